This is an optimization exercise on Yosys and OpenROAD, whose aim is small area and a short achievable clock period, not a production implementation.
Where RTL was checked, it was by simulation tests only, not by an equivalence proof against the original.
Order is by start time. A run may have started before the one above it ended, and the first run may already hold edits.
Some runs may be left out. An edit can pass the tests and still lose a function that they never use.
Function not checked in runs 4 to 8, 10, 13 to 15, 17, 23, 25 and 31: the RTL went through the layout flow alone.

[flow/config.mk]
export PLATFORM = sky130hd
export DESIGN_NAME = systolic_array_os
export DESIGN_NICKNAME = systolic_array_os
export VERILOG_FILES = /design/flow/design.v
export SDC_FILE = /design/flow/constraint.sdc
export NUM_CORES = 8
export LEC_CHECK = 0
export CAP_MARGIN = 20
export CORE_MARGIN = 2
export CORE_UTILIZATION = 40
export SLEW_MARGIN = 20
[flow/constraint.sdc]
create_clock -name core_clock -period 10.0 [get_ports {clk}]
set_input_delay 2.0000 -clock core_clock [delete_from_list [all_inputs] [get_ports {clk}]]
set_output_delay 2.0000 -clock core_clock [all_outputs]
set_load 0.01 [all_outputs]
[flow/design.v]
module mac_os #(
	parameter DATA_WIDTH = 16,
	parameter ACC_WIDTH = 64
	) (    
	input logic clk,
    input logic rstn,
	input logic acc_en,
    input logic signed  [DATA_WIDTH - 1:0] data_i,
	input logic signed  [DATA_WIDTH - 1:0] weight_i,
	output logic signed [DATA_WIDTH - 1:0] data_o,
    output logic signed [DATA_WIDTH - 1:0] weight_o,
	output signed [ACC_WIDTH  - 1:0] acc_o
    );
	logic signed [ACC_WIDTH  - 1:0] acc_r;
	logic signed [ACC_WIDTH  - 1:0] acc_prev_r;
	logic signed [DATA_WIDTH - 1:0] data_r;
    logic signed [DATA_WIDTH - 1:0] weight_r;
	always_ff @(posedge clk, negedge rstn) begin
		if(!rstn) begin
			acc_r      <= '0;
			data_r     <= '0;
            weight_r   <= '0;
		end else begin
            if (acc_en) begin
				acc_r    <= acc_prev_r + data_i * weight_i;
				data_r   <= data_i;
                weight_r <= weight_i;
			end
		end
	end
    assign acc_prev_r = acc_r;
	assign acc_o      = acc_r;
	assign data_o     = data_r;
    assign weight_o   = weight_r;
endmodule  
module pe_os #(
	parameter DATA_WIDTH = 16,
	parameter ACC_WIDTH = 64
	) (    
	input logic clk,
    input logic rstn,
	input logic acc_en,
    input logic signed  [DATA_WIDTH - 1:0] data_i,
	input logic signed  [DATA_WIDTH - 1:0] weight_i,
	output logic signed [DATA_WIDTH - 1:0] data_o,
	output logic signed [DATA_WIDTH - 1:0] weight_o,
	output logic signed [ACC_WIDTH  - 1:0] acc_o
    );
	mac_os #(
        .DATA_WIDTH(DATA_WIDTH),
        .ACC_WIDTH(ACC_WIDTH)
    ) mac_os_inst (
		.clk(clk),
		.rstn(rstn),
		.acc_en(acc_en),
		.data_i(data_i),
		.weight_i(weight_i),
		.data_o(data_o),
		.weight_o(weight_o),
		.acc_o(acc_o)
	);
endmodule
/*verilator lint_off UNUSEDSIGNAL*/
module systolic_array_os #(
    DATA_WIDTH = 16,
    ACC_WIDTH = 64
    )(
    input logic clk,
    input logic rstn,
    input  logic acc_en,
    input logic signed [DATA_WIDTH-1:0] data_0_i,
    input logic signed [DATA_WIDTH-1:0] data_1_i,
    input logic signed [DATA_WIDTH-1:0] data_2_i,
    input logic signed [DATA_WIDTH-1:0] data_3_i,
    input logic signed [DATA_WIDTH-1:0] weight_0_i,
    input logic signed [DATA_WIDTH-1:0] weight_1_i,
    input logic signed [DATA_WIDTH-1:0] weight_2_i,
    input logic signed [DATA_WIDTH-1:0] weight_3_i,
    output logic signed [ACC_WIDTH-1:0] acc_res_pe0_o,
    output logic signed [ACC_WIDTH-1:0] acc_res_pe1_o,
    output logic signed [ACC_WIDTH-1:0] acc_res_pe2_o,
    output logic signed [ACC_WIDTH-1:0] acc_res_pe3_o,
    output logic signed [ACC_WIDTH-1:0] acc_res_pe4_o,
    output logic signed [ACC_WIDTH-1:0] acc_res_pe5_o,
    output logic signed [ACC_WIDTH-1:0] acc_res_pe6_o,
    output logic signed [ACC_WIDTH-1:0] acc_res_pe7_o,
    output logic signed [ACC_WIDTH-1:0] acc_res_pe8_o,
    output logic signed [ACC_WIDTH-1:0] acc_res_pe9_o,
    output logic signed [ACC_WIDTH-1:0] acc_res_pe10_o,
    output logic signed [ACC_WIDTH-1:0] acc_res_pe11_o,
    output logic signed [ACC_WIDTH-1:0] acc_res_pe12_o,
    output logic signed [ACC_WIDTH-1:0] acc_res_pe13_o,
    output logic signed [ACC_WIDTH-1:0] acc_res_pe14_o,
    output logic signed [ACC_WIDTH-1:0] acc_res_pe15_o   
    );
    logic signed [DATA_WIDTH-1:0] data_pe0;
    logic signed [DATA_WIDTH-1:0] data_pe1;
    logic signed [DATA_WIDTH-1:0] data_pe2;
    logic signed [DATA_WIDTH-1:0] data_pe3;
    logic signed [DATA_WIDTH-1:0] data_pe4;
    logic signed [DATA_WIDTH-1:0] data_pe5;
    logic signed [DATA_WIDTH-1:0] data_pe6;
    logic signed [DATA_WIDTH-1:0] data_pe7;
    logic signed [DATA_WIDTH-1:0] data_pe8;
    logic signed [DATA_WIDTH-1:0] data_pe9;
    logic signed [DATA_WIDTH-1:0] data_pe10;
    logic signed [DATA_WIDTH-1:0] data_pe11;
    logic signed [DATA_WIDTH-1:0] data_pe12;
    logic signed [DATA_WIDTH-1:0] data_pe13;
    logic signed [DATA_WIDTH-1:0] data_pe14;
    logic signed [DATA_WIDTH-1:0] data_pe15;
    logic signed [DATA_WIDTH-1:0] weight_pe0;
    logic signed [DATA_WIDTH-1:0] weight_pe1;
    logic signed [DATA_WIDTH-1:0] weight_pe2;
    logic signed [DATA_WIDTH-1:0] weight_pe3;
    logic signed [DATA_WIDTH-1:0] weight_pe4;
    logic signed [DATA_WIDTH-1:0] weight_pe5;
    logic signed [DATA_WIDTH-1:0] weight_pe6;
    logic signed [DATA_WIDTH-1:0] weight_pe7;
    logic signed [DATA_WIDTH-1:0] weight_pe8;
    logic signed [DATA_WIDTH-1:0] weight_pe9;
    logic signed [DATA_WIDTH-1:0] weight_pe10;
    logic signed [DATA_WIDTH-1:0] weight_pe11;
    logic signed [DATA_WIDTH-1:0] weight_pe12;
    logic signed [DATA_WIDTH-1:0] weight_pe13;
    logic signed [DATA_WIDTH-1:0] weight_pe14;
    logic signed [DATA_WIDTH-1:0] weight_pe15;
    pe_os #(.DATA_WIDTH(DATA_WIDTH), .ACC_WIDTH(ACC_WIDTH)) pe_0 (
        .clk(clk),
        .rstn(rstn),
        .acc_en(acc_en),
        .data_i(data_0_i),
        .weight_i(weight_0_i),
        .data_o(data_pe0),
        .weight_o(weight_pe0),
        .acc_o(acc_res_pe0_o)
    );
    pe_os #(.DATA_WIDTH(DATA_WIDTH), .ACC_WIDTH(ACC_WIDTH)) pe_1 (
        .clk(clk),
        .rstn(rstn),
        .acc_en(acc_en),
        .data_i(data_pe0),
        .weight_i(weight_1_i),
        .data_o(data_pe1),
        .weight_o(weight_pe1),
        .acc_o(acc_res_pe1_o)
    );
    pe_os #(.DATA_WIDTH(DATA_WIDTH), .ACC_WIDTH(ACC_WIDTH)) pe_2 (
        .clk(clk),
        .rstn(rstn),
        .acc_en(acc_en),
        .data_i(data_pe1),
        .weight_i(weight_2_i),
        .data_o(data_pe2),
        .weight_o(weight_pe2),
        .acc_o(acc_res_pe2_o)
    );
    pe_os #(.DATA_WIDTH(DATA_WIDTH), .ACC_WIDTH(ACC_WIDTH)) pe_3 (
        .clk(clk),
        .rstn(rstn),
        .acc_en(acc_en),
        .data_i(data_pe2),
        .weight_i(weight_3_i),
        .data_o(data_pe3),
        .weight_o(weight_pe3),
        .acc_o(acc_res_pe3_o) 
    );
    pe_os #(.DATA_WIDTH(DATA_WIDTH), .ACC_WIDTH(ACC_WIDTH)) pe_4 (
        .clk(clk),
        .rstn(rstn),
        .acc_en(acc_en),
        .data_i(data_1_i),
        .weight_i(weight_pe0),
        .data_o(data_pe4),
        .weight_o(weight_pe4),
        .acc_o(acc_res_pe4_o)
    );
    pe_os #(.DATA_WIDTH(DATA_WIDTH), .ACC_WIDTH(ACC_WIDTH)) pe_5 (
        .clk(clk),
        .rstn(rstn),
        .acc_en(acc_en),
        .data_i(data_pe4),
        .weight_i(weight_pe1),
        .data_o(data_pe5),
        .weight_o(weight_pe5),
        .acc_o(acc_res_pe5_o)
    );
    pe_os #(.DATA_WIDTH(DATA_WIDTH), .ACC_WIDTH(ACC_WIDTH)) pe_6 (
        .clk(clk),
        .rstn(rstn),
        .acc_en(acc_en),
        .data_i(data_pe5),
        .weight_i(weight_pe2),
        .data_o(data_pe6),
        .weight_o(weight_pe6),
        .acc_o(acc_res_pe6_o)
    );
    pe_os #(.DATA_WIDTH(DATA_WIDTH), .ACC_WIDTH(ACC_WIDTH)) pe_7 (
        .clk(clk),
        .rstn(rstn),
        .acc_en(acc_en),
        .data_i(data_pe6),
        .weight_i(weight_pe3),
        .data_o(data_pe7),
        .weight_o(weight_pe7),
        .acc_o(acc_res_pe7_o)
    );
    pe_os #(.DATA_WIDTH(DATA_WIDTH), .ACC_WIDTH(ACC_WIDTH)) pe_8 (
        .clk(clk),
        .rstn(rstn),
        .acc_en(acc_en),
        .data_i(data_2_i),
        .weight_i(weight_pe4),
        .data_o(data_pe8),
        .weight_o(weight_pe8),
        .acc_o(acc_res_pe8_o)
    );
    pe_os #(.DATA_WIDTH(DATA_WIDTH), .ACC_WIDTH(ACC_WIDTH)) pe_9 (
        .clk(clk),
        .rstn(rstn),
        .acc_en(acc_en),
        .data_i(data_pe8),
        .weight_i(weight_pe5),
        .data_o(data_pe9),
        .weight_o(weight_pe9),
        .acc_o(acc_res_pe9_o)
    );
    pe_os #(.DATA_WIDTH(DATA_WIDTH), .ACC_WIDTH(ACC_WIDTH)) pe_10 (
        .clk(clk),
        .rstn(rstn),
        .acc_en(acc_en),
        .data_i(data_pe9),
        .weight_i(weight_pe6),
        .data_o(data_pe10),
        .weight_o(weight_pe10),
        .acc_o(acc_res_pe10_o)
    );
    pe_os #(.DATA_WIDTH(DATA_WIDTH), .ACC_WIDTH(ACC_WIDTH)) pe_11 (
        .clk(clk),
        .rstn(rstn),
        .acc_en(acc_en),
        .data_i(data_pe10),
        .weight_i(weight_pe7),
        .data_o(data_pe11),
        .weight_o(weight_pe11),
        .acc_o(acc_res_pe11_o) 
    );
    pe_os #(.DATA_WIDTH(DATA_WIDTH), .ACC_WIDTH(ACC_WIDTH)) pe_12 (
        .clk(clk),
        .rstn(rstn),
        .acc_en(acc_en),
        .data_i(data_3_i),
        .weight_i(weight_pe8),
        .data_o(data_pe12),
        .weight_o(weight_pe12),
        .acc_o(acc_res_pe12_o)
    );
    pe_os #(.DATA_WIDTH(DATA_WIDTH), .ACC_WIDTH(ACC_WIDTH)) pe_13 (
        .clk(clk),
        .rstn(rstn),
        .acc_en(acc_en),
        .data_i(data_pe12),
        .weight_i(weight_pe9),
        .data_o(data_pe13),
        .weight_o(weight_pe13),
        .acc_o(acc_res_pe13_o)
    );
    pe_os #(.DATA_WIDTH(DATA_WIDTH), .ACC_WIDTH(ACC_WIDTH)) pe_14 (
        .clk(clk),
        .rstn(rstn),
        .acc_en(acc_en),
        .data_i(data_pe13),
        .weight_i(weight_pe10),
        .data_o(data_pe14),
        .weight_o(weight_pe14),
        .acc_o(acc_res_pe14_o)
    );
    pe_os #(.DATA_WIDTH(DATA_WIDTH), .ACC_WIDTH(ACC_WIDTH)) pe_15 (
        .clk(clk),
        .rstn(rstn),
        .acc_en(acc_en),
        .data_i(data_pe14),
        .weight_i(weight_pe11),
        .data_o(data_pe15),
        .weight_o(weight_pe15),
        .acc_o(acc_res_pe15_o)
    );
endmodule  
[flow/run.sh]
#!/bin/bash
# synth_recipe.tcl (not shown) runs the flow's synth.tcl, then flattens the netlist and writes it again
# the make line also repeats each setting of config.mk as NAME=value (left out here)
make -C /OpenROAD-flow-scripts/flow DESIGN_CONFIG=/design/flow/config.mk WORK_HOME=/design/flow/orfs CLKGATE_MAP_FILE= SYNTH_SCRIPT=/design/flow/synth_recipe.tcl finish
==> flow_metrics.py, run 1 <==
metrics = {
    "sta": {
        "fin_skew_ps": 91.3,
        "final_hold_viol_count": 0,
        "tightest_slew_ps": 1250,
        "setup_viol": 0,
        "finalCritPeriodShare_pct": 92.9,
        "fmax_mhz": 108,
        "rsz0062_at_grt": "false",
        "tns_ps": 0,
        "slew_headroom_pct": 16.4,
        "post-route-min-period_ps": 9290,
        "finalMaxSlewViolations": 0,
        "fin_ws_ps": 715,
    },
    "final_layout": {
        "fin_cells": 44000,
        "areaGrowthSynthToFinish_pct": 11.4,
        "finalNetCount": 42800,
        "nFillCells": 75200,
        "final_core_util_pct": 44.7,
        "final_common_cell": "inv_1",
        "multi_input_area_um2": 244000,
        "mostFrequentLayoutCells": "8186 x inv_1, 6800 x fa_1, 2722 x nand2_1, 2608 x ha_1, 1881 x and2_1",
        "seqCellArea_um2": 35200,
        "drive_gt1_share_pct": 7.62,
    },
    "drt": {
        "wire_per_inst_um": 21.7,
        "drt_wl_total_um": 954000,
        "drt.antenna.violating_nets": 0,
        "drc": 0,
        "firstDrtPassIters": 6,
        "drt-initial-drc-count": 12500,
        "vias": 223000,
        "vias_per_cell": 5.07,
    },
    "die": {
        "core-area_um2": 783000,
        "io_pins": 1155,
        "rows": 325,
        "die_area_um2": 793000,
        "die_w_um": 890,
        "initial_utilization_pct": 40.1,
        "die-height_um": 890,
    },
    "critical_path": {
        "r2r_setup_slack_ps": 710,
        "slowest_delay_ps": 870,
        "slowest_stage": "fa_1",
        "end_kind": "flip-flop",
        "worstPathRequired_ps": 10940,
        "r2r_start": "pe_5.mac_os_inst.data_r[15]",
        "cp_top_family": "adder cells",
        "cp_num_cells": 26,
        "endpoint": "pe_6.mac_os_inst.acc_r[62]",
        "path_class": "reg2reg",
        "crit_path_start_kind": "flip-flop",
        "crit_fanout": 18,
        "rr_worst_depth": 26,
        "timing.rr.end": "pe_6.mac_os_inst.acc_r[62]",
        "startpoint": "pe_5.mac_os_inst.data_r[15]",
        "crit_buf_inv": 6,
        "arrival_ps": 10230,
    },
    "worst_hold_path": {
        "hold_class": "reg2reg",
    },
    "global_routing": {
        "grt_use_total_pct": 24.6,
        "grt_max_degree": 143,
        "overflow": 0,
        "grt_pass1_wl_um": 1500000,
        "antenna_found_initial": 119,
        "grt_pass1_vias": 246000,
    },
    "run_status": {
        "status": "finished clean",
    },
    "placement": {
        "dp_slack_ps": -103,
        "post-place-cells": 43500,
        "dp_hpwl_um": 796000,
        "port_buffers": 1154,
        "gp_congestion": 0.945,
    },
    "yosys": {
        "synth_ff_type": "dfrtp_1",
        "netlist_instances": 32100,
        "ys_seq_area_share_pct": 11.2,
        "syn_area_um2": 314000,
        "synth_top_cell_by_area": "fa_1",
        "synth_edf_count": 0,
        "synth_area_per_cell_um2": 9.79,
        "synthTopCellsByArea": "fa_1 43%, dfrtp_1 11%, ha_1 10%",
        "ys_types": 102,
        "yosys_warnings": 1,
        "synthDominantCellAreaShare_pct": 43.4,
        "ys_ff_latch": 1408,
        "ys_async_sr_fraction_pct": 100,
    },
    "clocking": {
        "cts-hold-fix-buffers": 0,
        "cts_resized": 0,
        "cts-root-buf": "clkbuf_16",
        "cts_tree": "done",
        "cts.sinks": 1408,
        "clk_latency_ps": 1060,
        "clk_pin_slew_worst_paths_ps": 60,
        "cts_max_level": 4,
        "postCtsSetupBuffers": 0,
        "clk_path_buf_depth": 4,
        "numCtsBuffers": 219,
    },
    "job": {
        "cap_violations": 0,
    },
}
-- routing by layer --
metal | up-vias | GRT usage, % | wire length, µm
li1 | 99600 | - | -
met1 | 116000 | 32.8 | 405000
met2 | 5841 | 39.8 | 441000
met3 | 1368 | 4.64 | 63000
met4 | 30 | 9.56 | 45900
met5 | - | 0.137 | 202
-- worst min-delay path by stage --
stage,endpoint,slack [ps],cells past startpoint,start
2_1_floorplan,pe_10.mac_os_inst.weight_r[15],480,2,pe_6.mac_os_inst.weight_r[15]
3_3_place_gp,pe_11.mac_os_inst.acc_r[63],460,1,pe_11.mac_os_inst.acc_r[63]
3_5_place_dp,pe_5.mac_os_inst.acc_r[63],460,1,pe_5.mac_os_inst.acc_r[63]
4_1_cts,pe_11.mac_os_inst.acc_r[63],480,1,pe_11.mac_os_inst.acc_r[63]
5_1_grt,pe_11.mac_os_inst.acc_r[63],490,1,pe_11.mac_os_inst.acc_r[63]
6_report,pe_11.mac_os_inst.acc_r[63],480,1,pe_11.mac_os_inst.acc_r[63]
-- final cells by class --
| cell class | count | share of cell area (%) |
|---|---|---|
| Antenna cell | 59 | 0.0422 |
| Inverter | 8205 | 8.80 |
| Tap cell | 10500 | 3.74 |
| Timing Repair Buffer | 2022 | 5.37 |
| Clock buffer | 283 | 1.75 |
| Multi-Input combinational cell | 21400 | 69.8 |
| Sequential cell | 1408 | 10.1 |
| Clock inverter | 123 | 0.487 |
-- per-stage QoR --
step / instance area [µm²] / hold WS, ps
floorplan: 314000 / 480
global placement: 342000 / 464
detailed placement: 342000 / 465
CTS: 350000 / 482
global route: 350000 / 491
finish: 350000 / 479
-- synth_stat cells, drive strengths merged, types with 631 or more instances --
library cell and instances:
a21oi 1055, nor2 755, o21ai 631, ha 2608
clkbuf 1049, dfrtp 1408, mux2 1192, nand2 2722
and2 1881, a21o 631, xnor2 680, fa 6816
inv 8192
-- logic make-up after synthesis --
| kind of cell | Yosys count | synth area share (%) |
|---|---|---|
| mux | 1196 | 4.29 |
| flops | 1408 | 11.2 |
| fa+ha+maj | 9424 | 53.8 |
| simple gates | 6348 | 9.80 |
| buf+inv | 9276 | 11.1 |
| compound gates | 3409 | 6.96 |
| xor+xnor | 1020 | 2.84 |
Power of run 1 is not shown: default switching activity piles up to over one toggle a cycle in this logic, so the estimate is an artifact.
## Run 2: large edit since run 1, in outline
flow/design.v: 288 -> 5383 lines; modules unchanged: 0
  mac_corner: new, 1756 lines, shown in part
  mac_edge: new, 1756 lines, not shown
  mac_inner: new, 1679 lines, not shown
  pe_os: edited, 27 -> 34 lines
  systolic_array_os: edited, 225 -> 158 lines, not shown
  removed: mac_os
==> module mac_corner as of run 2, first 113 of 1756 lines <==
module mac_corner (
    input  logic        clk,
    input  logic        rstn,
    input  logic        g,
    input  logic [15:0] x,
    input  logic [15:0] y,
    output logic [47:0] acc
);
    logic [47:0] r1, r2;
    logic [47:0] s_r, c_r;
    logic [15:0] yg1;
    logic p2;
    logic p3;
    logic p4;
    logic p5;
    logic p6;
    logic p7;
    logic p8;
    logic p9;
    logic p10;
    logic p11;
    logic p12;
    logic p13;
    logic p14;
    logic p15;
    logic p16;
    logic p17;
    logic p18;
    logic p19;
    logic p20;
    logic p21;
    logic p22;
    logic p23;
    logic p24;
    logic p25;
    logic p26;
    logic p27;
    logic p28;
    logic p29;
    logic p30;
    logic p31;
    logic p32;
    logic p33;
    logic p34;
    logic p35;
    logic p36;
    logic p37;
    logic p38;
    logic p39;
    logic p40;
    logic p41;
    logic p42;
    logic p43;
    logic p44;
    logic p45;
    logic p46;
    logic p47;
    logic p48;
    logic p49;
    logic p50;
    logic p51;
    logic p52;
    logic p53;
    logic p54;
    logic p55;
    logic p56;
    logic p57;
    logic p58;
    logic p59;
    logic p60;
    logic p61;
    logic p62;
    logic p63;
    logic p64;
    logic p65;
    logic p66;
    logic p67;
    logic p68;
    logic p69;
    logic p70;
    logic p71;
    logic p72;
    logic p73;
    logic p74;
    logic p75;
    logic p76;
    logic p77;
    logic p78;
    logic p79;
    logic p80;
    logic p81;
    logic p82;
    logic p83;
    logic p84;
    logic p85;
    logic p86;
    logic p87;
    logic p88;
    logic p89;
    logic p90;
    logic p91;
    logic p92;
    logic p93;
    logic p94;
    logic p95;
    logic p96;
    logic p97;
    logic p98;
    logic p99;
    logic p100;
    logic p101;
    logic p102;
    logic p103;
==> module pe_os as of run 2 <==
module pe_os #(
    parameter int KIND = 2,
    parameter int XA   = 1
) (
    input  logic        clk,
    input  logic        rstn,
    input  logic        en,       
    input  logic        g,        
    input  logic [15:0] data_i,
    input  logic [15:0] weight_i,
    output logic [15:0] data_o,
    output logic [15:0] weight_o,
    output logic [63:0] acc_o
);
    always_ff @(posedge clk)
        if (en) begin
            data_o   <= data_i;
            weight_o <= weight_i;
        end
    logic [15:0] x, y;
    assign x = XA ? data_i : weight_i;
    assign y = XA ? weight_i : data_i;
    logic [47:0] acc;
    generate
        if (KIND == 0) begin : g_mac
            mac_corner u_mac (.clk(clk), .rstn(rstn), .g(g), .x(x), .y(y), .acc(acc));
        end else if (KIND == 1) begin : g_mac
            mac_edge   u_mac (.clk(clk), .rstn(rstn), .g(g), .x(x), .y(y), .acc(acc));
        end else begin : g_mac
            mac_inner  u_mac (.clk(clk), .rstn(rstn), .g(g), .x(x), .y(y), .acc(acc));
        end
    endgenerate
    assign acc_o = {{16{acc[47]}}, acc};
endmodule
==> run 2 against run 1 <==
Register-to-register slack improved by 1400 ps. Worst setup slack improved by 1200 ps. Fmax increased by 15%. Clock-buffer cell count decreased by 10. Still clean on timing, DRC and antenna. Sequential share of layout area increased by 6.8 points. Largest cell class unchanged. Utilization about the same. Global-route usage increased by 0.35 points. Critical path depth decreased by 13. First-iteration DRC count decreased by 19%. Hold slack improved by 18 ps.
==> flow_metrics.py, run 2 <==
metrics = {
    "run_status": {
        "status": "finished clean",
    },
    "critical_path": {
        "slowest_delay_ps": 800,
        "end_kind": "output pin",
        "crit_fanout": 17,
        "r2r_setup_slack_ps": 2080,
        "crit_path_start_kind": "flip-flop",
        "crit_buf_inv": 1,
        "slowest_stage": "xor2_1",
        "cpMostUsedCell": "a21oi_1",
        "cp_top_family": "compound AO/OA/AOI/OAI gates",
        "arrival_ps": 6080,
        "worstPathRequired_ps": 8000,
        "path_class": "reg2out",
        "cp_cell_sequence": "ha_1 > a21o_1 > a21oi_1 > o21a_1 > o31ai_1 > a41oi_1 > and4bb_2 > o211ai_1 > o211a_1 > o41ai_1 > a21oi_1 > xor2_1 > clkdlybuf4s50_1",
    },
    "final_layout": {
        "nFillCells": 49800,
        "seqCellArea_um2": 39200,
        "drive_gt1_share_pct": 2.95,
        "multi_input_area_um2": 146000,
        "final_common_cell": "inv_1",
        "areaGrowthSynthToFinish_pct": 11.5,
        "fin_cells": 29300,
        "finalNetCount": 27400,
        "fin_area_um2": 233000,
        "mostFrequentLayoutCells": "4778 x inv_1, 3803 x fa_1, 1817 x nand2_1, 1796 x and2_1, 1376 x ha_1",
    },
    "clocking": {
        "clk_path_buf_depth": 4,
        "numCtsBuffers": 205,
        "cts-hold-fix-buffers": 0,
        "postCtsSetupBuffers": 0,
        "cts_max_level": 4,
        "cts_resized": 0,
        "cts.sinks": 1491,
        "clk_latency_ps": 980,
        "cts-root-buf": "clkbuf_16",
        "cts_tree": "done",
        "clk_pin_slew_worst_paths_ps": 60,
    },
    "placement": {
        "placed_cell_area_um2": 225000,
        "dp_hpwl_um": 497000,
        "port_buffers": 1154,
        "dp_slack_ps": 2050,
        "post-place-cells": 28800,
        "gp_congestion": 0.914,
    },
    "global_routing": {
        "grt_pass1_vias": 163000,
        "overflow": 0,
        "grt_max_degree": 213,
        "grt_pass1_wl_um": 1010000,
        "antenna_found_initial": 71,
        "grt_use_total_pct": 24.9,
    },
    "die": {
        "die_area_um2": 527000,
        "rows": 265,
        "die-height_um": 726,
        "core-area_um2": 520000,
        "initial_utilization_pct": 40.1,
        "die_w_um": 726,
        "io_pins": 1155,
    },
    "drt": {
        "wire_per_inst_um": 22.2,
        "firstDrtPassIters": 6,
        "drt-initial-drc-count": 10200,
        "drt_wl_total_um": 650000,
        "drc": 0,
        "vias_per_cell": 5.17,
        "vias": 151000,
        "drt.antenna.violating_nets": 0,
    },
    "yosys": {
        "yosys_warnings": 8,
        "netlist_instances": 21600,
        "synth_mux_area_share_pct": 0.0102,
        "synth_xor_area_share_pct": 3.04,
        "synth_area_per_cell_um2": 9.64,
        "ys_ff_latch": 1491,
        "synth_top_family_by_area": "adder cells",
        "synth_edf_count": 384,
        "ys_types": 104,
        "synth_ff_type": "dfrtp_1",
        "yosysMostFrequentCell": "inv_1",
        "synth_simple_gate_area_share_pct": 15.4,
        "ys_async_sr_fraction_pct": 74.2,
        "syn_area_um2": 209000,
        "ys_seq_area_share_pct": 18.8,
        "synth_compound_area_share_pct": 6.87,
        "synth_top_cell_by_area": "fa_1",
        "synth_common_cells": "4778 x inv_1, 3803 x fa_1, 1818 x nand2_1",
        "synthTopCellsByArea": "fa_1 36%, dfrtp_1 13%, inv_1 8.6%",
        "synthAdderAreaFrac_pct": 44.7,
        "synthDominantCellAreaShare_pct": 36.5,
    },
    "sta": {
        "tns_ps": 0,
        "post-route-min-period_ps": 8080,
        "rsz0062_at_grt": "false",
        "finalMaxSlewViolations": 0,
        "slew_headroom_pct": 19.1,
        "fin_ws_ps": 1920,
        "tightest_slew_ps": 1210,
        "setup_viol": 0,
        "fmax_mhz": 124,
        "finalCritPeriodShare_pct": 80.8,
        "fin_skew_ps": 105,
        "final_hold_viol_count": 0,
    },
    "job": {
        "cap_violations": 0,
    },
    "worst_hold_path": {
        "hold_class": "reg2reg",
    },
}
run 2: metal layers:
| metal | up-vias | part of all wire [%] | global-route usage (%) |
|---|---|---|---|
| met1 | 77800 | 41 | 32.2 |
| li1 | 67000 | - | - |
| met5 | - | 0.063 | 0.254 |
| met4 | 40 | 5.4 | 11.2 |
| met3 | 1155 | 8.0 | 5.37 |
| met2 | 5273 | 46 | 40.1 |
run 2: final cells by class:
| type | count | area share [%] |
|---|---|---|
| antenna | 38 | 0.0409 |
| inverter | 4781 | 7.72 |
| clock inverter | 102 | 0.566 |
| clock buffer | 273 | 2.44 |
| tap | 6942 | 3.73 |
| timing repair buffer | 1374 | 5.75 |
| multi-input combinational | 14300 | 62.9 |
| sequential | 1491 | 16.9 |
run 2: cell families after synthesis:
logic type	Yosys count
and+or+nand+nor	6136
buffers and inverters	5895
adders and majority gates	5179
AOI/OAI and AO/OA	2211
DFF	1491
xor gates and xnor gates	725
muxes	2
run 2: metrics by stage:
stage               util (%)  hold slack (ps)
detailed placement      43.3              487
floorplan                  -              418
finish                  44.7              497
global route            44.7              513
global placement        43.3              474
CTS                     44.7              500
run 2: final timing paths:
| check | from | endpoint | depth (start not counted) |
|---|---|---|---|
| setup / recovery | pe_2.genblk1.g_mac.u_mac.s_r[1] | acc_res_pe2_o[57] | 13 |
| hold / removal | pe_13.genblk1.g_mac.u_mac.acc_r[0] | pe_13.genblk1.g_mac.u_mac.acc_r[0] | 1 |
| setup reg to reg | pe_14.data_o[4] | pe_15.genblk1.g_mac.u_mac.acc_r[42] | 23 |
| hold reg to reg | pe_13.genblk1.g_mac.u_mac.acc_r[0] | pe_13.genblk1.g_mac.u_mac.acc_r[0] | 1 |
| max in group asynchronous | rstn | pe_2.genblk1.g_mac.u_mac.s_r[8] | 3 |
| min in group asynchronous | rstn | pe_3.genblk1.g_mac.u_mac.c_r[47] | 1 |
Power of run 2 is not shown: the default activity estimate is doubtful for this run.
==> run 3, diff against run 2 <==
==> flow/flow/run.sh (new file) <==
#!/bin/bash
# Layout flow: the standard flow, except that synthesis skips the quick
# ABC pass inside Yosys's "synth" command (synth -noabc).  That pass remaps the
# full adders the RTL spells out gate by gate; without it extract_fa finds them
# as written, with no inverters between them.  Everything else (the rest of
# ORFS's synthesis script, synth_recipe.tcl's flatten and renaming, and the
# layout steps) is the standard flow's own.
set -euo pipefail
sed 's/yosys synth -nofsm -noshare /yosys synth -nofsm -noshare -noabc /' synth_recipe.tcl > noabc_synth.tcl
grep -q -- '-noabc' noabc_synth.tcl
sed "s#SYNTH_SCRIPT=[^ ]*#SYNTH_SCRIPT=$PWD/noabc_synth.tcl#" standard.sh > noabc_standard.sh
grep -q 'noabc_synth.tcl' noabc_standard.sh
bash noabc_standard.sh synth > synth.log 2>&1
bash standard.sh > layout.log 2>&1
==> flow/standard.sh (new file) <==
#!/bin/bash
# synth_recipe.tcl (not shown) runs the flow's synth.tcl, then flattens the netlist and writes it again
# the make line also repeats each setting of config.mk as NAME=value (left out here)
make -C /OpenROAD-flow-scripts/flow DESIGN_CONFIG=/design/flow/config.mk WORK_HOME=/design/flow/orfs CLKGATE_MAP_FILE= SYNTH_SCRIPT=/design/flow/synth_recipe.tcl "${@:-finish}"
removed: flow/run.sh
==> run 3 against run 2 <==
Cell count fell by 12%. Die area is 4.3% lower. Still clean. Largest cell class unchanged. Worst setup slack better by 140 ps. Sequential cell count did not move. Critical endpoint is now pe_6.genblk1.g_mac.u_mac.acc_r[44]. Utilization up 0.078 points. Global-route usage grew 0.54 points. Fmax grew 1.7%. Routed wire length decreased by 1.4%.
==> flow_metrics.py, run 3 <==
metrics = {
    "run_status": {
        "status": "finished clean",
    },
    "critical_path": {
        "cpMostUsedCell": "fa_1",
        "timing.rr.end": "pe_6.genblk1.g_mac.u_mac.acc_r[44]",
        "crit_path_start_kind": "flip-flop",
        "crit_fanout": 18,
        "slowest_stage": "edfxtp_1",
        "r2r_start": "pe_5.data_o[2]",
        "end_kind": "flip-flop",
        "crit_buf_inv": 0,
        "worstPathRequired_ps": 10820,
        "rr_worst_depth": 17,
        "slowest_delay_ps": 1110,
        "arrival_ps": 8760,
        "cp_cell_sequence": "and2_1 > fa_1 > fa_1 > fa_1 > fa_1 > fa_1 > fa_1 > and3_1 > fa_1 > ha_1 > nand4_1 > a2111oi_0 > o21ai_0 > a21oi_1 > o21a_1 > o21ai_0 > a221oi_1",
        "r2r_setup_slack_ps": 2050,
        "cp_top_family": "adder cells",
        "path_class": "reg2reg",
    },
    "yosys": {
        "synth_top_cell_by_area": "fa_1",
        "synth_common_cells": "3803 x fa_1, 2137 x and3_1, 2101 x and2_1",
        "syn_area_um2": 200000,
        "yosys_warnings": 8,
        "synth_edf_count": 384,
        "synthTopCellsByArea": "fa_1 38%, dfrtp_1 14%, ha_1 8.6%",
        "synth_area_per_cell_um2": 10.9,
        "netlist_instances": 18400,
        "ys_types": 106,
        "synthDominantCellAreaShare_pct": 38.1,
        "yosysMostFrequentCell": "fa_1",
        "synth_ff_type": "dfrtp_1",
        "ys_ff_latch": 1491,
        "ys_seq_area_share_pct": 19.7,
        "ys_async_sr_fraction_pct": 74.2,
    },
    "clocking": {
        "cts.sinks": 1491,
        "clk_path_buf_depth": 4,
        "cts_resized": 0,
        "numCtsBuffers": 203,
        "clk_pin_slew_worst_paths_ps": 70,
        "cts_max_level": 4,
        "cts-root-buf": "clkbuf_16",
        "clk_latency_ps": 980,
        "postCtsSetupBuffers": 0,
        "cts_tree": "done",
        "cts-hold-fix-buffers": 0,
    },
    "final_layout": {
        "fin_area_um2": 223000,
        "nFillCells": 46500,
        "areaGrowthSynthToFinish_pct": 11.6,
        "finalNetCount": 24100,
        "final_core_util_pct": 44.8,
        "final_common_cell": "fa_1",
        "drive_gt1_share_pct": 3.43,
        "mostFrequentLayoutCells": "3803 x fa_1, 2137 x and3_1, 2101 x and2_1, 1376 x ha_1, 1320 x inv_1",
    },
    "global_routing": {
        "grt_pass1_vias": 153000,
        "overflow": 0,
        "antenna_found_initial": 51,
        "grt_pass1_wl_um": 976000,
        "grt_max_degree": 227,
        "grt_use_total_pct": 25.4,
    },
    "placement": {
        "placed_cell_area_um2": 216000,
        "gp_congestion": 0.910,
        "dp_hpwl_um": 480000,
        "port_buffers": 1154,
    },
    "die": {
        "core-area_um2": 497000,
        "rows": 259,
        "die_area_um2": 505000,
        "initial_utilization_pct": 40.1,
        "die_w_um": 710,
        "die-height_um": 710,
        "io_pins": 1155,
    },
    "worst_hold_path": {
        "min_from": "pe_4.genblk1.g_mac.u_mac.c_r[0]",
        "min_to": "pe_4.genblk1.g_mac.u_mac.s_r[0]",
        "min_path_cells": 1,
        "hold_class": "reg2reg",
    },
    "drt": {
        "drt.antenna.violating_nets": 0,
        "drc": 0,
        "drt-initial-drc-count": 10600,
        "vias_per_cell": 5.52,
        "firstDrtPassIters": 6,
        "vias": 141000,
        "drt_wl_total_um": 641000,
        "wire_per_inst_um": 25.0,
    },
    "sta": {
        "tightest_slew_ps": 1170,
        "rsz0062_at_grt": "false",
        "final_hold_viol_count": 0,
        "finalMaxSlewViolations": 0,
        "tns_ps": 0,
        "fmax_mhz": 126,
        "fin_skew_ps": 107,
        "finalCritPeriodShare_pct": 79.5,
        "slew_headroom_pct": 22.1,
        "post-route-min-period_ps": 7950,
        "setup_viol": 0,
        "whs_ps": 485,
    },
    "job": {
        "cap_violations": 0,
    },
}
-- run 3: cell types whose count changed in the layout (fill, tap and decap cells not counted), moves of 12 or more --
cell       change
and2_1       +305
and3_1      +1031
or2_2         +14
a21oi_1       -13
o2111ai_1     +12
a21o_1        +46
nand2b_1     -113
nand2_1     -1019
inv_1       -3458
nand3_1      -176
o211ai_1      +17
nor2b_1       -19
clkinv_1      +14
a31oi_1       +12
-- run 3: cell type report --
class                   count  area, µm²  share of cell area (%)
multi-input cells       14400     150000                    67.3
diodes                     46        115                  0.0517
clock inverters           109       1250                   0.562
well taps                6655       8330                    3.74
clock buffers             268       5680                    2.55
flip-flops and latches   1491      39200                    17.6
repair buffers           1371      13300                    5.98
inverters                1324       4990                    2.24
-- run 3: layer usage --
| metal | share of wire [%] | GRT usage (%) |
|---|---|---|
| met5 | 0.012 | 0 |
| met3 | 7.6 | 5.47 |
| met2 | 47 | 41.4 |
| met4 | 3.7 | 8.59 |
| met1 | 42 | 33.8 |
-- run 3: logic make-up (layout without fill, tap and decap cells) --
logic type               count (synthesis)  in the layout  share of synthesized area [%]
AO/OA/AOI/OAI                         2293           2293                           7.50
XOR/XNOR                               713            713                           3.13
adder cells (fa/ha/maj)               5179           5179                           46.8
buffers and inverters                 2524           3072                           5.28
flip-flops                            1491           1491                           19.7
multiplexers                             9              9                         0.0470
other                                    0             46                              0
AND/OR/NAND/NOR                       6170           6170                           17.6
-- run 3: worst max-delay path by stage --
stage | start | to | depth (start not counted)
3_3_place_gp | acc_en | pe_3.genblk1.g_mac.u_mac.c_r[16] | 12
5_1_grt | pe_5.data_o[1] | pe_6.genblk1.g_mac.u_mac.acc_r[44] | 18
4_1_cts | pe_2.genblk1.g_mac.u_mac.s_r[16] | acc_res_pe2_o[48] | 13
2_1_floorplan | acc_en | pe_3.genblk1.g_mac.u_mac.c_r[16] | 12
3_5_place_dp | acc_en | pe_3.genblk1.g_mac.u_mac.c_r[16] | 12
6_report | pe_5.data_o[2] | pe_6.genblk1.g_mac.u_mac.acc_r[44] | 17
-- run 3: metrics by stage --
step | setup WS, ps | cells
floorplan | 1940 | 18400
global placement | 2110 | 25200
finish | 2050 | 25600
global route | 1610 | 25600
CTS | 1990 | 25600
detailed placement | 1960 | 25200
Power of run 3 is not shown: the default activity estimate is doubtful for this run.
## Run 4: large edit since run 3, in outline
flow/design.v: 5383 -> 7858 lines; modules unchanged: 2
  mac_corner: edited, 1756 -> 2397 lines, not shown
  mac_edge: edited, 1756 -> 2397 lines, not shown
  mac_inner: edited, 1679 -> 2872 lines, shown in part
==> module mac_inner, changes in run 4, first 72 of 2172 lines <==
@@ -8,4 +8,3 @@
 );
-    logic [47:0] r1, r2;
-    logic [47:0] acc_r;
+    logic [47:0] acc_rn;      
     logic p1;
@@ -739,10 +738,10 @@
     logic gp729;
-    logic gp730;
-    logic gp731;
-    logic gp732;
-    logic gp733;
-    logic gp734;
-    logic gp735;
-    logic gp736;
-    logic gp737;
+    logic n730;
+    logic n731;
+    logic n732;
+    logic n733;
+    logic n734;
+    logic n735;
+    logic n736;
+    logic n737;
     logic n738;
@@ -833,272 +832,870 @@
     logic n823;
-    logic n824;
-    logic n825;
-    logic n826;
-    logic n827;
-    logic n828;
-    logic n829;
-    logic n830;
-    logic n831;
-    assign p1 = x[0] & y[0];
-    assign p2 = x[0] & y[1];
-    assign p3 = x[0] & y[2];
-    assign p4 = x[0] & y[3];
-    assign p5 = x[0] & y[4];
-    assign p6 = x[0] & y[5];
-    assign p7 = x[0] & y[6];
-    assign p8 = x[0] & y[7];
-    assign p9 = x[0] & y[8];
-    assign p10 = x[0] & y[9];
-    assign p11 = x[0] & y[10];
-    assign p12 = x[0] & y[11];
-    assign p13 = x[0] & y[12];
-    assign p14 = x[0] & y[13];
-    assign p15 = x[0] & y[14];
-    assign p16 = ~(x[0] & y[15]);
-    assign p17 = x[1] & y[0];
-    assign p18 = x[1] & y[1];
-    assign p19 = x[1] & y[2];
-    assign p20 = x[1] & y[3];
-    assign p21 = x[1] & y[4];
-    assign p22 = x[1] & y[5];
-    assign p23 = x[1] & y[6];
-    assign p24 = x[1] & y[7];
-    assign p25 = x[1] & y[8];
-    assign p26 = x[1] & y[9];
-    assign p27 = x[1] & y[10];
-    assign p28 = x[1] & y[11];
-    assign p29 = x[1] & y[12];
-    assign p30 = x[1] & y[13];
-    assign p31 = x[1] & y[14];
-    assign p32 = ~(x[1] & y[15]);
-    assign p33 = x[2] & y[0];
-    assign p34 = x[2] & y[1];
-    assign p35 = x[2] & y[2];
-    assign p36 = x[2] & y[3];
-    assign p37 = x[2] & y[4];
--- a/flow/config.mk
+++ b/flow/config.mk
@@ -10,2 +10,3 @@
 export CORE_UTILIZATION = 40
+export SETUP_SLACK_MARGIN = 4.0
 export SLEW_MARGIN = 20
==> run 4 against run 3 <==
Hold slack improved by 6.9 ps. First-iteration DRC count decreased by 10%. Non-clock buffer count increased by 1442. Cell count decreased by 4.8%. Via count decreased by 8.2%. Routed wire length decreased by 7.1%. Largest cell class unchanged. Critical path type unchanged.
==> flow_metrics.py, run 4 <==
metrics = {
    "run_status": {
        "status": "finished clean",
    },
    "clocking": {
        "cts.sinks": 1309,
        "numCtsBuffers": 182,
        "cts-root-buf": "clkbuf_16",
        "cts-hold-fix-buffers": 0,
        "cts_max_level": 4,
        "cts_tree": "done",
        "clk_pin_slew_worst_paths_ps": 60,
        "clk_latency_ps": 940,
        "clk_path_buf_depth": 4,
    },
    "sta": {
        "setup_viol": 0,
        "tns_ps": 0,
        "post-route-min-period_ps": 6590,
        "final_hold_viol_count": 0,
        "fin_skew_ps": 101,
        "rsz0062_at_grt": "true",
        "tightest_slew_ps": 1210,
        "slew_headroom_pct": 19.3,
        "finalMaxSlewViolations": 0,
        "finalCritPeriodShare_pct": 65.9,
        "fmax_mhz": 152,
    },
    "critical_path": {
        "cp_top_family": "adder cells",
        "crit_fanout": 4,
        "startpoint": "pe_14.data_o[2]",
        "rr_worst_depth": 24,
        "cpMostUsedCell": "fa_2",
        "arrival_ps": 7400,
        "slowest_delay_ps": 590,
        "crit_buf_inv": 4,
        "crit_path_start_kind": "flip-flop",
        "endpoint": "pe_15.genblk1.g_mac.u_mac.acc_rn[40]",
        "path_class": "reg2reg",
        "r2r_start": "pe_14.data_o[2]",
        "worstPathRequired_ps": 10800,
        "end_kind": "flip-flop",
        "slowest_stage": "fa_1",
        "cp_num_cells": 24,
        "cp_cell_sequence": "buf_6 > buf_16 > and2_4 > fa_2 > fa_2 > fa_2 > fa_2 > fa_1 > fa_1 > nand2b_4 > fa_1 > ha_4 > a21oi_2 > o211ai_1 > o31ai_2 > buf_4 > o21ai_4 > a21oi_4 > buf_6 > o21ai_4 > a31oi_1 > nand3b_1 > o2111ai_2 > xor2_1",
        "timing.rr.end": "pe_15.genblk1.g_mac.u_mac.acc_rn[40]",
        "r2r_setup_slack_ps": 3410,
    },
    "yosys": {
        "ys_types": 98,
        "yosys_warnings": 8,
        "synthDominantCellAreaShare_pct": 46.4,
        "synthTopCellsByArea": "fa_1 46%, dfstp_2 14%, nand2_1 8.3%",
        "synth_top_cell_by_area": "fa_1",
        "ys_seq_area_share_pct": 20.2,
        "netlist_instances": 16300,
        "synth_area_per_cell_um2": 10.9,
        "synth_edf_count": 384,
        "synth_ff_type": "dfstp_2",
        "syn_area_um2": 178000,
        "yosysMostFrequentCell": "fa_1",
        "synth_common_cells": "4122 x fa_1, 3908 x nand2_1, 1562 x inv_1",
        "ys_ff_latch": 1309,
        "ys_async_sr_fraction_pct": 70.7,
    },
    "drt": {
        "wire_per_inst_um": 24.4,
        "drt_wl_total_um": 595000,
        "vias_per_cell": 5.32,
        "drt.antenna.violating_nets": 0,
        "drc": 0,
        "drt-initial-drc-count": 9452,
        "vias": 130000,
        "firstDrtPassIters": 15,
    },
    "job": {
        "cap_violations": 0,
    },
    "die": {
        "core-area_um2": 442000,
        "die_w_um": 671,
        "initial_utilization_pct": 40.2,
        "die-height_um": 671,
        "die_area_um2": 450000,
        "rows": 244,
        "io_pins": 1155,
    },
    "global_routing": {
        "grt_max_degree": 151,
        "grt_use_total_pct": 26.2,
        "grt_pass1_vias": 144000,
        "overflow": 0,
        "grt_pass1_wl_um": 896000,
        "antenna_found_initial": 55,
    },
    "final_layout": {
        "final_common_cell": "nand2_1",
        "finalNetCount": 23400,
        "areaGrowthSynthToFinish_pct": 26.7,
        "nFillCells": 38700,
        "mostFrequentLayoutCells": "3802 x nand2_1, 3539 x fa_1, 1505 x inv_1, 1080 x buf_4, 922 x dfstp_2",
        "drive_gt1_share_pct": 26.9,
    },
    "worst_hold_path": {
        "min_from": "pe_0.data_o[12]",
        "hold_class": "reg2reg",
    },
    "placement": {
        "gp_congestion": 0.899,
        "port_buffers": 1154,
        "dp_hpwl_um": 420000,
    },
}
-- run 4: cell types whose count changed in the layout (fill, tap and decap cells not counted), sizes merged, moves of 209 or more --
| cell | delta |
|---|---|
| and2 | -1631 |
| buf | +1716 |
| nor2 | -209 |
| nand2b | +297 |
| a21oi | -455 |
| clkdlybuf4s50 | -333 |
| a21o | -230 |
| dfstp | +922 |
| and3 | -1867 |
| inv | +252 |
| nand2 | +3110 |
| ha | -507 |
| dfrtp | -1104 |
| fa | +319 |
-- run 4: how the worst min path moves through the flow --
stage / cells after the start / slack, ps / endpoint
6_report: 0 / 490 / pe_1.data_o[12]
5_1_grt: 0 / 500 / pe_1.data_o[12]
4_1_cts: 0 / 500 / pe_1.data_o[12]
3_5_place_dp: 0 / 460 / pe_8.weight_o[4]
3_3_place_gp: 0 / 470 / pe_8.weight_o[4]
2_1_floorplan: 0 / 420 / pe_1.data_o[0]
-- run 4: area by class of cell --
cell class                      instances  area (µm²)  share of cell area [%]
Clock buffer                          236        5100                    2.26
Multi-Input combinational cell      12400      141000                    62.7
Inverter                             1564        5930                    2.63
Clock inverter                         98        1270                   0.565
Tap cell                             5904        7390                    3.28
Sequential cell                      1309       35800                    15.9
Timing Repair Buffer                 2813       28400                    12.6
Antenna cell                           31        77.6                  0.0344
Timing Repair inverter                  4        35.0                  0.0156
-- run 4: worst register-to-register path, stage by stage (launching register included) --
cell and delay (ps):
edfxtp_1 430, buf_6 150, buf_16 120, and2_4 150, fa_2 330, fa_2 530, fa_2 440, fa_2 380
fa_1 540, fa_1 450, nand2b_4 160, fa_1 590, ha_4 210, a21oi_2 110, o211ai_1 120, o31ai_2 340
buf_4 180, o21ai_4 50, a21oi_4 160, buf_6 130, o21ai_4 60, a31oi_1 310, nand3b_1 170, o2111ai_2 130
xor2_1 190
-- run 4: per-layer routing --
layer	global-route usage (%)	wire length, µm	vias up
met3	5.92	50900	1354
li1	-	-	54200
met5	0	180	-
met2	42.8	285000	6069
met4	13.2	34600	28
met1	32.8	225000	68200
-- run 4: through the flow --
step                utilization (%)  instance area [µm²]  worst slack [ps]  hold WS [ps]  instances
floorplan                         -               180000              3720           419      16300
global placement               43.9               194000              1990           467      22500
detailed placement             43.9               194000              1900           462      22500
CTS                            49.3               218000              3320           499      24100
global route                   50.9               225000              3210           504      24400
finish                         51.0               225000              3410           491      24400
-- run 4: kinds of logic after synthesis --
group	after synthesis	share of synthesized area, %
and+or+nand+nor	5721	14.2
adders and majority gates	4991	52.5
buffers and inverters	2578	6.03
DFF	1309	20.2
AOI/OAI and AO/OA	1123	4.20
xor gates and xnor gates	576	2.84
other	2	0.00422
muxes	2	0.0113
-- run 4: what timing repair did --
action / in CTS / in global routing
setup endpoints to repair: 833 / 657
endpoints found under the hold margin: 0 / 0
pin swaps: 575 / 716
setup buffers: 1174 / 305
gates cloned: 22 / 6
resized for setup: 2752 / 1149
Power of run 4 is not shown: the default activity estimate is doubtful for this run.
==> run 5, diff against run 4 <==
--- a/flow/config.mk
+++ b/flow/config.mk
@@ -9,3 +9,3 @@
 export CORE_MARGIN = 2
-export CORE_UTILIZATION = 40
+export CORE_UTILIZATION = 60
 export SETUP_SLACK_MARGIN = 4.0
==> run 5 against run 4 <==
Sequential cell count is the same. Clock-buffer cell count shrank 19. Register-to-register slack gained 50 ps. Critical path depth shrank 8. Cell count shrank 7.8%.
==> flow_metrics.py, run 5 <==
metrics = {
    "die": {
        "core-area_um2": 294000,
        "die_w_um": 548,
        "io_pins": 1155,
        "die-height_um": 548,
        "die_area_um2": 301000,
        "rows": 199,
        "initial_utilization_pct": 60.4,
    },
    "drt": {
        "drt_wl_total_um": 571000,
        "drt-initial-drc-count": 12100,
        "wl_met2_um": 271000,
        "met3_length_um": 58100,
        "wire_per_inst_um": 25.4,
        "vias_per_cell": 5.92,
        "drt.antenna.violating_nets": 0,
        "drc": 0,
        "top_layer": "met5",
        "m1WireLength_um": 203000,
        "vias": 133000,
        "firstDrtPassIters": 20,
    },
    "sta": {
        "slew_headroom_pct": 17.6,
        "tightest_slew_ps": 1230,
        "post-route-min-period_ps": 6720,
        "fin_skew_ps": 61.3,
        "setup_viol": 0,
        "final_hold_viol_count": 0,
        "fin_ws_ps": 3280,
        "finalCritPeriodShare_pct": 67.2,
        "rsz0062_at_grt": "true",
        "finalMaxSlewViolations": 0,
        "tns_ps": 0,
        "fmax_mhz": 149,
    },
    "clocking": {
        "clk_pin_slew_worst_paths_ps": 60,
        "cts-hold-fix-buffers": 0,
        "cts_max_level": 4,
        "cts-root-buf": "clkbuf_16",
        "cts_tree": "done",
        "clk_latency_ps": 920,
        "cts.sinks": 1309,
        "clk_path_buf_depth": 4,
        "numCtsBuffers": 168,
    },
    "critical_path": {
        "startpoint": "pe_2.genblk1.g_mac.u_mac.c_rn[7]",
        "rr_worst_depth": 22,
        "crit_fanout": 6,
        "path_class": "reg2out",
        "end_kind": "output pin",
        "arrival_ps": 4720,
        "crit_path_start_kind": "flip-flop",
        "r2r_start": "pe_2.weight_o[15]",
        "worstPathRequired_ps": 8000,
    },
    "yosys": {
        "yosys_warnings": 8,
        "ys_async_sr_fraction_pct": 70.7,
        "netlist_instances": 16300,
        "syn_area_um2": 178000,
        "synth_ff_type": "dfstp_2",
        "synth_area_per_cell_um2": 10.9,
        "ys_seq_area_share_pct": 20.2,
        "synthTopCellsByArea": "fa_1 46%, dfstp_2 14%, nand2_1 8.3%",
        "ys_ff_latch": 1309,
        "synthDominantCellAreaShare_pct": 46.4,
        "synth_top_cell_by_area": "fa_1",
        "yosysMostFrequentCell": "fa_1",
        "synth_common_cells": "4122 x fa_1, 3908 x nand2_1, 1562 x inv_1",
        "ys_types": 98,
        "synth_edf_count": 384,
    },
    "final_layout": {
        "nFillCells": 19200,
        "areaGrowthSynthToFinish_pct": 25.7,
        "seqCellArea_um2": 35800,
        "mostFrequentLayoutCells": "3766 x nand2_1, 3452 x fa_1, 1509 x inv_1, 1135 x buf_4, 922 x dfstp_2",
        "drive_gt1_share_pct": 27.7,
        "multi_input_area_um2": 141000,
        "finalNetCount": 23500,
        "final_common_cell": "nand2_1",
    },
    "global_routing": {
        "grt_use_total_pct": 37.7,
        "overflow": 0,
        "grt_max_degree": 146,
        "grt_pass1_wl_um": 859000,
        "antenna_found_initial": 61,
        "grt_pass1_vias": 145000,
    },
    "worst_hold_path": {
        "min_from": "pe_4.weight_o[14]",
        "min_path_cells": 0,
        "hold_class": "reg2reg",
    },
    "placement": {
        "dp_slack_ps": 2000,
        "gp_congestion": 0.935,
        "dp_hpwl_um": 388000,
        "port_buffers": 1154,
    },
    "job": {
        "cap_violations": 0,
    },
    "run_status": {
        "status": "finished clean",
    },
}
## run 5: changes by cell type in the layout (fill, tap and decap cells not counted), sizes merged, moves of 8 or more
cell / previous run / this run
buf: 1935 / 2034
clkdlybuf4s50: 819 / 833
dlygate4sd2: 31 / 23
clkbuf: 252 / 239
dlymetal6s2s: 4 / 15
inv: 1587 / 1571
clkinv: 39 / 47
## run 5: per-layer routing
| metal | track usage, % | vias to the layer above |
|---|---|---|
| met4 | 21.0 | 46 |
| met1 | 47.3 | 68900 |
| met5 | 0 | - |
| met3 | 10.0 | 1835 |
| li1 | - | 54500 |
| met2 | 59.8 | 7820 |
## run 5: logic make-up (layout without fill, tap and decap cells)
group	after synthesis	count (layout)	share of synthesized area, %
multiplexers	2	2	0.0113
AND/OR/NAND/NOR	5721	5722	14.2
adder cells (fa/ha/maj)	4991	4991	52.5
XOR/XNOR	576	576	2.84
buffers and inverters	2578	4805	6.03
other	2	55	0.00422
flip-flops	1309	1309	20.2
AO/OA/AOI/OAI	1123	1123	4.20
## run 5: cell type report
| class | instances | share of cell area [%] |
|---|---|---|
| well taps | 3919 | 2.19 |
| flip-flops and latches | 1309 | 16.0 |
| clock buffers | 217 | 2.07 |
| diodes | 34 | 0.0381 |
| clock inverters | 86 | 0.483 |
| repair inverters | 2 | 0.00784 |
| inverters | 1564 | 2.67 |
| repair buffers | 2936 | 13.2 |
| multi-input cells | 12400 | 63.3 |
## run 5: worst max-delay path, stage by stage, from the launching register on
cell,delay [ps]
dfstp_2,570
ha_4,210
o41a_1,370
a211o_1,350
a31oi_4,240
a31oi_4,180
a211o_4,420
a41oi_4,330
o21a_1,190
nand2b_4,150
a21oi_2,60
a31oi_2,180
buf_4,160
buf_6,100
buf_6,90
buf_8,110
buf_6,100
## run 5: worst paths after layout
check,end,slack (ps)
setup reg to reg,pe_6.genblk1.g_mac.u_mac.acc_rn[45],3460
min in group asynchronous,pe_1.genblk1.g_mac.u_mac.s_rn[13],1520
max in group asynchronous,pe_8.genblk1.g_mac.u_mac.s_rn[37],6900
setup / recovery,acc_res_pe2_o[51],3280
hold / removal,pe_8.weight_o[14],530
hold reg to reg,pe_8.weight_o[14],530
## run 5: metrics by stage
stage                     hold slack (ps)  area [µm²]  util, %  cells
after floorplan                       419      180000        -  16300
after global placement                510      192000     65.2  20500
after detailed placement              509      192000     65.2  20500
after CTS                             518      217000     73.7  22200
after global routing                  519      223000     75.9  22500
final                                 529      224000     75.9  22500
## run 5: what timing repair did
action | CTS | global route
endpoints found under the setup margin | 768 | 598
pin swaps | 833 | 747
buffers inserted | 1286 | 305
cloned | 21 | 6
resized for setup | 2862 | 1208
Power of run 5 is not shown: the default activity estimate is doubtful for this run.
==> run 6: too many edits to list; what changed since run 5 <==
flow/design.v: 7858 -> 7512 lines; modules unchanged: 2
  mac_corner: edited, 2397 -> 2496 lines, shown in part
  mac_edge: edited, 2397 -> 2496 lines, not shown
  mac_inner: edited, 2872 -> 2328 lines, not shown
==> module mac_corner as of run 6, first 113 of 2496 lines <==
module mac_corner (
    input  logic        clk,
    input  logic        rstn,
    input  logic        g,
    input  logic [15:0] x,
    input  logic [15:0] y,
    output logic [47:0] acc
);
    logic [47:0] p_r;         
    logic [46:0] g_r;
    logic [15:0] yg1;
    logic p2;
    logic p3;
    logic p4;
    logic p5;
    logic p6;
    logic p7;
    logic p8;
    logic p9;
    logic p10;
    logic p11;
    logic p12;
    logic p13;
    logic p14;
    logic p15;
    logic p16;
    logic p17;
    logic p18;
    logic p19;
    logic p20;
    logic p21;
    logic p22;
    logic p23;
    logic p24;
    logic p25;
    logic p26;
    logic p27;
    logic p28;
    logic p29;
    logic p30;
    logic p31;
    logic p32;
    logic p33;
    logic p34;
    logic p35;
    logic p36;
    logic p37;
    logic p38;
    logic p39;
    logic p40;
    logic p41;
    logic p42;
    logic p43;
    logic p44;
    logic p45;
    logic p46;
    logic p47;
    logic p48;
    logic p49;
    logic p50;
    logic p51;
    logic p52;
    logic p53;
    logic p54;
    logic p55;
    logic p56;
    logic p57;
    logic p58;
    logic p59;
    logic p60;
    logic p61;
    logic p62;
    logic p63;
    logic p64;
    logic p65;
    logic p66;
    logic p67;
    logic p68;
    logic p69;
    logic p70;
    logic p71;
    logic p72;
    logic p73;
    logic p74;
    logic p75;
    logic p76;
    logic p77;
    logic p78;
    logic p79;
    logic p80;
    logic p81;
    logic p82;
    logic p83;
    logic p84;
    logic p85;
    logic p86;
    logic p87;
    logic p88;
    logic p89;
    logic p90;
    logic p91;
    logic p92;
    logic p93;
    logic p94;
    logic p95;
    logic p96;
    logic p97;
    logic p98;
    logic p99;
    logic p100;
    logic p101;
    logic p102;
    logic p103;
==> flow/flow/run.sh (replaced) <==
#!/bin/bash
set -euo pipefail
BUF_CELL=${BUF_CELL:-sky130_fd_sc_hd__buf_1}
sed 's/yosys synth -nofsm -noshare /yosys synth -nofsm -noshare -noabc /' synth_recipe.tcl > noabc_synth.tcl
grep -q -- '-noabc' noabc_synth.tcl
sed "s#SYNTH_SCRIPT=[^ ]*#SYNTH_SCRIPT=$PWD/noabc_synth.tcl#" standard.sh > noabc_standard.sh
grep -q 'noabc_synth.tcl' noabc_standard.sh
bash noabc_standard.sh synth > synth.log 2>&1
export BUFFER_PORTS_ARGS="-buffer_cell $BUF_CELL"
bash standard.sh > layout.log 2>&1
--- a/flow/config.mk
+++ b/flow/config.mk
@@ -9,4 +9,4 @@
 export CORE_MARGIN = 2
-export CORE_UTILIZATION = 60
-export SETUP_SLACK_MARGIN = 4.0
+export CORE_UTILIZATION = 40
+export SETUP_SLACK_MARGIN = 3.0
 export SLEW_MARGIN = 20
==> run 6 against run 5 <==
Clock skew fell by 8.2 ps. Fmax down 3.6%. Die area grew 51%. Utilization is 31 points lower. Cell count up 6.8%. Sequential cell count is 77 higher. Non-clock buffer count is 946 lower. Global-route usage down 12 points. Hold slack lost 86 ps. Via count is 5.0% lower. Critical endpoint is now acc_res_pe12_o[22].
==> flow_metrics.py, run 6 <==
metrics = {
    "run_status": {
        "status": "finished clean",
    },
    "worst_hold_path": {
        "min_path_cells": 0,
        "hold_class": "reg2reg",
    },
    "clocking": {
        "clk_pin_slew_worst_paths_ps": 70,
        "cts-root-buf": "clkbuf_16",
        "cts-hold-fix-buffers": 0,
        "cts.sinks": 1386,
        "clk_path_buf_depth": 4,
        "cts_max_level": 4,
        "numCtsBuffers": 192,
        "cts_tree": "done",
        "clk_latency_ps": 910,
    },
    "yosys": {
        "synthDominantCellAreaShare_pct": 44.5,
        "ys_ff_latch": 1386,
        "synth_area_per_cell_um2": 10.5,
        "synth_common_cells": "4002 x fa_1, 3967 x nand2_1, 1924 x inv_1",
        "synth_edf_count": 384,
        "ys_async_sr_fraction_pct": 72.3,
        "netlist_instances": 17100,
        "ys_seq_area_share_pct": 20.3,
        "syn_area_um2": 180000,
        "ys_types": 75,
        "synthTopCellsByArea": "fa_1 44%, dfrtp_1 14%, nand2_1 8.3%",
        "synth_top_cell_by_area": "fa_1",
        "synth_ff_type": "dfrtp_1",
        "yosysMostFrequentCell": "fa_1",
        "yosys_warnings": 8,
    },
    "final_layout": {
        "final_common_cell": "fa_1",
        "nFillCells": 42100,
        "drive_gt1_share_pct": 7.87,
        "mostFrequentLayoutCells": "3981 x fa_1, 3962 x nand2_1, 1924 x inv_1, 1118 x buf_1, 1000 x dfrtp_1",
        "fin_area_um2": 200000,
        "finalNetCount": 22900,
        "areaGrowthSynthToFinish_pct": 11.2,
    },
    "drt": {
        "drt-initial-drc-count": 9936,
        "firstDrtPassIters": 10,
        "drt_wl_total_um": 587000,
        "vias_per_cell": 5.26,
        "wire_per_inst_um": 24.4,
        "vias": 126000,
        "drt.antenna.violating_nets": 0,
        "drc": 0,
    },
    "die": {
        "die_area_um2": 455000,
        "core-area_um2": 448000,
        "initial_utilization_pct": 40.1,
        "io_pins": 1155,
        "rows": 246,
        "die_w_um": 675,
        "die-height_um": 675,
    },
    "critical_path": {
        "arrival_ps": 4970,
        "r2r_setup_slack_ps": 3100,
        "end_kind": "output pin",
        "crit_path_start_kind": "flip-flop",
        "slowest_stage": "a311o_2",
        "crit_fanout": 4,
        "worstPathRequired_ps": 8000,
        "rr_worst_depth": 21,
        "cpMostUsedCell": "a311o_2",
        "cp_cell_sequence": "ha_2 > a311o_2 > a311o_2 > a311o_2 > a311o_2 > nand3_4 > nand3_4 > a311oi_4 > inv_2 > a21o_4 > a311o_2 > a21oi_2 > xnor2_2 > buf_4",
        "slowest_delay_ps": 440,
        "path_class": "reg2out",
    },
    "placement": {
        "dp_hpwl_um": 435000,
        "placed_cell_area_um2": 186000,
        "dp_slack_ps": 1740,
        "gp_congestion": 0.904,
        "port_buffers": 1154,
    },
    "sta": {
        "fmax_mhz": 143,
        "fin_ws_ps": 3030,
        "slew_headroom_pct": 15.6,
        "tightest_slew_ps": 1260,
        "finalMaxSlewViolations": 0,
        "final_hold_viol_count": 0,
        "rsz0062_at_grt": "true",
        "post-route-min-period_ps": 6970,
        "finalCritPeriodShare_pct": 69.7,
        "fin_skew_ps": 53.1,
        "whs_ps": 443,
        "setup_viol": 0,
        "tns_ps": 0,
    },
    "global_routing": {
        "grt_max_degree": 189,
        "grt_pass1_vias": 137000,
        "antenna_found_initial": 60,
        "grt_use_total_pct": 25.9,
        "grt_pass1_wl_um": 881000,
        "overflow": 0,
    },
    "job": {
        "cap_violations": 0,
    },
}
==> run 6: routing by layer <==
layer | vias to the layer above | share of wire (%) | GRT usage, %
li1 | 53300 | - | -
met1 | 66000 | 37 | 31.9
met2 | 5691 | 48 | 42.3
met3 | 1358 | 8.0 | 5.33
met4 | 30 | 6.9 | 15.2
met5 | - | 0.031 | 0
==> run 6: logic make-up after synthesis <==
logic type / share of synthesized area (%)
simple gates: 13.8
fa+ha+maj: 50.7
buf+inv: 8.15
flops: 20.3
compound gates: 4.17
xor+xnor: 2.83
mux: 0.00556
==> run 6: worst paths after layout <==
kind	endpoint	from
max	acc_res_pe12_o[22]	pe_12.genblk1.g_mac.u_mac.p_r[2]
min	pe_1.data_o[4]	pe_0.data_o[4]
max reg2reg	pe_13.genblk1.g_mac.u_mac.acc_r[47]	pe_9.weight_o[10]
min reg2reg	pe_1.data_o[4]	pe_0.data_o[4]
max in group asynchronous	pe_11.genblk1.g_mac.u_mac.acc_r[24]	rstn
min in group asynchronous	pe_13.genblk1.g_mac.u_mac.acc_r[36]	rstn
==> run 6: cell type report <==
class                   instances  area, µm²  share of cell area (%)
diodes                         36       90.1                  0.0450
clock buffers                 236       5260                    2.62
clock inverters               117       1780                   0.891
inverters                    1925       7230                    3.61
multi-input cells           12400     130000                    64.9
flip-flops and latches       1386      36600                    18.3
well taps                    5952       7450                    3.72
repair buffers               1990      11900                    5.93
==> run 6: timing repair <==
action                                  CTS  global route
setup buffers                           437           140
pin swaps                                37            52
gates cloned                              2             1
endpoints found under the setup margin  349           215
resized for setup                       105           178
==> run 6: stage by stage <==
| step | util [%] | instances |
|---|---|---|
| 6_report | 44.6 | 24000 |
| 5_1_grt | 44.6 | 24000 |
| 4_1_cts | 44.1 | 23800 |
| 3_5_place_dp | 41.6 | 23100 |
| 3_3_place_gp | 41.6 | 23100 |
| 2_1_floorplan | - | 17100 |
==> run 6: worst max-delay path, delay by kind of cell, from the launching register on <==
family	cells	cell delay [ps]
simple gates	2	210
flops	1	430
buf+inv	2	270
fa+ha+maj	1	200
xor+xnor	1	160
compound gates	8	2740
Power of run 6 is left out: the tool's default activity adds up to more than one toggle a clock period on the data nets, which glitch-free logic cannot reach.
==> run 7, diff against run 6 <==
--- a/flow/config.mk
+++ b/flow/config.mk
@@ -10,3 +10,3 @@
 export CORE_UTILIZATION = 40
-export SETUP_SLACK_MARGIN = 3.0
+export SETUP_SLACK_MARGIN = 4.5
 export SLEW_MARGIN = 20
==> run 7 against run 6 <==
Via count grew 4.0%. Critical endpoint is now acc_res_pe12_o[21]. Global-route usage up 1.3 points. Non-clock buffer count increased by 895. Sequential cell count stayed put. Critical path depth did not move. Sequential share of layout area down 1.8 points. Fmax grew 2.2%. Largest cell class unchanged.
==> flow_metrics.py, run 7 <==
metrics = {
    "yosys": {
        "synth_top_cell_by_area": "fa_1",
        "ys_seq_area_share_pct": 20.3,
        "synth_area_per_cell_um2": 10.5,
        "ys_ff_latch": 1386,
        "synth_edf_count": 384,
        "ys_types": 75,
        "netlist_instances": 17100,
        "ys_async_sr_fraction_pct": 72.3,
        "syn_area_um2": 180000,
        "synthTopCellsByArea": "fa_1 44%, dfrtp_1 14%, nand2_1 8.3%",
        "yosysMostFrequentCell": "fa_1",
        "yosys_warnings": 8,
        "synthDominantCellAreaShare_pct": 44.5,
        "synth_ff_type": "dfrtp_1",
        "synth_common_cells": "4002 x fa_1, 3967 x nand2_1, 1924 x inv_1",
    },
    "die": {
        "die_area_um2": 455000,
        "die_w_um": 675,
        "io_pins": 1155,
        "die-height_um": 675,
        "rows": 246,
        "core-area_um2": 448000,
        "initial_utilization_pct": 40.1,
    },
    "global_routing": {
        "grt_pass1_vias": 143000,
        "use_met1_pct": 33.0,
        "grt_max_degree": 179,
        "grt_use_total_pct": 27.2,
        "use_met3_pct": 6.20,
        "top_usage_layer": "met2",
        "use_met2_pct": 44.4,
        "antenna_found_initial": 49,
        "overflow": 0,
        "grt_pass1_wl_um": 921000,
    },
    "final_layout": {
        "finalNetCount": 23800,
        "areaGrowthSynthToFinish_pct": 23.3,
        "nFillCells": 39700,
        "seqCellArea_um2": 36600,
        "mostFrequentLayoutCells": "3803 x nand2_1, 3042 x fa_1, 1852 x inv_1, 1102 x buf_4, 984 x dfrtp_1",
        "multi_input_area_um2": 140000,
        "final_common_cell": "nand2_1",
        "drive_gt1_share_pct": 25.3,
        "fin_area_um2": 222000,
    },
    "critical_path": {
        "cp_top_family": "compound AO/OA/AOI/OAI gates",
        "cpMostUsedCell": "a311o_2",
        "crit_fanout": 4,
        "slowest_delay_ps": 440,
        "cp_cell_sequence": "ha_2 > a311o_2 > a311o_2 > a311o_2 > a311o_2 > nand3_4 > nand3_4 > a311oi_4 > inv_2 > a21o_4 > a311o_2 > buf_4 > xor2_2 > buf_2",
        "arrival_ps": 4820,
        "crit_buf_inv": 3,
        "worstPathRequired_ps": 8000,
        "r2r_start": "pe_6.data_o[1]",
        "end_kind": "output pin",
        "crit_path_start_kind": "flip-flop",
        "timing.rr.end": "pe_7.genblk1.g_mac.u_mac.acc_r[47]",
        "path_class": "reg2out",
        "rr_worst_depth": 23,
        "slowest_stage": "a311o_2",
        "r2r_setup_slack_ps": 3460,
    },
    "drt": {
        "vias": 132000,
        "wire_per_inst_um": 25.1,
        "drt_wl_total_um": 625000,
        "drt-initial-drc-count": 9401,
        "firstDrtPassIters": 5,
        "drc": 0,
        "vias_per_cell": 5.28,
        "drt.antenna.violating_nets": 0,
    },
    "clocking": {
        "cts-hold-fix-buffers": 0,
        "cts_max_level": 4,
        "cts_tree": "done",
        "clk_path_buf_depth": 4,
        "cts-root-buf": "clkbuf_16",
        "clk_latency_ps": 970,
        "clk_pin_slew_worst_paths_ps": 50,
        "numCtsBuffers": 193,
        "cts.sinks": 1386,
    },
    "sta": {
        "whs_ps": 476,
        "tns_ps": 0,
        "fmax_mhz": 147,
        "fin_skew_ps": 82.4,
        "slew_headroom_pct": 21.0,
        "rsz0062_at_grt": "true",
        "finalCritPeriodShare_pct": 68.2,
        "finalMaxSlewViolations": 0,
        "tightest_slew_ps": 1180,
        "post-route-min-period_ps": 6820,
        "setup_viol": 0,
        "final_hold_viol_count": 0,
    },
    "job": {
        "cap_violations": 0,
    },
    "run_status": {
        "status": "finished clean",
    },
    "placement": {
        "port_buffers": 1154,
        "placed_cell_area_um2": 191000,
        "gp_congestion": 0.908,
        "dp_hpwl_um": 445000,
    },
    "worst_hold_path": {
        "min_from": "pe_4.weight_o[0]",
        "min_to": "pe_8.weight_o[0]",
        "hold_class": "reg2reg",
        "min_path_cells": 0,
    },
}
==> run 7: cell counts after synthesis <==
Identical to the previous run, type by type.
==> run 7: layout make-up <==
class	instances	share of cell area, %
inverter	1925	3.26
clock buffer	251	2.42
clock inverter	106	0.622
timing repair buffer	2885	10.6
tap	5952	3.35
multi-input combinational	12400	63.2
antenna	34	0.0383
sequential	1386	16.5
==> run 7: worst max-delay path by stage <==
stage	startpoint	to	slack, ps	depth (start not counted)
CTS	pe_12.genblk1.g_mac.u_mac.p_r[2]	acc_res_pe12_o[22]	3060	14
floorplan	pe_6.data_o[13]	pe_7.genblk1.g_mac.u_mac.acc_r[47]	3780	20
global route	pe_12.genblk1.g_mac.u_mac.p_r[2]	acc_res_pe12_o[22]	3100	14
global placement	acc_en	pe_2.genblk1.g_mac.u_mac.p_r[17]	2680	12
finish	pe_12.genblk1.g_mac.u_mac.p_r[2]	acc_res_pe12_o[21]	3180	14
detailed placement	acc_en	pe_2.genblk1.g_mac.u_mac.p_r[17]	2660	12
==> run 7: kinds of logic after synthesis <==
group / after synthesis / synth area share, %
compound gates: 1190 / 4.17
xor+xnor: 582 / 2.83
fa+ha+maj: 4897 / 50.7
buf+inv: 3316 / 8.15
flops: 1386 / 20.3
mux: 1 / 0.00556
simple gates: 5712 / 13.8
==> run 7: worst register-to-register path, cell delays in order, from the launching register on <==
cell,delay (ps)
edfxtp_1,440
buf_12,180
buf_6,110
buf_6,110
and2_4,130
fa_2,520
inv_2,40
fa_2,340
fa_2,340
fa_2,350
fa_2,350
fa_2,360
fa_2,360
ha_4,180
o41a_1,480
a211oi_4,300
o21a_1,210
o31a_1,260
o41a_1,270
o31ai_4,110
a221o_1,350
o41a_1,380
a211o_1,240
nand3_1,70
==> run 7: timing repair <==
item	CTS	global route
setup endpoints to repair	971	753
cloned	19	15
gates resized for setup	1827	949
setup buffers	1099	365
pin swaps	643	639
endpoints found under the hold margin	0	0
==> run 7: stage by stage <==
step	cells	utilization [%]	setup WS [ps]
5_1_grt	24900	49.5	3100
4_1_cts	24500	48.0	3060
3_3_place_gp	23000	42.5	2680
2_1_floorplan	17100	-	3780
6_report	24900	49.5	3180
3_5_place_dp	23000	42.5	2660
==> run 7: routing by layer <==
metal	routed length (µm)	share of wire [%]
met1	231000	37
met2	299000	48
met3	52000	8.3
met4	43100	6.9
met5	172	0.028
Power of run 7 is left out for the same reason.
--- run 8: outline of the changes from run 7 ---
flow/design.v: 7512 -> 7680 lines; modules unchanged: 0
  mac_corner: edited, 2496 -> 2496 lines, not shown
  mac_edge: edited, 2496 -> 2496 lines, not shown
  mac_inner: edited, 2328 -> 2496 lines, shown in part
  pe_os: edited, 34 -> 34 lines, not shown
  systolic_array_os: edited, 158 -> 158 lines, not shown
==> module mac_inner, changes in run 8, first 69 of 3318 lines <==
@@ -4,8 +4,9 @@
     input  logic        g,
-    input  logic [15:0] x,
-    input  logic [15:0] y,
+    input  logic [15:0] xn,      
+    input  logic [15:0] yn,      
     output logic [47:0] acc
 );
-    logic [47:0] acc_r;
-    logic p1;
+    logic [47:0] p_r;         
+    logic [46:0] g_r;
+    logic [15:0] yng1;
     logic p2;
@@ -265,3 +266,3 @@
     logic p256;
-    logic n257;
+    logic p257;
     logic n258;
@@ -762,1567 +763,1734 @@
     logic n753;
-    logic ap754;
-    logic ag755;
-    logic ap756;
-    logic ag757;
-    logic ap758;
-    logic ag759;
-    logic ap760;
-    logic ag761;
-    logic ap762;
-    logic ag763;
-    logic ap764;
-    logic ag765;
-    logic ap766;
-    logic ag767;
-    logic ap768;
-    logic ag769;
-    logic ap770;
-    logic ag771;
-    logic ap772;
-    logic ag773;
-    logic ap774;
-    logic ag775;
-    logic ap776;
-    logic ag777;
-    logic ap778;
-    logic ag779;
-    logic ap780;
-    logic ag781;
-    logic ap782;
-    logic ag783;
-    logic ap784;
-    logic ag785;
-    logic ap786;
-    logic ag787;
-    logic ap788;
-    logic ag789;
-    logic ap790;
-    logic ag791;
-    logic ap792;
-    logic ag793;
-    logic ap794;
-    logic ag795;
-    logic ap796;
-    logic ag797;
-    logic ap798;
-    logic ag799;
-    logic ap800;
-    logic ag801;
==> flow/flow/run.sh (replaced) <==
#!/bin/bash
# Layout flow: the standard flow (standard.sh) with these changes.
#  1. Synthesis skips the quick ABC pass inside Yosys's "synth" command
#     (synth -noabc). That pass remaps the full adders the RTL spells out gate
#     by gate; without it extract_fa finds them as written.
#  3. Every input and output port still gets its own buffer, but a plain
#     buffer cell (BUF_CELL) rather than the delay buffer buffer_ports picks
#     by itself; timing repair resizes them as needed.
# Each tool's output goes to synth.log and layout.log here (and ORFS's own
# logs under orfs/logs).
set -euo pipefail
BUF_CELL=sky130_fd_sc_hd__buf_1
HERE=$PWD
cp flow/abc.script abc.script
{
  echo 'proc synth {args} { yosys synth -nofsm -noshare -noabc {*}$args }'
  echo 'proc abc {args} {'
  echo '  set i [lsearch -exact $args -script]'
  echo "  if {\$i >= 0} { set args [lreplace \$args \$i [expr {\$i+1}] -script $HERE/abc.script] }"
  echo '  yosys abc {*}$args'
  echo '}'
  tail -n +2 synth_recipe.tcl
} > my_synth.tcl
head -1 synth_recipe.tcl | grep -q 'proc synth'
sed "s#SYNTH_SCRIPT=[^ ]*#SYNTH_SCRIPT=$HERE/my_synth.tcl#" standard.sh > my_standard.sh
grep -q 'my_synth.tcl' my_standard.sh
bash my_standard.sh synth > synth.log 2>&1
export BUFFER_PORTS_ARGS="-buffer_cell $BUF_CELL"
bash standard.sh > layout.log 2>&1
==> flow/flow/abc.script (new file) <==
strash
dch
map -D 1500
topo
stime -c
buffer -c
upsize -c
dnsize -c
--- a/flow/config.mk
+++ b/flow/config.mk
@@ -10,3 +10,3 @@
 export CORE_UTILIZATION = 40
-export SETUP_SLACK_MARGIN = 4.5
+export SETUP_SLACK_MARGIN = 4.0
 export SLEW_MARGIN = 20
==> run 8 against run 7 <==
Still clean. First-iteration DRC count is 6.5% higher. Fmax rose by 12%. Hold slack got worse by 21 ps. Clock skew fell by 34 ps. Design area decreased by 5.5%. Routed wire length decreased by 4.6%. Sequential share of layout area increased by 4.5 points. Area after synthesis grew 5.8%. Worst setup slack better by 750 ps. Synthesized cell count shrank 0.20%. Via count shrank 5.4%. Sequential cell count is 297 higher. Highest routed layer unchanged.
==> flow_metrics.py, run 8 <==
metrics = {
    "sta": {
        "finalCritPeriodShare_pct": 60.7,
        "final_hold_viol_count": 0,
        "fin_skew_ps": 48.6,
        "setup_viol": 0,
        "fmax_mhz": 165,
        "post-route-min-period_ps": 6070,
        "slew_headroom_pct": 23.9,
        "rsz0062_at_grt": "true",
        "fin_ws_ps": 3930,
        "tns_ps": 0,
        "finalMaxSlewViolations": 0,
        "whs_ps": 455,
        "tightest_slew_ps": 1130,
    },
    "critical_path": {
        "cp_top_family": "compound AO/OA/AOI/OAI gates",
        "crit_path_start_kind": "flip-flop",
        "end_kind": "output pin",
        "slowest_delay_ps": 430,
        "cp_cell_sequence": "ha_4 > or2_4 > a311o_1 > a2111oi_4 > nand2_4 > inv_4 > nor2_4 > nor2_4 > buf_12 > buf_8 > nor2_4 > a311oi_4 > buf_6 > xnor2_4 > buf_2",
        "worstPathRequired_ps": 8000,
        "crit_fanout": 5,
        "crit_buf_inv": 5,
        "path_class": "reg2out",
        "arrival_ps": 4070,
        "slowest_stage": "dfrtp_2",
        "cpMostUsedCell": "nor2_4",
    },
    "placement": {
        "placed_cell_area_um2": 195000,
        "dp_slack_ps": 2070,
        "gp_congestion": 0.933,
        "dp_hpwl_um": 458000,
        "port_buffers": 1154,
    },
    "job": {
        "cap_violations": 0,
    },
    "drt": {
        "wire_per_inst_um": 25.0,
        "firstDrtPassIters": 7,
        "drt.antenna.violating_nets": 0,
        "drt_wl_total_um": 596000,
        "vias_per_cell": 5.23,
        "drt-initial-drc-count": 10000,
        "vias": 125000,
        "drc": 0,
    },
    "die": {
        "die_area_um2": 482000,
        "rows": 253,
        "initial_utilization_pct": 40.1,
        "io_pins": 1155,
        "core-area_um2": 475000,
        "die_w_um": 694,
        "die-height_um": 694,
    },
    "final_layout": {
        "final_common_cell": "nor2_1",
        "finalNetCount": 22800,
        "mostFrequentLayoutCells": "4236 x nor2_1, 3970 x fa_1, 1268 x dfrtp_1, 1189 x inv_1, 1048 x ha_1",
        "drive_gt1_share_pct": 13.1,
        "areaGrowthSynthToFinish_pct": 10.2,
        "fin_area_um2": 210000,
        "nFillCells": 43900,
    },
    "yosys": {
        "synthTopCellsByArea": "fa_1 45%, dfrtp_1 17%, nor2_1 9.0%",
        "syn_area_um2": 190000,
        "synth_edf_count": 384,
        "ys_seq_area_share_pct": 23.1,
        "ys_types": 68,
        "synth_top_cell_by_area": "fa_1",
        "ys_async_sr_fraction_pct": 77.2,
        "synth_area_per_cell_um2": 11.2,
        "synth_ff_type": "dfrtp_1",
        "synthDominantCellAreaShare_pct": 44.9,
        "yosys_warnings": 8,
        "netlist_instances": 17100,
        "yosysMostFrequentCell": "nor2_1",
        "synth_common_cells": "4546 x nor2_1, 4272 x fa_1, 1413 x inv_1",
        "ys_ff_latch": 1683,
    },
    "global_routing": {
        "overflow": 0,
        "grt_pass1_vias": 137000,
        "grt_pass1_wl_um": 888000,
        "antenna_found_initial": 101,
        "grt_max_degree": 151,
        "grt_use_total_pct": 24.8,
    },
    "clocking": {
        "cts_tree": "done",
        "numCtsBuffers": 219,
        "clk_path_buf_depth": 4,
        "cts.sinks": 1683,
        "cts-root-buf": "clkbuf_16",
        "clk_latency_ps": 960,
        "clk_pin_slew_worst_paths_ps": 60,
        "cts_max_level": 4,
    },
    "run_status": {
        "status": "finished clean",
    },
    "worst_hold_path": {
        "hold_class": "reg2reg",
    },
}
run 8: changes by cell type after synthesis, moves of 334 or more:
cell,change
inv_1,-511
o21ai_0,-334
clkbuf_1,-366
and2_1,-739
buf_4,+433
nor2_1,+4189
nand2_1,-3282
run 8: kinds of logic after synthesis:
kind of cell             after synthesis  synth area share (%)
XOR/XNOR                             651                  2.99
AND/OR/NAND/NOR                     5785                  12.0
flip-flops                          1683                  23.1
buffers and inverters               3034                  8.02
AO/OA/AOI/OAI                        569                  2.05
adder cells (fa/ha/maj)             5328                  51.8
run 8: path summary, 6_finish.rpt:
path	endpoint	depth (start not counted)	slack, ps	startpoint
min	v1	2	450	v1
max in group asynchronous	pe_0.g_mac.u_mac.p_r[8]	3	6890	rstn
max reg2reg	pe_13.genblk1.g_mac.u_mac.p_r[46]	16	4210	pe_13.genblk1.g_mac.u_mac.p_r[34]
max	acc_res_pe12_o[56]	15	3930	pe_12.genblk1.g_mac.u_mac.p_r[8]
min reg2reg	v1	2	450	v1
min in group asynchronous	pe_11.genblk1.g_mac.u_mac.p_r[39]	1	1130	rstn
run 8: area by class of cell:
| class | instances | area (µm²) | share of cell area [%] |
|---|---|---|---|
| Sequential cell | 1683 | 44100 | 21.0 |
| Clock inverter | 142 | 1750 | 0.834 |
| Timing Repair inverter | 24 | 171 | 0.0817 |
| Clock buffer | 269 | 5890 | 2.81 |
| Multi-Input combinational cell | 12300 | 135000 | 64.4 |
| Inverter | 1446 | 5960 | 2.84 |
| Timing Repair Buffer | 1627 | 8960 | 4.27 |
| Tap cell | 6247 | 7820 | 3.73 |
| Antenna cell | 38 | 95.1 | 0.0453 |
run 8: what timing repair did:
item / 4_1_cts / 5_1_grt
pin swaps: 82 / 92
hold buffers: 0 / 0
setup endpoints to repair: 908 / 702
resized for setup: 413 / 535
buffers inserted: 160 / 231
cloned: 19 / 18
run 8: worst reg2reg max path: cells and delay by family, from the launching register on:
kind	cells	cell delay, ps
flip-flops	1	400
buffers and inverters	3	230
adder cells (fa/ha/maj)	13	5050
run 8: layer usage:
layer	share of wire (%)	up-vias	GRT usage, %
met3	9.8	1271	7.34
met4	6.4	48	13.6
met1	38	65800	31.2
li1	-	51600	-
met5	0.055	-	0
met2	46	5859	38.6
run 8: metrics by stage:
step | std cells | utilization, %
after floorplan | 17100 | -
after global placement | 22900 | 41.1
after detailed placement | 22900 | 41.1
after CTS | 23500 | 43.4
after global routing | 23800 | 44.2
final | 23800 | 44.2
Power of run 8 is not shown: the default activity estimate is doubtful for this run.
## Run 9: large edit since run 8, in outline
flow/design.v: 7680 -> 7512 lines; modules unchanged: 4
  mac_inner: edited, 2496 -> 2328 lines, shown in part
==> module mac_inner as of run 9, first 113 of 2328 lines <==
module mac_inner (
    input  logic        clk,
    input  logic        rstn,
    input  logic        g,
    input  logic [15:0] xn,      
    input  logic [15:0] yn,      
    output logic [47:0] acc
);
    logic [47:0] acc_r;
    logic p1;
    logic p2;
    logic p3;
    logic p4;
    logic p5;
    logic p6;
    logic p7;
    logic p8;
    logic p9;
    logic p10;
    logic p11;
    logic p12;
    logic p13;
    logic p14;
    logic p15;
    logic p16;
    logic p17;
    logic p18;
    logic p19;
    logic p20;
    logic p21;
    logic p22;
    logic p23;
    logic p24;
    logic p25;
    logic p26;
    logic p27;
    logic p28;
    logic p29;
    logic p30;
    logic p31;
    logic p32;
    logic p33;
    logic p34;
    logic p35;
    logic p36;
    logic p37;
    logic p38;
    logic p39;
    logic p40;
    logic p41;
    logic p42;
    logic p43;
    logic p44;
    logic p45;
    logic p46;
    logic p47;
    logic p48;
    logic p49;
    logic p50;
    logic p51;
    logic p52;
    logic p53;
    logic p54;
    logic p55;
    logic p56;
    logic p57;
    logic p58;
    logic p59;
    logic p60;
    logic p61;
    logic p62;
    logic p63;
    logic p64;
    logic p65;
    logic p66;
    logic p67;
    logic p68;
    logic p69;
    logic p70;
    logic p71;
    logic p72;
    logic p73;
    logic p74;
    logic p75;
    logic p76;
    logic p77;
    logic p78;
    logic p79;
    logic p80;
    logic p81;
    logic p82;
    logic p83;
    logic p84;
    logic p85;
    logic p86;
    logic p87;
    logic p88;
    logic p89;
    logic p90;
    logic p91;
    logic p92;
    logic p93;
    logic p94;
    logic p95;
    logic p96;
    logic p97;
    logic p98;
    logic p99;
    logic p100;
    logic p101;
    logic p102;
    logic p103;
    logic p104;
==> run 9 against run 8 <==
Register-to-register slack lost 170 ps. Sequential share of layout area is 2.9 points lower. First-iteration DRC count shrank 6.2%. Largest cell class unchanged.
==> flow_metrics.py, run 9 <==
metrics = {
    "run_status": {
        "status": "finished clean",
    },
    "yosys": {
        "netlist_instances": 16400,
        "synth_common_cells": "4376 x nor2_1, 4002 x fa_1, 1081 x nand2_1",
        "ys_types": 90,
        "ys_ff_latch": 1386,
        "synth_area_per_cell_um2": 10.7,
        "synthDominantCellAreaShare_pct": 45.6,
        "yosys_warnings": 8,
        "synthTopCellsByArea": "fa_1 46%, dfrtp_1 14%, nor2_1 9.4%",
        "synth_top_cell_by_area": "fa_1",
        "synth_ff_type": "dfrtp_1",
        "synth_edf_count": 384,
        "ys_async_sr_fraction_pct": 72.3,
        "ys_seq_area_share_pct": 20.9,
        "yosysMostFrequentCell": "nor2_1",
        "syn_area_um2": 176000,
    },
    "critical_path": {
        "cp_top_family": "adder cells",
        "crit_path_start_kind": "flip-flop",
        "path_class": "reg2reg",
        "crit_fanout": 8,
        "end_kind": "flip-flop",
        "crit_buf_inv": 3,
        "r2r_start": "pe_9.dn_o[0]",
        "timing.rr.end": "pe_10.genblk1.g_mac.u_mac.acc_r[44]",
        "rr_worst_depth": 19,
        "cp_cell_sequence": "buf_12 > buf_8 > or2_4 > fa_2 > fa_2 > fa_2 > fa_1 > fa_2 > fa_2 > ha_4 > a21o_1 > a221oi_4 > o221ai_4 > nand2_2 > nand3_4 > buf_12 > a2111oi_4 > xor2_1 > o21ai_1",
        "r2r_setup_slack_ps": 4040,
        "slowest_delay_ps": 590,
        "cp_num_cells": 19,
        "arrival_ps": 6780,
        "cpMostUsedCell": "fa_2",
        "worstPathRequired_ps": 10820,
        "slowest_stage": "fa_2",
    },
    "worst_hold_path": {
        "min_path_cells": 1,
        "min_to": "pe_2.genblk1.g_mac.u_mac.g_r[0]",
        "hold_class": "reg2reg",
        "min_from": "pe_2.genblk1.g_mac.u_mac.p_r[0]",
    },
    "drt": {
        "vias": 126000,
        "vias_per_cell": 5.33,
        "drt.antenna.violating_nets": 0,
        "drt-initial-drc-count": 9388,
        "drc": 0,
        "drt_wl_total_um": 587000,
        "wire_per_inst_um": 24.9,
        "firstDrtPassIters": 8,
    },
    "sta": {
        "fmax_mhz": 168,
        "tightest_slew_ps": 1290,
        "final_hold_viol_count": 0,
        "whs_ps": 488,
        "finalMaxSlewViolations": 0,
        "post-route-min-period_ps": 5960,
        "finalCritPeriodShare_pct": 59.6,
        "rsz0062_at_grt": "true",
        "slew_headroom_pct": 13.9,
        "fin_skew_ps": 77.3,
        "tns_ps": 0,
        "setup_viol": 0,
    },
    "die": {
        "initial_utilization_pct": 40.1,
        "die-height_um": 666,
        "io_pins": 1155,
        "die_w_um": 666,
        "die_area_um2": 444000,
        "rows": 243,
        "core-area_um2": 438000,
    },
    "clocking": {
        "cts.sinks": 1386,
        "cts_max_level": 4,
        "cts-root-buf": "clkbuf_16",
        "cts-hold-fix-buffers": 0,
        "clk_pin_slew_worst_paths_ps": 60,
        "numCtsBuffers": 183,
        "clk_latency_ps": 960,
        "cts_tree": "done",
        "clk_path_buf_depth": 4,
    },
    "final_layout": {
        "areaGrowthSynthToFinish_pct": 14.9,
        "fin_area_um2": 202000,
        "finalNetCount": 22600,
        "final_common_cell": "nor2_1",
        "drive_gt1_share_pct": 16.1,
        "mostFrequentLayoutCells": "4089 x nor2_1, 3576 x fa_1, 1137 x buf_1, 1059 x nand2_1, 995 x dfrtp_1",
        "nFillCells": 40200,
    },
    "global_routing": {
        "use_met1_pct": 33.1,
        "grt_max_degree": 149,
        "grt_pass1_vias": 137000,
        "grt_pass1_wl_um": 877000,
        "overflow": 0,
        "antenna_found_initial": 19,
        "top_usage_layer": "met2",
        "use_met3_pct": 6.15,
        "grt_use_total_pct": 26.4,
        "use_met2_pct": 42.0,
    },
    "placement": {
        "dp_hpwl_um": 432000,
        "placed_cell_area_um2": 182000,
        "gp_congestion": 0.923,
        "port_buffers": 1154,
    },
    "job": {
        "cap_violations": 0,
    },
}
[run 9: changes by cell type in the layout (fill, tap and decap cells not counted), sizes merged, moves of 101 or more]
cell | before | now
buf | 1611 | 2201
nand2 | 693 | 1085
dfrtp | 1299 | 1002
o21ai | 139 | 435
inv | 1341 | 1068
fa | 4272 | 4002
ha | 1056 | 858
nor2 | 4553 | 4382
a21oi | 186 | 332
or2 | 184 | 285
[run 9: timing repair]
action	4_1_cts	5_1_grt
gates cloned	11	9
resized for setup	391	788
buffers inserted	657	211
endpoints found under the setup margin	738	484
pin swaps	91	300
[run 9: worst reg2reg max path, cell delays in order, from the launching register on]
cell,delay [ps]
edfxtp_1,410
buf_12,170
buf_8,150
or2_4,230
fa_2,530
fa_2,440
fa_2,490
fa_1,530
fa_2,380
fa_2,590
ha_4,210
a21o_1,200
a221oi_4,330
o221ai_4,190
nand2_2,130
nand3_4,70
buf_12,170
a2111oi_4,370
xor2_1,200
o21ai_1,70
[run 9: logic make-up (layout without fill, tap and decap cells)]
kind of cell    after synthesis  after routing  share of synthesized area (%)
xor+xnor                    609            613                           3.05
other cells                   0              7                              0
fa+ha+maj                  4860           4860                           51.8
simple gates               6099           6101                           13.9
flops                      1386           1386                           20.9
buf+inv                    2331           3651                           6.30
compound gates             1162           1162                           4.17
[run 9: area by class of cell]
cell class | count | area, µm² | share of cell area [%]
Antenna cell | 7 | 17.5 | 0.00869
Clock buffer | 220 | 4890 | 2.43
Clock inverter | 121 | 1520 | 0.752
Inverter | 1093 | 4350 | 2.16
Multi-Input combinational cell | 12700 | 133000 | 65.7
Sequential cell | 1386 | 36600 | 18.2
Tap cell | 5757 | 7200 | 3.57
Timing Repair Buffer | 2212 | 14500 | 7.18
Timing Repair inverter | 5 | 52.6 | 0.0261
[run 9: worst max path at each step]
stage / start / endpoint / slack, ps
finish: pe_9.dn_o[0] / pe_10.genblk1.g_mac.u_mac.acc_r[44] / 4040
global route: pe_6.dn_o[2] / pe_7.genblk1.g_mac.u_mac.acc_r[32] / 3870
CTS: pe_12.dn_o[0] / pe_13.genblk1.g_mac.u_mac.acc_r[32] / 3960
detailed placement: acc_en / pe_1.genblk1.g_mac.u_mac.p_r[17] / 1680
global placement: acc_en / pe_1.genblk1.g_mac.u_mac.p_r[17] / 1720
floorplan: acc_en / pe_2.genblk1.g_mac.u_mac.p_r[17] / 3830
[run 9: stage by stage]
stage	util, %	worst slack (ps)	instances
floorplan	-	3830	16400
global placement	41.7	1720	22300
detailed placement	41.7	1680	22300
CTS	44.9	3960	23300
global route	46.1	3870	23500
finish	46.1	4040	23500
[run 9: per-layer routing]
layer	routed length, µm	part of all wire, %
met3	50400	8.6
met5	34	0.0058
met2	275000	47
met1	222000	38
met4	39500	6.7
Power of run 9 is left out: the tool's default activity adds up to more than one toggle a clock period on the data nets, which glitch-free logic cannot reach.
## Run 10: large edit since run 9, in outline
flow/design.v: 7512 -> 7508 lines; modules unchanged: 3
  mac_corner: edited, 2496 -> 2494 lines, shown in part
  mac_edge: edited, 2496 -> 2494 lines, not shown
==> module mac_corner as of run 10, first 113 of 2494 lines <==
module mac_corner (
    input  logic        clk,
    input  logic        rstn,
    input  logic        g,
    input  logic [15:0] xn,      
    input  logic [15:0] yn,      
    output logic [47:0] acc
);
    logic [47:0] p_r;         
    logic [46:0] g_r;
    logic p1;
    logic p2;
    logic p3;
    logic p4;
    logic p5;
    logic p6;
    logic p7;
    logic p8;
    logic p9;
    logic p10;
    logic p11;
    logic p12;
    logic p13;
    logic p14;
    logic p15;
    logic p16;
    logic p17;
    logic p18;
    logic p19;
    logic p20;
    logic p21;
    logic p22;
    logic p23;
    logic p24;
    logic p25;
    logic p26;
    logic p27;
    logic p28;
    logic p29;
    logic p30;
    logic p31;
    logic p32;
    logic p33;
    logic p34;
    logic p35;
    logic p36;
    logic p37;
    logic p38;
    logic p39;
    logic p40;
    logic p41;
    logic p42;
    logic p43;
    logic p44;
    logic p45;
    logic p46;
    logic p47;
    logic p48;
    logic p49;
    logic p50;
    logic p51;
    logic p52;
    logic p53;
    logic p54;
    logic p55;
    logic p56;
    logic p57;
    logic p58;
    logic p59;
    logic p60;
    logic p61;
    logic p62;
    logic p63;
    logic p64;
    logic p65;
    logic p66;
    logic p67;
    logic p68;
    logic p69;
    logic p70;
    logic p71;
    logic p72;
    logic p73;
    logic p74;
    logic p75;
    logic p76;
    logic p77;
    logic p78;
    logic p79;
    logic p80;
    logic p81;
    logic p82;
    logic p83;
    logic p84;
    logic p85;
    logic p86;
    logic p87;
    logic p88;
    logic p89;
    logic p90;
    logic p91;
    logic p92;
    logic p93;
    logic p94;
    logic p95;
    logic p96;
    logic p97;
    logic p98;
    logic p99;
    logic p100;
    logic p101;
    logic p102;
    logic p103;
--- a/flow/config.mk
+++ b/flow/config.mk
@@ -10,3 +10,3 @@
 export CORE_UTILIZATION = 40
-export SETUP_SLACK_MARGIN = 4.0
+export SETUP_SLACK_MARGIN = 4.5
 export SLEW_MARGIN = 20
==> run 10 against run 9 <==
Via count up 9.9%. Register-to-register slack better by 30 ps. First-iteration DRC count up 14%. Hold slack worse by 22 ps. Sequential cell count unchanged. Routed wire length up 6.8%. Highest routed layer unchanged.
==> flow_metrics.py, run 10 <==
metrics = {
    "clocking": {
        "clk_path_buf_depth": 4,
        "cts-root-buf": "clkbuf_16",
        "cts_max_level": 4,
        "clk_pin_slew_worst_paths_ps": 60,
        "cts.sinks": 1386,
        "cts-hold-fix-buffers": 0,
        "clk_latency_ps": 950,
        "cts_tree": "done",
        "numCtsBuffers": 197,
    },
    "yosys": {
        "ys_async_sr_fraction_pct": 72.3,
        "ys_seq_area_share_pct": 20.3,
        "syn_area_um2": 180000,
        "synth_common_cells": "4343 x nor2_1, 4002 x fa_1, 1995 x nand2_1",
        "synthTopCellsByArea": "fa_1 44%, dfrtp_1 14%, nor2_1 9.0%",
        "yosys_warnings": 8,
        "synthDominantCellAreaShare_pct": 44.4,
        "ys_types": 70,
        "synth_top_cell_by_area": "fa_1",
        "netlist_instances": 17700,
        "yosysMostFrequentCell": "nor2_1",
        "synth_ff_type": "dfrtp_1",
        "synth_area_per_cell_um2": 10.2,
        "ys_ff_latch": 1386,
        "synth_edf_count": 384,
    },
    "critical_path": {
        "slowest_delay_ps": 590,
        "cpMostUsedCell": "fa_2",
        "worstPathRequired_ps": 10840,
        "path_class": "reg2reg",
        "crit_path_start_kind": "flip-flop",
        "arrival_ps": 6780,
        "slowest_stage": "fa_2",
        "end_kind": "flip-flop",
        "cp_cell_sequence": "buf_6 > buf_12 > buf_8 > nor2_1 > fa_1 > fa_1 > fa_2 > fa_2 > fa_2 > fa_1 > ha_4 > buf_4 > nand2_1 > inv_1 > nand2_1 > nor2_1 > nand4_1 > nand3_4 > buf_6 > inv_4 > fa_2 > xor2_1 > a21oi_1",
        "crit_fanout": 6,
    },
    "final_layout": {
        "drive_gt1_share_pct": 24.5,
        "areaGrowthSynthToFinish_pct": 22.7,
        "mostFrequentLayoutCells": "4020 x nor2_1, 3347 x fa_1, 1914 x nand2_1, 1274 x buf_4, 951 x dfrtp_1",
        "fin_cells": 25600,
        "finalNetCount": 24500,
        "final_common_cell": "nor2_1",
    },
    "sta": {
        "setup_viol": 0,
        "post-route-min-period_ps": 5930,
        "fmax_mhz": 169,
        "tightest_slew_ps": 1330,
        "finalCritPeriodShare_pct": 59.3,
        "fin_skew_ps": 69.6,
        "final_hold_viol_count": 0,
        "rsz0062_at_grt": "true",
        "finalMaxSlewViolations": 0,
        "tns_ps": 0,
        "slew_headroom_pct": 11.6,
    },
    "drt": {
        "drt_wl_total_um": 627000,
        "vias": 138000,
        "drt-initial-drc-count": 10700,
        "vias_per_cell": 5.39,
        "firstDrtPassIters": 6,
        "wire_per_inst_um": 24.5,
        "drt.antenna.violating_nets": 0,
        "drc": 0,
    },
    "global_routing": {
        "overflow": 0,
        "antenna_found_initial": 35,
        "grt_pass1_wl_um": 937000,
        "grt_pass1_vias": 149000,
        "grt_use_total_pct": 27.2,
        "grt_max_degree": 202,
    },
    "placement": {
        "gp_congestion": 0.898,
        "post-place-cells": 23600,
        "dp_hpwl_um": 439000,
        "port_buffers": 1154,
    },
    "die": {
        "die_area_um2": 456000,
        "die_w_um": 676,
        "die-height_um": 676,
        "core-area_um2": 449000,
        "io_pins": 1155,
        "rows": 246,
        "initial_utilization_pct": 40.2,
    },
    "job": {
        "cap_violations": 0,
    },
    "run_status": {
        "status": "finished clean",
    },
    "worst_hold_path": {
        "hold_class": "reg2reg",
    },
}
run 10: changes by cell type after synthesis, moves of 33 or more:
cell / previous run / this run
xnor2_1: 191 / 129
o21ai_1: 67 / 20
or2_2: 271 / 365
o21ai_0: 360 / 629
clkbuf_1: 532 / 618
buf_1: 84 / 122
nor2_1: 4376 / 4343
nand2_1: 1081 / 1995
xor2_1: 416 / 474
inv_1: 1059 / 960
a21oi_1: 325 / 435
run 10: worst max-delay path, delay by kind of cell, from the launching register on:
family          cells  cell delay [ps]
simple gates        6              980
buf+inv             7              770
fa+ha+maj           8             3360
compound gates      1              160
xor+xnor            1              150
flops               1              410
run 10: logic make-up after synthesis:
| kind of cell | count (synthesis) | share of synthesized area, % |
|---|---|---|
| AOI/OAI and AO/OA | 1484 | 4.81 |
| and+or+nand+nor | 7041 | 15.5 |
| buffers and inverters | 2319 | 6.08 |
| xor gates and xnor gates | 603 | 2.93 |
| adders and majority gates | 4867 | 50.4 |
| DFF | 1386 | 20.3 |
run 10: metal layers:
metal / vias to the layer above / wire length [µm] / GRT usage, %
met4: 26 / 41000 / 14.8
met1: 71900 / 236000 / 33.8
met5: - / 180 / 0
met3: 1426 / 53400 / 6.30
met2: 6292 / 296000 / 44.1
li1: 58300 / - / -
run 10: area by class of cell:
| type | instances | area, µm² |
|---|---|---|
| diodes | 12 | 30.0 |
| repair inverters | 1 | 5.00 |
| inverters | 977 | 4180 |
| multi-input cells | 14000 | 143000 |
| clock buffers | 250 | 5400 |
| clock inverters | 115 | 1320 |
| flip-flops and latches | 1386 | 36700 |
| repair buffers | 2932 | 23000 |
| well taps | 5952 | 7450 |
| fillers | 40000 | 228000 |
run 10: path summary, 6_finish.rpt:
kind                               start                                   to  slack (ps)  cells after the start
setup / recovery           pe_10.dn_o[1]  pe_11.genblk1.g_mac.u_mac.acc_r[32]        4070                     23
hold / removal              pe_0.dn_o[5]                         pe_1.dn_o[5]         470                      0
setup reg to reg           pe_10.dn_o[1]  pe_11.genblk1.g_mac.u_mac.acc_r[32]        4070                     23
hold reg to reg             pe_0.dn_o[5]                         pe_1.dn_o[5]         470                      0
max in group asynchronous           rstn  pe_10.genblk1.g_mac.u_mac.acc_r[43]        6960                      3
min in group asynchronous           rstn   pe_7.genblk1.g_mac.u_mac.acc_r[44]        1140                      1
run 10: metrics by stage:
step	area, µm²	setup slack [ps]	utilization, %	hold WS, ps
after floorplan	183000	4410	-	423
after global placement	188000	3260	41.8	450
after detailed placement	188000	3290	41.8	451
after CTS	213000	3960	47.4	465
after global routing	221000	3850	49.3	483
final	221000	4070	49.3	466
run 10: what timing repair did:
| action | CTS | global route |
|---|---|---|
| setup endpoints to repair | 680 | 698 |
| cloned | 16 | 9 |
| setup buffers | 1127 | 450 |
| resized for setup | 2212 | 1209 |
| pin swaps | 683 | 750 |
Power of run 10 is left out for the same reason.
## Run 11: large edit since run 10, in outline
flow/design.v: 7508 -> 6380 lines; modules unchanged: 1
  mac_edge: edited, 2494 -> 1866 lines, shown in part
  mac_inner: edited, 2328 -> 1700 lines, not shown
  pe_os: edited, 34 -> 17 lines
  systolic_array_os: edited, 158 -> 303 lines, not shown
==> module mac_edge as of run 11, first 113 of 1866 lines <==
module mac_edge (
    input  logic        clk,
    input  logic        rstn,
    input  logic        g,
    input  logic [15:0] xn,      
    input  logic [23:0] yd,      
    output logic [47:0] acc
);
    logic [47:0] p_r;         
    logic [46:0] g_r;
    logic b1;
    logic b2;
    logic b3;
    logic b4;
    logic b5;
    logic b6;
    logic b7;
    logic b8;
    logic b9;
    logic b10;
    logic b11;
    logic b12;
    logic b13;
    logic b14;
    logic b15;
    logic b16;
    logic b17;
    logic b18;
    logic b19;
    logic b20;
    logic b21;
    logic b22;
    logic b23;
    logic b24;
    logic b25;
    logic b26;
    logic b27;
    logic b28;
    logic b29;
    logic b30;
    logic b31;
    logic b32;
    logic b33;
    logic b34;
    logic b35;
    logic b36;
    logic b37;
    logic b38;
    logic b39;
    logic b40;
    logic b41;
    logic b42;
    logic b43;
    logic b44;
    logic b45;
    logic b46;
    logic b47;
    logic b48;
    logic b49;
    logic b50;
    logic b51;
    logic b52;
    logic b53;
    logic b54;
    logic b55;
    logic b56;
    logic b57;
    logic b58;
    logic b59;
    logic b60;
    logic b61;
    logic b62;
    logic b63;
    logic b64;
    logic b65;
    logic b66;
    logic b67;
    logic b68;
    logic b69;
    logic b70;
    logic b71;
    logic b72;
    logic b73;
    logic b74;
    logic b75;
    logic b76;
    logic b77;
    logic b78;
    logic b79;
    logic b80;
    logic b81;
    logic b82;
    logic b83;
    logic b84;
    logic b85;
    logic b86;
    logic b87;
    logic b88;
    logic b89;
    logic b90;
    logic b91;
    logic b92;
    logic b93;
    logic b94;
    logic b95;
    logic b96;
    logic b97;
    logic b98;
    logic b99;
    logic b100;
    logic b101;
    logic b102;
    logic b103;
==> module pe_os as of run 11 <==
module pe_os #(
    parameter int WD = 16,
    parameter int WW = 16
) (
    input  logic          clk,
    input  logic          en,
    input  logic [WD-1:0] d_i,
    input  logic [WW-1:0] w_i,
    output logic [WD-1:0] d_o,
    output logic [WW-1:0] w_o
);
    always_ff @(posedge clk)
        if (en) begin
            d_o <= d_i;
            w_o <= w_i;
        end
endmodule
==> run 11 against run 10 <==
Design area down 7.0%. Highest routed layer unchanged. Largest cell class unchanged. Critical endpoint is now u_mac_11.acc_r[45]. Clock-buffer cell count grew 5. Still clean. Critical path depth is 3 lower. Sequential cell count is 90 higher. Utilization fell by 1.0 points.
==> flow_metrics.py, run 11 <==
metrics = {
    "final_layout": {
        "finalNetCount": 22600,
        "mostFrequentLayoutCells": "2318 x xor2_1, 1983 x fa_1, 1866 x nand2_1, 1667 x inv_1, 1654 x o22ai_1",
        "final_common_cell": "xor2_1",
        "fin_cells": 25100,
        "nFillCells": 38900,
        "fin_area_um2": 206000,
        "drive_gt1_share_pct": 20.8,
        "areaGrowthSynthToFinish_pct": 20.4,
    },
    "yosys": {
        "synthTopCellsByArea": "fa_1 27%, dfrtp_1 14%, xor2_1 12%",
        "synth_top_cell_by_area": "fa_1",
        "yosys_warnings": 8,
        "yosysMostFrequentCell": "xor2_1",
        "ys_types": 80,
        "ys_async_sr_fraction_pct": 65.9,
        "synth_common_cells": "2425 x xor2_1, 2337 x fa_1, 1922 x nand2_1",
        "synth_ff_type": "dfrtp_1",
        "synth_area_per_cell_um2": 9.60,
        "ys_seq_area_share_pct": 23.1,
        "synth_edf_count": 504,
        "ys_ff_latch": 1476,
        "netlist_instances": 17800,
        "synthDominantCellAreaShare_pct": 27.4,
        "syn_area_um2": 171000,
    },
    "worst_hold_path": {
        "hold_class": "reg2reg",
        "min_from": "v1",
        "min_to": "v1",
        "min_path_cells": 2,
    },
    "sta": {
        "final_hold_viol_count": 0,
        "tightest_slew_ps": 1150,
        "fmax_mhz": 175,
        "rsz0062_at_grt": "true",
        "setup_viol": 0,
        "finalMaxSlewViolations": 0,
        "post-route-min-period_ps": 5720,
        "finalCritPeriodShare_pct": 57.2,
        "tns_ps": 0,
        "slew_headroom_pct": 23.4,
        "whs_ps": 485,
        "fin_skew_ps": 130,
    },
    "placement": {
        "gp_congestion": 0.945,
        "dp_hpwl_um": 437000,
        "placed_cell_area_um2": 176000,
        "port_buffers": 1154,
        "post-place-cells": 23200,
    },
    "die": {
        "die_area_um2": 433000,
        "io_pins": 1155,
        "initial_utilization_pct": 40.1,
        "rows": 240,
        "core-area_um2": 426000,
        "die-height_um": 658,
        "die_w_um": 658,
    },
    "global_routing": {
        "grt_max_degree": 215,
        "grt_pass1_wl_um": 904000,
        "overflow": 0,
        "grt_use_total_pct": 27.6,
        "antenna_found_initial": 91,
        "grt_pass1_vias": 139000,
    },
    "critical_path": {
        "crit_path_start_kind": "flip-flop",
        "crit_fanout": 5,
        "r2r_start": "pe_7.w_o[0]",
        "timing.rr.end": "u_mac_11.acc_r[45]",
        "r2r_setup_slack_ps": 4280,
        "rr_worst_depth": 20,
        "path_class": "reg2reg",
        "end_kind": "flip-flop",
        "worstPathRequired_ps": 10770,
        "arrival_ps": 6490,
    },
    "clocking": {
        "cts_max_level": 4,
        "clk_latency_ps": 1020,
        "clk_pin_slew_worst_paths_ps": 60,
        "cts_tree": "done",
        "clk_path_buf_depth": 4,
        "cts-root-buf": "clkbuf_16",
        "cts.sinks": 1476,
        "numCtsBuffers": 198,
    },
    "drt": {
        "drt.antenna.violating_nets": 0,
        "vias_per_cell": 5.53,
        "firstDrtPassIters": 7,
        "wire_per_inst_um": 24.7,
        "drt-initial-drc-count": 14600,
        "vias": 139000,
        "drt_wl_total_um": 619000,
        "drc": 0,
    },
    "run_status": {
        "status": "finished clean",
    },
    "job": {
        "cap_violations": 0,
    },
}
==> run 11: cell count changes after synthesis, moves of 273 or more <==
cell / before / now
buf_1: 122 / 395
fa_1: 4002 / 2337
inv_1: 960 / 1901
nor2_1: 4343 / 1074
o22ai_1: 3 / 1816
or2_2: 365 / 28
xor2_1: 474 / 2425
==> run 11: cells by family (layout without fill, tap and decap cells) <==
group	after synthesis	count (layout)	share of synthesized area (%)
other cells	0	43	0
flops	1476	1476	23.1
xor+xnor	2585	2585	13.2
compound gates	3375	3375	11.9
simple gates	3355	3356	7.81
fa+ha+maj	3319	3319	34.5
buf+inv	3715	5228	9.47
==> run 11: worst max path at each step <==
stage / endpoint / start / slack [ps] / depth (start not counted)
2_1_floorplan: u_mac_0.p_r[17] / data_0_i[4] / 4430 / 12
3_3_place_gp: u_mac_8.p_r[18] / data_2_i[10] / 3290 / 12
3_5_place_dp: u_mac_8.p_r[18] / data_2_i[12] / 3220 / 12
4_1_cts: acc_res_pe8_o[42] / u_mac_8.p_r[16] / 4140 / 13
5_1_grt: u_mac_5.acc_r[32] / pe_1.w_o[4] / 4170 / 23
6_report: u_mac_11.acc_r[45] / pe_7.w_o[0] / 4280 / 20
==> run 11: timing repair <==
action | in CTS | in global routing
gates resized for setup | 1109 | 1435
hold buffers | 0 | 0
hold endpoints to repair | 0 | 0
pin swaps | 287 | 709
setup buffers | 1117 | 341
gates cloned | 13 | 4
endpoints found under the setup margin | 651 | 636
==> run 11: area by class of cell <==
cell class	instances	area [µm²]	area share (%)
multi-input cells	12600	124000	60.0
repair inverters	8	57.6	0.0279
diodes	43	108	0.0522
flip-flops and latches	1476	39500	19.2
repair buffers	2809	19800	9.63
clock buffers	255	5470	2.65
well taps	5687	7120	3.45
inverters	2041	8670	4.21
clock inverters	115	1580	0.769
==> run 11: worst max-delay path: stages, from the launching register on <==
cell and delay [ps]:
edfxtp_1 660, clkinvlp_4 240, buf_4 190, o22ai_1 200, xor2_1 140, fa_2 400, fa_1 570, fa_2 450
fa_2 400, fa_2 570, ha_4 210, a21o_1 190, a221oi_4 310, o22ai_2 140, nand2_2 100, nand3_4 110
buf_6 160, buf_4 130, a31oi_2 140, xor2_1 160, o21ai_0 80
==> run 11: stage by stage <==
| step | utilization [%] | setup slack, ps |
|---|---|---|
| finish | 48.3 | 4280 |
| global route | 48.3 | 4170 |
| CTS | 46.2 | 4140 |
| detailed placement | 41.2 | 3220 |
| global placement | 41.2 | 3290 |
| floorplan | - | 4430 |
==> run 11: layer usage <==
layer  global-route usage, %  vias up  part of all wire, %
met3                    8.15     1835                   11
met5                       0        -                0.072
li1                        -    60300                    -
met2                    41.7     7589                   44
met4                    16.8       70                  7.3
met1                    34.9    68900                   38
Power of run 11 is left out for the same reason.
==> run 12, diff against run 11 <==
--- a/flow/config.mk
+++ b/flow/config.mk
@@ -10,3 +10,3 @@
 export CORE_UTILIZATION = 40
-export SETUP_SLACK_MARGIN = 4.5
+export SETUP_SLACK_MARGIN = 4.0
 export SLEW_MARGIN = 20
==> run 12 against run 11 <==
Still clean. Die area unchanged. Routed wire length decreased by 2.3%. First-iteration DRC count decreased by 3.7%. Cell count decreased by 1.6%. Critical path type is now in2reg. Largest cell class unchanged.
==> flow_metrics.py, run 12 <==
metrics = {
    "clocking": {
        "cts-root-buf": "clkbuf_16",
        "clk_path_buf_depth": 4,
        "clk_pin_slew_worst_paths_ps": 60,
        "cts_tree": "done",
        "numCtsBuffers": 203,
        "clk_latency_ps": 950,
        "cts_max_level": 4,
        "cts.sinks": 1476,
    },
    "sta": {
        "tightest_slew_ps": 1110,
        "rsz0062_at_grt": "true",
        "fmax_mhz": 170,
        "final_hold_viol_count": 0,
        "fin_skew_ps": 68.5,
        "finalCritPeriodShare_pct": 58.7,
        "setup_viol": 0,
        "slew_headroom_pct": 25.8,
        "finalMaxSlewViolations": 0,
        "tns_ps": 0,
        "post-route-min-period_ps": 5870,
    },
    "drt": {
        "vias": 136000,
        "drt_wl_total_um": 604000,
        "firstDrtPassIters": 9,
        "drt.antenna.violating_nets": 0,
        "drt-initial-drc-count": 14000,
        "wire_per_inst_um": 24.5,
        "vias_per_cell": 5.52,
        "drc": 0,
    },
    "global_routing": {
        "antenna_found_initial": 70,
        "grt_pass1_wl_um": 888000,
        "grt_pass1_vias": 135000,
        "overflow": 0,
        "grt_max_degree": 205,
        "grt_use_total_pct": 27.1,
    },
    "critical_path": {
        "arrival_ps": 6640,
        "slowest_delay_ps": 800,
        "rr_worst_depth": 21,
        "cp_num_cells": 13,
        "cp_cell_sequence": "buf_1 > clkinv_1 > o22ai_1 > xor2_1 > fa_1 > fa_1 > fa_1 > fa_1 > fa_1 > inv_1 > ha_1 > nand2_1 > o21ai_0",
        "crit_buf_inv": 3,
        "path_class": "in2reg",
        "slowest_stage": "clkinv_1",
        "cpMostUsedCell": "fa_1",
        "worstPathRequired_ps": 10780,
        "crit_path_start_kind": "input port",
        "cp_top_family": "adder cells",
        "crit_fanout": 9,
        "end_kind": "flip-flop",
    },
    "placement": {
        "gp_congestion": 0.960,
        "port_buffers": 1154,
        "post-place-cells": 23200,
        "dp_hpwl_um": 441000,
    },
    "die": {
        "die_w_um": 658,
        "rows": 240,
        "die_area_um2": 433000,
        "core-area_um2": 426000,
        "initial_utilization_pct": 40.1,
        "io_pins": 1155,
        "die-height_um": 658,
    },
    "final_layout": {
        "mostFrequentLayoutCells": "2403 x xor2_1, 2330 x fa_1, 1915 x nand2_1, 1804 x o22ai_1, 1734 x inv_1",
        "fin_cells": 24700,
        "final_common_cell": "xor2_1",
        "areaGrowthSynthToFinish_pct": 13.3,
        "finalNetCount": 22200,
        "drive_gt1_share_pct": 10.7,
    },
    "yosys": {
        "yosysMostFrequentCell": "xor2_1",
        "yosys_warnings": 8,
        "ys_types": 80,
        "synth_edf_count": 504,
        "synth_top_cell_by_area": "fa_1",
        "synthTopCellsByArea": "fa_1 27%, dfrtp_1 14%, xor2_1 12%",
        "synth_common_cells": "2425 x xor2_1, 2337 x fa_1, 1922 x nand2_1",
        "ys_seq_area_share_pct": 23.1,
        "synthDominantCellAreaShare_pct": 27.4,
        "syn_area_um2": 171000,
        "ys_async_sr_fraction_pct": 65.9,
        "netlist_instances": 17800,
        "ys_ff_latch": 1476,
        "synth_area_per_cell_um2": 9.60,
        "synth_ff_type": "dfrtp_1",
    },
    "worst_hold_path": {
        "min_path_cells": 2,
        "hold_class": "reg2reg",
    },
    "job": {
        "cap_violations": 0,
    },
    "run_status": {
        "status": "finished clean",
    },
}
-- run 12: worst register-to-register path, delay by kind of cell, from the launching register on --
family / cells / cell delay [ps]
fa+ha+maj: 7 / 3080
buf+inv: 5 / 560
flops: 1 / 420
compound gates: 2 / 240
simple gates: 5 / 850
xor+xnor: 2 / 520
-- run 12: metal layers --
metal  global-route usage [%]  share of wire, %  up-vias
li1                         -                 -    59600
met1                     34.4                39    67300
met2                     41.9                44     7521
met3                     7.63                10     1714
met4                     14.9               6.8       44
met5                        0             0.046        -
-- run 12: layout make-up --
type / instances / area, µm²
fillers: 40300 / 233000
multi-input cells: 12600 / 116000
flip-flops and latches: 1476 / 39500
repair buffers: 2395 / 15500
inverters: 2041 / 8270
well taps: 5687 / 7120
clock buffers: 254 / 5480
clock inverters: 122 / 1480
diodes: 39 / 97.6
repair inverters: 9 / 50.0
-- run 12: cell families (layout without fill, tap and decap cells) --
logic type,count (synthesis),in the layout,synth area share (%)
AND/OR/NAND/NOR,3355,3358,7.81
buffers and inverters,3715,4821,9.47
flip-flops,1476,1476,23.1
AO/OA/AOI/OAI,3375,3375,11.9
XOR/XNOR,2585,2585,13.2
adder cells (fa/ha/maj),3319,3319,34.5
other,0,39,0
-- run 12: final timing paths --
path	startpoint	endpoint	slack, ps
worst min-delay path	v1	v1	490
worst max register to register	pe_4.d_o[15]	u_mac_5.acc_r[32]	4150
worst max-delay path	data_2_i[15]	u_mac_8.p_r[34]	4130
max in group asynchronous	rstn	u_mac_2.p_r[44]	7050
worst min register to register	v1	v1	490
min in group asynchronous	rstn	u_mac_3.p_r[44]	1130
-- run 12: what timing repair did --
| item | CTS | global route |
|---|---|---|
| hold buffers | 0 | 0 |
| gates resized for setup | 156 | 194 |
| endpoints found under the hold margin | 0 | 0 |
| pin swaps | 13 | 48 |
| buffers inserted | 680 | 373 |
| cloned | 1 | 11 |
| setup endpoints to repair | 335 | 330 |
-- run 12: per-stage QoR --
stage	utilization [%]	worst slack [ps]	instance area (µm²)	hold slack, ps
after floorplan	-	4000	171000	423
after global placement	41.2	3170	176000	464
after detailed placement	41.2	3080	176000	470
after CTS	44.5	4000	190000	495
after global routing	45.4	3860	194000	518
final	45.4	4130	194000	492
Power of run 12 is left out for the same reason.
==> run 13, diff against run 12 <==
--- a/flow/design.v
+++ b/flow/design.v
@@ -5212,138 +5212,138 @@
     logic as843;
-    assign b1 = ((yd[0] & ~xn[0]) | (yd[1] & 1'b0)) ^ yd[2];
-    assign b2 = ((yd[0] & ~xn[1]) | (yd[1] & ~xn[0])) ^ yd[2];
-    assign b3 = ((yd[0] & ~xn[2]) | (yd[1] & ~xn[1])) ^ yd[2];
-    assign b4 = ((yd[0] & ~xn[3]) | (yd[1] & ~xn[2])) ^ yd[2];
-    assign b5 = ((yd[0] & ~xn[4]) | (yd[1] & ~xn[3])) ^ yd[2];
-    assign b6 = ((yd[0] & ~xn[5]) | (yd[1] & ~xn[4])) ^ yd[2];
-    assign b7 = ((yd[0] & ~xn[6]) | (yd[1] & ~xn[5])) ^ yd[2];
-    assign b8 = ((yd[0] & ~xn[7]) | (yd[1] & ~xn[6])) ^ yd[2];
-    assign b9 = ((yd[0] & ~xn[8]) | (yd[1] & ~xn[7])) ^ yd[2];
-    assign b10 = ((yd[0] & ~xn[9]) | (yd[1] & ~xn[8])) ^ yd[2];
-    assign b11 = ((yd[0] & ~xn[10]) | (yd[1] & ~xn[9])) ^ yd[2];
-    assign b12 = ((yd[0] & ~xn[11]) | (yd[1] & ~xn[10])) ^ yd[2];
-    assign b13 = ((yd[0] & ~xn[12]) | (yd[1] & ~xn[11])) ^ yd[2];
-    assign b14 = ((yd[0] & ~xn[13]) | (yd[1] & ~xn[12])) ^ yd[2];
-    assign b15 = ((yd[0] & ~xn[14]) | (yd[1] & ~xn[13])) ^ yd[2];
-    assign b16 = ((yd[0] & ~xn[15]) | (yd[1] & ~xn[14])) ^ yd[2];
-    assign b17 = ~(((yd[0] & ~xn[15]) | (yd[1] & ~xn[15])) ^ yd[2]);
-    assign b18 = ((yd[3] & ~xn[0]) | (yd[4] & 1'b0)) ^ yd[5];
-    assign b19 = ((yd[3] & ~xn[1]) | (yd[4] & ~xn[0])) ^ yd[5];
-    assign b20 = ((yd[3] & ~xn[2]) | (yd[4] & ~xn[1])) ^ yd[5];
-    assign b21 = ((yd[3] & ~xn[3]) | (yd[4] & ~xn[2])) ^ yd[5];
-    assign b22 = ((yd[3] & ~xn[4]) | (yd[4] & ~xn[3])) ^ yd[5];
-    assign b23 = ((yd[3] & ~xn[5]) | (yd[4] & ~xn[4])) ^ yd[5];
-    assign b24 = ((yd[3] & ~xn[6]) | (yd[4] & ~xn[5])) ^ yd[5];
-    assign b25 = ((yd[3] & ~xn[7]) | (yd[4] & ~xn[6])) ^ yd[5];
-    assign b26 = ((yd[3] & ~xn[8]) | (yd[4] & ~xn[7])) ^ yd[5];
-    assign b27 = ((yd[3] & ~xn[9]) | (yd[4] & ~xn[8])) ^ yd[5];
-    assign b28 = ((yd[3] & ~xn[10]) | (yd[4] & ~xn[9])) ^ yd[5];
-    assign b29 = ((yd[3] & ~xn[11]) | (yd[4] & ~xn[10])) ^ yd[5];
-    assign b30 = ((yd[3] & ~xn[12]) | (yd[4] & ~xn[11])) ^ yd[5];
-    assign b31 = ((yd[3] & ~xn[13]) | (yd[4] & ~xn[12])) ^ yd[5];
-    assign b32 = ((yd[3] & ~xn[14]) | (yd[4] & ~xn[13])) ^ yd[5];
-    assign b33 = ((yd[3] & ~xn[15]) | (yd[4] & ~xn[14])) ^ yd[5];
-    assign b34 = ~(((yd[3] & ~xn[15]) | (yd[4] & ~xn[15])) ^ yd[5]);
-    assign b35 = ((yd[6] & ~xn[0]) | (yd[7] & 1'b0)) ^ yd[8];
-    assign b36 = ((yd[6] & ~xn[1]) | (yd[7] & ~xn[0])) ^ yd[8];
-    assign b37 = ((yd[6] & ~xn[2]) | (yd[7] & ~xn[1])) ^ yd[8];
-    assign b38 = ((yd[6] & ~xn[3]) | (yd[7] & ~xn[2])) ^ yd[8];
-    assign b39 = ((yd[6] & ~xn[4]) | (yd[7] & ~xn[3])) ^ yd[8];
-    assign b40 = ((yd[6] & ~xn[5]) | (yd[7] & ~xn[4])) ^ yd[8];
-    assign b41 = ((yd[6] & ~xn[6]) | (yd[7] & ~xn[5])) ^ yd[8];
-    assign b42 = ((yd[6] & ~xn[7]) | (yd[7] & ~xn[6])) ^ yd[8];
-    assign b43 = ((yd[6] & ~xn[8]) | (yd[7] & ~xn[7])) ^ yd[8];
-    assign b44 = ((yd[6] & ~xn[9]) | (yd[7] & ~xn[8])) ^ yd[8];
-    assign b45 = ((yd[6] & ~xn[10]) | (yd[7] & ~xn[9])) ^ yd[8];
-    assign b46 = ((yd[6] & ~xn[11]) | (yd[7] & ~xn[10])) ^ yd[8];
-    assign b47 = ((yd[6] & ~xn[12]) | (yd[7] & ~xn[11])) ^ yd[8];
-    assign b48 = ((yd[6] & ~xn[13]) | (yd[7] & ~xn[12])) ^ yd[8];
-    assign b49 = ((yd[6] & ~xn[14]) | (yd[7] & ~xn[13])) ^ yd[8];
-    assign b50 = ((yd[6] & ~xn[15]) | (yd[7] & ~xn[14])) ^ yd[8];
-    assign b51 = ~(((yd[6] & ~xn[15]) | (yd[7] & ~xn[15])) ^ yd[8]);
-    assign b52 = ((yd[9] & ~xn[0]) | (yd[10] & 1'b0)) ^ yd[11];
-    assign b53 = ((yd[9] & ~xn[1]) | (yd[10] & ~xn[0])) ^ yd[11];
-    assign b54 = ((yd[9] & ~xn[2]) | (yd[10] & ~xn[1])) ^ yd[11];
-    assign b55 = ((yd[9] & ~xn[3]) | (yd[10] & ~xn[2])) ^ yd[11];
-    assign b56 = ((yd[9] & ~xn[4]) | (yd[10] & ~xn[3])) ^ yd[11];
-    assign b57 = ((yd[9] & ~xn[5]) | (yd[10] & ~xn[4])) ^ yd[11];
-    assign b58 = ((yd[9] & ~xn[6]) | (yd[10] & ~xn[5])) ^ yd[11];
-    assign b59 = ((yd[9] & ~xn[7]) | (yd[10] & ~xn[6])) ^ yd[11];
-    assign b60 = ((yd[9] & ~xn[8]) | (yd[10] & ~xn[7])) ^ yd[11];
-    assign b61 = ((yd[9] & ~xn[9]) | (yd[10] & ~xn[8])) ^ yd[11];
-    assign b62 = ((yd[9] & ~xn[10]) | (yd[10] & ~xn[9])) ^ yd[11];
-    assign b63 = ((yd[9] & ~xn[11]) | (yd[10] & ~xn[10])) ^ yd[11];
-    assign b64 = ((yd[9] & ~xn[12]) | (yd[10] & ~xn[11])) ^ yd[11];
-    assign b65 = ((yd[9] & ~xn[13]) | (yd[10] & ~xn[12])) ^ yd[11];
-    assign b66 = ((yd[9] & ~xn[14]) | (yd[10] & ~xn[13])) ^ yd[11];
-    assign b67 = ((yd[9] & ~xn[15]) | (yd[10] & ~xn[14])) ^ yd[11];
-    assign b68 = ~(((yd[9] & ~xn[15]) | (yd[10] & ~xn[15])) ^ yd[11]);
-    assign b69 = ((yd[12] & ~xn[0]) | (yd[13] & 1'b0)) ^ yd[14];
-    assign b70 = ((yd[12] & ~xn[1]) | (yd[13] & ~xn[0])) ^ yd[14];
-    assign b71 = ((yd[12] & ~xn[2]) | (yd[13] & ~xn[1])) ^ yd[14];
-    assign b72 = ((yd[12] & ~xn[3]) | (yd[13] & ~xn[2])) ^ yd[14];
-    assign b73 = ((yd[12] & ~xn[4]) | (yd[13] & ~xn[3])) ^ yd[14];
-    assign b74 = ((yd[12] & ~xn[5]) | (yd[13] & ~xn[4])) ^ yd[14];
-    assign b75 = ((yd[12] & ~xn[6]) | (yd[13] & ~xn[5])) ^ yd[14];
-    assign b76 = ((yd[12] & ~xn[7]) | (yd[13] & ~xn[6])) ^ yd[14];
-    assign b77 = ((yd[12] & ~xn[8]) | (yd[13] & ~xn[7])) ^ yd[14];
-    assign b78 = ((yd[12] & ~xn[9]) | (yd[13] & ~xn[8])) ^ yd[14];
-    assign b79 = ((yd[12] & ~xn[10]) | (yd[13] & ~xn[9])) ^ yd[14];
-    assign b80 = ((yd[12] & ~xn[11]) | (yd[13] & ~xn[10])) ^ yd[14];
-    assign b81 = ((yd[12] & ~xn[12]) | (yd[13] & ~xn[11])) ^ yd[14];
-    assign b82 = ((yd[12] & ~xn[13]) | (yd[13] & ~xn[12])) ^ yd[14];
-    assign b83 = ((yd[12] & ~xn[14]) | (yd[13] & ~xn[13])) ^ yd[14];
-    assign b84 = ((yd[12] & ~xn[15]) | (yd[13] & ~xn[14])) ^ yd[14];
-    assign b85 = ~(((yd[12] & ~xn[15]) | (yd[13] & ~xn[15])) ^ yd[14]);
-    assign b86 = ((yd[15] & ~xn[0]) | (yd[16] & 1'b0)) ^ yd[17];
-    assign b87 = ((yd[15] & ~xn[1]) | (yd[16] & ~xn[0])) ^ yd[17];
-    assign b88 = ((yd[15] & ~xn[2]) | (yd[16] & ~xn[1])) ^ yd[17];
-    assign b89 = ((yd[15] & ~xn[3]) | (yd[16] & ~xn[2])) ^ yd[17];
-    assign b90 = ((yd[15] & ~xn[4]) | (yd[16] & ~xn[3])) ^ yd[17];
-    assign b91 = ((yd[15] & ~xn[5]) | (yd[16] & ~xn[4])) ^ yd[17];
-    assign b92 = ((yd[15] & ~xn[6]) | (yd[16] & ~xn[5])) ^ yd[17];
-    assign b93 = ((yd[15] & ~xn[7]) | (yd[16] & ~xn[6])) ^ yd[17];
-    assign b94 = ((yd[15] & ~xn[8]) | (yd[16] & ~xn[7])) ^ yd[17];
-    assign b95 = ((yd[15] & ~xn[9]) | (yd[16] & ~xn[8])) ^ yd[17];
-    assign b96 = ((yd[15] & ~xn[10]) | (yd[16] & ~xn[9])) ^ yd[17];
-    assign b97 = ((yd[15] & ~xn[11]) | (yd[16] & ~xn[10])) ^ yd[17];
-    assign b98 = ((yd[15] & ~xn[12]) | (yd[16] & ~xn[11])) ^ yd[17];
-    assign b99 = ((yd[15] & ~xn[13]) | (yd[16] & ~xn[12])) ^ yd[17];
-    assign b100 = ((yd[15] & ~xn[14]) | (yd[16] & ~xn[13])) ^ yd[17];
-    assign b101 = ((yd[15] & ~xn[15]) | (yd[16] & ~xn[14])) ^ yd[17];
-    assign b102 = ~(((yd[15] & ~xn[15]) | (yd[16] & ~xn[15])) ^ yd[17]);
-    assign b103 = ((yd[18] & ~xn[0]) | (yd[19] & 1'b0)) ^ yd[20];
-    assign b104 = ((yd[18] & ~xn[1]) | (yd[19] & ~xn[0])) ^ yd[20];
-    assign b105 = ((yd[18] & ~xn[2]) | (yd[19] & ~xn[1])) ^ yd[20];
-    assign b106 = ((yd[18] & ~xn[3]) | (yd[19] & ~xn[2])) ^ yd[20];
-    assign b107 = ((yd[18] & ~xn[4]) | (yd[19] & ~xn[3])) ^ yd[20];
-    assign b108 = ((yd[18] & ~xn[5]) | (yd[19] & ~xn[4])) ^ yd[20];
-    assign b109 = ((yd[18] & ~xn[6]) | (yd[19] & ~xn[5])) ^ yd[20];
-    assign b110 = ((yd[18] & ~xn[7]) | (yd[19] & ~xn[6])) ^ yd[20];
-    assign b111 = ((yd[18] & ~xn[8]) | (yd[19] & ~xn[7])) ^ yd[20];
-    assign b112 = ((yd[18] & ~xn[9]) | (yd[19] & ~xn[8])) ^ yd[20];
-    assign b113 = ((yd[18] & ~xn[10]) | (yd[19] & ~xn[9])) ^ yd[20];
-    assign b114 = ((yd[18] & ~xn[11]) | (yd[19] & ~xn[10])) ^ yd[20];
-    assign b115 = ((yd[18] & ~xn[12]) | (yd[19] & ~xn[11])) ^ yd[20];
-    assign b116 = ((yd[18] & ~xn[13]) | (yd[19] & ~xn[12])) ^ yd[20];
-    assign b117 = ((yd[18] & ~xn[14]) | (yd[19] & ~xn[13])) ^ yd[20];
-    assign b118 = ((yd[18] & ~xn[15]) | (yd[19] & ~xn[14])) ^ yd[20];
-    assign b119 = ~(((yd[18] & ~xn[15]) | (yd[19] & ~xn[15])) ^ yd[20]);
-    assign b120 = ((yd[21] & ~xn[0]) | (yd[22] & 1'b0)) ^ yd[23];
-    assign b121 = ((yd[21] & ~xn[1]) | (yd[22] & ~xn[0])) ^ yd[23];
-    assign b122 = ((yd[21] & ~xn[2]) | (yd[22] & ~xn[1])) ^ yd[23];
-    assign b123 = ((yd[21] & ~xn[3]) | (yd[22] & ~xn[2])) ^ yd[23];
-    assign b124 = ((yd[21] & ~xn[4]) | (yd[22] & ~xn[3])) ^ yd[23];
-    assign b125 = ((yd[21] & ~xn[5]) | (yd[22] & ~xn[4])) ^ yd[23];
-    assign b126 = ((yd[21] & ~xn[6]) | (yd[22] & ~xn[5])) ^ yd[23];
-    assign b127 = ((yd[21] & ~xn[7]) | (yd[22] & ~xn[6])) ^ yd[23];
-    assign b128 = ((yd[21] & ~xn[8]) | (yd[22] & ~xn[7])) ^ yd[23];
-    assign b129 = ((yd[21] & ~xn[9]) | (yd[22] & ~xn[8])) ^ yd[23];
-    assign b130 = ((yd[21] & ~xn[10]) | (yd[22] & ~xn[9])) ^ yd[23];
-    assign b131 = ((yd[21] & ~xn[11]) | (yd[22] & ~xn[10])) ^ yd[23];
-    assign b132 = ((yd[21] & ~xn[12]) | (yd[22] & ~xn[11])) ^ yd[23];
-    assign b133 = ((yd[21] & ~xn[13]) | (yd[22] & ~xn[12])) ^ yd[23];
-    assign b134 = ((yd[21] & ~xn[14]) | (yd[22] & ~xn[13])) ^ yd[23];
-    assign b135 = ((yd[21] & ~xn[15]) | (yd[22] & ~xn[14])) ^ yd[23];
-    assign b136 = ~(((yd[21] & ~xn[15]) | (yd[22] & ~xn[15])) ^ yd[23]);
+    assign b1 = ((~yd[0] & ~xn[0]) | (~yd[1] & 1'b0)) ^ yd[2];
+    assign b2 = ((~yd[0] & ~xn[1]) | (~yd[1] & ~xn[0])) ^ yd[2];
+    assign b3 = ((~yd[0] & ~xn[2]) | (~yd[1] & ~xn[1])) ^ yd[2];
+    assign b4 = ((~yd[0] & ~xn[3]) | (~yd[1] & ~xn[2])) ^ yd[2];
+    assign b5 = ((~yd[0] & ~xn[4]) | (~yd[1] & ~xn[3])) ^ yd[2];
+    assign b6 = ((~yd[0] & ~xn[5]) | (~yd[1] & ~xn[4])) ^ yd[2];
+    assign b7 = ((~yd[0] & ~xn[6]) | (~yd[1] & ~xn[5])) ^ yd[2];
+    assign b8 = ((~yd[0] & ~xn[7]) | (~yd[1] & ~xn[6])) ^ yd[2];
+    assign b9 = ((~yd[0] & ~xn[8]) | (~yd[1] & ~xn[7])) ^ yd[2];
+    assign b10 = ((~yd[0] & ~xn[9]) | (~yd[1] & ~xn[8])) ^ yd[2];
+    assign b11 = ((~yd[0] & ~xn[10]) | (~yd[1] & ~xn[9])) ^ yd[2];
+    assign b12 = ((~yd[0] & ~xn[11]) | (~yd[1] & ~xn[10])) ^ yd[2];
+    assign b13 = ((~yd[0] & ~xn[12]) | (~yd[1] & ~xn[11])) ^ yd[2];
+    assign b14 = ((~yd[0] & ~xn[13]) | (~yd[1] & ~xn[12])) ^ yd[2];
+    assign b15 = ((~yd[0] & ~xn[14]) | (~yd[1] & ~xn[13])) ^ yd[2];
+    assign b16 = ((~yd[0] & ~xn[15]) | (~yd[1] & ~xn[14])) ^ yd[2];
+    assign b17 = ~(((~yd[0] & ~xn[15]) | (~yd[1] & ~xn[15])) ^ yd[2]);
+    assign b18 = ((~yd[3] & ~xn[0]) | (~yd[4] & 1'b0)) ^ yd[5];
+    assign b19 = ((~yd[3] & ~xn[1]) | (~yd[4] & ~xn[0])) ^ yd[5];
+    assign b20 = ((~yd[3] & ~xn[2]) | (~yd[4] & ~xn[1])) ^ yd[5];
+    assign b21 = ((~yd[3] & ~xn[3]) | (~yd[4] & ~xn[2])) ^ yd[5];
+    assign b22 = ((~yd[3] & ~xn[4]) | (~yd[4] & ~xn[3])) ^ yd[5];
+    assign b23 = ((~yd[3] & ~xn[5]) | (~yd[4] & ~xn[4])) ^ yd[5];
+    assign b24 = ((~yd[3] & ~xn[6]) | (~yd[4] & ~xn[5])) ^ yd[5];
+    assign b25 = ((~yd[3] & ~xn[7]) | (~yd[4] & ~xn[6])) ^ yd[5];
+    assign b26 = ((~yd[3] & ~xn[8]) | (~yd[4] & ~xn[7])) ^ yd[5];
+    assign b27 = ((~yd[3] & ~xn[9]) | (~yd[4] & ~xn[8])) ^ yd[5];
+    assign b28 = ((~yd[3] & ~xn[10]) | (~yd[4] & ~xn[9])) ^ yd[5];
+    assign b29 = ((~yd[3] & ~xn[11]) | (~yd[4] & ~xn[10])) ^ yd[5];
+    assign b30 = ((~yd[3] & ~xn[12]) | (~yd[4] & ~xn[11])) ^ yd[5];
+    assign b31 = ((~yd[3] & ~xn[13]) | (~yd[4] & ~xn[12])) ^ yd[5];
+    assign b32 = ((~yd[3] & ~xn[14]) | (~yd[4] & ~xn[13])) ^ yd[5];
+    assign b33 = ((~yd[3] & ~xn[15]) | (~yd[4] & ~xn[14])) ^ yd[5];
+    assign b34 = ~(((~yd[3] & ~xn[15]) | (~yd[4] & ~xn[15])) ^ yd[5]);
+    assign b35 = ((~yd[6] & ~xn[0]) | (~yd[7] & 1'b0)) ^ yd[8];
+    assign b36 = ((~yd[6] & ~xn[1]) | (~yd[7] & ~xn[0])) ^ yd[8];
+    assign b37 = ((~yd[6] & ~xn[2]) | (~yd[7] & ~xn[1])) ^ yd[8];
+    assign b38 = ((~yd[6] & ~xn[3]) | (~yd[7] & ~xn[2])) ^ yd[8];
+    assign b39 = ((~yd[6] & ~xn[4]) | (~yd[7] & ~xn[3])) ^ yd[8];
+    assign b40 = ((~yd[6] & ~xn[5]) | (~yd[7] & ~xn[4])) ^ yd[8];
+    assign b41 = ((~yd[6] & ~xn[6]) | (~yd[7] & ~xn[5])) ^ yd[8];
+    assign b42 = ((~yd[6] & ~xn[7]) | (~yd[7] & ~xn[6])) ^ yd[8];
+    assign b43 = ((~yd[6] & ~xn[8]) | (~yd[7] & ~xn[7])) ^ yd[8];
+    assign b44 = ((~yd[6] & ~xn[9]) | (~yd[7] & ~xn[8])) ^ yd[8];
+    assign b45 = ((~yd[6] & ~xn[10]) | (~yd[7] & ~xn[9])) ^ yd[8];
+    assign b46 = ((~yd[6] & ~xn[11]) | (~yd[7] & ~xn[10])) ^ yd[8];
+    assign b47 = ((~yd[6] & ~xn[12]) | (~yd[7] & ~xn[11])) ^ yd[8];
+    assign b48 = ((~yd[6] & ~xn[13]) | (~yd[7] & ~xn[12])) ^ yd[8];
+    assign b49 = ((~yd[6] & ~xn[14]) | (~yd[7] & ~xn[13])) ^ yd[8];
+    assign b50 = ((~yd[6] & ~xn[15]) | (~yd[7] & ~xn[14])) ^ yd[8];
+    assign b51 = ~(((~yd[6] & ~xn[15]) | (~yd[7] & ~xn[15])) ^ yd[8]);
+    assign b52 = ((~yd[9] & ~xn[0]) | (~yd[10] & 1'b0)) ^ yd[11];
+    assign b53 = ((~yd[9] & ~xn[1]) | (~yd[10] & ~xn[0])) ^ yd[11];
+    assign b54 = ((~yd[9] & ~xn[2]) | (~yd[10] & ~xn[1])) ^ yd[11];
+    assign b55 = ((~yd[9] & ~xn[3]) | (~yd[10] & ~xn[2])) ^ yd[11];
+    assign b56 = ((~yd[9] & ~xn[4]) | (~yd[10] & ~xn[3])) ^ yd[11];
+    assign b57 = ((~yd[9] & ~xn[5]) | (~yd[10] & ~xn[4])) ^ yd[11];
+    assign b58 = ((~yd[9] & ~xn[6]) | (~yd[10] & ~xn[5])) ^ yd[11];
+    assign b59 = ((~yd[9] & ~xn[7]) | (~yd[10] & ~xn[6])) ^ yd[11];
+    assign b60 = ((~yd[9] & ~xn[8]) | (~yd[10] & ~xn[7])) ^ yd[11];
+    assign b61 = ((~yd[9] & ~xn[9]) | (~yd[10] & ~xn[8])) ^ yd[11];
+    assign b62 = ((~yd[9] & ~xn[10]) | (~yd[10] & ~xn[9])) ^ yd[11];
+    assign b63 = ((~yd[9] & ~xn[11]) | (~yd[10] & ~xn[10])) ^ yd[11];
+    assign b64 = ((~yd[9] & ~xn[12]) | (~yd[10] & ~xn[11])) ^ yd[11];
+    assign b65 = ((~yd[9] & ~xn[13]) | (~yd[10] & ~xn[12])) ^ yd[11];
+    assign b66 = ((~yd[9] & ~xn[14]) | (~yd[10] & ~xn[13])) ^ yd[11];
+    assign b67 = ((~yd[9] & ~xn[15]) | (~yd[10] & ~xn[14])) ^ yd[11];
+    assign b68 = ~(((~yd[9] & ~xn[15]) | (~yd[10] & ~xn[15])) ^ yd[11]);
+    assign b69 = ((~yd[12] & ~xn[0]) | (~yd[13] & 1'b0)) ^ yd[14];
+    assign b70 = ((~yd[12] & ~xn[1]) | (~yd[13] & ~xn[0])) ^ yd[14];
+    assign b71 = ((~yd[12] & ~xn[2]) | (~yd[13] & ~xn[1])) ^ yd[14];
+    assign b72 = ((~yd[12] & ~xn[3]) | (~yd[13] & ~xn[2])) ^ yd[14];
+    assign b73 = ((~yd[12] & ~xn[4]) | (~yd[13] & ~xn[3])) ^ yd[14];
+    assign b74 = ((~yd[12] & ~xn[5]) | (~yd[13] & ~xn[4])) ^ yd[14];
+    assign b75 = ((~yd[12] & ~xn[6]) | (~yd[13] & ~xn[5])) ^ yd[14];
+    assign b76 = ((~yd[12] & ~xn[7]) | (~yd[13] & ~xn[6])) ^ yd[14];
+    assign b77 = ((~yd[12] & ~xn[8]) | (~yd[13] & ~xn[7])) ^ yd[14];
+    assign b78 = ((~yd[12] & ~xn[9]) | (~yd[13] & ~xn[8])) ^ yd[14];
+    assign b79 = ((~yd[12] & ~xn[10]) | (~yd[13] & ~xn[9])) ^ yd[14];
+    assign b80 = ((~yd[12] & ~xn[11]) | (~yd[13] & ~xn[10])) ^ yd[14];
+    assign b81 = ((~yd[12] & ~xn[12]) | (~yd[13] & ~xn[11])) ^ yd[14];
+    assign b82 = ((~yd[12] & ~xn[13]) | (~yd[13] & ~xn[12])) ^ yd[14];
+    assign b83 = ((~yd[12] & ~xn[14]) | (~yd[13] & ~xn[13])) ^ yd[14];
+    assign b84 = ((~yd[12] & ~xn[15]) | (~yd[13] & ~xn[14])) ^ yd[14];
+    assign b85 = ~(((~yd[12] & ~xn[15]) | (~yd[13] & ~xn[15])) ^ yd[14]);
+    assign b86 = ((~yd[15] & ~xn[0]) | (~yd[16] & 1'b0)) ^ yd[17];
+    assign b87 = ((~yd[15] & ~xn[1]) | (~yd[16] & ~xn[0])) ^ yd[17];
+    assign b88 = ((~yd[15] & ~xn[2]) | (~yd[16] & ~xn[1])) ^ yd[17];
+    assign b89 = ((~yd[15] & ~xn[3]) | (~yd[16] & ~xn[2])) ^ yd[17];
+    assign b90 = ((~yd[15] & ~xn[4]) | (~yd[16] & ~xn[3])) ^ yd[17];
+    assign b91 = ((~yd[15] & ~xn[5]) | (~yd[16] & ~xn[4])) ^ yd[17];
+    assign b92 = ((~yd[15] & ~xn[6]) | (~yd[16] & ~xn[5])) ^ yd[17];
+    assign b93 = ((~yd[15] & ~xn[7]) | (~yd[16] & ~xn[6])) ^ yd[17];
+    assign b94 = ((~yd[15] & ~xn[8]) | (~yd[16] & ~xn[7])) ^ yd[17];
+    assign b95 = ((~yd[15] & ~xn[9]) | (~yd[16] & ~xn[8])) ^ yd[17];
+    assign b96 = ((~yd[15] & ~xn[10]) | (~yd[16] & ~xn[9])) ^ yd[17];
+    assign b97 = ((~yd[15] & ~xn[11]) | (~yd[16] & ~xn[10])) ^ yd[17];
+    assign b98 = ((~yd[15] & ~xn[12]) | (~yd[16] & ~xn[11])) ^ yd[17];
+    assign b99 = ((~yd[15] & ~xn[13]) | (~yd[16] & ~xn[12])) ^ yd[17];
+    assign b100 = ((~yd[15] & ~xn[14]) | (~yd[16] & ~xn[13])) ^ yd[17];
+    assign b101 = ((~yd[15] & ~xn[15]) | (~yd[16] & ~xn[14])) ^ yd[17];
+    assign b102 = ~(((~yd[15] & ~xn[15]) | (~yd[16] & ~xn[15])) ^ yd[17]);
+    assign b103 = ((~yd[18] & ~xn[0]) | (~yd[19] & 1'b0)) ^ yd[20];
+    assign b104 = ((~yd[18] & ~xn[1]) | (~yd[19] & ~xn[0])) ^ yd[20];
+    assign b105 = ((~yd[18] & ~xn[2]) | (~yd[19] & ~xn[1])) ^ yd[20];
+    assign b106 = ((~yd[18] & ~xn[3]) | (~yd[19] & ~xn[2])) ^ yd[20];
+    assign b107 = ((~yd[18] & ~xn[4]) | (~yd[19] & ~xn[3])) ^ yd[20];
+    assign b108 = ((~yd[18] & ~xn[5]) | (~yd[19] & ~xn[4])) ^ yd[20];
+    assign b109 = ((~yd[18] & ~xn[6]) | (~yd[19] & ~xn[5])) ^ yd[20];
+    assign b110 = ((~yd[18] & ~xn[7]) | (~yd[19] & ~xn[6])) ^ yd[20];
+    assign b111 = ((~yd[18] & ~xn[8]) | (~yd[19] & ~xn[7])) ^ yd[20];
+    assign b112 = ((~yd[18] & ~xn[9]) | (~yd[19] & ~xn[8])) ^ yd[20];
+    assign b113 = ((~yd[18] & ~xn[10]) | (~yd[19] & ~xn[9])) ^ yd[20];
+    assign b114 = ((~yd[18] & ~xn[11]) | (~yd[19] & ~xn[10])) ^ yd[20];
+    assign b115 = ((~yd[18] & ~xn[12]) | (~yd[19] & ~xn[11])) ^ yd[20];
+    assign b116 = ((~yd[18] & ~xn[13]) | (~yd[19] & ~xn[12])) ^ yd[20];
+    assign b117 = ((~yd[18] & ~xn[14]) | (~yd[19] & ~xn[13])) ^ yd[20];
+    assign b118 = ((~yd[18] & ~xn[15]) | (~yd[19] & ~xn[14])) ^ yd[20];
+    assign b119 = ~(((~yd[18] & ~xn[15]) | (~yd[19] & ~xn[15])) ^ yd[20]);
+    assign b120 = ((~yd[21] & ~xn[0]) | (~yd[22] & 1'b0)) ^ yd[23];
+    assign b121 = ((~yd[21] & ~xn[1]) | (~yd[22] & ~xn[0])) ^ yd[23];
+    assign b122 = ((~yd[21] & ~xn[2]) | (~yd[22] & ~xn[1])) ^ yd[23];
+    assign b123 = ((~yd[21] & ~xn[3]) | (~yd[22] & ~xn[2])) ^ yd[23];
+    assign b124 = ((~yd[21] & ~xn[4]) | (~yd[22] & ~xn[3])) ^ yd[23];
+    assign b125 = ((~yd[21] & ~xn[5]) | (~yd[22] & ~xn[4])) ^ yd[23];
+    assign b126 = ((~yd[21] & ~xn[6]) | (~yd[22] & ~xn[5])) ^ yd[23];
+    assign b127 = ((~yd[21] & ~xn[7]) | (~yd[22] & ~xn[6])) ^ yd[23];
+    assign b128 = ((~yd[21] & ~xn[8]) | (~yd[22] & ~xn[7])) ^ yd[23];
+    assign b129 = ((~yd[21] & ~xn[9]) | (~yd[22] & ~xn[8])) ^ yd[23];
+    assign b130 = ((~yd[21] & ~xn[10]) | (~yd[22] & ~xn[9])) ^ yd[23];
+    assign b131 = ((~yd[21] & ~xn[11]) | (~yd[22] & ~xn[10])) ^ yd[23];
+    assign b132 = ((~yd[21] & ~xn[12]) | (~yd[22] & ~xn[11])) ^ yd[23];
+    assign b133 = ((~yd[21] & ~xn[13]) | (~yd[22] & ~xn[12])) ^ yd[23];
+    assign b134 = ((~yd[21] & ~xn[14]) | (~yd[22] & ~xn[13])) ^ yd[23];
+    assign b135 = ((~yd[21] & ~xn[15]) | (~yd[22] & ~xn[14])) ^ yd[23];
+    assign b136 = ~(((~yd[21] & ~xn[15]) | (~yd[22] & ~xn[15])) ^ yd[23]);
     assign n137 = yd[2] ^ acc_r[0] ^ b1;
@@ -6123,125 +6123,125 @@
     logic [23:0] dd_0;    
-    assign dd_0[0] = data_0_i[0] ^ 1'b0;
-    assign dd_0[1] = (data_0_i[1] & ~data_0_i[0] & ~1'b0) | (~data_0_i[1] & data_0_i[0] & 1'b0);
+    assign dd_0[0] = (data_0_i[0] ^ 1'b0);
+    assign dd_0[1] = ((data_0_i[1] & ~data_0_i[0] & ~1'b0) | (~data_0_i[1] & data_0_i[0] & 1'b0));
     assign dd_0[2] = data_0_i[1];
-    assign dd_0[3] = data_0_i[2] ^ data_0_i[1];
-    assign dd_0[4] = (data_0_i[3] & ~data_0_i[2] & ~data_0_i[1]) | (~data_0_i[3] & data_0_i[2] & data_0_i[1]);
+    assign dd_0[3] = (data_0_i[2] ^ data_0_i[1]);
+    assign dd_0[4] = ((data_0_i[3] & ~data_0_i[2] & ~data_0_i[1]) | (~data_0_i[3] & data_0_i[2] & data_0_i[1]));
     assign dd_0[5] = data_0_i[3];
-    assign dd_0[6] = data_0_i[4] ^ data_0_i[3];
-    assign dd_0[7] = (data_0_i[5] & ~data_0_i[4] & ~data_0_i[3]) | (~data_0_i[5] & data_0_i[4] & data_0_i[3]);
+    assign dd_0[6] = (data_0_i[4] ^ data_0_i[3]);
+    assign dd_0[7] = ((data_0_i[5] & ~data_0_i[4] & ~data_0_i[3]) | (~data_0_i[5] & data_0_i[4] & data_0_i[3]));
     assign dd_0[8] = data_0_i[5];
-    assign dd_0[9] = data_0_i[6] ^ data_0_i[5];
-    assign dd_0[10] = (data_0_i[7] & ~data_0_i[6] & ~data_0_i[5]) | (~data_0_i[7] & data_0_i[6] & data_0_i[5]);
+    assign dd_0[9] = (data_0_i[6] ^ data_0_i[5]);
+    assign dd_0[10] = ((data_0_i[7] & ~data_0_i[6] & ~data_0_i[5]) | (~data_0_i[7] & data_0_i[6] & data_0_i[5]));
     assign dd_0[11] = data_0_i[7];
-    assign dd_0[12] = data_0_i[8] ^ data_0_i[7];
-    assign dd_0[13] = (data_0_i[9] & ~data_0_i[8] & ~data_0_i[7]) | (~data_0_i[9] & data_0_i[8] & data_0_i[7]);
+    assign dd_0[12] = (data_0_i[8] ^ data_0_i[7]);
+    assign dd_0[13] = ((data_0_i[9] & ~data_0_i[8] & ~data_0_i[7]) | (~data_0_i[9] & data_0_i[8] & data_0_i[7]));
     assign dd_0[14] = data_0_i[9];
-    assign dd_0[15] = data_0_i[10] ^ data_0_i[9];
-    assign dd_0[16] = (data_0_i[11] & ~data_0_i[10] & ~data_0_i[9]) | (~data_0_i[11] & data_0_i[10] & data_0_i[9]);
+    assign dd_0[15] = (data_0_i[10] ^ data_0_i[9]);
+    assign dd_0[16] = ((data_0_i[11] & ~data_0_i[10] & ~data_0_i[9]) | (~data_0_i[11] & data_0_i[10] & data_0_i[9]));
     assign dd_0[17] = data_0_i[11];
-    assign dd_0[18] = data_0_i[12] ^ data_0_i[11];
-    assign dd_0[19] = (data_0_i[13] & ~data_0_i[12] & ~data_0_i[11]) | (~data_0_i[13] & data_0_i[12] & data_0_i[11]);
+    assign dd_0[18] = (data_0_i[12] ^ data_0_i[11]);
+    assign dd_0[19] = ((data_0_i[13] & ~data_0_i[12] & ~data_0_i[11]) | (~data_0_i[13] & data_0_i[12] & data_0_i[11]));
     assign dd_0[20] = data_0_i[13];
-    assign dd_0[21] = data_0_i[14] ^ data_0_i[13];
-    assign dd_0[22] = (data_0_i[15] & ~data_0_i[14] & ~data_0_i[13]) | (~data_0_i[15] & data_0_i[14] & data_0_i[13]);
+    assign dd_0[21] = (data_0_i[14] ^ data_0_i[13]);
+    assign dd_0[22] = ((data_0_i[15] & ~data_0_i[14] & ~data_0_i[13]) | (~data_0_i[15] & data_0_i[14] & data_0_i[13]));
     assign dd_0[23] = data_0_i[15];
     logic [23:0] wd_0;    
-    assign wd_0[0] = weight_0_i[0] ^ 1'b0;
-    assign wd_0[1] = (weight_0_i[1] & ~weight_0_i[0] & ~1'b0) | (~weight_0_i[1] & weight_0_i[0] & 1'b0);
+    assign wd_0[0] = (weight_0_i[0] ^ 1'b0);
+    assign wd_0[1] = ((weight_0_i[1] & ~weight_0_i[0] & ~1'b0) | (~weight_0_i[1] & weight_0_i[0] & 1'b0));
     assign wd_0[2] = weight_0_i[1];
-    assign wd_0[3] = weight_0_i[2] ^ weight_0_i[1];
-    assign wd_0[4] = (weight_0_i[3] & ~weight_0_i[2] & ~weight_0_i[1]) | (~weight_0_i[3] & weight_0_i[2] & weight_0_i[1]);
+    assign wd_0[3] = (weight_0_i[2] ^ weight_0_i[1]);
+    assign wd_0[4] = ((weight_0_i[3] & ~weight_0_i[2] & ~weight_0_i[1]) | (~weight_0_i[3] & weight_0_i[2] & weight_0_i[1]));
     assign wd_0[5] = weight_0_i[3];
-    assign wd_0[6] = weight_0_i[4] ^ weight_0_i[3];
-    assign wd_0[7] = (weight_0_i[5] & ~weight_0_i[4] & ~weight_0_i[3]) | (~weight_0_i[5] & weight_0_i[4] & weight_0_i[3]);
+    assign wd_0[6] = (weight_0_i[4] ^ weight_0_i[3]);
+    assign wd_0[7] = ((weight_0_i[5] & ~weight_0_i[4] & ~weight_0_i[3]) | (~weight_0_i[5] & weight_0_i[4] & weight_0_i[3]));
     assign wd_0[8] = weight_0_i[5];
-    assign wd_0[9] = weight_0_i[6] ^ weight_0_i[5];
-    assign wd_0[10] = (weight_0_i[7] & ~weight_0_i[6] & ~weight_0_i[5]) | (~weight_0_i[7] & weight_0_i[6] & weight_0_i[5]);
+    assign wd_0[9] = (weight_0_i[6] ^ weight_0_i[5]);
+    assign wd_0[10] = ((weight_0_i[7] & ~weight_0_i[6] & ~weight_0_i[5]) | (~weight_0_i[7] & weight_0_i[6] & weight_0_i[5]));
     assign wd_0[11] = weight_0_i[7];
-    assign wd_0[12] = weight_0_i[8] ^ weight_0_i[7];
-    assign wd_0[13] = (weight_0_i[9] & ~weight_0_i[8] & ~weight_0_i[7]) | (~weight_0_i[9] & weight_0_i[8] & weight_0_i[7]);
+    assign wd_0[12] = (weight_0_i[8] ^ weight_0_i[7]);
+    assign wd_0[13] = ((weight_0_i[9] & ~weight_0_i[8] & ~weight_0_i[7]) | (~weight_0_i[9] & weight_0_i[8] & weight_0_i[7]));
     assign wd_0[14] = weight_0_i[9];
-    assign wd_0[15] = weight_0_i[10] ^ weight_0_i[9];
-    assign wd_0[16] = (weight_0_i[11] & ~weight_0_i[10] & ~weight_0_i[9]) | (~weight_0_i[11] & weight_0_i[10] & weight_0_i[9]);
+    assign wd_0[15] = (weight_0_i[10] ^ weight_0_i[9]);
+    assign wd_0[16] = ((weight_0_i[11] & ~weight_0_i[10] & ~weight_0_i[9]) | (~weight_0_i[11] & weight_0_i[10] & weight_0_i[9]));
     assign wd_0[17] = weight_0_i[11];
-    assign wd_0[18] = weight_0_i[12] ^ weight_0_i[11];
-    assign wd_0[19] = (weight_0_i[13] & ~weight_0_i[12] & ~weight_0_i[11]) | (~weight_0_i[13] & weight_0_i[12] & weight_0_i[11]);
+    assign wd_0[18] = (weight_0_i[12] ^ weight_0_i[11]);
+    assign wd_0[19] = ((weight_0_i[13] & ~weight_0_i[12] & ~weight_0_i[11]) | (~weight_0_i[13] & weight_0_i[12] & weight_0_i[11]));
     assign wd_0[20] = weight_0_i[13];
-    assign wd_0[21] = weight_0_i[14] ^ weight_0_i[13];
-    assign wd_0[22] = (weight_0_i[15] & ~weight_0_i[14] & ~weight_0_i[13]) | (~weight_0_i[15] & weight_0_i[14] & weight_0_i[13]);
+    assign wd_0[21] = (weight_0_i[14] ^ weight_0_i[13]);
+    assign wd_0[22] = ((weight_0_i[15] & ~weight_0_i[14] & ~weight_0_i[13]) | (~weight_0_i[15] & weight_0_i[14] & weight_0_i[13]));
     assign wd_0[23] = weight_0_i[15];
     logic [23:0] wd_1;    
-    assign wd_1[0] = weight_1_i[0] ^ 1'b0;
-    assign wd_1[1] = (weight_1_i[1] & ~weight_1_i[0] & ~1'b0) | (~weight_1_i[1] & weight_1_i[0] & 1'b0);
+    assign wd_1[0] = ~(weight_1_i[0] ^ 1'b0);
+    assign wd_1[1] = ~((weight_1_i[1] & ~weight_1_i[0] & ~1'b0) | (~weight_1_i[1] & weight_1_i[0] & 1'b0));
     assign wd_1[2] = weight_1_i[1];
-    assign wd_1[3] = weight_1_i[2] ^ weight_1_i[1];
-    assign wd_1[4] = (weight_1_i[3] & ~weight_1_i[2] & ~weight_1_i[1]) | (~weight_1_i[3] & weight_1_i[2] & weight_1_i[1]);
+    assign wd_1[3] = ~(weight_1_i[2] ^ weight_1_i[1]);
+    assign wd_1[4] = ~((weight_1_i[3] & ~weight_1_i[2] & ~weight_1_i[1]) | (~weight_1_i[3] & weight_1_i[2] & weight_1_i[1]));
     assign wd_1[5] = weight_1_i[3];
-    assign wd_1[6] = weight_1_i[4] ^ weight_1_i[3];
-    assign wd_1[7] = (weight_1_i[5] & ~weight_1_i[4] & ~weight_1_i[3]) | (~weight_1_i[5] & weight_1_i[4] & weight_1_i[3]);
+    assign wd_1[6] = ~(weight_1_i[4] ^ weight_1_i[3]);
+    assign wd_1[7] = ~((weight_1_i[5] & ~weight_1_i[4] & ~weight_1_i[3]) | (~weight_1_i[5] & weight_1_i[4] & weight_1_i[3]));
     assign wd_1[8] = weight_1_i[5];
-    assign wd_1[9] = weight_1_i[6] ^ weight_1_i[5];
-    assign wd_1[10] = (weight_1_i[7] & ~weight_1_i[6] & ~weight_1_i[5]) | (~weight_1_i[7] & weight_1_i[6] & weight_1_i[5]);
+    assign wd_1[9] = ~(weight_1_i[6] ^ weight_1_i[5]);
+    assign wd_1[10] = ~((weight_1_i[7] & ~weight_1_i[6] & ~weight_1_i[5]) | (~weight_1_i[7] & weight_1_i[6] & weight_1_i[5]));
     assign wd_1[11] = weight_1_i[7];
-    assign wd_1[12] = weight_1_i[8] ^ weight_1_i[7];
-    assign wd_1[13] = (weight_1_i[9] & ~weight_1_i[8] & ~weight_1_i[7]) | (~weight_1_i[9] & weight_1_i[8] & weight_1_i[7]);
+    assign wd_1[12] = ~(weight_1_i[8] ^ weight_1_i[7]);
+    assign wd_1[13] = ~((weight_1_i[9] & ~weight_1_i[8] & ~weight_1_i[7]) | (~weight_1_i[9] & weight_1_i[8] & weight_1_i[7]));
     assign wd_1[14] = weight_1_i[9];
-    assign wd_1[15] = weight_1_i[10] ^ weight_1_i[9];
-    assign wd_1[16] = (weight_1_i[11] & ~weight_1_i[10] & ~weight_1_i[9]) | (~weight_1_i[11] & weight_1_i[10] & weight_1_i[9]);
+    assign wd_1[15] = ~(weight_1_i[10] ^ weight_1_i[9]);
+    assign wd_1[16] = ~((weight_1_i[11] & ~weight_1_i[10] & ~weight_1_i[9]) | (~weight_1_i[11] & weight_1_i[10] & weight_1_i[9]));
     assign wd_1[17] = weight_1_i[11];
-    assign wd_1[18] = weight_1_i[12] ^ weight_1_i[11];
-    assign wd_1[19] = (weight_1_i[13] & ~weight_1_i[12] & ~weight_1_i[11]) | (~weight_1_i[13] & weight_1_i[12] & weight_1_i[11]);
+    assign wd_1[18] = ~(weight_1_i[12] ^ weight_1_i[11]);
+    assign wd_1[19] = ~((weight_1_i[13] & ~weight_1_i[12] & ~weight_1_i[11]) | (~weight_1_i[13] & weight_1_i[12] & weight_1_i[11]));
     assign wd_1[20] = weight_1_i[13];
-    assign wd_1[21] = weight_1_i[14] ^ weight_1_i[13];
-    assign wd_1[22] = (weight_1_i[15] & ~weight_1_i[14] & ~weight_1_i[13]) | (~weight_1_i[15] & weight_1_i[14] & weight_1_i[13]);
+    assign wd_1[21] = ~(weight_1_i[14] ^ weight_1_i[13]);
+    assign wd_1[22] = ~((weight_1_i[15] & ~weight_1_i[14] & ~weight_1_i[13]) | (~weight_1_i[15] & weight_1_i[14] & weight_1_i[13]));
     assign wd_1[23] = weight_1_i[15];
     logic [23:0] wd_2;    
-    assign wd_2[0] = weight_2_i[0] ^ 1'b0;
-    assign wd_2[1] = (weight_2_i[1] & ~weight_2_i[0] & ~1'b0) | (~weight_2_i[1] & weight_2_i[0] & 1'b0);
+    assign wd_2[0] = ~(weight_2_i[0] ^ 1'b0);
+    assign wd_2[1] = ~((weight_2_i[1] & ~weight_2_i[0] & ~1'b0) | (~weight_2_i[1] & weight_2_i[0] & 1'b0));
     assign wd_2[2] = weight_2_i[1];
-    assign wd_2[3] = weight_2_i[2] ^ weight_2_i[1];
-    assign wd_2[4] = (weight_2_i[3] & ~weight_2_i[2] & ~weight_2_i[1]) | (~weight_2_i[3] & weight_2_i[2] & weight_2_i[1]);
+    assign wd_2[3] = ~(weight_2_i[2] ^ weight_2_i[1]);
+    assign wd_2[4] = ~((weight_2_i[3] & ~weight_2_i[2] & ~weight_2_i[1]) | (~weight_2_i[3] & weight_2_i[2] & weight_2_i[1]));
     assign wd_2[5] = weight_2_i[3];
-    assign wd_2[6] = weight_2_i[4] ^ weight_2_i[3];
-    assign wd_2[7] = (weight_2_i[5] & ~weight_2_i[4] & ~weight_2_i[3]) | (~weight_2_i[5] & weight_2_i[4] & weight_2_i[3]);
+    assign wd_2[6] = ~(weight_2_i[4] ^ weight_2_i[3]);
+    assign wd_2[7] = ~((weight_2_i[5] & ~weight_2_i[4] & ~weight_2_i[3]) | (~weight_2_i[5] & weight_2_i[4] & weight_2_i[3]));
     assign wd_2[8] = weight_2_i[5];
-    assign wd_2[9] = weight_2_i[6] ^ weight_2_i[5];
-    assign wd_2[10] = (weight_2_i[7] & ~weight_2_i[6] & ~weight_2_i[5]) | (~weight_2_i[7] & weight_2_i[6] & weight_2_i[5]);
+    assign wd_2[9] = ~(weight_2_i[6] ^ weight_2_i[5]);
+    assign wd_2[10] = ~((weight_2_i[7] & ~weight_2_i[6] & ~weight_2_i[5]) | (~weight_2_i[7] & weight_2_i[6] & weight_2_i[5]));
     assign wd_2[11] = weight_2_i[7];
-    assign wd_2[12] = weight_2_i[8] ^ weight_2_i[7];
-    assign wd_2[13] = (weight_2_i[9] & ~weight_2_i[8] & ~weight_2_i[7]) | (~weight_2_i[9] & weight_2_i[8] & weight_2_i[7]);
+    assign wd_2[12] = ~(weight_2_i[8] ^ weight_2_i[7]);
+    assign wd_2[13] = ~((weight_2_i[9] & ~weight_2_i[8] & ~weight_2_i[7]) | (~weight_2_i[9] & weight_2_i[8] & weight_2_i[7]));
     assign wd_2[14] = weight_2_i[9];
-    assign wd_2[15] = weight_2_i[10] ^ weight_2_i[9];
-    assign wd_2[16] = (weight_2_i[11] & ~weight_2_i[10] & ~weight_2_i[9]) | (~weight_2_i[11] & weight_2_i[10] & weight_2_i[9]);
+    assign wd_2[15] = ~(weight_2_i[10] ^ weight_2_i[9]);
+    assign wd_2[16] = ~((weight_2_i[11] & ~weight_2_i[10] & ~weight_2_i[9]) | (~weight_2_i[11] & weight_2_i[10] & weight_2_i[9]));
     assign wd_2[17] = weight_2_i[11];
-    assign wd_2[18] = weight_2_i[12] ^ weight_2_i[11];
-    assign wd_2[19] = (weight_2_i[13] & ~weight_2_i[12] & ~weight_2_i[11]) | (~weight_2_i[13] & weight_2_i[12] & weight_2_i[11]);
+    assign wd_2[18] = ~(weight_2_i[12] ^ weight_2_i[11]);
+    assign wd_2[19] = ~((weight_2_i[13] & ~weight_2_i[12] & ~weight_2_i[11]) | (~weight_2_i[13] & weight_2_i[12] & weight_2_i[11]));
     assign wd_2[20] = weight_2_i[13];
-    assign wd_2[21] = weight_2_i[14] ^ weight_2_i[13];
-    assign wd_2[22] = (weight_2_i[15] & ~weight_2_i[14] & ~weight_2_i[13]) | (~weight_2_i[15] & weight_2_i[14] & weight_2_i[13]);
+    assign wd_2[21] = ~(weight_2_i[14] ^ weight_2_i[13]);
+    assign wd_2[22] = ~((weight_2_i[15] & ~weight_2_i[14] & ~weight_2_i[13]) | (~weight_2_i[15] & weight_2_i[14] & weight_2_i[13]));
     assign wd_2[23] = weight_2_i[15];
     logic [23:0] wd_3;    
-    assign wd_3[0] = weight_3_i[0] ^ 1'b0;
-    assign wd_3[1] = (weight_3_i[1] & ~weight_3_i[0] & ~1'b0) | (~weight_3_i[1] & weight_3_i[0] & 1'b0);
+    assign wd_3[0] = ~(weight_3_i[0] ^ 1'b0);
+    assign wd_3[1] = ~((weight_3_i[1] & ~weight_3_i[0] & ~1'b0) | (~weight_3_i[1] & weight_3_i[0] & 1'b0));
     assign wd_3[2] = weight_3_i[1];
-    assign wd_3[3] = weight_3_i[2] ^ weight_3_i[1];
-    assign wd_3[4] = (weight_3_i[3] & ~weight_3_i[2] & ~weight_3_i[1]) | (~weight_3_i[3] & weight_3_i[2] & weight_3_i[1]);
+    assign wd_3[3] = ~(weight_3_i[2] ^ weight_3_i[1]);
+    assign wd_3[4] = ~((weight_3_i[3] & ~weight_3_i[2] & ~weight_3_i[1]) | (~weight_3_i[3] & weight_3_i[2] & weight_3_i[1]));
     assign wd_3[5] = weight_3_i[3];
-    assign wd_3[6] = weight_3_i[4] ^ weight_3_i[3];
-    assign wd_3[7] = (weight_3_i[5] & ~weight_3_i[4] & ~weight_3_i[3]) | (~weight_3_i[5] & weight_3_i[4] & weight_3_i[3]);
+    assign wd_3[6] = ~(weight_3_i[4] ^ weight_3_i[3]);
+    assign wd_3[7] = ~((weight_3_i[5] & ~weight_3_i[4] & ~weight_3_i[3]) | (~weight_3_i[5] & weight_3_i[4] & weight_3_i[3]));
     assign wd_3[8] = weight_3_i[5];
-    assign wd_3[9] = weight_3_i[6] ^ weight_3_i[5];
-    assign wd_3[10] = (weight_3_i[7] & ~weight_3_i[6] & ~weight_3_i[5]) | (~weight_3_i[7] & weight_3_i[6] & weight_3_i[5]);
+    assign wd_3[9] = ~(weight_3_i[6] ^ weight_3_i[5]);
+    assign wd_3[10] = ~((weight_3_i[7] & ~weight_3_i[6] & ~weight_3_i[5]) | (~weight_3_i[7] & weight_3_i[6] & weight_3_i[5]));
     assign wd_3[11] = weight_3_i[7];
-    assign wd_3[12] = weight_3_i[8] ^ weight_3_i[7];
-    assign wd_3[13] = (weight_3_i[9] & ~weight_3_i[8] & ~weight_3_i[7]) | (~weight_3_i[9] & weight_3_i[8] & weight_3_i[7]);
+    assign wd_3[12] = ~(weight_3_i[8] ^ weight_3_i[7]);
+    assign wd_3[13] = ~((weight_3_i[9] & ~weight_3_i[8] & ~weight_3_i[7]) | (~weight_3_i[9] & weight_3_i[8] & weight_3_i[7]));
     assign wd_3[14] = weight_3_i[9];
-    assign wd_3[15] = weight_3_i[10] ^ weight_3_i[9];
-    assign wd_3[16] = (weight_3_i[11] & ~weight_3_i[10] & ~weight_3_i[9]) | (~weight_3_i[11] & weight_3_i[10] & weight_3_i[9]);
+    assign wd_3[15] = ~(weight_3_i[10] ^ weight_3_i[9]);
+    assign wd_3[16] = ~((weight_3_i[11] & ~weight_3_i[10] & ~weight_3_i[9]) | (~weight_3_i[11] & weight_3_i[10] & weight_3_i[9]));
     assign wd_3[17] = weight_3_i[11];
-    assign wd_3[18] = weight_3_i[12] ^ weight_3_i[11];
-    assign wd_3[19] = (weight_3_i[13] & ~weight_3_i[12] & ~weight_3_i[11]) | (~weight_3_i[13] & weight_3_i[12] & weight_3_i[11]);
+    assign wd_3[18] = ~(weight_3_i[12] ^ weight_3_i[11]);
+    assign wd_3[19] = ~((weight_3_i[13] & ~weight_3_i[12] & ~weight_3_i[11]) | (~weight_3_i[13] & weight_3_i[12] & weight_3_i[11]));
     assign wd_3[20] = weight_3_i[13];
-    assign wd_3[21] = weight_3_i[14] ^ weight_3_i[13];
-    assign wd_3[22] = (weight_3_i[15] & ~weight_3_i[14] & ~weight_3_i[13]) | (~weight_3_i[15] & weight_3_i[14] & weight_3_i[13]);
+    assign wd_3[21] = ~(weight_3_i[14] ^ weight_3_i[13]);
+    assign wd_3[22] = ~((weight_3_i[15] & ~weight_3_i[14] & ~weight_3_i[13]) | (~weight_3_i[15] & weight_3_i[14] & weight_3_i[13]));
     assign wd_3[23] = weight_3_i[15];
==> run 13 against run 12 <==
Sequential cell count did not move. Largest cell class unchanged. Critical path type is now reg2out. Routed wire length decreased by 2.9%. Clock-buffer cell count is 17 lower. Hold slack worse by 7.1 ps. Fmax is 0.12% higher.
==> flow_metrics.py, run 13 <==
metrics = {
    "sta": {
        "tightest_slew_ps": 1160,
        "finalCritPeriodShare_pct": 58.6,
        "rsz0062_at_grt": "true",
        "finalMaxSlewViolations": 0,
        "fin_skew_ps": 63.4,
        "fmax_mhz": 171,
        "setup_viol": 0,
        "slew_headroom_pct": 22.7,
        "final_hold_viol_count": 0,
        "tns_ps": 0,
        "post-route-min-period_ps": 5860,
    },
    "final_layout": {
        "drive_gt1_share_pct": 9.22,
        "seqCellArea_um2": 39500,
        "finalNetCount": 21800,
        "nFillCells": 40800,
        "mostFrequentLayoutCells": "2399 x xor2_1, 2336 x fa_1, 1816 x nand2_1, 1811 x o22ai_1, 1731 x inv_1",
        "multi_input_area_um2": 116000,
        "areaGrowthSynthToFinish_pct": 11.7,
        "final_common_cell": "xor2_1",
    },
    "worst_hold_path": {
        "min_path_cells": 2,
        "hold_class": "reg2reg",
    },
    "yosys": {
        "ys_seq_area_share_pct": 23.0,
        "yosys_warnings": 8,
        "synthDominantCellAreaShare_pct": 27.3,
        "synth_common_cells": "2430 x xor2_1, 2337 x fa_1, 1823 x nand2_1",
        "synth_top_cell_by_area": "fa_1",
        "ys_types": 82,
        "ys_async_sr_fraction_pct": 65.9,
        "syn_area_um2": 171000,
        "ys_ff_latch": 1476,
        "synth_edf_count": 504,
        "synth_ff_type": "dfrtp_1",
        "yosysMostFrequentCell": "xor2_1",
        "synthTopCellsByArea": "fa_1 27%, dfrtp_1 14%, xor2_1 12%",
        "synth_area_per_cell_um2": 9.64,
        "netlist_instances": 17800,
    },
    "clocking": {
        "cts_tree": "done",
        "cts-hold-fix-buffers": 0,
        "cts_max_level": 4,
        "clk_path_buf_depth": 4,
        "clk_pin_slew_worst_paths_ps": 60,
        "clk_latency_ps": 940,
        "cts-root-buf": "clkbuf_16",
        "cts.sinks": 1476,
        "numCtsBuffers": 202,
    },
    "job": {
        "cap_violations": 0,
    },
    "placement": {
        "port_buffers": 1154,
        "gp_congestion": 0.936,
        "dp_hpwl_um": 428000,
    },
    "drt": {
        "drt-initial-drc-count": 12600,
        "drt.antenna.violating_nets": 0,
        "firstDrtPassIters": 8,
        "drc": 0,
        "drt_wl_total_um": 587000,
        "vias_per_cell": 5.48,
        "vias": 133000,
        "wire_per_inst_um": 24.2,
    },
    "critical_path": {
        "slowest_delay_ps": 530,
        "worstPathRequired_ps": 8000,
        "cp_top_family": "simple AND/OR/NAND/NOR gates",
        "crit_buf_inv": 3,
        "slowest_stage": "xor2_2",
        "crit_path_start_kind": "flip-flop",
        "cp_num_cells": 15,
        "end_kind": "output pin",
        "arrival_ps": 3860,
        "crit_fanout": 6,
        "path_class": "reg2out",
        "rr_worst_depth": 19,
        "cp_cell_sequence": "ha_1 > nor2_1 > o21ai_2 > nand3_1 > nand2_2 > nand3_2 > nand2_4 > inv_2 > nor4_4 > nor2_4 > buf_12 > nor3_2 > nand2_1 > xor2_2 > buf_1",
    },
    "die": {
        "initial_utilization_pct": 40.1,
        "io_pins": 1155,
        "die-height_um": 658,
        "core-area_um2": 427000,
        "die_area_um2": 433000,
        "rows": 240,
        "die_w_um": 658,
    },
    "global_routing": {
        "grt_pass1_vias": 135000,
        "antenna_found_initial": 62,
        "grt_pass1_wl_um": 872000,
        "overflow": 0,
        "grt_use_total_pct": 26.5,
        "grt_max_degree": 209,
    },
    "run_status": {
        "status": "finished clean",
    },
}
run 13: worst paths after layout:
path / start / to / slack, ps
hold reg to reg: v1 / v1 / 490
setup / recovery: u_mac_2.p_r[2] / acc_res_pe2_o[34] / 4140
hold / removal: v1 / v1 / 490
setup reg to reg: pe_5.d_o[12] / u_mac_6.acc_r[45] / 4160
max in group asynchronous: rstn / u_mac_4.p_r[18] / 7060
min in group asynchronous: rstn / u_mac_12.p_r[40] / 1060
run 13: layer usage:
layer / vias to the layer above / global-route usage [%] / routed length, µm
met1: 66100 / 33.8 / 229000
li1: 58700 / - / -
met4: 32 / 15.1 / 39300
met5: - / 0 / 204
met2: 6696 / 41.1 / 263000
met3: 1368 / 6.64 / 55200
run 13: what timing repair did:
item                       CTS  global route
buffers inserted           534           285
setup endpoints to repair  323           303
gates resized for setup     64           115
pin swaps                   12            24
cloned                       0             4
run 13: layout make-up:
type	count	area share, %
clock buffer	237	2.79
multi-input combinational	12600	60.8
sequential	1476	20.6
antenna	31	0.0406
tap	5687	3.72
clock inverter	138	0.947
inverter	1878	3.71
timing repair buffer	2211	7.32
run 13: logic make-up after synthesis:
| group | share of synthesized area (%) |
|---|---|
| compound gates | 12.1 |
| xor+xnor | 13.3 |
| fa+ha+maj | 34.5 |
| buf+inv | 9.48 |
| flops | 23.0 |
| simple gates | 7.56 |
run 13: through the flow:
step / instance area [µm²] / setup WS (ps) / hold slack, ps / instances / util, %
2_1_floorplan: 171000 / 4030 / 423 / 17800 / -
3_3_place_gp: 175000 / 3210 / 466 / 23000 / 41.1
3_5_place_dp: 175000 / 3180 / 477 / 23000 / 41.1
4_1_cts: 188000 / 3940 / 493 / 23900 / 44.1
5_1_grt: 191000 / 3950 / 511 / 24200 / 44.8
6_report: 191000 / 4140 / 485 / 24200 / 44.8
run 13: worst register-to-register path: cells and delay by family, from the launching register on:
| family | cells | cell delay [ps] |
|---|---|---|
| fa+ha+maj | 6 | 2810 |
| xor+xnor | 2 | 390 |
| compound gates | 5 | 1000 |
| buf+inv | 3 | 680 |
| flops | 1 | 320 |
| simple gates | 3 | 460 |
Power of run 13 is left out for the same reason.
--- run 14: outline of the changes from run 13 ---
flow/design.v: 6380 -> 5733 lines; modules unchanged: 1
  mac_corner: edited, 2494 -> 2192 lines, shown in part
  mac_edge: edited, 1866 -> 1673 lines, not shown
  mac_inner: edited, 1700 -> 1529 lines, not shown
  fa_x: new, 10 lines
  ha_x: new, 9 lines
  systolic_array_os: edited, 303 -> 303 lines, not shown
==> module mac_corner as of run 14, first 56 of 2192 lines <==
module mac_corner (
    input  logic        clk,
    input  logic        rstn,
    input  logic        g,
    input  logic [15:0] xn,      
    input  logic [15:0] yn,      
    output logic [47:0] acc
);
    logic [47:0] p_r;         
    logic [46:0] g_r;
    logic p1;
    logic p2;
    logic p3;
    logic p4;
    logic p5;
    logic p6;
    logic p7;
    logic p8;
    logic p9;
    logic p10;
    logic p11;
    logic p12;
    logic p13;
    logic p14;
    logic p15;
    logic p16;
    logic p17;
    logic p18;
    logic p19;
    logic p20;
    logic p21;
    logic p22;
    logic p23;
    logic p24;
    logic p25;
    logic p26;
    logic p27;
    logic p28;
    logic p29;
    logic p30;
    logic p31;
    logic p32;
    logic p33;
    logic p34;
    logic p35;
    logic p36;
    logic p37;
    logic p38;
    logic p39;
    logic p40;
    logic p41;
    logic p42;
    logic p43;
    logic p44;
    logic p45;
    logic p46;
==> module fa_x as of run 14 <==
module fa_x (
    input  logic a,
    input  logic b,
    input  logic c,
    output logic s,
    output logic co
);
    assign s  = a ^ b ^ c;
    assign co = (a & b) | (a & c) | (b & c);
endmodule
==> module ha_x as of run 14 <==
module ha_x (
    input  logic a,
    input  logic b,
    output logic s,
    output logic co
);
    assign s  = a ^ b;
    assign co = a & b;
endmodule
--- a/flow/flow/run.sh
+++ b/flow/flow/run.sh
@@ -2,5 +2,9 @@
 # Layout flow: the standard flow (standard.sh) with these changes.
-#  1. Synthesis skips the quick ABC pass inside Yosys's "synth" command
-#     (synth -noabc). That pass remaps the full adders the RTL spells out gate
-#     by gate; without it extract_fa finds them as written.
+#  1. Synthesis maps the RTL's one-bit adder modules (fa_x, ha_x) straight
+#     onto the library's full and half adder cells (fa_map.v), before Yosys's
+#     "synth" runs, and skips the quick ABC pass inside "synth" (-noabc).
+#     The compressor trees then come out exactly as the RTL writes them, and
+#     extract_fa only looks for further full adders (-fa): the half adders
+#     are all written out, and the ones it would find are parts of other
+#     logic that it could only build with inverters around them.
 #  3. Every input and output port still gets its own buffer, but a plain
@@ -14,4 +18,12 @@
 cp flow/abc.script abc.script
+cp flow/fa_map.v fa_map.v
 {
-  echo 'proc synth {args} { yosys synth -nofsm -noshare -noabc {*}$args }'
+  echo 'proc synth {args} {'
+  echo '  if {[lsearch -exact $args ":fine"] >= 0 && ![info exists ::adders_mapped]} {'
+  echo '    set ::adders_mapped 1'
+  echo "    yosys techmap -map $HERE/fa_map.v"
+  echo '  }'
+  echo '  yosys synth -nofsm -noshare -noabc {*}$args'
+  echo '}'
+  echo 'proc extract_fa {args} { yosys extract_fa -fa {*}$args }'
   echo 'proc abc {args} {'
==> flow/flow/fa_map.v (new file) <==
// Maps the RTL's one-bit adders (fa_x, ha_x) onto the library's adder cells.
module fa_x (input a, input b, input c, output s, output co);
  sky130_fd_sc_hd__fa_1 _TECHMAP_REPLACE_ (.A(a), .B(b), .CIN(c), .SUM(s), .COUT(co));
endmodule

module ha_x (input a, input b, output s, output co);
  sky130_fd_sc_hd__ha_1 _TECHMAP_REPLACE_ (.A(a), .B(b), .SUM(s), .COUT(co));
endmodule
==> run 14 against run 13 <==
First-iteration DRC count grew 4.0%. Clock-buffer cell count grew 18. Clock skew is 23 ps higher. Largest cell class unchanged. Highest routed layer unchanged. Fmax increased by 0.59%. Critical path depth fell by 2. Non-clock buffer count fell by 6. Utilization up 0.23 points. Synthesized cell count down 3.3%. Routed wire length shrank 2.4%. Critical path type unchanged.
==> flow_metrics.py, run 14 <==
metrics = {
    "clocking": {
        "cts-root-buf": "clkbuf_16",
        "cts_max_level": 4,
        "numCtsBuffers": 201,
        "clk_latency_ps": 980,
        "clk_path_buf_depth": 4,
        "clk_pin_slew_worst_paths_ps": 70,
        "cts_tree": "done",
        "cts.sinks": 1476,
        "cts-hold-fix-buffers": 0,
    },
    "sta": {
        "tightest_slew_ps": 1140,
        "fin_skew_ps": 86.0,
        "finalMaxSlewViolations": 0,
        "tns_ps": 0,
        "final_hold_viol_count": 0,
        "finalCritPeriodShare_pct": 58.2,
        "post-route-min-period_ps": 5820,
        "rsz0062_at_grt": "true",
        "fmax_mhz": 172,
        "setup_viol": 0,
        "slew_headroom_pct": 23.9,
    },
    "critical_path": {
        "path_class": "reg2out",
        "crit_buf_inv": 4,
        "end_kind": "output pin",
        "cp_top_family": "compound AO/OA/AOI/OAI gates",
        "slowest_delay_ps": 430,
        "crit_fanout": 6,
        "worstPathRequired_ps": 8000,
        "arrival_ps": 3820,
        "slowest_stage": "dfrtp_1",
        "crit_path_start_kind": "flip-flop",
        "cp_cell_sequence": "a21oi_2 > nor4_2 > nor2_1 > inv_2 > a31oi_4 > nor4_4 > nor2_2 > buf_12 > buf_4 > nor3_1 > a31oi_1 > xor2_1 > buf_1",
    },
    "final_layout": {
        "nFillCells": 39000,
        "mostFrequentLayoutCells": "2395 x xor2_1, 2350 x fa_1, 2165 x nand2_1, 1809 x o22ai_1, 1151 x buf_1",
        "finalNetCount": 20800,
        "seqCellArea_um2": 39500,
        "drive_gt1_share_pct": 9.06,
        "areaGrowthSynthToFinish_pct": 12.0,
        "multi_input_area_um2": 114000,
        "final_common_cell": "xor2_1",
    },
    "yosys": {
        "synthDominantCellAreaShare_pct": 28.3,
        "synthTopCellsByArea": "fa_1 28%, dfrtp_1 15%, xor2_1 13%",
        "ys_ff_latch": 1476,
        "yosys_warnings": 8,
        "synth_ff_type": "dfrtp_1",
        "synth_edf_count": 504,
        "synth_common_cells": "2408 x xor2_1, 2350 x fa_1, 2171 x nand2_1",
        "ys_async_sr_fraction_pct": 65.9,
        "ys_seq_area_share_pct": 23.7,
        "yosysMostFrequentCell": "xor2_1",
        "syn_area_um2": 166000,
        "ys_types": 72,
        "netlist_instances": 17200,
        "synth_top_cell_by_area": "fa_1",
        "synth_area_per_cell_um2": 9.68,
    },
    "drt": {
        "drt-initial-drc-count": 13100,
        "drt.antenna.violating_nets": 0,
        "drt_wl_total_um": 573000,
        "vias": 131000,
        "drc": 0,
        "vias_per_cell": 5.61,
        "wire_per_inst_um": 24.5,
        "firstDrtPassIters": 6,
    },
    "job": {
        "cap_violations": 0,
    },
    "worst_hold_path": {
        "hold_class": "reg2reg",
    },
    "placement": {
        "gp_congestion": 0.908,
        "port_buffers": 1154,
        "dp_hpwl_um": 412000,
    },
    "die": {
        "rows": 236,
        "core-area_um2": 414000,
        "io_pins": 1155,
        "initial_utilization_pct": 40.2,
        "die-height_um": 649,
        "die_w_um": 649,
        "die_area_um2": 421000,
    },
    "global_routing": {
        "antenna_found_initial": 68,
        "grt_pass1_wl_um": 855000,
        "grt_pass1_vias": 132000,
        "overflow": 0,
        "grt_use_total_pct": 26.6,
        "grt_max_degree": 229,
    },
    "run_status": {
        "status": "finished clean",
    },
}
run 14: cell count changes after synthesis, moves of 23 or more:
cell | before | now
a21oi_1 | 456 | 433
buf_1 | 202 | 116
clkbuf_1 | 1039 | 1237
ha_1 | 982 | 663
inv_1 | 1739 | 867
nand2_1 | 1823 | 2171
nand3_1 | 122 | 80
nor3_1 | 93 | 141
o21ai_0 | 767 | 964
or2_2 | 30 | 64
run 14: worst reg2reg max path, delay by kind of cell (launching register included):
| kind | cells | cell delay (ps) |
|---|---|---|
| AOI/OAI and AO/OA | 6 | 1520 |
| xor gates and xnor gates | 2 | 350 |
| adders and majority gates | 6 | 2710 |
| buffers and inverters | 1 | 280 |
| DFF | 1 | 320 |
| and+or+nand+nor | 2 | 430 |
run 14: layout make-up:
class	instances	area share (%)
multi-input combinational	12800	61.4
inverter	975	1.98
tap	5474	3.68
clock buffer	255	3.00
timing repair buffer	2205	7.88
antenna	42	0.0564
clock inverter	120	0.830
sequential	1476	21.2
run 14: final timing paths:
kind / startpoint / slack, ps / to / depth (start not counted)
max: u_mac_8.g_r[1] / 4180 / acc_res_pe8_o[42] / 13
min: v1 / 490 / v1 / 2
max reg2reg: pe_10.d_o[6] / 4220 / u_mac_11.acc_r[44] / 17
min reg2reg: v1 / 490 / v1 / 2
max in group asynchronous: rstn / 6730 / u_mac_5.acc_r[36] / 3
min in group asynchronous: rstn / 1140 / u_mac_11.acc_r[13] / 1
run 14: what timing repair did:
action / 4_1_cts / 5_1_grt
pin swaps: 2 / 7
setup buffers: 605 / 221
resized for setup: 41 / 73
cloned: 0 / 2
setup endpoints to repair: 303 / 300
run 14: cell families after synthesis:
family	after synthesis	synth area share [%]
and+or+nand+nor	3565	8.53
adders and majority gates	3013	33.3
xor gates and xnor gates	2599	13.7
other	1	0.00225
DFF	1476	23.7
AOI/OAI and AO/OA	3591	12.8
buffers and inverters	2928	7.96
run 14: metal layers:
layer | routed length, µm | part of all wire (%) | track usage (%) | up-vias
li1 | - | - | - | 57600
met1 | 221000 | 39 | 33.6 | 65300
met2 | 259000 | 45 | 41.2 | 6628
met3 | 50500 | 8.8 | 5.89 | 1351
met4 | 41700 | 7.3 | 16.8 | 24
met5 | 173 | 0.030 | 0 | -
run 14: stage by stage:
stage	std cells	area [µm²]	hold WS, ps	utilization [%]	setup slack (ps)
after floorplan	17200	166000	423	-	4070
after global placement	22100	170000	465	41.1	3240
after detailed placement	22100	170000	473	41.1	3210
after CTS	23100	184000	489	44.4	3910
after global routing	23300	186000	517	45.0	3940
final	23300	186000	491	45.0	4180
Power of run 14 is left out for the same reason.
==> run 15, diff against run 14 <==
--- a/flow/config.mk
+++ b/flow/config.mk
@@ -10,2 +10,3 @@
 export CORE_UTILIZATION = 40
+export CTS_BUF_LIST = sky130_fd_sc_hd__clkbuf_4 sky130_fd_sc_hd__clkbuf_8
 export SETUP_SLACK_MARGIN = 4.0
==> run 15 against run 14 <==
Worst setup slack worse by 81 ps. Critical path type unchanged. Via count is 0.80% higher. Critical endpoint is now acc_res_pe1_o[14]. Global-route usage is 0.10 points higher. Fmax is 1.4% lower. Sequential cell count stayed put. Utilization is 0.085 points higher. Cell count is 0.95% higher. Synthesized cell count stayed put. Critical path depth is 4 lower.
==> flow_metrics.py, run 15 <==
metrics = {
    "die": {
        "die_w_um": 649,
        "die_area_um2": 421000,
        "io_pins": 1155,
        "rows": 236,
        "core-area_um2": 414000,
        "die-height_um": 649,
        "initial_utilization_pct": 40.2,
    },
    "critical_path": {
        "crit_fanout": 4,
        "cpMostUsedCell": "a21oi_1",
        "arrival_ps": 3910,
        "slowest_stage": "xor2_1",
        "cp_top_family": "compound AO/OA/AOI/OAI gates",
        "slowest_delay_ps": 740,
        "end_kind": "output pin",
        "path_class": "reg2out",
        "cp_cell_sequence": "a21oi_2 > nor4_1 > nor2_1 > inv_2 > a21oi_1 > o31ai_1 > a21oi_1 > xor2_1 > buf_1",
        "crit_path_start_kind": "flip-flop",
        "crit_buf_inv": 2,
        "worstPathRequired_ps": 8000,
    },
    "yosys": {
        "synth_area_per_cell_um2": 9.68,
        "synth_common_cells": "2408 x xor2_1, 2350 x fa_1, 2171 x nand2_1",
        "yosys_warnings": 8,
        "syn_area_um2": 166000,
        "ys_async_sr_fraction_pct": 65.9,
        "ys_types": 72,
        "synth_top_cell_by_area": "fa_1",
        "yosysMostFrequentCell": "xor2_1",
        "synth_edf_count": 504,
        "synthTopCellsByArea": "fa_1 28%, dfrtp_1 15%, xor2_1 13%",
        "netlist_instances": 17200,
        "synth_ff_type": "dfrtp_1",
        "synthDominantCellAreaShare_pct": 28.3,
        "ys_ff_latch": 1476,
        "ys_seq_area_share_pct": 23.7,
    },
    "sta": {
        "slew_headroom_pct": 14.2,
        "final_hold_viol_count": 0,
        "tns_ps": 0,
        "post-route-min-period_ps": 5910,
        "fmax_mhz": 169,
        "finalCritPeriodShare_pct": 59.1,
        "tightest_slew_ps": 1290,
        "setup_viol": 0,
        "rsz0062_at_grt": "true",
        "finalMaxSlewViolations": 0,
        "fin_skew_ps": 71.5,
    },
    "clocking": {
        "cts.sinks": 1476,
        "cts_tree": "done",
        "cts-root-buf": "clkbuf_8",
        "clk_latency_ps": 1130,
        "cts_max_level": 5,
        "clk_pin_slew_worst_paths_ps": 60,
        "numCtsBuffers": 311,
        "clk_path_buf_depth": 4,
    },
    "final_layout": {
        "final_common_cell": "xor2_1",
        "mostFrequentLayoutCells": "2391 x xor2_1, 2350 x fa_1, 2164 x nand2_1, 1809 x o22ai_1, 1143 x buf_1",
        "finalNetCount": 20900,
        "drive_gt1_share_pct": 10.7,
        "areaGrowthSynthToFinish_pct": 12.2,
        "nFillCells": 39200,
    },
    "drt": {
        "firstDrtPassIters": 9,
        "vias": 132000,
        "drc": 0,
        "drt-initial-drc-count": 12900,
        "drt_wl_total_um": 575000,
        "drt.antenna.violating_nets": 0,
        "vias_per_cell": 5.60,
        "wire_per_inst_um": 24.4,
    },
    "placement": {
        "port_buffers": 1154,
        "gp_congestion": 0.908,
        "dp_hpwl_um": 412000,
    },
    "global_routing": {
        "grt_pass1_vias": 133000,
        "grt_use_total_pct": 26.7,
        "grt_max_degree": 229,
        "overflow": 0,
        "antenna_found_initial": 66,
        "grt_pass1_wl_um": 858000,
    },
    "job": {
        "cap_violations": 0,
    },
    "run_status": {
        "status": "finished clean",
    },
    "worst_hold_path": {
        "hold_class": "reg2reg",
    },
}
-- run 15: worst paths after layout --
check	startpoint	end	slack, ps	cells after the start
setup reg to reg	pe_11.w_o[7]	u_mac_15.acc_r[36]	4130	19
hold reg to reg	v1	v1	490	2
max in group asynchronous	rstn	u_mac_5.acc_r[37]	6890	3
min in group asynchronous	rstn	u_mac_3.g_r[3]	990	1
setup / recovery	u_mac_1.g_r[1]	acc_res_pe1_o[14]	4090	9
hold / removal	v1	v1	490	2
-- run 15: routing by layer --
layer	share of wire, %	global-route usage [%]	vias to the layer above	wire (µm)
met5	0.028	0	-	159
met4	7.4	17.0	24	42400
met3	8.9	5.95	1450	51300
met2	45	41.4	6955	260000
met1	39	33.6	65600	222000
li1	-	-	57900	-
-- run 15: worst min-delay path, stage by stage, from the launching register on --
cell and delay, ps:
dfrtp_1 320, inv_1 60, nand2_1 70
-- run 15: timing repair --
action                                  CTS  global route
cloned                                    1             2
gates resized for setup                  93           124
hold endpoints to repair                  0             0
endpoints found under the setup margin  382           324
hold buffers                              0             0
pin swaps                                14            21
setup buffers                           646           207
-- run 15: cells by family after synthesis --
group / Yosys count / share of synthesized area (%)
compound gates: 3591 / 12.8
xor+xnor: 2599 / 13.7
flops: 1476 / 23.7
buf+inv: 2928 / 7.96
simple gates: 3565 / 8.53
other cells: 1 / 0.00225
fa+ha+maj: 3013 / 33.3
-- run 15: metrics by stage --
stage | hold slack, ps | worst slack [ps] | utilization [%] | area [µm²] | cells
3_5_place_dp | 473 | 3210 | 41.1 | 170000 | 22100
4_1_cts | 488 | 3990 | 44.5 | 184000 | 23300
3_3_place_gp | 465 | 3240 | 41.1 | 170000 | 22100
2_1_floorplan | 423 | 4070 | - | 166000 | 17200
5_1_grt | 516 | 3800 | 45.1 | 187000 | 23500
6_report | 490 | 4090 | 45.1 | 187000 | 23600
-- run 15: layout make-up --
cell class / count / area, µm² / area share (%)
sequential: 1476 / 39500 / 21.2
clock buffer: 456 / 5690 / 3.05
clock inverter: 113 / 1220 / 0.655
tap: 5474 / 6850 / 3.67
timing repair buffer: 2234 / 14900 / 7.99
multi-input combinational: 12800 / 115000 / 61.5
inverter: 975 / 3680 / 1.97
antenna: 42 / 105 / 0.0563
Power of run 15 is left out for the same reason.
--- run 16: outline of the changes from run 15 ---
flow/design.v: 5733 -> 5213 lines; modules unchanged: 5
  mac_corner: edited, 2192 -> 1672 lines, shown in part
  systolic_array_os: edited, 303 -> 303 lines
==> module mac_corner as of run 16, first 113 of 1672 lines <==
module mac_corner (
    input  logic        clk,
    input  logic        rstn,
    input  logic        g,
    input  logic [15:0] xn,      
    input  logic [23:0] yd,      
    output logic [47:0] acc
);
    logic [47:0] p_r;         
    logic [46:0] g_r;
    logic b1;
    logic b2;
    logic b3;
    logic b4;
    logic b5;
    logic b6;
    logic b7;
    logic b8;
    logic b9;
    logic b10;
    logic b11;
    logic b12;
    logic b13;
    logic b14;
    logic b15;
    logic b16;
    logic b17;
    logic b18;
    logic b19;
    logic b20;
    logic b21;
    logic b22;
    logic b23;
    logic b24;
    logic b25;
    logic b26;
    logic b27;
    logic b28;
    logic b29;
    logic b30;
    logic b31;
    logic b32;
    logic b33;
    logic b34;
    logic b35;
    logic b36;
    logic b37;
    logic b38;
    logic b39;
    logic b40;
    logic b41;
    logic b42;
    logic b43;
    logic b44;
    logic b45;
    logic b46;
    logic b47;
    logic b48;
    logic b49;
    logic b50;
    logic b51;
    logic b52;
    logic b53;
    logic b54;
    logic b55;
    logic b56;
    logic b57;
    logic b58;
    logic b59;
    logic b60;
    logic b61;
    logic b62;
    logic b63;
    logic b64;
    logic b65;
    logic b66;
    logic b67;
    logic b68;
    logic b69;
    logic b70;
    logic b71;
    logic b72;
    logic b73;
    logic b74;
    logic b75;
    logic b76;
    logic b77;
    logic b78;
    logic b79;
    logic b80;
    logic b81;
    logic b82;
    logic b83;
    logic b84;
    logic b85;
    logic b86;
    logic b87;
    logic b88;
    logic b89;
    logic b90;
    logic b91;
    logic b92;
    logic b93;
    logic b94;
    logic b95;
    logic b96;
    logic b97;
    logic b98;
    logic b99;
    logic b100;
    logic b101;
    logic b102;
    logic b103;
==> module systolic_array_os, changes in run 16 <==
@@ -199,3 +199,3 @@
     logic [47:0] acc_0;
-    mac_corner u_mac_0 (.clk(clk), .rstn(rstn), .g(gate[0]), .xn(~data_0_i), .yn(~weight_0_i), .acc(acc_0));
+    mac_corner u_mac_0 (.clk(clk), .rstn(rstn), .g(gate[0]), .xn(~data_0_i), .yd(wd_0), .acc(acc_0));
     assign acc_res_pe0_o = {{16{acc_0[47]}}, acc_0};
--- a/flow/config.mk
+++ b/flow/config.mk
@@ -10,3 +10,2 @@
 export CORE_UTILIZATION = 40
-export CTS_BUF_LIST = sky130_fd_sc_hd__clkbuf_4 sky130_fd_sc_hd__clkbuf_8
 export SETUP_SLACK_MARGIN = 4.0
==> run 16 against run 15 <==
Fmax grew 1.4%. Utilization down 0.15 points. Register-to-register slack gained 60 ps. Sequential share of layout area is 0.18 points higher. Critical path depth rose by 2. Clock skew shrank 3.2 ps. Clock-buffer cell count is 221 lower. Routed wire length is 2.9% lower. First-iteration DRC count shrank 5.6%. Critical endpoint is now acc_res_pe2_o[29].
==> flow_metrics.py, run 16 <==
metrics = {
    "run_status": {
        "status": "finished clean",
    },
    "yosys": {
        "synthTopCellsByArea": "fa_1 27%, dfrtp_1 15%, xor2_1 14%",
        "ys_seq_area_share_pct": 23.8,
        "syn_area_um2": 165000,
        "synthDominantCellAreaShare_pct": 27.2,
        "synth_ff_type": "dfrtp_1",
        "synth_area_per_cell_um2": 9.66,
        "yosysMostFrequentCell": "xor2_1",
        "ys_async_sr_fraction_pct": 65.8,
        "netlist_instances": 17100,
        "ys_types": 69,
        "yosys_warnings": 8,
        "ys_ff_latch": 1472,
        "synth_edf_count": 504,
        "synth_top_cell_by_area": "fa_1",
        "synth_common_cells": "2548 x xor2_1, 2242 x fa_1, 2177 x nand2_1",
    },
    "sta": {
        "tightest_slew_ps": 1150,
        "fin_ws_ps": 4180,
        "slew_headroom_pct": 23.4,
        "fin_skew_ps": 68.3,
        "rsz0062_at_grt": "true",
        "fmax_mhz": 172,
        "setup_viol": 0,
        "tns_ps": 0,
        "finalMaxSlewViolations": 0,
        "final_hold_viol_count": 0,
        "post-route-min-period_ps": 5820,
        "finalCritPeriodShare_pct": 58.2,
    },
    "critical_path": {
        "crit_fanout": 5,
        "worstPathRequired_ps": 8000,
        "startpoint": "u_mac_2.g_r[1]",
        "r2r_setup_slack_ps": 4190,
        "arrival_ps": 3820,
        "r2r_start": "pe_9.w_o[0]",
        "slowest_stage": "xor2_1",
        "slowest_delay_ps": 630,
        "crit_path_start_kind": "flip-flop",
        "cp_cell_sequence": "a21oi_2 > nor4_2 > nor2_2 > inv_2 > a31oi_1 > buf_4 > nor2_1 > nor2_2 > o21a_1 > xor2_1 > buf_1",
        "cpMostUsedCell": "nor2_2",
        "path_class": "reg2out",
        "end_kind": "output pin",
    },
    "final_layout": {
        "areaGrowthSynthToFinish_pct": 11.8,
        "final_common_cell": "xor2_1",
        "finalNetCount": 20600,
        "drive_gt1_share_pct": 9.11,
        "mostFrequentLayoutCells": "2533 x xor2_1, 2242 x fa_1, 2176 x nand2_1, 1936 x o22ai_1, 1147 x buf_1",
        "final_core_util_pct": 45.0,
    },
    "clocking": {
        "numCtsBuffers": 196,
        "cts_tree": "done",
        "cts-root-buf": "clkbuf_16",
        "clk_path_buf_depth": 4,
        "cts_max_level": 4,
        "clk_latency_ps": 940,
        "cts.sinks": 1472,
        "clk_pin_slew_worst_paths_ps": 60,
    },
    "global_routing": {
        "grt_pass1_vias": 131000,
        "antenna_found_initial": 57,
        "overflow": 0,
        "grt_max_degree": 231,
        "grt_pass1_wl_um": 839000,
        "grt_use_total_pct": 26.2,
    },
    "worst_hold_path": {
        "min_from": "pe_1.w_o[2]",
        "hold_class": "reg2reg",
    },
    "die": {
        "die_area_um2": 418000,
        "initial_utilization_pct": 40.2,
        "die-height_um": 646,
        "io_pins": 1155,
        "die_w_um": 646,
        "rows": 235,
        "core-area_um2": 410000,
    },
    "drt": {
        "vias_per_cell": 5.60,
        "vias": 130000,
        "firstDrtPassIters": 6,
        "drt-initial-drc-count": 12200,
        "wire_per_inst_um": 24.1,
        "drt_wl_total_um": 559000,
        "drc": 0,
        "drt.antenna.violating_nets": 0,
    },
    "placement": {
        "port_buffers": 1154,
        "dp_hpwl_um": 402000,
        "gp_congestion": 0.922,
        "dp_slack_ps": 3170,
    },
    "job": {
        "cap_violations": 0,
    },
}
run 16: changes by cell type after synthesis, moves of 13 or more:
cell      before   now
nor2_1      1009   767
xor2_1      2408  2548
o22ai_1     1809  1936
fa_1        2350  2242
inv_1        867   816
o21ai_0      964   920
o21ai_1       45    79
inv_2         10    39
clkinv_1      98   114
buf_1        116   129
run 16: final cells by class:
class | instances | area (µm²)
fill | 38900 | 226000
multi-input combinational | 12700 | 113000
sequential | 1472 | 39400
timing repair buffer | 2192 | 14300
tap | 5451 | 6820
clock buffer | 235 | 5310
inverter | 969 | 3650
clock inverter | 129 | 1780
antenna | 38 | 95.1
run 16: timing repair:
item | CTS | global route
gates resized for setup | 39 | 69
setup buffers | 587 | 216
pin swaps | 5 | 8
setup endpoints to repair | 313 | 308
hold buffers | 0 | 0
run 16: path summary, 6_finish.rpt:
check                                endpoint  cells past startpoint
hold reg to reg                   pe_5.w_o[2]                      0
setup / recovery            acc_res_pe2_o[29]                     11
hold / removal                    pe_5.w_o[2]                      0
max in group asynchronous      u_mac_2.p_r[7]                      3
min in group asynchronous     u_mac_3.p_r[47]                      1
setup reg to reg           u_mac_13.acc_r[44]                     17
run 16: worst max-delay path: cells and delay by family (launching register included):
family / cells / cell delay, ps
AND/OR/NAND/NOR: 4 / 570
flip-flops: 1 / 460
buffers and inverters: 3 / 580
AO/OA/AOI/OAI: 3 / 620
XOR/XNOR: 1 / 630
run 16: stage by stage:
| stage | hold WS [ps] | instances | area, µm² |
|---|---|---|---|
| after global routing | 495 | 23200 | 184000 |
| after CTS | 454 | 22900 | 182000 |
| after detailed placement | 440 | 22000 | 169000 |
| after floorplan | 423 | 17100 | 165000 |
| after global placement | 466 | 22000 | 169000 |
| final | 455 | 23200 | 184000 |
run 16: cells by family after synthesis:
group | count (synthesis) | share of synthesized area, %
buf+inv | 2937 | 8.04
flops | 1472 | 23.8
fa+ha+maj | 2905 | 32.2
xor+xnor | 2737 | 14.5
simple gates | 3337 | 8.10
other cells | 1 | 0.00227
compound gates | 3699 | 13.3
run 16: per-layer routing:
layer | wire length (µm) | track usage [%] | vias up
met4 | 39000 | 16.1 | 28
met2 | 257000 | 41.5 | 6319
met5 | 170 | 0 | -
met3 | 47900 | 5.62 | 1235
li1 | - | - | 57500
met1 | 215000 | 32.9 | 64800
Power of run 16 is left out for the same reason.
==> run 17, diff against run 16 <==
==> flow/design.v: back to that of run 14 <==
--- a/flow/config.mk
+++ b/flow/config.mk
@@ -10,2 +10,4 @@
 export CORE_UTILIZATION = 40
+export CTS_CLUSTER_DIAMETER = 120
+export CTS_CLUSTER_SIZE = 24
 export SETUP_SLACK_MARGIN = 4.0
==> run 17 against run 16 <==
Sequential share of layout area rose by 0.29 points. Sequential cell count increased by 4. First-iteration DRC count up 2.9%. Utilization down 0.86 points. Cell count is 0.22% lower. Clock-buffer cell count is 111 lower. Hold slack improved by 49 ps. Fmax down 0.39%. Highest routed layer unchanged.
==> flow_metrics.py, run 17 <==
metrics = {
    "run_status": {
        "status": "finished clean",
    },
    "yosys": {
        "synthDominantCellAreaShare_pct": 28.3,
        "synth_top_cell_by_area": "fa_1",
        "ys_types": 72,
        "synth_edf_count": 504,
        "synthTopCellsByArea": "fa_1 28%, dfrtp_1 15%, xor2_1 13%",
        "synth_xor_area_share_pct": 13.7,
        "synth_ff_type": "dfrtp_1",
        "synth_mux_area_share_pct": 0,
        "yosysMostFrequentCell": "xor2_1",
        "synth_simple_gate_area_share_pct": 8.53,
        "synth_area_per_cell_um2": 9.68,
        "netlist_instances": 17200,
        "yosys_warnings": 8,
        "synthAdderAreaFrac_pct": 33.3,
        "ys_async_sr_fraction_pct": 65.9,
        "synth_compound_area_share_pct": 12.8,
        "ys_seq_area_share_pct": 23.7,
        "syn_area_um2": 166000,
        "synth_top_family_by_area": "adder cells",
        "synth_common_cells": "2408 x xor2_1, 2350 x fa_1, 2171 x nand2_1",
        "ys_ff_latch": 1476,
    },
    "global_routing": {
        "grt_pass1_wl_um": 849000,
        "overflow": 0,
        "grt_max_degree": 229,
        "grt_use_total_pct": 26.4,
        "antenna_found_initial": 65,
        "grt_pass1_vias": 131000,
    },
    "drt": {
        "drc": 0,
        "vias": 130000,
        "wire_per_inst_um": 24.5,
        "firstDrtPassIters": 6,
        "drt_wl_total_um": 568000,
        "vias_per_cell": 5.62,
        "drt.antenna.violating_nets": 0,
        "drt-initial-drc-count": 12500,
    },
    "clocking": {
        "clk_path_buf_depth": 4,
        "numCtsBuffers": 99,
        "cts-root-buf": "clkbuf_16",
        "clk_latency_ps": 960,
        "cts.sinks": 1476,
        "cts-hold-fix-buffers": 0,
        "cts_max_level": 3,
        "clk_pin_slew_worst_paths_ps": 110,
        "cts_tree": "done",
    },
    "sta": {
        "fmax_mhz": 171,
        "setup_viol": 0,
        "tns_ps": 0,
        "slew_headroom_pct": 23.4,
        "post-route-min-period_ps": 5850,
        "fin_skew_ps": 103,
        "finalMaxSlewViolations": 0,
        "finalCritPeriodShare_pct": 58.5,
        "final_hold_viol_count": 0,
        "tightest_slew_ps": 1140,
        "rsz0062_at_grt": "true",
    },
    "critical_path": {
        "end_kind": "output pin",
        "arrival_ps": 3850,
        "slowest_stage": "dfrtp_1",
        "worstPathRequired_ps": 8000,
        "slowest_delay_ps": 460,
        "cp_cell_sequence": "a21oi_1 > o21ai_2 > nand3_1 > nor3_2 > o21ai_1 > nand2_2 > inv_2 > nor4_4 > nor2_4 > nor2_2 > nor2_1 > xor2_1 > buf_1",
        "path_class": "reg2out",
        "crit_fanout": 8,
        "r2r_setup_slack_ps": 4230,
        "crit_path_start_kind": "flip-flop",
    },
    "job": {
        "cap_violations": 0,
    },
    "final_layout": {
        "finalNetCount": 20700,
        "drive_gt1_share_pct": 8.21,
        "final_common_cell": "xor2_1",
        "nFillCells": 39400,
        "areaGrowthSynthToFinish_pct": 9.74,
        "mostFrequentLayoutCells": "2394 x xor2_1, 2350 x fa_1, 2169 x nand2_1, 1809 x o22ai_1, 1151 x buf_1",
    },
    "die": {
        "die_area_um2": 421000,
        "die-height_um": 649,
        "die_w_um": 649,
        "io_pins": 1155,
        "initial_utilization_pct": 40.2,
        "core-area_um2": 414000,
        "rows": 236,
    },
    "placement": {
        "dp_hpwl_um": 412000,
        "port_buffers": 1154,
        "gp_congestion": 0.908,
    },
    "worst_hold_path": {
        "hold_class": "reg2reg",
    },
}
-- run 17: changes by cell type after synthesis, moves of 12 or more --
cell	before	now
inv_1	816	867
o21ai_0	920	964
nor2_1	767	1009
xor2_1	2548	2408
inv_2	39	10
o21ai_1	79	45
clkinv_1	114	98
buf_1	129	116
o22ai_1	1936	1809
fa_1	2242	2350
a21oi_1	445	433
-- run 17: per-stage QoR --
stage	worst slack, ps	area, µm²	utilization, %	instances	hold slack, ps
floorplan	4070	166000	-	17200	423
global placement	3240	170000	41.1	22100	465
detailed placement	3210	170000	41.1	22100	473
CTS	3890	180000	43.5	22900	499
global route	3940	182000	44.1	23100	530
finish	4150	183000	44.1	23100	504
-- run 17: final cells by class --
| class | instances | area [µm²] | share of cell area [%] |
|---|---|---|---|
| multi-input combinational | 12800 | 114000 | 62.7 |
| clock buffer | 124 | 2700 | 1.48 |
| sequential | 1476 | 39500 | 21.6 |
| tap | 5474 | 6850 | 3.75 |
| clock inverter | 56 | 693 | 0.380 |
| inverter | 975 | 3690 | 2.02 |
| timing repair buffer | 2205 | 14700 | 8.04 |
| antenna | 38 | 95.1 | 0.0521 |
-- run 17: path summary, 6_finish.rpt --
path                           startpoint            endpoint  cells after the start
max                        u_mac_0.g_r[0]   acc_res_pe0_o[35]                     13
min                                    v1                  v1                      2
max reg2reg                   pe_3.w_o[0]   u_mac_7.acc_r[44]                     19
min reg2reg                            v1                  v1                      2
max in group asynchronous            rstn   u_mac_5.acc_r[33]                      3
min in group asynchronous            rstn  u_mac_11.acc_r[16]                      1
-- run 17: cells by family (layout without fill, tap and decap cells) --
family / after synthesis / after routing
and+or+nand+nor: 3565 / 3565
adders and majority gates: 3013 / 3013
other: 1 / 62
xor gates and xnor gates: 2599 / 2599
buffers and inverters: 2928 / 3360
AOI/OAI and AO/OA: 3591 / 3591
DFF: 1476 / 1476
-- run 17: critical path, delay by kind of cell, from the launching register on --
kind / cells / cell delay [ps]
AOI/OAI and AO/OA: 3 / 760
xor gates and xnor gates: 1 / 280
buffers and inverters: 2 / 370
DFF: 1 / 460
and+or+nand+nor: 7 / 1020
-- run 17: timing repair --
action / 4_1_cts / 5_1_grt
cloned: 0 / 0
resized for setup: 47 / 68
buffers inserted: 608 / 218
pin swaps: 3 / 5
endpoints found under the hold margin: 0 / 0
setup endpoints to repair: 309 / 303
-- run 17: metal layers --
| layer | vias up | track usage, % | part of all wire (%) |
|---|---|---|---|
| li1 | 57200 | - | - |
| met1 | 65000 | 33.5 | 39 |
| met2 | 6535 | 41.2 | 45 |
| met3 | 1278 | 5.49 | 8.6 |
| met4 | 32 | 16.3 | 7.3 |
| met5 | - | 0 | 0.034 |
Power of run 17 is left out for the same reason.
==> run 18, diff against run 17 <==
==> flow/design.v: back to that of run 16 <==
--- a/flow/config.mk
+++ b/flow/config.mk
@@ -10,5 +10,3 @@
 export CORE_UTILIZATION = 40
-export CTS_CLUSTER_DIAMETER = 120
-export CTS_CLUSTER_SIZE = 24
-export SETUP_SLACK_MARGIN = 4.0
+export SETUP_SLACK_MARGIN = 4.3
 export SLEW_MARGIN = 20
==> run 18 against run 17 <==
Still clean on timing, DRC and antenna. Hold slack worse by 51 ps. Via count rose by 0.84%. First-iteration DRC count down 1.1%. Non-clock buffer count is 131 higher. Global-route usage rose by 0.31 points. Sequential cell count is 4 lower. Worst setup slack gained 180 ps. Area after synthesis decreased by 0.75%. Sequential share of layout area shrank 0.56 points. Utilization rose by 1.5 points. Clock-buffer cell count increased by 120. Cell count grew 0.87%. Critical path type is now in2reg. Highest routed layer unchanged.
==> flow_metrics.py, run 18 <==
metrics = {
    "run_status": {
        "status": "finished clean",
    },
    "critical_path": {
        "timing.rr.end": "u_mac_14.acc_r[38]",
        "slowest_stage": "clkinv_1",
        "crit_path_start_kind": "input port",
        "slowest_delay_ps": 840,
        "worstPathRequired_ps": 10740,
        "endpoint": "u_mac_12.p_r[18]",
        "arrival_ps": 6410,
        "r2r_start": "pe_13.d_o[9]",
        "crit_buf_inv": 2,
        "startpoint": "data_3_i[11]",
        "cpMostUsedCell": "fa_1",
        "end_kind": "flip-flop",
        "rr_worst_depth": 19,
        "crit_fanout": 17,
        "cp_num_cells": 12,
        "cp_top_family": "adder cells",
        "path_class": "in2reg",
        "cp_cell_sequence": "buf_1 > clkinv_1 > o22ai_1 > xor2_1 > fa_1 > fa_1 > fa_1 > fa_1 > fa_1 > ha_1 > nand2_1 > o21ai_0",
        "r2r_setup_slack_ps": 4370,
    },
    "global_routing": {
        "antenna_found_initial": 67,
        "grt_pass1_vias": 133000,
        "grt_pass1_wl_um": 852000,
        "grt_max_degree": 222,
        "overflow": 0,
        "grt_use_total_pct": 26.7,
    },
    "clocking": {
        "clk_latency_ps": 960,
        "cts_tree": "done",
        "numCtsBuffers": 196,
        "clk_pin_slew_worst_paths_ps": 60,
        "cts-hold-fix-buffers": 0,
        "clk_path_buf_depth": 4,
        "cts_max_level": 4,
        "cts-root-buf": "clkbuf_16",
        "cts.sinks": 1472,
    },
    "final_layout": {
        "finalNetCount": 20700,
        "drive_gt1_share_pct": 11.1,
        "nFillCells": 38600,
        "areaGrowthSynthToFinish_pct": 13.3,
        "final_core_util_pct": 45.6,
        "final_common_cell": "xor2_1",
        "mostFrequentLayoutCells": "2524 x xor2_1, 2227 x fa_1, 2156 x nand2_1, 1924 x o22ai_1, 1122 x buf_1",
    },
    "sta": {
        "final_hold_viol_count": 0,
        "slew_headroom_pct": 25.2,
        "finalMaxSlewViolations": 0,
        "rsz0062_at_grt": "true",
        "tightest_slew_ps": 1120,
        "fin_skew_ps": 92.3,
        "fin_ws_ps": 4340,
        "tns_ps": 0,
        "fmax_mhz": 177,
        "setup_viol": 0,
        "post-route-min-period_ps": 5660,
        "finalCritPeriodShare_pct": 56.6,
    },
    "die": {
        "die-height_um": 646,
        "rows": 235,
        "die_area_um2": 418000,
        "core-area_um2": 410000,
        "initial_utilization_pct": 40.2,
        "die_w_um": 646,
        "io_pins": 1155,
    },
    "worst_hold_path": {
        "hold_class": "reg2reg",
    },
    "drt": {
        "drc": 0,
        "vias": 131000,
        "vias_per_cell": 5.62,
        "firstDrtPassIters": 6,
        "drt-initial-drc-count": 12400,
        "drt.antenna.violating_nets": 0,
        "drt_wl_total_um": 569000,
        "wire_per_inst_um": 24.4,
    },
    "yosys": {
        "synth_common_cells": "2548 x xor2_1, 2242 x fa_1, 2177 x nand2_1",
        "yosysMostFrequentCell": "xor2_1",
        "yosys_warnings": 8,
        "ys_ff_latch": 1472,
        "ys_types": 69,
        "synthTopCellsByArea": "fa_1 27%, dfrtp_1 15%, xor2_1 14%",
        "synth_top_cell_by_area": "fa_1",
        "ys_seq_area_share_pct": 23.8,
        "synth_ff_type": "dfrtp_1",
        "synth_area_per_cell_um2": 9.66,
        "ys_async_sr_fraction_pct": 65.8,
        "synth_edf_count": 504,
        "netlist_instances": 17100,
        "synthDominantCellAreaShare_pct": 27.2,
        "syn_area_um2": 165000,
    },
    "job": {
        "cap_violations": 0,
    },
    "placement": {
        "dp_slack_ps": 3400,
        "gp_congestion": 0.906,
        "port_buffers": 1154,
        "dp_hpwl_um": 404000,
    },
}
-- run 18: changes by cell type in the layout (fill, tap and decap cells not counted), moves of 25 or more --
| cell | change |
|---|---|
| inv_1 | -53 |
| clkinv_2 | +25 |
| buf_4 | +124 |
| buf_1 | -29 |
| bufinv_16 | +27 |
| o21ai_1 | +38 |
| inv_2 | +30 |
| clkbuf_16 | +101 |
| nor2_1 | -268 |
| clkinv_1 | +34 |
| xor2_1 | +130 |
| o22ai_1 | +115 |
| o21ai_0 | -53 |
| fa_1 | -123 |
-- run 18: logic make-up after synthesis --
family / Yosys count / share of synthesized area [%]
DFF: 1472 / 23.8
buffers and inverters: 2937 / 8.04
adders and majority gates: 2905 / 32.2
and+or+nand+nor: 3337 / 8.10
AOI/OAI and AO/OA: 3699 / 13.3
xor gates and xnor gates: 2737 / 14.5
other: 1 / 0.00227
-- run 18: worst register-to-register path: stages (launching register included) --
cell and delay (ps):
edfxtp_1 510, buf_4 210, o22ai_1 210, xor2_1 130
fa_1 480, fa_1 480, fa_1 490, fa_1 470
fa_1 500, ha_1 360, a21o_1 240, a221oi_4 290
o32ai_2 140, nand2_2 120, nand3_4 140, inv_4 120
nor3_1 50, a311oi_1 290, xor2_1 170, o21ai_1 70
-- run 18: layout make-up --
type	instances	area, µm²	area share (%)
Timing Repair Buffer	2336	15600	8.37
Antenna cell	38	95.1	0.0509
Sequential cell	1472	39400	21.1
Clock buffer	244	5410	2.90
Multi-Input combinational cell	12700	114000	61.2
Inverter	969	3670	1.96
Tap cell	5451	6820	3.65
Clock inverter	121	1480	0.789
-- run 18: worst min path at each step --
| stage | startpoint | end | slack [ps] | cells past startpoint |
|---|---|---|---|---|
| 4_1_cts | pe_7.w_o[14] | pe_11.w_o[14] | 460 | 0 |
| 5_1_grt | pe_7.w_o[14] | pe_11.w_o[14] | 460 | 0 |
| 2_1_floorplan | v1 | v1 | 420 | 2 |
| 3_5_place_dp | pe_7.w_o[14] | pe_11.w_o[14] | 450 | 0 |
| 3_3_place_gp | pe_7.w_o[14] | pe_11.w_o[14] | 440 | 0 |
| 6_report | pe_7.w_o[14] | pe_11.w_o[14] | 450 | 0 |
-- run 18: per-layer routing --
metal	share of wire, %	track usage [%]	vias up
met2	45	41.4	6692
li1	-	-	57800
met3	9.3	6.43	1480
met5	0.054	0.0231	-
met1	38	33.3	65200
met4	7.6	17.4	48
-- run 18: through the flow --
stage          hold WS (ps)  cells  instance area (µm²)
4_1_cts                 455  23200               185000
6_report                453  23300               187000
3_5_place_dp            448  22000               169000
3_3_place_gp            443  22000               169000
2_1_floorplan           423  17100               165000
5_1_grt                 463  23300               187000
-- run 18: what timing repair did --
action	4_1_cts	5_1_grt
pin swaps	27	111
gates resized for setup	137	289
cloned	0	7
endpoints found under the setup margin	433	372
hold endpoints to repair	0	0
buffers inserted	827	108
Power of run 18 is left out for the same reason.
==> run 19, diff against run 18 <==
--- a/flow/config.mk
+++ b/flow/config.mk
@@ -10,3 +10,5 @@
 export CORE_UTILIZATION = 40
-export SETUP_SLACK_MARGIN = 4.3
+export CTS_CLUSTER_DIAMETER = 120
+export CTS_CLUSTER_SIZE = 24
+export SETUP_SLACK_MARGIN = 4.5
 export SLEW_MARGIN = 20
==> run 19 against run 18 <==
Still clean. Clock-buffer cell count decreased by 122. Area after synthesis unchanged. Die area unchanged. Sequential cell count unchanged. Clock skew decreased by 14 ps. Design area increased by 0.97%. Synthesized cell count unchanged. Hold slack improved by 45 ps. Routed wire length increased by 0.88%. Via count increased by 0.43%. First-iteration DRC count increased by 4.4%. Largest cell class unchanged.
==> flow_metrics.py, run 19 <==
metrics = {
    "yosys": {
        "ys_seq_area_share_pct": 23.8,
        "synth_area_per_cell_um2": 9.66,
        "synth_top_cell_by_area": "fa_1",
        "ys_async_sr_fraction_pct": 65.8,
        "yosysMostFrequentCell": "xor2_1",
        "synth_compound_area_share_pct": 13.3,
        "synth_edf_count": 504,
        "synthTopCellsByArea": "fa_1 27%, dfrtp_1 15%, xor2_1 14%",
        "synthAdderAreaFrac_pct": 32.2,
        "synth_xor_area_share_pct": 14.5,
        "ys_ff_latch": 1472,
        "synth_top_family_by_area": "adder cells",
        "ys_types": 69,
        "netlist_instances": 17100,
        "synthDominantCellAreaShare_pct": 27.2,
        "synth_common_cells": "2548 x xor2_1, 2242 x fa_1, 2177 x nand2_1",
        "synth_ff_type": "dfrtp_1",
        "yosys_warnings": 8,
        "synth_mux_area_share_pct": 0,
        "syn_area_um2": 165000,
        "synth_simple_gate_area_share_pct": 8.10,
    },
    "drt": {
        "drc": 0,
        "vias_per_cell": 5.64,
        "wire_per_inst_um": 24.6,
        "firstDrtPassIters": 8,
        "drt.antenna.violating_nets": 0,
        "drt_wl_total_um": 574000,
        "drt-initial-drc-count": 12900,
        "vias": 132000,
    },
    "clocking": {
        "cts.sinks": 1472,
        "cts_tree": "done",
        "clk_path_buf_depth": 4,
        "clk_pin_slew_worst_paths_ps": 100,
        "clk_latency_ps": 930,
        "cts-hold-fix-buffers": 0,
        "cts_max_level": 3,
        "numCtsBuffers": 99,
        "cts-root-buf": "clkbuf_16",
    },
    "final_layout": {
        "drive_gt1_share_pct": 15.1,
        "final_common_cell": "xor2_1",
        "multi_input_area_um2": 117000,
        "fin_area_um2": 189000,
        "finalNetCount": 20800,
        "fin_cells": 23400,
        "nFillCells": 38700,
        "seqCellArea_um2": 39400,
        "mostFrequentLayoutCells": "2486 x xor2_1, 2128 x nand2_1, 2101 x fa_1, 1847 x o22ai_1, 1113 x buf_4",
        "areaGrowthSynthToFinish_pct": 14.4,
    },
    "placement": {
        "placed_cell_area_um2": 169000,
        "port_buffers": 1154,
        "dp_hpwl_um": 404000,
        "gp_congestion": 0.934,
        "dp_slack_ps": 3390,
        "post-place-cells": 22000,
    },
    "critical_path": {
        "end_kind": "flip-flop",
        "crit_buf_inv": 4,
        "slowest_delay_ps": 560,
        "cp_top_family": "adder cells",
        "r2r_setup_slack_ps": 4480,
        "worstPathRequired_ps": 10750,
        "slowest_stage": "fa_1",
        "cpMostUsedCell": "fa_1",
        "crit_path_start_kind": "flip-flop",
        "r2r_start": "pe_6.d_o[9]",
        "timing.rr.end": "u_mac_7.acc_r[47]",
        "cp_cell_sequence": "buf_12 > buf_8 > o22ai_4 > xor2_1 > fa_1 > fa_1 > fa_2 > fa_1 > fa_1 > ha_4 > inv_4 > nor2_4 > a221oi_4 > o32ai_4 > nand2_2 > nand3_4 > buf_6 > a31oi_4 > xor2_1 > o21ai_1",
        "endpoint": "u_mac_7.acc_r[47]",
        "arrival_ps": 6270,
        "path_class": "reg2reg",
        "crit_fanout": 7,
        "startpoint": "pe_6.d_o[9]",
        "cp_num_cells": 20,
        "rr_worst_depth": 20,
    },
    "sta": {
        "fin_ws_ps": 4480,
        "tightest_slew_ps": 1160,
        "finalMaxSlewViolations": 0,
        "final_hold_viol_count": 0,
        "tns_ps": 0,
        "finalCritPeriodShare_pct": 55.2,
        "fmax_mhz": 181,
        "post-route-min-period_ps": 5520,
        "setup_viol": 0,
        "slew_headroom_pct": 22.8,
        "rsz0062_at_grt": "true",
        "fin_skew_ps": 78.3,
    },
    "die": {
        "die_w_um": 646,
        "die-height_um": 646,
        "initial_utilization_pct": 40.2,
        "core-area_um2": 410000,
        "die_area_um2": 418000,
        "rows": 235,
        "io_pins": 1155,
    },
    "global_routing": {
        "grt_use_total_pct": 26.7,
        "antenna_found_initial": 64,
        "grt_pass1_vias": 132000,
        "grt_pass1_wl_um": 849000,
        "grt_max_degree": 236,
        "overflow": 0,
    },
    "worst_hold_path": {
        "hold_class": "reg2reg",
    },
    "job": {
        "cap_violations": 0,
    },
    "run_status": {
        "status": "finished clean",
    },
}
==> run 19: cell counts after synthesis <==
No cell type changed its count.
==> run 19: worst reg2reg max path, stage by stage, from the launching register on <==
cell and delay, ps:
edfxtp_1 430, buf_12 170, buf_8 150, o22ai_4 140
xor2_1 100, fa_1 460, fa_1 560, fa_2 460
fa_1 420, fa_1 550, ha_4 250, inv_4 70
nor2_4 40, a221oi_4 330, o32ai_4 160, nand2_2 140
nand3_4 240, buf_6 230, a31oi_4 230, xor2_1 170
o21ai_1 70
==> run 19: layer usage <==
metal,up-vias,part of all wire (%),GRT usage [%],wire length [µm]
li1,57900,-,-,-
met1,65900,38,33.6,219000
met4,24,7.6,17.1,43500
met2,6655,45,41.5,260000
met3,1315,9.0,5.89,51600
met5,-,0.028,0,160
==> run 19: cell type report <==
class | count | share of cell area, %
sequential | 1472 | 20.9
clock inverter | 54 | 0.431
multi-input combinational | 12700 | 62.2
inverter | 969 | 2.03
tap | 5451 | 3.61
clock buffer | 122 | 1.39
antenna | 46 | 0.0610
timing repair buffer | 2534 | 9.42
==> run 19: worst min path at each step <==
stage	slack [ps]	start	cells past startpoint	to
6_report	500	v1	2	v1
5_1_grt	510	pe_7.w_o[20]	0	pe_11.w_o[20]
4_1_cts	490	pe_1.w_o[2]	0	pe_5.w_o[2]
3_5_place_dp	470	pe_1.w_o[2]	0	pe_5.w_o[2]
3_3_place_gp	450	pe_1.w_o[2]	0	pe_5.w_o[2]
2_1_floorplan	420	v1	2	v1
==> run 19: stage by stage <==
step	utilization [%]	hold WS (ps)
after global routing	46.0	508
after global placement	41.1	451
after CTS	44.6	494
after floorplan	-	423
final	46.0	497
after detailed placement	41.1	466
==> run 19: what timing repair did <==
| action | CTS | global route |
|---|---|---|
| pin swaps | 70 | 351 |
| hold endpoints to repair | 0 | 0 |
| cloned | 4 | 6 |
| buffers inserted | 936 | 200 |
| gates resized for setup | 406 | 932 |
| endpoints found under the setup margin | 574 | 494 |
==> run 19: kinds of logic (layout without fill, tap and decap cells) <==
group	count (synthesis)	in the layout
adder cells (fa/ha/maj)	2905	2905
AND/OR/NAND/NOR	3337	3342
other	1	74
flip-flops	1472	1472
AO/OA/AOI/OAI	3699	3699
XOR/XNOR	2737	2737
buffers and inverters	2937	3679
Power of run 19 is left out for the same reason.
==> run 20, diff against run 19 <==
--- a/flow/config.mk
+++ b/flow/config.mk
@@ -12,3 +12,3 @@
 export CTS_CLUSTER_SIZE = 24
-export SETUP_SLACK_MARGIN = 4.5
+export SETUP_SLACK_MARGIN = 4.0
 export SLEW_MARGIN = 20
==> run 20 against run 19 <==
Sequential cell count stayed put. Die area unchanged. Synthesized cell count stayed put. Via count down 2.2%. Critical path depth is 9 lower. Global-route usage fell by 0.61 points. Routed wire length is 3.3% lower. Critical path type is now reg2out.
==> flow_metrics.py, run 20 <==
metrics = {
    "critical_path": {
        "crit_path_start_kind": "flip-flop",
        "cp_cell_sequence": "a21oi_2 > nor4_2 > nor2_2 > inv_2 > a31oi_1 > buf_4 > inv_1 > a21oi_2 > o21ai_0 > xor2_2 > buf_1",
        "end_kind": "output pin",
        "arrival_ps": 3830,
        "cpMostUsedCell": "a21oi_2",
        "worstPathRequired_ps": 8000,
        "slowest_stage": "xor2_2",
        "crit_fanout": 5,
        "path_class": "reg2out",
        "slowest_delay_ps": 650,
    },
    "final_layout": {
        "final_core_util_pct": 44.1,
        "finalNetCount": 20500,
        "areaGrowthSynthToFinish_pct": 9.67,
        "mostFrequentLayoutCells": "2531 x xor2_1, 2242 x fa_1, 2176 x nand2_1, 1936 x o22ai_1, 1147 x buf_1",
        "drive_gt1_share_pct": 8.33,
        "final_common_cell": "xor2_1",
    },
    "yosys": {
        "ys_types": 69,
        "synth_xor_area_share_pct": 14.5,
        "ys_ff_latch": 1472,
        "ys_async_sr_fraction_pct": 65.8,
        "synth_common_cells": "2548 x xor2_1, 2242 x fa_1, 2177 x nand2_1",
        "synth_mux_area_share_pct": 0,
        "synth_top_cell_by_area": "fa_1",
        "ys_seq_area_share_pct": 23.8,
        "synthAdderAreaFrac_pct": 32.2,
        "synth_simple_gate_area_share_pct": 8.10,
        "synth_area_per_cell_um2": 9.66,
        "syn_area_um2": 165000,
        "synth_edf_count": 504,
        "yosysMostFrequentCell": "xor2_1",
        "synthTopCellsByArea": "fa_1 27%, dfrtp_1 15%, xor2_1 14%",
        "netlist_instances": 17100,
        "synth_top_family_by_area": "adder cells",
        "synth_compound_area_share_pct": 13.3,
        "synth_ff_type": "dfrtp_1",
        "synthDominantCellAreaShare_pct": 27.2,
        "yosys_warnings": 8,
    },
    "die": {
        "die-height_um": 646,
        "rows": 235,
        "die_area_um2": 418000,
        "die_w_um": 646,
        "initial_utilization_pct": 40.2,
        "io_pins": 1155,
        "core-area_um2": 410000,
    },
    "run_status": {
        "status": "finished clean",
    },
    "sta": {
        "fmax_mhz": 171,
        "setup_viol": 0,
        "whs_ps": 464,
        "post-route-min-period_ps": 5830,
        "rsz0062_at_grt": "true",
        "final_hold_viol_count": 0,
        "fin_skew_ps": 89.1,
        "slew_headroom_pct": 25.5,
        "tns_ps": 0,
        "finalCritPeriodShare_pct": 58.3,
        "tightest_slew_ps": 1120,
        "finalMaxSlewViolations": 0,
    },
    "worst_hold_path": {
        "hold_class": "reg2reg",
    },
    "clocking": {
        "clk_path_buf_depth": 4,
        "clk_latency_ps": 940,
        "numCtsBuffers": 100,
        "clk_pin_slew_worst_paths_ps": 100,
        "cts-root-buf": "clkbuf_16",
        "cts.sinks": 1472,
        "cts_tree": "done",
        "cts_max_level": 3,
        "cts-hold-fix-buffers": 0,
    },
    "placement": {
        "port_buffers": 1154,
        "gp_congestion": 0.922,
        "dp_hpwl_um": 402000,
    },
    "global_routing": {
        "grt_max_degree": 231,
        "use_met1_pct": 32.7,
        "overflow": 0,
        "grt_use_total_pct": 26.1,
        "top_usage_layer": "met2",
        "grt_pass1_wl_um": 833000,
        "use_met2_pct": 41.3,
        "grt_pass1_vias": 130000,
        "antenna_found_initial": 53,
        "use_met3_pct": 5.53,
    },
    "drt": {
        "drt-initial-drc-count": 12300,
        "drt_wl_total_um": 555000,
        "drc": 0,
        "firstDrtPassIters": 8,
        "drt.antenna.violating_nets": 0,
        "wire_per_inst_um": 24.1,
        "vias": 129000,
        "vias_per_cell": 5.60,
    },
    "job": {
        "cap_violations": 0,
    },
}
-- run 20: cell counts after synthesis --
Identical to the previous run, type by type.
-- run 20: what timing repair did --
item | in CTS | in global routing
setup endpoints to repair | 319 | 309
setup buffers | 596 | 212
gates resized for setup | 44 | 76
pin swaps | 6 | 5
-- run 20: logic make-up (layout without fill, tap and decap cells) --
logic type	Yosys count	after routing
buffers and inverters	2937	3346
other	1	61
DFF	1472	1472
adders and majority gates	2905	2905
AOI/OAI and AO/OA	3699	3699
xor gates and xnor gates	2737	2737
and+or+nand+nor	3337	3337
-- run 20: layer usage --
metal | vias up | routed length (µm) | share of wire (%)
li1 | 57100 | - | -
met1 | 64400 | 214000 | 39
met2 | 6135 | 255000 | 46
met3 | 1151 | 47400 | 8.5
met4 | 32 | 38100 | 6.9
met5 | - | 210 | 0.038
-- run 20: final timing paths --
check / startpoint / slack [ps] / end / cells after the start
setup / recovery: u_mac_2.g_r[1] / 4170 / acc_res_pe2_o[20] / 11
hold / removal: pe_1.w_o[2] / 460 / pe_5.w_o[2] / 0
setup reg to reg: pe_9.w_o[0] / 4180 / u_mac_13.acc_r[44] / 17
hold reg to reg: pe_1.w_o[2] / 460 / pe_5.w_o[2] / 0
max in group asynchronous: rstn / 7000 / u_mac_2.p_r[17] / 3
min in group asynchronous: rstn / 1060 / u_mac_3.p_r[47] / 1
-- run 20: critical path, delay by kind of cell, from the launching register on --
kind / cells / cell delay [ps]
AOI/OAI and AO/OA: 4 / 860
buffers and inverters: 4 / 670
xor gates and xnor gates: 1 / 650
and+or+nand+nor: 2 / 260
DFF: 1 / 470
-- run 20: through the flow --
stage	area [µm²]	worst slack, ps	std cells
4_1_cts	178000	4000	22800
5_1_grt	181000	3890	23000
3_5_place_dp	169000	3170	22000
2_1_floorplan	165000	4000	17100
6_report	181000	4170	23000
3_3_place_gp	169000	3160	22000
-- run 20: layout make-up --
type / instances / area, µm²
Fill cell: 39200 / 229000
Clock inverter: 59 / 907
Multi-Input combinational cell: 12700 / 113000
Tap cell: 5451 / 6820
Antenna cell: 33 / 82.6
Clock buffer: 121 / 2710
Timing Repair Buffer: 2197 / 14200
Sequential cell: 1472 / 39400
Inverter: 969 / 3650
Power of run 20 is left out for the same reason.
## Run 21: large edit since run 20, in outline
flow/design.v: 5213 -> 5213 lines; modules unchanged: 4
  mac_corner: edited, 1672 -> 1672 lines, shown in part
  mac_edge: edited, 1673 -> 1673 lines, not shown
  systolic_array_os: edited, 303 -> 303 lines, not shown
==> module mac_corner, changes in run 21, first 28 of 275 lines <==
@@ -934,138 +934,138 @@
     logic as1120;
-    assign b1 = ((~yd[0] & ~xn[0]) | (~yd[1] & 1'b0)) ^ yd[2];
-    assign b2 = ((~yd[0] & ~xn[1]) | (~yd[1] & ~xn[0])) ^ yd[2];
-    assign b3 = ((~yd[0] & ~xn[2]) | (~yd[1] & ~xn[1])) ^ yd[2];
-    assign b4 = ((~yd[0] & ~xn[3]) | (~yd[1] & ~xn[2])) ^ yd[2];
-    assign b5 = ((~yd[0] & ~xn[4]) | (~yd[1] & ~xn[3])) ^ yd[2];
-    assign b6 = ((~yd[0] & ~xn[5]) | (~yd[1] & ~xn[4])) ^ yd[2];
-    assign b7 = ((~yd[0] & ~xn[6]) | (~yd[1] & ~xn[5])) ^ yd[2];
-    assign b8 = ((~yd[0] & ~xn[7]) | (~yd[1] & ~xn[6])) ^ yd[2];
-    assign b9 = ((~yd[0] & ~xn[8]) | (~yd[1] & ~xn[7])) ^ yd[2];
-    assign b10 = ((~yd[0] & ~xn[9]) | (~yd[1] & ~xn[8])) ^ yd[2];
-    assign b11 = ((~yd[0] & ~xn[10]) | (~yd[1] & ~xn[9])) ^ yd[2];
-    assign b12 = ((~yd[0] & ~xn[11]) | (~yd[1] & ~xn[10])) ^ yd[2];
-    assign b13 = ((~yd[0] & ~xn[12]) | (~yd[1] & ~xn[11])) ^ yd[2];
-    assign b14 = ((~yd[0] & ~xn[13]) | (~yd[1] & ~xn[12])) ^ yd[2];
-    assign b15 = ((~yd[0] & ~xn[14]) | (~yd[1] & ~xn[13])) ^ yd[2];
-    assign b16 = ((~yd[0] & ~xn[15]) | (~yd[1] & ~xn[14])) ^ yd[2];
-    assign b17 = ~(((~yd[0] & ~xn[15]) | (~yd[1] & ~xn[15])) ^ yd[2]);
-    assign b18 = ((~yd[3] & ~xn[0]) | (~yd[4] & 1'b0)) ^ yd[5];
-    assign b19 = ((~yd[3] & ~xn[1]) | (~yd[4] & ~xn[0])) ^ yd[5];
-    assign b20 = ((~yd[3] & ~xn[2]) | (~yd[4] & ~xn[1])) ^ yd[5];
-    assign b21 = ((~yd[3] & ~xn[3]) | (~yd[4] & ~xn[2])) ^ yd[5];
-    assign b22 = ((~yd[3] & ~xn[4]) | (~yd[4] & ~xn[3])) ^ yd[5];
-    assign b23 = ((~yd[3] & ~xn[5]) | (~yd[4] & ~xn[4])) ^ yd[5];
-    assign b24 = ((~yd[3] & ~xn[6]) | (~yd[4] & ~xn[5])) ^ yd[5];
-    assign b25 = ((~yd[3] & ~xn[7]) | (~yd[4] & ~xn[6])) ^ yd[5];
-    assign b26 = ((~yd[3] & ~xn[8]) | (~yd[4] & ~xn[7])) ^ yd[5];
--- a/flow/config.mk
+++ b/flow/config.mk
@@ -12,3 +12,3 @@
 export CTS_CLUSTER_SIZE = 24
-export SETUP_SLACK_MARGIN = 4.0
+export SETUP_SLACK_MARGIN = 4.5
 export SLEW_MARGIN = 20
==> run 21 against run 20 <==
Critical path type unchanged. Die area is essentially flat. Cell count up 2.3%. Clock skew down 17 ps. Utilization up 2.1 points. Non-clock buffer count increased by 434. Synthesized cell count about the same. Hold slack improved by 34 ps. Sequential share of layout area shrank 0.96 points.
==> flow_metrics.py, run 21 <==
metrics = {
    "run_status": {
        "status": "finished clean",
    },
    "critical_path": {
        "worstPathRequired_ps": 8000,
        "cpMostUsedCell": "buf_12",
        "crit_fanout": 8,
        "slowest_stage": "dfrtp_1",
        "slowest_delay_ps": 440,
        "cp_cell_sequence": "nand4_1 > nand3_2 > a221o_1 > a221oi_2 > a21boi_4 > buf_12 > clkinvlp_4 > a41oi_2 > nor2_2 > nand2_2 > xor2_4 > buf_12 > buf_12 > buf_16 > buf_6",
        "path_class": "reg2out",
        "crit_path_start_kind": "flip-flop",
        "arrival_ps": 3860,
        "end_kind": "output pin",
    },
    "sta": {
        "slew_headroom_pct": 18.5,
        "tns_ps": 0,
        "final_hold_viol_count": 0,
        "tightest_slew_ps": 1220,
        "fmax_mhz": 171,
        "finalMaxSlewViolations": 0,
        "rsz0062_at_grt": "true",
        "fin_skew_ps": 72.1,
        "fin_ws_ps": 4140,
        "setup_viol": 0,
        "finalCritPeriodShare_pct": 58.6,
        "post-route-min-period_ps": 5860,
    },
    "clocking": {
        "cts-root-buf": "clkbuf_16",
        "clk_latency_ps": 940,
        "cts.sinks": 1472,
        "clk_pin_slew_worst_paths_ps": 110,
        "cts_tree": "done",
        "clk_path_buf_depth": 4,
        "cts_max_level": 3,
        "numCtsBuffers": 93,
        "cts-hold-fix-buffers": 0,
    },
    "yosys": {
        "ys_seq_area_share_pct": 23.9,
        "syn_area_um2": 165000,
        "synth_common_cells": "2541 x xor2_1, 2242 x fa_1, 2222 x nand2_1",
        "netlist_instances": 17100,
        "yosysMostFrequentCell": "xor2_1",
        "synth_area_per_cell_um2": 9.66,
        "synthTopCellsByArea": "fa_1 27%, dfrtp_1 15%, xor2_1 13%",
        "synth_ff_type": "dfrtp_1",
        "ys_async_sr_fraction_pct": 65.8,
        "synth_edf_count": 504,
        "yosys_warnings": 8,
        "ys_ff_latch": 1472,
        "ys_types": 73,
        "synthDominantCellAreaShare_pct": 27.2,
        "synth_top_cell_by_area": "fa_1",
    },
    "die": {
        "die_w_um": 646,
        "die_area_um2": 417000,
        "io_pins": 1155,
        "die-height_um": 646,
        "core-area_um2": 410000,
        "rows": 235,
        "initial_utilization_pct": 40.2,
    },
    "global_routing": {
        "grt_use_total_pct": 26.4,
        "use_met2_pct": 40.9,
        "top_usage_layer": "met2",
        "use_met3_pct": 5.79,
        "grt_pass1_wl_um": 844000,
        "overflow": 0,
        "grt_pass1_vias": 132000,
        "use_met1_pct": 33.9,
        "antenna_found_initial": 50,
        "grt_max_degree": 188,
    },
    "final_layout": {
        "drive_gt1_share_pct": 15.4,
        "mostFrequentLayoutCells": "2489 x xor2_1, 2189 x nand2_1, 2059 x fa_1, 1815 x o22ai_1, 1210 x buf_4",
        "final_common_cell": "xor2_1",
        "areaGrowthSynthToFinish_pct": 15.0,
        "finalNetCount": 21000,
    },
    "drt": {
        "vias": 132000,
        "wire_per_inst_um": 24.2,
        "vias_per_cell": 5.62,
        "drt.antenna.violating_nets": 0,
        "drt-initial-drc-count": 13200,
        "drc": 0,
        "firstDrtPassIters": 9,
        "drt_wl_total_um": 568000,
    },
    "job": {
        "cap_violations": 0,
    },
    "placement": {
        "dp_hpwl_um": 406000,
        "port_buffers": 1154,
        "gp_congestion": 0.929,
        "dp_slack_ps": 3340,
    },
    "worst_hold_path": {
        "hold_class": "reg2reg",
    },
}
run 21: changes by cell type after synthesis, sizes merged, moves of 8 or more:
cell	before	now
inv	855	957
o22ai	1936	1928
a21oi	445	395
xnor2	189	179
nand2	2183	2224
clkbuf	1237	1105
a31oi	67	75
buf	731	761
o21ai	1003	1029
run 21: metrics by stage:
| step | std cells | hold slack, ps | instance area, µm² | utilization [%] |
|---|---|---|---|---|
| finish | 23500 | 498 | 190000 | 46.3 |
| CTS | 23200 | 500 | 183000 | 44.7 |
| global route | 23500 | 521 | 190000 | 46.2 |
| detailed placement | 22000 | 474 | 169000 | 41.2 |
| global placement | 22000 | 466 | 169000 | 41.2 |
| floorplan | 17100 | 423 | 165000 | - |
run 21: what timing repair did:
action,4_1_cts,5_1_grt
endpoints found under the hold margin,0,0
gates resized for setup,387,1024
pin swaps,73,370
buffers inserted,1016,253
cloned,5,7
endpoints found under the setup margin,527,474
run 21: cells by family after synthesis:
logic type	count (synthesis)	share of synthesized area, %
XOR/XNOR	2720	14.4
AND/OR/NAND/NOR	3366	8.11
flip-flops	1472	23.9
buffers and inverters	2931	8.03
adder cells (fa/ha/maj)	2905	32.2
AO/OA/AOI/OAI	3688	13.3
other	1	0.00227
run 21: critical path, delay by kind of cell, from the launching register on:
kind            cells  cell delay, ps
compound gates      4            1080
buf+inv             6             800
flops               1             440
simple gates        4             420
xor+xnor            1             180
run 21: layout make-up:
| class | count | area [µm²] |
|---|---|---|
| Antenna cell | 30 | 75.1 |
| Clock buffer | 123 | 2560 |
| Clock inverter | 42 | 531 |
| Fill cell | 38300 | 220000 |
| Inverter | 1065 | 4200 |
| Multi-Input combinational cell | 12700 | 117000 |
| Sequential cell | 1472 | 39400 |
| Tap cell | 5451 | 6820 |
| Timing Repair Buffer | 2631 | 18800 |
| Timing Repair inverter | 1 | 5.00 |
run 21: routing by layer:
metal  share of wire [%]  wire (µm)
met3                 8.7      49700
met5               0.034        195
met1                  39     223000
met4                 7.1      40300
met2                  45     255000
run 21: worst paths after layout:
check	start	end	slack, ps	depth (start not counted)
min	v1	v1	500	2
max	u_mac_8.p_r[18]	acc_res_pe8_o[60]	4140	15
max in group asynchronous	rstn	u_mac_0.p_r[24]	6890	3
min reg2reg	v1	v1	500	2
max reg2reg	pe_9.w_o[4]	u_mac_13.acc_r[38]	4460	21
min in group asynchronous	rstn	u_mac_14.acc_r[35]	1130	1
Power of run 21 is left out for the same reason.
==> run 22, diff against run 21 <==
==> flow/design.v: back to that of run 16 <==
--- a/flow/config.mk
+++ b/flow/config.mk
@@ -12,3 +12,3 @@
 export CTS_CLUSTER_SIZE = 24
-export SETUP_SLACK_MARGIN = 4.5
+export SETUP_SLACK_MARGIN = 4.9
 export SLEW_MARGIN = 20
==> run 22 against run 21 <==
Utilization grew 3.9 points. Hold slack got worse by 16 ps. Design area is 8.4% higher. Cell count up 2.0%. Largest cell class unchanged. Synthesized cell count is essentially flat. Worst setup slack gained 230 ps. Sequential cell count stayed put. Die area about the same. Register-to-register slack gained 60 ps.
==> flow_metrics.py, run 22 <==
metrics = {
    "run_status": {
        "status": "finished clean",
    },
    "drt": {
        "wire_per_inst_um": 25.0,
        "drc": 0,
        "vias": 137000,
        "drt_wl_total_um": 599000,
        "drt-initial-drc-count": 13200,
        "drt.antenna.violating_nets": 0,
        "vias_per_cell": 5.70,
        "firstDrtPassIters": 8,
    },
    "global_routing": {
        "grt_use_total_pct": 27.5,
        "grt_max_degree": 228,
        "overflow": 0,
        "grt_pass1_wl_um": 877000,
        "grt_pass1_vias": 138000,
        "antenna_found_initial": 55,
    },
    "sta": {
        "rsz0062_at_grt": "true",
        "whs_ps": 482,
        "fmax_mhz": 178,
        "tightest_slew_ps": 1190,
        "slew_headroom_pct": 20.4,
        "post-route-min-period_ps": 5620,
        "setup_viol": 0,
        "final_hold_viol_count": 0,
        "finalCritPeriodShare_pct": 56.2,
        "finalMaxSlewViolations": 0,
        "fin_skew_ps": 100,
        "tns_ps": 0,
    },
    "critical_path": {
        "worstPathRequired_ps": 8000,
        "r2r_setup_slack_ps": 4520,
        "crit_path_start_kind": "flip-flop",
        "crit_fanout": 7,
        "startpoint": "u_mac_2.p_r[15]",
        "rr_worst_depth": 19,
        "end_kind": "output pin",
        "arrival_ps": 3620,
        "r2r_start": "pe_13.d_o[3]",
        "path_class": "reg2out",
        "timing.rr.end": "u_mac_14.acc_r[46]",
    },
    "yosys": {
        "syn_area_um2": 165000,
        "synthTopCellsByArea": "fa_1 27%, dfrtp_1 15%, xor2_1 14%",
        "synth_edf_count": 504,
        "ys_types": 69,
        "synth_mux_area_share_pct": 0,
        "ys_seq_area_share_pct": 23.8,
        "netlist_instances": 17100,
        "synthAdderAreaFrac_pct": 32.2,
        "synth_top_family_by_area": "adder cells",
        "synth_xor_area_share_pct": 14.5,
        "synth_area_per_cell_um2": 9.66,
        "yosys_warnings": 8,
        "synth_simple_gate_area_share_pct": 8.10,
        "synthDominantCellAreaShare_pct": 27.2,
        "ys_ff_latch": 1472,
        "synth_common_cells": "2548 x xor2_1, 2242 x fa_1, 2177 x nand2_1",
        "synth_compound_area_share_pct": 13.3,
        "ys_async_sr_fraction_pct": 65.8,
        "synth_ff_type": "dfrtp_1",
        "synth_top_cell_by_area": "fa_1",
        "yosysMostFrequentCell": "xor2_1",
    },
    "clocking": {
        "numCtsBuffers": 105,
        "cts-hold-fix-buffers": 0,
        "cts_tree": "done",
        "cts_max_level": 3,
        "cts.sinks": 1472,
        "clk_pin_slew_worst_paths_ps": 100,
        "cts-root-buf": "clkbuf_16",
        "clk_path_buf_depth": 4,
        "clk_latency_ps": 930,
    },
    "job": {
        "cap_violations": 0,
    },
    "placement": {
        "gp_congestion": 0.908,
        "dp_hpwl_um": 405000,
        "port_buffers": 1154,
    },
    "die": {
        "io_pins": 1155,
        "rows": 235,
        "die_w_um": 646,
        "initial_utilization_pct": 40.2,
        "die-height_um": 646,
        "core-area_um2": 410000,
        "die_area_um2": 418000,
    },
    "final_layout": {
        "finalNetCount": 21500,
        "nFillCells": 36400,
        "mostFrequentLayoutCells": "2403 x xor2_1, 2051 x nand2_1, 1730 x fa_1, 1623 x o22ai_1, 1453 x buf_4",
        "areaGrowthSynthToFinish_pct": 24.6,
        "drive_gt1_share_pct": 26.9,
        "final_common_cell": "xor2_1",
    },
    "worst_hold_path": {
        "min_from": "pe_0.w_o[23]",
        "hold_class": "reg2reg",
        "min_to": "pe_4.w_o[23]",
        "min_path_cells": 0,
    },
}
[run 22: what timing repair did]
item / in CTS / in global routing
cloned: 17 / 10
resized for setup: 1829 / 1644
pin swaps: 521 / 801
buffers inserted: 1413 / 384
endpoints found under the setup margin: 701 / 668
[run 22: how the worst max path moves through the flow]
stage / endpoint / slack (ps) / cells past startpoint
2_1_floorplan: u_mac_0.p_r[20] / 4500 / 15
6_report: acc_res_pe2_o[40] / 4380 / 11
4_1_cts: acc_res_pe2_o[42] / 4280 / 16
5_1_grt: acc_res_pe8_o[56] / 4200 / 17
3_3_place_gp: u_mac_0.p_r[18] / 3380 / 13
3_5_place_dp: u_mac_0.p_r[18] / 3350 / 13
[run 22: area by class of cell]
| type | instances | area, µm² | share of cell area (%) |
|---|---|---|---|
| clock inverters | 59 | 921 | 0.448 |
| well taps | 5451 | 6820 | 3.32 |
| inverters | 969 | 4240 | 2.06 |
| multi-input cells | 12700 | 126000 | 61.0 |
| flip-flops and latches | 1472 | 39500 | 19.2 |
| repair buffers | 3176 | 25800 | 12.6 |
| diodes | 27 | 67.6 | 0.0329 |
| clock buffers | 132 | 2790 | 1.36 |
[run 22: worst max-delay path, stage by stage (launching register included)]
cell     delay, ps
dfrtp_2        450
nand2_1        100
nor3_2         320
nand2_2        210
nor4_4         370
nor2_4          60
buf_12         150
o21ai_4        140
buf_4          160
a21oi_1         60
nor2_1         430
buf_1          230
[run 22: per-stage QoR]
| stage | instance area [µm²] | utilization [%] | cells | worst slack [ps] |
|---|---|---|---|---|
| 2_1_floorplan | 169000 | - | 17100 | 4500 |
| 3_3_place_gp | 170000 | 41.6 | 21900 | 3380 |
| 3_5_place_dp | 170000 | 41.6 | 22000 | 3350 |
| 4_1_cts | 195000 | 47.6 | 23600 | 4280 |
| 5_1_grt | 206000 | 50.1 | 24000 | 4200 |
| 6_report | 206000 | 50.1 | 24000 | 4380 |
[run 22: metal layers]
metal | wire length [µm] | vias up | part of all wire, % | global-route usage, %
li1 | - | 59100 | - | -
met1 | 224000 | 68700 | 37 | 34.4
met2 | 273000 | 7200 | 46 | 43.2
met3 | 53400 | 1603 | 8.9 | 5.66
met4 | 48000 | 32 | 8.0 | 18.0
met5 | 210 | - | 0.035 | 0
[run 22: cell families (layout without fill, tap and decap cells)]
group / count (synthesis) / count (layout)
AO/OA/AOI/OAI: 3699 / 3699
AND/OR/NAND/NOR: 3337 / 3341
buffers and inverters: 2937 / 4336
adder cells (fa/ha/maj): 2905 / 2905
XOR/XNOR: 2737 / 2737
flip-flops: 1472 / 1472
other: 1 / 55
Power of run 22 is left out for the same reason.
--- run 23: outline of the changes from run 22 ---
flow/design.v: 5213 -> 6021 lines; modules unchanged: 5
  mac_corner: edited, 1672 -> 2076 lines, shown in part
  mac_edge: edited, 1673 -> 2077 lines, not shown
==> module mac_corner, changes in run 23, first 94 of 1123 lines <==
@@ -886,50 +886,252 @@
     logic pp1072;
-    logic as1073;
-    logic as1074;
-    logic as1075;
-    logic as1076;
-    logic as1077;
-    logic as1078;
-    logic as1079;
-    logic as1080;
-    logic as1081;
-    logic as1082;
-    logic as1083;
-    logic as1084;
-    logic as1085;
-    logic as1086;
-    logic as1087;
-    logic as1088;
-    logic as1089;
-    logic as1090;
-    logic as1091;
-    logic as1092;
-    logic as1093;
-    logic as1094;
-    logic as1095;
-    logic as1096;
-    logic as1097;
-    logic as1098;
-    logic as1099;
-    logic as1100;
-    logic as1101;
-    logic as1102;
-    logic as1103;
-    logic as1104;
-    logic as1105;
-    logic as1106;
-    logic as1107;
-    logic as1108;
-    logic as1109;
-    logic as1110;
-    logic as1111;
-    logic as1112;
-    logic as1113;
-    logic as1114;
-    logic as1115;
-    logic as1116;
-    logic as1117;
-    logic as1118;
-    logic as1119;
-    logic as1120;
+    logic gg1073;
+    logic pp1074;
+    logic gg1075;
+    logic pp1076;
+    logic gg1077;
+    logic pp1078;
+    logic gg1079;
+    logic pp1080;
+    logic gg1081;
+    logic pp1082;
+    logic gg1083;
+    logic pp1084;
+    logic gg1085;
+    logic pp1086;
+    logic gg1087;
+    logic pp1088;
+    logic gg1089;
+    logic pp1090;
+    logic gg1091;
+    logic pp1092;
+    logic gg1093;
+    logic pp1094;
+    logic gg1095;
+    logic pp1096;
+    logic gg1097;
+    logic pp1098;
+    logic gg1099;
+    logic pp1100;
+    logic gg1101;
+    logic pp1102;
+    logic gg1103;
+    logic pp1104;
+    logic gg1105;
+    logic pp1106;
+    logic gg1107;
+    logic pp1108;
+    logic gg1109;
+    logic pp1110;
+    logic gg1111;
+    logic pp1112;
+    logic gg1113;
+    logic pp1114;
+    logic gg1115;
+    logic pp1116;
--- a/flow/config.mk
+++ b/flow/config.mk
@@ -12,3 +12,3 @@
 export CTS_CLUSTER_SIZE = 24
-export SETUP_SLACK_MARGIN = 4.9
+export SETUP_SLACK_MARGIN = 4.5
 export SLEW_MARGIN = 20
==> run 23 against run 22 <==
Die area grew 1.9%. Clock-buffer cell count shrank 7. Still clean. Via count grew 0.13%. Clock skew shrank 30 ps. First-iteration DRC count grew 1.5%. Worst setup slack lost 15 ps. Sequential share of layout area grew 1.3 points. Fmax shrank 0.26%.
==> flow_metrics.py, run 23 <==
metrics = {
    "global_routing": {
        "antenna_found_initial": 45,
        "overflow": 0,
        "grt_pass1_wl_um": 876000,
        "grt_pass1_vias": 137000,
        "grt_use_total_pct": 26.8,
        "grt_max_degree": 236,
    },
    "sta": {
        "setup_viol": 0,
        "slew_headroom_pct": 20.7,
        "tightest_slew_ps": 1190,
        "rsz0062_at_grt": "true",
        "final_hold_viol_count": 0,
        "fmax_mhz": 177,
        "tns_ps": 0,
        "finalMaxSlewViolations": 0,
        "finalCritPeriodShare_pct": 56.4,
        "fin_skew_ps": 70.1,
        "post-route-min-period_ps": 5640,
    },
    "critical_path": {
        "crit_path_start_kind": "flip-flop",
        "end_kind": "output pin",
        "crit_fanout": 4,
        "path_class": "reg2out",
        "arrival_ps": 3640,
        "worstPathRequired_ps": 8000,
    },
    "yosys": {
        "synth_common_cells": "2573 x xor2_1, 2382 x nand2_1, 2242 x fa_1",
        "yosysMostFrequentCell": "xor2_1",
        "ys_async_sr_fraction_pct": 65.8,
        "syn_area_um2": 168000,
        "ys_types": 75,
        "synth_edf_count": 504,
        "yosys_warnings": 8,
        "synth_area_per_cell_um2": 9.53,
        "synth_ff_type": "dfrtp_1",
        "synthTopCellsByArea": "fa_1 27%, dfrtp_1 14%, xor2_1 13%",
        "netlist_instances": 17700,
        "synth_top_cell_by_area": "fa_1",
        "ys_seq_area_share_pct": 23.4,
        "synthDominantCellAreaShare_pct": 26.7,
        "ys_ff_latch": 1472,
    },
    "clocking": {
        "numCtsBuffers": 105,
        "cts_tree": "done",
        "cts-root-buf": "clkbuf_16",
        "cts.sinks": 1472,
        "clk_path_buf_depth": 4,
        "cts-hold-fix-buffers": 0,
        "cts_max_level": 3,
        "clk_pin_slew_worst_paths_ps": 100,
        "clk_latency_ps": 940,
    },
    "drt": {
        "vias_per_cell": 5.68,
        "firstDrtPassIters": 8,
        "drt_wl_total_um": 588000,
        "wire_per_inst_um": 24.4,
        "vias": 137000,
        "drt.antenna.violating_nets": 0,
        "drt-initial-drc-count": 13300,
        "drc": 0,
    },
    "placement": {
        "gp_congestion": 0.925,
        "post-place-cells": 22600,
        "port_buffers": 1154,
        "placed_cell_area_um2": 172000,
        "dp_hpwl_um": 416000,
    },
    "die": {
        "io_pins": 1155,
        "core-area_um2": 420000,
        "die_w_um": 653,
        "die-height_um": 653,
        "rows": 238,
        "die_area_um2": 426000,
        "initial_utilization_pct": 40.1,
    },
    "final_layout": {
        "areaGrowthSynthToFinish_pct": 14.9,
        "fin_cells": 24100,
        "nFillCells": 39200,
        "mostFrequentLayoutCells": "2521 x xor2_1, 2328 x nand2_1, 2102 x fa_1, 1843 x o22ai_1, 1212 x buf_4",
        "fin_area_um2": 193000,
        "finalNetCount": 21500,
        "drive_gt1_share_pct": 15.7,
        "final_common_cell": "xor2_1",
    },
    "worst_hold_path": {
        "hold_class": "reg2reg",
    },
    "job": {
        "cap_violations": 0,
    },
    "run_status": {
        "status": "finished clean",
    },
}
## run 23: cell count changes after synthesis, moves of 31 or more
cell / change
a21oi_1: +137
o21ai_1: -56
nand2_1: +205
nor2_1: +67
o21ai_0: +79
inv_2: -31
## run 23: stage by stage
stage                     setup WS [ps]  util, %  hold slack, ps
final                              4360     46.1             465
after global placement             3210     41.0             435
after global routing               4230     46.1             488
after detailed placement           3230     41.0             446
after floorplan                    4480        -             423
after CTS                          4240     44.7             470
## run 23: kinds of logic after synthesis
logic type	share of synthesized area, %
compound gates	13.9
buf+inv	7.88
xor+xnor	14.4
fa+ha+maj	31.6
other cells	0.00223
flops	23.4
simple gates	8.79
## run 23: critical path: stages, from the launching register on
cell and delay (ps):
dfrtp_2 410, clkinvlp_4 180, o31ai_4 250, a21oi_4 70, nor3_2 170, a211oi_2 100
o31ai_4 280, a31oi_4 140, buf_12 160, nor4_4 340, xor2_2 400, buf_1 210
## run 23: cell type report
cell class | count | area [µm²] | area share [%]
Antenna cell | 29 | 72.6 | 0.0375
Clock buffer | 125 | 2780 | 1.44
Clock inverter | 67 | 917 | 0.474
Inverter | 962 | 3730 | 1.93
Multi-Input combinational cell | 13300 | 121000 | 62.5
Sequential cell | 1472 | 39600 | 20.5
Tap cell | 5520 | 6910 | 3.57
Timing Repair Buffer | 2631 | 18400 | 9.53
## run 23: per-layer routing
layer / vias up / GRT usage (%) / routed length [µm]
met5: - / 0 / 158
met4: 24 / 14.8 / 38100
met3: 1418 / 5.87 / 50400
met2: 6741 / 42.8 / 273000
met1: 68600 / 33.8 / 227000
li1: 60100 / - / -
## run 23: path summary, 6_finish.rpt
check | start | endpoint | slack [ps] | depth (start not counted)
min reg2reg | pe_7.w_o[14] | pe_11.w_o[14] | 460 | 0
max reg2reg | pe_10.w_o[9] | u_mac_14.acc_r[47] | 4390 | 20
min in group asynchronous | rstn | u_mac_3.p_r[38] | 1120 | 1
max in group asynchronous | rstn | u_mac_5.acc_r[28] | 6990 | 4
min | pe_7.w_o[14] | pe_11.w_o[14] | 460 | 0
max | u_mac_2.p_r[5] | acc_res_pe2_o[34] | 4360 | 11
## run 23: timing repair
item,4_1_cts,5_1_grt
gates cloned,5,3
endpoints found under the hold margin,0,0
buffers inserted,991,241
resized for setup,568,874
endpoints found under the setup margin,487,499
pin swaps,100,345
Power of run 23 is left out for the same reason.
==> run 24, diff against run 23 <==
==> flow/design.v: back to that of run 16 <==
--- a/flow/config.mk
+++ b/flow/config.mk
@@ -12,2 +12,4 @@
 export CTS_CLUSTER_SIZE = 24
+export GPL_ROUTABILITY_DRIVEN = 0
+export PLACE_DENSITY = 0.7
 export SETUP_SLACK_MARGIN = 4.5
==> run 24 against run 23 <==
Still clean. Cell count is 2.7% lower. Sequential share of layout area is 0.30 points higher. Worst setup slack worse by 150 ps. First-iteration DRC count is 17% higher. Critical path depth is 8 higher. Routed wire length is 0.91% lower. Area after synthesis is 1.9% lower. Synthesized cell count is 3.3% lower. Hold slack hardly changed. Register-to-register slack worse by 180 ps. Critical path type is now reg2reg. Highest routed layer unchanged.
==> flow_metrics.py, run 24 <==
metrics = {
    "sta": {
        "tns_ps": 0,
        "fin_skew_ps": 78.8,
        "rsz0062_at_grt": "true",
        "setup_viol": 0,
        "whs_ps": 465,
        "tightest_slew_ps": 1180,
        "post-route-min-period_ps": 5790,
        "final_hold_viol_count": 0,
        "fmax_mhz": 173,
        "finalCritPeriodShare_pct": 57.9,
        "finalMaxSlewViolations": 0,
        "slew_headroom_pct": 21.1,
    },
    "critical_path": {
        "path_class": "reg2reg",
        "cpMostUsedCell": "fa_2",
        "crit_buf_inv": 2,
        "endpoint": "u_mac_14.acc_r[38]",
        "slowest_stage": "fa_1",
        "cp_top_family": "adder cells",
        "r2r_setup_slack_ps": 4210,
        "crit_path_start_kind": "flip-flop",
        "cp_cell_sequence": "buf_4 > o22ai_2 > xor2_2 > fa_2 > fa_2 > fa_2 > fa_1 > fa_1 > ha_4 > a21o_1 > a221oi_4 > o32ai_2 > nand2_1 > nand3_4 > inv_4 > nor3_2 > a311oi_2 > xor2_1 > o21ai_1",
        "rr_worst_depth": 19,
        "arrival_ps": 6510,
        "end_kind": "flip-flop",
        "cp_num_cells": 19,
        "crit_fanout": 4,
        "slowest_delay_ps": 570,
        "worstPathRequired_ps": 10730,
        "timing.rr.end": "u_mac_14.acc_r[38]",
        "r2r_start": "pe_10.w_o[0]",
        "startpoint": "pe_10.w_o[0]",
    },
    "yosys": {
        "ys_seq_area_share_pct": 23.8,
        "synth_top_cell_by_area": "fa_1",
        "synth_common_cells": "2548 x xor2_1, 2242 x fa_1, 2177 x nand2_1",
        "synth_area_per_cell_um2": 9.66,
        "ys_types": 69,
        "yosysMostFrequentCell": "xor2_1",
        "ys_async_sr_fraction_pct": 65.8,
        "yosys_warnings": 8,
        "syn_area_um2": 165000,
        "netlist_instances": 17100,
        "ys_ff_latch": 1472,
        "synthDominantCellAreaShare_pct": 27.2,
        "synthTopCellsByArea": "fa_1 27%, dfrtp_1 15%, xor2_1 14%",
        "synth_edf_count": 504,
        "synth_ff_type": "dfrtp_1",
    },
    "final_layout": {
        "final_common_cell": "xor2_1",
        "drive_gt1_share_pct": 15.5,
        "nFillCells": 37000,
        "multi_input_area_um2": 118000,
        "mostFrequentLayoutCells": "2475 x xor2_1, 2134 x nand2_1, 2106 x fa_1, 1809 x o22ai_1, 1204 x buf_4",
        "areaGrowthSynthToFinish_pct": 15.0,
        "seqCellArea_um2": 39400,
        "fin_cells": 23400,
        "finalNetCount": 20900,
    },
    "drt": {
        "drt_wl_total_um": 583000,
        "vias": 137000,
        "drt-initial-drc-count": 15600,
        "wire_per_inst_um": 24.9,
        "drt.antenna.violating_nets": 0,
        "drc": 0,
        "vias_per_cell": 5.82,
        "firstDrtPassIters": 9,
    },
    "global_routing": {
        "grt_pass1_wl_um": 854000,
        "grt_use_total_pct": 26.7,
        "overflow": 0,
        "grt_max_degree": 239,
        "grt_pass1_vias": 137000,
        "antenna_found_initial": 56,
    },
    "placement": {
        "dp_hpwl_um": 400000,
        "post-place-cells": 22000,
        "port_buffers": 1154,
    },
    "worst_hold_path": {
        "min_path_cells": 0,
        "hold_class": "reg2reg",
    },
    "job": {
        "cap_violations": 0,
    },
    "die": {
        "rows": 235,
        "die-height_um": 646,
        "initial_utilization_pct": 40.2,
        "die_area_um2": 418000,
        "die_w_um": 646,
        "io_pins": 1155,
        "core-area_um2": 410000,
    },
    "clocking": {
        "clk_latency_ps": 930,
        "cts.sinks": 1472,
        "numCtsBuffers": 101,
        "cts-root-buf": "clkbuf_16",
        "cts_max_level": 3,
        "clk_path_buf_depth": 4,
        "clk_pin_slew_worst_paths_ps": 100,
        "cts-hold-fix-buffers": 0,
        "cts_tree": "done",
    },
    "run_status": {
        "status": "finished clean",
    },
}
-- run 24: changes by cell type in the layout (fill, tap and decap cells not counted), sizes merged, moves of 31 or more --
cell / delta
clkbuf: +32
o21ai: -31
nor2: -67
buf: -39
a21oi: -144
nand2: -213
-- run 24: worst min-delay path by stage --
stage,slack [ps],endpoint,startpoint
after floorplan,420,v1,v1
after CTS,460,pe_4.w_o[21],pe_0.w_o[21]
after detailed placement,440,pe_4.w_o[21],pe_0.w_o[21]
after global routing,490,pe_4.w_o[21],pe_0.w_o[21]
after global placement,440,pe_4.w_o[21],pe_0.w_o[21]
final,460,pe_4.w_o[21],pe_0.w_o[21]
-- run 24: kinds of logic (layout without fill, tap and decap cells) --
| family | Yosys count | in the layout | synth area share [%] |
|---|---|---|---|
| compound gates | 3699 | 3699 | 13.3 |
| xor+xnor | 2737 | 2737 | 14.5 |
| fa+ha+maj | 2905 | 2905 | 32.2 |
| buf+inv | 2937 | 3775 | 8.04 |
| flops | 1472 | 1472 | 23.8 |
| other cells | 1 | 66 | 0.00227 |
| simple gates | 3337 | 3341 | 8.10 |
-- run 24: cell type report --
class                   count  area share, %
multi-input cells       12700           62.1
clock buffers             126           1.43
clock inverters            57          0.427
well taps                5451           3.59
inverters                 969           2.00
repair buffers           2623           9.62
diodes                     38         0.0501
flip-flops and latches   1472           20.8
-- run 24: repair_timing --
| action | in CTS | in global routing |
|---|---|---|
| setup buffers | 985 | 250 |
| pin swaps | 69 | 389 |
| resized for setup | 338 | 1015 |
| setup endpoints to repair | 577 | 506 |
| gates cloned | 4 | 4 |
-- run 24: metrics by stage --
step / worst slack (ps) / area, µm² / util (%)
3_5_place_dp: 3030 / 169000 / 41.1
2_1_floorplan: 4480 / 165000 / -
3_3_place_gp: 3030 / 169000 / 41.1
4_1_cts: 4330 / 183000 / 44.7
5_1_grt: 4120 / 190000 / 46.3
6_report: 4210 / 190000 / 46.3
-- run 24: routing by layer --
metal	track usage [%]	wire length [µm]	share of wire, %
met1	31.4	202000	35
met4	21.8	56900	9.8
met3	7.42	64900	11
met5	0	147	0.025
met2	40.8	259000	44
Power of run 24 is left out for the same reason.
==> run 25, diff against run 24 <==
--- a/flow/design.v
+++ b/flow/design.v
@@ -3353,3 +3353,4 @@
 );
-    logic [47:0] acc_r;
+    logic [47:0] acc_r;       
+    logic        c_r;
     logic b1;
@@ -3793,300 +3794,300 @@
     logic n574;
-    logic ap575;
-    logic ag576;
-    logic ap577;
-    logic ag578;
-    logic ap579;
-    logic ag580;
-    logic ap581;
-    logic ag582;
-    logic ap583;
-    logic ag584;
-    logic ap585;
-    logic ag586;
-    logic ap588;
-    logic ag589;
-    logic ap590;
-    logic ag591;
-    logic ap592;
-    logic ag593;
-    logic ap595;
-    logic ag596;
-    logic ap597;
-    logic ag598;
-    logic ap600;
-    logic ag601;
-    logic ap602;
-    logic ag603;
-    logic ap605;
-    logic ag606;
-    logic ap608;
-    logic ag609;
-    logic ap611;
-    logic ag612;
-    logic ap614;
-    logic ag615;
-    logic ap617;
-    logic ag618;
-    logic ap620;
-    logic ag621;
-    logic ap623;
-    logic ag624;
-    logic ap626;
-    logic ag627;
-    logic ap629;
-    logic ag630;
-    logic ap632;
-    logic ag633;
-    logic ap635;
-    logic ag636;
-    logic ap638;
-    logic ag639;
-    logic ap641;
-    logic ag642;
-    logic ap643;
-    logic ag644;
-    logic ap646;
-    logic ag647;
-    logic ap648;
-    logic ag649;
-    logic ap651;
-    logic ag652;
-    logic ap653;
-    logic ag654;
-    logic ap656;
-    logic ag657;
-    logic ap659;
-    logic ag660;
-    logic ap662;
-    logic ag663;
-    logic ap665;
-    logic ag666;
-    logic ap668;
-    logic ag669;
-    logic ap671;
-    logic ag672;
-    logic ap674;
-    logic ag675;
-    logic ap677;
-    logic ag678;
-    logic ap680;
-    logic ag681;
-    logic ap683;
-    logic ag684;
-    logic ap686;
-    logic ag687;
-    logic ap689;
-    logic ag690;
-    logic ap692;
-    logic ag693;
-    logic ap695;
-    logic ag696;
-    logic ap698;
-    logic ag699;
-    logic ap701;
-    logic ag702;
-    logic ap704;
-    logic ag705;
-    logic gg707;
-    logic pp708;
-    logic gg709;
-    logic pp710;
-    logic gg711;
-    logic pp712;
-    logic gg713;
-    logic pp714;
-    logic gg715;
-    logic pp716;
-    logic gg717;
-    logic pp718;
-    logic gg719;
-    logic pp720;
-    logic gg721;
-    logic pp722;
-    logic gg723;
-    logic pp724;
-    logic gg725;
-    logic pp726;
-    logic gg727;
-    logic pp728;
-    logic gg729;
-    logic pp730;
-    logic gg731;
-    logic pp732;
-    logic gg733;
-    logic pp734;
-    logic gg735;
-    logic pp736;
-    logic gg737;
-    logic pp738;
-    logic gg739;
-    logic pp740;
-    logic gg741;
-    logic pp742;
-    logic gg743;
-    logic pp744;
-    logic gg745;
-    logic pp746;
-    logic gg747;
-    logic pp748;
-    logic gg749;
-    logic pp750;
-    logic gg751;
-    logic pp752;
-    logic gg753;
-    logic pp754;
-    logic gg755;
-    logic pp756;
-    logic gg757;
-    logic pp758;
-    logic gg759;
-    logic pp760;
-    logic gg761;
-    logic pp762;
-    logic gg763;
-    logic pp764;
-    logic gg765;
-    logic pp766;
-    logic gg767;
-    logic pp768;
-    logic gg769;
-    logic pp770;
-    logic gg771;
-    logic pp772;
-    logic gg773;
-    logic pp774;
-    logic gg775;
-    logic pp776;
-    logic gg777;
-    logic pp778;
-    logic gg779;
-    logic pp780;
-    logic gg781;
-    logic pp782;
-    logic gg783;
-    logic pp784;
-    logic gg785;
-    logic pp786;
-    logic gg787;
-    logic pp788;
-    logic gg789;
-    logic pp790;
-    logic gg791;
-    logic pp792;
-    logic gg793;
-    logic pp794;
-    logic gg795;
-    logic pp796;
-    logic gg797;
-    logic pp798;
-    logic gg799;
-    logic pp800;
-    logic gg801;
-    logic pp802;
-    logic gg803;
-    logic pp804;
-    logic gg805;
-    logic pp806;
-    logic gg807;
-    logic pp808;
-    logic gg809;
-    logic pp810;
-    logic gg811;
-    logic pp812;
-    logic gg813;
-    logic pp814;
-    logic gg815;
-    logic pp816;
-    logic gg817;
-    logic pp818;
-    logic gg819;
-    logic pp820;
-    logic gg821;
-    logic pp822;
-    logic gg823;
-    logic pp824;
-    logic gg825;
-    logic pp826;
-    logic gg827;
-    logic pp828;
-    logic gg829;
-    logic pp830;
-    logic gg831;
-    logic pp832;
-    logic gg833;
-    logic pp834;
-    logic gg835;
-    logic pp836;
-    logic gg837;
-    logic pp838;
-    logic gg839;
-    logic pp840;
-    logic gg841;
-    logic pp842;
-    logic gg843;
-    logic pp844;
-    logic gg845;
-    logic pp846;
-    logic gg847;
-    logic pp848;
-    logic gg849;
-    logic pp850;
-    logic gg851;
-    logic pp852;
-    logic gg853;
-    logic pp854;
-    logic gg855;
-    logic pp856;
-    logic gg857;
-    logic pp858;
-    logic gg859;
-    logic pp860;
-    logic gg861;
-    logic pp862;
-    logic gg863;
-    logic pp864;
-    logic gg865;
-    logic pp866;
-    logic gg867;
-    logic pp868;
-    logic gg869;
-    logic pp870;
-    logic gg871;
-    logic pp872;
-    logic gg873;
-    logic pp874;
-    logic gg875;
-    logic pp876;
-    logic gg877;
-    logic pp878;
-    logic gg879;
-    logic pp880;
-    logic gg881;
-    logic pp882;
-    logic gg883;
-    logic pp884;
-    logic gg885;
-    logic pp886;
-    logic gg887;
-    logic pp888;
-    logic gg889;
-    logic pp890;
-    logic gg891;
-    logic pp892;
-    logic gg893;
-    logic pp894;
-    logic gg895;
-    logic pp896;
-    logic gg897;
-    logic pp898;
-    logic gg899;
-    logic pp900;
-    logic gg901;
-    logic pp902;
-    logic gg903;
-    logic pp904;
-    logic gg905;
-    logic pp906;
-    logic gg907;
-    logic pp908;
+    logic n575;
+    logic ap576;
+    logic ag577;
+    logic ap578;
+    logic ag579;
+    logic ap580;
+    logic ag581;
+    logic ap582;
+    logic ag583;
+    logic ap584;
+    logic ag585;
+    logic ap586;
+    logic ag587;
+    logic ap589;
+    logic ag590;
+    logic ap591;
+    logic ag592;
+    logic ap593;
+    logic ag594;
+    logic ap596;
+    logic ag597;
+    logic ap598;
+    logic ag599;
+    logic ap601;
+    logic ag602;
+    logic ap603;
+    logic ag604;
+    logic ap606;
+    logic ag607;
+    logic ap609;
+    logic ag610;
+    logic ap612;
+    logic ag613;
+    logic ap615;
+    logic ag616;
+    logic ap618;
+    logic ag619;
+    logic ap621;
+    logic ag622;
+    logic ap624;
+    logic ag625;
+    logic ap627;
+    logic ag628;
+    logic ap630;
+    logic ag631;
+    logic ap633;
+    logic ag634;
+    logic ap636;
+    logic ag637;
+    logic ap639;
+    logic ag640;
+    logic ap642;
+    logic ag643;
+    logic ap644;
+    logic ag645;
+    logic ap647;
+    logic ag648;
+    logic ap649;
+    logic ag650;
+    logic ap652;
+    logic ag653;
+    logic ap654;
+    logic ag655;
+    logic ap657;
+    logic ag658;
+    logic ap660;
+    logic ag661;
+    logic gg662;
+    logic pp663;
+    logic gg664;
+    logic pp665;
+    logic gg666;
+    logic pp667;
+    logic gg668;
+    logic pp669;
+    logic gg670;
+    logic pp671;
+    logic gg672;
+    logic pp673;
+    logic gg674;
+    logic pp675;
+    logic gg676;
+    logic pp677;
+    logic gg678;
+    logic pp679;
+    logic gg680;
+    logic pp681;
+    logic gg682;
+    logic pp683;
+    logic gg684;
+    logic pp685;
+    logic gg686;
+    logic pp687;
+    logic gg688;
+    logic pp689;
+    logic gg690;
+    logic pp691;
+    logic gg692;
+    logic pp693;
+    logic gg694;
+    logic pp695;
+    logic gg696;
+    logic pp697;
+    logic gg698;
+    logic pp699;
+    logic gg700;
+    logic pp701;
+    logic gg702;
+    logic pp703;
+    logic gg704;
+    logic pp705;
+    logic gg706;
+    logic pp707;
+    logic gg708;
+    logic pp709;
+    logic gg710;
+    logic pp711;
+    logic gg712;
+    logic pp713;
+    logic gg714;
+    logic pp715;
+    logic gg716;
+    logic pp717;
+    logic gg718;
+    logic pp719;
+    logic gg720;
+    logic pp721;
+    logic gg722;
+    logic pp723;
+    logic gg724;
+    logic pp725;
+    logic gg726;
+    logic pp727;
+    logic gg728;
+    logic pp729;
+    logic gg730;
+    logic pp731;
+    logic gg732;
+    logic pp733;
+    logic gg734;
+    logic pp735;
+    logic gg736;
+    logic pp737;
+    logic gg738;
+    logic pp739;
+    logic gg740;
+    logic pp741;
+    logic gg742;
+    logic pp743;
+    logic gg744;
+    logic pp745;
+    logic gg746;
+    logic pp747;
+    logic gg748;
+    logic pp749;
+    logic gg750;
+    logic pp751;
+    logic gg752;
+    logic pp753;
+    logic gg754;
+    logic pp755;
+    logic gg756;
+    logic pp757;
+    logic gg758;
+    logic pp759;
+    logic gg760;
+    logic pp761;
+    logic gg762;
+    logic pp763;
+    logic gg764;
+    logic pp765;
+    logic gg766;
+    logic pp767;
+    logic gg768;
+    logic pp769;
+    logic gg770;
+    logic pp771;
+    logic gg772;
+    logic pp773;
+    logic gg774;
+    logic pp775;
+    logic gg776;
+    logic pp777;
+    logic gg778;
+    logic pp779;
+    logic gg780;
+    logic pp781;
+    logic gg782;
+    logic pp783;
+    logic gg784;
+    logic pp785;
+    logic gg786;
+    logic pp787;
+    logic gg788;
+    logic pp789;
+    logic gg790;
+    logic pp791;
+    logic gg792;
+    logic pp793;
+    logic gg794;
+    logic pp795;
+    logic gg796;
+    logic pp797;
+    logic gg798;
+    logic pp799;
+    logic gg800;
+    logic pp801;
+    logic gg802;
+    logic pp803;
+    logic gg804;
+    logic pp805;
+    logic gg806;
+    logic pp807;
+    logic gg808;
+    logic pp809;
+    logic gg810;
+    logic pp811;
+    logic gg812;
+    logic pp813;
+    logic gg814;
+    logic pp815;
+    logic gg816;
+    logic pp817;
+    logic gg818;
+    logic pp819;
+    logic gg820;
+    logic pp821;
+    logic gg822;
+    logic pp823;
+    logic gg824;
+    logic pp825;
+    logic gg826;
+    logic pp827;
+    logic as828;
+    logic as829;
+    logic as830;
+    logic as831;
+    logic as832;
+    logic as833;
+    logic as834;
+    logic as835;
+    logic as836;
+    logic as837;
+    logic as838;
+    logic as839;
+    logic as840;
+    logic as841;
+    logic as842;
+    logic as843;
+    logic as844;
+    logic as845;
+    logic as846;
+    logic as847;
+    logic as848;
+    logic as849;
+    logic as850;
+    logic as851;
+    logic as852;
+    logic as853;
+    logic as854;
+    logic as855;
+    logic as856;
+    logic as857;
+    logic as858;
+    logic as859;
+    logic as860;
+    logic ap861;
+    logic ag862;
+    logic ap864;
+    logic ag865;
+    logic ap867;
+    logic ag868;
+    logic ap870;
+    logic ag871;
+    logic ap873;
+    logic ag874;
+    logic ap876;
+    logic ag877;
+    logic ap879;
+    logic ag880;
+    logic ap882;
+    logic ag883;
+    logic ap885;
+    logic ag886;
+    logic ap888;
+    logic ag889;
+    logic ap891;
+    logic ag892;
+    logic ap894;
+    logic ag895;
+    logic ap897;
+    logic ag898;
+    logic ap900;
+    logic ag901;
+    logic ap903;
+    logic ag904;
+    logic ap906;
+    logic ag907;
     logic gg909;
@@ -4149,10 +4150,10 @@
     logic pp966;
-    logic as967;
-    logic as968;
-    logic as969;
-    logic as970;
-    logic as971;
-    logic as972;
-    logic as973;
-    logic as974;
+    logic gg967;
+    logic pp968;
+    logic gg969;
+    logic pp970;
+    logic gg971;
+    logic pp972;
+    logic gg973;
+    logic pp974;
     logic as975;
@@ -4173,26 +4174,18 @@
     logic as990;
-    logic as991;
-    logic as992;
-    logic as993;
-    logic as994;
-    logic as995;
-    logic as996;
-    logic as997;
-    logic as998;
-    logic as999;
-    logic as1000;
-    logic as1001;
-    logic as1002;
-    logic as1003;
-    logic as1004;
-    logic as1005;
-    logic as1006;
-    logic as1007;
-    logic as1008;
-    logic as1009;
-    logic as1010;
-    logic as1011;
-    logic as1012;
-    logic as1013;
-    logic as1014;
+    logic ic991;
+    logic ic992;
+    logic ic993;
+    logic ic994;
+    logic ic995;
+    logic ic996;
+    logic ic997;
+    logic ic998;
+    logic ic999;
+    logic ic1000;
+    logic ic1001;
+    logic ic1002;
+    logic ic1003;
+    logic ic1004;
+    logic ic1005;
+    logic ic1006;
     assign b1 = ((~yd[0] & ~xn[0]) | (~yd[1] & 1'b0)) ^ yd[2];
@@ -4485,390 +4478,387 @@
     assign n558 = ~n556;
-    assign n559 = ~n556;
-    assign n560 = ~n556;
-    assign n561 = ~n556;
-    assign n562 = ~n556;
-    assign n563 = ~n556;
-    assign n564 = ~n556;
-    assign n565 = ~n556;
-    assign n566 = ~n556;
-    assign n567 = ~n556;
-    assign n568 = ~n556;
-    assign n569 = ~n556;
-    assign n570 = ~n556;
-    assign n571 = ~n556;
-    assign n572 = ~n556;
-    assign n573 = ~n556;
-    assign n574 = ~n556;
-    assign ap575 = n137 ^ 1'b0;
-    assign ag576 = n137 & 1'b0;
-    assign ap577 = n140 ^ 1'b0;
-    assign ag578 = n140 & 1'b0;
-    assign ap579 = n146 ^ 1'b0;
-    assign ag580 = n146 & 1'b0;
-    assign ap581 = n152 ^ 1'b0;
-    assign ag582 = n152 & 1'b0;
-    assign ap583 = n161 ^ 1'b0;
-    assign ag584 = n161 & 1'b0;
-    ha_x u587 (.a(n170), .b(n162), .s(ap585), .co(ag586));
-    assign ap588 = n182 ^ 1'b0;
-    assign ag589 = n182 & 1'b0;
-    assign ap590 = n194 ^ 1'b0;
-    assign ag591 = n194 & 1'b0;
-    ha_x u594 (.a(n209), .b(n195), .s(ap592), .co(ag593));
-    assign ap595 = n224 ^ 1'b0;
-    assign ag596 = n224 & 1'b0;
-    ha_x u599 (.a(n242), .b(n225), .s(ap597), .co(ag598));
-    assign ap600 = n260 ^ 1'b0;
-    assign ag601 = n260 & 1'b0;
-    ha_x u604 (.a(n281), .b(n261), .s(ap602), .co(ag603));
-    ha_x u607 (.a(n282), .b(n302), .s(ap605), .co(ag606));
-    ha_x u610 (.a(n303), .b(n326), .s(ap608), .co(ag609));
-    ha_x u613 (.a(n327), .b(n350), .s(ap611), .co(ag612));
-    ha_x u616 (.a(n351), .b(n373), .s(ap614), .co(ag615));
-    ha_x u619 (.a(n396), .b(n374), .s(ap617), .co(ag618));
-    ha_x u622 (.a(n397), .b(n417), .s(ap620), .co(ag621));
-    ha_x u625 (.a(n437), .b(n418), .s(ap623), .co(ag624));
-    ha_x u628 (.a(n438), .b(n455), .s(ap626), .co(ag627));
-    ha_x u631 (.a(n472), .b(n456), .s(ap629), .co(ag630));
-    ha_x u634 (.a(n473), .b(n487), .s(ap632), .co(ag633));
-    ha_x u637 (.a(n501), .b(n488), .s(ap635), .co(ag636));
-    ha_x u640 (.a(n502), .b(n513), .s(ap638), .co(ag639));
-    assign ap641 = n524 ^ 1'b0;
-    assign ag642 = n524 & 1'b0;
-    ha_x u645 (.a(n533), .b(n525), .s(ap643), .co(ag644));
-    assign ap646 = n541 ^ 1'b0;
-    assign ag647 = n541 & 1'b0;
-    ha_x u650 (.a(n547), .b(n542), .s(ap648), .co(ag649));
-    assign ap651 = n552 ^ 1'b0;
-    assign ag652 = n552 & 1'b0;
-    ha_x u655 (.a(n555), .b(n553), .s(ap653), .co(ag654));
-    ha_x u658 (.a(acc_r[31]), .b(n558), .s(ap656), .co(ag657));
-    ha_x u661 (.a(acc_r[32]), .b(n559), .s(ap659), .co(ag660));
-    ha_x u664 (.a(acc_r[33]), .b(n560), .s(ap662), .co(ag663));
-    ha_x u667 (.a(acc_r[34]), .b(n561), .s(ap665), .co(ag666));
-    ha_x u670 (.a(acc_r[35]), .b(n562), .s(ap668), .co(ag669));
-    ha_x u673 (.a(acc_r[36]), .b(n563), .s(ap671), .co(ag672));
-    ha_x u676 (.a(acc_r[37]), .b(n564), .s(ap674), .co(ag675));
-    ha_x u679 (.a(acc_r[38]), .b(n565), .s(ap677), .co(ag678));
-    ha_x u682 (.a(acc_r[39]), .b(n566), .s(ap680), .co(ag681));
-    ha_x u685 (.a(acc_r[40]), .b(n567), .s(ap683), .co(ag684));
-    ha_x u688 (.a(acc_r[41]), .b(n568), .s(ap686), .co(ag687));
-    ha_x u691 (.a(acc_r[42]), .b(n569), .s(ap689), .co(ag690));
-    ha_x u694 (.a(acc_r[43]), .b(n570), .s(ap692), .co(ag693));
-    ha_x u697 (.a(acc_r[44]), .b(n571), .s(ap695), .co(ag696));
-    ha_x u700 (.a(acc_r[45]), .b(n572), .s(ap698), .co(ag699));
-    ha_x u703 (.a(acc_r[46]), .b(n573), .s(ap701), .co(ag702));
-    ha_x u706 (.a(acc_r[47]), .b(n574), .s(ap704), .co(ag705));
-    assign gg707 = ag576 | (ap575 & 1'b0);
-    assign pp708 = ap575 & 1'b0;
-    assign gg709 = ag580 | (ap579 & ag578);
-    assign pp710 = ap579 & ap577;
-    assign gg711 = ag584 | (ap583 & ag582);
-    assign pp712 = ap583 & ap581;
-    assign gg713 = ag589 | (ap588 & ag586);
-    assign pp714 = ap588 & ap585;
-    assign gg715 = ag593 | (ap592 & ag591);
-    assign pp716 = ap592 & ap590;
-    assign gg717 = ag598 | (ap597 & ag596);
-    assign pp718 = ap597 & ap595;
-    assign gg719 = ag603 | (ap602 & ag601);
-    assign pp720 = ap602 & ap600;
-    assign gg721 = ag609 | (ap608 & ag606);
-    assign pp722 = ap608 & ap605;
-    assign gg723 = ag615 | (ap614 & ag612);
-    assign pp724 = ap614 & ap611;
-    assign gg725 = ag621 | (ap620 & ag618);
-    assign pp726 = ap620 & ap617;
-    assign gg727 = ag627 | (ap626 & ag624);
-    assign pp728 = ap626 & ap623;
-    assign gg729 = ag633 | (ap632 & ag630);
-    assign pp730 = ap632 & ap629;
-    assign gg731 = ag639 | (ap638 & ag636);
-    assign pp732 = ap638 & ap635;
-    assign gg733 = ag644 | (ap643 & ag642);
-    assign pp734 = ap643 & ap641;
-    assign gg735 = ag649 | (ap648 & ag647);
-    assign pp736 = ap648 & ap646;
-    assign gg737 = ag654 | (ap653 & ag652);
-    assign pp738 = ap653 & ap651;
-    assign gg739 = ag660 | (ap659 & ag657);
-    assign pp740 = ap659 & ap656;
-    assign gg741 = ag666 | (ap665 & ag663);
-    assign pp742 = ap665 & ap662;
-    assign gg743 = ag672 | (ap671 & ag669);
-    assign pp744 = ap671 & ap668;
-    assign gg745 = ag678 | (ap677 & ag675);
-    assign pp746 = ap677 & ap674;
-    assign gg747 = ag684 | (ap683 & ag681);
-    assign pp748 = ap683 & ap680;
-    assign gg749 = ag690 | (ap689 & ag687);
-    assign pp750 = ap689 & ap686;
-    assign gg751 = ag696 | (ap695 & ag693);
-    assign pp752 = ap695 & ap692;
-    assign gg753 = ag702 | (ap701 & ag699);
-    assign pp754 = ap701 & ap698;
-    assign gg755 = ag578 | (ap577 & gg707);
-    assign pp756 = ap577 & pp708;
-    assign gg757 = gg709 | (pp710 & gg707);
-    assign pp758 = pp710 & pp708;
-    assign gg759 = ag586 | (ap585 & gg711);
-    assign pp760 = ap585 & pp712;
-    assign gg761 = gg713 | (pp714 & gg711);
-    assign pp762 = pp714 & pp712;
-    assign gg763 = ag596 | (ap595 & gg715);
-    assign pp764 = ap595 & pp716;
-    assign gg765 = gg717 | (pp718 & gg715);
-    assign pp766 = pp718 & pp716;
-    assign gg767 = ag606 | (ap605 & gg719);
-    assign pp768 = ap605 & pp720;
-    assign gg769 = gg721 | (pp722 & gg719);
-    assign pp770 = pp722 & pp720;
-    assign gg771 = ag618 | (ap617 & gg723);
-    assign pp772 = ap617 & pp724;
-    assign gg773 = gg725 | (pp726 & gg723);
-    assign pp774 = pp726 & pp724;
-    assign gg775 = ag630 | (ap629 & gg727);
-    assign pp776 = ap629 & pp728;
-    assign gg777 = gg729 | (pp730 & gg727);
-    assign pp778 = pp730 & pp728;
-    assign gg779 = ag642 | (ap641 & gg731);
-    assign pp780 = ap641 & pp732;
-    assign gg781 = gg733 | (pp734 & gg731);
-    assign pp782 = pp734 & pp732;
-    assign gg783 = ag652 | (ap651 & gg735);
-    assign pp784 = ap651 & pp736;
-    assign gg785 = gg737 | (pp738 & gg735);
-    assign pp786 = pp738 & pp736;
-    assign gg787 = ag663 | (ap662 & gg739);
-    assign pp788 = ap662 & pp740;
-    assign gg789 = gg741 | (pp742 & gg739);
-    assign pp790 = pp742 & pp740;
-    assign gg791 = ag675 | (ap674 & gg743);
-    assign pp792 = ap674 & pp744;
-    assign gg793 = gg745 | (pp746 & gg743);
-    assign pp794 = pp746 & pp744;
-    assign gg795 = ag687 | (ap686 & gg747);
-    assign pp796 = ap686 & pp748;
-    assign gg797 = gg749 | (pp750 & gg747);
-    assign pp798 = pp750 & pp748;
-    assign gg799 = ag699 | (ap698 & gg751);
-    assign pp800 = ap698 & pp752;
-    assign gg801 = gg753 | (pp754 & gg751);
-    assign pp802 = pp754 & pp752;
-    assign gg803 = ag582 | (ap581 & gg757);
-    assign pp804 = ap581 & pp758;
-    assign gg805 = gg711 | (pp712 & gg757);
-    assign pp806 = pp712 & pp758;
-    assign gg807 = gg759 | (pp760 & gg757);
-    assign pp808 = pp760 & pp758;
-    assign gg809 = gg761 | (pp762 & gg757);
-    assign pp810 = pp762 & pp758;
-    assign gg811 = ag601 | (ap600 & gg765);
-    assign pp812 = ap600 & pp766;
-    assign gg813 = gg719 | (pp720 & gg765);
-    assign pp814 = pp720 & pp766;
-    assign gg815 = gg767 | (pp768 & gg765);
-    assign pp816 = pp768 & pp766;
-    assign gg817 = gg769 | (pp770 & gg765);
-    assign pp818 = pp770 & pp766;
-    assign gg819 = ag624 | (ap623 & gg773);
-    assign pp820 = ap623 & pp774;
-    assign gg821 = gg727 | (pp728 & gg773);
-    assign pp822 = pp728 & pp774;
-    assign gg823 = gg775 | (pp776 & gg773);
-    assign pp824 = pp776 & pp774;
-    assign gg825 = gg777 | (pp778 & gg773);
-    assign pp826 = pp778 & pp774;
-    assign gg827 = ag647 | (ap646 & gg781);
-    assign pp828 = ap646 & pp782;
-    assign gg829 = gg735 | (pp736 & gg781);
-    assign pp830 = pp736 & pp782;
-    assign gg831 = gg783 | (pp784 & gg781);
-    assign pp832 = pp784 & pp782;
-    assign gg833 = gg785 | (pp786 & gg781);
-    assign pp834 = pp786 & pp782;
-    assign gg835 = ag669 | (ap668 & gg789);
-    assign pp836 = ap668 & pp790;
-    assign gg837 = gg743 | (pp744 & gg789);
-    assign pp838 = pp744 & pp790;
-    assign gg839 = gg791 | (pp792 & gg789);
-    assign pp840 = pp792 & pp790;
-    assign gg841 = gg793 | (pp794 & gg789);
-    assign pp842 = pp794 & pp790;
-    assign gg843 = ag693 | (ap692 & gg797);
-    assign pp844 = ap692 & pp798;
-    assign gg845 = gg751 | (pp752 & gg797);
-    assign pp846 = pp752 & pp798;
-    assign gg847 = gg799 | (pp800 & gg797);
-    assign pp848 = pp800 & pp798;
-    assign gg849 = gg801 | (pp802 & gg797);
-    assign pp850 = pp802 & pp798;
-    assign gg851 = ag591 | (ap590 & gg809);
-    assign pp852 = ap590 & pp810;
-    assign gg853 = gg715 | (pp716 & gg809);
-    assign pp854 = pp716 & pp810;
-    assign gg855 = gg763 | (pp764 & gg809);
-    assign pp856 = pp764 & pp810;
-    assign gg857 = gg765 | (pp766 & gg809);
-    assign pp858 = pp766 & pp810;
-    assign gg859 = gg811 | (pp812 & gg809);
-    assign pp860 = pp812 & pp810;
-    assign gg861 = gg813 | (pp814 & gg809);
-    assign pp862 = pp814 & pp810;
-    assign gg863 = gg815 | (pp816 & gg809);
-    assign pp864 = pp816 & pp810;
-    assign gg865 = gg817 | (pp818 & gg809);
-    assign pp866 = pp818 & pp810;
-    assign gg867 = ag636 | (ap635 & gg825);
-    assign pp868 = ap635 & pp826;
-    assign gg869 = gg731 | (pp732 & gg825);
-    assign pp870 = pp732 & pp826;
-    assign gg871 = gg779 | (pp780 & gg825);
-    assign pp872 = pp780 & pp826;
-    assign gg873 = gg781 | (pp782 & gg825);
-    assign pp874 = pp782 & pp826;
-    assign gg875 = gg827 | (pp828 & gg825);
-    assign pp876 = pp828 & pp826;
-    assign gg877 = gg829 | (pp830 & gg825);
-    assign pp878 = pp830 & pp826;
-    assign gg879 = gg831 | (pp832 & gg825);
-    assign pp880 = pp832 & pp826;
-    assign gg881 = gg833 | (pp834 & gg825);
-    assign pp882 = pp834 & pp826;
-    assign gg883 = ag681 | (ap680 & gg841);
-    assign pp884 = ap680 & pp842;
-    assign gg885 = gg747 | (pp748 & gg841);
-    assign pp886 = pp748 & pp842;
-    assign gg887 = gg795 | (pp796 & gg841);
-    assign pp888 = pp796 & pp842;
-    assign gg889 = gg797 | (pp798 & gg841);
-    assign pp890 = pp798 & pp842;
-    assign gg891 = gg843 | (pp844 & gg841);
-    assign pp892 = pp844 & pp842;
-    assign gg893 = gg845 | (pp846 & gg841);
-    assign pp894 = pp846 & pp842;
-    assign gg895 = gg847 | (pp848 & gg841);
-    assign pp896 = pp848 & pp842;
-    assign gg897 = gg849 | (pp850 & gg841);
-    assign pp898 = pp850 & pp842;
-    assign gg899 = ag612 | (ap611 & gg865);
-    assign pp900 = ap611 & pp866;
-    assign gg901 = gg723 | (pp724 & gg865);
-    assign pp902 = pp724 & pp866;
-    assign gg903 = gg771 | (pp772 & gg865);
-    assign pp904 = pp772 & pp866;
-    assign gg905 = gg773 | (pp774 & gg865);
-    assign pp906 = pp774 & pp866;
-    assign gg907 = gg819 | (pp820 & gg865);
-    assign pp908 = pp820 & pp866;
-    assign gg909 = gg821 | (pp822 & gg865);
-    assign pp910 = pp822 & pp866;
-    assign gg911 = gg823 | (pp824 & gg865);
-    assign pp912 = pp824 & pp866;
-    assign gg913 = gg825 | (pp826 & gg865);
-    assign pp914 = pp826 & pp866;
-    assign gg915 = gg867 | (pp868 & gg865);
-    assign pp916 = pp868 & pp866;
-    assign gg917 = gg869 | (pp870 & gg865);
-    assign pp918 = pp870 & pp866;
-    assign gg919 = gg871 | (pp872 & gg865);
-    assign pp920 = pp872 & pp866;
-    assign gg921 = gg873 | (pp874 & gg865);
-    assign pp922 = pp874 & pp866;
-    assign gg923 = gg875 | (pp876 & gg865);
-    assign pp924 = pp876 & pp866;
-    assign gg925 = gg877 | (pp878 & gg865);
-    assign pp926 = pp878 & pp866;
-    assign gg927 = gg879 | (pp880 & gg865);
-    assign pp928 = pp880 & pp866;
-    assign gg929 = gg881 | (pp882 & gg865);
-    assign pp930 = pp882 & pp866;
-    assign gg931 = ag705 | (ap704 & gg897);
-    assign pp932 = ap704 & pp898;
-    assign gg933 = ag657 | (ap656 & gg929);
-    assign pp934 = ap656 & pp930;
-    assign gg935 = gg739 | (pp740 & gg929);
-    assign pp936 = pp740 & pp930;
-    assign gg937 = gg787 | (pp788 & gg929);
-    assign pp938 = pp788 & pp930;
-    assign gg939 = gg789 | (pp790 & gg929);
-    assign pp940 = pp790 & pp930;
-    assign gg941 = gg835 | (pp836 & gg929);
-    assign pp942 = pp836 & pp930;
-    assign gg943 = gg837 | (pp838 & gg929);
-    assign pp944 = pp838 & pp930;
-    assign gg945 = gg839 | (pp840 & gg929);
-    assign pp946 = pp840 & pp930;
-    assign gg947 = gg841 | (pp842 & gg929);
-    assign pp948 = pp842 & pp930;
-    assign gg949 = gg883 | (pp884 & gg929);
-    assign pp950 = pp884 & pp930;
-    assign gg951 = gg885 | (pp886 & gg929);
-    assign pp952 = pp886 & pp930;
-    assign gg953 = gg887 | (pp888 & gg929);
-    assign pp954 = pp888 & pp930;
-    assign gg955 = gg889 | (pp890 & gg929);
-    assign pp956 = pp890 & pp930;
-    assign gg957 = gg891 | (pp892 & gg929);
-    assign pp958 = pp892 & pp930;
-    assign gg959 = gg893 | (pp894 & gg929);
-    assign pp960 = pp894 & pp930;
-    assign gg961 = gg895 | (pp896 & gg929);
-    assign pp962 = pp896 & pp930;
-    assign gg963 = gg897 | (pp898 & gg929);
-    assign pp964 = pp898 & pp930;
-    assign gg965 = gg931 | (pp932 & gg929);
-    assign pp966 = pp932 & pp930;
-    assign as967 = ap575 ^ 1'b0;
-    assign as968 = ap577 ^ gg707;
-    assign as969 = ap579 ^ gg755;
-    assign as970 = ap581 ^ gg757;
-    assign as971 = ap583 ^ gg803;
-    assign as972 = ap585 ^ gg805;
-    assign as973 = ap588 ^ gg807;
-    assign as974 = ap590 ^ gg809;
-    assign as975 = ap592 ^ gg851;
-    assign as976 = ap595 ^ gg853;
-    assign as977 = ap597 ^ gg855;
-    assign as978 = ap600 ^ gg857;
-    assign as979 = ap602 ^ gg859;
-    assign as980 = ap605 ^ gg861;
-    assign as981 = ap608 ^ gg863;
-    assign as982 = ap611 ^ gg865;
-    assign as983 = ap614 ^ gg899;
-    assign as984 = ap617 ^ gg901;
-    assign as985 = ap620 ^ gg903;
-    assign as986 = ap623 ^ gg905;
-    assign as987 = ap626 ^ gg907;
-    assign as988 = ap629 ^ gg909;
-    assign as989 = ap632 ^ gg911;
-    assign as990 = ap635 ^ gg913;
-    assign as991 = ap638 ^ gg915;
-    assign as992 = ap641 ^ gg917;
-    assign as993 = ap643 ^ gg919;
-    assign as994 = ap646 ^ gg921;
-    assign as995 = ap648 ^ gg923;
-    assign as996 = ap651 ^ gg925;
-    assign as997 = ap653 ^ gg927;
-    assign as998 = ap656 ^ gg929;
-    assign as999 = ap659 ^ gg933;
-    assign as1000 = ap662 ^ gg935;
-    assign as1001 = ap665 ^ gg937;
-    assign as1002 = ap668 ^ gg939;
-    assign as1003 = ap671 ^ gg941;
-    assign as1004 = ap674 ^ gg943;
-    assign as1005 = ap677 ^ gg945;
-    assign as1006 = ap680 ^ gg947;
-    assign as1007 = ap683 ^ gg949;
-    assign as1008 = ap686 ^ gg951;
-    assign as1009 = ap689 ^ gg953;
-    assign as1010 = ap692 ^ gg955;
-    assign as1011 = ap695 ^ gg957;
-    assign as1012 = ap698 ^ gg959;
-    assign as1013 = ap701 ^ gg961;
-    assign as1014 = ap704 ^ gg963;
+    assign n559 = ~(acc_r[32] ^ c_r);
+    assign n560 = acc_r[32] | c_r;
+    assign n561 = ~n560;
+    assign n562 = ~n560;
+    assign n563 = ~n560;
+    assign n564 = ~n560;
+    assign n565 = ~n560;
+    assign n566 = ~n560;
+    assign n567 = ~n560;
+    assign n568 = ~n560;
+    assign n569 = ~n560;
+    assign n570 = ~n560;
+    assign n571 = ~n560;
+    assign n572 = ~n560;
+    assign n573 = ~n560;
+    assign n574 = ~n560;
+    assign n575 = ~n560;
+    assign ap576 = n137 ^ 1'b0;
+    assign ag577 = n137 & 1'b0;
+    assign ap578 = n140 ^ 1'b0;
+    assign ag579 = n140 & 1'b0;
+    assign ap580 = n146 ^ 1'b0;
+    assign ag581 = n146 & 1'b0;
+    assign ap582 = n152 ^ 1'b0;
+    assign ag583 = n152 & 1'b0;
+    assign ap584 = n161 ^ 1'b0;
+    assign ag585 = n161 & 1'b0;
+    ha_x u588 (.a(n170), .b(n162), .s(ap586), .co(ag587));
+    assign ap589 = n182 ^ 1'b0;
+    assign ag590 = n182 & 1'b0;
+    assign ap591 = n194 ^ 1'b0;
+    assign ag592 = n194 & 1'b0;
+    ha_x u595 (.a(n209), .b(n195), .s(ap593), .co(ag594));
+    assign ap596 = n224 ^ 1'b0;
+    assign ag597 = n224 & 1'b0;
+    ha_x u600 (.a(n242), .b(n225), .s(ap598), .co(ag599));
+    assign ap601 = n260 ^ 1'b0;
+    assign ag602 = n260 & 1'b0;
+    ha_x u605 (.a(n281), .b(n261), .s(ap603), .co(ag604));
+    ha_x u608 (.a(n282), .b(n302), .s(ap606), .co(ag607));
+    ha_x u611 (.a(n303), .b(n326), .s(ap609), .co(ag610));
+    ha_x u614 (.a(n327), .b(n350), .s(ap612), .co(ag613));
+    ha_x u617 (.a(n351), .b(n373), .s(ap615), .co(ag616));
+    ha_x u620 (.a(n396), .b(n374), .s(ap618), .co(ag619));
+    ha_x u623 (.a(n397), .b(n417), .s(ap621), .co(ag622));
+    ha_x u626 (.a(n437), .b(n418), .s(ap624), .co(ag625));
+    ha_x u629 (.a(n438), .b(n455), .s(ap627), .co(ag628));
+    ha_x u632 (.a(n472), .b(n456), .s(ap630), .co(ag631));
+    ha_x u635 (.a(n473), .b(n487), .s(ap633), .co(ag634));
+    ha_x u638 (.a(n501), .b(n488), .s(ap636), .co(ag637));
+    ha_x u641 (.a(n502), .b(n513), .s(ap639), .co(ag640));
+    assign ap642 = n524 ^ 1'b0;
+    assign ag643 = n524 & 1'b0;
+    ha_x u646 (.a(n533), .b(n525), .s(ap644), .co(ag645));
+    assign ap647 = n541 ^ 1'b0;
+    assign ag648 = n541 & 1'b0;
+    ha_x u651 (.a(n547), .b(n542), .s(ap649), .co(ag650));
+    assign ap652 = n552 ^ 1'b0;
+    assign ag653 = n552 & 1'b0;
+    ha_x u656 (.a(n555), .b(n553), .s(ap654), .co(ag655));
+    ha_x u659 (.a(acc_r[31]), .b(n558), .s(ap657), .co(ag658));
+    assign ap660 = 1'b0 ^ 1'b0;
+    assign ag661 = 1'b0 & 1'b0;
+    assign gg662 = ag577 | (ap576 & 1'b0);
+    assign pp663 = ap576 & 1'b0;
+    assign gg664 = ag581 | (ap580 & ag579);
+    assign pp665 = ap580 & ap578;
+    assign gg666 = ag585 | (ap584 & ag583);
+    assign pp667 = ap584 & ap582;
+    assign gg668 = ag590 | (ap589 & ag587);
+    assign pp669 = ap589 & ap586;
+    assign gg670 = ag594 | (ap593 & ag592);
+    assign pp671 = ap593 & ap591;
+    assign gg672 = ag599 | (ap598 & ag597);
+    assign pp673 = ap598 & ap596;
+    assign gg674 = ag604 | (ap603 & ag602);
+    assign pp675 = ap603 & ap601;
+    assign gg676 = ag610 | (ap609 & ag607);
+    assign pp677 = ap609 & ap606;
+    assign gg678 = ag616 | (ap615 & ag613);
+    assign pp679 = ap615 & ap612;
+    assign gg680 = ag622 | (ap621 & ag619);
+    assign pp681 = ap621 & ap618;
+    assign gg682 = ag628 | (ap627 & ag625);
+    assign pp683 = ap627 & ap624;
+    assign gg684 = ag634 | (ap633 & ag631);
+    assign pp685 = ap633 & ap630;
+    assign gg686 = ag640 | (ap639 & ag637);
+    assign pp687 = ap639 & ap636;
+    assign gg688 = ag645 | (ap644 & ag643);
+    assign pp689 = ap644 & ap642;
+    assign gg690 = ag650 | (ap649 & ag648);
+    assign pp691 = ap649 & ap647;
+    assign gg692 = ag655 | (ap654 & ag653);
+    assign pp693 = ap654 & ap652;
+    assign gg694 = ag661 | (ap660 & ag658);
+    assign pp695 = ap660 & ap657;
+    assign gg696 = ag579 | (ap578 & gg662);
+    assign pp697 = ap578 & pp663;
+    assign gg698 = gg664 | (pp665 & gg662);
+    assign pp699 = pp665 & pp663;
+    assign gg700 = ag587 | (ap586 & gg666);
+    assign pp701 = ap586 & pp667;
+    assign gg702 = gg668 | (pp669 & gg666);
+    assign pp703 = pp669 & pp667;
+    assign gg704 = ag597 | (ap596 & gg670);
+    assign pp705 = ap596 & pp671;
+    assign gg706 = gg672 | (pp673 & gg670);
+    assign pp707 = pp673 & pp671;
+    assign gg708 = ag607 | (ap606 & gg674);
+    assign pp709 = ap606 & pp675;
+    assign gg710 = gg676 | (pp677 & gg674);
+    assign pp711 = pp677 & pp675;
+    assign gg712 = ag619 | (ap618 & gg678);
+    assign pp713 = ap618 & pp679;
+    assign gg714 = gg680 | (pp681 & gg678);
+    assign pp715 = pp681 & pp679;
+    assign gg716 = ag631 | (ap630 & gg682);
+    assign pp717 = ap630 & pp683;
+    assign gg718 = gg684 | (pp685 & gg682);
+    assign pp719 = pp685 & pp683;
+    assign gg720 = ag643 | (ap642 & gg686);
+    assign pp721 = ap642 & pp687;
+    assign gg722 = gg688 | (pp689 & gg686);
+    assign pp723 = pp689 & pp687;
+    assign gg724 = ag653 | (ap652 & gg690);
+    assign pp725 = ap652 & pp691;
+    assign gg726 = gg692 | (pp693 & gg690);
+    assign pp727 = pp693 & pp691;
+    assign gg728 = ag583 | (ap582 & gg698);
+    assign pp729 = ap582 & pp699;
+    assign gg730 = gg666 | (pp667 & gg698);
+    assign pp731 = pp667 & pp699;
+    assign gg732 = gg700 | (pp701 & gg698);
+    assign pp733 = pp701 & pp699;
+    assign gg734 = gg702 | (pp703 & gg698);
+    assign pp735 = pp703 & pp699;
+    assign gg736 = ag602 | (ap601 & gg706);
+    assign pp737 = ap601 & pp707;
+    assign gg738 = gg674 | (pp675 & gg706);
+    assign pp739 = pp675 & pp707;
+    assign gg740 = gg708 | (pp709 & gg706);
+    assign pp741 = pp709 & pp707;
+    assign gg742 = gg710 | (pp711 & gg706);
+    assign pp743 = pp711 & pp707;
+    assign gg744 = ag625 | (ap624 & gg714);
+    assign pp745 = ap624 & pp715;
+    assign gg746 = gg682 | (pp683 & gg714);
+    assign pp747 = pp683 & pp715;
+    assign gg748 = gg716 | (pp717 & gg714);
+    assign pp749 = pp717 & pp715;
+    assign gg750 = gg718 | (pp719 & gg714);
+    assign pp751 = pp719 & pp715;
+    assign gg752 = ag648 | (ap647 & gg722);
+    assign pp753 = ap647 & pp723;
+    assign gg754 = gg690 | (pp691 & gg722);
+    assign pp755 = pp691 & pp723;
+    assign gg756 = gg724 | (pp725 & gg722);
+    assign pp757 = pp725 & pp723;
+    assign gg758 = gg726 | (pp727 & gg722);
+    assign pp759 = pp727 & pp723;
+    assign gg760 = ag592 | (ap591 & gg734);
+    assign pp761 = ap591 & pp735;
+    assign gg762 = gg670 | (pp671 & gg734);
+    assign pp763 = pp671 & pp735;
+    assign gg764 = gg704 | (pp705 & gg734);
+    assign pp765 = pp705 & pp735;
+    assign gg766 = gg706 | (pp707 & gg734);
+    assign pp767 = pp707 & pp735;
+    assign gg768 = gg736 | (pp737 & gg734);
+    assign pp769 = pp737 & pp735;
+    assign gg770 = gg738 | (pp739 & gg734);
+    assign pp771 = pp739 & pp735;
+    assign gg772 = gg740 | (pp741 & gg734);
+    assign pp773 = pp741 & pp735;
+    assign gg774 = gg742 | (pp743 & gg734);
+    assign pp775 = pp743 & pp735;
+    assign gg776 = ag637 | (ap636 & gg750);
+    assign pp777 = ap636 & pp751;
+    assign gg778 = gg686 | (pp687 & gg750);
+    assign pp779 = pp687 & pp751;
+    assign gg780 = gg720 | (pp721 & gg750);
+    assign pp781 = pp721 & pp751;
+    assign gg782 = gg722 | (pp723 & gg750);
+    assign pp783 = pp723 & pp751;
+    assign gg784 = gg752 | (pp753 & gg750);
+    assign pp785 = pp753 & pp751;
+    assign gg786 = gg754 | (pp755 & gg750);
+    assign pp787 = pp755 & pp751;
+    assign gg788 = gg756 | (pp757 & gg750);
+    assign pp789 = pp757 & pp751;
+    assign gg790 = gg758 | (pp759 & gg750);
+    assign pp791 = pp759 & pp751;
+    assign gg792 = ag613 | (ap612 & gg774);
+    assign pp793 = ap612 & pp775;
+    assign gg794 = gg678 | (pp679 & gg774);
+    assign pp795 = pp679 & pp775;
+    assign gg796 = gg712 | (pp713 & gg774);
+    assign pp797 = pp713 & pp775;
+    assign gg798 = gg714 | (pp715 & gg774);
+    assign pp799 = pp715 & pp775;
+    assign gg800 = gg744 | (pp745 & gg774);
+    assign pp801 = pp745 & pp775;
+    assign gg802 = gg746 | (pp747 & gg774);
+    assign pp803 = pp747 & pp775;
+    assign gg804 = gg748 | (pp749 & gg774);
+    assign pp805 = pp749 & pp775;
+    assign gg806 = gg750 | (pp751 & gg774);
+    assign pp807 = pp751 & pp775;
+    assign gg808 = gg776 | (pp777 & gg774);
+    assign pp809 = pp777 & pp775;
+    assign gg810 = gg778 | (pp779 & gg774);
+    assign pp811 = pp779 & pp775;
+    assign gg812 = gg780 | (pp781 & gg774);
+    assign pp813 = pp781 & pp775;
+    assign gg814 = gg782 | (pp783 & gg774);
+    assign pp815 = pp783 & pp775;
+    assign gg816 = gg784 | (pp785 & gg774);
+    assign pp817 = pp785 & pp775;
+    assign gg818 = gg786 | (pp787 & gg774);
+    assign pp819 = pp787 & pp775;
+    assign gg820 = gg788 | (pp789 & gg774);
+    assign pp821 = pp789 & pp775;
+    assign gg822 = gg790 | (pp791 & gg774);
+    assign pp823 = pp791 & pp775;
+    assign gg824 = ag658 | (ap657 & gg822);
+    assign pp825 = ap657 & pp823;
+    assign gg826 = gg694 | (pp695 & gg822);
+    assign pp827 = pp695 & pp823;
+    assign as828 = ap576 ^ 1'b0;
+    assign as829 = ap578 ^ gg662;
+    assign as830 = ap580 ^ gg696;
+    assign as831 = ap582 ^ gg698;
+    assign as832 = ap584 ^ gg728;
+    assign as833 = ap586 ^ gg730;
+    assign as834 = ap589 ^ gg732;
+    assign as835 = ap591 ^ gg734;
+    assign as836 = ap593 ^ gg760;
+    assign as837 = ap596 ^ gg762;
+    assign as838 = ap598 ^ gg764;
+    assign as839 = ap601 ^ gg766;
+    assign as840 = ap603 ^ gg768;
+    assign as841 = ap606 ^ gg770;
+    assign as842 = ap609 ^ gg772;
+    assign as843 = ap612 ^ gg774;
+    assign as844 = ap615 ^ gg792;
+    assign as845 = ap618 ^ gg794;
+    assign as846 = ap621 ^ gg796;
+    assign as847 = ap624 ^ gg798;
+    assign as848 = ap627 ^ gg800;
+    assign as849 = ap630 ^ gg802;
+    assign as850 = ap633 ^ gg804;
+    assign as851 = ap636 ^ gg806;
+    assign as852 = ap639 ^ gg808;
+    assign as853 = ap642 ^ gg810;
+    assign as854 = ap644 ^ gg812;
+    assign as855 = ap647 ^ gg814;
+    assign as856 = ap649 ^ gg816;
+    assign as857 = ap652 ^ gg818;
+    assign as858 = ap654 ^ gg820;
+    assign as859 = ap657 ^ gg822;
+    assign as860 = ap660 ^ gg824;
+    ha_x u863 (.a(n559), .b(n556), .s(ap861), .co(ag862));
+    ha_x u866 (.a(acc_r[33]), .b(n561), .s(ap864), .co(ag865));
+    ha_x u869 (.a(acc_r[34]), .b(n562), .s(ap867), .co(ag868));
+    ha_x u872 (.a(acc_r[35]), .b(n563), .s(ap870), .co(ag871));
+    ha_x u875 (.a(acc_r[36]), .b(n564), .s(ap873), .co(ag874));
+    ha_x u878 (.a(acc_r[37]), .b(n565), .s(ap876), .co(ag877));
+    ha_x u881 (.a(acc_r[38]), .b(n566), .s(ap879), .co(ag880));
+    ha_x u884 (.a(acc_r[39]), .b(n567), .s(ap882), .co(ag883));
+    ha_x u887 (.a(acc_r[40]), .b(n568), .s(ap885), .co(ag886));
+    ha_x u890 (.a(acc_r[41]), .b(n569), .s(ap888), .co(ag889));
+    ha_x u893 (.a(acc_r[42]), .b(n570), .s(ap891), .co(ag892));
+    ha_x u896 (.a(acc_r[43]), .b(n571), .s(ap894), .co(ag895));
+    ha_x u899 (.a(acc_r[44]), .b(n572), .s(ap897), .co(ag898));
+    ha_x u902 (.a(acc_r[45]), .b(n573), .s(ap900), .co(ag901));
+    ha_x u905 (.a(acc_r[46]), .b(n574), .s(ap903), .co(ag904));
+    ha_x u908 (.a(acc_r[47]), .b(n575), .s(ap906), .co(ag907));
+    assign gg909 = ag862 | (ap861 & 1'b0);
+    assign pp910 = ap861 & 1'b0;
+    assign gg911 = ag868 | (ap867 & ag865);
+    assign pp912 = ap867 & ap864;
+    assign gg913 = ag874 | (ap873 & ag871);
+    assign pp914 = ap873 & ap870;
+    assign gg915 = ag880 | (ap879 & ag877);
+    assign pp916 = ap879 & ap876;
+    assign gg917 = ag886 | (ap885 & ag883);
+    assign pp918 = ap885 & ap882;
+    assign gg919 = ag892 | (ap891 & ag889);
+    assign pp920 = ap891 & ap888;
+    assign gg921 = ag898 | (ap897 & ag895);
+    assign pp922 = ap897 & ap894;
+    assign gg923 = ag904 | (ap903 & ag901);
+    assign pp924 = ap903 & ap900;
+    assign gg925 = ag865 | (ap864 & gg909);
+    assign pp926 = ap864 & pp910;
+    assign gg927 = gg911 | (pp912 & gg909);
+    assign pp928 = pp912 & pp910;
+    assign gg929 = ag877 | (ap876 & gg913);
+    assign pp930 = ap876 & pp914;
+    assign gg931 = gg915 | (pp916 & gg913);
+    assign pp932 = pp916 & pp914;
+    assign gg933 = ag889 | (ap888 & gg917);
+    assign pp934 = ap888 & pp918;
+    assign gg935 = gg919 | (pp920 & gg917);
+    assign pp936 = pp920 & pp918;
+    assign gg937 = ag901 | (ap900 & gg921);
+    assign pp938 = ap900 & pp922;
+    assign gg939 = gg923 | (pp924 & gg921);
+    assign pp940 = pp924 & pp922;
+    assign gg941 = ag871 | (ap870 & gg927);
+    assign pp942 = ap870 & pp928;
+    assign gg943 = gg913 | (pp914 & gg927);
+    assign pp944 = pp914 & pp928;
+    assign gg945 = gg929 | (pp930 & gg927);
+    assign pp946 = pp930 & pp928;
+    assign gg947 = gg931 | (pp932 & gg927);
+    assign pp948 = pp932 & pp928;
+    assign gg949 = ag895 | (ap894 & gg935);
+    assign pp950 = ap894 & pp936;
+    assign gg951 = gg921 | (pp922 & gg935);
+    assign pp952 = pp922 & pp936;
+    assign gg953 = gg937 | (pp938 & gg935);
+    assign pp954 = pp938 & pp936;
+    assign gg955 = gg939 | (pp940 & gg935);
+    assign pp956 = pp940 & pp936;
+    assign gg957 = ag883 | (ap882 & gg947);
+    assign pp958 = ap882 & pp948;
+    assign gg959 = gg917 | (pp918 & gg947);
+    assign pp960 = pp918 & pp948;
+    assign gg961 = gg933 | (pp934 & gg947);
+    assign pp962 = pp934 & pp948;
+    assign gg963 = gg935 | (pp936 & gg947);
+    assign pp964 = pp936 & pp948;
+    assign gg965 = gg949 | (pp950 & gg947);
+    assign pp966 = pp950 & pp948;
+    assign gg967 = gg951 | (pp952 & gg947);
+    assign pp968 = pp952 & pp948;
+    assign gg969 = gg953 | (pp954 & gg947);
+    assign pp970 = pp954 & pp948;
+    assign gg971 = gg955 | (pp956 & gg947);
+    assign pp972 = pp956 & pp948;
+    assign gg973 = ag907 | (ap906 & gg971);
+    assign pp974 = ap906 & pp972;
+    assign as975 = ap861 ^ 1'b0;
+    assign as976 = ap864 ^ gg909;
+    assign as977 = ap867 ^ gg925;
+    assign as978 = ap870 ^ gg927;
+    assign as979 = ap873 ^ gg941;
+    assign as980 = ap876 ^ gg943;
+    assign as981 = ap879 ^ gg945;
+    assign as982 = ap882 ^ gg947;
+    assign as983 = ap885 ^ gg957;
+    assign as984 = ap888 ^ gg959;
+    assign as985 = ap891 ^ gg961;
+    assign as986 = ap894 ^ gg963;
+    assign as987 = ap897 ^ gg965;
+    assign as988 = ap900 ^ gg967;
+    assign as989 = ap903 ^ gg969;
+    assign as990 = ap906 ^ gg971;
+    assign ic991 = c_r & acc_r[32];
+    assign ic992 = ic991 & acc_r[33];
+    assign ic993 = ic992 & acc_r[34];
+    assign ic994 = ic993 & acc_r[35];
+    assign ic995 = ic994 & acc_r[36];
+    assign ic996 = ic995 & acc_r[37];
+    assign ic997 = ic996 & acc_r[38];
+    assign ic998 = ic997 & acc_r[39];
+    assign ic999 = ic998 & acc_r[40];
+    assign ic1000 = ic999 & acc_r[41];
+    assign ic1001 = ic1000 & acc_r[42];
+    assign ic1002 = ic1001 & acc_r[43];
+    assign ic1003 = ic1002 & acc_r[44];
+    assign ic1004 = ic1003 & acc_r[45];
+    assign ic1005 = ic1004 & acc_r[46];
+    assign ic1006 = ic1005 & acc_r[47];
     always_ff @(posedge clk or negedge rstn)
-        if (!rstn) acc_r <= '0;
-        else       acc_r <= g ? {as1014, as1013, as1012, as1011, as1010, as1009, as1008, as1007, as1006, as1005, as1004, as1003, as1002, as1001, as1000, as999, as998, as997, as996, as995, as994, as993, as992, as991, as990, as989, as988, as987, as986, as985, as984, as983, as982, as981, as980, as979, as978, as977, as976, as975, as974, as973, as972, as971, as970, as969, as968, as967} : acc_r;
-    assign acc = acc_r;
+        if (!rstn) begin
+            acc_r <= '0;
+            c_r   <= 1'b0;
+        end else if (g) begin
+            acc_r <= {as990, as989, as988, as987, as986, as985, as984, as983, as982, as981, as980, as979, as978, as977, as976, as975, as859, as858, as857, as856, as855, as854, as853, as852, as851, as850, as849, as848, as847, as846, as845, as844, as843, as842, as841, as840, as839, as838, as837, as836, as835, as834, as833, as832, as831, as830, as829, as828};
+            c_r   <= as860;
+        end
+    assign acc = {acc_r[47] ^ ic1005, acc_r[46] ^ ic1004, acc_r[45] ^ ic1003, acc_r[44] ^ ic1002, acc_r[43] ^ ic1001, acc_r[42] ^ ic1000, acc_r[41] ^ ic999, acc_r[40] ^ ic998, acc_r[39] ^ ic997, acc_r[38] ^ ic996, acc_r[37] ^ ic995, acc_r[36] ^ ic994, acc_r[35] ^ ic993, acc_r[34] ^ ic992, acc_r[33] ^ ic991, acc_r[32] ^ c_r, acc_r[31:0]};
 endmodule
--- a/flow/config.mk
+++ b/flow/config.mk
@@ -12,4 +12,2 @@
 export CTS_CLUSTER_SIZE = 24
-export GPL_ROUTABILITY_DRIVEN = 0
-export PLACE_DENSITY = 0.7
 export SETUP_SLACK_MARGIN = 4.5
==> run 25 against run 24 <==
Fmax rose by 3.0%. Clock-buffer cell count rose by 1. Global-route usage fell by 0.36 points. Non-clock buffer count fell by 30. Area after synthesis rose by 1.7%. Synthesized cell count rose by 2.2%. Critical path depth fell by 6. Worst setup slack improved by 170 ps.
==> flow_metrics.py, run 25 <==
metrics = {
    "sta": {
        "tns_ps": 0,
        "setup_viol": 0,
        "post-route-min-period_ps": 5620,
        "finalCritPeriodShare_pct": 56.2,
        "final_hold_viol_count": 0,
        "tightest_slew_ps": 1140,
        "rsz0062_at_grt": "true",
        "fmax_mhz": 178,
        "fin_ws_ps": 4380,
        "finalMaxSlewViolations": 0,
        "slew_headroom_pct": 24.3,
        "fin_skew_ps": 62.9,
    },
    "yosys": {
        "synth_top_family_by_area": "adder cells",
        "synthTopCellsByArea": "fa_1 27%, dfrtp_1 15%, xor2_1 13%",
        "ys_seq_area_share_pct": 23.6,
        "ys_types": 62,
        "synth_ff_type": "dfrtp_1",
        "ys_ff_latch": 1481,
        "synth_mux_area_share_pct": 0,
        "synth_xor_area_share_pct": 14.2,
        "synth_area_per_cell_um2": 9.61,
        "synth_simple_gate_area_share_pct": 8.36,
        "synth_compound_area_share_pct": 12.8,
        "netlist_instances": 17500,
        "synth_common_cells": "2517 x xor2_1, 2242 x fa_1, 1991 x nand2_1",
        "synthDominantCellAreaShare_pct": 26.7,
        "synth_edf_count": 504,
        "yosysMostFrequentCell": "xor2_1",
        "synth_top_cell_by_area": "fa_1",
        "yosys_warnings": 8,
        "syn_area_um2": 168000,
        "synthAdderAreaFrac_pct": 31.7,
        "ys_async_sr_fraction_pct": 66.0,
    },
    "global_routing": {
        "overflow": 0,
        "grt_max_degree": 231,
        "grt_use_total_pct": 26.3,
        "grt_pass1_wl_um": 855000,
        "antenna_found_initial": 52,
        "grt_pass1_vias": 132000,
    },
    "final_layout": {
        "nFillCells": 39200,
        "finalNetCount": 21000,
        "areaGrowthSynthToFinish_pct": 13.1,
        "drive_gt1_share_pct": 15.3,
        "mostFrequentLayoutCells": "2455 x xor2_1, 2185 x fa_1, 1947 x nand2_1, 1880 x o22ai_1, 1157 x buf_4",
        "final_common_cell": "xor2_1",
        "fin_area_um2": 190000,
    },
    "drt": {
        "firstDrtPassIters": 5,
        "vias_per_cell": 5.58,
        "vias": 131000,
        "drt.antenna.violating_nets": 0,
        "wire_per_inst_um": 24.5,
        "drc": 0,
        "drt-initial-drc-count": 12700,
        "drt_wl_total_um": 577000,
    },
    "clocking": {
        "numCtsBuffers": 100,
        "cts-root-buf": "clkbuf_16",
        "cts-hold-fix-buffers": 0,
        "cts_max_level": 3,
        "cts.sinks": 1481,
        "clk_latency_ps": 950,
        "cts_tree": "done",
        "clk_path_buf_depth": 4,
        "clk_pin_slew_worst_paths_ps": 100,
    },
    "job": {
        "cap_violations": 0,
    },
    "critical_path": {
        "slowest_delay_ps": 400,
        "arrival_ps": 3620,
        "crit_fanout": 8,
        "cp_top_family": "simple AND/OR/NAND/NOR gates",
        "path_class": "reg2out",
        "cp_cell_sequence": "inv_1 > nor2_4 > nand2_1 > nor3_1 > nand3_1 > nor2_2 > nand3_1 > o21ai_4 > nand2_2 > nor2_4 > xor2_4 > clkbuf_16 > clkbuf_2",
        "end_kind": "output pin",
        "worstPathRequired_ps": 8000,
        "crit_path_start_kind": "flip-flop",
        "slowest_stage": "dfrtp_2",
        "crit_buf_inv": 3,
    },
    "die": {
        "core-area_um2": 417000,
        "die_w_um": 652,
        "die-height_um": 652,
        "die_area_um2": 425000,
        "io_pins": 1155,
        "rows": 237,
        "initial_utilization_pct": 40.3,
    },
    "placement": {
        "gp_congestion": 0.914,
        "dp_slack_ps": 3240,
        "dp_hpwl_um": 408000,
        "port_buffers": 1154,
        "placed_cell_area_um2": 170000,
    },
    "worst_hold_path": {
        "hold_class": "reg2reg",
    },
    "run_status": {
        "status": "finished clean",
    },
}
## run 25: cell types whose count changed in the layout (fill, tap and decap cells not counted), moves of 104 or more
cell,previous run,this run
inv_1,784,927
buf_6,84,188
nand2_1,2134,1947
buf_1,1049,882
nor2_1,696,883
## run 25: area by class of cell
class                   count  area [µm²]  area share [%]
inverters                1080        4170            2.19
diodes                     31        77.6          0.0408
well taps                5497        6880            3.62
clock buffers             127        2740            1.44
flip-flops and latches   1481       39600            20.9
clock inverters            56         744           0.392
repair buffers           2593       19200            10.1
multi-input cells       12700      116000            61.3
## run 25: worst paths after layout
path	start	endpoint	slack (ps)	cells after the start
hold reg to reg	v1	v1	490	2
hold / removal	v1	v1	490	2
setup reg to reg	pe_10.w_o[0]	u_mac_14.acc_r[26]	4550	19
max in group asynchronous	rstn	u_mac_7.acc_r[41]	6700	3
min in group asynchronous	rstn	u_mac_3.p_r[44]	1170	1
setup / recovery	u_mac_8.p_r[32]	acc_res_pe8_o[58]	4380	13
## run 25: worst register-to-register path, stage by stage (launching register included)
cell and delay, ps:
edfxtp_1 420, buf_12 170, buf_4 160, o22ai_2 180
xor2_1 190, fa_1 460, fa_1 480, fa_2 410
fa_1 520, fa_1 410, ha_1 340, a21oi_2 180
o21bai_1 100, a21oi_2 190, o21ai_4 100, a221o_2 470
a31oi_4 240, nor2_2 70, xnor2_2 180, o21ai_1 80
## run 25: cell families after synthesis
kind of cell    Yosys count
flops                  1481
fa+ha+maj              2905
other cells               1
compound gates         3634
buf+inv                3325
simple gates           3391
xor+xnor               2732
## run 25: what timing repair did
action,4_1_cts,5_1_grt
resized for setup,429,980
pin swaps,80,299
cloned,9,8
setup buffers,904,276
endpoints found under the setup margin,586,530
## run 25: layer usage
| layer | routed length [µm] | part of all wire, % | global-route usage, % |
|---|---|---|---|
| met3 | 52800 | 9.2 | 6.54 |
| met4 | 39800 | 6.9 | 15.2 |
| met2 | 267000 | 46 | 42.2 |
| met1 | 216000 | 38 | 32.3 |
| met5 | 249 | 0.043 | 0 |
## run 25: per-stage QoR
| step | hold WS (ps) | util [%] | cells |
|---|---|---|---|
| CTS | 490 | 44.1 | 23200 |
| floorplan | 423 | - | 17500 |
| finish | 493 | 45.5 | 23600 |
| global placement | 466 | 40.7 | 22100 |
| detailed placement | 470 | 40.7 | 22100 |
| global route | 514 | 45.5 | 23500 |
Power of run 25 is left out for the same reason.
==> run 26, diff against run 25 <==
==> flow/design.v: back to that of run 16 <==
==> flow/flow/abc.script (replaced) <==
strash
dch
map -D 1200
topo
stime -c
buffer -c
upsize -c
dnsize -c
==> run 26 against run 25 <==
Still clean. Area after synthesis is 0.77% lower. Sequential share of layout area grew 0.31 points. Worst setup slack improved by 110 ps. Global-route usage grew 0.53 points. Utilization down 0.78 points. Die area shrank 0.77%. Sequential cell count shrank 9. Register-to-register slack better by 50 ps. Non-clock buffer count decreased by 282. Synthesized cell count down 0.41%.
==> flow_metrics.py, run 26 <==
metrics = {
    "clocking": {
        "clk_pin_slew_worst_paths_ps": 100,
        "clk_path_buf_depth": 4,
        "clk_latency_ps": 930,
        "numCtsBuffers": 101,
        "cts_max_level": 3,
        "cts.sinks": 1472,
        "cts-root-buf": "clkbuf_16",
        "cts_tree": "done",
    },
    "drt": {
        "drc": 0,
        "vias": 134000,
        "drt.antenna.violating_nets": 0,
        "drt_wl_total_um": 584000,
        "drt-initial-drc-count": 12900,
        "firstDrtPassIters": 7,
        "vias_per_cell": 5.72,
        "wire_per_inst_um": 24.9,
    },
    "final_layout": {
        "nFillCells": 39400,
        "fin_area_um2": 186000,
        "finalNetCount": 20900,
        "fin_cells": 23500,
        "mostFrequentLayoutCells": "2348 x xor2_1, 2249 x nand2_1, 2188 x fa_1, 1885 x o22ai_1, 1120 x buf_1",
        "areaGrowthSynthToFinish_pct": 11.6,
        "final_common_cell": "xor2_1",
        "drive_gt1_share_pct": 11.6,
    },
    "global_routing": {
        "antenna_found_initial": 64,
        "grt_max_degree": 214,
        "grt_pass1_vias": 134000,
        "grt_pass1_wl_um": 868000,
        "overflow": 0,
        "grt_use_total_pct": 26.9,
    },
    "placement": {
        "post-place-cells": 22400,
        "port_buffers": 1154,
        "placed_cell_area_um2": 171000,
        "dp_hpwl_um": 412000,
        "gp_congestion": 0.905,
    },
    "job": {
        "cap_violations": 0,
    },
    "sta": {
        "setup_viol": 0,
        "fin_skew_ps": 73.2,
        "finalCritPeriodShare_pct": 55.1,
        "tightest_slew_ps": 1130,
        "finalMaxSlewViolations": 0,
        "slew_headroom_pct": 24.5,
        "fmax_mhz": 181,
        "rsz0062_at_grt": "true",
        "final_hold_viol_count": 0,
        "tns_ps": 0,
        "post-route-min-period_ps": 5510,
    },
    "yosys": {
        "syn_area_um2": 167000,
        "synth_top_cell_by_area": "fa_1",
        "yosysMostFrequentCell": "xor2_1",
        "synth_common_cells": "2389 x xor2_1, 2277 x nand2_1, 2242 x fa_1",
        "synthDominantCellAreaShare_pct": 26.9,
        "netlist_instances": 17400,
        "synthTopCellsByArea": "fa_1 27%, dfrtp_1 15%, xor2_1 13%",
        "ys_types": 72,
        "ys_seq_area_share_pct": 23.6,
        "ys_async_sr_fraction_pct": 65.8,
        "yosys_warnings": 8,
        "synth_edf_count": 504,
        "synth_ff_type": "dfrtp_1",
        "synth_area_per_cell_um2": 9.58,
        "ys_ff_latch": 1472,
    },
    "die": {
        "io_pins": 1155,
        "rows": 237,
        "initial_utilization_pct": 40.1,
        "die_area_um2": 422000,
        "die_w_um": 649,
        "core-area_um2": 416000,
        "die-height_um": 649,
    },
    "worst_hold_path": {
        "hold_class": "reg2reg",
    },
    "critical_path": {
        "worstPathRequired_ps": 10740,
        "crit_path_start_kind": "input port",
        "path_class": "in2reg",
        "arrival_ps": 6250,
        "crit_fanout": 17,
        "end_kind": "flip-flop",
    },
    "run_status": {
        "status": "finished clean",
    },
}
[run 26: layout make-up]
type	instances	area [µm²]	share of cell area, %
multi-input combinational	13000	117000	62.7
sequential	1472	39400	21.2
timing repair buffer	2311	15400	8.27
tap	5497	6880	3.70
inverter	1046	4100	2.21
clock buffer	123	2710	1.45
clock inverter	59	790	0.424
antenna	33	82.6	0.0444
[run 26: metrics by stage]
step           setup WS, ps  hold slack [ps]  util [%]
6_report               4490              493      44.8
3_5_place_dp           3200              477      41.0
2_1_floorplan          4490              423         -
5_1_grt                4440              532      44.7
3_3_place_gp           3180              465      41.0
4_1_cts                4450              501      43.8
[run 26: cell families after synthesis]
| logic type | count (synthesis) | synth area share, % |
|---|---|---|
| xor gates and xnor gates | 2577 | 13.5 |
| buffers and inverters | 3015 | 8.18 |
| adders and majority gates | 2905 | 31.9 |
| other | 1 | 0.00225 |
| AOI/OAI and AO/OA | 3892 | 14.1 |
| DFF | 1472 | 23.6 |
| and+or+nand+nor | 3536 | 8.67 |
[run 26: repair_timing]
item,in CTS,in global routing
pin swaps,48,127
setup endpoints to repair,504,499
cloned,9,10
setup buffers,731,157
gates resized for setup,215,567
endpoints found under the hold margin,0,0
hold buffers,0,0
[run 26: path summary, 6_finish.rpt]
kind | from | end | slack, ps | cells past startpoint
hold / removal | v1 | v1 | 490 | 2
setup / recovery | data_3_i[6] | u_mac_12.p_r[18] | 4490 | 12
min in group asynchronous | rstn | u_mac_11.acc_r[16] | 1130 | 1
hold reg to reg | v1 | v1 | 490 | 2
setup reg to reg | pe_9.w_o[0] | u_mac_13.acc_r[26] | 4600 | 18
max in group asynchronous | rstn | u_mac_5.acc_r[33] | 6820 | 3
[run 26: per-layer routing]
metal / global-route usage [%] / share of wire (%)
met5: 0 / 0.030
met4: 16.0 / 6.9
met3: 5.35 / 8.5
met2: 42.4 / 46
met1: 34.2 / 39
[run 26: worst max-delay path, cell delays in order]
cell and delay (ps):
buf_1 70, clkinv_1 750, o22ai_1 530, xor2_1 140, fa_1 460, fa_1 520, fa_1 430, fa_1 410
fa_1 470, ha_1 280, nand2_1 60, o21ai_0 80
Power of run 26 is left out for the same reason.
==> run 27, diff against run 26 <==
--- a/flow/config.mk
+++ b/flow/config.mk
@@ -12,3 +12,3 @@
 export CTS_CLUSTER_SIZE = 24
-export SETUP_SLACK_MARGIN = 4.5
+export SETUP_SLACK_MARGIN = 4.65
 export SLEW_MARGIN = 20
==> run 27 against run 26 <==
Global-route usage increased by 0.28 points. First-iteration DRC count increased by 3.7%. Routed wire length increased by 1.9%. Critical endpoint is now acc_res_pe2_o[42]. Clock skew increased by 16 ps. Largest cell class unchanged. Area after synthesis unchanged. Worst setup slack improved by 52 ps. Cell count increased by 1.4%. Die area unchanged. Non-clock buffer count increased by 330.
==> flow_metrics.py, run 27 <==
metrics = {
    "sta": {
        "setup_viol": 0,
        "fin_skew_ps": 88.9,
        "final_hold_viol_count": 0,
        "whs_ps": 494,
        "rsz0062_at_grt": "true",
        "finalCritPeriodShare_pct": 54.6,
        "finalMaxSlewViolations": 0,
        "tightest_slew_ps": 1180,
        "slew_headroom_pct": 21.6,
        "tns_ps": 0,
        "fmax_mhz": 183,
        "post-route-min-period_ps": 5460,
    },
    "drt": {
        "drt-initial-drc-count": 13400,
        "drt_wl_total_um": 596000,
        "wire_per_inst_um": 25.0,
        "drt.antenna.violating_nets": 0,
        "drc": 0,
        "vias": 136000,
        "vias_per_cell": 5.71,
        "firstDrtPassIters": 9,
    },
    "critical_path": {
        "crit_fanout": 4,
        "end_kind": "output pin",
        "r2r_start": "pe_3.w_o[4]",
        "path_class": "reg2out",
        "crit_path_start_kind": "flip-flop",
        "arrival_ps": 3460,
        "rr_worst_depth": 17,
        "r2r_setup_slack_ps": 4620,
        "timing.rr.end": "u_mac_7.acc_r[33]",
        "worstPathRequired_ps": 8000,
    },
    "worst_hold_path": {
        "min_to": "v1",
        "min_path_cells": 2,
        "min_from": "v1",
        "hold_class": "reg2reg",
    },
    "clocking": {
        "clk_latency_ps": 930,
        "cts.sinks": 1472,
        "clk_pin_slew_worst_paths_ps": 100,
        "numCtsBuffers": 99,
        "clk_path_buf_depth": 4,
        "cts_tree": "done",
        "cts_max_level": 3,
        "cts-root-buf": "clkbuf_16",
    },
    "die": {
        "die_w_um": 649,
        "rows": 237,
        "die-height_um": 649,
        "io_pins": 1155,
        "die_area_um2": 422000,
        "core-area_um2": 416000,
        "initial_utilization_pct": 40.1,
    },
    "placement": {
        "gp_congestion": 0.914,
        "port_buffers": 1154,
        "dp_hpwl_um": 416000,
    },
    "global_routing": {
        "grt_pass1_vias": 136000,
        "grt_pass1_wl_um": 877000,
        "overflow": 0,
        "antenna_found_initial": 59,
        "grt_use_total_pct": 27.1,
        "grt_max_degree": 214,
    },
    "final_layout": {
        "finalNetCount": 21300,
        "drive_gt1_share_pct": 16.6,
        "areaGrowthSynthToFinish_pct": 15.9,
        "final_core_util_pct": 46.5,
        "mostFrequentLayoutCells": "2310 x xor2_1, 2214 x nand2_1, 2074 x fa_1, 1829 x o22ai_1, 1205 x buf_4",
        "final_common_cell": "xor2_1",
        "nFillCells": 38700,
    },
    "yosys": {
        "ys_seq_area_share_pct": 23.6,
        "synth_xor_area_share_pct": 13.5,
        "synth_mux_area_share_pct": 0,
        "synth_ff_type": "dfrtp_1",
        "yosysMostFrequentCell": "xor2_1",
        "ys_async_sr_fraction_pct": 65.8,
        "synth_compound_area_share_pct": 14.1,
        "synth_common_cells": "2389 x xor2_1, 2277 x nand2_1, 2242 x fa_1",
        "yosys_warnings": 8,
        "synth_edf_count": 504,
        "syn_area_um2": 167000,
        "synthTopCellsByArea": "fa_1 27%, dfrtp_1 15%, xor2_1 13%",
        "synth_simple_gate_area_share_pct": 8.67,
        "ys_types": 72,
        "synth_top_family_by_area": "adder cells",
        "synth_top_cell_by_area": "fa_1",
        "netlist_instances": 17400,
        "synthAdderAreaFrac_pct": 31.9,
        "synthDominantCellAreaShare_pct": 26.9,
        "synth_area_per_cell_um2": 9.58,
        "ys_ff_latch": 1472,
    },
    "job": {
        "cap_violations": 0,
    },
    "run_status": {
        "status": "finished clean",
    },
}
## run 27: how the worst max path moves through the flow
stage | start | end | slack (ps) | cells after the start
after floorplan | weight_0_i[13] | u_mac_0.p_r[18] | 4550 | 15
after global placement | weight_0_i[9] | u_mac_0.p_r[18] | 3510 | 14
after detailed placement | weight_0_i[1] | u_mac_0.p_r[20] | 3460 | 12
after CTS | u_mac_2.g_r[7] | acc_res_pe2_o[43] | 4430 | 13
after global routing | u_mac_2.p_r[31] | acc_res_pe2_o[58] | 4400 | 13
final | u_mac_2.p_r[14] | acc_res_pe2_o[42] | 4540 | 12
## run 27: area by class of cell
class                   count  area, µm²  area share, %
multi-input cells       13000     120000           62.1
flip-flops and latches   1472      39500           20.4
repair buffers           2641      19200           9.97
well taps                5497       6880           3.56
inverters                1046       4200           2.18
clock buffers             125       2620           1.36
clock inverters            53        742          0.384
diodes                     38       95.1         0.0492
## run 27: per-layer routing
| metal | part of all wire, % | vias to the layer above | GRT usage [%] |
|---|---|---|---|
| met5 | 0.034 | - | 0 |
| met4 | 7.0 | 32 | 16.1 |
| met3 | 8.8 | 1520 | 5.66 |
| met2 | 46 | 7111 | 43.6 |
| met1 | 38 | 68000 | 33.8 |
| li1 | - | 59400 | - |
## run 27: metrics by stage
stage                     worst slack, ps  cell area [µm²]  instances
after floorplan                      4550           167000      17400
after global placement               3510           171000      22300
after detailed placement             3460           171000      22400
after CTS                            4430           186000      23500
after global routing                 4400           193000      23800
final                                4540           193000      23800
## run 27: cells by family (layout without fill, tap and decap cells)
family / count (synthesis) / count (layout)
AO/OA/AOI/OAI: 3892 / 3892
buffers and inverters: 3015 / 3865
flip-flops: 1472 / 1472
adder cells (fa/ha/maj): 2905 / 2905
AND/OR/NAND/NOR: 3536 / 3556
XOR/XNOR: 2577 / 2577
other: 1 / 66
## run 27: what timing repair did
item	CTS	global route
cloned	13	18
setup buffers	975	258
gates resized for setup	579	1078
setup endpoints to repair	617	613
hold buffers	0	0
pin swaps	130	302
## run 27: worst max-delay path, cell delays in order (launching register included)
cell and delay, ps:
dfrtp_1 380, inv_2 70, nor4_4 300, nand4_1 220
o21ai_4 200, buf_12 160, nand3_4 170, buf_4 190
buf_6 110, a21oi_4 130, nor3_2 60, a211oi_2 330
buf_2 220
Power of run 27 is left out for the same reason.
==> run 28, diff against run 27 <==
==> flow/flow/abc.script (replaced) <==
strash
dch
map -D 1500
topo
stime -c
--- a/flow/config.mk
+++ b/flow/config.mk
@@ -12,3 +12,3 @@
 export CTS_CLUSTER_SIZE = 24
-export SETUP_SLACK_MARGIN = 4.65
+export SETUP_SLACK_MARGIN = 4.5
 export SLEW_MARGIN = 20
==> run 28 against run 27 <==
Non-clock buffer count grew 71. Synthesized cell count fell by 9.7%. Sequential share of layout area rose by 0.20 points. Worst setup slack got worse by 160 ps. Design area down 1.0%. Register-to-register slack lost 200 ps. Critical path depth rose by 5. Clock skew rose by 5.1 ps. Hold slack gained 25 ps. Highest routed layer unchanged.
==> flow_metrics.py, run 28 <==
metrics = {
    "run_status": {
        "status": "finished clean",
    },
    "critical_path": {
        "worstPathRequired_ps": 8000,
        "arrival_ps": 3620,
        "cp_top_family": "buffers and inverters",
        "crit_path_start_kind": "flip-flop",
        "end_kind": "output pin",
        "r2r_start": "pe_6.d_o[8]",
        "crit_buf_inv": 6,
        "path_class": "reg2out",
        "slowest_delay_ps": 440,
        "startpoint": "u_mac_3.p_r[4]",
        "cp_cell_sequence": "inv_2 > o21ai_2 > nand3_1 > nand2_2 > nor2_4 > inv_4 > a31oi_4 > buf_6 > nor4_4 > nor2_2 > buf_6 > o21ai_4 > nand2_2 > nor2_4 > xor2_4 > clkbuf_16 > buf_2",
        "crit_fanout": 8,
        "slowest_stage": "dfrtp_1",
    },
    "yosys": {
        "synth_common_cells": "2548 x xor2_1, 2242 x fa_1, 2183 x nand2_1",
        "synthTopCellsByArea": "fa_1 28%, dfrtp_1 15%, xor2_1 14%",
        "ys_types": 44,
        "synth_edf_count": 504,
        "ys_ff_latch": 1472,
        "yosysMostFrequentCell": "xor2_1",
        "synth_top_cell_by_area": "fa_1",
        "syn_area_um2": 160000,
        "synthDominantCellAreaShare_pct": 28.1,
        "synth_area_per_cell_um2": 10.2,
        "ys_async_sr_fraction_pct": 65.8,
        "netlist_instances": 15700,
        "yosys_warnings": 8,
        "ys_seq_area_share_pct": 24.7,
        "synth_ff_type": "dfrtp_1",
    },
    "placement": {
        "gp_congestion": 0.923,
        "port_buffers": 1154,
        "post-place-cells": 21800,
        "dp_hpwl_um": 400000,
    },
    "final_layout": {
        "finalNetCount": 21000,
        "areaGrowthSynthToFinish_pct": 19.8,
        "fin_cells": 23300,
        "final_core_util_pct": 48.0,
        "drive_gt1_share_pct": 17.0,
        "final_common_cell": "xor2_1",
        "mostFrequentLayoutCells": "2482 x xor2_1, 2135 x nand2_1, 2080 x fa_1, 1834 x o22ai_1, 1268 x buf_4",
    },
    "sta": {
        "final_hold_viol_count": 0,
        "rsz0062_at_grt": "true",
        "fmax_mhz": 178,
        "whs_ps": 520,
        "fin_skew_ps": 94.0,
        "tightest_slew_ps": 1170,
        "finalMaxSlewViolations": 0,
        "slew_headroom_pct": 21.4,
        "finalCritPeriodShare_pct": 56.2,
        "setup_viol": 0,
        "tns_ps": 0,
        "post-route-min-period_ps": 5620,
    },
    "drt": {
        "drt_wl_total_um": 572000,
        "vias_per_cell": 5.69,
        "drt.antenna.violating_nets": 0,
        "drt-initial-drc-count": 12700,
        "drc": 0,
        "firstDrtPassIters": 8,
        "wire_per_inst_um": 24.5,
        "vias": 133000,
    },
    "job": {
        "cap_violations": 0,
    },
    "clocking": {
        "clk_pin_slew_worst_paths_ps": 90,
        "clk_path_buf_depth": 4,
        "cts_max_level": 3,
        "numCtsBuffers": 100,
        "cts-root-buf": "clkbuf_16",
        "cts_tree": "done",
        "clk_latency_ps": 960,
        "cts.sinks": 1472,
    },
    "worst_hold_path": {
        "hold_class": "reg2reg",
        "min_from": "u_mac_5.acc_r[36]",
    },
    "die": {
        "die_w_um": 636,
        "rows": 232,
        "io_pins": 1155,
        "initial_utilization_pct": 40.1,
        "die-height_um": 636,
        "core-area_um2": 398000,
        "die_area_um2": 404000,
    },
    "global_routing": {
        "overflow": 0,
        "antenna_found_initial": 51,
        "grt_pass1_wl_um": 853000,
        "grt_max_degree": 199,
        "grt_use_total_pct": 27.5,
        "grt_pass1_vias": 135000,
    },
}
run 28: area by class of cell:
type | count | area (µm²)
Clock inverter | 57 | 808
Tap cell | 5265 | 6590
Sequential cell | 1472 | 39400
Inverter | 969 | 3990
Timing Repair Buffer | 2712 | 19500
Clock buffer | 124 | 2670
Fill cell | 36700 | 207000
Antenna cell | 36 | 90.1
Multi-Input combinational cell | 12700 | 118000
run 28: routing by layer:
layer  part of all wire [%]  up-vias  routed length (µm)  global-route usage [%]
li1                       -    58300                   -                       -
met1                     37    66300              214000                    33.7
met2                     45     6573              259000                    43.2
met3                    8.3     1529               47200                    5.47
met4                    8.8       24               50500                    20.2
met5                  0.029        -                 167                       0
run 28: worst min-delay path: cells and delay by family (launching register included):
family           cells  cell delay, ps
AND/OR/NAND/NOR      1              50
flip-flops           1             380
AO/OA/AOI/OAI        1              60
run 28: worst paths after layout:
check	cells past startpoint	end	slack, ps
worst max-delay path	17	acc_res_pe3_o[56]	4380
worst min-delay path	2	u_mac_5.acc_r[36]	520
worst max register to register	21	u_mac_7.acc_r[44]	4420
worst min register to register	2	u_mac_5.acc_r[36]	520
max in group asynchronous	3	u_mac_3.p_r[20]	6660
min in group asynchronous	1	u_mac_12.p_r[47]	1190
run 28: kinds of logic after synthesis:
kind of cell	Yosys count	share of synthesized area (%)
flip-flops	1472	24.7
buffers and inverters	1561	5.06
XOR/XNOR	2737	15.0
AND/OR/NAND/NOR	3337	8.29
other	1	0.00235
AO/OA/AOI/OAI	3699	13.7
adder cells (fa/ha/maj)	2905	33.3
run 28: through the flow:
step                      setup WS [ps]  area, µm²
after floorplan                   -3940     160000
after global placement             3130     169000
after detailed placement           3100     169000
after CTS                          4300     185000
after global routing               4210     191000
final                              4380     191000
run 28: what timing repair did:
action / 4_1_cts / 5_1_grt
gates cloned: 4 / 7
resized for setup: 771 / 1041
hold buffers: 0 / 0
pin swaps: 178 / 401
setup buffers: 1027 / 242
endpoints found under the setup margin: 620 / 517
Power of run 28 is left out for the same reason.
==> run 29, diff against run 28 <==
==> flow/flow/abc.script (replaced) <==
strash
dch
map -D 1200
topo
stime -c
buffer -c
upsize -c
dnsize -c
--- a/flow/config.mk
+++ b/flow/config.mk
@@ -10,4 +10,4 @@
 export CORE_UTILIZATION = 40
-export CTS_CLUSTER_DIAMETER = 120
-export CTS_CLUSTER_SIZE = 24
+export CTS_CLUSTER_DIAMETER = 100
+export CTS_CLUSTER_SIZE = 30
 export SETUP_SLACK_MARGIN = 4.5
==> run 29 against run 28 <==
Still clean. Sequential cell count is the same. Die area grew 4.4%. Sequential share of layout area grew 0.44 points. Critical path type is now in2reg. Routed wire length grew 2.1%. Synthesized cell count grew 11%.
==> flow_metrics.py, run 29 <==
metrics = {
    "die": {
        "core-area_um2": 416000,
        "die_w_um": 649,
        "die_area_um2": 422000,
        "initial_utilization_pct": 40.1,
        "rows": 237,
        "io_pins": 1155,
        "die-height_um": 649,
    },
    "sta": {
        "post-route-min-period_ps": 5490,
        "finalCritPeriodShare_pct": 54.9,
        "slew_headroom_pct": 25.4,
        "rsz0062_at_grt": "true",
        "final_hold_viol_count": 0,
        "tightest_slew_ps": 1120,
        "fin_skew_ps": 63.3,
        "setup_viol": 0,
        "finalMaxSlewViolations": 0,
        "tns_ps": 0,
        "fmax_mhz": 182,
    },
    "global_routing": {
        "grt_max_degree": 214,
        "antenna_found_initial": 65,
        "grt_use_total_pct": 26.8,
        "grt_pass1_wl_um": 867000,
        "grt_pass1_vias": 134000,
        "overflow": 0,
    },
    "critical_path": {
        "worstPathRequired_ps": 10770,
        "end_kind": "flip-flop",
        "path_class": "in2reg",
        "crit_fanout": 17,
        "arrival_ps": 6260,
        "crit_path_start_kind": "input port",
    },
    "yosys": {
        "synth_area_per_cell_um2": 9.58,
        "yosysMostFrequentCell": "xor2_1",
        "yosys_warnings": 8,
        "ys_types": 72,
        "ys_seq_area_share_pct": 23.6,
        "netlist_instances": 17400,
        "synthTopCellsByArea": "fa_1 27%, dfrtp_1 15%, xor2_1 13%",
        "synth_edf_count": 504,
        "synth_common_cells": "2389 x xor2_1, 2277 x nand2_1, 2242 x fa_1",
        "synthDominantCellAreaShare_pct": 26.9,
        "syn_area_um2": 167000,
        "ys_ff_latch": 1472,
        "ys_async_sr_fraction_pct": 65.8,
        "synth_ff_type": "dfrtp_1",
        "synth_top_cell_by_area": "fa_1",
    },
    "placement": {
        "port_buffers": 1154,
        "dp_hpwl_um": 412000,
        "gp_congestion": 0.905,
    },
    "clocking": {
        "clk_latency_ps": 940,
        "cts_tree": "done",
        "numCtsBuffers": 114,
        "cts.sinks": 1472,
        "clk_path_buf_depth": 4,
        "clk_pin_slew_worst_paths_ps": 100,
        "cts-root-buf": "clkbuf_16",
        "cts_max_level": 3,
    },
    "final_layout": {
        "areaGrowthSynthToFinish_pct": 12.2,
        "mostFrequentLayoutCells": "2352 x xor2_1, 2247 x nand2_1, 2181 x fa_1, 1898 x o22ai_1, 1122 x buf_1",
        "finalNetCount": 21000,
        "drive_gt1_share_pct": 11.8,
        "final_common_cell": "xor2_1",
    },
    "drt": {
        "drt-initial-drc-count": 13200,
        "wire_per_inst_um": 24.8,
        "drt.antenna.violating_nets": 0,
        "vias": 134000,
        "drt_wl_total_um": 584000,
        "firstDrtPassIters": 12,
        "vias_per_cell": 5.70,
        "drc": 0,
    },
    "run_status": {
        "status": "finished clean",
    },
    "worst_hold_path": {
        "hold_class": "reg2reg",
    },
    "job": {
        "cap_violations": 0,
    },
}
## run 29: changes by cell type in the layout (fill, tap and decap cells not counted), sizes merged, moves of 108 or more
cell,previous run,this run
nand2,2183,2291
clkinv,878,123
inv,86,975
buf,2667,2320
xor2,2548,2389
a31oi,67,196
## run 29: area by class of cell
| class | count | area [µm²] |
|---|---|---|
| Fill cell | 39400 | 229000 |
| Multi-Input combinational cell | 13000 | 117000 |
| Sequential cell | 1472 | 39400 |
| Timing Repair Buffer | 2345 | 15600 |
| Tap cell | 5497 | 6880 |
| Inverter | 1046 | 4050 |
| Clock buffer | 126 | 2990 |
| Clock inverter | 85 | 1460 |
| Antenna cell | 29 | 72.6 |
## run 29: kinds of logic (layout without fill, tap and decap cells)
logic type               after synthesis  in the layout  synth area share [%]
buffers and inverters               3015           3602                  8.18
adder cells (fa/ha/maj)             2905           2905                  31.9
other                                  1             57               0.00225
AO/OA/AOI/OAI                       3892           3892                  14.1
AND/OR/NAND/NOR                     3536           3554                  8.67
flip-flops                          1472           1472                  23.6
XOR/XNOR                            2577           2577                  13.5
## run 29: path summary, 6_finish.rpt
| kind | slack [ps] | startpoint | endpoint | cells after the start |
|---|---|---|---|---|
| min in group asynchronous | 1110 | rstn | u_mac_15.acc_r[42] | 1 |
| max in group asynchronous | 6830 | rstn | u_mac_1.p_r[32] | 3 |
| worst min-delay path | 490 | v1 | v1 | 2 |
| worst max-delay path | 4510 | data_2_i[7] | u_mac_8.p_r[18] | 12 |
| worst min register to register | 490 | v1 | v1 | 2 |
| worst max register to register | 4540 | pe_9.w_o[0] | u_mac_13.acc_r[45] | 18 |
## run 29: what timing repair did
| item | CTS | global route |
|---|---|---|
| buffers inserted | 749 | 173 |
| endpoints found under the setup margin | 523 | 495 |
| hold buffers | 0 | 0 |
| pin swaps | 40 | 126 |
| cloned | 8 | 11 |
| resized for setup | 212 | 510 |
## run 29: worst max-delay path, stage by stage
cell      delay [ps]
buf_1            290
clkinv_1         680
o22ai_1          360
xor2_1           160
fa_1             500
fa_1             520
fa_1             430
fa_1             420
fa_1             470
ha_1             280
nand2_1           60
o21ai_0           80
## run 29: layer usage
layer	vias to the layer above	share of wire, %	global-route usage (%)
met5	-	0.040	0
met4	36	6.9	15.9
met3	1383	8.4	5.34
met2	6831	46	42.4
met1	67100	39	34.1
li1	58900	-	-
## run 29: through the flow
stage | utilization, % | std cells | setup slack [ps] | cell area [µm²] | hold WS (ps)
after detailed placement | 41.0 | 22400 | 3200 | 171000 | 477
after global placement | 41.0 | 22400 | 3180 | 171000 | 465
after floorplan | - | 17400 | 4490 | 167000 | 423
after global routing | 45.0 | 23500 | 4420 | 187000 | 533
final | 45.0 | 23600 | 4510 | 187000 | 493
after CTS | 44.0 | 23300 | 4460 | 183000 | 501
Power of run 29 is left out for the same reason.
==> run 30, diff against run 29 <==
==> flow/design.v: back to that of run 21 <==
--- a/flow/config.mk
+++ b/flow/config.mk
@@ -10,4 +10,4 @@
 export CORE_UTILIZATION = 40
-export CTS_CLUSTER_DIAMETER = 100
-export CTS_CLUSTER_SIZE = 30
+export CTS_CLUSTER_DIAMETER = 120
+export CTS_CLUSTER_SIZE = 24
 export SETUP_SLACK_MARGIN = 4.5
==> run 30 against run 29 <==
Hold slack gained 7.1 ps. Non-clock buffer count shrank 48. Via count shrank 0.41%. Fmax grew 0.48%. Design area shrank 0.75%.
==> flow_metrics.py, run 30 <==
metrics = {
    "run_status": {
        "status": "finished clean",
    },
    "global_routing": {
        "grt_pass1_vias": 135000,
        "grt_pass1_wl_um": 880000,
        "grt_max_degree": 151,
        "antenna_found_initial": 52,
        "grt_use_total_pct": 27.3,
        "overflow": 0,
    },
    "clocking": {
        "clk_latency_ps": 930,
        "cts_max_level": 3,
        "cts-root-buf": "clkbuf_16",
        "cts-hold-fix-buffers": 0,
        "cts_tree": "done",
        "cts.sinks": 1472,
        "clk_pin_slew_worst_paths_ps": 110,
        "clk_path_buf_depth": 4,
        "numCtsBuffers": 105,
    },
    "final_layout": {
        "finalNetCount": 21000,
        "nFillCells": 39700,
        "drive_gt1_share_pct": 10.8,
        "mostFrequentLayoutCells": "2367 x xor2_1, 2282 x nand2_1, 2191 x fa_1, 1889 x o22ai_1, 1131 x buf_1",
        "final_common_cell": "xor2_1",
        "seqCellArea_um2": 39400,
        "multi_input_area_um2": 116000,
        "areaGrowthSynthToFinish_pct": 11.2,
    },
    "sta": {
        "finalMaxSlewViolations": 0,
        "setup_viol": 0,
        "fmax_mhz": 183,
        "final_hold_viol_count": 0,
        "rsz0062_at_grt": "true",
        "post-route-min-period_ps": 5460,
        "tightest_slew_ps": 1200,
        "tns_ps": 0,
        "slew_headroom_pct": 19.5,
        "finalCritPeriodShare_pct": 54.6,
        "fin_skew_ps": 52.8,
    },
    "yosys": {
        "synth_area_per_cell_um2": 9.57,
        "ys_seq_area_share_pct": 23.6,
        "synth_edf_count": 504,
        "synthDominantCellAreaShare_pct": 26.9,
        "netlist_instances": 17400,
        "syn_area_um2": 167000,
        "yosys_warnings": 8,
        "synth_common_cells": "2377 x xor2_1, 2299 x nand2_1, 2242 x fa_1",
        "synthTopCellsByArea": "fa_1 27%, dfrtp_1 15%, xor2_1 12%",
        "ys_async_sr_fraction_pct": 65.8,
        "ys_types": 80,
        "synth_top_cell_by_area": "fa_1",
        "ys_ff_latch": 1472,
        "synth_ff_type": "dfrtp_1",
        "yosysMostFrequentCell": "xor2_1",
    },
    "critical_path": {
        "slowest_delay_ps": 440,
        "end_kind": "output pin",
        "slowest_stage": "dfrtp_2",
        "timing.rr.end": "u_mac_11.acc_r[33]",
        "worstPathRequired_ps": 8000,
        "crit_path_start_kind": "flip-flop",
        "rr_worst_depth": 19,
        "crit_fanout": 17,
        "path_class": "reg2out",
        "cp_cell_sequence": "nand2_1 > nor3_2 > nand2_1 > nor2_1 > nand3_1 > nor2_4 > nor2_4 > buf_12 > o31ai_4 > nand3_4 > nand2_4 > buf_1",
        "r2r_start": "pe_7.w_o[10]",
        "r2r_setup_slack_ps": 4590,
        "arrival_ps": 3460,
    },
    "drt": {
        "vias": 134000,
        "drt-initial-drc-count": 13300,
        "firstDrtPassIters": 8,
        "drt.antenna.violating_nets": 0,
        "vias_per_cell": 5.66,
        "drt_wl_total_um": 592000,
        "wire_per_inst_um": 25.1,
        "drc": 0,
    },
    "die": {
        "io_pins": 1155,
        "die_area_um2": 423000,
        "die_w_um": 650,
        "core-area_um2": 416000,
        "die-height_um": 650,
        "rows": 237,
        "initial_utilization_pct": 40.1,
    },
    "worst_hold_path": {
        "hold_class": "reg2reg",
        "min_to": "v1",
        "min_from": "v1",
        "min_path_cells": 2,
    },
    "job": {
        "cap_violations": 0,
    },
    "placement": {
        "dp_hpwl_um": 427000,
        "port_buffers": 1154,
        "gp_congestion": 0.947,
    },
}
run 30: changes by cell type after synthesis, sizes merged, moves of 9 or more:
cell    change
nand3      +26
xnor2       -9
xor2       -12
inv       +114
nand2      +25
a21oi      -43
clkbuf    -134
nor2       +12
o21ai      +35
buf        +37
run 30: per-stage QoR:
step	hold slack, ps	setup slack (ps)	instance area [µm²]	util (%)	std cells
finish	500	4540	186000	44.6	23600
global route	533	4400	186000	44.6	23600
CTS	501	4470	183000	44.0	23500
detailed placement	473	3510	171000	41.1	22500
global placement	464	3530	171000	41.1	22500
floorplan	423	4410	167000	-	17500
run 30: cell families after synthesis:
family                     Yosys count  synth area share [%]
AOI/OAI and AO/OA                 3895                  14.1
xor gates and xnor gates          2556                  13.4
adders and majority gates         2905                  31.8
buffers and inverters             3027                  8.21
DFF                               1472                  23.6
other                                1               0.00225
and+or+nand+nor                   3587                  8.86
run 30: worst max-delay path: cells and delay by family, from the launching register on:
family,cells,cell delay [ps]
AO/OA/AOI/OAI,1,310
buffers and inverters,2,320
flip-flops,1,440
AND/OR/NAND/NOR,9,1440
run 30: per-layer routing:
layer	share of wire (%)	global-route usage, %	up-vias	wire length, µm
met1	39	34.2	66700	228000
met5	0.031	0	-	181
met3	8.4	5.46	1323	49600
met4	7.6	17.6	26	45100
li1	-	-	59100	-
met2	45	43.2	6637	269000
run 30: worst max-delay path by stage:
stage,from,to,slack [ps],cells past startpoint
global route,u_mac_0.p_r[24],acc_res_pe0_o[48],4400,12
global placement,weight_0_i[5],u_mac_0.p_r[18],3530,14
finish,u_mac_0.p_r[15],acc_res_pe0_o[59],4540,12
floorplan,weight_0_i[13],u_mac_0.p_r[18],4410,15
CTS,u_mac_3.p_r[13],acc_res_pe3_o[18],4470,10
detailed placement,weight_0_i[5],u_mac_0.p_r[18],3510,14
run 30: final cells by class:
| type | count | area share [%] |
|---|---|---|
| Antenna cell | 37 | 0.0499 |
| Clock buffer | 122 | 1.49 |
| Timing Repair inverter | 1 | 0.00270 |
| Tap cell | 5497 | 3.71 |
| Inverter | 1155 | 2.37 |
| Timing Repair Buffer | 2297 | 8.12 |
| Multi-Input combinational cell | 13000 | 62.5 |
| Clock inverter | 69 | 0.495 |
| Sequential cell | 1472 | 21.2 |
run 30: repair_timing:
| action | in CTS | in global routing |
|---|---|---|
| setup buffers | 814 | 96 |
| setup endpoints to repair | 457 | 453 |
| gates cloned | 6 | 6 |
| resized for setup | 118 | 355 |
| hold endpoints to repair | 0 | 0 |
| pin swaps | 26 | 80 |
Power of run 30 is left out for the same reason.
## Run 31: large edit since run 30, in outline
flow/design.v: 5213 -> 5223 lines; modules unchanged: 4
  mac_corner: edited, 1672 -> 1672 lines, not shown
  mac_edge: edited, 1673 -> 1673 lines, shown in part
  bpp_x: new, 10 lines
  systolic_array_os: edited, 303 -> 303 lines, not shown
==> module mac_edge as of run 31, first 108 of 1673 lines <==
module mac_edge (
    input  logic        clk,
    input  logic        rstn,
    input  logic        g,
    input  logic [15:0] x,
    input  logic [23:0] yd,      
    output logic [47:0] acc
);
    logic [47:0] p_r;         
    logic [46:0] g_r;
    logic b1;
    logic b2;
    logic b4;
    logic b6;
    logic b8;
    logic b10;
    logic b12;
    logic b14;
    logic b16;
    logic b18;
    logic b20;
    logic b22;
    logic b24;
    logic b26;
    logic b28;
    logic b30;
    logic b32;
    logic b33;
    logic b34;
    logic b36;
    logic b38;
    logic b40;
    logic b42;
    logic b44;
    logic b46;
    logic b48;
    logic b50;
    logic b52;
    logic b54;
    logic b56;
    logic b58;
    logic b60;
    logic b62;
    logic b64;
    logic b65;
    logic b66;
    logic b68;
    logic b70;
    logic b72;
    logic b74;
    logic b76;
    logic b78;
    logic b80;
    logic b82;
    logic b84;
    logic b86;
    logic b88;
    logic b90;
    logic b92;
    logic b94;
    logic b96;
    logic b97;
    logic b98;
    logic b100;
    logic b102;
    logic b104;
    logic b106;
    logic b108;
    logic b110;
    logic b112;
    logic b114;
    logic b116;
    logic b118;
    logic b120;
    logic b122;
    logic b124;
    logic b126;
    logic b128;
    logic b129;
    logic b130;
    logic b132;
    logic b134;
    logic b136;
    logic b138;
    logic b140;
    logic b142;
    logic b144;
    logic b146;
    logic b148;
    logic b150;
    logic b152;
    logic b154;
    logic b156;
    logic b158;
    logic b160;
    logic b161;
    logic b162;
    logic b164;
    logic b166;
    logic b168;
    logic b170;
    logic b172;
    logic b174;
    logic b176;
    logic b178;
    logic b180;
    logic b182;
    logic b184;
==> module bpp_x as of run 31 <==
module bpp_x (
    input  logic one,
    input  logic two,
    input  logic neg,
    input  logic xa,
    input  logic xb,
    output logic p
);
    assign p = ((one & xa) | (two & xb)) ^ neg;
endmodule
--- a/flow/flow/run.sh
+++ b/flow/flow/run.sh
@@ -2,9 +2,2 @@
 # Layout flow: the standard flow (standard.sh) with these changes.
-#  1. Synthesis maps the RTL's one-bit adder modules (fa_x, ha_x) straight
-#     onto the library's full and half adder cells (fa_map.v), before Yosys's
-#     "synth" runs, and skips the quick ABC pass inside "synth" (-noabc).
-#     The compressor trees then come out exactly as the RTL writes them, and
-#     extract_fa only looks for further full adders (-fa): the half adders
-#     are all written out, and the ones it would find are parts of other
-#     logic that it could only build with inverters around them.
 #  3. Every input and output port still gets its own buffer, but a plain
--- a/flow/flow/fa_map.v
+++ b/flow/flow/fa_map.v
@@ -8 +8,7 @@
 endmodule
+
+module bpp_x (input one, input two, input neg, input xa, input xb, output p);
+  wire mn;
+  sky130_fd_sc_hd__a22oi_1 u0 (.A1(one), .A2(xa), .B1(two), .B2(xb), .Y(mn));
+  sky130_fd_sc_hd__xnor2_1 u1 (.A(mn), .B(neg), .Y(p));
+endmodule
==> run 31 against run 30 <==
Via count grew 0.36%. Register-to-register slack worse by 50 ps. Clock skew rose by 22 ps. Largest cell class unchanged. Critical endpoint is now u_mac_10.acc_r[33]. Non-clock buffer count increased by 204. First-iteration DRC count is 1.6% higher. Still clean on timing, DRC and antenna. Cell count is 0.16% higher.
==> flow_metrics.py, run 31 <==
metrics = {
    "final_layout": {
        "nFillCells": 39000,
        "finalNetCount": 21100,
        "areaGrowthSynthToFinish_pct": 13.3,
        "multi_input_area_um2": 117000,
        "final_common_cell": "nand2_1",
        "seqCellArea_um2": 39400,
        "fin_cells": 23700,
        "final_core_util_pct": 45.5,
        "mostFrequentLayoutCells": "2295 x nand2_1, 2162 x fa_1, 1529 x xor2_1, 1118 x buf_4, 1112 x buf_1",
        "drive_gt1_share_pct": 12.3,
    },
    "yosys": {
        "ys_seq_area_share_pct": 23.7,
        "synth_edf_count": 504,
        "synthDominantCellAreaShare_pct": 27.0,
        "syn_area_um2": 166000,
        "yosys_warnings": 8,
        "synth_area_per_cell_um2": 9.78,
        "netlist_instances": 17000,
        "synth_top_cell_by_area": "fa_1",
        "ys_types": 72,
        "synth_common_cells": "2310 x nand2_1, 2242 x fa_1, 1546 x xor2_1",
        "yosysMostFrequentCell": "nand2_1",
        "ys_ff_latch": 1472,
        "synth_ff_type": "dfrtp_1",
        "ys_async_sr_fraction_pct": 65.8,
        "synthTopCellsByArea": "fa_1 27%, dfrtp_1 15%, edfxtp_1 9.1%",
    },
    "sta": {
        "post-route-min-period_ps": 5460,
        "finalCritPeriodShare_pct": 54.6,
        "fin_ws_ps": 4540,
        "fmax_mhz": 183,
        "tightest_slew_ps": 1190,
        "tns_ps": 0,
        "setup_viol": 0,
        "slew_headroom_pct": 20.7,
        "finalMaxSlewViolations": 0,
        "final_hold_viol_count": 0,
        "fin_skew_ps": 75.1,
        "rsz0062_at_grt": "true",
    },
    "placement": {
        "dp_hpwl_um": 408000,
        "gp_congestion": 0.915,
        "dp_slack_ps": 3190,
        "post-place-cells": 22400,
        "port_buffers": 1154,
    },
    "global_routing": {
        "top_usage_layer": "met2",
        "overflow": 0,
        "use_met3_pct": 5.37,
        "use_met1_pct": 34.4,
        "grt_pass1_wl_um": 865000,
        "grt_max_degree": 233,
        "grt_use_total_pct": 27.0,
        "grt_pass1_vias": 135000,
        "antenna_found_initial": 47,
        "use_met2_pct": 42.3,
    },
    "run_status": {
        "status": "finished clean",
    },
    "drt": {
        "drt.antenna.violating_nets": 0,
        "vias": 134000,
        "drc": 0,
        "drt_wl_total_um": 581000,
        "vias_per_cell": 5.67,
        "wire_per_inst_um": 24.5,
        "drt-initial-drc-count": 13500,
        "firstDrtPassIters": 7,
    },
    "clocking": {
        "clk_latency_ps": 940,
        "numCtsBuffers": 102,
        "cts_max_level": 3,
        "clk_path_buf_depth": 4,
        "cts_tree": "done",
        "cts-root-buf": "clkbuf_16",
        "cts.sinks": 1472,
        "cts-hold-fix-buffers": 0,
        "clk_pin_slew_worst_paths_ps": 110,
    },
    "die": {
        "die-height_um": 648,
        "die_w_um": 648,
        "die_area_um2": 421000,
        "core-area_um2": 413000,
        "rows": 236,
        "initial_utilization_pct": 40.2,
        "io_pins": 1155,
    },
    "critical_path": {
        "crit_fanout": 14,
        "cp_cell_sequence": "buf_4 > o22ai_1 > xor2_1 > fa_1 > fa_1 > fa_2 > fa_2 > fa_1 > ha_4 > a21o_1 > a221o_1 > a21oi_2 > o221ai_4 > buf_12 > buf_4 > a21oi_1 > xor2_1 > o21ai_0",
        "slowest_stage": "fa_1",
        "slowest_delay_ps": 580,
        "cpMostUsedCell": "fa_1",
        "path_class": "reg2reg",
        "arrival_ps": 6180,
        "crit_path_start_kind": "flip-flop",
        "end_kind": "flip-flop",
        "worstPathRequired_ps": 10720,
    },
    "worst_hold_path": {
        "hold_class": "reg2reg",
    },
    "job": {
        "cap_violations": 0,
    },
}
-- run 31: changes by cell type after synthesis, moves of 120 or more --
cell / change
xnor2_1: +838
o22ai_1: -841
buf_1: -120
a22oi_1: +840
clkbuf_1: -197
xor2_1: -831
-- run 31: cells by family after synthesis --
family	count (synthesis)	synth area share, %
other	1	0.00226
flip-flops	1472	23.7
adder cells (fa/ha/maj)	2905	32.0
AO/OA/AOI/OAI	3869	14.7
buffers and inverters	2549	7.16
AND/OR/NAND/NOR	3627	8.92
XOR/XNOR	2563	13.5
-- run 31: through the flow --
stage	cell area, µm²	hold WS (ps)
floorplan	166000	423
global placement	172000	465
detailed placement	172000	474
CTS	185000	497
global route	188000	514
finish	188000	489
-- run 31: final cells by class --
cell class	count	area share [%]
antenna	33	0.0439
clock buffer	121	1.41
clock inverter	63	0.465
inverter	1002	2.01
multi-input combinational	13000	62.4
sequential	1472	20.9
tap	5474	3.64
timing repair buffer	2501	9.09
-- run 31: critical path, delay by kind of cell (launching register included) --
family / cells / cell delay (ps)
buffers and inverters: 3 / 520
XOR/XNOR: 2 / 400
flip-flops: 1 / 490
AO/OA/AOI/OAI: 7 / 1260
adder cells (fa/ha/maj): 6 / 2550
-- run 31: path summary, 6_finish.rpt --
check	start	end	slack, ps	depth (start not counted)
min in group asynchronous	rstn	u_mac_12.g_r[34]	1070	1
max reg2reg	pe_9.d_o[12]	u_mac_10.acc_r[33]	4540	18
max in group asynchronous	rstn	u_mac_10.acc_r[19]	6930	3
max	pe_9.d_o[12]	u_mac_10.acc_r[33]	4540	18
min reg2reg	v1	v1	490	2
min	v1	v1	490	2
-- run 31: metal layers --
metal / vias up / wire [µm] / share of wire [%]
li1: 59100 / - / -
met1: 67000 / 227000 / 39
met2: 6774 / 264000 / 45
met3: 1301 / 49500 / 8.5
met4: 20 / 39600 / 6.8
met5: - / 136 / 0.023
-- run 31: what timing repair did --
action / 4_1_cts / 5_1_grt
gates cloned: 5 / 7
hold endpoints to repair: 0 / 0
setup buffers: 936 / 136
resized for setup: 122 / 417
endpoints found under the setup margin: 493 / 453
pin swaps: 29 / 142
Power of run 31 is left out for the same reason.
==> run 32, diff against run 31 <==
==> flow/design.v: back to that of run 21 <==
--- a/flow/flow/run.sh
+++ b/flow/flow/run.sh
@@ -2,2 +2,9 @@
 # Layout flow: the standard flow (standard.sh) with these changes.
+#  1. Synthesis maps the RTL's one-bit adder modules (fa_x, ha_x) straight
+#     onto the library's full and half adder cells (fa_map.v), before Yosys's
+#     "synth" runs, and skips the quick ABC pass inside "synth" (-noabc).
+#     The compressor trees then come out exactly as the RTL writes them, and
+#     extract_fa only looks for further full adders (-fa): the half adders
+#     are all written out, and the ones it would find are parts of other
+#     logic that it could only build with inverters around them.
 #  3. Every input and output port still gets its own buffer, but a plain
--- a/flow/flow/fa_map.v
+++ b/flow/flow/fa_map.v
@@ -8,7 +8 @@
 endmodule
-
-module bpp_x (input one, input two, input neg, input xa, input xb, output p);
-  wire mn;
-  sky130_fd_sc_hd__a22oi_1 u0 (.A1(one), .A2(xa), .B1(two), .B2(xb), .Y(mn));
-  sky130_fd_sc_hd__xnor2_1 u1 (.A(mn), .B(neg), .Y(p));
-endmodule
--- a/flow/config.mk
+++ b/flow/config.mk
@@ -10,4 +10,4 @@
 export CORE_UTILIZATION = 40
-export CTS_CLUSTER_DIAMETER = 120
-export CTS_CLUSTER_SIZE = 24
+export CTS_CLUSTER_DIAMETER = 100
+export CTS_CLUSTER_SIZE = 30
 export SETUP_SLACK_MARGIN = 4.5
==> run 32 against run 31 <==
Still clean on timing, DRC and antenna. Worst setup slack worse by 50 ps. Non-clock buffer count is 115 lower. Via count is 0.28% higher. Synthesized cell count is 2.7% higher. Area after synthesis is 0.51% higher. Critical endpoint is now u_mac_10.acc_r[37].
==> flow_metrics.py, run 32 <==
metrics = {
    "run_status": {
        "status": "finished clean",
    },
    "final_layout": {
        "final_core_util_pct": 45.3,
        "final_common_cell": "xor2_1",
        "mostFrequentLayoutCells": "2355 x xor2_1, 2281 x nand2_1, 2137 x fa_1, 1859 x o22ai_1, 1105 x buf_1",
        "drive_gt1_share_pct": 12.4,
        "fin_cells": 23700,
        "fin_area_um2": 188000,
        "areaGrowthSynthToFinish_pct": 12.8,
        "finalNetCount": 21100,
    },
    "critical_path": {
        "cpMostUsedCell": "fa_2",
        "startpoint": "pe_9.d_o[13]",
        "slowest_delay_ps": 590,
        "worstPathRequired_ps": 10760,
        "end_kind": "flip-flop",
        "arrival_ps": 6260,
        "crit_path_start_kind": "flip-flop",
        "path_class": "reg2reg",
        "cp_cell_sequence": "buf_6 > o22ai_2 > xor2_2 > fa_2 > fa_2 > fa_2 > fa_2 > fa_1 > ha_4 > inv_4 > nor2_1 > a221o_1 > a21o_1 > nand2_2 > nand3_4 > clkbuf_16 > a31oi_1 > or2_1 > a31oi_1",
        "crit_fanout": 6,
        "r2r_start": "pe_9.d_o[13]",
        "slowest_stage": "fa_1",
    },
    "placement": {
        "placed_cell_area_um2": 171000,
        "post-place-cells": 22500,
        "port_buffers": 1154,
        "dp_hpwl_um": 427000,
        "gp_congestion": 0.947,
    },
    "sta": {
        "setup_viol": 0,
        "rsz0062_at_grt": "true",
        "tightest_slew_ps": 1190,
        "tns_ps": 0,
        "fmax_mhz": 182,
        "slew_headroom_pct": 20.3,
        "post-route-min-period_ps": 5510,
        "fin_skew_ps": 102,
        "final_hold_viol_count": 0,
        "finalCritPeriodShare_pct": 55.1,
        "finalMaxSlewViolations": 0,
    },
    "clocking": {
        "cts-root-buf": "clkbuf_16",
        "cts_tree": "done",
        "clk_latency_ps": 970,
        "cts.sinks": 1472,
        "cts_max_level": 3,
        "clk_path_buf_depth": 4,
        "numCtsBuffers": 113,
        "clk_pin_slew_worst_paths_ps": 110,
    },
    "yosys": {
        "synth_ff_type": "dfrtp_1",
        "synth_edf_count": 504,
        "ys_async_sr_fraction_pct": 65.8,
        "synthDominantCellAreaShare_pct": 26.9,
        "synth_top_cell_by_area": "fa_1",
        "ys_ff_latch": 1472,
        "syn_area_um2": 167000,
        "yosysMostFrequentCell": "xor2_1",
        "synth_common_cells": "2377 x xor2_1, 2299 x nand2_1, 2242 x fa_1",
        "yosys_warnings": 8,
        "netlist_instances": 17400,
        "ys_seq_area_share_pct": 23.6,
        "synth_area_per_cell_um2": 9.57,
        "ys_types": 80,
        "synthTopCellsByArea": "fa_1 27%, dfrtp_1 15%, xor2_1 12%",
    },
    "die": {
        "initial_utilization_pct": 40.1,
        "die_area_um2": 423000,
        "die_w_um": 650,
        "die-height_um": 650,
        "io_pins": 1155,
        "rows": 237,
        "core-area_um2": 416000,
    },
    "global_routing": {
        "grt_max_degree": 151,
        "antenna_found_initial": 50,
        "overflow": 0,
        "grt_pass1_vias": 135000,
        "grt_pass1_wl_um": 879000,
        "grt_use_total_pct": 27.3,
    },
    "drt": {
        "drt_wl_total_um": 595000,
        "wire_per_inst_um": 25.1,
        "vias": 135000,
        "drt-initial-drc-count": 13600,
        "firstDrtPassIters": 8,
        "vias_per_cell": 5.67,
        "drt.antenna.violating_nets": 0,
        "drc": 0,
    },
    "worst_hold_path": {
        "hold_class": "reg2reg",
        "min_from": "v1",
    },
    "job": {
        "cap_violations": 0,
    },
}
## run 32: changes by cell type in the layout (fill, tap and decap cells not counted), sizes merged, moves of 112 or more
| cell | change |
|---|---|
| o22ai | +837 |
| a22oi | -840 |
| xnor2 | -838 |
| xor2 | +831 |
| clkinv | +112 |
| buf | -112 |
## run 32: final timing paths
kind	cells after the start	to	slack (ps)
min in group asynchronous	1	u_mac_11.acc_r[19]	1150
hold reg to reg	2	v1	500
setup / recovery	19	u_mac_10.acc_r[37]	4490
setup reg to reg	19	u_mac_10.acc_r[37]	4490
hold / removal	2	v1	500
max in group asynchronous	3	u_mac_2.p_r[11]	6700
## run 32: cells by family after synthesis
| logic type | after synthesis | share of synthesized area [%] |
|---|---|---|
| fa+ha+maj | 2905 | 31.8 |
| other cells | 1 | 0.00225 |
| simple gates | 3587 | 8.86 |
| compound gates | 3895 | 14.1 |
| flops | 1472 | 23.6 |
| buf+inv | 3027 | 8.21 |
| xor+xnor | 2556 | 13.4 |
## run 32: cell type report
class / instances / area [µm²]
multi-input combinational: 13000 / 117000
clock inverter: 90 / 1480
fill: 39300 / 228000
sequential: 1472 / 39400
tap: 5497 / 6880
inverter: 1155 / 4410
timing repair buffer: 2386 / 16200
timing repair inverter: 1 / 5.00
clock buffer: 118 / 2890
antenna: 36 / 90.1
## run 32: critical path, delay by kind of cell, from the launching register on
family	cells	cell delay, ps
adders and majority gates	6	2440
buffers and inverters	3	510
AOI/OAI and AO/OA	5	1070
and+or+nand+nor	4	470
xor gates and xnor gates	1	200
DFF	1	570
## run 32: metrics by stage
stage	worst slack, ps	hold slack, ps
after global routing	4340	531
final	4490	498
after CTS	4410	500
after detailed placement	3510	473
after floorplan	4410	423
after global placement	3530	464
## run 32: layer usage
layer	track usage [%]	vias up	routed length, µm
li1	-	59300	-
met1	34.2	66900	228000
met2	43.3	6989	272000
met3	5.34	1380	50900
met4	17.2	14	44800
met5	0	-	94
## run 32: repair_timing
item	4_1_cts	5_1_grt
setup endpoints to repair	469	468
hold buffers	0	0
pin swaps	40	160
cloned	6	11
resized for setup	141	625
setup buffers	822	172
Power of run 32 is left out for the same reason.
==> run 33, diff against run 32 <==
--- a/flow/config.mk
+++ b/flow/config.mk
@@ -10,5 +10,5 @@
 export CORE_UTILIZATION = 40
-export CTS_CLUSTER_DIAMETER = 100
-export CTS_CLUSTER_SIZE = 30
-export SETUP_SLACK_MARGIN = 4.5
+export CTS_CLUSTER_DIAMETER = 120
+export CTS_CLUSTER_SIZE = 24
+export SETUP_SLACK_MARGIN = 4.4
 export SLEW_MARGIN = 20
==> run 33 against run 32 <==
Still clean on timing, DRC and antenna. Hold slack better by 15 ps. Clock skew shrank 48 ps. Synthesized cell count unchanged. Routed wire length down 0.97%. Die area did not move. Area after synthesis unchanged. Clock-buffer cell count increased by 10. Cell count down 0.85%. Register-to-register slack is essentially flat. Via count fell by 0.81%.
==> flow_metrics.py, run 33 <==
metrics = {
    "final_layout": {
        "drive_gt1_share_pct": 9.24,
        "fin_area_um2": 183000,
        "mostFrequentLayoutCells": "2374 x xor2_1, 2288 x nand2_1, 2224 x fa_1, 1926 x o22ai_1, 1130 x buf_1",
        "areaGrowthSynthToFinish_pct": 9.87,
        "finalNetCount": 21000,
        "nFillCells": 39800,
        "seqCellArea_um2": 39400,
        "multi_input_area_um2": 115000,
        "final_common_cell": "xor2_1",
    },
    "sta": {
        "setup_viol": 0,
        "fin_skew_ps": 53.7,
        "tns_ps": 0,
        "post-route-min-period_ps": 5540,
        "final_hold_viol_count": 0,
        "rsz0062_at_grt": "true",
        "finalMaxSlewViolations": 0,
        "slew_headroom_pct": 21.0,
        "finalCritPeriodShare_pct": 55.4,
        "fmax_mhz": 181,
        "tightest_slew_ps": 1180,
    },
    "global_routing": {
        "use_met3_pct": 5.46,
        "grt_pass1_vias": 134000,
        "antenna_found_initial": 42,
        "grt_pass1_wl_um": 875000,
        "overflow": 0,
        "grt_max_degree": 203,
        "use_met2_pct": 43.2,
        "top_usage_layer": "met2",
        "grt_use_total_pct": 27.2,
        "use_met1_pct": 34.0,
    },
    "placement": {
        "port_buffers": 1154,
        "dp_hpwl_um": 429000,
        "gp_congestion": 0.952,
        "placed_cell_area_um2": 171000,
    },
    "yosys": {
        "synth_compound_area_share_pct": 14.1,
        "synth_common_cells": "2377 x xor2_1, 2299 x nand2_1, 2242 x fa_1",
        "synth_edf_count": 504,
        "ys_async_sr_fraction_pct": 65.8,
        "synthTopCellsByArea": "fa_1 27%, dfrtp_1 15%, xor2_1 12%",
        "netlist_instances": 17400,
        "synthDominantCellAreaShare_pct": 26.9,
        "yosys_warnings": 8,
        "synth_top_cell_by_area": "fa_1",
        "synth_ff_type": "dfrtp_1",
        "synth_top_family_by_area": "adder cells",
        "synth_area_per_cell_um2": 9.57,
        "syn_area_um2": 167000,
        "synth_xor_area_share_pct": 13.4,
        "synthAdderAreaFrac_pct": 31.8,
        "synth_mux_area_share_pct": 0,
        "synth_simple_gate_area_share_pct": 8.86,
        "yosysMostFrequentCell": "xor2_1",
        "ys_types": 80,
        "ys_ff_latch": 1472,
        "ys_seq_area_share_pct": 23.6,
    },
    "drt": {
        "firstDrtPassIters": 8,
        "vias_per_cell": 5.67,
        "drt_wl_total_um": 590000,
        "vias": 133000,
        "wire_per_inst_um": 25.1,
        "drt.antenna.violating_nets": 0,
        "drc": 0,
        "drt-initial-drc-count": 13700,
    },
    "clocking": {
        "cts_max_level": 3,
        "cts.sinks": 1472,
        "cts-root-buf": "clkbuf_16",
        "clk_path_buf_depth": 4,
        "clk_pin_slew_worst_paths_ps": 90,
        "clk_latency_ps": 920,
        "cts-hold-fix-buffers": 0,
        "cts_tree": "done",
        "numCtsBuffers": 104,
    },
    "die": {
        "die_w_um": 650,
        "die_area_um2": 423000,
        "die-height_um": 650,
        "rows": 237,
        "io_pins": 1155,
        "initial_utilization_pct": 40.1,
        "core-area_um2": 416000,
    },
    "critical_path": {
        "crit_buf_inv": 3,
        "rr_worst_depth": 19,
        "r2r_setup_slack_ps": 4480,
        "r2r_start": "pe_14.d_o[10]",
        "cp_cell_sequence": "nand2_1 > nor3_2 > nand2_1 > nor2_4 > nand3_1 > nor2_4 > nor2_2 > buf_8 > o31ai_4 > nand3_4 > buf_6 > nand2_8 > buf_6",
        "timing.rr.end": "u_mac_15.acc_r[38]",
        "cp_top_family": "simple AND/OR/NAND/NOR gates",
        "arrival_ps": 3540,
        "crit_fanout": 14,
        "worstPathRequired_ps": 8000,
        "slowest_delay_ps": 440,
        "slowest_stage": "dfrtp_2",
        "path_class": "reg2out",
        "end_kind": "output pin",
        "crit_path_start_kind": "flip-flop",
    },
    "worst_hold_path": {
        "min_to": "v1",
        "min_from": "v1",
        "hold_class": "reg2reg",
        "min_path_cells": 2,
    },
    "job": {
        "cap_violations": 0,
    },
    "run_status": {
        "status": "finished clean",
    },
}
-- run 33: cell counts after synthesis --
Identical to the previous run, type by type.
-- run 33: cell type report --
cell class                      instances  share of cell area, %
Clock inverter                         61                  0.417
Clock buffer                          128                   1.51
Tap cell                             5497                   3.75
Timing Repair inverter                  1                0.00273
Multi-Input combinational cell      13000                   62.7
Inverter                             1155                   2.37
Timing Repair Buffer                 2208                   7.75
Antenna cell                           32                 0.0437
Sequential cell                      1472                   21.5
-- run 33: logic make-up after synthesis --
| family | after synthesis |
|---|---|
| AO/OA/AOI/OAI | 3895 |
| AND/OR/NAND/NOR | 3587 |
| buffers and inverters | 3027 |
| adder cells (fa/ha/maj) | 2905 |
| XOR/XNOR | 2556 |
| flip-flops | 1472 |
| other | 1 |
-- run 33: routing by layer --
metal	vias up	part of all wire [%]	wire, µm
li1	58900	-	-
met1	66600	38	227000
met2	6707	46	269000
met3	1298	8.4	49300
met4	12	7.5	44400
met5	-	0.013	79
-- run 33: worst max path at each step --
| stage | to | depth (start not counted) | start |
|---|---|---|---|
| 3_3_place_gp | u_mac_0.p_r[18] | 15 | weight_0_i[7] |
| 4_1_cts | acc_res_pe8_o[45] | 10 | u_mac_8.g_r[1] |
| 5_1_grt | acc_res_pe8_o[46] | 11 | u_mac_8.p_r[3] |
| 3_5_place_dp | u_mac_0.p_r[18] | 15 | weight_0_i[7] |
| 6_report | acc_res_pe0_o[47] | 13 | u_mac_0.p_r[15] |
| 2_1_floorplan | u_mac_0.p_r[18] | 13 | weight_0_i[3] |
-- run 33: stage by stage --
stage | hold slack [ps] | instances | util (%) | setup WS, ps
finish | 512 | 23500 | 44.1 | 4460
global route | 542 | 23500 | 44.1 | 4330
CTS | 509 | 23400 | 43.6 | 4210
detailed placement | 485 | 22500 | 41.1 | 3530
global placement | 476 | 22500 | 41.1 | 3520
floorplan | 423 | 17500 | - | 4350
-- run 33: tightest hold or removal path: stages (launching register included) --
cell and delay, ps:
dfrtp_1 340, inv_1 80, nand2_1 70
-- run 33: what timing repair did --
| item | CTS | global route |
|---|---|---|
| resized for setup | 69 | 181 |
| setup endpoints to repair | 399 | 378 |
| pin swaps | 20 | 42 |
| cloned | 5 | 6 |
| setup buffers | 668 | 129 |
Power of run 33 is left out for the same reason.
==> run 34, diff against run 33 <==
==> flow/flow/abc.script (replaced) <==
strash
dch
map -D 1000
topo
stime -c
buffer -c
upsize -c
dnsize -c
--- a/flow/config.mk
+++ b/flow/config.mk
@@ -12,3 +12,3 @@
 export CTS_CLUSTER_SIZE = 24
-export SETUP_SLACK_MARGIN = 4.4
+export SETUP_SLACK_MARGIN = 4.5
 export SLEW_MARGIN = 20
==> run 34 against run 33 <==
Still clean. Sequential share of layout area shrank 0.68 points. Routed wire length shrank 0.36%. Critical path depth shrank 1. Cell count grew 5.3%.
==> flow_metrics.py, run 34 <==
metrics = {
    "clocking": {
        "cts-root-buf": "clkbuf_16",
        "cts_tree": "done",
        "clk_path_buf_depth": 4,
        "cts_max_level": 3,
        "clk_pin_slew_worst_paths_ps": 100,
        "cts-hold-fix-buffers": 0,
        "cts.sinks": 1472,
        "clk_latency_ps": 940,
        "numCtsBuffers": 95,
    },
    "final_layout": {
        "mostFrequentLayoutCells": "2541 x nand2_1, 2240 x xor2_1, 2229 x fa_1, 1920 x o22ai_1, 1197 x inv_1",
        "fin_area_um2": 189000,
        "nFillCells": 41000,
        "final_common_cell": "nand2_1",
        "finalNetCount": 22000,
        "areaGrowthSynthToFinish_pct": 10.6,
        "drive_gt1_share_pct": 9.75,
        "multi_input_area_um2": 119000,
        "fin_cells": 24800,
        "seqCellArea_um2": 39400,
    },
    "critical_path": {
        "r2r_setup_slack_ps": 4600,
        "crit_path_start_kind": "input port",
        "end_kind": "flip-flop",
        "path_class": "in2reg",
        "crit_fanout": 17,
        "arrival_ps": 6180,
        "worstPathRequired_ps": 10730,
    },
    "yosys": {
        "ys_seq_area_share_pct": 23.0,
        "syn_area_um2": 171000,
        "yosysMostFrequentCell": "nand2_1",
        "netlist_instances": 18500,
        "synth_top_family_by_area": "adder cells",
        "yosys_warnings": 8,
        "ys_ff_latch": 1472,
        "synth_area_per_cell_um2": 9.28,
        "synth_common_cells": "2561 x nand2_1, 2242 x fa_1, 2242 x xor2_1",
        "synth_mux_area_share_pct": 0,
        "synthAdderAreaFrac_pct": 31.0,
        "synth_top_cell_by_area": "fa_1",
        "ys_async_sr_fraction_pct": 65.8,
        "synthDominantCellAreaShare_pct": 26.2,
        "synth_compound_area_share_pct": 15.3,
        "synth_xor_area_share_pct": 12.2,
        "ys_types": 70,
        "synth_edf_count": 504,
        "synth_simple_gate_area_share_pct": 9.96,
        "synth_ff_type": "dfrtp_1",
        "synthTopCellsByArea": "fa_1 26%, dfrtp_1 14%, xor2_1 11%",
    },
    "drt": {
        "drc": 0,
        "m1WireLength_um": 230000,
        "drt_wl_total_um": 588000,
        "drt-initial-drc-count": 13800,
        "top_layer": "met5",
        "met3_length_um": 49600,
        "wl_met2_um": 267000,
        "drt.antenna.violating_nets": 0,
        "wire_per_inst_um": 23.7,
        "vias_per_cell": 5.67,
        "firstDrtPassIters": 7,
        "vias": 141000,
    },
    "die": {
        "die-height_um": 658,
        "die_w_um": 658,
        "io_pins": 1155,
        "rows": 240,
        "initial_utilization_pct": 40.1,
        "core-area_um2": 427000,
        "die_area_um2": 433000,
    },
    "sta": {
        "finalCritPeriodShare_pct": 54.5,
        "fmax_mhz": 184,
        "finalMaxSlewViolations": 0,
        "final_hold_viol_count": 0,
        "rsz0062_at_grt": "true",
        "slew_headroom_pct": 13.3,
        "setup_viol": 0,
        "tns_ps": 0,
        "tightest_slew_ps": 1300,
        "post-route-min-period_ps": 5450,
        "fin_skew_ps": 80.8,
    },
    "placement": {
        "placed_cell_area_um2": 175000,
        "gp_congestion": 0.936,
        "dp_hpwl_um": 423000,
        "post-place-cells": 23600,
        "port_buffers": 1154,
    },
    "global_routing": {
        "grt_max_degree": 208,
        "grt_use_total_pct": 26.4,
        "grt_pass1_wl_um": 884000,
        "antenna_found_initial": 59,
        "grt_pass1_vias": 141000,
        "overflow": 0,
    },
    "job": {
        "cap_violations": 0,
    },
    "worst_hold_path": {
        "hold_class": "reg2reg",
    },
    "run_status": {
        "status": "finished clean",
    },
}
-- run 34: changes by cell type after synthesis, sizes merged, moves of 50 or more --
cell,previous run,this run
a211oi,37,87
a21oi,418,481
a31oi,190,337
inv,1047,1229
nand2,2309,2575
nand3,197,305
nor2,751,863
o211ai,26,90
o21bai,43,128
or2,130,80
xor2,2377,2242
-- run 34: timing repair --
action,4_1_cts,5_1_grt
pin swaps,17,54
buffers inserted,810,115
resized for setup,101,263
endpoints found under the setup margin,399,467
cloned,4,22
-- run 34: kinds of logic after synthesis --
family	count (synthesis)
AO/OA/AOI/OAI	4319
XOR/XNOR	2384
adder cells (fa/ha/maj)	2905
buffers and inverters	3252
flip-flops	1472
other	1
AND/OR/NAND/NOR	4120
-- run 34: layer usage --
metal	vias to the layer above	GRT usage, %
li1	62700	-
met1	69900	33.5
met2	6677	41.7
met3	1317	5.43
met4	32	15.6
met5	-	0
-- run 34: per-stage QoR --
step	util [%]	setup WS (ps)	hold WS, ps
after floorplan	-	4410	423
after global placement	41.1	3380	465
after CTS	43.8	4500	495
after global routing	44.4	4420	509
final	44.4	4550	497
after detailed placement	41.1	3350	473
-- run 34: path summary, 6_finish.rpt --
| path | startpoint | depth (start not counted) | endpoint |
|---|---|---|---|
| max in group asynchronous | rstn | 3 | u_mac_2.p_r[14] |
| worst max-delay path | weight_2_i[12] | 12 | u_mac_2.p_r[18] |
| worst min-delay path | v1 | 2 | v1 |
| worst min register to register | v1 | 2 | v1 |
| min in group asynchronous | rstn | 1 | u_mac_12.p_r[22] |
| worst max register to register | pe_5.w_o[1] | 19 | u_mac_9.acc_r[46] |
-- run 34: final cells by class --
| class | instances | share of cell area [%] |
|---|---|---|
| Clock buffer | 117 | 1.39 |
| Inverter | 1337 | 2.72 |
| Sequential cell | 1472 | 20.8 |
| Clock inverter | 55 | 0.347 |
| Timing Repair Buffer | 2304 | 8.05 |
| Timing Repair inverter | 1 | 0.00264 |
| Tap cell | 5687 | 3.76 |
| Antenna cell | 37 | 0.0489 |
| Multi-Input combinational cell | 13800 | 62.9 |
-- run 34: worst max-delay path: stages --
cell      delay (ps)
buf_1            150
clkinv_1         620
o22ai_1          370
xor2_1           200
fa_1             490
fa_1             450
fa_1             410
fa_1             480
fa_1             520
ha_1             290
nand2_1           70
o21ai_0          110
Power of run 34 is left out for the same reason.
==> run 35, diff against run 34 <==
==> flow/flow/abc.script (replaced) <==
strash
dch
map -D 1200
topo
stime -c
buffer -c
upsize -c
dnsize -c
--- a/flow/config.mk
+++ b/flow/config.mk
@@ -12,3 +12,3 @@
 export CTS_CLUSTER_SIZE = 24
-export SETUP_SLACK_MARGIN = 4.5
+export SETUP_SLACK_MARGIN = 4.55
 export SLEW_MARGIN = 20
==> run 35 against run 34 <==
Critical path depth rose by 5. Sequential cell count unchanged. Clock-buffer cell count grew 4. Via count decreased by 4.2%. Critical path type is now reg2reg. Cell count is 4.2% lower. Worst setup slack improved by 11 ps. Clock skew rose by 13 ps. Routed wire length increased by 1.9%. Fmax grew 0.20%. First-iteration DRC count is 2.5% lower. Sequential share of layout area is essentially flat.
==> flow_metrics.py, run 35 <==
metrics = {
    "clocking": {
        "cts.sinks": 1472,
        "clk_latency_ps": 940,
        "cts-hold-fix-buffers": 0,
        "clk_pin_slew_worst_paths_ps": 90,
        "cts_max_level": 3,
        "cts_tree": "done",
        "numCtsBuffers": 104,
        "clk_path_buf_depth": 4,
        "cts-root-buf": "clkbuf_16",
    },
    "final_layout": {
        "finalNetCount": 21200,
        "drive_gt1_share_pct": 13.4,
        "final_core_util_pct": 45.4,
        "areaGrowthSynthToFinish_pct": 13.2,
        "nFillCells": 39200,
        "final_common_cell": "xor2_1",
        "mostFrequentLayoutCells": "2340 x xor2_1, 2267 x nand2_1, 2104 x fa_1, 1825 x o22ai_1, 1108 x buf_1",
    },
    "global_routing": {
        "grt_use_total_pct": 27.4,
        "antenna_found_initial": 43,
        "grt_pass1_vias": 135000,
        "use_met3_pct": 5.42,
        "use_met2_pct": 43.2,
        "grt_max_degree": 207,
        "top_usage_layer": "met2",
        "overflow": 0,
        "grt_pass1_wl_um": 881000,
        "use_met1_pct": 34.2,
    },
    "sta": {
        "tns_ps": 0,
        "tightest_slew_ps": 1100,
        "fmax_mhz": 184,
        "rsz0062_at_grt": "true",
        "setup_viol": 0,
        "finalCritPeriodShare_pct": 54.4,
        "slew_headroom_pct": 26.6,
        "fin_skew_ps": 94.0,
        "final_hold_viol_count": 0,
        "whs_ps": 491,
        "finalMaxSlewViolations": 0,
        "post-route-min-period_ps": 5440,
    },
    "yosys": {
        "syn_area_um2": 167000,
        "synth_top_cell_by_area": "fa_1",
        "ys_types": 80,
        "synth_area_per_cell_um2": 9.57,
        "synth_common_cells": "2377 x xor2_1, 2299 x nand2_1, 2242 x fa_1",
        "netlist_instances": 17400,
        "yosysMostFrequentCell": "xor2_1",
        "synthDominantCellAreaShare_pct": 26.9,
        "yosys_warnings": 8,
        "ys_ff_latch": 1472,
        "synth_edf_count": 504,
        "synthTopCellsByArea": "fa_1 27%, dfrtp_1 15%, xor2_1 12%",
        "ys_seq_area_share_pct": 23.6,
        "ys_async_sr_fraction_pct": 65.8,
        "synth_ff_type": "dfrtp_1",
    },
    "critical_path": {
        "cp_cell_sequence": "buf_4 > o22ai_1 > xor2_1 > fa_1 > fa_2 > fa_2 > fa_1 > fa_1 > ha_4 > a21o_1 > a221o_1 > a21oi_4 > o221ai_4 > buf_4 > a221oi_2 > nand2b_1 > a31oi_1",
        "arrival_ps": 6170,
        "end_kind": "flip-flop",
        "rr_worst_depth": 17,
        "cpMostUsedCell": "fa_1",
        "crit_fanout": 5,
        "slowest_stage": "fa_1",
        "slowest_delay_ps": 560,
        "crit_path_start_kind": "flip-flop",
        "worstPathRequired_ps": 10730,
        "path_class": "reg2reg",
    },
    "die": {
        "io_pins": 1155,
        "die_area_um2": 423000,
        "rows": 237,
        "die-height_um": 650,
        "die_w_um": 650,
        "core-area_um2": 416000,
        "initial_utilization_pct": 40.1,
    },
    "job": {
        "cap_violations": 0,
    },
    "drt": {
        "drt.antenna.violating_nets": 0,
        "drt_wl_total_um": 599000,
        "firstDrtPassIters": 7,
        "drt-initial-drc-count": 13400,
        "wire_per_inst_um": 25.2,
        "vias_per_cell": 5.68,
        "drc": 0,
        "vias": 135000,
    },
    "worst_hold_path": {
        "min_path_cells": 2,
        "hold_class": "reg2reg",
    },
    "placement": {
        "gp_congestion": 0.953,
        "dp_hpwl_um": 428000,
        "port_buffers": 1154,
    },
    "run_status": {
        "status": "finished clean",
    },
}
-- run 35: cell count changes after synthesis, moves of 43 or more --
cell	delta
buf_2	-53
xor2_1	+135
a21oi_1	-43
nand2_1	-262
nor2_1	-98
nand3_1	-108
a211oi_1	-44
a31oi_1	-139
inv_1	-179
o211ai_1	-64
o21bai_1	-88
-- run 35: final cells by class --
cell class	count	area, µm²	share of cell area, %
diodes	33	82.6	0.0437
clock buffers	121	2710	1.43
clock inverters	66	901	0.476
inverters	1155	4460	2.36
multi-input cells	13000	118000	62.5
flip-flops and latches	1472	39400	20.8
well taps	5497	6880	3.64
repair buffers	2416	16500	8.70
repair inverters	1	5.00	0.00265
-- run 35: per-stage QoR --
step / cell area (µm²) / instances / setup slack (ps)
after floorplan: 167000 / 17500 / 4480
after global placement: 171000 / 22500 / 3510
after detailed placement: 171000 / 22500 / 3490
after CTS: 184000 / 23500 / 4480
after global routing: 189000 / 23700 / 4410
final: 189000 / 23700 / 4560
-- run 35: final timing paths --
kind / startpoint / end / slack, ps
worst max-delay path: pe_14.d_o[9] / u_mac_15.acc_r[38] / 4560
worst min-delay path: v1 / v1 / 490
worst max register to register: pe_14.d_o[9] / u_mac_15.acc_r[38] / 4560
worst min register to register: v1 / v1 / 490
max in group asynchronous: rstn / u_mac_2.p_r[11] / 7030
min in group asynchronous: rstn / u_mac_11.acc_r[27] / 1050
-- run 35: cell families after synthesis --
kind of cell | synth area share (%)
AO/OA/AOI/OAI | 14.1
other | 0.00225
buffers and inverters | 8.21
XOR/XNOR | 13.4
flip-flops | 23.6
AND/OR/NAND/NOR | 8.86
adder cells (fa/ha/maj) | 31.8
-- run 35: repair_timing --
item / 4_1_cts / 5_1_grt
setup buffers: 849 / 170
setup endpoints to repair: 493 / 501
pin swaps: 58 / 231
resized for setup: 187 / 795
gates cloned: 10 / 11
-- run 35: worst max-delay path: cells and delay by family (launching register included) --
family,cells,cell delay (ps)
fa+ha+maj,6,2530
compound gates,7,1490
flops,1,520
xor+xnor,1,150
simple gates,1,140
buf+inv,2,400
-- run 35: layer usage --
| metal | wire length [µm] | share of wire, % |
|---|---|---|
| met5 | 116 | 0.019 |
| met4 | 48300 | 8.1 |
| met3 | 50700 | 8.5 |
| met1 | 228000 | 38 |
| met2 | 271000 | 45 |
Power of run 35 is left out for the same reason.
==> run 36, diff against run 35 <==
--- a/flow/config.mk
+++ b/flow/config.mk
@@ -12,3 +12,4 @@
 export CTS_CLUSTER_SIZE = 24
-export SETUP_SLACK_MARGIN = 4.55
+export SETUP_SLACK_MARGIN = 4.5
 export SLEW_MARGIN = 20
+export TNS_END_PERCENT = 30
==> run 36 against run 35 <==
Critical endpoint is now u_mac_0.p_r[18]. Global-route usage down 0.53 points. Die area is the same. Design area fell by 2.1%. Clock skew down 10 ps. Worst setup slack worse by 95 ps. Via count decreased by 1.1%. Highest routed layer unchanged. Fmax is 1.7% lower.
==> flow_metrics.py, run 36 <==
metrics = {
    "run_status": {
        "status": "finished clean",
    },
    "drt": {
        "vias_per_cell": 5.65,
        "drt-initial-drc-count": 12800,
        "drt.antenna.violating_nets": 0,
        "drt_wl_total_um": 587000,
        "firstDrtPassIters": 7,
        "drc": 0,
        "vias": 133000,
        "wire_per_inst_um": 24.9,
    },
    "yosys": {
        "yosys_warnings": 8,
        "syn_area_um2": 167000,
        "synth_edf_count": 504,
        "ys_seq_area_share_pct": 23.6,
        "synth_ff_type": "dfrtp_1",
        "yosysMostFrequentCell": "xor2_1",
        "synth_common_cells": "2377 x xor2_1, 2299 x nand2_1, 2242 x fa_1",
        "ys_async_sr_fraction_pct": 65.8,
        "synth_area_per_cell_um2": 9.57,
        "netlist_instances": 17400,
        "synth_top_cell_by_area": "fa_1",
        "synthDominantCellAreaShare_pct": 26.9,
        "ys_types": 80,
        "ys_ff_latch": 1472,
        "synthTopCellsByArea": "fa_1 27%, dfrtp_1 15%, xor2_1 12%",
    },
    "critical_path": {
        "path_class": "in2reg",
        "worstPathRequired_ps": 10750,
        "crit_fanout": 22,
        "slowest_delay_ps": 520,
        "r2r_setup_slack_ps": 4560,
        "slowest_stage": "fa_1",
        "cp_top_family": "adder cells",
        "end_kind": "flip-flop",
        "cpMostUsedCell": "fa_1",
        "crit_path_start_kind": "input port",
        "crit_buf_inv": 3,
        "arrival_ps": 6280,
        "cp_cell_sequence": "buf_1 > buf_4 > nor2_1 > nor2_1 > inv_1 > o22ai_1 > xor2_1 > fa_1 > fa_1 > fa_1 > fa_1 > fa_1 > ha_1 > nand2_1 > o21ai_0",
    },
    "clocking": {
        "cts_max_level": 3,
        "clk_latency_ps": 930,
        "numCtsBuffers": 100,
        "clk_path_buf_depth": 4,
        "cts-hold-fix-buffers": 0,
        "clk_pin_slew_worst_paths_ps": 90,
        "cts.sinks": 1472,
        "cts_tree": "done",
        "cts-root-buf": "clkbuf_16",
    },
    "sta": {
        "fmax_mhz": 181,
        "setup_viol": 0,
        "fin_skew_ps": 84.1,
        "post-route-min-period_ps": 5530,
        "finalCritPeriodShare_pct": 55.3,
        "finalMaxSlewViolations": 0,
        "rsz0062_at_grt": "true",
        "tns_ps": 0,
        "slew_headroom_pct": 20.9,
        "final_hold_viol_count": 0,
        "tightest_slew_ps": 1180,
    },
    "job": {
        "cap_violations": 0,
    },
    "final_layout": {
        "final_common_cell": "xor2_1",
        "fin_cells": 23600,
        "areaGrowthSynthToFinish_pct": 10.9,
        "mostFrequentLayoutCells": "2371 x xor2_1, 2284 x nand2_1, 2196 x fa_1, 1883 x o22ai_1, 1124 x buf_1",
        "nFillCells": 39700,
        "drive_gt1_share_pct": 10.3,
        "finalNetCount": 21000,
    },
    "die": {
        "die_w_um": 650,
        "io_pins": 1155,
        "die-height_um": 650,
        "rows": 237,
        "core-area_um2": 416000,
        "initial_utilization_pct": 40.1,
        "die_area_um2": 423000,
    },
    "placement": {
        "gp_congestion": 0.944,
        "dp_hpwl_um": 425000,
        "post-place-cells": 22500,
        "port_buffers": 1154,
    },
    "global_routing": {
        "grt_pass1_vias": 134000,
        "grt_use_total_pct": 26.9,
        "use_met3_pct": 5.84,
        "antenna_found_initial": 45,
        "grt_pass1_wl_um": 868000,
        "top_usage_layer": "met2",
        "grt_max_degree": 176,
        "use_met1_pct": 33.5,
        "overflow": 0,
        "use_met2_pct": 42.7,
    },
    "worst_hold_path": {
        "hold_class": "reg2reg",
    },
}
run 36: cell counts after synthesis:
No cell type changed its count.
run 36: path summary, 6_finish.rpt:
kind,from,to,depth (start not counted)
max,weight_0_i[3],u_mac_0.p_r[18],15
min,v1,v1,2
max reg2reg,pe_3.w_o[13],u_mac_7.acc_r[40],20
min reg2reg,v1,v1,2
max in group asynchronous,rstn,u_mac_3.g_r[34],3
min in group asynchronous,rstn,u_mac_12.p_r[44],1
run 36: repair_timing:
| action | in CTS | in global routing |
|---|---|---|
| endpoints found under the setup margin | 441 | 515 |
| pin swaps | 26 | 87 |
| endpoints found under the hold margin | 0 | 0 |
| setup buffers | 642 | 212 |
| gates resized for setup | 82 | 369 |
| gates cloned | 3 | 16 |
run 36: kinds of logic after synthesis:
kind of cell	synth area share, %
and+or+nand+nor	8.86
AOI/OAI and AO/OA	14.1
DFF	23.6
xor gates and xnor gates	13.4
other	0.00225
adders and majority gates	31.8
buffers and inverters	8.21
run 36: worst min-delay path: stages (launching register included):
cell and delay [ps]:
dfrtp_1 330, inv_1 70, nand2_1 70
run 36: layout make-up:
class	count	area, µm²	area share (%)
inverter	1155	4350	2.35
tap	5497	6880	3.71
timing repair buffer	2260	15100	8.16
clock inverter	68	843	0.455
antenna	37	92.6	0.0500
multi-input combinational	13000	116000	62.6
clock buffer	114	2590	1.40
sequential	1472	39400	21.3
run 36: through the flow:
step / hold WS, ps / util, % / instance area (µm²) / setup WS [ps]
floorplan: 423 / - / 167000 / 4410
global placement: 471 / 41.1 / 171000 / 3540
detailed placement: 488 / 41.1 / 171000 / 3520
CTS: 511 / 43.5 / 181000 / 4240
global route: 529 / 44.5 / 185000 / 4340
finish: 500 / 44.5 / 185000 / 4470
run 36: routing by layer:
| metal | routed length [µm] | part of all wire [%] | vias up |
|---|---|---|---|
| li1 | - | - | 59000 |
| met1 | 225000 | 38 | 66500 |
| met2 | 268000 | 46 | 6495 |
| met3 | 50700 | 8.6 | 1304 |
| met4 | 43700 | 7.4 | 14 |
| met5 | 98 | 0.017 | - |
Power of run 36 is left out for the same reason.
==> run 37, diff against run 36 <==
--- a/flow/config.mk
+++ b/flow/config.mk
@@ -12,4 +12,4 @@
 export CTS_CLUSTER_SIZE = 24
-export SETUP_SLACK_MARGIN = 4.5
+export SETUP_SLACK_MARGIN = 4.7
 export SLEW_MARGIN = 20
-export TNS_END_PERCENT = 30
+export TNS_END_PERCENT = 10
==> run 37 against run 36 <==
Fmax rose by 0.18%. Critical path depth rose by 2. Via count rose by 1.0%. Worst setup slack better by 10 ps. Sequential share of layout area down 0.43 points. Critical path type is now reg2reg. Still clean.
==> flow_metrics.py, run 37 <==
metrics = {
    "run_status": {
        "status": "finished clean",
    },
    "yosys": {
        "synth_area_per_cell_um2": 9.57,
        "synth_edf_count": 504,
        "synthAdderAreaFrac_pct": 31.8,
        "syn_area_um2": 167000,
        "ys_seq_area_share_pct": 23.6,
        "synth_simple_gate_area_share_pct": 8.86,
        "synthTopCellsByArea": "fa_1 27%, dfrtp_1 15%, xor2_1 12%",
        "ys_types": 80,
        "synth_compound_area_share_pct": 14.1,
        "yosysMostFrequentCell": "xor2_1",
        "synth_top_family_by_area": "adder cells",
        "ys_async_sr_fraction_pct": 65.8,
        "netlist_instances": 17400,
        "synth_xor_area_share_pct": 13.4,
        "synth_top_cell_by_area": "fa_1",
        "synthDominantCellAreaShare_pct": 26.9,
        "synth_common_cells": "2377 x xor2_1, 2299 x nand2_1, 2242 x fa_1",
        "ys_ff_latch": 1472,
        "synth_ff_type": "dfrtp_1",
        "synth_mux_area_share_pct": 0,
        "yosys_warnings": 8,
    },
    "drt": {
        "wire_per_inst_um": 25.1,
        "drt_wl_total_um": 596000,
        "firstDrtPassIters": 8,
        "drt.antenna.violating_nets": 0,
        "drt-initial-drc-count": 13300,
        "drc": 0,
        "vias_per_cell": 5.67,
        "vias": 135000,
    },
    "critical_path": {
        "arrival_ps": 6270,
        "worstPathRequired_ps": 10750,
        "r2r_setup_slack_ps": 4480,
        "path_class": "reg2reg",
        "end_kind": "flip-flop",
        "crit_fanout": 6,
        "r2r_start": "pe_14.d_o[11]",
        "timing.rr.end": "u_mac_15.acc_r[38]",
        "rr_worst_depth": 17,
        "crit_path_start_kind": "flip-flop",
    },
    "die": {
        "io_pins": 1155,
        "die-height_um": 650,
        "rows": 237,
        "die_w_um": 650,
        "core-area_um2": 416000,
        "die_area_um2": 423000,
        "initial_utilization_pct": 40.1,
    },
    "sta": {
        "rsz0062_at_grt": "true",
        "fmax_mhz": 181,
        "tightest_slew_ps": 1260,
        "tns_ps": 0,
        "setup_viol": 0,
        "slew_headroom_pct": 15.4,
        "post-route-min-period_ps": 5520,
        "finalCritPeriodShare_pct": 55.2,
        "fin_skew_ps": 98.4,
        "final_hold_viol_count": 0,
        "finalMaxSlewViolations": 0,
    },
    "clocking": {
        "cts-hold-fix-buffers": 0,
        "numCtsBuffers": 105,
        "cts-root-buf": "clkbuf_16",
        "cts_max_level": 3,
        "cts.sinks": 1472,
        "clk_pin_slew_worst_paths_ps": 100,
        "clk_latency_ps": 970,
        "cts_tree": "done",
        "clk_path_buf_depth": 4,
    },
    "global_routing": {
        "use_met2_pct": 43.0,
        "grt_max_degree": 198,
        "grt_use_total_pct": 27.4,
        "use_met1_pct": 34.4,
        "overflow": 0,
        "top_usage_layer": "met2",
        "antenna_found_initial": 44,
        "use_met3_pct": 5.30,
        "grt_pass1_wl_um": 883000,
        "grt_pass1_vias": 136000,
    },
    "worst_hold_path": {
        "min_from": "v1",
        "min_to": "v1",
        "min_path_cells": 2,
        "hold_class": "reg2reg",
    },
    "placement": {
        "dp_hpwl_um": 425000,
        "port_buffers": 1154,
        "post-place-cells": 22500,
        "gp_congestion": 0.952,
    },
    "job": {
        "cap_violations": 0,
    },
    "final_layout": {
        "final_common_cell": "xor2_1",
        "finalNetCount": 21200,
        "drive_gt1_share_pct": 13.4,
        "fin_cells": 23700,
        "mostFrequentLayoutCells": "2331 x xor2_1, 2270 x nand2_1, 2084 x fa_1, 1825 x o22ai_1, 1085 x buf_1",
        "areaGrowthSynthToFinish_pct": 13.2,
    },
}
-- run 37: repair_timing --
action	in CTS	in global routing
gates resized for setup	339	652
buffers inserted	893	111
pin swaps	100	188
setup endpoints to repair	602	706
gates cloned	10	10
-- run 37: worst max-delay path, cell delays in order, from the launching register on --
cell      delay, ps
edfxtp_1        530
buf_6           190
o22ai_4         160
xor2_2          220
fa_2            510
fa_2            370
fa_2            370
fa_1            470
fa_1            570
ha_4            230
a21o_1          170
a221o_1         400
a21oi_4         210
o221ai_4        230
buf_6           190
a221oi_4        240
nand2b_4        170
a31oi_1          60
-- run 37: cell families after synthesis --
family | Yosys count
compound gates | 3895
xor+xnor | 2556
fa+ha+maj | 2905
buf+inv | 3027
flops | 1472
other cells | 1
simple gates | 3587
-- run 37: worst max-delay path by stage --
stage	startpoint	end	slack [ps]	depth (start not counted)
floorplan	weight_0_i[7]	u_mac_0.p_r[18]	4480	16
global placement	weight_0_i[7]	u_mac_0.p_r[18]	3600	13
detailed placement	weight_0_i[7]	u_mac_0.p_r[20]	3520	13
CTS	u_mac_2.p_r[4]	acc_res_pe2_o[14]	4530	8
global route	pe_14.d_o[11]	u_mac_15.acc_r[38]	4390	17
finish	pe_14.d_o[11]	u_mac_15.acc_r[38]	4480	17
-- run 37: metal layers --
layer,routed length (µm),up-vias
met5,78,-
met4,49000,12
met3,50700,1380
met2,268000,6869
li1,-,59300
met1,228000,67200
-- run 37: final cells by class --
cell class / count / area (µm²)
Sequential cell: 1472 / 39400
Tap cell: 5497 / 6880
Multi-Input combinational cell: 13000 / 118000
Fill cell: 39000 / 227000
Inverter: 1155 / 4370
Clock inverter: 65 / 941
Antenna cell: 38 / 95.1
Clock buffer: 127 / 2770
Timing Repair Buffer: 2404 / 16500
-- run 37: through the flow --
stage / instance area [µm²] / setup WS [ps] / hold WS (ps) / utilization (%)
after CTS: 185000 / 4530 / 510 / 44.4
after detailed placement: 171000 / 3520 / 484 / 41.1
final: 189000 / 4480 / 501 / 45.4
after floorplan: 168000 / 4480 / 423 / -
after global routing: 189000 / 4390 / 531 / 45.4
after global placement: 171000 / 3600 / 466 / 41.1
Power of run 37 is left out for the same reason.
==> run 38, diff against run 37 <==
--- a/flow/config.mk
+++ b/flow/config.mk
@@ -9,7 +9,6 @@
 export CORE_MARGIN = 2
-export CORE_UTILIZATION = 40
+export CORE_UTILIZATION = 30
 export CTS_CLUSTER_DIAMETER = 120
 export CTS_CLUSTER_SIZE = 24
-export SETUP_SLACK_MARGIN = 4.7
+export SETUP_SLACK_MARGIN = 4.5
 export SLEW_MARGIN = 20
-export TNS_END_PERCENT = 10
==> run 38 against run 37 <==
Global-route usage down 6.0 points. Register-to-register slack worse by 120 ps. Cell count up 7.6%. Still clean. Die area up 33%. Critical path type unchanged. Worst setup slack worse by 120 ps. Sequential share of layout area about the same. Sequential cell count unchanged. Synthesized cell count unchanged. Routed wire length up 5.1%. Utilization down 11 points. Non-clock buffer count down 140. Hold slack worse by 4.7 ps. Highest routed layer unchanged.
==> flow_metrics.py, run 38 <==
metrics = {
    "run_status": {
        "status": "finished clean",
    },
    "clocking": {
        "clk_path_buf_depth": 4,
        "cts.sinks": 1472,
        "cts_tree": "done",
        "clk_latency_ps": 970,
        "cts-hold-fix-buffers": 0,
        "cts-root-buf": "clkbuf_16",
        "cts_max_level": 3,
        "clk_pin_slew_worst_paths_ps": 110,
        "numCtsBuffers": 106,
    },
    "sta": {
        "finalCritPeriodShare_pct": 56.4,
        "final_hold_viol_count": 0,
        "whs_ps": 497,
        "setup_viol": 0,
        "post-route-min-period_ps": 5640,
        "slew_headroom_pct": 24.0,
        "rsz0062_at_grt": "true",
        "tightest_slew_ps": 1140,
        "fmax_mhz": 177,
        "fin_skew_ps": 73.9,
        "finalMaxSlewViolations": 0,
        "tns_ps": 0,
        "fin_ws_ps": 4360,
    },
    "yosys": {
        "synth_area_per_cell_um2": 9.57,
        "ys_types": 80,
        "synth_edf_count": 504,
        "ys_async_sr_fraction_pct": 65.8,
        "syn_area_um2": 167000,
        "synth_top_cell_by_area": "fa_1",
        "synth_ff_type": "dfrtp_1",
        "yosysMostFrequentCell": "xor2_1",
        "netlist_instances": 17400,
        "synthTopCellsByArea": "fa_1 27%, dfrtp_1 15%, xor2_1 12%",
        "yosys_warnings": 8,
        "synthDominantCellAreaShare_pct": 26.9,
        "ys_seq_area_share_pct": 23.6,
        "ys_ff_latch": 1472,
        "synth_common_cells": "2377 x xor2_1, 2299 x nand2_1, 2242 x fa_1",
    },
    "global_routing": {
        "grt_pass1_wl_um": 912000,
        "overflow": 0,
        "grt_max_degree": 220,
        "grt_pass1_vias": 136000,
        "antenna_found_initial": 38,
        "grt_use_total_pct": 21.5,
    },
    "final_layout": {
        "finalNetCount": 21000,
        "seqCellArea_um2": 39400,
        "areaGrowthSynthToFinish_pct": 13.0,
        "final_common_cell": "xor2_1",
        "mostFrequentLayoutCells": "2352 x xor2_1, 2273 x nand2_1, 2187 x fa_1, 1894 x o22ai_1, 1105 x buf_1",
        "multi_input_area_um2": 116000,
        "nFillCells": 56200,
        "drive_gt1_share_pct": 11.1,
    },
    "critical_path": {
        "end_kind": "flip-flop",
        "cpMostUsedCell": "fa_2",
        "r2r_start": "pe_14.d_o[13]",
        "arrival_ps": 6440,
        "slowest_delay_ps": 620,
        "crit_path_start_kind": "flip-flop",
        "crit_fanout": 7,
        "cp_cell_sequence": "buf_4 > o22ai_2 > xor2_2 > fa_2 > fa_2 > fa_1 > fa_2 > fa_1 > ha_4 > a21o_1 > a221o_1 > a21oi_4 > o221ai_4 > buf_6 > a21oi_1 > xor2_1 > o21ai_0",
        "startpoint": "pe_14.d_o[13]",
        "slowest_stage": "fa_1",
        "path_class": "reg2reg",
        "worstPathRequired_ps": 10800,
    },
    "job": {
        "cap_violations": 0,
    },
    "drt": {
        "vias": 135000,
        "drc": 0,
        "top_layer": "met5",
        "drt.antenna.violating_nets": 0,
        "met3_length_um": 61000,
        "drt_wl_total_um": 626000,
        "vias_per_cell": 5.29,
        "firstDrtPassIters": 7,
        "wl_met2_um": 276000,
        "drt-initial-drc-count": 14100,
        "wire_per_inst_um": 24.5,
        "m1WireLength_um": 241000,
    },
    "die": {
        "initial_utilization_pct": 30.0,
        "core-area_um2": 556000,
        "rows": 274,
        "die_w_um": 750,
        "die_area_um2": 563000,
        "io_pins": 1155,
        "die-height_um": 750,
    },
    "placement": {
        "port_buffers": 1154,
        "dp_hpwl_um": 456000,
        "gp_congestion": 0.938,
        "dp_slack_ps": 3510,
    },
    "worst_hold_path": {
        "min_from": "v1",
        "hold_class": "reg2reg",
    },
}
run 38: cell counts after synthesis:
Identical to the previous run, type by type.
run 38: area by class of cell:
| class | count | area share [%] |
|---|---|---|
| Clock buffer | 126 | 1.51 |
| Multi-Input combinational cell | 13000 | 61.7 |
| Tap cell | 7452 | 4.94 |
| Antenna cell | 26 | 0.0345 |
| Clock inverter | 68 | 0.491 |
| Timing Repair Buffer | 2264 | 8.09 |
| Inverter | 1155 | 2.33 |
| Sequential cell | 1472 | 20.9 |
run 38: metal layers:
layer	global-route usage, %	vias to the layer above
li1	-	59000
met1	26.7	67500
met2	33.3	7164
met3	5.70	1460
met4	13.2	8
met5	0	-
run 38: cell families after synthesis:
| kind of cell | synth area share [%] |
|---|---|
| AO/OA/AOI/OAI | 14.1 |
| AND/OR/NAND/NOR | 8.86 |
| buffers and inverters | 8.21 |
| adder cells (fa/ha/maj) | 31.8 |
| XOR/XNOR | 13.4 |
| flip-flops | 23.6 |
| other | 0.00225 |
run 38: path summary, 6_finish.rpt:
kind	end	slack [ps]	depth (start not counted)
worst max-delay path	u_mac_15.acc_r[32]	4360	17
worst min-delay path	v1	500	2
worst max register to register	u_mac_15.acc_r[32]	4360	17
worst min register to register	v1	500	2
max in group asynchronous	u_mac_3.p_r[33]	6780	3
min in group asynchronous	u_mac_11.acc_r[30]	1060	1
run 38: metrics by stage:
step | instance area, µm² | utilization, % | cells
detailed placement | 174000 | 31.2 | 24400
global placement | 173000 | 31.2 | 24400
global route | 189000 | 33.9 | 25500
finish | 189000 | 34.0 | 25600
floorplan | 167000 | - | 17500
CTS | 185000 | 33.3 | 25400
run 38: worst max-delay path, delay by kind of cell, from the launching register on:
kind | cells | cell delay, ps
flops | 1 | 520
xor+xnor | 2 | 470
fa+ha+maj | 6 | 2650
buf+inv | 2 | 370
compound gates | 7 | 1490
run 38: timing repair:
item                                    in CTS  in global routing
pin swaps                                   30                115
buffers inserted                           736                131
endpoints found under the setup margin     490                504
gates cloned                                 8                 11
resized for setup                          138                470
Power of run 38 is left out for the same reason.
==> run 39, diff against run 38 <==
--- a/flow/config.mk
+++ b/flow/config.mk
@@ -9,3 +9,3 @@
 export CORE_MARGIN = 2
-export CORE_UTILIZATION = 30
+export CORE_UTILIZATION = 55
 export CTS_CLUSTER_DIAMETER = 120
==> run 39 against run 38 <==
Fmax rose by 3.5%. Sequential share of layout area rose by 0.60 points. First-iteration DRC count fell by 4.1%. Largest cell class unchanged.
==> flow_metrics.py, run 39 <==
metrics = {
    "worst_hold_path": {
        "min_to": "pe_5.w_o[15]",
        "hold_class": "reg2reg",
        "min_from": "pe_1.w_o[15]",
        "min_path_cells": 0,
    },
    "sta": {
        "slew_headroom_pct": 24.3,
        "setup_viol": 0,
        "post-route-min-period_ps": 5450,
        "rsz0062_at_grt": "true",
        "fin_skew_ps": 76.1,
        "final_hold_viol_count": 0,
        "fmax_mhz": 183,
        "finalMaxSlewViolations": 0,
        "tightest_slew_ps": 1140,
        "tns_ps": 0,
        "finalCritPeriodShare_pct": 54.5,
    },
    "final_layout": {
        "mostFrequentLayoutCells": "2363 x xor2_1, 2282 x nand2_1, 2180 x fa_1, 1889 x o22ai_1, 1145 x buf_1",
        "areaGrowthSynthToFinish_pct": 9.83,
        "final_common_cell": "xor2_1",
        "finalNetCount": 21000,
        "drive_gt1_share_pct": 10.5,
    },
    "clocking": {
        "cts-root-buf": "clkbuf_16",
        "numCtsBuffers": 92,
        "cts_max_level": 3,
        "cts-hold-fix-buffers": 0,
        "clk_pin_slew_worst_paths_ps": 100,
        "cts_tree": "done",
        "clk_latency_ps": 940,
        "cts.sinks": 1472,
        "clk_path_buf_depth": 4,
    },
    "placement": {
        "dp_hpwl_um": 395000,
        "gp_congestion": 0.964,
        "port_buffers": 1154,
    },
    "critical_path": {
        "rr_worst_depth": 21,
        "r2r_setup_slack_ps": 4550,
        "r2r_start": "pe_10.d_o[14]",
        "slowest_delay_ps": 560,
        "cp_cell_sequence": "buf_12 > buf_4 > o22ai_2 > xor2_2 > or2_4 > nand2_1 > fa_1 > fa_2 > fa_1 > fa_1 > ha_4 > inv_2 > nor2_1 > a221o_1 > a21oi_4 > o221ai_4 > buf_12 > clkbuf_16 > a211oi_4 > or2_1 > a31oi_1",
        "crit_path_start_kind": "flip-flop",
        "slowest_stage": "fa_1",
        "arrival_ps": 6180,
        "crit_fanout": 7,
        "crit_buf_inv": 5,
        "end_kind": "flip-flop",
        "worstPathRequired_ps": 10730,
        "path_class": "reg2reg",
        "timing.rr.end": "u_mac_11.acc_r[43]",
        "cp_top_family": "adder cells",
        "cpMostUsedCell": "fa_1",
    },
    "yosys": {
        "netlist_instances": 17400,
        "synthDominantCellAreaShare_pct": 26.9,
        "synth_ff_type": "dfrtp_1",
        "ys_seq_area_share_pct": 23.6,
        "yosys_warnings": 8,
        "synth_area_per_cell_um2": 9.57,
        "synth_top_cell_by_area": "fa_1",
        "ys_async_sr_fraction_pct": 65.8,
        "synth_edf_count": 504,
        "synthTopCellsByArea": "fa_1 27%, dfrtp_1 15%, xor2_1 12%",
        "synth_common_cells": "2377 x xor2_1, 2299 x nand2_1, 2242 x fa_1",
        "syn_area_um2": 167000,
        "ys_ff_latch": 1472,
        "yosysMostFrequentCell": "xor2_1",
        "ys_types": 80,
    },
    "die": {
        "die_w_um": 555,
        "io_pins": 1155,
        "die-height_um": 555,
        "core-area_um2": 303000,
        "initial_utilization_pct": 55.2,
        "rows": 202,
        "die_area_um2": 308000,
    },
    "run_status": {
        "status": "finished clean",
    },
    "global_routing": {
        "grt_use_total_pct": 35.3,
        "grt_pass1_wl_um": 831000,
        "antenna_found_initial": 24,
        "grt_max_degree": 154,
        "overflow": 0,
        "grt_pass1_vias": 132000,
    },
    "drt": {
        "firstDrtPassIters": 7,
        "met3_length_um": 53000,
        "top_layer": "met5",
        "drc": 0,
        "drt_wl_total_um": 553000,
        "vias": 133000,
        "drt-initial-drc-count": 13600,
        "m1WireLength_um": 215000,
        "drt.antenna.violating_nets": 0,
        "vias_per_cell": 6.02,
        "wl_met2_um": 248000,
        "wire_per_inst_um": 25.1,
    },
    "job": {
        "cap_violations": 0,
    },
}
run 39: changes by cell type in the layout (fill, tap and decap cells not counted), sizes merged, moves of 3 or more:
cell	delta
nand2	-6
clkinvlp	+3
clkbuf	-41
buf	+77
clkinv	-4
inv	-23
diode	-6
run 39: worst register-to-register path, stage by stage (launching register included):
cell and delay, ps:
edfxtp_1 430, buf_12 170, buf_4 150, o22ai_2 220, xor2_2 260, or2_4 180, nand2_1 70, fa_1 500
fa_2 380, fa_1 480, fa_1 560, ha_4 210, inv_2 90, nor2_1 50, a221o_1 370, a21oi_4 230
o221ai_4 160, buf_12 190, clkbuf_16 160, a211oi_4 200, or2_1 130, a31oi_1 60
run 39: cells by family (layout without fill, tap and decap cells):
family          count (synthesis)  count (layout)  synth area share [%]
flops                        1472            1472                  23.6
xor+xnor                     2556            2556                  13.4
compound gates               3895            3896                  14.1
other cells                     1              48               0.00225
fa+ha+maj                    2905            2905                  31.8
buf+inv                      3027            3624                  8.21
simple gates                 3587            3596                  8.86
run 39: through the flow:
| stage | std cells | hold slack (ps) | worst slack, ps | area, µm² | utilization [%] |
|---|---|---|---|---|---|
| final | 22100 | 471 | 4550 | 183000 | 60.6 |
| after global routing | 22100 | 501 | 4360 | 183000 | 60.6 |
| after CTS | 21900 | 482 | 4490 | 181000 | 59.7 |
| after detailed placement | 20900 | 463 | 3520 | 169000 | 55.8 |
| after global placement | 20900 | 449 | 3550 | 169000 | 55.8 |
| after floorplan | 17500 | 423 | 4410 | 167000 | - |
run 39: routing by layer:
metal | up-vias | GRT usage (%)
met5 | - | 0
met4 | 16 | 19.4
met3 | 1252 | 7.90
met2 | 6790 | 54.5
met1 | 65700 | 46.4
li1 | 59000 | -
run 39: worst max path at each step:
stage	start	end	depth (start not counted)
after global placement	weight_3_i[9]	u_mac_3.p_r[18]	12
after floorplan	weight_0_i[13]	u_mac_0.p_r[18]	15
after global routing	pe_10.d_o[14]	u_mac_11.acc_r[43]	21
after detailed placement	weight_0_i[9]	u_mac_0.p_r[18]	13
after CTS	u_mac_4.p_r[2]	acc_res_pe4_o[18]	10
final	pe_10.d_o[14]	u_mac_11.acc_r[43]	21
run 39: area by class of cell:
cell class              instances  area [µm²]
fillers                     26000      119000
multi-input cells           13000      116000
flip-flops and latches       1472       39400
repair buffers               2306       15600
well taps                    3978        4980
inverters                    1155        4400
clock buffers                 120        2440
clock inverters                42         591
diodes                         20        50.0
repair inverters                1        7.51
run 39: timing repair:
item	in CTS	in global routing
setup endpoints to repair	455	437
pin swaps	22	115
gates cloned	2	10
gates resized for setup	67	357
setup buffers	826	106
Power of run 39 is left out for the same reason.

port drivers added, routing unchanged:
The flow's constraints put no driver on any port. The routed layouts listed below were extracted and timed again, unchanged, in two steps. Step 1 assumes that a clkbuf_16 drives the clock port and a buf_2 every other input. Step 2 also shifts input and output timing later by t, the mid clock arrival at the registers, as if the neighbouring blocks saw the same clock. Three values: ideal ports, drivers, drivers and shift; two values: the first two.
run	t (ns)	setup slack, ns	slew at the worst register clock pin (ns)
run 1	1.157	0.715 / 0.715 / -0.226	0.08 / 0.08
run 2	1.065	1.917 / 1.787 / 2.076	0.07 / 0.07
run 3	1.047	2.052 / 2.052 / 1.885	0.08 / 0.08
run 4	1.024	3.405 / 3.307 / 2.376	0.07 / 0.07
run 5	1.010	3.279 / 3.156 / 2.813	0.07 / 0.07
run 6	1.011	3.029 / 2.913 / 2.105	0.07 / 0.07
run 7	1.044	3.183 / 3.055 / 3.458	0.08 / 0.08
run 8	1.042	3.935 / 3.824 / 3.076	0.07 / 0.07
run 9	1.025	4.042 / 3.906 / 2.881	0.07 / 0.07
run 10	1.020	4.067 / 3.972 / 3.565	0.07 / 0.07
run 11	1.066	4.281 / 4.227 / 3.474	0.08 / 0.08
run 12	1.026	4.134 / 4.050 / 3.110	0.07 / 0.07
run 13	1.020	4.141 / 4.029 / 3.210	0.07 / 0.07
run 14	1.050	4.175 / 4.058 / 3.282	0.08 / 0.08
run 15	1.211	4.095 / 3.986 / 3.075	0.07 / 0.07
run 16	1.024	4.176 / 4.058 / 3.269	0.08 / 0.08
run 17	1.023	4.153 / 4.037 / 3.314	0.11 / 0.11
run 18	1.031	4.336 / 4.236 / 3.378	0.08 / 0.08
run 19	1.019	4.481 / 4.385 / 3.523	0.11 / 0.11
run 20	1.014	4.166 / 4.048 / 3.301	0.11 / 0.11
run 21	1.028	4.143 / 4.021 / 3.577	0.11 / 0.11
run 22	1.009	4.375 / 4.259 / 3.905	0.11 / 0.11
run 23	1.020	4.361 / 4.240 / 3.543	0.12 / 0.12
run 24	1.006	4.214 / 4.214 / 3.478	0.12 / 0.12
run 25	1.022	4.383 / 4.267 / 3.476	0.11 / 0.11
run 26	1.014	4.490 / 4.416 / 3.550	0.12 / 0.12
run 27	0.996	4.542 / 4.432 / 3.743	0.11 / 0.11
run 28	1.024	4.381 / 4.269 / 3.431	0.12 / 0.12
run 29	1.040	4.514 / 4.482 / 3.519	0.12 / 0.12
run 30	1.022	4.540 / 4.428 / 3.605	0.12 / 0.12
run 31	1.006	4.542 / 4.480 / 3.627	0.11 / 0.11
run 32	1.040	4.492 / 4.458 / 3.619	0.12 / 0.12
run 33	1.018	4.460 / 4.343 / 3.546	0.11 / 0.11
run 34	1.008	4.551 / 4.480 / 3.541	0.11 / 0.11
run 35	1.012	4.562 / 4.464 / 3.604	0.11 / 0.11
run 36	1.009	4.467 / 4.397 / 3.518	0.11 / 0.11
run 37	1.035	4.477 / 4.470 / 3.498	0.11 / 0.11
run 38	1.050	4.358 / 4.358 / 3.562	0.12 / 0.12
run 39	1.008	4.547 / 4.460 / 3.638	0.11 / 0.11
Met with ideal ports but missed after step 2: setup timing in run 1. For run 9, which loses most, drivers alone change the setup slack by -0.136 ns; drivers and shift together by -1.161 ns.
